Context: an optimization exercise on an open-source flow, tuned for small area and a short achievable clock period. The choices shown serve that exercise and are no tape-out recipe. RTL that was checked went through simulation tests only; none was proved equivalent to the original. Runs are listed by start time; runs that overlapped did not see each other's results, and the first one shown may already differ from the original design. Not every run is shown, and edits may drop behaviour that the tests do not exercise. No functional check of the RTL was part of runs 2, 4, 6, 7, 11, 13, 18 to 20, 28, 34 to 40, 43, 45 to 50, 55 to 57, 62, 64, 68 and 69. In runs 24 to 59 and 61 to 71 the design's own scripts or RTL, not TritonCTS, make the clock network. The clock port is modelled as an ideal driver, which makes a skipped or thinned clock tree look cheaper than it is; a real chip needs a root buffer or a tree. Power is estimated from default activity; no workload was simulated.

$ cat flow/run.sh
#!/bin/bash
# synth_recipe.tcl (not shown) runs the flow's synth.tcl, then flattens the netlist and writes it again
# the make line also repeats each setting of config.mk as NAME=value (left out here)
make -C /OpenROAD-flow-scripts/flow DESIGN_CONFIG=/design/flow/config.mk WORK_HOME=/design/flow/orfs CLKGATE_MAP_FILE= SYNTH_SCRIPT=/design/flow/synth_recipe.tcl finish
$ cat flow/constraint.sdc
create_clock -name core_clock -period 22.0 [get_ports {clk}]
set_input_delay 4.4000 -clock core_clock [delete_from_list [all_inputs] [get_ports {clk}]]
set_output_delay 4.4000 -clock core_clock [all_outputs]
set_load 0.01 [all_outputs]
$ cat flow/config.mk
export PLATFORM = sky130hd
export DESIGN_NAME = mul16_top
export DESIGN_NICKNAME = mul16_top
export VERILOG_FILES = /design/flow/design.v
export SDC_FILE = /design/flow/constraint.sdc
export NUM_CORES = 4
export LEC_CHECK = 0
export CAP_MARGIN = 20
export CORE_MARGIN = 2
export CORE_UTILIZATION = 40
export SLEW_MARGIN = 20
$ cat flow/design.v
module mul16_top(
    input clk,
    input [15:0] a,
    input [15:0] b,
    output reg [31:0] res
);
    reg [15:0] a_r, b_r;
    wire [31:0] p;
    multiplier u_mul(.a(a_r), .b(b_r), .res(p));
    always @(posedge clk) begin
        a_r <= a;
        b_r <= b;
        res <= p;
    end
endmodule

module multiplier(
    input [15:0] a,
    input [15:0] b,
    output [31:0] res
);
    reg [31:0] tmp;
    reg [31:0] multiplicand;
    integer i;
    always @(*) begin
        tmp = 0;
        multiplicand = {16'b0, a}; 
        for (i = 0; i < 16; i = i + 1) begin
            if (b[i] == 1) begin
                tmp = tmp + multiplicand;
            end
            multiplicand = multiplicand << 1;
        end
    end
    assign res = tmp;
endmodule
==> results of run 1 <==
==> per-layer routing <==
| layer | GRT usage (%) | share of wire, % | vias to the layer above |
|---|---|---|---|
| li1 | - | - | 8493 |
| met1 | 36.74 | 47 | 8159 |
| met2 | 43.50 | 45 | 546 |
| met3 | 2.593 | 5.1 | 94 |
| met4 | 9.096 | 3.1 | 0 |
| met5 | 0 | 0 | - |
==> state kept, by name, summed over array words and instances, names as in the netlist <==
signal,cells
res,32
a_r,16
b_r,16
==> placed cells by master (no fill, tap or decap), types with 14 or more instances in the layout <==
cell and count:
nor3_1 35, ha_1 253, o211ai_1 35, buf_4 129, o31ai_1 15, o21ai_0 151, a21o_1 60, a211oi_1 26
a21oi_1 173, a21oi_2 23, fa_1 14, o21a_1 56, nor2b_1 26, nand3_1 44, mux2_2 50, o21ai_1 15
clkdlybuf4s50_1 64, nor2_1 164, dfxtp_1 62, xor2_1 56, inv_1 113, nand2_1 264, a31oi_1 26, and2_1 23
or3_1 17, nand2b_1 37, xnor2_1 108, mux2i_1 16
==> final cells by class <==
cell class              count  share of cell area (%)
multi-input cells        1983                   77.40
repair buffers            195                   8.550
flip-flops and latches     64                   6.741
well taps                 525                   3.442
inverters                 115                   2.262
clock buffers              10                   1.252
clock inverters             6                  0.3541
==> logic make-up (layout without fill, tap and decap cells) <==
family	after synthesis	in the layout	share of synthesized area, %
AO/OA/AOI/OAI	774	774	31.68
AND/OR/NAND/NOR	687	687	19.49
adder cells (fa/ha/maj)	288	288	22.97
buffers and inverters	184	326	4.347
XOR/XNOR	166	166	8.988
multiplexers	68	68	4.595
flip-flops	64	64	7.921
==> how the worst max path moves through the flow <==
stage	start	endpoint	slack, ns
after floorplan	b_r[0]	res[30]	2.45
after global placement	b_r[0]	res[30]	-0.16
after detailed placement	b_r[0]	res[29]	-0.37
after CTS	b_r[0]	res[29]	0.0005
after global routing	b_r[0]	res[30]	-0.19
final	b_r[0]	res[30]	1.0
==> through the flow <==
stage / util [%] / TNS [ns] / cell area, µm² / instances / worst slack (ns)
after CTS: 45.86 / 0 / 18260 / 2864 / 0.0004725
after global placement: 45.00 / -0.4713 / 17920 / 2847 / -0.1642
after floorplan: - / 0 / 16180 / 2231 / 2.448
after detailed placement: 45.00 / -1.123 / 17920 / 2847 / -0.3672
after global routing: 47.92 / -0.5745 / 19080 / 2898 / -0.1926
final: 47.92 / 0 / 19080 / 2898 / 0.9989
==> worst register-to-register path: cells and delay by family, from the launching register on <==
kind                       cells  cell delay (ns)
muxes                          6             1.54
buffers and inverters          8             0.69
and+or+nand+nor               16             3.05
xor gates and xnor gates      12             1.72
DFF                            1             0.40
adders and majority gates     16             5.08
AOI/OAI and AO/OA             43             8.37
==> timing repair <==
action,in CTS,in global routing
setup endpoints to repair,6,11
buffers inserted,1,34
resized for setup,8,128
pin swaps,1,29
==> flow_summary_export.csv, run 1 <==
group,metric,value,unit
clock_tree,numClockSinks,64,
clock_tree,holdBufCountCts,0,
synth,yosys_warnings,2,
synth,synthTopCellsByArea,"ha_1, dfxtp_1, a21oi_1",
critical_path,reg2reg_depth,101,
route,viasPerCell,5.967,
route,vias,17292,
timing,hold_ws,0.5829,ns
timing,fmax,47.62,MHz
critical_path,path_common_cell,"ha_1",
finish,fillers,4045,
clock_tree,numCtsBuffers,9,
placed_design,gp_congestion,0.9612,
synth,yosysTopAreaCellShare,21.12,%
critical_path,cp_slowest_cell,"or4_1",
status,status,"no timing/DRC/antenna violations",
timing,max_slew.worst_pin.slew,0.8846,ns
route,routed_wl,57.11,mm
die,core-area,0.03982,mm²
placed_design,hpwl,44.20,mm
route,route.detailed.drc,0,
route,wl_per_cell,19.71,µm
timing,final.period_utilization,95.46,%
worst_hold_path,hold_path_class,"register to register",
clock_tree,cts_tree,"built",
clock_tree,htreeDepth,3,
synth,synthFlopType,"dfxtp_1",
timing,hold_viol_final,0,
clock_tree,clock-root-buffer,"clkbuf_16",
critical_path,path_delay_family,"compound AO/OA/AOI/OAI gates",
clock_tree,cts_buffer_depth,2,
timing,maxSlewViolCount,0,
worst_hold_path,whs_endpoint,"res[0]",
critical_path,arrival,21.27,ns
finish,multiInputGateArea,0.01477,mm²
route,drtIter0Drc,1396,
timing,period_needed,21.00,ns
global_routing,grt_max_degree,44,
critical_path,reg2reg_from,"b_r[0]",
finish,ff_latch_area,0.001286,mm²
finish,drive_gt1_share,14.41,%
synth,ys_seq_area_share,7.921,%
critical_path,reg2reg_slack,1.0,ns
critical_path,cp_num_buf_inv,8,
synth,ys_types,87,
worst_hold_path,min-delay-start,"b_r[0]",
critical_path,path_depth,101,
critical_path,r2r-end,"res[30]",
die,placementRows,73,
synth,ys_ff_latch,64,
timing,skew,0.02309,ns
timing,setup-violations-final,0,
finish,area_delta_synth_final,17.97,%
critical_path,crit_fanout,14,
global_routing,grtUsageTotal,26.73,%
global_routing,grt_pass1_wl,88.38,mm
critical_path,endpoint_kind,"register",
clock_tree,path_clk_slew,0.08,ns
die,ios,65,
run,timing.max_cap.violations,0,
critical_path,start_kind,"register",
critical_path,crit_path_max_incr_delay,0.52,ns
route,drtPass1Iterations,5,
die,fp.dieArea,0.04206,mm²
global_routing,grt_remaining_overflow,0,
synth,synth_async_sr_flop_share,0,%
synth,syn_avg_cell_area,7.250,µm²
worst_hold_path,whs_path_depth,1,
synth,netlist.top_cell.by_area,"ha_1",
die,start_util,40.62,%
placed_design,io_buffers,64,
synth,synth_commonest_cells,"ha_1, nand2_1, a21oi_1",
timing,max_slew_margin,40.95,%
global_routing,grt_pass1_vias,16241,
clock_tree,clock_latency,0.39,ns
synth,synth.most_common_cell,"ha_1",
finish,nets,2689,
die,die_y,205.1,µm
synth,syn-cell-area,0.01618,mm²
global_routing,antenna_found_initial,0,
critical_path,required,22.27,ns
finish,antennaDiodeCount,0,
critical_path,crit_type,"register to register",
route,antenna_left,0,
synth,synth_cells,2231,
die,die_x,205.1,µm
synth,synth_edf_count,0,
Power of run 1 is not shown: default switching activity piles up to over one toggle a cycle in this logic, so the estimate is an artifact.
## Run 2: large edit since run 1, in outline
flow/design.v: 36 -> 1175 lines; modules unchanged: 1
  multiplier: edited, 20 -> 1151 lines, shown in part
  mul_fa: new, 4 lines
  mul_ha: new, 4 lines
==> module multiplier, changes in run 2, first 27 of 1164 lines <==
@@ -3,18 +3,1149 @@
     input [15:0] b,
     output [31:0] res
 );
-    reg [31:0] tmp;
-    reg [31:0] multiplicand;
-    integer i;
-    always @(*) begin
-        tmp = 0;
-        multiplicand = {16'b0, a}; 
-        for (i = 0; i < 16; i = i + 1) begin
-            if (b[i] == 1) begin
-                tmp = tmp + multiplicand;
-            end
-            multiplicand = multiplicand << 1;
-        end
-    end
-    assign res = tmp;
+  wire pp1;
+  wire pp2;
+  wire pp3;
+  wire pp4;
+  wire pp5;
+  wire pp6;
+  wire pp7;
+  wire pp8;
+  wire pp9;
==> module mul_fa as of run 2 <==
module mul_fa(input a, input b, input ci, output s, output co);
  assign s = a ^ b ^ ci;
  assign co = (a & b) | (a & ci) | (b & ci);
endmodule
==> module mul_ha as of run 2 <==
module mul_ha(input a, input b, output s, output c);
  assign s = a ^ b;
  assign c = a & b;
endmodule
--- a/flow/config.mk
+++ b/flow/config.mk
@@ -9,3 +9,4 @@
 export CORE_MARGIN = 2
 export CORE_UTILIZATION = 40
 export SLEW_MARGIN = 20
+export SYNTH_HIERARCHICAL = 1
==> run 2 against run 1 <==
Against the previous run:
- area after synthesis down 45%
- non-clock buffer count down 130
- wire length down 60%
- worst hold slack better by 0.17 ns
- final area down 48%
- register-to-register slack better by 15 ns
- sequential share of layout area up 6.1 points
- fmax rose to 3.6 times the previous value
- core utilization down 2.1 points
- first-iteration DRC count down 74%
- critical path type unchanged
- largest cell class unchanged
==> flow_summary_export.csv, run 2 <==
group,metric,value,unit
timing,maxSlewViolCount,0,
route,wl_per_cell,20.48,µm
finish,mostFrequentLayoutCells,"and2_1, fa_1, dfxtp_1, clkdlybuf4s50_1, ha_1",
synth,synth_commonest_cells,"and2_1, fa_1, dfxtp_1",
die,start_util,40.62,%
clock_tree,path_clk_slew,0.06,ns
die,fp.dieArea,0.02330,mm²
clock_tree,holdBufCountCts,0,
global_routing,grt_remaining_overflow,0,
synth,synth_cells,802,
route,wl_met3,1.177,mm
clock_tree,htreeDepth,3,
global_routing,grtUsageTotal,20.36,%
global_routing,grt_max_degree,17,
synth,synth_edf_count,0,
timing,fin_ws,16.15,ns
global_routing,grt_pass1_vias,6509,
critical_path,crit_path_max_incr_delay,0.78,ns
critical_path,arrival,6.11,ns
clock_tree,cts_setup_buffers,0,
synth,netlist.top_cell.by_area,"fa_1",
clock_tree,numClockSinks,64,
clock_tree,cts_buffer_depth,2,
status,status,"no timing/DRC/antenna violations",
clock_tree,clock-root-buffer,"clkbuf_16",
finish,largest_reg_flops,32,
route,route.detailed.drc,0,
die,placementRows,54,
die,die_x,152.6,µm
synth,syn-cell-area,0.008837,mm²
timing,final.period_utilization,26.58,%
die,ios,65,
clock_tree,post_cts_resized,0,
critical_path,reg2reg_depth,15,
synth,synth_async_sr_flop_share,0,%
finish,mostFrequentLayoutCell,"and2_1",
clock_tree,cts_tree,"built",
placed_design,pre_cts_ws,16.16,ns
critical_path,path_depth,15,
finish,fillers,2054,
die,core-area,0.02176,mm²
critical_path,reg2reg_slack,16.15,ns
global_routing,antenna_found_initial,0,
critical_path,endpoint_kind,"register",
synth,syn_avg_cell_area,11.02,µm²
placed_design,hpwl,17.08,mm
worst_hold_path,whs_path_depth,1,
critical_path,cp_num_buf_inv,0,
timing,period_needed,5.848,ns
route,drtPass1Iterations,5,
worst_hold_path,min-delay-start,"b_r[0]",
global_routing,grt_pass1_wl,36.60,mm
route,antenna_left,0,
finish,final_core_util,45.85,%
synth,yosysTopAreaCellShare,44.40,%
route,drtIter0Drc,368,
synth,synthFlopType,"dfxtp_1",
route,wl_met2,10.91,mm
finish,nets,1111,
placed_design,io_buffers,64,
timing,max_slew_margin,48.42,%
finish,reg_top3,"res x32, a_r x16, b_r x16",
synth,ys_ff_latch,64,
route,routed_wl,22.97,mm
timing,finalSetupTns,0,ns
clock_tree,numCtsBuffers,9,
critical_path,crit_end,"res[30]",
critical_path,start_kind,"register",
synth,ys_seq_area_share,14.50,%
finish,area_delta_synth_final,12.88,%
worst_hold_path,whs_endpoint,"res[0]",
## run 2: cell count changes after synthesis, moves of 50 or more
cell | previous run | this run
inv_1 | 113 | 2
and2_1 | 23 | 256
ha_1 | 273 | 45
xor2_1 | 58 | 4
a21o_1 | 60 | 8
o21a_1 | 57 | 1
nor2_1 | 166 | 14
a21oi_1 | 200 | 34
xnor2_1 | 108 | 21
o21ai_0 | 167 | 12
nand2_1 | 265 | 23
fa_1 | 15 | 196
mux2_2 | 50 | 0
## run 2: layout make-up
| type | count | area share [%] |
|---|---|---|
| Tap cell | 280 | 3.512 |
| Clock buffer | 9 | 2.258 |
| Clock inverter | 7 | 0.9658 |
| Inverter | 2 | 0.07525 |
| Timing Repair Buffer | 65 | 6.497 |
| Multi-Input combinational cell | 695 | 73.85 |
| Sequential cell | 64 | 12.84 |
## run 2: per-layer routing
layer / GRT usage, % / up-vias
li1: - / 2682
met1: 27.94 / 3129
met2: 33.31 / 163
met3: 3.697 / 18
met4: 5.644 / 0
met5: 0 / -
## run 2: cells by family (layout without fill, tap and decap cells)
kind of cell | count (synthesis) | after routing | synth area share, %
buffers and inverters | 43 | 83 | 2.138
DFF | 64 | 64 | 14.50
xor gates and xnor gates | 25 | 25 | 2.478
adders and majority gates | 241 | 241 | 50.77
and+or+nand+nor | 331 | 331 | 22.41
AOI/OAI and AO/OA | 98 | 98 | 7.702
## run 2: metrics by stage
step / instance area (µm²) / instances / hold slack [ns]
global placement: 9654 / 1106 / 0.7462
floorplan: 8837 / 802 / 0.5933
CTS: 9976 / 1122 / 0.7593
finish: 9976 / 1122 / 0.7513
global route: 9976 / 1122 / 0.7950
detailed placement: 9654 / 1106 / 0.7516
Power of run 2 is not shown: the default activity estimate is doubtful for this run.
==> run 3: too many edits to list; what changed since run 2 <==
flow/design.v: 1175 -> 1654 lines; modules unchanged: 3
  multiplier: edited, 1151 -> 1630 lines, shown in part
==> module multiplier, changes in run 3, first 73 of 917 lines <==
@@ -679,6 +679,231 @@
   wire c674;
   wire s675;
   wire c676;
+  wire g677;
+  wire p678;
+  wire g679;
+  wire p680;
+  wire g681;
+  wire p682;
+  wire g683;
+  wire p684;
+  wire g685;
+  wire p686;
+  wire g687;
+  wire p688;
+  wire g689;
+  wire p690;
+  wire g691;
+  wire p692;
+  wire g693;
+  wire p694;
+  wire g695;
+  wire p696;
+  wire g697;
+  wire p698;
+  wire g699;
+  wire p700;
+  wire g701;
+  wire p702;
+  wire g703;
+  wire p704;
+  wire g705;
+  wire p706;
+  wire g707;
+  wire p708;
+  wire g709;
+  wire p710;
+  wire g711;
+  wire p712;
+  wire g713;
+  wire p714;
+  wire g715;
+  wire p716;
+  wire g717;
+  wire p718;
+  wire g719;
+  wire p720;
+  wire g721;
+  wire p722;
+  wire g723;
+  wire p724;
+  wire g725;
+  wire p726;
+  wire g727;
+  wire p728;
+  wire g729;
+  wire p730;
+  wire g731;
+  wire p732;
+  wire g733;
+  wire p734;
+  wire g735;
+  wire p736;
+  wire g737;
+  wire p738;
+  wire g739;
+  wire p740;
+  wire g741;
+  wire G742;
+  wire P743;
+  wire G744;
+  wire P745;
==> run 3 against run 2 <==
Against the previous run:
- critical path depth did not move
- worst hold slack worse by 0.0074 ns
- synthesized cell count shrank 8.4%
- global-route usage is 0.37 points lower
- worst setup slack improved by 0.23 ns
- core utilization up 0.20 points
- fmax rose by 4.0%
- critical path type unchanged
==> flow_summary_export.csv, run 3 <==
group,metric,value,unit
status,status,"no timing/DRC/antenna violations",
placed_design,io_buffers,64,
global_routing,use_met2,34.29,%
critical_path,start_kind,"register",
synth,ys_seq_area_share,15.20,%
critical_path,crit_fanout,16,
global_routing,use_met3,3.394,%
finish,nets,1052,
finish,mostFrequentLayoutCell,"and2_1",
die,start_util,40.47,%
synth,syn_avg_cell_area,11.47,µm²
finish,area_delta_synth_final,13.81,%
route,viasPerCell,5.225,
clock_tree,cts_tree,"built",
finish,largest_reg_flops,32,
critical_path,crit_path_max_incr_delay,0.77,ns
synth,synthTopCellsByArea,"fa_1, and2_1, dfxtp_1",
global_routing,grt_remaining_overflow,0,
route,drtPass1Iterations,5,
clock_tree,numCtsBuffers,9,
finish,reg_top3,"res x32, a_r x16, b_r x16",
synth,ys_types,40,
critical_path,crit_type,"register to register",
die,die_x,149.1,µm
global_routing,grt_pass1_wl,33.42,mm
synth,synth_async_sr_flop_share,0,%
timing,fin_ws,16.38,ns
timing,finalSetupTns,0,ns
die,fp.dieArea,0.02224,mm²
critical_path,reg2reg_slack,16.38,ns
clock_tree,clock-root-buffer,"clkbuf_16",
route,wl_met2,10.74,mm
worst_hold_path,hold_path_class,"register to register",
timing,hold_viol_final,0,
synth,yosys_warnings,7,
finish,fillers,1936,
route,routed_wl,20.97,mm
clock_tree,htreeDepth,3,
finish,fin_area,0.009590,mm²
die,core-area,0.02082,mm²
synth,syn-cell-area,0.008427,mm²
timing,maxSlewViolCount,0,
placed_design,pre_cts_ws,16.41,ns
placed_design,dp_cells,1039,
critical_path,cp_num_buf_inv,0,
clock_tree,numClockSinks,64,
route,wl_met3,905,µm
timing,period_needed,5.621,ns
clock_tree,path_clk_slew,0.06,ns
route,routed.top_layer,"met4",
route,wl_per_cell,19.87,µm
critical_path,required,22.24,ns
placed_design,dpl_cell_area,0.009269,mm²
synth,synthFlopType,"dfxtp_1",
global_routing,grtUsageTotal,20.00,%
critical_path,cp_slowest_cell,"dfxtp_1",
route,vias,5512,
global_routing,grtUsageMet1,24.46,%
timing,final.period_utilization,25.55,%
finish,antennaDiodeCount,0,
finish,regMostFlops,"res",
placed_design,gp_congestion,0.8724,
timing,skew,0.009708,ns
timing,setup-violations-final,0,
timing,hold_ws,0.7440,ns
timing,max_slew_margin,51.65,%
synth,yosysTopAreaCellShare,47.28,%
run,timing.max_cap.violations,0,
route,drtIter0Drc,270,
global_routing,grt-busiest-layer,"met2",
clock_tree,cts_setup_buffers,0,
[run 3: changes by cell type in the layout (fill, tap and decap cells not counted), sizes merged, moves of 5 or more]
| cell | delta |
|---|---|
| inv | +12 |
| o211ai | -8 |
| a21oi | -19 |
| xnor2 | -11 |
| xor2 | +5 |
| o21ai | -7 |
| nand2 | -11 |
[run 3: logic make-up after synthesis]
family          share of synthesized area (%)
simple gates                            22.23
fa+ha+maj                               53.96
flops                                   15.20
compound gates                          4.321
buf+inv                                 2.316
xor+xnor                                1.975
[run 3: power groups by stage]
stage / logic, mW / registers, mW / clock network, mW
2_1_floorplan: 0.794 / 0.194 / 0
3_3_place_gp: 1.05 / 0.193 / 0
3_5_place_dp: 1.07 / 0.194 / 0
4_1_cts: 1.08 / 0.192 / 0.164
5_1_grt: 1.20 / 0.194 / 0.167
6_report: 1.06 / 0.191 / 0.159
[run 3: per-module statistics from Yosys (local to each module, per instance)]
module / cell area (µm²) / flops+latches
multiplier: 3054 / 0
mul16_top: 1281 / 64
mul_ha: 12.51 / 0
mul_fa: 20.02 / 0
[run 3: path summary, 6_finish.rpt]
check | start | to | depth (start not counted)
worst max-delay path | a_r[8] | res[31] | 15
worst min-delay path | b_r[0] | res[0] | 1
worst max register to register | a_r[8] | res[31] | 15
worst min register to register | b_r[0] | res[0] | 1
[run 3: final cells by class]
class,count,area (µm²),share of cell area [%]
tap,275,344.1,3.588
multi-input combinational,622,6950,72.47
sequential,64,1281,13.36
timing repair buffer,64,640.6,6.680
clock buffer,9,225.2,2.348
inverter,14,52.55,0.5479
clock inverter,7,96.34,1.005
==> run 4: too many edits to list; what changed since run 3 <==
flow/design.v: 1654 -> 1650 lines; modules unchanged: 2
  multiplier: edited, 1630 -> 1630 lines, shown in part
  removed: mul_ha
==> module multiplier, changes in run 4, first 36 of 688 lines <==
@@ -904,284 +904,284 @@
   wire P899;
   wire G900;
   wire P901;
-  assign pp1 = a[0] & b[0];
-  assign pp2 = a[1] & b[0];
-  assign pp3 = a[2] & b[0];
-  assign pp4 = a[3] & b[0];
-  assign pp5 = a[4] & b[0];
-  assign pp6 = a[5] & b[0];
-  assign pp7 = a[6] & b[0];
-  assign pp8 = a[7] & b[0];
-  assign pp9 = a[8] & b[0];
-  assign pp10 = a[9] & b[0];
-  assign pp11 = a[10] & b[0];
-  assign pp12 = a[11] & b[0];
-  assign pp13 = a[12] & b[0];
-  assign pp14 = a[13] & b[0];
-  assign pp15 = a[14] & b[0];
-  assign pp16 = a[15] & b[0];
-  assign pp17 = a[0] & b[1];
-  assign pp18 = a[1] & b[1];
-  assign pp19 = a[2] & b[1];
-  assign pp20 = a[3] & b[1];
-  assign pp21 = a[4] & b[1];
-  assign pp22 = a[5] & b[1];
-  assign pp23 = a[6] & b[1];
-  assign pp24 = a[7] & b[1];
-  assign pp25 = a[8] & b[1];
-  assign pp26 = a[9] & b[1];
-  assign pp27 = a[10] & b[1];
-  assign pp28 = a[11] & b[1];
-  assign pp29 = a[12] & b[1];
-  assign pp30 = a[13] & b[1];
-  assign pp31 = a[14] & b[1];
-  assign pp32 = a[15] & b[1];
==> run 4 against run 3 <==
Against the previous run:
- largest cell class unchanged
- first-iteration DRC count increased by 31%
- still clean
- non-clock buffer count unchanged
- fmax is 15% lower
- critical endpoint is now res[29]
- global-route usage shrank 0.098 points
- worst hold slack better by 0.086 ns
- critical path depth stayed put
==> flow_summary_export.csv, run 4 <==
group,metric,value,unit
critical_path,startpoint,"a_r[10]",
clock_tree,post_cts_resized,0,
timing,hold_viol_final,0,
finish,area_delta_synth_final,13.11,%
placed_design,dpl_cell_area,0.008761,mm²
critical_path,r2r-end,"res[29]",
synth,synthFlopType,"dfxtp_1",
clock_tree,cts_tree,"built",
clock_tree,clock_latency,0.36,ns
synth,syn-cell-area,0.007988,mm²
timing,finalSetupTns,0,ns
finish,final_core_util,46.27,%
global_routing,grt_pass1_vias,6006,
critical_path,reg2reg_slack,15.40,ns
finish,nets,1058,
synth,netlist.top_cell.by_area,"fa_1",
worst_hold_path,hold_path_class,"register to register",
global_routing,grt_remaining_overflow,0,
worst_hold_path,min-delay-start,"b_r[0]",
synth,yosysTopAreaCellShare,53.63,%
placed_design,gp_congestion,0.8199,
finish,final_cells,1051,
global_routing,grt_max_degree,17,
timing,fin_ws,15.40,ns
finish,reg_top3,"res x32, a_r x16, b_r x16",
critical_path,crit_type,"register to register",
die,die_y,145.3,µm
critical_path,crit_fanout,16,
finish,mostFrequentLayoutCell,"nand2_1",
route,drtIter0Drc,355,
synth,ys_types,44,
finish,mostFrequentLayoutCells,"nand2_1, fa_1, dfxtp_1, clkdlybuf4s50_1, ha_1",
finish,drive_gt1_share,3.053,%
synth,synth_async_sr_flop_share,0,%
clock_tree,holdBufCountCts,0,
timing,period_needed,6.597,ns
route,antenna_left,0,
clock_tree,cts_buffer_depth,2,
global_routing,grt_pass1_wl,32.35,mm
synth,yosys_warnings,7,
timing,max_slew_margin,44.14,%
route,routed_wl,19.60,mm
worst_hold_path,whs_endpoint,"res[0]",
route,viasPerCell,5.167,
status,status,"no timing/DRC/antenna violations",
timing,setup-violations-final,0,
synth,syn_avg_cell_area,10.58,µm²
finish,fin_area,0.009035,mm²
critical_path,start_kind,"register",
synth,ys_seq_area_share,16.04,%
die,fp.dieArea,0.02112,mm²
placed_design,dp_cells,1035,
synth,synth.most_common_cell,"nand2_1",
clock_tree,cts_setup_buffers,0,
route,route.detailed.drc,0,
critical_path,required,22.29,ns
clock_tree,clock-root-buffer,"clkbuf_16",
finish,regMostFlops,"res",
clock_tree,numClockSinks,64,
run,timing.max_cap.violations,0,
synth,ys_ff_latch,64,
critical_path,arrival,6.89,ns
timing,maxSlewViolCount,0,
timing,fmax,151.6,MHz
die,ios,65,
critical_path,reg2reg_depth,15,
die,die_x,145.3,µm
clock_tree,numCtsBuffers,9,
global_routing,antenna_found_initial,0,
placed_design,hpwl,14.83,mm
timing,skew,0.01090,ns
==> run 4: area by class of cell <==
cell class | instances | area (µm²)
multi-input cells | 636 | 6485
clock buffers | 10 | 239.0
clock inverters | 6 | 35.03
fillers | 1845 | 10490
inverters | 6 | 22.52
flip-flops and latches | 64 | 1281
repair buffers | 64 | 640.6
well taps | 265 | 331.6
==> run 4: cells by family after synthesis <==
logic type | synth area share [%]
simple gates | 14.94
compound gates | 4.668
other cells | 0.04695
buf+inv | 3.430
xor+xnor | 2.412
flops | 16.04
fa+ha+maj | 58.33
mux | 0.1253
==> run 4: per-module statistics from Yosys, one instance, submodules excluded <==
module      copies in the design  cells inside
multiplier                     1           481
mul16_top                      1            64
mul_fa                       210             1
==> run 4: critical path, stage by stage (launching register included) <==
cell and delay (ns):
dfxtp_1 0.84, nand2_1 0.17, fa_1 0.59, fa_1 0.43, fa_1 0.49, fa_1 0.42, fa_1 0.52, fa_1 0.42
ha_1 0.40, nand3_1 0.15, nor3b_1 0.61, nand3_1 0.16, a211oi_1 0.56, o21ai_0 0.35, a31oi_1 0.28, xnor2_1 0.13
==> run 4: metal layers <==
metal	vias up	track usage, %	share of wire [%]
li1	2363	-	-
met2	171	33.86	52
met1	2856	26.10	41
met4	0	6.765	2.6
met5	-	0	0
met3	40	3.145	4.6
==> run 4: how the worst max path moves through the flow <==
stage          endpoint  slack [ns]  depth (start not counted)
5_1_grt         res[28]       15.21                         15
3_3_place_gp    res[28]       15.71                         15
2_1_floorplan   res[26]       16.34                         17
6_report        res[29]       15.40                         15
3_5_place_dp    res[28]       15.59                         15
4_1_cts         res[28]       15.57                         15
Power of run 4 is not shown: the default activity estimate is doubtful for this run.
==> run 5: changes to the inputs <==
==> flow/design.v: back to that of run 3 <==
--- a/flow/config.mk
+++ b/flow/config.mk
@@ -5,6 +5,7 @@
 export SDC_FILE = /design/flow/constraint.sdc
 export NUM_CORES = 4
 export LEC_CHECK = 0
+export ABC_CLOCK_PERIOD_IN_PS = 2000
 export CAP_MARGIN = 20
 export CORE_MARGIN = 2
 export CORE_UTILIZATION = 40
==> run 5 against run 4 <==
Against the previous run:
- synthesized cell count shrank 2.6%
- still clean on timing, DRC and antenna
- final area grew 6.1%
- via count grew 1.5%
- critical path depth is the same
- fmax grew 17%
- count of clock-buffer cells in the layout shrank 1
- cell count grew 0.38%
- critical path type unchanged
- critical endpoint is now res[31]
- largest cell class unchanged
- highest routed layer unchanged
- global-route usage grew 0.098 points
- register-to-register slack gained 0.98 ns
==> flow_summary_export.csv, run 5 <==
group,metric,value,unit
synth,netlist.top_cell.by_area,"fa_1",
global_routing,grtUsageMet1,24.46,%
die,placementRows,53,
placed_design,hpwl,15.44,mm
placed_design,gp_congestion,0.8724,
placed_design,pre_cts_ws,16.41,ns
global_routing,antenna_found_initial,1,
route,drtPass1Iterations,5,
global_routing,grt_max_degree,17,
timing,hold_ws,0.7440,ns
route,vias,5512,
synth,synthFlopType,"dfxtp_1",
finish,final_cells,1055,
synth,ys_types,40,
finish,nets,1052,
synth,synth_edf_count,0,
route,antenna_left,0,
die,core-area,0.02082,mm²
synth,ys_ff_latch,64,
clock_tree,holdBufCountCts,0,
critical_path,start_kind,"register",
critical_path,reg2reg_depth,15,
die,die_x,149.1,µm
die,ios,65,
route,drtIter0Drc,270,
route,routed_wl,20.97,mm
global_routing,grt-busiest-layer,"met2",
timing,fin_ws,16.38,ns
clock_tree,numClockSinks,64,
clock_tree,clock-root-buffer,"clkbuf_16",
clock_tree,cts_setup_buffers,0,
finish,largest_reg_flops,32,
route,wl_per_cell,19.87,µm
global_routing,grt_pass1_wl,33.42,mm
critical_path,crit_end,"res[31]",
timing,setup-violations-final,0,
timing,final.period_utilization,25.55,%
finish,final_core_util,46.06,%
die,die_y,149.1,µm
finish,mostFrequentLayoutCells,"and2_1, fa_1, dfxtp_1, clkdlybuf4s50_1, ha_1",
critical_path,crit_path_max_incr_delay,0.77,ns
finish,mostFrequentLayoutCell,"and2_1",
timing,skew,0.009708,ns
global_routing,grt_remaining_overflow,0,
clock_tree,cts_tree,"built",
synth,synth_commonest_cells,"and2_1, fa_1, dfxtp_1",
global_routing,grtUsageTotal,20.00,%
die,fp.dieArea,0.02224,mm²
critical_path,crit_type,"register to register",
status,status,"no timing/DRC/antenna violations",
clock_tree,numCtsBuffers,9,
timing,hold_viol_final,0,
synth,yosys_warnings,7,
synth,synth.most_common_cell,"and2_1",
timing,finalSetupTns,0,ns
synth,yosysTopAreaCellShare,47.28,%
route,viasPerCell,5.225,
finish,area_delta_synth_final,13.81,%
placed_design,io_buffers,64,
synth,synth_top_family_by_area,"adder cells",
critical_path,arrival,5.86,ns
critical_path,reg2reg_from,"a_r[8]",
critical_path,path_delay_family,"adder cells",
die,start_util,40.47,%
critical_path,startpoint,"a_r[8]",
synth,synth_async_sr_flop_share,0,%
finish,reg_top3,"res x32, a_r x16, b_r x16",
clock_tree,post_cts_resized,0,
timing,max_slew.worst_pin.slew,0.7243,ns
clock_tree,htreeDepth,3,
synth,ys_seq_area_share,15.20,%
-- run 5: cell count changes in the layout (fill, tap and decap cells not counted), sizes merged, moves of 3 or more --
cell	previous run	this run
nand2	261	12
xnor2	13	10
inv	6	14
fa	214	199
a21oi	15	18
o21bai	0	3
nand2b	6	3
conb	15	0
nand4	1	5
and2	4	258
ha	30	45
-- run 5: layer usage --
| layer | vias up | share of wire (%) |
|---|---|---|
| li1 | 2393 | - |
| met1 | 2915 | 40 |
| met2 | 162 | 51 |
| met3 | 42 | 4.3 |
| met4 | 0 | 4.7 |
| met5 | - | 0 |
-- run 5: area by class of cell --
cell class	count	area (µm²)	area share, %
multi-input cells	622	6950	72.47
flip-flops and latches	64	1281	13.36
repair buffers	64	640.6	6.680
well taps	275	344.1	3.588
clock buffers	9	225.2	2.348
clock inverters	7	96.34	1.005
inverters	14	52.55	0.5479
-- run 5: Yosys stat by module (local to each module, per instance) --
module	copies in the design	cell area, µm²
mul_fa	195	20.02
mul_ha	15	12.51
mul16_top	1	1281
multiplier	1	3054
-- run 5: how the worst min path moves through the flow --
stage / slack (ns) / from / end / cells past startpoint
2_1_floorplan: 0.59 / a_r[0] / res[0] / 2
3_3_place_gp: 0.72 / b_r[0] / res[0] / 1
3_5_place_dp: 0.75 / b_r[0] / res[0] / 1
4_1_cts: 0.75 / b_r[0] / res[0] / 1
5_1_grt: 0.79 / b_r[0] / res[0] / 1
6_report: 0.74 / b_r[0] / res[0] / 1
-- run 5: power by group --
| group | switching [mW] | internal [mW] |
|---|---|---|
| logic | 0.564 | 0.501 |
| clock network | 0.0593 | 0.0994 |
| registers | 0.0238 | 0.167 |
==> run 6: changes to the inputs <==
--- a/flow/design.v
+++ b/flow/design.v
@@ -874,52 +874,6 @@
   wire P853;
   wire G854;
   wire P855;
-  wire G856;
-  wire P857;
-  wire G858;
-  wire P859;
-  wire G860;
-  wire P861;
-  wire G862;
-  wire P863;
-  wire G864;
-  wire P865;
-  wire G866;
-  wire P867;
-  wire G868;
-  wire P869;
-  wire G870;
-  wire P871;
-  wire G872;
-  wire P873;
-  wire G874;
-  wire P875;
-  wire G876;
-  wire P877;
-  wire G878;
-  wire P879;
-  wire G880;
-  wire P881;
-  wire G882;
-  wire P883;
-  wire G884;
-  wire P885;
-  wire G886;
-  wire P887;
-  wire G888;
-  wire P889;
-  wire G890;
-  wire P891;
-  wire G892;
-  wire P893;
-  wire G894;
-  wire P895;
-  wire G896;
-  wire P897;
-  wire G898;
-  wire P899;
-  wire G900;
-  wire P901;
   assign pp1 = a[0] & b[0];
   assign pp2 = a[1] & b[0];
   assign pp3 = a[2] & b[0];
@@ -1483,166 +1437,120 @@
   assign P771 = p736 & p734;
   assign G772 = g739 | (p740 & g737);
   assign P773 = p740 & p738;
-  assign G774 = g681 | (p682 & G742);
-  assign P775 = p682 & P743;
-  assign G776 = G744 | (P745 & G742);
-  assign P777 = P745 & P743;
-  assign G778 = g689 | (p690 & G746);
-  assign P779 = p690 & P747;
-  assign G780 = G748 | (P749 & G746);
-  assign P781 = P749 & P747;
-  assign G782 = g697 | (p698 & G750);
-  assign P783 = p698 & P751;
-  assign G784 = G752 | (P753 & G750);
-  assign P785 = P753 & P751;
-  assign G786 = g705 | (p706 & G754);
-  assign P787 = p706 & P755;
-  assign G788 = G756 | (P757 & G754);
-  assign P789 = P757 & P755;
-  assign G790 = g713 | (p714 & G758);
-  assign P791 = p714 & P759;
-  assign G792 = G760 | (P761 & G758);
-  assign P793 = P761 & P759;
-  assign G794 = g721 | (p722 & G762);
-  assign P795 = p722 & P763;
-  assign G796 = G764 | (P765 & G762);
-  assign P797 = P765 & P763;
-  assign G798 = g729 | (p730 & G766);
-  assign P799 = p730 & P767;
-  assign G800 = G768 | (P769 & G766);
-  assign P801 = P769 & P767;
-  assign G802 = g737 | (p738 & G770);
-  assign P803 = p738 & P771;
-  assign G804 = G772 | (P773 & G770);
-  assign P805 = P773 & P771;
-  assign G806 = g685 | (p686 & G776);
-  assign P807 = p686 & P777;
-  assign G808 = G746 | (P747 & G776);
-  assign P809 = P747 & P777;
-  assign G810 = G778 | (P779 & G776);
-  assign P811 = P779 & P777;
-  assign G812 = G780 | (P781 & G776);
-  assign P813 = P781 & P777;
-  assign G814 = g701 | (p702 & G784);
-  assign P815 = p702 & P785;
-  assign G816 = G754 | (P755 & G784);
-  assign P817 = P755 & P785;
-  assign G818 = G786 | (P787 & G784);
-  assign P819 = P787 & P785;
-  assign G820 = G788 | (P789 & G784);
-  assign P821 = P789 & P785;
-  assign G822 = g717 | (p718 & G792);
-  assign P823 = p718 & P793;
-  assign G824 = G762 | (P763 & G792);
-  assign P825 = P763 & P793;
-  assign G826 = G794 | (P795 & G792);
-  assign P827 = P795 & P793;
-  assign G828 = G796 | (P797 & G792);
-  assign P829 = P797 & P793;
-  assign G830 = g733 | (p734 & G800);
-  assign P831 = p734 & P801;
-  assign G832 = G770 | (P771 & G800);
-  assign P833 = P771 & P801;
-  assign G834 = G802 | (P803 & G800);
-  assign P835 = P803 & P801;
-  assign G836 = G804 | (P805 & G800);
-  assign P837 = P805 & P801;
-  assign G838 = g693 | (p694 & G812);
-  assign P839 = p694 & P813;
-  assign G840 = G750 | (P751 & G812);
-  assign P841 = P751 & P813;
-  assign G842 = G782 | (P783 & G812);
-  assign P843 = P783 & P813;
-  assign G844 = G784 | (P785 & G812);
-  assign P845 = P785 & P813;
-  assign G846 = G814 | (P815 & G812);
-  assign P847 = P815 & P813;
-  assign G848 = G816 | (P817 & G812);
-  assign P849 = P817 & P813;
-  assign G850 = G818 | (P819 & G812);
-  assign P851 = P819 & P813;
-  assign G852 = G820 | (P821 & G812);
-  assign P853 = P821 & P813;
-  assign G854 = g725 | (p726 & G828);
-  assign P855 = p726 & P829;
-  assign G856 = G766 | (P767 & G828);
-  assign P857 = P767 & P829;
-  assign G858 = G798 | (P799 & G828);
-  assign P859 = P799 & P829;
-  assign G860 = G800 | (P801 & G828);
-  assign P861 = P801 & P829;
-  assign G862 = G830 | (P831 & G828);
-  assign P863 = P831 & P829;
-  assign G864 = G832 | (P833 & G828);
-  assign P865 = P833 & P829;
-  assign G866 = G834 | (P835 & G828);
-  assign P867 = P835 & P829;
-  assign G868 = G836 | (P837 & G828);
-  assign P869 = P837 & P829;
-  assign G870 = g709 | (p710 & G852);
-  assign P871 = p710 & P853;
-  assign G872 = G758 | (P759 & G852);
-  assign P873 = P759 & P853;
-  assign G874 = G790 | (P791 & G852);
-  assign P875 = P791 & P853;
-  assign G876 = G792 | (P793 & G852);
-  assign P877 = P793 & P853;
-  assign G878 = G822 | (P823 & G852);
-  assign P879 = P823 & P853;
-  assign G880 = G824 | (P825 & G852);
-  assign P881 = P825 & P853;
-  assign G882 = G826 | (P827 & G852);
-  assign P883 = P827 & P853;
-  assign G884 = G828 | (P829 & G852);
-  assign P885 = P829 & P853;
-  assign G886 = G854 | (P855 & G852);
-  assign P887 = P855 & P853;
-  assign G888 = G856 | (P857 & G852);
-  assign P889 = P857 & P853;
-  assign G890 = G858 | (P859 & G852);
-  assign P891 = P859 & P853;
-  assign G892 = G860 | (P861 & G852);
-  assign P893 = P861 & P853;
-  assign G894 = G862 | (P863 & G852);
-  assign P895 = P863 & P853;
-  assign G896 = G864 | (P865 & G852);
-  assign P897 = P865 & P853;
-  assign G898 = G866 | (P867 & G852);
-  assign P899 = P867 & P853;
-  assign G900 = G868 | (P869 & G852);
-  assign P901 = P869 & P853;
+  assign G774 = G744 | (P745 & G742);
+  assign P775 = P745 & P743;
+  assign G776 = G748 | (P749 & G746);
+  assign P777 = P749 & P747;
+  assign G778 = G752 | (P753 & G750);
+  assign P779 = P753 & P751;
+  assign G780 = G756 | (P757 & G754);
+  assign P781 = P757 & P755;
+  assign G782 = G760 | (P761 & G758);
+  assign P783 = P761 & P759;
+  assign G784 = G764 | (P765 & G762);
+  assign P785 = P765 & P763;
+  assign G786 = G768 | (P769 & G766);
+  assign P787 = P769 & P767;
+  assign G788 = G772 | (P773 & G770);
+  assign P789 = P773 & P771;
+  assign G790 = G776 | (P777 & G774);
+  assign P791 = P777 & P775;
+  assign G792 = G780 | (P781 & G778);
+  assign P793 = P781 & P779;
+  assign G794 = G784 | (P785 & G782);
+  assign P795 = P785 & P783;
+  assign G796 = G788 | (P789 & G786);
+  assign P797 = P789 & P787;
+  assign G798 = G792 | (P793 & G790);
+  assign P799 = P793 & P791;
+  assign G800 = G796 | (P797 & G794);
+  assign P801 = P797 & P795;
+  assign G802 = G800 | (P801 & G798);
+  assign P803 = P801 & P799;
+  assign G804 = G794 | (P795 & G798);
+  assign P805 = P795 & P799;
+  assign G806 = G778 | (P779 & G790);
+  assign P807 = P779 & P791;
+  assign G808 = G782 | (P783 & G798);
+  assign P809 = P783 & P799;
+  assign G810 = G786 | (P787 & G804);
+  assign P811 = P787 & P805;
+  assign G812 = G746 | (P747 & G774);
+  assign P813 = P747 & P775;
+  assign G814 = G750 | (P751 & G790);
+  assign P815 = P751 & P791;
+  assign G816 = G754 | (P755 & G806);
+  assign P817 = P755 & P807;
+  assign G818 = G758 | (P759 & G798);
+  assign P819 = P759 & P799;
+  assign G820 = G762 | (P763 & G808);
+  assign P821 = P763 & P809;
+  assign G822 = G766 | (P767 & G804);
+  assign P823 = P767 & P805;
+  assign G824 = G770 | (P771 & G810);
+  assign P825 = P771 & P811;
+  assign G826 = g681 | (p682 & G742);
+  assign P827 = p682 & P743;
+  assign G828 = g685 | (p686 & G774);
+  assign P829 = p686 & P775;
+  assign G830 = g689 | (p690 & G812);
+  assign P831 = p690 & P813;
+  assign G832 = g693 | (p694 & G790);
+  assign P833 = p694 & P791;
+  assign G834 = g697 | (p698 & G814);
+  assign P835 = p698 & P815;
+  assign G836 = g701 | (p702 & G806);
+  assign P837 = p702 & P807;
+  assign G838 = g705 | (p706 & G816);
+  assign P839 = p706 & P817;
+  assign G840 = g709 | (p710 & G798);
+  assign P841 = p710 & P799;
+  assign G842 = g713 | (p714 & G818);
+  assign P843 = p714 & P819;
+  assign G844 = g717 | (p718 & G808);
+  assign P845 = p718 & P809;
+  assign G846 = g721 | (p722 & G820);
+  assign P847 = p722 & P821;
+  assign G848 = g725 | (p726 & G804);
+  assign P849 = p726 & P805;
+  assign G850 = g729 | (p730 & G822);
+  assign P851 = p730 & P823;
+  assign G852 = g733 | (p734 & G810);
+  assign P853 = p734 & P811;
+  assign G854 = g737 | (p738 & G824);
+  assign P855 = p738 & P825;
   assign res[0] = (p678 ^ 1'b0);
   assign res[1] = (p680 ^ g741);
   assign res[2] = (p682 ^ G742);
-  assign res[3] = (p684 ^ G774);
-  assign res[4] = (p686 ^ G776);
-  assign res[5] = (p688 ^ G806);
-  assign res[6] = (p690 ^ G808);
-  assign res[7] = (p692 ^ G810);
-  assign res[8] = (p694 ^ G812);
-  assign res[9] = (p696 ^ G838);
-  assign res[10] = (p698 ^ G840);
-  assign res[11] = (p700 ^ G842);
-  assign res[12] = (p702 ^ G844);
-  assign res[13] = (p704 ^ G846);
-  assign res[14] = (p706 ^ G848);
-  assign res[15] = (p708 ^ G850);
-  assign res[16] = (p710 ^ G852);
-  assign res[17] = (p712 ^ G870);
-  assign res[18] = (p714 ^ G872);
-  assign res[19] = (p716 ^ G874);
-  assign res[20] = (p718 ^ G876);
-  assign res[21] = (p720 ^ G878);
-  assign res[22] = (p722 ^ G880);
-  assign res[23] = (p724 ^ G882);
-  assign res[24] = (p726 ^ G884);
-  assign res[25] = (p728 ^ G886);
-  assign res[26] = (p730 ^ G888);
-  assign res[27] = (p732 ^ G890);
-  assign res[28] = (p734 ^ G892);
-  assign res[29] = (p736 ^ G894);
-  assign res[30] = (p738 ^ G896);
-  assign res[31] = (p740 ^ G898);
+  assign res[3] = (p684 ^ G826);
+  assign res[4] = (p686 ^ G774);
+  assign res[5] = (p688 ^ G828);
+  assign res[6] = (p690 ^ G812);
+  assign res[7] = (p692 ^ G830);
+  assign res[8] = (p694 ^ G790);
+  assign res[9] = (p696 ^ G832);
+  assign res[10] = (p698 ^ G814);
+  assign res[11] = (p700 ^ G834);
+  assign res[12] = (p702 ^ G806);
+  assign res[13] = (p704 ^ G836);
+  assign res[14] = (p706 ^ G816);
+  assign res[15] = (p708 ^ G838);
+  assign res[16] = (p710 ^ G798);
+  assign res[17] = (p712 ^ G840);
+  assign res[18] = (p714 ^ G818);
+  assign res[19] = (p716 ^ G842);
+  assign res[20] = (p718 ^ G808);
+  assign res[21] = (p720 ^ G844);
+  assign res[22] = (p722 ^ G820);
+  assign res[23] = (p724 ^ G846);
+  assign res[24] = (p726 ^ G804);
+  assign res[25] = (p728 ^ G848);
+  assign res[26] = (p730 ^ G822);
+  assign res[27] = (p732 ^ G850);
+  assign res[28] = (p734 ^ G810);
+  assign res[29] = (p736 ^ G852);
+  assign res[30] = (p738 ^ G824);
+  assign res[31] = (p740 ^ G854);
 endmodule
 module mul_fa(input a, input b, input ci, output s, output co);
   assign s = a ^ b ^ ci;
==> run 6 against run 5 <==
Against the previous run:
- area after synthesis is 0.34% higher
- critical endpoint is now res[25]
- combinational power hardly changed
- core utilization is 0.24 points lower
- non-clock buffer count stayed put
- sequential power hardly changed
- register-to-register slack worse by 0.18 ns
- wire length is 0.42% higher
- sequential cell count stayed put
- critical path depth stayed put
==> flow_summary_export.csv, run 6 <==
group,metric,value,unit
finish,antennaDiodeCount,0,
critical_path,crit_end,"res[25]",
finish,mostFrequentLayoutCell,"and2_1",
synth,synth_async_sr_flop_share,0,%
timing,final.period_utilization,26.36,%
route,wl_per_cell,20.15,µm
global_routing,grt_pass1_wl,34.22,mm
clock_tree,holdBufCountCts,0,
synth,ys_ff_latch,64,
clock_tree,htreeDepth,3,
die,ios,65,
placed_design,hpwl,16.11,mm
die,fp.dieArea,0.02232,mm²
die,die_y,149.4,µm
placed_design,dpl_cell_area,0.009298,mm²
die,core-area,0.02089,mm²
route,met1Wirelength,8.544,mm
global_routing,grt_max_degree,17,
critical_path,crit_path_max_incr_delay,0.83,ns
synth,synth_fa_ha_area_share,56.23,%
clock_tree,cts_buffer_depth,2,
critical_path,path_common_cell,"fa_1",
status,status,"no timing/DRC/antenna violations",
route,wl_met3,860,µm
synth,ys_seq_area_share,15.15,%
finish,regMostFlops,"res",
synth,synth_cells,725,
synth,synth_commonest_cells,"and2_1, fa_1, dfxtp_1",
finish,area_delta_synth_final,13.18,%
finish,nets,1052,
critical_path,worstPathCellList,"and2_1 -> fa_1 -> fa_1 -> fa_1 -> fa_1 -> fa_1 -> fa_1 -> ha_1 -> a21oi_1 -> o21ai_0 -> a31o_2 -> a41oi_2 -> o21bai_1 -> fa_1 -> xor2_1",
global_routing,grtUsageTotal,20.62,%
finish,ff_latch_area,0.001281,mm²
route,wl_met2,11.17,mm
timing,skew,0.01441,ns
critical_path,reg2reg_depth,15,
finish,mostFrequentLayoutCells,"and2_1, fa_1, dfxtp_1, clkdlybuf4s50_1, ha_1",
global_routing,grt_pass1_vias,6351,
timing,fmax,172.4,MHz
timing,setup-violations-final,0,
finish,drive_gt1_share,3.377,%
synth,synthFlopType,"dfxtp_1",
finish,largest_reg_flops,32,
synth,synth.most_common_cell,"and2_1",
critical_path,endpoint_kind,"register",
critical_path,reg2reg_from,"a_r[8]",
die,placementRows,53,
synth,yosysTopAreaCellShare,49.72,%
route,vias,5350,
global_routing,use_met2,36.47,%
synth,synth_compound_area_share,3.862,%
die,die_x,149.4,µm
critical_path,path_depth,15,
global_routing,grt-busiest-layer,"met2",
timing,fin_ws,16.20,ns
timing,period_needed,5.800,ns
route,routed.top_layer,"met4",
finish,fillers,1932,
synth,synthMuxAreaShare,0,%
critical_path,cp_slowest_cell,"dfxtp_1",
synth,synth_edf_count,0,
die,start_util,40.48,%
critical_path,startpoint,"a_r[8]",
timing,finalSetupTns,0,ns
placed_design,io_buffers,64,
synth,ys_types,33,
global_routing,grt_remaining_overflow,0,
finish,reg_top3,"res x32, a_r x16, b_r x16",
critical_path,start_kind,"register",
synth,yosys.area_share.xor_xnor,1.450,%
critical_path,crit_fanout,16,
run 6: how the worst min path moves through the flow:
stage,slack (ns),start,end,cells past startpoint
4_1_cts,0.81,b_r[0],res[0],1
6_report,0.80,b_r[0],res[0],1
5_1_grt,0.85,b_r[0],res[0],1
3_3_place_gp,0.80,b_r[0],res[0],1
3_5_place_dp,0.80,b_r[0],res[0],1
2_1_floorplan,0.70,a_r[1],res[1],3
run 6: cells by family (layout without fill, tap and decap cells):
kind of cell	count (synthesis)	count (layout)
and+or+nand+nor	276	276
DFF	64	64
AOI/OAI and AO/OA	47	47
adders and majority gates	254	254
xor gates and xnor gates	14	14
buffers and inverters	70	115
run 6: report_power, final:
group	internal, mW	leakage (nW)	switching (mW)
Combinational	0.483	3.53	0.551
Sequential	0.168	0.540	0.0237
Clock	0.0763	0.132	0.0609
run 6: layout make-up:
cell class / count / share of cell area (%)
clock inverter: 7 / 0.4968
tap: 275 / 3.595
sequential: 64 / 13.39
multi-input combinational: 591 / 72.10
clock buffer: 9 / 2.353
inverter: 35 / 1.373
timing repair buffer: 64 / 6.694
run 6: Yosys stat by module (local to each module, per instance):
module | flip-flops and latches | cell area [µm²]
mul16_top | 64 | 1281
mul_fa | 0 | 20.02
multiplier | 0 | 3083
mul_ha | 0 | 12.51
run 6: worst register-to-register path, stage by stage, from the launching register on:
cell and delay [ns]:
dfxtp_1 0.83, and2_1 0.25, fa_1 0.43, fa_1 0.51, fa_1 0.43, fa_1 0.43, fa_1 0.52, fa_1 0.42
ha_1 0.34, a21oi_1 0.18, o21ai_0 0.15, a31o_2 0.25, a41oi_2 0.28, o21bai_1 0.12, fa_1 0.38, xor2_1 0.17
==> run 7: changes to the inputs <==
--- a/flow/config.mk
+++ b/flow/config.mk
@@ -5,7 +5,7 @@
 export SDC_FILE = /design/flow/constraint.sdc
 export NUM_CORES = 4
 export LEC_CHECK = 0
-export ABC_CLOCK_PERIOD_IN_PS = 2000
+export ABC_CLOCK_PERIOD_IN_PS = 1000
 export CAP_MARGIN = 20
 export CORE_MARGIN = 2
 export CORE_UTILIZATION = 40
==> run 7 against run 6 <==
Against the previous run:
- core utilization did not move
- die area did not move
- count of clock-buffer cells in the layout did not move
- sequential power barely moved
- synthesized cell count did not move
- clock skew did not move
- total power did not move
- fmax did not move
- via count did not move
- critical path type unchanged
- largest cell class unchanged
- largest power group unchanged
==> flow_summary_export.csv, run 7 <==
group,metric,value,unit
power_and_ir_drop,seqPwrFrac,14.0,%
power_and_ir_drop,p_int,0.7271,mW
global_routing,grt_pass1_vias,6351,
die,start_util,40.48,%
critical_path,cp_num_buf_inv,0,
global_routing,grt_pass1_wl,34.22,mm
status,status,"no timing/DRC/antenna violations",
worst_hold_path,min-delay-start,"b_r[0]",
timing,skew,0.01441,ns
die,core-area,0.02089,mm²
critical_path,path_common_cell,"fa_1",
timing,maxSlewViolCount,0,
finish,largest_reg_flops,32,
finish,final_core_util,45.82,%
finish,area_delta_synth_final,13.18,%
synth,synth_edf_count,0,
critical_path,startpoint,"a_r[8]",
placed_design,pre_cts_ws,16.19,ns
route,routed_wl,21.06,mm
critical_path,required,22.22,ns
critical_path,crit_type,"register to register",
synth,synth_commonest_cells,"and2_1, fa_1, dfxtp_1",
synth,syn_avg_cell_area,11.66,µm²
die,die_x,149.4,µm
finish,mostFrequentLayoutCell,"and2_1",
timing,hold_ws,0.7969,ns
global_routing,grt_remaining_overflow,0,
placed_design,hpwl,16.11,mm
critical_path,worstPathCellList,"and2_1 -> fa_1 -> fa_1 -> fa_1 -> fa_1 -> fa_1 -> fa_1 -> ha_1 -> a21oi_1 -> o21ai_0 -> a31o_2 -> a41oi_2 -> o21bai_1 -> fa_1 -> xor2_1",
die,die_y,149.4,µm
finish,mostFrequentLayoutCells,"and2_1, fa_1, dfxtp_1, clkdlybuf4s50_1, ha_1",
finish,regMostFlops,"res",
critical_path,start_kind,"register",
finish,reg_top3,"res x32, a_r x16, b_r x16",
finish,antennaDiodeCount,0,
global_routing,antenna_found_initial,0,
synth,ys_types,33,
synth,synthTopCellsByArea,"fa_1, and2_1, dfxtp_1",
power_and_ir_drop,switching_share,46.64,%
synth,yosysTopAreaCellShare,49.72,%
critical_path,path_delay_family,"adder cells",
power_and_ir_drop,combPwrFrac,75.9,%
critical_path,cp_slowest_cell,"dfxtp_1",
timing,finalSetupTns,0,ns
placed_design,dpl_cell_area,0.009298,mm²
critical_path,crit_path_max_incr_delay,0.83,ns
worst_hold_path,hold_path_class,"register to register",
global_routing,grtUsageTotal,20.62,%
timing,fmax,172.4,MHz
die,fp.dieArea,0.02232,mm²
synth,synthFlopType,"dfxtp_1",
timing,fin_ws,16.20,ns
timing,setup-violations-final,0,
critical_path,crit_fanout,16,
route,wl_per_cell,20.15,µm
finish,nets,1052,
synth,syn-cell-area,0.008456,mm²
clock_tree,cts_buffer_depth,2,
critical_path,arrival,6.02,ns
clock_tree,numClockSinks,64,
clock_tree,htreeDepth,3,
clock_tree,numCtsBuffers,9,
power_and_ir_drop,clkPwrFrac,10.1,%
route,viasPerCell,5.120,
critical_path,endpoint_kind,"register",
timing,max_slew.worst_pin.slew,0.7892,ns
finish,fin_area,0.009570,mm²
synth,synth.most_common_cell,"and2_1",
worst_hold_path,whs_path_depth,1,
timing,max_slew_margin,47.31,%
critical_path,reg2reg_slack,16.20,ns
-- run 7: kinds of logic (layout without fill, tap and decap cells) --
group | count (synthesis) | in the layout | share of synthesized area [%]
buffers and inverters | 70 | 115 | 3.241
AO/OA/AOI/OAI | 47 | 47 | 3.862
flip-flops | 64 | 64 | 15.15
XOR/XNOR | 14 | 14 | 1.450
AND/OR/NAND/NOR | 276 | 276 | 20.07
adder cells (fa/ha/maj) | 254 | 254 | 56.23
-- run 7: power by group through the flow --
stage,logic [mW],clock network [mW],registers (mW)
global route,1.19,0.147,0.195
finish,1.03,0.137,0.191
global placement,1.03,0,0.195
floorplan,0.744,0,0.195
detailed placement,1.06,0,0.195
CTS,1.07,0.142,0.192
-- run 7: layout make-up --
| cell class | count | area (µm²) |
|---|---|---|
| well taps | 275 | 344.1 |
| inverters | 35 | 131.4 |
| repair buffers | 64 | 640.6 |
| multi-input cells | 591 | 6900 |
| fillers | 1932 | 11320 |
| clock buffers | 9 | 225.2 |
| flip-flops and latches | 64 | 1281 |
| clock inverters | 7 | 47.55 |
-- run 7: how the worst max path moves through the flow --
stage,to,slack (ns),cells past startpoint
global placement,res[27],16.28,15
finish,res[25],16.20,15
detailed placement,res[23],16.19,15
global route,res[25],15.90,15
CTS,res[25],16.17,15
floorplan,res[27],16.88,15
-- run 7: modules after synthesis (local to each module, per instance) --
module | cell area (µm²) | cells
mul16_top | 1281 | 64
multiplier | 3083 | 451
mul_fa | 20.02 | 1
mul_ha | 12.51 | 1
-- run 7: metal layers --
layer  part of all wire [%]  up-vias  GRT usage, %
met1                     41     2879         26.03
li1                       -     2318             -
met5                      0        -             0
met2                     53      126         36.47
met3                    4.1       27         3.058
met4                    2.3        0         6.524
==> run 8: changes to the inputs <==
==> flow/design.v: back to that of run 3 <==
==> run 8 against run 7 <==
Against the previous run:
- synthesized cell count increased by 1.4%
- critical path depth unchanged
- sequential power about the same
- via count rose by 3.0%
- first-iteration DRC count up 26%
- core utilization up 0.24 points
==> flow_summary_export.csv, run 8 <==
group,metric,value,unit
power_and_ir_drop,clkPwrFrac,11.2,%
power_and_ir_drop,switching_share,45.75,%
timing,max_slew_margin,51.65,%
finish,area_delta_synth_final,13.81,%
global_routing,grt_pass1_wl,33.42,mm
clock_tree,clock_latency,0.35,ns
die,ios,65,
clock_tree,holdBufCountCts,0,
power_and_ir_drop,p_clk,0.159,mW
critical_path,start_kind,"register",
synth,synthMuxAreaShare,0,%
finish,mostFrequentLayoutCells,"and2_1, fa_1, dfxtp_1, clkdlybuf4s50_1, ha_1",
critical_path,crit_fanout,16,
synth,yosysTopAreaCellShare,47.28,%
synth,syn-cell-area,0.008427,mm²
status,status,"no timing/DRC/antenna violations",
timing,final.period_utilization,25.55,%
power_and_ir_drop,powerComb,1.06,mW
global_routing,antenna_found_initial,1,
synth,synthSimpleGateAreaFrac,22.23,%
finish,regMostFlops,"res",
worst_hold_path,min-delay-start,"b_r[0]",
worst_hold_path,whs_endpoint,"res[0]",
route,antenna_left,0,
synth,netlist.top_cell.by_area,"fa_1",
placed_design,gp_congestion,0.8724,
route,vias,5512,
critical_path,crit_type,"register to register",
route,route.detailed.drc,0,
timing,skew,0.009708,ns
clock_tree,numCtsBuffers,9,
critical_path,reg2reg_slack,16.38,ns
route,wl_per_cell,19.87,µm
power_and_ir_drop,combPwrFrac,75.3,%
finish,largest_reg_flops,32,
synth,syn_avg_cell_area,11.47,µm²
route,drtPass1Iterations,5,
critical_path,reg2reg_depth,15,
synth,synth_compound_area_share,4.321,%
placed_design,io_buffers,64,
placed_design,dpl_cell_area,0.009269,mm²
critical_path,required,22.24,ns
clock_tree,path_clk_slew,0.06,ns
finish,antennaDiodeCount,0,
clock_tree,cts_setup_buffers,0,
timing,finalSetupTns,0,ns
finish,drive_gt1_share,3.462,%
global_routing,grt_pass1_vias,6244,
critical_path,r2r-end,"res[31]",
route,viasPerCell,5.225,
timing,max_slew.worst_pin.slew,0.7243,ns
route,routed_wl,20.97,mm
worst_hold_path,hold_path_class,"register to register",
timing,fin_ws,16.38,ns
die,die_y,149.1,µm
clock_tree,cts_tree,"built",
power_and_ir_drop,powerSeq,0.191,mW
placed_design,pre_cts_ws,16.41,ns
timing,maxSlewViolCount,0,
clock_tree,htreeDepth,3,
finish,fin_area,0.009590,mm²
synth,synth_commonest_cells,"and2_1, fa_1, dfxtp_1",
global_routing,grt_remaining_overflow,0,
timing,period_needed,5.621,ns
finish,final_cells,1055,
timing,setup-violations-final,0,
synth,synthTopCellsByArea,"fa_1, and2_1, dfxtp_1",
clock_tree,post_cts_resized,0,
finish,final_core_util,46.06,%
die,placementRows,53,
global_routing,grtUsageTotal,20.00,%
==> run 8: cell types whose count changed after synthesis, sizes merged, moves of 4 or more <==
| cell | previous run | this run |
|---|---|---|
| inv | 35 | 14 |
| fa | 210 | 199 |
| nor2 | 2 | 11 |
| and2 | 254 | 258 |
| nand3 | 0 | 4 |
| o211ai | 4 | 0 |
| xor2 | 5 | 9 |
==> run 8: worst max path at each step <==
stage / endpoint / depth (start not counted)
floorplan: res[31] / 17
global route: res[29] / 15
global placement: res[31] / 15
detailed placement: res[31] / 15
finish: res[31] / 15
CTS: res[31] / 1
==> run 8: routing by layer <==
layer	track usage (%)	up-vias	share of wire (%)
li1	-	2393	-
met1	24.46	2915	40
met2	34.29	162	51
met3	3.394	42	4.3
met4	9.905	0	4.7
met5	0	-	0
==> run 8: worst max-delay path, cell delays in order (launching register included) <==
cell     delay, ns
dfxtp_1       0.77
and2_1        0.24
fa_1          0.45
fa_1          0.53
fa_1          0.47
fa_1          0.40
fa_1          0.50
fa_1          0.41
ha_1          0.37
a21o_1        0.20
a31oi_1       0.26
nor2_1        0.07
o21ai_0       0.29
and2_4        0.24
o21ai_1       0.11
a21o_1        0.19
==> run 8: layout make-up <==
| class | instances | area [µm²] | area share (%) |
|---|---|---|---|
| clock buffers | 9 | 225.2 | 2.348 |
| inverters | 14 | 52.55 | 0.5479 |
| flip-flops and latches | 64 | 1281 | 13.36 |
| clock inverters | 7 | 96.34 | 1.005 |
| multi-input cells | 622 | 6950 | 72.47 |
| repair buffers | 64 | 640.6 | 6.680 |
| well taps | 275 | 344.1 | 3.588 |
==> run 9: changes to the inputs <==
--- a/flow/config.mk
+++ b/flow/config.mk
@@ -5,9 +5,8 @@
 export SDC_FILE = /design/flow/constraint.sdc
 export NUM_CORES = 4
 export LEC_CHECK = 0
-export ABC_CLOCK_PERIOD_IN_PS = 1000
 export CAP_MARGIN = 20
 export CORE_MARGIN = 2
-export CORE_UTILIZATION = 40
+export CORE_UTILIZATION = 70
 export SLEW_MARGIN = 20
 export SYNTH_HIERARCHICAL = 1
==> run 9 against run 8 <==
Against the previous run:
- worst hold slack better by 0.0028 ns
- critical path depth stayed put
- still clean
- worst setup slack worse by 0.11 ns
- count of clock-buffer cells in the layout is 2 higher
- fmax is 1.8% lower
- sequential cell count stayed put
==> flow_summary_export.csv, run 9 <==
group,metric,value,unit
critical_path,path_delay_family,"adder cells",
finish,drive_gt1_share,3.462,%
critical_path,crit_type,"register to register",
clock_tree,htreeDepth,3,
finish,final_core_util,79.24,%
synth,synthFlopType,"dfxtp_1",
critical_path,reg2reg_slack,16.27,ns
global_routing,use_met2,55.97,%
global_routing,grt_max_degree,17,
critical_path,crit_end,"res[29]",
clock_tree,clock_latency,0.35,ns
die,placementRows,40,
route,drtIter0Drc,442,
route,wl_met3,1.390,mm
synth,ys_seq_area_share,15.20,%
die,die_x,113.7,µm
critical_path,crit_path_max_incr_delay,0.76,ns
status,status,"no timing/DRC/antenna violations",
critical_path,worstPathCellList,"and2_1 -> fa_1 -> fa_1 -> fa_1 -> fa_1 -> fa_1 -> fa_1 -> ha_1 -> a21o_1 -> a31oi_1 -> nor2_1 -> o21ai_0 -> nand2_1 -> a311oi_1 -> nor3_1",
die,core-area,0.01186,mm²
finish,mostFrequentLayoutCells,"and2_1, fa_1, dfxtp_1, clkdlybuf4s50_1, ha_1",
synth,synth.most_common_cell,"and2_1",
timing,period_needed,5.726,ns
critical_path,path_depth,15,
route,vias,5643,
synth,yosys_warnings,7,
critical_path,required,22.23,ns
critical_path,cp_num_buf_inv,0,
timing,fmax,174.6,MHz
finish,nets,1052,
global_routing,grt-busiest-layer,"met2",
timing,final.period_utilization,26.03,%
route,met1Wirelength,7.802,mm
synth,synthTopCellsByArea,"fa_1, and2_1, dfxtp_1",
finish,mostFrequentLayoutCell,"and2_1",
placed_design,dp_cells,911,
worst_hold_path,min-delay-start,"b_r[0]",
die,die_y,113.7,µm
finish,antennaDiodeCount,0,
run,timing.max_cap.violations,0,
clock_tree,clock-root-buffer,"clkbuf_16",
clock_tree,numCtsBuffers,9,
global_routing,grtUsageTotal,34.31,%
timing,max_slew_margin,52.98,%
critical_path,endpoint_kind,"register",
worst_hold_path,whs_endpoint,"res[0]",
global_routing,grtUsageMet1,44.52,%
synth,netlist.top_cell.by_area,"fa_1",
synth,synth_edf_count,0,
clock_tree,post_cts_resized,0,
placed_design,io_buffers,64,
synth,syn_avg_cell_area,11.47,µm²
synth,syn-cell-area,0.008427,mm²
finish,regMostFlops,"res",
timing,setup-violations-final,0,
synth,synth_cells,735,
clock_tree,numClockSinks,64,
critical_path,path_common_cell,"fa_1",
finish,largest_reg_flops,32,
global_routing,grt_pass1_vias,6420,
global_routing,grt_remaining_overflow,0,
global_routing,use_met3,7.279,%
synth,synth_async_sr_flop_share,0,%
critical_path,startpoint,"a_r[10]",
placed_design,gp_congestion,0.9127,
synth,ys_ff_latch,64,
clock_tree,holdBufCountCts,0,
synth,synth_commonest_cells,"and2_1, fa_1, dfxtp_1",
die,fp.dieArea,0.01293,mm²
die,start_util,71.04,%
critical_path,reg2reg_depth,15,
run 9: logic make-up (layout without fill, tap and decap cells):
family	count (synthesis)	in the layout	synth area share [%]
and+or+nand+nor	308	308	22.23
adders and majority gates	244	244	53.96
DFF	64	64	15.20
AOI/OAI and AO/OA	51	51	4.321
buffers and inverters	49	94	2.316
xor gates and xnor gates	19	19	1.975
run 9: worst register-to-register path: stages (launching register included):
cell and delay, ns:
dfxtp_1 0.76, and2_1 0.29, fa_1 0.43, fa_1 0.52
fa_1 0.44, fa_1 0.39, fa_1 0.51, fa_1 0.41
ha_1 0.37, a21o_1 0.20, a31oi_1 0.25, nor2_1 0.12
o21ai_0 0.36, nand2_1 0.17, a311oi_1 0.34, nor3_1 0.07
run 9: per-module statistics from Yosys, one instance, submodules excluded:
| module | cells inside | times used |
|---|---|---|
| multiplier | 461 | 1 |
| mul_ha | 1 | 15 |
| mul16_top | 64 | 1 |
| mul_fa | 1 | 195 |
run 9: metrics by stage:
step | worst slack, ns | instance area [µm²] | hold slack, ns
6_report | 16.27 | 9399 | 0.7467
5_1_grt | 15.98 | 9399 | 0.7665
3_5_place_dp | 16.34 | 9109 | 0.7126
2_1_floorplan | 16.94 | 8427 | 0.5919
4_1_cts | 16.30 | 9399 | 0.7309
3_3_place_gp | 16.53 | 9109 | 0.7089
run 9: final cells by class:
type,count,area [µm²]
multi-input combinational,622,6950
fill,786,2462
sequential,64,1281
timing repair buffer,64,640.6
clock buffer,11,252.7
tap,147,183.9
inverter,14,52.55
clock inverter,5,37.54
Power of run 9 is not shown: the default activity estimate is doubtful for this run.
==> run 10: changes to the inputs <==
--- a/flow/config.mk
+++ b/flow/config.mk
@@ -7,6 +7,6 @@
 export LEC_CHECK = 0
 export CAP_MARGIN = 20
 export CORE_MARGIN = 2
-export CORE_UTILIZATION = 70
+export CORE_UTILIZATION = 55
 export SLEW_MARGIN = 20
 export SYNTH_HIERARCHICAL = 1
==> run 10 against run 9 <==
Against the previous run:
- still clean on timing, DRC and antenna
- global-route usage down 6.8 points
- cell count increased by 4.4%
- wire length rose by 1.9%
- clock skew fell by 0.0018 ns
- critical path type is now register to output port
- largest cell class unchanged
- highest routed layer unchanged
==> flow_summary_export.csv, run 10 <==
group,metric,value,unit
route,viasPerCell,5.538,
timing,finalSetupTns,0,ns
synth,synth_commonest_cells,"and2_1, fa_1, dfxtp_1",
finish,antennaDiodeCount,0,
global_routing,grt_pass1_vias,6166,
global_routing,grt_pass1_wl,33.59,mm
route,vias,5361,
route,wl_per_cell,21.05,µm
finish,regMostFlops,"res",
synth,synth_fa_ha_area_share,53.96,%
synth,netlist.top_cell.by_area,"fa_1",
synth,synth_async_sr_flop_share,0,%
timing,maxSlewViolCount,0,
route,wl_met2,10.53,mm
critical_path,cp_slowest_cell,"clkdlybuf4s50_1",
timing,skew,0.008516,ns
placed_design,hpwl,15.83,mm
finish,mostFrequentLayoutCell,"and2_1",
clock_tree,holdBufCountCts,0,
status,status,"no timing/DRC/antenna violations",
route,routed.top_layer,"met4",
global_routing,grt_max_degree,17,
clock_tree,cts_buffer_depth,2,
timing,fin_ws,16.39,ns
global_routing,grtUsageTotal,27.53,%
critical_path,required,17.60,ns
timing,setup-violations-final,0,
timing,period_needed,5.606,ns
synth,ys_ff_latch,64,
finish,mostFrequentLayoutCells,"and2_1, fa_1, dfxtp_1, clkdlybuf4s50_1, ha_1",
critical_path,reg2reg_depth,15,
placed_design,io_buffers,64,
critical_path,path_delay_family,"buffers and inverters",
synth,yosys.area_share.xor_xnor,1.975,%
worst_hold_path,hold_path_class,"register to register",
run,timing.max_cap.violations,0,
finish,final_cells,968,
global_routing,use_met3,6.177,%
route,route.detailed.drc,0,
finish,drive_gt1_share,3.462,%
global_routing,antenna_found_initial,0,
finish,largest_reg_flops,32,
clock_tree,numClockSinks,64,
critical_path,reg2reg_slack,16.40,ns
placed_design,dp_cells,952,
synth,synth_compound_area_share,4.321,%
route,met1Wirelength,8.275,mm
placed_design,gp_congestion,0.8463,
die,ios,65,
die,fp.dieArea,0.01633,mm²
route,antenna_left,0,
route,drtPass1Iterations,4,
synth,yosys_warnings,7,
die,placementRows,45,
route,drtIter0Drc,315,
synth,synthSimpleGateAreaFrac,22.23,%
synth,synth_edf_count,0,
synth,synthMuxAreaShare,0,%
critical_path,reg2reg_from,"a_r[10]",
synth,synth_cells,735,
critical_path,crit_type,"register to output port",
timing,fmax,178.4,MHz
clock_tree,numCtsBuffers,9,
worst_hold_path,whs_endpoint,"res[0]",
critical_path,start_kind,"register",
route,routed_wl,20.38,mm
global_routing,grt-busiest-layer,"met2",
clock_tree,cts_setup_buffers,0,
synth,synth_top_family_by_area,"adder cells",
synth,synth.most_common_cell,"and2_1",
die,die_y,127.8,µm
-- run 10: changes by cell type in the layout (fill, tap and decap cells not counted), sizes merged --
cell and delta:
bufinv +3, inv +1, clkinvlp -2, clkbuf -2
-- run 10: area by class of cell --
| type | instances | area (µm²) |
|---|---|---|
| Multi-Input combinational cell | 622 | 6950 |
| Sequential cell | 64 | 1281 |
| Clock buffer | 9 | 225.2 |
| Timing Repair Buffer | 64 | 640.6 |
| Tap cell | 188 | 235.2 |
| Clock inverter | 7 | 125.1 |
| Inverter | 14 | 52.55 |
| Fill cell | 1228 | 5579 |
-- run 10: metrics by stage --
stage / utilization [%] / hold WS [ns] / area, µm²
2_1_floorplan: - / 0.5919 / 8427
3_3_place_gp: 60.70 / 0.7475 / 9160
3_5_place_dp: 60.70 / 0.7394 / 9160
4_1_cts: 63.03 / 0.7473 / 9510
5_1_grt: 63.03 / 0.7769 / 9510
6_report: 63.03 / 0.7582 / 9510
-- run 10: how the worst max path moves through the flow --
stage | start | to | slack (ns) | cells past startpoint
6_report | res[22] | res[22] | 16.39 | 1
3_5_place_dp | a_r[10] | res[31] | 16.38 | 15
4_1_cts | a_r[10] | res[31] | 16.37 | 15
3_3_place_gp | a_r[10] | res[29] | 16.46 | 15
2_1_floorplan | b_r[7] | res[31] | 16.94 | 17
5_1_grt | a_r[9] | res[29] | 16.12 | 15
-- run 10: modules after synthesis (local to each module, per instance) --
module      flip-flops and latches  copies in the design  cells
mul16_top                       64                     1     64
multiplier                       0                     1    461
mul_ha                           0                    15      1
mul_fa                           0                   195      1
Power of run 10 is not shown: the default activity estimate is doubtful for this run.
==> run 11: too many edits to list; what changed since run 10 <==
flow/design.v: 1654 -> 1558 lines; modules unchanged: 2
  multiplier: edited, 1630 -> 1538 lines, shown in part
  removed: mul_ha
==> module multiplier as of run 11, first 61 of 1538 lines <==
module multiplier(
    input [15:0] a,
    input [15:0] b,
    output [31:0] res
);
  wire pp1;
  wire pp2;
  wire pp3;
  wire pp4;
  wire pp5;
  wire pp6;
  wire pp7;
  wire pp8;
  wire pp9;
  wire pp10;
  wire pp11;
  wire pp12;
  wire pp13;
  wire pp14;
  wire pp15;
  wire pp16;
  wire pp17;
  wire pp18;
  wire pp19;
  wire pp20;
  wire pp21;
  wire pp22;
  wire pp23;
  wire pp24;
  wire pp25;
  wire pp26;
  wire pp27;
  wire pp28;
  wire pp29;
  wire pp30;
  wire pp31;
  wire pp32;
  wire pp33;
  wire pp34;
  wire pp35;
  wire pp36;
  wire pp37;
  wire pp38;
  wire pp39;
  wire pp40;
  wire pp41;
  wire pp42;
  wire pp43;
  wire pp44;
  wire pp45;
  wire pp46;
  wire pp47;
  wire pp48;
  wire pp49;
  wire pp50;
  wire pp51;
  wire pp52;
  wire pp53;
  wire pp54;
  wire pp55;
  wire pp56;
--- a/flow/config.mk
+++ b/flow/config.mk
@@ -7,6 +7,6 @@
 export LEC_CHECK = 0
 export CAP_MARGIN = 20
 export CORE_MARGIN = 2
-export CORE_UTILIZATION = 55
+export CORE_UTILIZATION = 40
 export SLEW_MARGIN = 20
 export SYNTH_HIERARCHICAL = 1
==> run 11 against run 10 <==
Against the previous run:
- still clean on timing, DRC and antenna
- global-route usage shrank 8.1 points
- wire length fell by 4.8%
- via count down 0.80%
- sequential cell count did not move
- core utilization shrank 16 points
- cell count rose by 7.5%
- worst setup slack got worse by 0.44 ns
- register-to-register slack got worse by 0.45 ns
- fmax fell by 7.3%
- critical endpoint is now res[30]
==> flow_summary_export.csv, run 11 <==
group,metric,value,unit
critical_path,crit_type,"register to register",
synth,synth_cells,744,
synth,netlist.top_cell.by_area,"fa_1",
finish,largest_reg_flops,32,
placed_design,gp_congestion,0.8800,
route,vias,5318,
die,placementRows,51,
synth,synth_async_sr_flop_share,0,%
finish,reg_top3,"res x32, a_r x16, b_r x16",
clock_tree,cts_setup_buffers,0,
critical_path,path_common_cell,"fa_1",
route,viasPerCell,5.109,
synth,syn_avg_cell_area,10.76,µm²
clock_tree,clock-root-buffer,"clkbuf_16",
die,start_util,41.02,%
clock_tree,cts_tree,"built",
route,routed_wl,19.41,mm
route,drtPass1Iterations,5,
finish,regMostFlops,"res",
synth,ys_ff_latch,64,
global_routing,grt_remaining_overflow,0,
critical_path,worstPathCellList,"nand2_1 -> fa_1 -> fa_1 -> fa_1 -> fa_1 -> fa_1 -> fa_1 -> ha_1 -> and4_2 -> a221oi_2 -> a21bo_4 -> o31ai_4 -> o31ai_1 -> fa_1 -> inv_1",
critical_path,endpoint_kind,"register",
global_routing,grtUsageTotal,19.42,%
timing,fmax,165.4,MHz
synth,synth_commonest_cells,"nand2_1, fa_1, dfxtp_1",
critical_path,cp_slowest_cell,"dfxtp_1",
critical_path,arrival,6.29,ns
status,status,"no timing/DRC/antenna violations",
route,drtIter0Drc,280,
critical_path,crit_fanout,16,
critical_path,reg2reg_from,"b_r[6]",
global_routing,grt_pass1_vias,5848,
clock_tree,numCtsBuffers,9,
clock_tree,clock_latency,0.35,ns
finish,antennaDiodeCount,0,
finish,area_delta_synth_final,13.51,%
synth,ys_seq_area_share,16.00,%
clock_tree,post_cts_resized,0,
die,die_x,145.5,µm
synth,synthTopCellsByArea,"fa_1, dfxtp_1, nand2_1",
synth,synth_edf_count,0,
finish,mostFrequentLayoutCells,"nand2_1, fa_1, dfxtp_1, clkdlybuf4s50_1, ha_1",
clock_tree,htreeDepth,3,
global_routing,grt_pass1_wl,31.50,mm
timing,finalSetupTns,0,ns
critical_path,startpoint,"b_r[6]",
route,route.detailed.drc,0,
timing,final.period_utilization,27.48,%
global_routing,antenna_found_initial,0,
timing,hold_viol_final,0,
clock_tree,numClockSinks,64,
synth,yosysTopAreaCellShare,56.24,%
timing,setup-violations-final,0,
synth,synth.most_common_cell,"nand2_1",
die,ios,65,
route,antenna_left,0,
clock_tree,path_clk_slew,0.06,ns
clock_tree,holdBufCountCts,0,
synth,yosys_warnings,7,
die,core-area,0.01953,mm²
critical_path,required,22.25,ns
die,fp.dieArea,0.02117,mm²
worst_hold_path,min-delay-start,"b_r[0]",
clock_tree,cts_buffer_depth,2,
placed_design,hpwl,15.21,mm
synth,synthFlopType,"dfxtp_1",
timing,period_needed,6.046,ns
finish,mostFrequentLayoutCell,"nand2_1",
critical_path,crit_path_max_incr_delay,0.78,ns
run,timing.max_cap.violations,0,
run 11: kinds of logic after synthesis:
group | count (synthesis) | synth area share (%)
xor gates and xnor gates | 14 | 1.531
other | 1 | 0.04682
AOI/OAI and AO/OA | 40 | 3.796
DFF | 64 | 16.00
adders and majority gates | 254 | 60.77
and+or+nand+nor | 281 | 13.54
buffers and inverters | 90 | 4.312
run 11: worst paths after layout:
path,to,cells after the start,slack (ns)
setup / recovery,res[30],15,15.95
hold / removal,res[0],1,0.76
setup reg to reg,res[30],15,15.95
hold reg to reg,res[0],1,0.76
run 11: cell type report:
type / instances / area [µm²]
Sequential cell: 64 / 1281
Clock buffer: 9 / 225.2
Tap cell: 265 / 331.6
Inverter: 28 / 105.1
Timing Repair Buffer: 64 / 640.6
Clock inverter: 7 / 72.57
Fill cell: 1892 / 10440
Multi-Input combinational cell: 604 / 6435
run 11: metrics by stage:
step	utilization (%)	cells	setup slack, ns	area [µm²]
2_1_floorplan	-	758	16.40	8061
3_3_place_gp	45.03	1025	16.10	8793
3_5_place_dp	45.03	1025	15.97	8793
4_1_cts	46.56	1041	15.93	9091
5_1_grt	46.56	1041	15.73	9091
6_report	46.56	1041	15.95	9091
run 11: per-module statistics from Yosys, one instance, submodules excluded:
module / cells inside / flip-flops and latches
multiplier: 470 / 0
mul16_top: 64 / 64
mul_fa: 1 / 0
run 11: per-layer routing:
metal  GRT usage [%]  wire [µm]
met2           32.80       9957
met5               0          0
met1           24.37       7457
met4           8.284        849
met3           4.044       1141
Power of run 11 is not shown: the default activity estimate is doubtful for this run.
==> run 12: too many edits to list; what changed since run 11 <==
flow/design.v: 1558 -> 1846 lines; modules unchanged: 2
  multiplier: edited, 1538 -> 1826 lines, shown in part
==> module multiplier, changes in run 12, first 73 of 585 lines <==
@@ -858,6 +858,150 @@
   wire P853;
   wire G854;
   wire P855;
+  wire G856;
+  wire P857;
+  wire G858;
+  wire P859;
+  wire G860;
+  wire P861;
+  wire G862;
+  wire P863;
+  wire G864;
+  wire P865;
+  wire G866;
+  wire P867;
+  wire G868;
+  wire P869;
+  wire G870;
+  wire P871;
+  wire G872;
+  wire P873;
+  wire G874;
+  wire P875;
+  wire G876;
+  wire P877;
+  wire G878;
+  wire P879;
+  wire G880;
+  wire P881;
+  wire G882;
+  wire P883;
+  wire G884;
+  wire P885;
+  wire G886;
+  wire P887;
+  wire G888;
+  wire P889;
+  wire G890;
+  wire P891;
+  wire G892;
+  wire P893;
+  wire G894;
+  wire P895;
+  wire G896;
+  wire P897;
+  wire G898;
+  wire P899;
+  wire G900;
+  wire P901;
+  wire G902;
+  wire P903;
+  wire G904;
+  wire P905;
+  wire G906;
+  wire P907;
+  wire G908;
+  wire P909;
+  wire G910;
+  wire P911;
+  wire G912;
+  wire P913;
+  wire G914;
+  wire P915;
+  wire G916;
+  wire P917;
+  wire G918;
+  wire P919;
+  wire G920;
+  wire P921;
+  wire G922;
+  wire P923;
+  wire G924;
==> run 12 against run 11 <==
Against the previous run:
- highest routed layer unchanged
- register-to-register slack better by 0.38 ns
- cell count up 6.0%
- area after synthesis up 3.4%
- clock skew down 0.0021 ns
- core utilization down 0.52 points
- global-route usage up 0.79 points
- final area up 2.8%
- critical path type unchanged
- worst setup slack better by 0.38 ns
- critical path depth unchanged
==> flow_summary_export.csv, run 12 <==
group,metric,value,unit
status,status,"no timing/DRC/antenna violations",
critical_path,crit_type,"register to register",
synth,netlist.top_cell.by_area,"fa_1",
route,drtIter0Drc,329,
synth,yosys_warnings,7,
die,die_y,147.9,µm
clock_tree,path_clk_slew,0.06,ns
clock_tree,numCtsBuffers,9,
critical_path,reg2reg_slack,16.33,ns
global_routing,grt_pass1_wl,33.96,mm
timing,final.period_utilization,25.76,%
timing,max_slew.worst_pin.slew,0.8423,ns
finish,reg_top3,"res x32, a_r x16, b_r x16",
critical_path,path_delay_family,"adder cells",
synth,ys_ff_latch,64,
placed_design,dpl_cell_area,0.009046,mm²
clock_tree,clock_latency,0.35,ns
placed_design,io_buffers,64,
die,start_util,40.78,%
route,viasPerCell,5.449,
worst_hold_path,whs_path_depth,1,
synth,syn_avg_cell_area,10.27,µm²
route,routed_wl,20.95,mm
global_routing,grt_pass1_vias,6468,
die,fp.dieArea,0.02186,mm²
timing,setup-violations-final,0,
critical_path,startpoint,"a_r[4]",
finish,area_delta_synth_final,12.89,%
die,core-area,0.02030,mm²
synth,synth_commonest_cells,"nand2_1, fa_1, dfxtp_1",
synth,synthFlopType,"dfxtp_1",
synth,synth.most_common_cell,"nand2_1",
critical_path,crit_end,"res[27]",
finish,nets,1102,
synth,ys_seq_area_share,15.48,%
route,drtPass1Iterations,6,
clock_tree,holdBufCountCts,0,
die,ios,65,
route,wl_met3,1.340,mm
clock_tree,cts_buffer_depth,2,
placed_design,gp_congestion,0.8509,
synth,syn-cell-area,0.008278,mm²
route,met1Wirelength,8.150,mm
clock_tree,cts_setup_buffers,0,
run,timing.max_cap.violations,0,
critical_path,reg2reg_depth,15,
route,wl_met2,10.48,mm
timing,finalSetupTns,0,ns
timing,fmax,176.5,MHz
global_routing,use_met2,33.53,%
critical_path,required,22.28,ns
clock_tree,cts_tree,"built",
timing,max_slew_margin,43.77,%
critical_path,arrival,5.95,ns
timing,hold_viol_final,0,
worst_hold_path,hold_path_class,"register to register",
global_routing,use_met3,3.673,%
synth,ys_types,47,
clock_tree,post_cts_resized,0,
critical_path,cp_num_buf_inv,0,
critical_path,path_common_cell,"fa_1",
synth,synth_edf_count,0,
critical_path,worstPathCellList,"nand2_1 -> fa_1 -> fa_1 -> fa_1 -> fa_1 -> fa_1 -> fa_1 -> ha_1 -> a21oi_1 -> o21ai_1 -> a21o_1 -> a211o_1 -> a31o_1 -> a21oi_1 -> xor2_1",
global_routing,grtUsageTotal,20.21,%
die,die_x,147.9,µm
finish,mostFrequentLayoutCells,"nand2_1, fa_1, dfxtp_1, clkdlybuf4s50_1, ha_1",
route,antenna_left,0,
clock_tree,clock-root-buffer,"clkbuf_16",
die,placementRows,52,
route,wl_per_cell,18.99,µm
global_routing,antenna_found_initial,0,
-- run 12: worst min path at each step --
| stage | startpoint | to |
|---|---|---|
| floorplan | b_r[0] | res[0] |
| global placement | b_r[0] | res[0] |
| detailed placement | b_r[0] | res[0] |
| CTS | b_r[0] | res[0] |
| global route | b_r[0] | res[0] |
| finish | b_r[0] | res[0] |
-- run 12: kinds of logic after synthesis --
logic type / count (synthesis) / share of synthesized area [%]
AO/OA/AOI/OAI: 82 / 6.922
XOR/XNOR: 28 / 2.962
adder cells (fa/ha/maj): 241 / 55.47
buffers and inverters: 73 / 3.492
flip-flops: 64 / 15.48
other: 1 / 0.04530
AND/OR/NAND/NOR: 317 / 15.63
-- run 12: stage by stage --
| step | utilization, % | setup slack (ns) | hold slack, ns | cells |
|---|---|---|---|---|
| 2_1_floorplan | - | 16.61 | 0.6290 | 820 |
| 3_3_place_gp | 44.56 | 16.45 | 0.8243 | 1087 |
| 3_5_place_dp | 44.56 | 16.36 | 0.8233 | 1087 |
| 4_1_cts | 46.04 | 16.34 | 0.7940 | 1103 |
| 5_1_grt | 46.04 | 16.06 | 0.8333 | 1103 |
| 6_report | 46.04 | 16.33 | 0.8036 | 1103 |
-- run 12: per-module statistics from Yosys, one instance, submodules excluded --
module	cells	copies in the design	cell area [µm²]	flip-flops and latches
multiplier	532	1	2793	0
mul16_top	64	1	1281	64
mul_fa	1	210	20.02	0
-- run 12: cell type report --
cell class	count	area (µm²)
Tap cell	270	337.8
Inverter	5	18.77
Timing Repair Buffer	65	648.1
Clock inverter	5	56.30
Multi-Input combinational cell	683	6760
Clock buffer	11	242.7
Sequential cell	64	1281
Fill cell	1927	10950
Power of run 12 is not shown: the default activity estimate is doubtful for this run.
==> run 13: too many edits to list; what changed since run 12 <==
flow/design.v: 1846 -> 1171 lines; modules unchanged: 2
  multiplier: edited, 1826 -> 1151 lines, shown in part
==> module multiplier, changes in run 13, first 73 of 693 lines <==
@@ -679,329 +679,6 @@
   wire c674;
   wire s675;
   wire c676;
-  wire g677;
-  wire p678;
-  wire g679;
-  wire p680;
-  wire g681;
-  wire p682;
-  wire g683;
-  wire p684;
-  wire g685;
-  wire p686;
-  wire g687;
-  wire p688;
-  wire g689;
-  wire p690;
-  wire g691;
-  wire p692;
-  wire g693;
-  wire p694;
-  wire g695;
-  wire p696;
-  wire g697;
-  wire p698;
-  wire g699;
-  wire p700;
-  wire g701;
-  wire p702;
-  wire g703;
-  wire p704;
-  wire g705;
-  wire p706;
-  wire g707;
-  wire p708;
-  wire g709;
-  wire p710;
-  wire g711;
-  wire p712;
-  wire g713;
-  wire p714;
-  wire g715;
-  wire p716;
-  wire g717;
-  wire p718;
-  wire g719;
-  wire p720;
-  wire g721;
-  wire p722;
-  wire g723;
-  wire p724;
-  wire g725;
-  wire p726;
-  wire g727;
-  wire p728;
-  wire g729;
-  wire p730;
-  wire g731;
-  wire p732;
-  wire g733;
-  wire p734;
-  wire g735;
-  wire p736;
-  wire g737;
-  wire p738;
-  wire g739;
-  wire p740;
-  wire g741;
-  wire G742;
-  wire P743;
-  wire G744;
-  wire P745;
==> run 13 against run 12 <==
Against the previous run:
- wire length rose by 6.5%
- first-iteration DRC count is 9.4% lower
- non-clock buffer count increased by 1
- fmax decreased by 3.0%
- cell count is 3.8% higher
- worst setup slack worse by 0.17 ns
- global-route usage is 0.75 points higher
- register-to-register slack lost 0.17 ns
- clock skew rose by 0.0027 ns
- largest cell class unchanged
==> flow_summary_export.csv, run 13 <==
group,metric,value,unit
status,status,"no timing/DRC/antenna violations",
run,timing.max_cap.violations,0,
timing,hold_viol_final,0,
placed_design,gp_congestion,0.8806,
global_routing,grtUsageTotal,20.96,%
finish,final_cells,1145,
placed_design,dpl_cell_area,0.009243,mm²
global_routing,antenna_found_initial,0,
synth,ys_seq_area_share,15.12,%
finish,fillers,2025,
timing,fin_ws,16.16,ns
clock_tree,cts_setup_buffers,0,
finish,antennaDiodeCount,0,
die,start_util,40.56,%
route,viasPerCell,5.374,
synth,synth_cells,845,
route,vias,6153,
critical_path,reg2reg_depth,15,
route,antenna_left,0,
clock_tree,htreeDepth,3,
timing,max_slew_margin,39.40,%
finish,largest_reg_flops,32,
clock_tree,path_clk_slew,0.06,ns
global_routing,grt_remaining_overflow,0,
clock_tree,clock_latency,0.35,ns
critical_path,cp_slowest_cell,"dfxtp_1",
finish,reg_top3,"res x32, a_r x16, b_r x16",
timing,setup-violations-final,0,
finish,drive_gt1_share,4.023,%
die,placementRows,53,
synth,syn-cell-area,0.008472,mm²
clock_tree,cts_buffer_depth,2,
critical_path,endpoint_kind,"register",
timing,final.period_utilization,26.55,%
timing,finalSetupTns,0,ns
synth,synth.most_common_cell,"nand2_1",
placed_design,hpwl,16.65,mm
placed_design,io_buffers,64,
route,routed_wl,22.32,mm
timing,max_slew.worst_pin.slew,0.9077,ns
finish,mostFrequentLayoutCells,"nand2_1, fa_1, dfxtp_1, clkdlybuf4s50_1, ha_1",
worst_hold_path,whs_path_depth,4,
route,wl_per_cell,19.49,µm
synth,synthFlopType,"dfxtp_1",
synth,ys_types,56,
die,ios,65,
synth,synth_edf_count,0,
finish,final_core_util,45.62,%
timing,fmax,171.2,MHz
critical_path,crit_type,"register to register",
critical_path,required,22.23,ns
global_routing,grt_pass1_vias,6640,
clock_tree,cts_tree,"built",
synth,synthTopCellsByArea,"fa_1, dfxtp_1, nand2_1",
synth,netlist.top_cell.by_area,"fa_1",
worst_hold_path,hold_path_class,"register to register",
timing,period_needed,5.841,ns
die,core-area,0.02089,mm²
critical_path,path_common_cell,"fa_1",
global_routing,grt_max_degree,17,
critical_path,crit_path_max_incr_delay,0.82,ns
synth,synth_commonest_cells,"nand2_1, fa_1, clkbuf_1",
timing,skew,0.01124,ns
critical_path,start_kind,"register",
clock_tree,clock-root-buffer,"clkbuf_16",
placed_design,dp_cells,1129,
critical_path,arrival,6.07,ns
clock_tree,post_cts_resized,0,
finish,mostFrequentLayoutCell,"nand2_1",
clock_tree,holdBufCountCts,0,
synth,synth_async_sr_flop_share,0,%
-- run 13: final cells by class --
type / count / area (µm²) / share of cell area (%)
multi-input combinational: 716 / 6932 / 72.74
sequential: 64 / 1281 / 13.45
timing repair buffer: 66 / 655.6 / 6.880
tap: 275 / 344.1 / 3.611
clock buffer: 14 / 274.0 / 2.876
inverter: 8 / 30.03 / 0.3151
clock inverter: 2 / 12.51 / 0.1313
-- run 13: metal layers --
layer	up-vias	track usage [%]	part of all wire (%)
li1	2701	-	-
met1	3183	26.31	40
met2	222	35.60	51
met3	47	4.116	5.3
met4	0	8.429	3.5
met5	-	0	0
-- run 13: path summary, 6_finish.rpt --
| check | start | endpoint | slack (ns) |
|---|---|---|---|
| min reg2reg | b_r[15] | res[31] | 0.80 |
| min | b_r[15] | res[31] | 0.80 |
| max | a_r[4] | res[28] | 16.16 |
| max reg2reg | a_r[4] | res[28] | 16.16 |
-- run 13: kinds of logic after synthesis --
| kind of cell | synth area share, % |
|---|---|
| AND/OR/NAND/NOR | 16.70 |
| adder cells (fa/ha/maj) | 54.29 |
| AO/OA/AOI/OAI | 7.783 |
| buffers and inverters | 3.677 |
| flip-flops | 15.12 |
| XOR/XNOR | 2.378 |
| other | 0.04426 |
-- run 13: critical path, delay by kind of cell, from the launching register on --
| kind | cells | cell delay (ns) |
|---|---|---|
| AND/OR/NAND/NOR | 6 | 0.98 |
| flip-flops | 1 | 0.82 |
| AO/OA/AOI/OAI | 2 | 0.58 |
| adder cells (fa/ha/maj) | 7 | 3.32 |
-- run 13: modules after synthesis (local to each module, per instance) --
module,area (µm²),cells inside,copies in the design,flops+latches
mul_fa,20.02,1,210,0
mul16_top,1281,64,1,64
multiplier,2987,571,1,0
Power of run 13 is not shown: the default activity estimate is doubtful for this run.
==> run 14: changes to the inputs <==
==> flow/design.v: back to that of run 3 <==
--- a/flow/config.mk
+++ b/flow/config.mk
@@ -8,5 +8,6 @@
 export CAP_MARGIN = 20
 export CORE_MARGIN = 2
 export CORE_UTILIZATION = 40
+export CTS_BUF_LIST = sky130_fd_sc_hd__clkbuf_8
 export SLEW_MARGIN = 20
 export SYNTH_HIERARCHICAL = 1
==> run 14 against run 13 <==
Against the previous run:
- die area fell by 0.51%
- count of clock-buffer cells in the layout fell by 5
- worst setup slack improved by 0.19 ns
- still clean
- sequential cell count did not move
- fmax rose by 3.3%
- global-route usage fell by 0.92 points
- first-iteration DRC count fell by 14%
- sequential share of layout area rose by 0.057 points
- final area fell by 0.42%
- wire length fell by 6.4%
==> flow_summary_export.csv, run 14 <==
group,metric,value,unit
clock_tree,clock_latency,0.39,ns
route,drtPass1Iterations,4,
critical_path,path_delay_family,"adder cells",
die,die_y,149.1,µm
timing,fmax,176.9,MHz
clock_tree,holdBufCountCts,0,
synth,synthFlopType,"dfxtp_1",
finish,fin_area,0.009489,mm²
status,status,"no timing/DRC/antenna violations",
finish,antennaDiodeCount,0,
finish,final_core_util,45.57,%
timing,period_needed,5.653,ns
placed_design,pre_cts_ws,16.41,ns
route,route.detailed.drc,0,
run,timing.max_cap.violations,0,
clock_tree,htreeDepth,3,
route,drtIter0Drc,257,
route,viasPerCell,5.173,
placed_design,hpwl,15.44,mm
placed_design,dp_cells,1039,
clock_tree,post_cts_resized,0,
placed_design,gp_congestion,0.8724,
critical_path,crit_path_max_incr_delay,0.81,ns
critical_path,worstPathCellList,"and2_1 -> fa_1 -> fa_1 -> fa_1 -> fa_1 -> fa_1 -> fa_1 -> ha_1 -> a21o_1 -> a31oi_1 -> nor2_1 -> o21ai_0 -> and2_4 -> o21ai_1 -> a21o_1",
synth,synth_top_family_by_area,"adder cells",
synth,synth.most_common_cell,"and2_1",
synth,ys_seq_area_share,15.20,%
synth,synth_compound_area_share,4.321,%
critical_path,start_kind,"register",
critical_path,cp_num_buf_inv,0,
finish,area_delta_synth_final,12.61,%
die,core-area,0.02082,mm²
timing,maxSlewViolCount,0,
finish,reg_top3,"res x32, a_r x16, b_r x16",
timing,fin_ws,16.35,ns
clock_tree,cts_tree,"built",
synth,yosys_warnings,7,
global_routing,grt_max_degree,17,
timing,skew,0.01666,ns
synth,synthSimpleGateAreaFrac,22.23,%
die,die_x,149.1,µm
clock_tree,path_clk_slew,0.08,ns
critical_path,endpoint_kind,"register",
synth,synthTopCellsByArea,"fa_1, and2_1, dfxtp_1",
critical_path,crit_fanout,16,
timing,hold_ws,0.7552,ns
placed_design,io_buffers,64,
critical_path,cp_slowest_cell,"dfxtp_1",
die,fp.dieArea,0.02224,mm²
die,placementRows,53,
global_routing,grt_pass1_wl,33.32,mm
synth,yosys.area_share.xor_xnor,1.975,%
synth,synth_async_sr_flop_share,0,%
synth,synth_edf_count,0,
finish,nets,1052,
timing,final.period_utilization,25.70,%
route,vias,5458,
finish,largest_reg_flops,32,
timing,hold_viol_final,0,
global_routing,antenna_found_initial,1,
critical_path,path_common_cell,"fa_1",
finish,regMostFlops,"res",
synth,synthMuxAreaShare,0,%
critical_path,arrival,5.94,ns
clock_tree,clock-root-buffer,"clkbuf_8",
worst_hold_path,hold_path_class,"register to register",
route,wl_per_cell,19.79,µm
die,ios,65,
timing,max_slew_margin,49.40,%
synth,synth_commonest_cells,"and2_1, fa_1, dfxtp_1",
finish,final_cells,1055,
[run 14: cell types whose count changed in the layout (fill, tap and decap cells not counted), moves of 7 or more]
cell / before / now
nand2_1: 280 / 12
and2_1: 6 / 257
conb_1: 15 / 0
ha_1: 30 / 45
a21oi_1: 28 / 15
fa_1: 211 / 199
clkbuf_16: 9 / 0
nor2_1: 19 / 11
xor2_1: 16 / 9
[run 14: worst paths after layout]
check	slack, ns	depth (start not counted)	from	to
worst max register to register	16.35	15	a_r[10]	res[31]
worst min register to register	0.76	1	b_r[0]	res[0]
worst max-delay path	16.35	15	a_r[10]	res[31]
worst min-delay path	0.76	1	b_r[0]	res[0]
[run 14: area by class of cell]
class | instances | area (µm²) | share of cell area (%)
Multi-Input combinational cell | 622 | 6950 | 73.25
Sequential cell | 64 | 1281 | 13.50
Inverter | 14 | 52.55 | 0.5538
Clock buffer | 9 | 123.9 | 1.305
Tap cell | 275 | 344.1 | 3.626
Clock inverter | 7 | 96.34 | 1.015
Timing Repair Buffer | 64 | 640.6 | 6.751
[run 14: layer usage]
layer	part of all wire [%]	track usage [%]	vias to the layer above	routed length [µm]
met5	0	0	-	0
met4	4.4	10.14	0	928
met3	5.2	3.761	37	1077
met2	51	34.10	166	10650
met1	39	24.39	2862	8224
li1	-	-	2393	-
[run 14: power breakdown]
group / leakage (nW) / switching, mW / total [mW] / internal, mW
combinational: 3.50 / 0.563 / 1.06 / 0.500
sequential: 0.540 / 0.0239 / 0.191 / 0.167
clock: 0.113 / 0.0556 / 0.120 / 0.0639
total: 4.15 / 0.642 / 1.37 / 0.731
==> run 15: changes to the inputs <==
==> flow/design.v: back to that of run 12 <==
==> flow/flow/run.sh (new file) <==
#!/bin/bash
# Own layout flow: the standard ORFS flow (standard.sh), with
#  - port buffers of a small, fast buffer cell instead of the default delay buffer,
#  - clock tree built from one buffer type and without dummy loads.
# Every tool's output goes to standard.log here; ORFS keeps per-step logs in orfs/logs.
set -euo pipefail
cd "$(dirname "$0")/.."
export BUFFER_PORTS_ARGS="-buffer_cell sky130_fd_sc_hd__buf_1"
export CTS_ARGS="-sink_clustering_enable -repair_clock_nets -dont_use_dummy_load -buf_list sky130_fd_sc_hd__clkbuf_8"
bash standard.sh > standard.log 2>&1
==> flow/standard.sh (new file) <==
#!/bin/bash
# synth_recipe.tcl (not shown) runs the flow's synth.tcl, then flattens the netlist and writes it again
# the make line also repeats each setting of config.mk as NAME=value (left out here)
make -C /OpenROAD-flow-scripts/flow DESIGN_CONFIG=/design/flow/config.mk WORK_HOME=/design/flow/orfs CLKGATE_MAP_FILE= SYNTH_SCRIPT=/design/flow/synth_recipe.tcl "${@:-finish}"
--- a/flow/config.mk
+++ b/flow/config.mk
@@ -8,6 +8,5 @@
 export CAP_MARGIN = 20
 export CORE_MARGIN = 2
 export CORE_UTILIZATION = 40
-export CTS_BUF_LIST = sky130_fd_sc_hd__clkbuf_8
 export SLEW_MARGIN = 20
 export SYNTH_HIERARCHICAL = 1
removed: flow/run.sh
==> run 15 against run 14 <==
Against the previous run:
- worst hold slack better by 0.061 ns
- non-clock buffer count is 1 higher
- final area down 7.6%
- core utilization fell by 2.4 points
- sequential cell count unchanged
- wire length grew 0.43%
- sequential share of layout area is 1.1 points higher
- cell count increased by 3.9%
- synthesized cell count grew 9.7%
- die area decreased by 1.7%
- largest cell class unchanged
- fmax down 1.5%
- area after synthesis is 1.8% lower
==> flow_summary_export.csv, run 15 <==
group,metric,value,unit
status,status,"no timing/DRC/antenna violations",
timing,max_slew_margin,41.36,%
timing,final.period_utilization,26.10,%
critical_path,crit_fanout,16,
synth,synthSimpleGateAreaFrac,15.63,%
synth,synth.most_common_cell,"nand2_1",
global_routing,grt_pass1_wl,33.17,mm
timing,period_needed,5.742,ns
route,drtIter0Drc,381,
finish,nets,1102,
clock_tree,cts_tree,"built",
critical_path,endpoint_kind,"register",
clock_tree,numClockSinks,64,
global_routing,antenna_found_initial,0,
global_routing,use_met3,2.963,%
synth,synth_edf_count,0,
route,routed_wl,20.97,mm
synth,synth_cells,806,
global_routing,grt-busiest-layer,"met2",
global_routing,use_met2,33.49,%
synth,synth_fa_ha_area_share,55.47,%
critical_path,reg2reg_from,"a_r[9]",
placed_design,io_buffers,64,
synth,ys_types,47,
clock_tree,clock-root-buffer,"clkbuf_8",
placed_design,pre_cts_ws,16.31,ns
clock_tree,path_clk_slew,0.08,ns
critical_path,crit_end,"res[27]",
timing,hold_ws,0.8158,ns
critical_path,crit_type,"register to register",
critical_path,start_kind,"register",
worst_hold_path,whs_path_depth,1,
die,start_util,40.78,%
critical_path,startpoint,"a_r[9]",
worst_hold_path,whs_endpoint,"res[0]",
route,route.detailed.drc,0,
clock_tree,holdBufCountCts,0,
finish,drive_gt1_share,2.785,%
clock_tree,cts_buffer_depth,2,
route,viasPerCell,5.433,
finish,regMostFlops,"res",
synth,synth_top_family_by_area,"adder cells",
synth,syn_avg_cell_area,10.27,µm²
synth,synth_async_sr_flop_share,0,%
die,core-area,0.02030,mm²
finish,largest_reg_flops,32,
route,met1Wirelength,8.514,mm
timing,fmax,174.2,MHz
timing,hold_viol_final,0,
synth,yosys_warnings,7,
synth,ys_seq_area_share,15.48,%
global_routing,grt_remaining_overflow,0,
route,routed.top_layer,"met4",
synth,synthMuxAreaShare,0,%
synth,synthTopCellsByArea,"fa_1, dfxtp_1, nand2_1",
timing,setup-violations-final,0,
clock_tree,htreeDepth,3,
route,wl_met2,10.75,mm
clock_tree,numCtsBuffers,9,
finish,mostFrequentLayoutCell,"nand2_1",
die,fp.dieArea,0.02186,mm²
synth,yosysTopAreaCellShare,50.79,%
route,wl_per_cell,19.14,µm
timing,max_slew.worst_pin.slew,0.8783,ns
finish,reg_top3,"res x32, a_r x16, b_r x16",
global_routing,grt_pass1_vias,6162,
finish,fillers,2018,
die,ios,65,
route,vias,5955,
critical_path,reg2reg_slack,16.26,ns
timing,finalSetupTns,0,ns
[run 15: cell count changes in the layout (fill, tap and decap cells not counted), sizes merged, moves of 10 or more]
cell / previous run / this run
a21oi: 18 / 28
and2: 258 / 1
buf: 0 / 65
clkdlybuf4s50: 64 / 0
conb: 0 / 15
fa: 199 / 210
ha: 45 / 31
nand2: 12 / 275
[run 15: cell type report]
type | count | share of cell area (%)
clock buffers | 9 | 1.412
well taps | 270 | 3.852
multi-input cells | 683 | 77.09
repair buffers | 65 | 2.825
inverters | 5 | 0.2140
flip-flops and latches | 64 | 14.61
[run 15: modules after synthesis, one instance, submodules excluded]
module | flip-flops and latches | area, µm² | cells | copies in the design
multiplier | 0 | 2793 | 532 | 1
mul16_top | 64 | 1281 | 64 | 1
mul_fa | 0 | 20.02 | 1 | 210
[run 15: worst max-delay path, cell delays in order (launching register included)]
cell and delay, ns:
dfxtp_1 0.83, nand2_1 0.17, fa_1 0.60, fa_1 0.44, fa_1 0.49, fa_1 0.39
fa_1 0.51, fa_1 0.42, ha_1 0.42, a21oi_1 0.25, o21ai_1 0.14, a21o_1 0.19
a211o_1 0.26, a31o_1 0.19, a21oi_1 0.21, xor2_1 0.16
[run 15: cell families after synthesis]
kind of cell,count (synthesis)
compound gates,82
xor+xnor,28
fa+ha+maj,241
buf+inv,73
flops,64
other cells,1
simple gates,317
[run 15: per-stage QoR]
stage / cell area, µm² / utilization, % / std cells
2_1_floorplan: 8330 / - / 820
3_3_place_gp: 8646 / 42.59 / 1087
3_5_place_dp: 8646 / 42.59 / 1087
4_1_cts: 8770 / 43.20 / 1096
5_1_grt: 8770 / 43.20 / 1096
6_report: 8770 / 43.20 / 1096
Power of run 15 is not shown: the default activity estimate is doubtful for this run.
==> run 16: changes to the inputs <==
==> flow/flow/run.sh (replaced) <==
#!/bin/bash
# Own layout flow: the standard ORFS flow (standard.sh), with
#  - port buffers of a small, fast buffer cell instead of the default delay buffer,
#  - clock tree built from one buffer type and without dummy loads.
#  - timing repair aiming for setup slack above a margin, so that the design is sized for
#    the period it can reach rather than left at minimum size by the loose clock.
# Every tool's output goes to standard.log here; ORFS keeps per-step logs in orfs/logs.
set -euo pipefail
cd "$(dirname "$0")/.."
export BUFFER_PORTS_ARGS="-buffer_cell sky130_fd_sc_hd__buf_1"
export CTS_ARGS="-sink_clustering_enable -repair_clock_nets -dont_use_dummy_load -buf_list sky130_fd_sc_hd__clkbuf_8"
export SETUP_SLACK_MARGIN=16.4
bash standard.sh > standard.log 2>&1
==> run 16 against run 15 <==
Against the previous run:
- worst hold slack worse by 0.17 ns
- sequential cell count is the same
- sequential share of layout area increased by 0.41 points
- worst setup slack better by 0.34 ns
- via count down 0.44%
- highest routed layer unchanged
==> flow_summary_export.csv, run 16 <==
group,metric,value,unit
status,status,"no timing/DRC/antenna violations",
finish,final_core_util,43.41,%
run,timing.max_cap.violations,0,
clock_tree,numCtsBuffers,9,
global_routing,grt_pass1_vias,6173,
critical_path,startpoint,"a_r[10]",
timing,max_slew_margin,44.00,%
global_routing,grt_remaining_overflow,0,
finish,area_delta_synth_final,6.454,%
placed_design,io_buffers,64,
placed_design,gp_congestion,0.8397,
synth,ys_types,47,
global_routing,grt_pass1_wl,33.19,mm
synth,ys_seq_area_share,15.48,%
route,wl_per_cell,19.18,µm
clock_tree,post_cts_resized,10,
critical_path,crit_fanout,16,
die,placementRows,52,
critical_path,required,22.31,ns
synth,synth.most_common_cell,"nand2_1",
route,vias,5929,
die,die_x,147.9,µm
finish,mostFrequentLayoutCells,"nand2_1, fa_1, buf_1",
placed_design,hpwl,16.11,mm
synth,syn-cell-area,0.008278,mm²
route,drtIter0Drc,343,
global_routing,use_met3,2.963,%
critical_path,reg2reg_from,"a_r[10]",
synth,ys_ff_latch,64,
global_routing,grtUsageMet1,26.69,%
die,start_util,40.78,%
global_routing,grt-busiest-layer,"met2",
finish,antennaDiodeCount,0,
critical_path,crit_end,"res[27]",
clock_tree,holdBufCountCts,0,
finish,reg_top3,"res x32, a_r x16, b_r x16",
timing,hold_viol_final,0,
clock_tree,clock-root-buffer,"clkbuf_8",
route,antenna_left,0,
clock_tree,numClockSinks,64,
die,ios,65,
synth,yosysTopAreaCellShare,50.79,%
route,viasPerCell,5.410,
timing,fmax,185.2,MHz
finish,final_cells,1096,
critical_path,path_delay_family,"adder cells",
timing,period_needed,5.399,ns
clock_tree,cts_setup_buffers,0,
clock_tree,path_clk_slew,0.07,ns
die,die_y,147.9,µm
route,routed_wl,21.03,mm
synth,synth_async_sr_flop_share,0,%
global_routing,grt_max_degree,17,
timing,hold_ws,0.6494,ns
critical_path,endpoint_kind,"register",
critical_path,worstPathCellList,"nand2_1 -> fa_1 -> fa_1 -> fa_1 -> fa_1 -> fa_1 -> fa_1 -> ha_1 -> a21oi_1 -> o21ai_1 -> a21o_1 -> a211o_1 -> a31o_1 -> a21oi_1 -> xor2_1",
global_routing,grtUsageTotal,20.00,%
synth,synthTopCellsByArea,"fa_1, dfxtp_1, nand2_1",
die,core-area,0.02030,mm²
critical_path,crit_path_max_incr_delay,0.60,ns
finish,fillers,2011,
route,route.detailed.drc,0,
finish,largest_reg_flops,32,
synth,synth_edf_count,0,
global_routing,antenna_found_initial,0,
synth,synth_cells,806,
synth,syn_avg_cell_area,10.27,µm²
critical_path,arrival,5.71,ns
finish,regMostFlops,"res",
critical_path,r2r-end,"res[27]",
route,drtPass1Iterations,6,
run 16: cell counts after synthesis:
Identical to the previous run, type by type.
run 16: kinds of logic after synthesis:
kind of cell,after synthesis,share of synthesized area [%]
buffers and inverters,73,3.492
flip-flops,64,15.48
XOR/XNOR,28,2.962
other,1,0.04530
AO/OA/AOI/OAI,82,6.922
AND/OR/NAND/NOR,317,15.63
adder cells (fa/ha/maj),241,55.47
run 16: metal layers:
metal  up-vias  routed length (µm)  part of all wire [%]
met3        44                1019                   4.8
met4         0                 684                   3.3
li1       2561                   -                     -
met5         -                   0                     0
met2       232               10650                    51
met1      3092                8674                    41
run 16: modules after synthesis (local to each module, per instance):
module      cell area, µm²  times used  cells inside
mul_fa               20.02         210             1
mul16_top             1281           1            64
multiplier            2793           1           532
run 16: layout make-up:
cell class / instances / area, µm² / area share [%]
timing repair buffer: 65 / 247.7 / 2.811
inverter: 5 / 18.77 / 0.2130
clock buffer: 9 / 123.9 / 1.406
multi-input combinational: 683 / 6760 / 76.71
sequential: 64 / 1324 / 15.02
tap: 270 / 337.8 / 3.834
run 16: metrics by stage:
stage / area, µm² / worst slack [ns]
6_report: 8812 / 16.60
5_1_grt: 8812 / 16.40
4_1_cts: 8782 / 16.40
3_5_place_dp: 8646 / 16.31
3_3_place_gp: 8646 / 16.39
2_1_floorplan: 8330 / 16.61
run 16: worst min path at each step:
stage / startpoint / endpoint / depth (start not counted)
3_3_place_gp: b_r[0] / res[0] / 1
5_1_grt: b_r[0] / res[0] / 1
3_5_place_dp: b_r[0] / res[0] / 1
2_1_floorplan: b_r[0] / res[0] / 2
4_1_cts: b_r[0] / res[0] / 1
6_report: b_r[0] / res[0] / 1
Power of run 16 is not shown: the default activity estimate is doubtful for this run.
==> run 17: changes to the inputs <==
--- a/flow/flow/run.sh
+++ b/flow/flow/run.sh
@@ -9,5 +9,5 @@
 cd "$(dirname "$0")/.."
 export BUFFER_PORTS_ARGS="-buffer_cell sky130_fd_sc_hd__buf_1"
 export CTS_ARGS="-sink_clustering_enable -repair_clock_nets -dont_use_dummy_load -buf_list sky130_fd_sc_hd__clkbuf_8"
-export SETUP_SLACK_MARGIN=16.4
+export SETUP_SLACK_MARGIN=16.7
 bash standard.sh > standard.log 2>&1
==> run 17 against run 16 <==
Against the previous run:
- still clean on timing, DRC and antenna
- worst hold slack worse by 0.0086 ns
- cell count grew 2.7%
- fmax rose by 3.0%
- global-route usage up 0.11 points
- wire length is 2.0% higher
- register-to-register slack improved by 0.27 ns
- sequential cell count unchanged
- area after synthesis unchanged
- core utilization is 1.5 points higher
- critical endpoint is now res[28]
- highest routed layer unchanged
==> flow_summary_export.csv, run 17 <==
group,metric,value,unit
global_routing,grt_max_degree,17,
timing,hold_ws,0.6408,ns
die,placementRows,52,
synth,yosysTopAreaCellShare,50.79,%
finish,mostFrequentLayoutCells,"nand2_1, fa_1, buf_1",
timing,skew,0.03000,ns
clock_tree,clock_latency,0.38,ns
synth,synthMuxAreaShare,0,%
critical_path,start_kind,"register",
timing,maxSlewViolCount,0,
synth,syn-cell-area,0.008278,mm²
finish,fillers,1974,
finish,largest_reg_flops,32,
synth,synth_edf_count,0,
synth,synth_compound_area_share,6.923,%
timing,hold_viol_final,0,
finish,drive_gt1_share,10.51,%
finish,nets,1132,
die,start_util,40.78,%
finish,multiInputGateArea,0.006778,mm²
synth,ys_seq_area_share,15.48,%
timing,finalSetupTns,0,ns
clock_tree,cts_tree,"built",
synth,netlist.top_cell.by_area,"fa_1",
critical_path,crit_path_max_incr_delay,0.32,ns
route,drtIter0Drc,316,
finish,area_delta_synth_final,10.16,%
critical_path,path_delay_family,"flip-flops",
clock_tree,path_clk_slew,0.07,ns
route,antenna_left,0,
status,status,"no timing/DRC/antenna violations",
route,wl_met3,1.261,mm
synth,synthFlopType,"dfxtp_1",
die,die_x,147.9,µm
clock_tree,cts_buffer_depth,2,
route,wl_met2,10.96,mm
global_routing,grtUsageTotal,20.12,%
die,core-area,0.02030,mm²
route,route.detailed.drc,0,
synth,synth.most_common_cell,"nand2_1",
run,timing.max_cap.violations,0,
route,met1Wirelength,8.523,mm
route,drtPass1Iterations,7,
synth,yosys_warnings,7,
worst_hold_path,hold_path_class,"register to register",
synth,synth_fa_ha_area_share,55.47,%
critical_path,worstPathCellList,"buf_1",
timing,max_slew.worst_pin.slew,0.5418,ns
global_routing,grt_remaining_overflow,0,
synth,synth_cells,806,
synth,ys_ff_latch,64,
synth,syn_avg_cell_area,10.27,µm²
timing,final.period_utilization,23.84,%
critical_path,required,17.60,ns
critical_path,endpoint_kind,"output port",
die,fp.dieArea,0.02186,mm²
placed_design,gp_congestion,0.8372,
finish,antennaDiodeCount,0,
placed_design,dpl_cell_area,0.008653,mm²
timing,period_needed,5.244,ns
route,viasPerCell,5.358,
finish,reg_top3,"res x32, a_r x16, b_r x16",
global_routing,antenna_found_initial,0,
route,wl_per_cell,19.05,µm
synth,synth_commonest_cells,"nand2_1, fa_1, dfxtp_1",
critical_path,cp_num_buf_inv,1,
route,routed.top_layer,"met4",
synth,synth_top_family_by_area,"adder cells",
timing,max_slew_margin,63.81,%
synth,synthTopCellsByArea,"fa_1, dfxtp_1, nand2_1",
finish,regMostFlops,"res",
## run 17: timing repair
| item | 4_1_cts | 5_1_grt |
|---|---|---|
| resized for setup | 36 | 23 |
| setup endpoints to repair | 12 | 15 |
| setup buffers | 0 | 29 |
| pin swaps | 0 | 0 |
## run 17: worst paths after layout
| path | startpoint | to | slack (ns) | cells past startpoint |
|---|---|---|---|---|
| worst min register to register | a_r[0] | res[0] | 0.64 | 1 |
| worst min-delay path | a_r[0] | res[0] | 0.64 | 1 |
| worst max register to register | b_r[11] | res[27] | 16.87 | 15 |
| worst max-delay path | res[28] | res[28] | 16.76 | 1 |
## run 17: stage by stage
stage	std cells	util (%)
4_1_cts	1097	43.52
2_1_floorplan	820	-
3_3_place_gp	1088	42.63
3_5_place_dp	1088	42.63
6_report	1126	44.92
5_1_grt	1126	44.92
## run 17: layout make-up
type                            instances  area share, %
Multi-Input combinational cell        683          74.33
Sequential cell                        64          15.07
Timing Repair Buffer                   95          5.338
Tap cell                              270          3.705
Clock buffer                            9          1.358
Inverter                                5         0.2058
## run 17: routing by layer
metal / vias up / GRT usage [%]
li1: 2622 / -
met1: 3128 / 25.47
met2: 240 / 34.40
met3: 43 / 3.549
met4: 0 / 8.095
met5: - / 0
## run 17: Yosys stat by module (local to each module, per instance)
module / cells / copies in the design / cell area [µm²] / flops+latches
multiplier: 532 / 1 / 2793 / 0
mul16_top: 64 / 1 / 1281 / 64
mul_fa: 1 / 210 / 20.02 / 0
Power of run 17 is not shown: the default activity estimate is doubtful for this run.
==> run 18: changes to the inputs <==
==> flow/design.v: back to that of run 4 <==
==> run 18 against run 17 <==
Against the previous run:
- count of clock-buffer cells in the layout unchanged
- critical path type is now register to register
- global-route usage up 0.57 points
- non-clock buffer count up 23
- still clean on timing, DRC and antenna
- wire length down 3.8%
==> flow_summary_export.csv, run 18 <==
group,metric,value,unit
die,core-area,0.01953,mm²
synth,ys_types,44,
synth,synth_fa_ha_area_share,58.33,%
timing,skew,0.02733,ns
die,die_x,145.3,µm
global_routing,grt_pass1_vias,6371,
finish,reg_top3,"res x32, a_r x16, b_r x16",
clock_tree,clock_latency,0.37,ns
finish,fillers,1856,
die,die_y,145.3,µm
critical_path,worstPathCellList,"nand2_2 -> fa_1 -> fa_1 -> fa_1 -> fa_2 -> fa_1 -> fa_1 -> ha_4 -> a211oi_2 -> nor2_1 -> o41a_1 -> a221o_1 -> or2_4 -> buf_6 -> a21o_1 -> xnor2_1",
synth,synth_edf_count,0,
global_routing,grtUsageTotal,20.69,%
finish,mostFrequentLayoutCells,"nand2_1, fa_1, buf_1",
clock_tree,numCtsBuffers,9,
critical_path,crit_type,"register to register",
critical_path,path_delay_family,"adder cells",
finish,drive_gt1_share,15.01,%
critical_path,crit_path_max_incr_delay,0.57,ns
synth,synth_top_family_by_area,"adder cells",
synth,synthTopCellsByArea,"fa_1, dfxtp_1, nand2_1",
clock_tree,path_clk_slew,0.08,ns
timing,max_slew.worst_pin.slew,0.4928,ns
critical_path,crit_fanout,7,
critical_path,start_kind,"register",
timing,fmax,187.2,MHz
route,viasPerCell,5.237,
synth,yosysTopAreaCellShare,53.63,%
clock_tree,cts_buffer_depth,2,
finish,final_cells,1098,
synth,ys_ff_latch,64,
placed_design,dp_cells,1036,
finish,fin_area,0.009173,mm²
route,drtPass1Iterations,5,
critical_path,cp_num_buf_inv,1,
route,antenna_left,0,
die,fp.dieArea,0.02112,mm²
synth,syn_avg_cell_area,10.58,µm²
timing,finalSetupTns,0,ns
synth,synth.most_common_cell,"nand2_1",
run,timing.max_cap.violations,0,
clock_tree,clock-root-buffer,"clkbuf_8",
clock_tree,cts_tree,"built",
timing,setup-violations-final,0,
status,status,"no timing/DRC/antenna violations",
global_routing,grt_max_degree,17,
clock_tree,numClockSinks,64,
synth,yosys.area_share.xor_xnor,2.412,%
synth,synth_compound_area_share,4.668,%
finish,largest_reg_flops,32,
timing,maxSlewViolCount,0,
timing,period_needed,5.343,ns
timing,max_slew_margin,66.30,%
route,vias,5750,
clock_tree,holdBufCountCts,0,
synth,syn-cell-area,0.007988,mm²
finish,nets,1112,
synth,synth_async_sr_flop_share,0,%
synth,synth_commonest_cells,"nand2_1, fa_1, dfxtp_1",
placed_design,dpl_cell_area,0.008401,mm²
synth,synthMuxAreaShare,0.1253,%
finish,antennaDiodeCount,0,
placed_design,hpwl,14.85,mm
route,route.detailed.drc,0,
worst_hold_path,hold_path_class,"register to register",
route,drtIter0Drc,304,
placed_design,gp_congestion,0.8588,
synth,synth_cells,755,
timing,final.period_utilization,24.29,%
clock_tree,cts_setup_buffers,41,
critical_path,endpoint_kind,"register",
-- run 18: metrics by stage --
stage | hold WS, ns | util, % | worst slack [ns]
after global placement | 0.8051 | 43.02 | 15.66
final | 0.6880 | 46.98 | 16.66
after global routing | 0.7079 | 46.98 | 16.56
after CTS | 0.6902 | 46.00 | 16.69
after floorplan | 0.6215 | - | 16.69
after detailed placement | 0.8143 | 43.02 | 15.77
-- run 18: cell type report --
type                            instances  area, µm²  area share (%)
Sequential cell                        64       1368           14.91
Timing Repair Buffer                  118      691.9           7.543
Clock buffer                            9      123.9           1.350
Multi-Input combinational cell        636       6635           72.34
Inverter                                6      22.52          0.2455
Tap cell                              265      331.6           3.615
-- run 18: path summary, 6_finish.rpt --
check,from,to,slack (ns),depth (start not counted)
max,b_r[8],res[25],16.66,16
min,a_r[0],res[0],0.69,1
max reg2reg,b_r[8],res[25],16.66,16
min reg2reg,a_r[0],res[0],0.69,1
-- run 18: per-layer routing --
metal,track usage (%),up-vias,share of wire [%]
met3,4.277,65,7.0
li1,-,2469,-
met1,25.14,2947,38
met2,35.07,269,50
met5,0,-,0
met4,10.44,0,5.1
-- run 18: Yosys stat by module (local to each module, per instance) --
module,copies in the design,flops+latches,cells inside,cell area (µm²)
mul16_top,1,64,64,1281
mul_fa,210,0,1,20.02
multiplier,1,0,481,2502
-- run 18: kinds of logic (layout without fill, tap and decap cells) --
kind of cell / after synthesis / after routing
AOI/OAI and AO/OA: 54 / 54
xor gates and xnor gates: 22 / 22
adders and majority gates: 244 / 244
buffers and inverters: 69 / 133
DFF: 64 / 64
muxes: 1 / 1
other: 1 / 15
and+or+nand+nor: 300 / 300
Power of run 18 is not shown: the default activity estimate is doubtful for this run.
==> run 19: changes to the inputs <==
==> flow/design.v: back to that of run 13 <==
==> run 19 against run 18 <==
Against the previous run:
- still clean on timing, DRC and antenna
- global-route usage grew 0.086 points
- final area grew 3.5%
- via count grew 11%
- first-iteration DRC count grew 34%
- die area grew 5.9%
- critical endpoint is now res[26]
==> flow_summary_export.csv, run 19 <==
group,metric,value,unit
synth,yosys_warnings,7,
route,viasPerCell,5.374,
critical_path,cp_slowest_cell,"dfxtp_1",
critical_path,cp_num_buf_inv,1,
timing,period_needed,5.235,ns
route,wl_met3,1.292,mm
placed_design,gp_congestion,0.8429,
timing,fmax,191.0,MHz
route,routed.top_layer,"met4",
clock_tree,clock_latency,0.37,ns
clock_tree,numClockSinks,64,
synth,ys_ff_latch,64,
placed_design,dp_cells,1128,
synth,synth_compound_area_share,7.783,%
route,antenna_left,0,
placed_design,pre_cts_ws,16.18,ns
finish,regMostFlops,"res",
critical_path,required,17.60,ns
timing,fin_ws,16.76,ns
global_routing,grt-busiest-layer,"met2",
critical_path,endpoint_kind,"output port",
finish,mostFrequentLayoutCell,"nand2_1",
synth,synthFlopType,"dfxtp_1",
synth,synthSimpleGateAreaFrac,16.70,%
route,routed_wl,22.64,mm
critical_path,arrival,0.84,ns
synth,synth.most_common_cell,"nand2_1",
global_routing,use_met2,34.61,%
timing,hold_viol_final,0,
run,timing.max_cap.violations,0,
synth,synth_fa_ha_area_share,54.29,%
synth,synthTopCellsByArea,"fa_1, dfxtp_1, nand2_1",
status,status,"no timing/DRC/antenna violations",
die,placementRows,53,
clock_tree,cts_tree,"built",
synth,netlist.top_cell.by_area,"fa_1",
clock_tree,htreeDepth,3,
route,route.detailed.drc,0,
route,wl_met2,11.53,mm
critical_path,crit_path_max_incr_delay,0.32,ns
synth,synth_top_family_by_area,"adder cells",
die,die_x,149.5,µm
synth,synth_async_sr_flop_share,0,%
finish,fillers,1998,
placed_design,io_buffers,64,
synth,synth_commonest_cells,"nand2_1, fa_1, clkbuf_1",
die,ios,65,
synth,yosys.area_share.xor_xnor,2.378,%
route,met1Wirelength,9.163,mm
critical_path,start_kind,"register",
critical_path,worstPathCellList,"buf_1",
clock_tree,numCtsBuffers,9,
finish,drive_gt1_share,13.36,%
timing,maxSlewViolCount,0,
finish,largest_reg_flops,32,
die,fp.dieArea,0.02236,mm²
finish,reg_top3,"res x32, a_r x16, b_r x16",
route,drtPass1Iterations,5,
clock_tree,cts_buffer_depth,2,
route,vias,6384,
timing,setup-violations-final,0,
synth,yosysTopAreaCellShare,49.86,%
worst_hold_path,hold_path_class,"register to register",
global_routing,grtUsageMet1,26.87,%
global_routing,grt_pass1_vias,6497,
critical_path,crit_fanout,1,
global_routing,grtUsageTotal,20.78,%
synth,synth_edf_count,0,
timing,skew,0.01994,ns
die,core-area,0.02089,mm²
synth,synthMuxAreaShare,0,%
==> run 19: kinds of logic after synthesis <==
family	after synthesis
xor gates and xnor gates	23
other	1
buffers and inverters	79
AOI/OAI and AO/OA	93
adders and majority gates	241
DFF	64
and+or+nand+nor	344
==> run 19: final timing paths <==
check / startpoint / endpoint / cells past startpoint
worst min register to register: b_r[0] / res[0] / 1
worst max register to register: b_r[0] / res[26] / 15
worst min-delay path: b_r[0] / res[0] / 1
worst max-delay path: res[26] / res[26] / 1
==> run 19: Yosys stat by module, one instance, submodules excluded <==
module / area [µm²] / times used / flops+latches
mul16_top: 1281 / 1 / 64
multiplier: 2987 / 1 / 0
mul_fa: 20.02 / 210 / 0
==> run 19: stage by stage <==
step / util, % / hold slack, ns / cell area [µm²]
after floorplan: - / 0.5126 / 8524
after global placement: 42.29 / 0.7941 / 8835
after detailed placement: 42.29 / 0.7919 / 8835
after CTS: 43.43 / 0.6070 / 9071
after global routing: 45.46 / 0.6129 / 9497
final: 45.46 / 0.5928 / 9497
==> run 19: cell type report <==
| class | count | area (µm²) | share of cell area (%) |
|---|---|---|---|
| clock buffers | 9 | 123.9 | 1.304 |
| inverters | 8 | 30.03 | 0.3162 |
| multi-input cells | 716 | 6993 | 73.64 |
| flip-flops and latches | 64 | 1374 | 14.47 |
| well taps | 275 | 344.1 | 3.623 |
| repair buffers | 116 | 631.9 | 6.653 |
==> run 19: repair_timing <==
item | CTS | global route
setup buffers | 5 | 46
pin swaps | 1 | 2
endpoints found under the hold margin | 0 | 0
resized for setup | 44 | 24
hold buffers | 0 | 0
setup endpoints to repair | 14 | 12
Power of run 19 is not shown: the default activity estimate is doubtful for this run.
==> run 20: changes to the inputs <==
==> flow/design.v: back to that of run 11 <==
==> run 20 against run 19 <==
Against the previous run:
- fmax fell by 0.50%
- area after synthesis fell by 5.5%
- first-iteration DRC count rose by 5.6%
- critical path depth rose by 16
- cell count fell by 8.2%
- via count fell by 13%
- register-to-register slack got worse by 0.13 ns
- sequential cell count did not move
- worst setup slack got worse by 0.026 ns
- count of clock-buffer cells in the layout did not move
- final area fell by 3.0%
- critical path type is now register to register
- highest routed layer unchanged
==> flow_summary_export.csv, run 20 <==
group,metric,value,unit
clock_tree,cts_buffer_depth,2,
timing,final.period_utilization,23.92,%
route,wl_per_cell,18.97,µm
status,status,"no timing/DRC/antenna violations",
timing,hold_viol_final,0,
synth,synth.most_common_cell,"nand2_1",
timing,maxSlewViolCount,0,
synth,synth_edf_count,0,
worst_hold_path,whs_endpoint,"res[0]",
critical_path,reg2reg_depth,17,
finish,final_core_util,47.16,%
placed_design,dp_cells,1025,
placed_design,gp_congestion,0.8364,
synth,synth_cells,744,
synth,yosys_warnings,7,
route,wl_met3,1.233,mm
finish,mostFrequentLayoutCell,"nand2_1",
timing,finalSetupTns,0,ns
clock_tree,numClockSinks,64,
timing,skew,0.02044,ns
route,viasPerCell,5.088,
die,core-area,0.01953,mm²
critical_path,cp_slowest_cell,"fa_1",
finish,antennaDiodeCount,0,
timing,hold_ws,0.6320,ns
route,antenna_left,0,
route,vias,5551,
synth,ys_types,35,
finish,regMostFlops,"res",
die,ios,65,
worst_hold_path,hold_path_class,"register to register",
route,wl_met2,10.83,mm
clock_tree,clock_latency,0.38,ns
synth,synth_commonest_cells,"nand2_1, fa_1, dfxtp_1",
critical_path,r2r-end,"res[30]",
route,routed_wl,20.70,mm
synth,ys_ff_latch,64,
clock_tree,numCtsBuffers,9,
placed_design,pre_cts_ws,16.03,ns
finish,fillers,1879,
global_routing,antenna_found_initial,0,
route,met1Wirelength,8.147,mm
critical_path,path_delay_family,"adder cells",
route,routed.top_layer,"met4",
critical_path,endpoint_kind,"register",
finish,reg_top3,"res x32, a_r x16, b_r x16",
synth,netlist.top_cell.by_area,"fa_1",
placed_design,dpl_cell_area,0.008408,mm²
route,drtPass1Iterations,5,
finish,fin_area,0.009209,mm²
critical_path,reg2reg_slack,16.74,ns
worst_hold_path,whs_path_depth,1,
finish,nets,1115,
finish,mostFrequentLayoutCells,"nand2_1, fa_1, buf_1",
finish,largest_reg_flops,32,
finish,final_cells,1091,
die,start_util,41.02,%
route,drtIter0Drc,431,
synth,syn_avg_cell_area,10.76,µm²
critical_path,required,22.28,ns
critical_path,crit_path_max_incr_delay,0.53,ns
global_routing,grtUsageTotal,20.78,%
clock_tree,clock-root-buffer,"clkbuf_8",
synth,yosysTopAreaCellShare,56.24,%
placed_design,hpwl,15.05,mm
clock_tree,htreeDepth,3,
timing,period_needed,5.262,ns
global_routing,grt_remaining_overflow,0,
finish,drive_gt1_share,16.10,%
timing,fin_ws,16.74,ns
die,fp.dieArea,0.02117,mm²
-- run 20: what timing repair did --
action,in CTS,in global routing
pin swaps,9,4
gates resized for setup,77,14
hold endpoints to repair,0,0
setup buffers,51,6
setup endpoints to repair,16,10
-- run 20: how the worst max path moves through the flow --
stage	slack (ns)	startpoint	end	depth (start not counted)
finish	16.74	b_r[6]	res[30]	17
floorplan	16.70	a_r[14]	res[23]	17
global route	16.54	b_r[6]	res[30]	18
CTS	16.65	b_r[9]	res[30]	18
detailed placement	16.03	a_r[4]	res[30]	16
global placement	16.12	a_r[3]	res[30]	16
-- run 20: layout make-up --
cell class,count,area [µm²],area share [%]
Multi-Input combinational cell,604,6565,71.29
Tap cell,265,331.6,3.601
Timing Repair Buffer,121,686.9,7.459
Sequential cell,64,1396,15.16
Clock buffer,9,123.9,1.345
Inverter,28,105.1,1.141
-- run 20: cells by family (layout without fill, tap and decap cells) --
kind of cell	count (synthesis)	count (layout)	synth area share, %
AND/OR/NAND/NOR	281	281	13.54
XOR/XNOR	14	14	1.531
other	1	15	0.04682
flip-flops	64	64	16.00
adder cells (fa/ha/maj)	254	254	60.77
buffers and inverters	90	158	4.312
AO/OA/AOI/OAI	40	40	3.796
-- run 20: layer usage --
metal	GRT usage, %	up-vias
met1	26.54	2921
met3	4.107	37
met5	0	-
li1	-	2386
met4	6.127	0
met2	36.04	207
-- run 20: per-module statistics from Yosys, one instance, submodules excluded --
module	copies in the design	cell area (µm²)	flip-flops and latches
multiplier	1	2524	0
mul16_top	1	1281	64
mul_fa	210	20.02	0
Power of run 20 is not shown: the default activity estimate is doubtful for this run.
## Run 21: large edit since run 20, in outline
flow/design.v: 1558 -> 1867 lines; modules unchanged: 2
  multiplier: edited, 1538 -> 1841 lines, shown in part
  mul_xnor: new, 3 lines
  mul_or: new, 3 lines
==> module multiplier, changes in run 21, first 31 of 683 lines <==
@@ -858,6 +858,150 @@
   wire P853;
   wire G854;
   wire P855;
+  wire G856;
+  wire P857;
+  wire G858;
+  wire P859;
+  wire G860;
+  wire P861;
+  wire G862;
+  wire P863;
+  wire G864;
+  wire P865;
+  wire G866;
+  wire P867;
+  wire G868;
+  wire P869;
+  wire G870;
+  wire P871;
+  wire G872;
+  wire P873;
+  wire G874;
+  wire P875;
+  wire G876;
+  wire P877;
+  wire G878;
+  wire P879;
+  wire G880;
+  wire P881;
+  wire G882;
==> module mul_xnor as of run 21 <==
module mul_xnor(input a, input b, output y);
  assign y = ~(a ^ b);
endmodule
==> module mul_or as of run 21 <==
module mul_or(input a, input b, output y);
  assign y = a | b;
endmodule
--- a/flow/flow/run.sh
+++ b/flow/flow/run.sh
@@ -9,5 +9,5 @@
 cd "$(dirname "$0")/.."
 export BUFFER_PORTS_ARGS="-buffer_cell sky130_fd_sc_hd__buf_1"
 export CTS_ARGS="-sink_clustering_enable -repair_clock_nets -dont_use_dummy_load -buf_list sky130_fd_sc_hd__clkbuf_8"
-export SETUP_SLACK_MARGIN=16.7
+export SETUP_SLACK_MARGIN=16.85
 bash standard.sh > standard.log 2>&1
==> run 21 against run 20 <==
Against the previous run:
- still clean on timing, DRC and antenna
- via count grew 9.8%
- first-iteration DRC count shrank 12%
- area after synthesis grew 2.4%
- clock skew increased by 0.0017 ns
- global-route usage fell by 0.074 points
- highest routed layer unchanged
==> flow_summary_export.csv, run 21 <==
group,metric,value,unit
global_routing,grtUsageTotal,20.70,%
critical_path,crit_path_max_incr_delay,0.34,ns
global_routing,antenna_found_initial,0,
worst_hold_path,hold_path_class,"register to register",
synth,synth_compound_area_share,6.989,%
synth,synth_edf_count,0,
route,vias,6096,
timing,final.period_utilization,23.72,%
synth,synth_top_family_by_area,"adder cells",
global_routing,grt_pass1_vias,6471,
timing,fmax,191.6,MHz
timing,skew,0.02209,ns
synth,synth.most_common_cell,"nand2_1",
synth,synthSimpleGateAreaFrac,16.92,%
die,fp.dieArea,0.02166,mm²
placed_design,hpwl,15.96,mm
synth,synth_fa_ha_area_share,52.34,%
worst_hold_path,whs_path_depth,1,
critical_path,cp_slowest_cell,"dfxtp_2",
finish,mostFrequentLayoutCell,"nand2_1",
clock_tree,cts_buffer_depth,2,
timing,maxSlewViolCount,0,
clock_tree,holdBufCountCts,0,
critical_path,arrival,0.82,ns
timing,max_slew_margin,63.76,%
route,antenna_left,0,
clock_tree,numCtsBuffers,9,
clock_tree,numClockSinks,64,
synth,yosys.area_share.xor_xnor,4.593,%
critical_path,endpoint_kind,"output port",
synth,synth_cells,820,
critical_path,start_kind,"register",
critical_path,worstPathCellList,"buf_6",
timing,hold_viol_final,0,
synth,yosys_warnings,7,
synth,synth_commonest_cells,"nand2_1, fa_1, dfxtp_1",
die,start_util,40.65,%
synth,synthTopCellsByArea,"fa_1, dfxtp_1, nand2_1",
route,routed_wl,21.80,mm
clock_tree,clock_latency,0.37,ns
synth,syn_avg_cell_area,9.999,µm²
critical_path,path_delay_family,"flip-flops",
status,status,"no timing/DRC/antenna violations",
global_routing,grt_pass1_wl,34.26,mm
global_routing,grt_remaining_overflow,0,
timing,max_slew.worst_pin.slew,0.5426,ns
synth,yosysTopAreaCellShare,47.61,%
route,wl_per_cell,19.26,µm
finish,largest_reg_flops,32,
run,timing.max_cap.violations,0,
finish,nets,1123,
critical_path,required,17.60,ns
critical_path,crit_fanout,1,
synth,synthMuxAreaShare,0,%
clock_tree,cts_tree,"built",
route,drtIter0Drc,378,
die,ios,65,
synth,netlist.top_cell.by_area,"fa_1",
route,drtPass1Iterations,6,
die,die_x,147.2,µm
clock_tree,clock-root-buffer,"clkbuf_8",
synth,synth_async_sr_flop_share,0,%
timing,finalSetupTns,0,ns
route,route.detailed.drc,0,
finish,drive_gt1_share,17.29,%
synth,ys_types,47,
placed_design,gp_congestion,0.8532,
global_routing,grt_max_degree,17,
clock_tree,path_clk_slew,0.07,ns
die,placementRows,52,
synth,ys_seq_area_share,15.63,%
run 21: per-module statistics from Yosys (local to each module, per instance):
module / flip-flops and latches / copies in the design
mul_or: 0 / 15
mul_fa: 0 / 195
mul16_top: 64 / 1
mul_xnor: 0 / 15
multiplier: 0 / 1
run 21: through the flow:
step | util, % | hold WS [ns] | worst slack (ns) | instance area, µm² | instances
final | 45.65 | 0.6233 | 16.78 | 9208 | 1132
after global routing | 45.65 | 0.6366 | 16.74 | 9208 | 1132
after CTS | 44.31 | 0.6210 | 16.76 | 8936 | 1114
after detailed placement | 42.21 | 0.8311 | 16.33 | 8514 | 1087
after global placement | 42.21 | 0.8294 | 16.46 | 8514 | 1087
after floorplan | - | 0.6290 | 16.85 | 8239 | 820
run 21: layout make-up:
type / count / area [µm²]
tap: 270 / 337.8
multi-input combinational: 683 / 6695
sequential: 64 / 1376
inverter: 5 / 18.77
clock buffer: 9 / 123.9
fill: 1975 / 10960
timing repair buffer: 101 / 655.6
run 21: worst paths after layout:
check	from	endpoint	slack (ns)
setup / recovery	res[26]	res[26]	16.78
hold / removal	b_r[0]	res[0]	0.62
setup reg to reg	b_r[7]	res[27]	16.99
hold reg to reg	b_r[0]	res[0]	0.62
run 21: what timing repair did:
item / 4_1_cts / 5_1_grt
resized for setup: 86 / 37
setup endpoints to repair: 44 / 46
hold endpoints to repair: 0 / 0
buffers inserted: 18 / 18
pin swaps: 0 / 2
run 21: metal layers:
layer  vias up  wire, µm  global-route usage (%)
met2       243     11120                   34.21
met4         0       584                   7.740
li1       2670         -                       -
met3        36      1261                   3.913
met5         -         0                       0
met1      3147      8832                   27.27
Power of run 21 is not shown: the default activity estimate is doubtful for this run.
==> run 22: changes to the inputs <==
--- a/flow/flow/run.sh
+++ b/flow/flow/run.sh
@@ -9,5 +9,5 @@
 cd "$(dirname "$0")/.."
 export BUFFER_PORTS_ARGS="-buffer_cell sky130_fd_sc_hd__buf_1"
 export CTS_ARGS="-sink_clustering_enable -repair_clock_nets -dont_use_dummy_load -buf_list sky130_fd_sc_hd__clkbuf_8"
-export SETUP_SLACK_MARGIN=16.85
+export SETUP_SLACK_MARGIN=16.7
 bash standard.sh > standard.log 2>&1
--- a/flow/config.mk
+++ b/flow/config.mk
@@ -7,6 +7,6 @@
 export LEC_CHECK = 0
 export CAP_MARGIN = 20
 export CORE_MARGIN = 2
-export CORE_UTILIZATION = 40
+export CORE_UTILIZATION = 55
 export SLEW_MARGIN = 20
 export SYNTH_HIERARCHICAL = 1
==> run 22 against run 21 <==
Against the previous run:
- still clean on timing, DRC and antenna
- cell count is 9.3% lower
- wire length down 3.5%
- clock skew increased by 0.0072 ns
- sequential share of layout area up 0.69 points
- count of clock-buffer cells in the layout is the same
- critical path depth unchanged
- critical endpoint unchanged
==> flow_summary_export.csv, run 22 <==
group,metric,value,unit
die,ios,65,
critical_path,required,17.60,ns
synth,synth_async_sr_flop_share,0,%
timing,setup-violations-final,0,
run,timing.max_cap.violations,0,
timing,period_needed,5.246,ns
critical_path,startpoint,"res[26]",
synth,syn-cell-area,0.008199,mm²
clock_tree,clock-root-buffer,"clkbuf_8",
timing,hold_viol_final,0,
synth,ys_ff_latch,64,
clock_tree,cts_buffer_depth,2,
timing,fin_ws,16.75,ns
route,vias,6086,
route,routed.top_layer,"met4",
timing,hold_ws,0.6046,ns
synth,yosys_warnings,7,
finish,final_core_util,60.21,%
global_routing,grtUsageMet1,35.00,%
synth,ys_seq_area_share,15.63,%
critical_path,crit_fanout,1,
synth,synth_commonest_cells,"nand2_1, fa_1, dfxtp_1",
clock_tree,clock_latency,0.37,ns
finish,nets,1104,
clock_tree,numCtsBuffers,9,
critical_path,cp_num_buf_inv,1,
synth,synth_edf_count,0,
global_routing,grt-busiest-layer,"met2",
critical_path,path_delay_family,"flip-flops",
critical_path,endpoint_kind,"output port",
critical_path,reg2reg_slack,16.84,ns
global_routing,use_met3,3.993,%
finish,regMostFlops,"res",
global_routing,grtUsageTotal,27.45,%
status,status,"no timing/DRC/antenna violations",
critical_path,reg2reg_from,"a_r[12]",
placed_design,io_buffers,64,
synth,ys_types,47,
finish,mostFrequentLayoutCell,"nand2_1",
finish,area_delta_synth_final,6.730,%
clock_tree,path_clk_slew,0.08,ns
route,drtPass1Iterations,6,
route,route.detailed.drc,0,
synth,synth_cells,820,
placed_design,dpl_cell_area,0.008399,mm²
route,met1Wirelength,8.198,mm
synth,netlist.top_cell.by_area,"fa_1",
die,die_y,126.1,µm
die,placementRows,44,
critical_path,crit_end,"res[26]",
route,wl_met3,1.185,mm
global_routing,grt_pass1_vias,6479,
route,drtIter0Drc,504,
timing,final.period_utilization,23.85,%
die,fp.dieArea,0.01590,mm²
critical_path,crit_path_max_incr_delay,0.32,ns
critical_path,cp_slowest_cell,"dfxtp_1",
worst_hold_path,hold_path_class,"register to register",
die,core-area,0.01453,mm²
route,wl_met2,10.85,mm
timing,maxSlewViolCount,0,
critical_path,crit_type,"register to output port",
route,antenna_left,0,
timing,max_slew.worst_pin.slew,0.4866,ns
timing,finalSetupTns,0,ns
timing,skew,0.02934,ns
finish,mostFrequentLayoutCells,"nand2_1, fa_1, buf_1",
clock_tree,holdBufCountCts,0,
finish,fillers,1283,
route,routed_wl,21.03,mm
route,wl_per_cell,20.48,µm
[run 22: cell counts after synthesis]
No cell type changed its count.
[run 22: repair_timing]
action / in CTS / in global routing
hold endpoints to repair: 0 / 0
resized for setup: 29 / 24
setup endpoints to repair: 12 / 12
setup buffers: 0 / 18
pin swaps: 0 / 0
gates cloned: 0 / 0
[run 22: how the worst min path moves through the flow]
stage | from | endpoint | cells past startpoint
floorplan | b_r[0] | res[0] | 2
global placement | b_r[0] | res[0] | 1
detailed placement | b_r[0] | res[0] | 1
CTS | b_r[0] | res[0] | 1
global route | b_r[0] | res[0] | 1
finish | b_r[0] | res[0] | 1
[run 22: area by class of cell]
| cell class | instances | area [µm²] | share of cell area (%) |
|---|---|---|---|
| Tap cell | 184 | 230.2 | 2.631 |
| Inverter | 5 | 18.77 | 0.2145 |
| Clock buffer | 9 | 123.9 | 1.416 |
| Timing Repair Buffer | 82 | 375.4 | 4.289 |
| Sequential cell | 64 | 1369 | 15.64 |
| Multi-Input combinational cell | 683 | 6634 | 75.81 |
[run 22: cells by family (layout without fill, tap and decap cells)]
family,count (synthesis),after routing,synth area share (%)
and+or+nand+nor,332,332,16.92
DFF,64,64,15.63
xor gates and xnor gates,43,43,4.593
adders and majority gates,226,226,52.34
AOI/OAI and AO/OA,82,82,6.989
buffers and inverters,73,96,3.525
[run 22: per-module statistics from Yosys, one instance, submodules excluded]
| module | cells inside | flip-flops and latches |
|---|---|---|
| mul_or | 1 | 0 |
| mul16_top | 64 | 64 |
| mul_xnor | 1 | 0 |
| mul_fa | 1 | 0 |
| multiplier | 531 | 0 |
Power of run 22 is not shown: the default activity estimate is doubtful for this run.
==> run 23: changes to the inputs <==
--- a/flow/config.mk
+++ b/flow/config.mk
@@ -7,6 +7,6 @@
 export LEC_CHECK = 0
 export CAP_MARGIN = 20
 export CORE_MARGIN = 2
-export CORE_UTILIZATION = 55
+export CORE_UTILIZATION = 40
 export SLEW_MARGIN = 20
 export SYNTH_HIERARCHICAL = 1
==> run 23 against run 22 <==
Against the previous run:
- critical path type unchanged
- critical endpoint is now res[30]
- global-route usage is 6.7 points lower
- largest cell class unchanged
- cell count is 9.7% higher
- register-to-register slack hardly changed
- worst setup slack worse by 0.0040 ns
==> flow_summary_export.csv, run 23 <==
group,metric,value,unit
critical_path,required,17.60,ns
die,die_x,147.2,µm
finish,buf_share,5.634,%
route,routed_wl,21.33,mm
synth,ys_types,47,
placed_design,dp_cells,1086,
synth,synthTopCellsByArea,"fa_1, dfxtp_1, nand2_1",
route,vias,6035,
global_routing,grtUsageTotal,20.75,%
timing,hold_viol_final,0,
global_routing,antenna_found_initial,0,
critical_path,cp_num_buf_inv,1,
timing,maxSlewViolCount,0,
die,num_tap_cells,270,
die,core-area,0.02017,mm²
route,drtIter0Drc,325,
timing,finalSetupTns,0,ns
synth,synth_commonest_cells,"nand2_1, fa_1, dfxtp_1",
finish,ff_latch_area,0.001366,mm²
critical_path,cp_slowest_cell,"dfxtp_1",
finish,n_clock_buffer,9,
critical_path,crit_fanout,1,
timing,final.period_utilization,23.86,%
synth,syn_avg_cell_area,9.999,µm²
clock_tree,numCtsBuffers,9,
global_routing,grt_max_degree,17,
synth,synth_cells,820,
die,placementRows,52,
timing,hold_ws,0.6088,ns
route,drtPass1Iterations,5,
finish,regMostFlops,"res",
synth,netlist.top_cell.by_area,"fa_1",
die,start_util,40.65,%
timing,period_needed,5.250,ns
critical_path,worstPathCellList,"buf_1",
synth,ys_seq_area_share,15.63,%
route,wl_per_cell,18.93,µm
finish,multiInputGateArea,0.006640,mm²
clock_tree,holdBufCountCts,0,
finish,multi_input_area_share,73.83,%
placed_design,dpl_cell_area,0.008507,mm²
global_routing,grt_pass1_wl,34.59,mm
timing,fmax,190.5,MHz
finish,largest_reg_flops,32,
critical_path,endpoint_kind,"output port",
critical_path,arrival,0.85,ns
synth,yosysTopAreaCellShare,47.61,%
finish,drive_gt1_share,10.62,%
synth,synth_edf_count,0,
synth,ys_ff_latch,64,
finish,mostFrequentLayoutCells,"nand2_1, fa_1, buf_1",
critical_path,crit_type,"register to output port",
timing,max_slew.worst_pin.slew,0.5515,ns
timing,fin_ws,16.75,ns
timing,max_slew_margin,63.16,%
finish,multi_input_gates,683,
finish,fin_area,0.008994,mm²
placed_design,pre_cts_ws,16.34,ns
run,timing.max_cap.violations,0,
critical_path,start_kind,"register",
critical_path,path_delay_family,"flip-flops",
timing,setup-violations-final,0,
finish,fillers,1943,
clock_tree,htreeDepth,3,
global_routing,grt_pass1_vias,6635,
finish,seq_share,15.19,%
placed_design,hpwl,15.99,mm
status,status,"no timing/DRC/antenna violations",
route,route.detailed.drc,0,
finish,largestClassByArea,"multi-input gates",
clock_tree,clock-root-buffer,"clkbuf_8",
## run 23: cell types whose count changed in the layout (fill, tap and decap cells not counted)
| cell | delta |
|---|---|
| buf_2 | +1 |
| buf_1 | -1 |
| ha_2 | +1 |
| buf_12 | +2 |
| a21oi_2 | +1 |
| buf_4 | +12 |
| dfxtp_4 | -1 |
| a21oi_1 | -1 |
| ha_1 | -1 |
| dfxtp_2 | +1 |
## run 23: worst register-to-register path: cells and delay by family (launching register included)
kind	cells	cell delay, ns
and+or+nand+nor	1	0.08
AOI/OAI and AO/OA	6	1.16
DFF	1	0.42
adders and majority gates	7	3.13
xor gates and xnor gates	1	0.15
buffers and inverters	1	0.14
## run 23: logic make-up (layout without fill, tap and decap cells)
logic type                 count (synthesis)  count (layout)  synth area share, %
AOI/OAI and AO/OA                         82              82                6.989
and+or+nand+nor                          332             332                16.92
adders and majority gates                226             226                52.34
xor gates and xnor gates                  43              43                4.593
buffers and inverters                     73             110                3.525
DFF                                       64              64                15.63
## run 23: path summary, 6_finish.rpt
kind,startpoint,end,slack [ns],cells past startpoint
max,res[30],res[30],16.75,1
min reg2reg,b_r[0],res[0],0.61,1
min,b_r[0],res[0],0.61,1
max reg2reg,b_r[6],res[27],16.85,16
## run 23: modules after synthesis, one instance, submodules excluded
module / times used / cells
mul16_top: 1 / 64
mul_fa: 195 / 1
mul_or: 15 / 1
mul_xnor: 15 / 1
multiplier: 1 / 531
## run 23: repair_timing
item	in CTS	in global routing
endpoints found under the setup margin	12	13
buffers inserted	0	32
cloned	0	0
resized for setup	28	27
## run 23: layer usage
metal	GRT usage, %	wire, µm
met1	24.81	8320
met2	37.06	11030
met3	3.447	1143
met4	8.798	838
met5	0	0
Power of run 23 is not shown: the default activity estimate is doubtful for this run.
==> run 24: changes to the inputs <==
==> flow/flow/run.sh (replaced) <==
#!/bin/bash
# Own layout flow: the standard ORFS flow (standard.sh), with
#  - port buffers of a small, fast buffer cell instead of the default delay buffer;
#  - the clock tree rebuilt after CTS as one level of four buffers driven by the clock
#    port (flatten_clock.tcl), which shortens the clock's insertion delay for all
#    registers alike;
#  - timing repair aiming for setup slack above a margin, so that the design is sized for
#    the period it can reach rather than left at minimum size by the loose clock.
# make's output goes to standard.log here; ORFS keeps each step's log in orfs/logs.
set -euo pipefail
cd "$(dirname "$0")/.."
export BUFFER_PORTS_ARGS="-buffer_cell sky130_fd_sc_hd__buf_1"
export CTS_ARGS="-sink_clustering_enable -repair_clock_nets -dont_use_dummy_load -buf_list sky130_fd_sc_hd__clkbuf_8"
export POST_CTS_TCL="$PWD/flow/flatten_clock.tcl"
export SETUP_SLACK_MARGIN=16.9
bash standard.sh > standard.log 2>&1
==> flow/flow/flatten_clock.tcl (new file) <==
# Rebuild the clock tree that CTS made as a single level: the clock port drives
# NLEAF clock buffers directly, each driving the registers of one region of the
# core. This removes the root buffer level and so the clock's insertion delay
# (it does not skew registers against each other: all go through one buffer).
set nleaf 4
set bufcell sky130_fd_sc_hd__clkbuf_16
set block [ord::get_db_block]
set clknet [$block findNet clk]
# every register clock pin (sink) of the tree, and every clock-tree buffer
set sinks {}
set bufs {}
set todo [list $clknet]
while {[llength $todo]} {
  set net [lindex $todo 0]
  set todo [lrange $todo 1 end]
  foreach it [$net getITerms] {
    if {![$it isInputSignal] && [$it getIoType] ne "INPUT"} { continue }
    set inst [$it getInst]
    set m [[$inst getMaster] getName]
    if {[string match "sky130_fd_sc_hd__clkbuf*" $m] || [string match "sky130_fd_sc_hd__clkinv*" $m] || [string match "sky130_fd_sc_hd__buf*" $m]} {
      if {[lsearch -exact $bufs $inst] < 0} {
        lappend bufs $inst
        foreach o [$inst getITerms] {
          if {[$o isOutputSignal]} { lappend todo [$o getNet] }
        }
      }
    } else {
      lappend sinks $it
    }
  }
}
puts "flatten_clock: [llength $sinks] sinks, [llength $bufs] buffers"
# split the sinks into nleaf groups: halves by x, then each half by y
proc loc {it} {
  set b [[$it getInst] getBBox]
  return [list [expr {([$b xMin] + [$b xMax]) / 2}] [expr {([$b yMin] + [$b yMax]) / 2}]]
}
proc split_by {items idx} {
  set s [lsort -real -index 1 [lmap it $items {list $it [lindex [loc $it] $idx]}]]
  set n [expr {[llength $s] / 2}]
  return [list [lmap p [lrange $s 0 [expr {$n - 1}]] {lindex $p 0}] [lmap p [lrange $s $n end] {lindex $p 0}]]
}
set groups {}
foreach half [split_by $sinks 0] {
  foreach q [split_by $half 1] { lappend groups $q }
}
# remove the old tree
foreach inst $bufs {
  foreach o [$inst getITerms] {
    if {[$o isOutputSignal]} {
      set n [$o getNet]
      foreach it [$n getITerms] { $it disconnect }
      odb::dbNet_destroy $n
    }
  }
  odb::dbInst_destroy $inst
}
# one buffer per group, at the group's centre
set master [[ord::get_db] findMaster $bufcell]
set k 0
foreach g $groups {
  set sx 0; set sy 0
  foreach it $g { lassign [loc $it] x y; incr sx $x; incr sy $y }
  set cx [expr {$sx / [llength $g]}]; set cy [expr {$sy / [llength $g]}]
  set inst [odb::dbInst_create $block $master "clkbuf_leaf_$k"]
  set net [odb::dbNet_create $block "clknet_leaf_$k"]
  $net setSigType CLOCK
  [$inst findITerm A] connect $clknet
  [$inst findITerm X] connect $net
  foreach it $g { $it connect $net }
  $inst setLocation $cx $cy
  $inst setPlacementStatus PLACED
  puts "flatten_clock: clkbuf_leaf_$k drives [llength $g] sinks"
  incr k
}
detailed_placement
estimate_parasitics -placement
# size the design again for the new clock tree
repair_timing_helper
detailed_placement
check_placement -verbose
--- a/flow/config.mk
+++ b/flow/config.mk
@@ -7,6 +7,6 @@
 export LEC_CHECK = 0
 export CAP_MARGIN = 20
 export CORE_MARGIN = 2
-export CORE_UTILIZATION = 40
+export CORE_UTILIZATION = 55
 export SLEW_MARGIN = 20
 export SYNTH_HIERARCHICAL = 1
==> run 24 against run 23 <==
Against the previous run:
- still clean on timing, DRC and antenna
- area after synthesis is the same
- clock skew grew 0.00059 ns
- sequential share of layout area grew 0.13 points
- core utilization grew 18 points
- die area shrank 27%
- critical path type unchanged
- largest cell class unchanged
==> flow_summary_export.csv, run 24 <==
group,metric,value,unit
timing,period_needed,5.010,ns
synth,synth_edf_count,0,
synth,synthMuxAreaShare,0,%
critical_path,crit_path_max_incr_delay,0.33,ns
finish,nets,1122,
route,routed_wl,22.24,mm
finish,mostFrequentLayoutCells,"nand2_1, fa_1, buf_4",
placed_design,hpwl,16.46,mm
route,drtIter0Drc,445,
synth,synth_cells,820,
placed_design,pre_cts_ws,16.35,ns
route,wl_per_cell,21.29,µm
synth,ys_ff_latch,64,
timing,grt_setup_unrepaired,"yes",
synth,ys_seq_area_share,15.63,%
finish,antennaDiodeCount,0,
synth,yosysTopAreaCellShare,47.61,%
critical_path,worstPathCellList,"buf_2",
global_routing,antenna_found_initial,0,
placed_design,gp_congestion,0.9099,
critical_path,path_delay_family,"flip-flops",
global_routing,grtUsageTotal,28.27,%
critical_path,start_kind,"register",
timing,maxSlewViolCount,0,
critical_path,endpoint_kind,"output port",
clock_tree,numClockSinks,64,
global_routing,grt_pass1_wl,34.80,mm
synth,netlist.top_cell.by_area,"fa_1",
timing,max_slew.worst_pin.slew,0.4993,ns
timing,finalSetupTns,0,ns
synth,synth_commonest_cells,"nand2_1, fa_1, dfxtp_1",
worst_hold_path,whs_path_depth,1,
die,start_util,56.41,%
die,ios,65,
route,route.detailed.drc,0,
status,status,"no timing/DRC/antenna violations",
timing,final.period_utilization,22.77,%
synth,syn_avg_cell_area,9.999,µm²
synth,synth_compound_area_share,6.989,%
die,core-area,0.01453,mm²
finish,drive_gt1_share,16.84,%
die,die_x,126.1,µm
die,die_y,126.1,µm
finish,fillers,1230,
global_routing,grt_max_degree,17,
synth,synth_top_family_by_area,"adder cells",
critical_path,path_depth,1,
finish,regMostFlops,"res",
synth,synthTopCellsByArea,"fa_1, dfxtp_1, nand2_1",
critical_path,reg2reg_depth,13,
synth,synth.most_common_cell,"nand2_1",
worst_hold_path,min-delay-start,"a_r[0]",
critical_path,crit_fanout,1,
synth,synth_async_sr_flop_share,0,%
critical_path,cp_slowest_cell,"dfxtp_1",
route,viasPerCell,5.866,
die,placementRows,44,
synth,yosys.area_share.xor_xnor,4.593,%
synth,yosys_warnings,7,
critical_path,arrival,0.61,ns
timing,max_slew_margin,66.65,%
synth,synthSimpleGateAreaFrac,16.92,%
timing,skew,0.02580,ns
route,vias,6130,
synth,syn-cell-area,0.008199,mm²
finish,mostFrequentLayoutCell,"nand2_1",
synth,ys_types,47,
critical_path,startpoint,"res[13]",
finish,reg_top3,"res x32, a_r x16, b_r x16",
critical_path,reg2reg_from,"b_r[14]",
route,antenna_left,0,
critical_path,required,17.60,ns
finish,area_delta_synth_final,11.16,%
timing,hold_viol_final,0,
global_routing,grt_pass1_vias,6748,
critical_path,crit_type,"register to output port",
worst_hold_path,hold_path_class,"register to register",
clock_tree,path_clk_slew,0.10,ns
run,timing.max_cap.violations,0,
clock_tree,clock_latency,0.16,ns
timing,setup-violations-final,0,
critical_path,cp_num_buf_inv,1,
synth,synth_fa_ha_area_share,52.34,%
timing,fmax,199.6,MHz
die,fp.dieArea,0.01590,mm²
timing,fin_ws,16.99,ns
finish,largest_reg_flops,32,
route,drtPass1Iterations,5,
placed_design,io_buffers,64,
synth,synthFlopType,"dfxtp_1",
global_routing,grt_remaining_overflow,0,
==> run 24: cell counts after synthesis <==
Identical to the previous run, type by type.
==> run 24: logic make-up (layout without fill, tap and decap cells) <==
| kind of cell | after synthesis | after routing |
|---|---|---|
| AND/OR/NAND/NOR | 332 | 332 |
| adder cells (fa/ha/maj) | 226 | 226 |
| AO/OA/AOI/OAI | 82 | 82 |
| buffers and inverters | 73 | 114 |
| flip-flops | 64 | 64 |
| XOR/XNOR | 43 | 43 |
==> run 24: worst paths after layout <==
| kind | end | slack (ns) |
|---|---|---|
| min reg2reg | res[0] | 0.66 |
| min | res[0] | 0.66 |
| max reg2reg | res[29] | 17.03 |
| max | res[13] | 16.99 |
==> run 24: per-layer routing <==
layer / vias up / part of all wire, % / GRT usage [%]
met3: 52 / 5.3 / 3.653
met2: 262 / 52 / 50.13
met1: 3152 / 39 / 35.28
met5: - / 0 / 0
met4: 0 / 3.6 / 11.18
li1: 2664 / - / -
==> run 24: metrics by stage <==
step	area (µm²)	hold slack, ns	std cells	utilization, %
finish	9114	0.6589	1045	62.71
global route	9114	0.6676	1045	62.71
detailed placement	8399	0.8311	1000	57.79
global placement	8399	0.8142	1000	57.79
floorplan	8249	0.6290	820	-
==> run 24: layout make-up <==
cell class	instances	area [µm²]	share of cell area (%)
Sequential cell	64	1396	15.32
Inverter	5	18.77	0.2059
Tap cell	184	230.2	2.526
Multi-Input combinational cell	683	6746	74.03
Timing Repair Buffer	105	621.8	6.823
Buffer	4	100.1	1.098
Power of run 24 is not shown: the default activity estimate is doubtful for this run.
==> run 25: changes to the inputs <==
--- a/flow/flow/run.sh
+++ b/flow/flow/run.sh
@@ -12,5 +12,5 @@
 export BUFFER_PORTS_ARGS="-buffer_cell sky130_fd_sc_hd__buf_1"
 export CTS_ARGS="-sink_clustering_enable -repair_clock_nets -dont_use_dummy_load -buf_list sky130_fd_sc_hd__clkbuf_8"
 export POST_CTS_TCL="$PWD/flow/flatten_clock.tcl"
-export SETUP_SLACK_MARGIN=16.9
+export SETUP_SLACK_MARGIN=17.0
 bash standard.sh > standard.log 2>&1
==> run 25 against run 24 <==
Against the previous run:
- cell count grew 0.19%
- sequential share of layout area shrank 0.15 points
- critical path type unchanged
- clock skew grew 0.0050 ns
- first-iteration DRC count shrank 17%
==> flow_summary_export.csv, run 25 <==
group,metric,value,unit
synth,yosysTopAreaCellShare,47.61,%
synth,synthSimpleGateAreaFrac,16.92,%
synth,ys_types,47,
synth,synth_commonest_cells,"nand2_1, fa_1, dfxtp_1",
synth,synth_edf_count,0,
finish,largest_reg_flops,32,
timing,grt_setup_unrepaired,"yes",
finish,nets,1124,
finish,area_delta_synth_final,12.22,%
placed_design,io_buffers,64,
clock_tree,numClockSinks,64,
finish,reg_top3,"res x32, a_r x16, b_r x16",
critical_path,cp_num_buf_inv,1,
critical_path,path_delay_family,"flip-flops",
run,timing.max_cap.violations,0,
route,route.detailed.drc,0,
finish,mostFrequentLayoutCells,"nand2_1, fa_1, buf_4",
status,status,"no timing/DRC/antenna violations",
synth,synth.most_common_cell,"nand2_1",
critical_path,crit_fanout,1,
synth,yosys.area_share.xor_xnor,4.593,%
synth,synth_top_family_by_area,"adder cells",
global_routing,grtUsageTotal,27.64,%
critical_path,crit_path_max_incr_delay,0.34,ns
route,antenna_left,0,
worst_hold_path,min-delay-start,"a_r[0]",
global_routing,grt_remaining_overflow,0,
die,start_util,56.41,%
finish,antennaDiodeCount,0,
synth,ys_ff_latch,64,
clock_tree,path_clk_slew,0.10,ns
die,core-area,0.01453,mm²
route,vias,6098,
finish,final_core_util,63.31,%
synth,synth_fa_ha_area_share,52.34,%
finish,regMostFlops,"res",
worst_hold_path,hold_path_class,"register to register",
critical_path,required,17.60,ns
synth,yosys_warnings,7,
critical_path,start_kind,"register",
synth,synth_cells,820,
route,viasPerCell,5.824,
timing,setup-violations-final,0,
timing,maxSlewViolCount,0,
finish,mostFrequentLayoutCell,"nand2_1",
synth,syn_avg_cell_area,9.999,µm²
critical_path,reg2reg_from,"a_r[8]",
die,die_x,126.1,µm
synth,ys_seq_area_share,15.63,%
synth,synthMuxAreaShare,0,%
synth,synthFlopType,"dfxtp_1",
critical_path,crit_type,"register to output port",
route,wl_per_cell,20.91,µm
synth,synthTopCellsByArea,"fa_1, dfxtp_1, nand2_1",
synth,synth_compound_area_share,6.989,%
route,drtPass1Iterations,5,
critical_path,cp_slowest_cell,"dfxtp_2",
route,drtIter0Drc,368,
critical_path,r2r-end,"res[27]",
timing,skew,0.03083,ns
critical_path,reg2reg_depth,15,
die,ios,65,
global_routing,antenna_found_initial,0,
timing,final.period_utilization,22.78,%
global_routing,grt_pass1_vias,6454,
timing,max_slew.worst_pin.slew,0.4902,ns
timing,fmax,199.6,MHz
critical_path,endpoint_kind,"output port",
synth,syn-cell-area,0.008199,mm²
clock_tree,clock_latency,0.16,ns
global_routing,grt_pass1_wl,33.80,mm
[run 25: cell counts after synthesis]
Identical to the previous run, type by type.
[run 25: final cells by class]
| type | instances | area, µm² | area share, % |
|---|---|---|---|
| Buffer | 4 | 100.1 | 1.088 |
| Inverter | 5 | 18.77 | 0.2040 |
| Multi-Input combinational cell | 683 | 6809 | 74.00 |
| Sequential cell | 64 | 1396 | 15.18 |
| Tap cell | 184 | 230.2 | 2.502 |
| Timing Repair Buffer | 107 | 646.9 | 7.030 |
[run 25: worst register-to-register path, stage by stage, from the launching register on]
cell,delay (ns)
dfxtp_4,0.43
nand2_1,0.12
fa_1,0.46
fa_1,0.54
fa_2,0.47
fa_2,0.35
fa_1,0.50
fa_1,0.44
ha_4,0.28
a21oi_2,0.17
o21ai_1,0.12
a21o_1,0.18
a211o_1,0.25
a31o_1,0.20
a21oi_2,0.17
xor2_1,0.14
[run 25: per-layer routing]
layer | part of all wire, % | GRT usage [%] | up-vias
li1 | - | - | 2666
met1 | 39 | 35.36 | 3129
met3 | 4.7 | 2.846 | 48
met2 | 53 | 49.34 | 255
met5 | 0 | 0 | -
met4 | 2.9 | 9.308 | 0
[run 25: per-stage QoR]
step           cell area [µm²]  worst slack (ns)  cells
6_report                  9201             16.99   1047
5_1_grt                   9201             16.93   1047
3_5_place_dp              8407             16.40   1000
3_3_place_gp              8407             16.52   1000
2_1_floorplan             8298             17.00    820
[run 25: worst max path at each step]
| stage | endpoint | depth (start not counted) |
|---|---|---|
| 2_1_floorplan | res[27] | 18 |
| 3_5_place_dp | res[27] | 15 |
| 6_report | res[22] | 1 |
| 5_1_grt | res[29] | 15 |
| 3_3_place_gp | res[27] | 15 |
Power of run 25 is not shown: the default activity estimate is doubtful for this run.
==> run 26: changes to the inputs <==
==> flow/flow/run.sh (replaced) <==
#!/bin/bash
# Own layout flow: the standard ORFS flow (standard.sh), with
#  - port buffers of a small, fast buffer cell instead of the default delay buffer;
#  - the clock tree rebuilt after CTS as one level of four buffers driven by the clock
#    port (flatten_clock_core.tcl), which shortens the clock's insertion delay for all
#    registers alike;
#  - after that, and after global routing, timing repair aiming for setup slack above a
#    margin, so that the design is sized for the period it can reach rather than left at
#    minimum size by the loose clock.
# make's output goes to standard.log here; ORFS keeps each step's log in orfs/logs.
set -euo pipefail
cd "$(dirname "$0")/.."
export FLOW_DIR_OWN="$PWD/flow"
export FLOW_SETUP_MARGIN=16.95
export BUFFER_PORTS_ARGS="-buffer_cell sky130_fd_sc_hd__buf_1"
export CTS_ARGS="-sink_clustering_enable -repair_clock_nets -dont_use_dummy_load -buf_list sky130_fd_sc_hd__clkbuf_8"
export POST_CTS_TCL="$PWD/flow/flatten_clock_post.tcl"
export PRE_GLOBAL_ROUTE_TCL="$PWD/flow/grt_margin.tcl"
bash standard.sh > standard.log 2>&1
==> flow/flow/flatten_clock_core.tcl (new file) <==
# Rebuild the clock tree that CTS made as a single level: the clock port drives
# NLEAF clock buffers directly, each driving the registers of one region of the
# core. This removes the root buffer level and so the clock's insertion delay
# (it does not skew registers against each other: all go through one buffer).
set nleaf 4
set bufcell sky130_fd_sc_hd__clkbuf_16
set block [ord::get_db_block]
set clknet [$block findNet clk]
# every register clock pin (sink) of the tree, and every clock-tree buffer
set sinks {}
set bufs {}
set todo [list $clknet]
while {[llength $todo]} {
  set net [lindex $todo 0]
  set todo [lrange $todo 1 end]
  foreach it [$net getITerms] {
    if {![$it isInputSignal] && [$it getIoType] ne "INPUT"} { continue }
    set inst [$it getInst]
    set m [[$inst getMaster] getName]
    if {[string match "sky130_fd_sc_hd__clkbuf*" $m] || [string match "sky130_fd_sc_hd__clkinv*" $m] || [string match "sky130_fd_sc_hd__buf*" $m]} {
      if {[lsearch -exact $bufs $inst] < 0} {
        lappend bufs $inst
        foreach o [$inst getITerms] {
          if {[$o isOutputSignal]} { lappend todo [$o getNet] }
        }
      }
    } else {
      lappend sinks $it
    }
  }
}
puts "flatten_clock: [llength $sinks] sinks, [llength $bufs] buffers"
# split the sinks into nleaf groups: halves by x, then each half by y
proc loc {it} {
  set b [[$it getInst] getBBox]
  return [list [expr {([$b xMin] + [$b xMax]) / 2}] [expr {([$b yMin] + [$b yMax]) / 2}]]
}
proc split_by {items idx} {
  set s [lsort -real -index 1 [lmap it $items {list $it [lindex [loc $it] $idx]}]]
  set n [expr {[llength $s] / 2}]
  return [list [lmap p [lrange $s 0 [expr {$n - 1}]] {lindex $p 0}] [lmap p [lrange $s $n end] {lindex $p 0}]]
}
set groups {}
foreach half [split_by $sinks 0] {
  foreach q [split_by $half 1] { lappend groups $q }
}
# remove the old tree
foreach inst $bufs {
  foreach o [$inst getITerms] {
    if {[$o isOutputSignal]} {
      set n [$o getNet]
      foreach it [$n getITerms] { $it disconnect }
      odb::dbNet_destroy $n
    }
  }
  odb::dbInst_destroy $inst
}
# one buffer per group, at the group's centre
set master [[ord::get_db] findMaster $bufcell]
set k 0
foreach g $groups {
  set sx 0; set sy 0
  foreach it $g { lassign [loc $it] x y; incr sx $x; incr sy $y }
  set cx [expr {$sx / [llength $g]}]; set cy [expr {$sy / [llength $g]}]
  set inst [odb::dbInst_create $block $master "clkbuf_leaf_$k"]
  set net [odb::dbNet_create $block "clknet_leaf_$k"]
  $net setSigType CLOCK
  [$inst findITerm A] connect $clknet
  [$inst findITerm X] connect $net
  foreach it $g { $it connect $net }
  $inst setLocation $cx $cy
  $inst setPlacementStatus PLACED
  puts "flatten_clock: clkbuf_leaf_$k drives [llength $g] sinks"
  incr k
}
==> flow/flow/flatten_clock_post.tcl (new file) <==
source $::env(FLOW_DIR_OWN)/flatten_clock_core.tcl
detailed_placement
estimate_parasitics -placement
# size the design for the period it can reach: repair setup against a margin
set ::env(SETUP_SLACK_MARGIN) $::env(FLOW_SETUP_MARGIN)
repair_timing_helper
detailed_placement
check_placement -verbose
==> flow/flow/grt_margin.tcl (new file) <==
# the global-route stage's timing repair uses the same setup margin as after CTS
set ::env(SETUP_SLACK_MARGIN) $::env(FLOW_SETUP_MARGIN)
removed: flow/flow/flatten_clock.tcl
==> run 26 against run 25 <==
Against the previous run:
- fmax decreased by 0.37%
- wire length increased by 2.5%
- critical path depth unchanged
- global-route usage up 1.6 points
- critical endpoint is now res[19]
- highest routed layer unchanged
==> flow_summary_export.csv, run 26 <==
group,metric,value,unit
finish,reg_top3,"res x32, a_r x16, b_r x16",
synth,synthTopCellsByArea,"fa_1, dfxtp_1, nand2_1",
timing,finalSetupTns,0,ns
critical_path,crit_fanout,1,
critical_path,endpoint_kind,"output port",
critical_path,cp_slowest_cell,"dfxtp_1",
route,drtPass1Iterations,5,
route,route.detailed.drc,0,
critical_path,arrival,0.63,ns
synth,ys_ff_latch,64,
critical_path,crit_type,"register to output port",
synth,yosysTopAreaCellShare,47.61,%
synth,yosys_warnings,7,
global_routing,antenna_found_initial,0,
finish,mostFrequentLayoutCells,"nand2_1, fa_1, buf_1",
timing,period_needed,5.029,ns
finish,regMostFlops,"res",
timing,fmax,198.8,MHz
global_routing,grt_pass1_vias,6843,
timing,setup-violations-final,0,
clock_tree,clock_latency,0.16,ns
synth,ys_types,47,
finish,nets,1132,
worst_hold_path,hold_path_class,"register to register",
finish,mostFrequentLayoutCell,"nand2_1",
route,vias,6269,
die,placementRows,44,
synth,synth_cells,820,
critical_path,reg2reg_depth,16,
die,die_x,126.1,µm
critical_path,crit_path_max_incr_delay,0.32,ns
timing,max_slew_margin,63.13,%
route,antenna_left,0,
die,fp.dieArea,0.01590,mm²
synth,syn_avg_cell_area,9.999,µm²
timing,final.period_utilization,22.86,%
die,start_util,56.41,%
synth,syn-cell-area,0.008199,mm²
placed_design,io_buffers,64,
synth,synth_async_sr_flop_share,0,%
timing,grt_setup_unrepaired,"yes",
route,drtIter0Drc,371,
global_routing,grt_max_degree,17,
finish,drive_gt1_share,15.04,%
die,ios,65,
critical_path,worstPathCellList,"buf_1",
placed_design,hpwl,16.11,mm
synth,netlist.top_cell.by_area,"fa_1",
critical_path,required,17.60,ns
timing,hold_viol_final,0,
clock_tree,path_clk_slew,0.09,ns
timing,max_slew.worst_pin.slew,0.5506,ns
route,viasPerCell,5.942,
critical_path,path_depth,1,
run,timing.max_cap.violations,0,
global_routing,grt_remaining_overflow,0,
finish,area_delta_synth_final,12.03,%
timing,skew,0.02317,ns
synth,synth_edf_count,0,
worst_hold_path,whs_path_depth,1,
synth,synthFlopType,"dfxtp_1",
finish,antennaDiodeCount,0,
status,status,"no timing/DRC/antenna violations",
timing,hold_ws,0.6545,ns
critical_path,path_delay_family,"flip-flops",
placed_design,pre_cts_ws,16.36,ns
synth,ys_seq_area_share,15.63,%
placed_design,gp_congestion,0.9516,
timing,fin_ws,16.97,ns
global_routing,grt_pass1_wl,35.58,mm
route,routed_wl,22.44,mm
die,core-area,0.01453,mm²
die,die_y,126.1,µm
finish,largest_reg_flops,32,
critical_path,start_kind,"register",
global_routing,grtUsageTotal,29.22,%
critical_path,cp_num_buf_inv,1,
synth,synth_commonest_cells,"nand2_1, fa_1, dfxtp_1",
synth,synth.most_common_cell,"nand2_1",
clock_tree,numClockSinks,64,
timing,maxSlewViolCount,0,
route,wl_per_cell,21.27,µm
-- run 26: Yosys stat by module (local to each module, per instance) --
module | cells | flops+latches
mul_or | 1 | 0
multiplier | 531 | 0
mul_fa | 1 | 0
mul_xnor | 1 | 0
mul16_top | 64 | 64
-- run 26: kinds of logic after synthesis --
| group | after synthesis | synth area share [%] |
|---|---|---|
| adder cells (fa/ha/maj) | 226 | 52.34 |
| AND/OR/NAND/NOR | 332 | 16.92 |
| buffers and inverters | 73 | 3.525 |
| flip-flops | 64 | 15.63 |
| AO/OA/AOI/OAI | 82 | 6.989 |
| XOR/XNOR | 43 | 4.593 |
-- run 26: cell type report --
cell class	count	area, µm²
tap	184	230.2
multi-input combinational	683	6787
timing repair buffer	115	659.4
inverter	5	18.77
sequential	64	1390
fill	1192	5349
buffer	4	100.1
-- run 26: stage by stage --
| step | area (µm²) | util (%) | instances |
|---|---|---|---|
| after detailed placement | 8407 | 57.84 | 1001 |
| after global placement | 8407 | 57.84 | 1001 |
| after floorplan | 8199 | - | 820 |
| after global routing | 9185 | 63.20 | 1055 |
| final | 9185 | 63.20 | 1055 |
-- run 26: metal layers --
metal / global-route usage [%] / wire length [µm] / vias up
li1: - / - / 2693
met1: 36.54 / 8679 / 3259
met4: 12.61 / 876 / 0
met5: 0 / 0 / -
met2: 50.95 / 11680 / 268
met3: 4.121 / 1203 / 49
-- run 26: worst paths after layout --
check / start / to / slack (ns)
max: res[19] / res[19] / 16.97
min: a_r[0] / res[0] / 0.65
max reg2reg: b_r[7] / res[27] / 17.03
min reg2reg: a_r[0] / res[0] / 0.65
Power of run 26 is not shown: the default activity estimate is doubtful for this run.
==> run 27: changes to the inputs <==
--- a/flow/flow/run.sh
+++ b/flow/flow/run.sh
@@ -11,7 +11,7 @@
 set -euo pipefail
 cd "$(dirname "$0")/.."
 export FLOW_DIR_OWN="$PWD/flow"
-export FLOW_SETUP_MARGIN=16.95
+export FLOW_SETUP_MARGIN=16.85
 export BUFFER_PORTS_ARGS="-buffer_cell sky130_fd_sc_hd__buf_1"
 export CTS_ARGS="-sink_clustering_enable -repair_clock_nets -dont_use_dummy_load -buf_list sky130_fd_sc_hd__clkbuf_8"
 export POST_CTS_TCL="$PWD/flow/flatten_clock_post.tcl"
==> run 27 against run 26 <==
Against the previous run:
- register-to-register slack worse by 0.099 ns
- fmax down 0.79%
- final area down 3.0%
- critical path type is now register to register
- sequential cell count unchanged
- worst setup slack worse by 0.040 ns
- synthesized cell count unchanged
- still clean on timing, DRC and antenna
- global-route usage down 0.47 points
- first-iteration DRC count up 18%
- sequential share of layout area up 0.36 points
- wire length down 2.0%
- worst hold slack worse by 0.025 ns
- clock skew down 0.00082 ns
==> flow_summary_export.csv, run 27 <==
group,metric,value,unit
timing,setup-violations-final,0,
critical_path,crit_type,"register to register",
placed_design,dp_cells,1001,
finish,final_core_util,61.29,%
timing,final.period_utilization,23.04,%
synth,synthFlopType,"dfxtp_1",
synth,synth.most_common_cell,"nand2_1",
route,vias,6238,
global_routing,grtUsageTotal,28.75,%
route,drtPass1Iterations,5,
finish,antennaDiodeCount,0,
die,die_y,126.1,µm
critical_path,endpoint_kind,"register",
synth,synth_edf_count,0,
global_routing,grt_pass1_vias,6692,
route,routed_wl,21.99,mm
finish,regMostFlops,"res",
finish,fillers,1218,
synth,ys_types,47,
synth,syn_avg_cell_area,9.999,µm²
placed_design,gp_congestion,0.9516,
synth,synth_commonest_cells,"nand2_1, fa_1, dfxtp_1",
finish,mostFrequentLayoutCell,"nand2_1",
synth,synthMuxAreaShare,0,%
route,drtIter0Drc,439,
worst_hold_path,hold_path_class,"register to register",
die,die_x,126.1,µm
timing,finalSetupTns,0,ns
critical_path,arrival,5.14,ns
synth,ys_seq_area_share,15.63,%
global_routing,grt_max_degree,17,
synth,synth_top_family_by_area,"adder cells",
synth,yosys_warnings,7,
die,start_util,56.41,%
global_routing,antenna_found_initial,0,
route,antenna_left,0,
die,core-area,0.01453,mm²
die,placementRows,44,
critical_path,start_kind,"register",
status,status,"no timing/DRC/antenna violations",
timing,hold_viol_final,0,
timing,hold_ws,0.6291,ns
timing,grt_setup_unrepaired,"yes",
synth,syn-cell-area,0.008199,mm²
finish,largest_reg_flops,32,
timing,max_slew.worst_pin.slew,0.5987,ns
finish,multiInputGateArea,0.006666,mm²
clock_tree,clock_latency,0.16,ns
timing,fmax,197.3,MHz
route,viasPerCell,5.998,
clock_tree,path_clk_slew,0.09,ns
placed_design,dpl_cell_area,0.008407,mm²
finish,mostFrequentLayoutCells,"nand2_1, fa_1, buf_1",
synth,synthTopCellsByArea,"fa_1, dfxtp_1, nand2_1",
synth,synth_compound_area_share,6.989,%
synth,synth_async_sr_flop_share,0,%
finish,area_delta_synth_final,8.637,%
finish,ff_latch_area,0.001380,mm²
timing,maxSlewViolCount,0,
critical_path,required,22.07,ns
finish,reg_top3,"res x32, a_r x16, b_r x16",
placed_design,io_buffers,64,
timing,skew,0.02235,ns
timing,period_needed,5.069,ns
finish,fin_area,0.008907,mm²
synth,synth_fa_ha_area_share,52.34,%
synth,synth_cells,820,
placed_design,pre_cts_ws,16.36,ns
die,fp.dieArea,0.01590,mm²
global_routing,grt_remaining_overflow,0,
die,ios,65,
[run 27: logic make-up after synthesis]
| group | after synthesis |
|---|---|
| AOI/OAI and AO/OA | 82 |
| xor gates and xnor gates | 43 |
| adders and majority gates | 226 |
| buffers and inverters | 73 |
| DFF | 64 |
| and+or+nand+nor | 332 |
[run 27: Yosys stat by module, one instance, submodules excluded]
module | times used | cell area [µm²] | cells inside
mul_xnor | 15 | 8.758 | 1
mul16_top | 1 | 1281 | 64
mul_or | 15 | 6.256 | 1
multiplier | 1 | 2789 | 531
mul_fa | 195 | 20.02 | 1
[run 27: area by class of cell]
class                      count  share of cell area [%]
tap                          184                   2.585
inverter                       5                  0.2107
multi-input combinational    683                   74.84
timing repair buffer         100                   5.745
sequential                    64                   15.49
buffer                         4                   1.124
[run 27: critical path, cell delays in order, from the launching register on]
cell,delay [ns]
dfxtp_4,0.47
nand2_1,0.11
fa_1,0.47
fa_1,0.54
fa_1,0.43
fa_1,0.42
fa_1,0.46
fa_1,0.50
ha_2,0.32
a21oi_1,0.18
o21ai_1,0.12
a21o_1,0.19
a211o_1,0.26
a31o_1,0.21
a21oi_2,0.17
xor2_1,0.15
[run 27: per-layer routing]
layer  global-route usage, %  wire length [µm]
met1                   36.09              8361
met2                   50.76             11580
met3                   3.568              1326
met4                   11.57               720
met5                       0                 0
[run 27: final timing paths]
| path | cells after the start | start | to |
|---|---|---|---|
| setup / recovery | 15 | a_r[7] | res[27] |
| hold reg to reg | 1 | b_r[0] | res[0] |
| setup reg to reg | 15 | a_r[7] | res[27] |
| hold / removal | 1 | b_r[0] | res[0] |
Power of run 27 is not shown: the default activity estimate is doubtful for this run.
==> run 28: changes to the inputs <==
--- a/flow/design.v
+++ b/flow/design.v
@@ -1501,66 +1501,66 @@
   mul_fa u_s675 (.a(pp240), .b(pp255), .ci(c620), .s(s675), .co(c676));
   assign g677 = pp1 & 1'b1;
   assign p678 = pp1 ^ 1'b1;
-  assign g679 = pp17 & pp2;
-  assign p680 = pp17 ^ pp2;
-  assign g681 = pp33 & s621;
-  assign p682 = pp33 ^ s621;
-  assign g683 = c622 & s623;
-  assign p684 = c622 ^ s623;
-  assign g685 = c624 & s625;
-  assign p686 = c624 ^ s625;
-  assign g687 = c626 & s627;
-  assign p688 = c626 ^ s627;
-  assign g689 = c628 & s629;
-  assign p690 = c628 ^ s629;
-  assign g691 = c630 & s631;
-  assign p692 = c630 ^ s631;
-  assign g693 = c632 & s633;
-  assign p694 = c632 ^ s633;
-  assign g695 = c634 & s635;
-  assign p696 = c634 ^ s635;
-  assign g697 = c636 & s637;
-  assign p698 = c636 ^ s637;
-  assign g699 = c638 & s639;
-  assign p700 = c638 ^ s639;
-  assign g701 = c640 & s641;
-  assign p702 = c640 ^ s641;
-  assign g703 = c642 & s643;
-  assign p704 = c642 ^ s643;
-  assign g705 = c644 & s645;
-  assign p706 = c644 ^ s645;
-  assign g707 = c646 & s647;
-  assign p708 = c646 ^ s647;
-  assign g709 = c648 & s649;
-  assign p710 = c648 ^ s649;
-  assign g711 = c650 & s651;
-  assign p712 = c650 ^ s651;
-  assign g713 = c652 & s653;
-  assign p714 = c652 ^ s653;
-  assign g715 = c654 & s655;
-  assign p716 = c654 ^ s655;
-  assign g717 = c656 & s657;
-  assign p718 = c656 ^ s657;
-  assign g719 = s659 & c658;
-  assign p720 = s659 ^ c658;
-  assign g721 = s661 & c660;
-  assign p722 = s661 ^ c660;
-  assign g723 = c662 & s663;
-  assign p724 = c662 ^ s663;
-  assign g725 = c664 & s665;
-  assign p726 = c664 ^ s665;
-  assign g727 = s667 & c666;
-  assign p728 = s667 ^ c666;
-  assign g729 = s669 & c668;
-  assign p730 = s669 ^ c668;
-  assign g731 = s671 & c670;
-  assign p732 = s671 ^ c670;
-  assign g733 = s673 & c672;
-  assign p734 = s673 ^ c672;
-  assign g735 = s675 & c674;
-  assign p736 = s675 ^ c674;
-  assign g737 = pp256 & c676;
-  assign p738 = pp256 ^ c676;
+  mul_and u_g679 (.a(pp17), .b(pp2), .y(g679));
+  mul_xor u_p680 (.a(pp17), .b(pp2), .y(p680));
+  mul_and u_g681 (.a(pp33), .b(s621), .y(g681));
+  mul_xor u_p682 (.a(pp33), .b(s621), .y(p682));
+  mul_and u_g683 (.a(c622), .b(s623), .y(g683));
+  mul_xor u_p684 (.a(c622), .b(s623), .y(p684));
+  mul_and u_g685 (.a(c624), .b(s625), .y(g685));
+  mul_xor u_p686 (.a(c624), .b(s625), .y(p686));
+  mul_and u_g687 (.a(c626), .b(s627), .y(g687));
+  mul_xor u_p688 (.a(c626), .b(s627), .y(p688));
+  mul_and u_g689 (.a(c628), .b(s629), .y(g689));
+  mul_xor u_p690 (.a(c628), .b(s629), .y(p690));
+  mul_and u_g691 (.a(c630), .b(s631), .y(g691));
+  mul_xor u_p692 (.a(c630), .b(s631), .y(p692));
+  mul_and u_g693 (.a(c632), .b(s633), .y(g693));
+  mul_xor u_p694 (.a(c632), .b(s633), .y(p694));
+  mul_and u_g695 (.a(c634), .b(s635), .y(g695));
+  mul_xor u_p696 (.a(c634), .b(s635), .y(p696));
+  mul_and u_g697 (.a(c636), .b(s637), .y(g697));
+  mul_xor u_p698 (.a(c636), .b(s637), .y(p698));
+  mul_and u_g699 (.a(c638), .b(s639), .y(g699));
+  mul_xor u_p700 (.a(c638), .b(s639), .y(p700));
+  mul_and u_g701 (.a(c640), .b(s641), .y(g701));
+  mul_xor u_p702 (.a(c640), .b(s641), .y(p702));
+  mul_and u_g703 (.a(c642), .b(s643), .y(g703));
+  mul_xor u_p704 (.a(c642), .b(s643), .y(p704));
+  mul_and u_g705 (.a(c644), .b(s645), .y(g705));
+  mul_xor u_p706 (.a(c644), .b(s645), .y(p706));
+  mul_and u_g707 (.a(c646), .b(s647), .y(g707));
+  mul_xor u_p708 (.a(c646), .b(s647), .y(p708));
+  mul_and u_g709 (.a(c648), .b(s649), .y(g709));
+  mul_xor u_p710 (.a(c648), .b(s649), .y(p710));
+  mul_and u_g711 (.a(c650), .b(s651), .y(g711));
+  mul_xor u_p712 (.a(c650), .b(s651), .y(p712));
+  mul_and u_g713 (.a(c652), .b(s653), .y(g713));
+  mul_xor u_p714 (.a(c652), .b(s653), .y(p714));
+  mul_and u_g715 (.a(c654), .b(s655), .y(g715));
+  mul_xor u_p716 (.a(c654), .b(s655), .y(p716));
+  mul_and u_g717 (.a(c656), .b(s657), .y(g717));
+  mul_xor u_p718 (.a(c656), .b(s657), .y(p718));
+  mul_and u_g719 (.a(s659), .b(c658), .y(g719));
+  mul_xor u_p720 (.a(s659), .b(c658), .y(p720));
+  mul_and u_g721 (.a(s661), .b(c660), .y(g721));
+  mul_xor u_p722 (.a(s661), .b(c660), .y(p722));
+  mul_and u_g723 (.a(c662), .b(s663), .y(g723));
+  mul_xor u_p724 (.a(c662), .b(s663), .y(p724));
+  mul_and u_g725 (.a(c664), .b(s665), .y(g725));
+  mul_xor u_p726 (.a(c664), .b(s665), .y(p726));
+  mul_and u_g727 (.a(s667), .b(c666), .y(g727));
+  mul_xor u_p728 (.a(s667), .b(c666), .y(p728));
+  mul_and u_g729 (.a(s669), .b(c668), .y(g729));
+  mul_xor u_p730 (.a(s669), .b(c668), .y(p730));
+  mul_and u_g731 (.a(s671), .b(c670), .y(g731));
+  mul_xor u_p732 (.a(s671), .b(c670), .y(p732));
+  mul_and u_g733 (.a(s673), .b(c672), .y(g733));
+  mul_xor u_p734 (.a(s673), .b(c672), .y(p734));
+  mul_and u_g735 (.a(s675), .b(c674), .y(g735));
+  mul_xor u_p736 (.a(s675), .b(c674), .y(p736));
+  mul_and u_g737 (.a(pp256), .b(c676), .y(g737));
+  mul_xor u_p738 (.a(pp256), .b(c676), .y(p738));
   assign g739 = 1'b1 & 1'b1;
   assign p740 = 1'b1 ^ 1'b1;
   assign g741 = g677 | (p678 & 1'b1);
@@ -1859,6 +1859,12 @@
   assign s = a ^ b ^ ci;
   assign co = (a & b) | (a & ci) | (b & ci);
 endmodule
+module mul_and(input a, input b, output y);
+  assign y = a & b;
+endmodule
+module mul_xor(input a, input b, output y);
+  assign y = a ^ b;
+endmodule
 module mul_xnor(input a, input b, output y);
   assign y = ~(a ^ b);
 endmodule
--- a/flow/flow/run.sh
+++ b/flow/flow/run.sh
@@ -11,7 +11,7 @@
 set -euo pipefail
 cd "$(dirname "$0")/.."
 export FLOW_DIR_OWN="$PWD/flow"
-export FLOW_SETUP_MARGIN=16.85
+export FLOW_SETUP_MARGIN=0
 export BUFFER_PORTS_ARGS="-buffer_cell sky130_fd_sc_hd__buf_1"
 export CTS_ARGS="-sink_clustering_enable -repair_clock_nets -dont_use_dummy_load -buf_list sky130_fd_sc_hd__clkbuf_8"
 export POST_CTS_TCL="$PWD/flow/flatten_clock_post.tcl"
==> run 28 against run 27 <==
Against the previous run:
- register-to-register slack lost 0.74 ns
- synthesized cell count grew 7.4%
- core utilization shrank 3.5 points
- final area shrank 2.5%
- fmax shrank 13%
- cell count grew 2.8%
- sequential cell count is the same
- die area grew 2.1%
- critical path depth shrank 1
- first-iteration DRC count grew 5.7%
- worst setup slack lost 0.74 ns
==> flow_summary_export.csv, run 28 <==
group,metric,value,unit
global_routing,antenna_found_initial,0,
placed_design,dpl_cell_area,0.008586,mm²
die,ios,65,
synth,synth.most_common_cell,"nand2_1",
critical_path,r2r-end,"res[24]",
synth,synthTopCellsByArea,"fa_1, dfxtp_1, nand2_1",
die,start_util,55.70,%
critical_path,reg2reg_slack,16.19,ns
timing,finalSetupTns,0,ns
global_routing,grtUsageTotal,30.18,%
synth,synth_edf_count,0,
finish,final_core_util,57.78,%
route,antenna_left,0,
critical_path,path_common_cell,"fa_1",
critical_path,crit_type,"register to register",
synth,synth_commonest_cells,"nand2_1, fa_1, clkbuf_1",
global_routing,grt_pass1_wl,36.97,mm
finish,area_delta_synth_final,3.736,%
worst_hold_path,whs_path_depth,1,
finish,largest_reg_flops,32,
placed_design,dp_cells,1065,
route,drtPass1Iterations,7,
placed_design,hpwl,17.39,mm
timing,hold_viol_final,0,
critical_path,cp_slowest_cell,"dfxtp_1",
placed_design,gp_congestion,0.9969,
run,timing.max_cap.violations,0,
critical_path,start_kind,"register",
timing,setup-violations-final,0,
finish,drive_gt1_share,1.703,%
synth,netlist.top_cell.by_area,"fa_1",
timing,grt_setup_unrepaired,"no",
finish,regMostFlops,"res",
finish,final_cells,1069,
synth,ys_types,53,
critical_path,crit_fanout,16,
die,placementRows,45,
global_routing,grt_pass1_vias,7019,
route,route.detailed.drc,0,
clock_tree,clock_latency,0.15,ns
finish,reg_top3,"res x32, a_r x16, b_r x16",
timing,period_needed,5.808,ns
status,status,"no timing/DRC/antenna violations",
synth,ys_ff_latch,64,
synth,syn-cell-area,0.008373,mm²
synth,synth_async_sr_flop_share,0,%
route,drtIter0Drc,464,
clock_tree,numClockSinks,64,
synth,yosysTopAreaCellShare,46.62,%
critical_path,path_delay_family,"adder cells",
route,routed_wl,22.70,mm
finish,mostFrequentLayoutCells,"nand2_1, fa_1, dfxtp_1, buf_1, xor2_1",
clock_tree,path_clk_slew,0.09,ns
finish,antennaDiodeCount,0,
global_routing,grt_max_degree,17,
synth,syn_avg_cell_area,9.504,µm²
finish,fin_area,0.008686,mm²
critical_path,required,21.99,ns
synth,yosys_warnings,7,
critical_path,reg2reg_depth,14,
critical_path,arrival,5.80,ns
timing,final.period_utilization,26.40,%
worst_hold_path,hold_path_class,"register to register",
critical_path,cp_num_buf_inv,0,
critical_path,endpoint_kind,"register",
placed_design,io_buffers,64,
route,wl_per_cell,21.23,µm
critical_path,worstPathCellList,"nand2_1 -> fa_1 -> fa_1 -> fa_1 -> fa_1 -> fa_1 -> fa_1 -> xor2_1 -> nand2_1 -> o21ai_1 -> a211oi_1 -> a31oi_2 -> a31oi_1 -> xor2_1",
route,viasPerCell,6.018,
die,fp.dieArea,0.01623,mm²
die,core-area,0.01503,mm²
## run 28: cell type report
type	count	area [µm²]
multi-input cells	743	6807
fillers	1344	6347
flip-flops and latches	64	1281
repair buffers	64	240.2
well taps	188	235.2
plain buffers	4	100.1
inverters	6	22.52
## run 28: per-stage QoR
stage / setup WS, ns / hold WS [ns]
floorplan: 16.86 / 0.6290
global placement: 16.41 / 0.7715
detailed placement: 16.32 / 0.8012
global route: 15.76 / 0.8645
finish: 16.19 / 0.8275
## run 28: worst max path at each step
stage | endpoint | from | depth (start not counted)
floorplan | res[24] | a_r[10] | 16
finish | res[24] | b_r[6] | 14
global route | res[24] | b_r[6] | 14
detailed placement | res[24] | b_r[6] | 14
global placement | res[24] | b_r[6] | 14
## run 28: per-module statistics from Yosys, one instance, submodules excluded
module	flip-flops and latches	cells	times used
multiplier	0	532	1
mul16_top	64	64	1
mul_fa	0	1	195
mul_xnor	0	1	15
mul_xor	0	1	30
mul_and	0	1	30
mul_or	0	1	15
## run 28: cells by family (layout without fill, tap and decap cells)
kind of cell	after synthesis	in the layout	synth area share, %
compound gates	90	90	7.621
flops	64	64	15.30
buf+inv	74	74	3.407
fa+ha+maj	195	195	46.62
xor+xnor	65	65	6.799
simple gates	392	392	20.13
mux	1	1	0.1196
## run 28: routing by layer
metal	global-route usage [%]	part of all wire, %	up-vias
li1	-	-	2756
met1	38.24	39	3306
met2	49.76	49	298
met3	5.193	6.7	73
met4	16.48	5.4	0
met5	0	0	-
Power of run 28 is not shown: the default activity estimate is doubtful for this run.
==> run 29: changes to the inputs <==
==> flow/design.v: back to that of run 21 <==
==> run 29 against run 28 <==
Against the previous run:
- global-route usage fell by 1.5 points
- sequential share of layout area rose by 0.31 points
- core utilization up 0.75 points
- first-iteration DRC count shrank 30%
- worst setup slack better by 0.043 ns
- final area is 2.1% lower
- worst hold slack better by 0.019 ns
- largest cell class unchanged
- highest routed layer unchanged
==> flow_summary_export.csv, run 29 <==
group,metric,value,unit
worst_hold_path,whs_path_depth,1,
die,num_tap_cells,184,
synth,ys_ff_latch,64,
timing,setup-violations-final,0,
finish,nFlopsAndLatches,64,
global_routing,grt_pass1_wl,34.77,mm
synth,synthTopCellsByArea,"fa_1, dfxtp_1, nand2_1",
route,drtPass1Iterations,5,
finish,reg_top3,"res x32, a_r x16, b_r x16",
clock_tree,clock_latency,0.15,ns
clock_tree,path_clk_slew,0.09,ns
finish,multiInputGateArea,0.006629,mm²
synth,syn_avg_cell_area,9.999,µm²
route,drtIter0Drc,326,
die,placementRows,44,
synth,synthFlopType,"dfxtp_1",
synth,ys_types,47,
worst_hold_path,min-delay-start,"b_r[0]",
status,status,"no timing/DRC/antenna violations",
finish,antennaDiodeCount,0,
synth,synth_cells,820,
finish,nets,1082,
timing,finalSetupTns,0,ns
global_routing,grtUsageMet1,35.96,%
route,viasPerCell,6.025,
synth,synth_edf_count,0,
route,route.detailed.drc,0,
route,met1Wirelength,8.261,mm
timing,hold_viol_final,0,
synth,synth_commonest_cells,"nand2_1, fa_1, dfxtp_1",
die,die_x,126.1,µm
clock_tree,numClockSinks,64,
timing,final.period_utilization,26.21,%
global_routing,use_met3,3.908,%
global_routing,antenna_found_initial,0,
die,fp.dieArea,0.01590,mm²
synth,synth_async_sr_flop_share,0,%
critical_path,reg2reg_slack,16.23,ns
synth,syn-cell-area,0.008199,mm²
die,ios,65,
critical_path,r2r-end,"res[27]",
global_routing,grt_pass1_vias,6679,
finish,fillers,1256,
timing,grt_setup_unrepaired,"no",
route,antenna_left,0,
critical_path,required,22.07,ns
finish,ff_latch_area,0.001281,mm²
route,vias,6055,
finish,drive_gt1_share,2.192,%
critical_path,arrival,5.83,ns
synth,netlist.top_cell.by_area,"fa_1",
route,routed_wl,21.47,mm
finish,mostFrequentLayoutCell,"nand2_1",
route,routed.top_layer,"met4",
timing,fmax,173.5,MHz
finish,regMostFlops,"res",
critical_path,start_kind,"register",
finish,largestClassByArea,"multi-input gates",
finish,nNonClkInverters,5,
finish,area_delta_synth_final,3.754,%
placed_design,gp_congestion,0.9516,
timing,skew,0.02319,ns
route,wl_met2,11.16,mm
finish,seq_share,15.06,%
finish,largest_reg_flops,32,
global_routing,use_met2,50.00,%
die,die_y,126.1,µm
route,wl_met3,1.204,mm
synth,yosys_warnings,7,
die,core-area,0.01453,mm²
synth,synth.most_common_cell,"nand2_1",
-- run 29: how the worst max path moves through the flow --
stage          startpoint  endpoint  slack, ns  cells after the start
5_1_grt            b_r[6]   res[27]      16.09                     15
6_report           b_r[6]   res[27]      16.23                     15
3_3_place_gp       b_r[6]   res[27]      16.44                     15
3_5_place_dp       b_r[6]   res[27]      16.36                     15
2_1_floorplan      b_r[6]   res[27]      16.67                     18
-- run 29: worst max-delay path: stages, from the launching register on --
cell     delay [ns]
dfxtp_1        0.85
nand2_1        0.18
fa_1           0.59
fa_1           0.43
fa_1           0.49
fa_1           0.40
fa_1           0.51
fa_1           0.41
ha_1           0.41
a21oi_1        0.25
o21ai_1        0.14
a21o_1         0.20
a211o_1        0.26
a31o_1         0.19
a21oi_1        0.22
xor2_1         0.16
-- run 29: Yosys stat by module (local to each module, per instance) --
module      flip-flops and latches  cells  copies in the design
mul_xnor                         0      1                    15
mul_or                           0      1                    15
mul_fa                           0      1                   195
mul16_top                       64     64                     1
multiplier                       0    531                     1
-- run 29: metrics by stage --
step	setup slack, ns	util, %	hold slack [ns]	cells	instance area [µm²]
after floorplan	16.67	-	0.6290	820	8199
after detailed placement	16.36	57.84	0.8414	1001	8407
final	16.23	58.53	0.8462	1005	8507
after global placement	16.44	57.84	0.8311	1001	8407
after global routing	16.09	58.53	0.8821	1005	8507
-- run 29: cell families after synthesis --
kind of cell | after synthesis | synth area share (%)
and+or+nand+nor | 332 | 16.92
adders and majority gates | 226 | 52.34
AOI/OAI and AO/OA | 82 | 6.989
buffers and inverters | 73 | 3.525
DFF | 64 | 15.63
xor gates and xnor gates | 43 | 4.593
Power of run 29 is not shown: the default activity estimate is doubtful for this run.
==> run 30: changes to the inputs <==
--- a/flow/flow/run.sh
+++ b/flow/flow/run.sh
@@ -12,6 +12,7 @@
 cd "$(dirname "$0")/.."
 export FLOW_DIR_OWN="$PWD/flow"
 export FLOW_SETUP_MARGIN=0
+export FLOW_IN_REG_CELL=sky130_fd_sc_hd__dfxtp_4
 export BUFFER_PORTS_ARGS="-buffer_cell sky130_fd_sc_hd__buf_1"
 export CTS_ARGS="-sink_clustering_enable -repair_clock_nets -dont_use_dummy_load -buf_list sky130_fd_sc_hd__clkbuf_8"
 export POST_CTS_TCL="$PWD/flow/flatten_clock_post.tcl"
--- a/flow/flow/flatten_clock_post.tcl
+++ b/flow/flow/flatten_clock_post.tcl
@@ -1,4 +1,9 @@
 source $::env(FLOW_DIR_OWN)/flatten_clock_core.tcl
+if {[info exists ::env(FLOW_IN_REG_CELL)] && $::env(FLOW_IN_REG_CELL) ne ""} {
+  foreach inst [get_cells {a_r* b_r*}] {
+    replace_cell $inst $::env(FLOW_IN_REG_CELL)
+  }
+}
 detailed_placement
 estimate_parasitics -placement
 # size the design for the period it can reach: repair setup against a margin
==> run 30 against run 29 <==
Against the previous run:
- critical path type unchanged
- final area grew 1.4%
- critical path depth is the same
- critical endpoint unchanged
- register-to-register slack gained 0.46 ns
- worst hold slack lost 0.21 ns
- worst setup slack gained 0.46 ns
==> flow_summary_export.csv, run 30 <==
group,metric,value,unit
status,status,"no timing/DRC/antenna violations",
clock_tree,numClockSinks,64,
synth,syn_avg_cell_area,9.999,µm²
finish,mostFrequentLayoutCells,"nand2_1, fa_1, buf_1",
critical_path,startpoint,"b_r[6]",
finish,final_core_util,59.36,%
synth,synthFlopType,"dfxtp_1",
global_routing,use_met3,3.738,%
synth,synth_top_family_by_area,"adder cells",
die,ios,65,
timing,maxSlewViolCount,0,
timing,finalSetupTns,0,ns
synth,ys_ff_latch,64,
die,core-area,0.01453,mm²
finish,drive_gt1_share,6.090,%
global_routing,grtUsageMet1,36.09,%
synth,synth_compound_area_share,6.989,%
placed_design,dpl_cell_area,0.008407,mm²
synth,synthTopCellsByArea,"fa_1, dfxtp_1, nand2_1",
route,drtIter0Drc,439,
critical_path,crit_fanout,16,
timing,period_needed,5.310,ns
route,drtPass1Iterations,5,
route,antenna_left,0,
synth,synth_edf_count,0,
finish,regMostFlops,"res",
die,fp.dieArea,0.01590,mm²
synth,synth_cells,820,
die,die_y,126.1,µm
synth,ys_types,47,
route,viasPerCell,5.978,
timing,max_slew_margin,59.94,%
synth,syn-cell-area,0.008199,mm²
synth,synth_async_sr_flop_share,0,%
route,routed.top_layer,"met4",
critical_path,arrival,5.38,ns
global_routing,grt-busiest-layer,"met2",
clock_tree,path_clk_slew,0.09,ns
timing,hold_viol_final,0,
timing,fmax,188.3,MHz
synth,ys_seq_area_share,15.63,%
run,timing.max_cap.violations,0,
timing,grt_setup_unrepaired,"no",
route,vias,6008,
synth,synth_fa_ha_area_share,52.34,%
timing,max_slew.worst_pin.slew,0.5997,ns
synth,synthMuxAreaShare,0,%
finish,fin_area,0.008627,mm²
clock_tree,clock_latency,0.15,ns
critical_path,reg2reg_slack,16.69,ns
route,met1Wirelength,8.279,mm
finish,mostFrequentLayoutCell,"nand2_1",
synth,synth.most_common_cell,"nand2_1",
global_routing,grt_pass1_vias,6672,
critical_path,start_kind,"register",
timing,final.period_utilization,24.14,%
global_routing,grt_pass1_wl,34.71,mm
timing,setup-violations-final,0,
synth,netlist.top_cell.by_area,"fa_1",
worst_hold_path,hold_path_class,"register to register",
route,wl_met2,11.20,mm
synth,yosys_warnings,7,
synth,synth_commonest_cells,"nand2_1, fa_1, dfxtp_1",
route,route.detailed.drc,0,
synth,yosys.area_share.xor_xnor,4.593,%
route,wl_met3,1.130,mm
placed_design,hpwl,16.11,mm
critical_path,crit_type,"register to register",
critical_path,reg2reg_from,"b_r[6]",
die,placementRows,44,
synth,synthSimpleGateAreaFrac,16.92,%
## run 30: cell count changes in the layout (fill, tap and decap cells not counted)
cell / previous run / this run
dfxtp_1: 64 / 32
dfxtp_4: 0 / 32
## run 30: kinds of logic (layout without fill, tap and decap cells)
| family | Yosys count | in the layout |
|---|---|---|
| xor gates and xnor gates | 43 | 43 |
| buffers and inverters | 73 | 74 |
| adders and majority gates | 226 | 226 |
| and+or+nand+nor | 332 | 332 |
| AOI/OAI and AO/OA | 82 | 82 |
| DFF | 64 | 64 |
## run 30: per-stage QoR
| step | std cells | hold WS, ns |
|---|---|---|
| global route | 1005 | 0.6462 |
| floorplan | 820 | 0.6290 |
| finish | 1005 | 0.6328 |
| global placement | 1001 | 0.8311 |
| detailed placement | 1001 | 0.8414 |
## run 30: critical path, cell delays in order (launching register included)
cell     delay [ns]
dfxtp_4        0.49
nand2_1        0.12
fa_1           0.56
fa_1           0.43
fa_1           0.49
fa_1           0.40
fa_1           0.51
fa_1           0.41
ha_1           0.41
a21oi_1        0.25
o21ai_1        0.13
a21o_1         0.19
a211o_1        0.26
a31o_1         0.19
a21oi_1        0.22
xor2_1         0.16
## run 30: worst paths after layout
check	end	depth (start not counted)
hold reg to reg	res[0]	1
setup reg to reg	res[27]	15
hold / removal	res[0]	1
setup / recovery	res[27]	15
## run 30: area by class of cell
class,count,area [µm²]
Buffer,4,100.1
Tap cell,184,230.2
Sequential cell,64,1401
Multi-Input combinational cell,683,6629
Timing Repair Buffer,65,247.7
Fill cell,1236,5907
Inverter,5,18.77
Power of run 30 is not shown: the default activity estimate is doubtful for this run.
==> run 31: changes to the inputs <==
--- a/flow/flow/run.sh
+++ b/flow/flow/run.sh
@@ -12,7 +12,7 @@
 cd "$(dirname "$0")/.."
 export FLOW_DIR_OWN="$PWD/flow"
 export FLOW_SETUP_MARGIN=0
-export FLOW_IN_REG_CELL=sky130_fd_sc_hd__dfxtp_4
+export FLOW_IN_REG_CELL=sky130_fd_sc_hd__dfxtp_2
 export BUFFER_PORTS_ARGS="-buffer_cell sky130_fd_sc_hd__buf_1"
 export CTS_ARGS="-sink_clustering_enable -repair_clock_nets -dont_use_dummy_load -buf_list sky130_fd_sc_hd__clkbuf_8"
 export POST_CTS_TCL="$PWD/flow/flatten_clock_post.tcl"
==> run 31 against run 30 <==
Against the previous run:
- still clean
- worst setup slack got worse by 0.14 ns
- via count decreased by 0.23%
- worst hold slack improved by 0.046 ns
- clock skew increased by 0.0015 ns
- sequential share of layout area decreased by 0.78 points
- wire length decreased by 0.25%
- first-iteration DRC count decreased by 22%
- sequential cell count unchanged
- cell count unchanged
- register-to-register slack got worse by 0.14 ns
- core utilization decreased by 0.55 points
- area after synthesis unchanged
==> flow_summary_export.csv, run 31 <==
group,metric,value,unit
placed_design,io_buffers,64,
placed_design,dpl_cell_area,0.008407,mm²
placed_design,hpwl,16.11,mm
status,status,"no timing/DRC/antenna violations",
synth,synth_cells,820,
die,fp.dieArea,0.01590,mm²
placed_design,gp_congestion,0.9516,
global_routing,grtUsageTotal,28.64,%
timing,maxSlewViolCount,0,
die,ios,65,
clock_tree,numClockSinks,64,
global_routing,grt_remaining_overflow,0,
synth,ys_seq_area_share,15.63,%
global_routing,grt_pass1_vias,6680,
finish,ff_latch_area,0.001321,mm²
placed_design,pre_cts_ws,16.36,ns
timing,final.period_utilization,24.76,%
finish,regMostFlops,"res",
critical_path,reg2reg_depth,15,
timing,fin_ws,16.55,ns
finish,mostFrequentLayoutCells,"nand2_1, fa_1, buf_1",
timing,max_slew.worst_pin.slew,0.5943,ns
global_routing,grt_pass1_wl,34.81,mm
synth,ys_ff_latch,64,
die,die_x,126.1,µm
synth,synth_commonest_cells,"nand2_1, fa_1, dfxtp_1",
synth,netlist.top_cell.by_area,"fa_1",
route,antenna_left,0,
synth,synth_edf_count,0,
route,wl_per_cell,21.28,µm
critical_path,crit_type,"register to register",
timing,grt_setup_unrepaired,"no",
clock_tree,clock_latency,0.16,ns
critical_path,reg2reg_slack,16.55,ns
timing,period_needed,5.448,ns
timing,fmax,183.6,MHz
timing,skew,0.02339,ns
critical_path,required,22.07,ns
timing,finalSetupTns,0,ns
global_routing,antenna_found_initial,0,
worst_hold_path,hold_path_class,"register to register",
finish,fin_area,0.008547,mm²
route,drtPass1Iterations,5,
synth,synthTopCellsByArea,"fa_1, dfxtp_1, nand2_1",
synth,synth_async_sr_flop_share,0,%
worst_hold_path,whs_endpoint,"res[0]",
route,vias,5994,
critical_path,crit_fanout,16,
timing,hold_ws,0.6784,ns
finish,final_core_util,58.81,%
critical_path,reg2reg_from,"b_r[6]",
die,placementRows,44,
critical_path,r2r-end,"res[27]",
placed_design,dp_cells,1001,
synth,yosysTopAreaCellShare,47.61,%
finish,largest_reg_flops,32,
critical_path,startpoint,"b_r[6]",
critical_path,endpoint_kind,"register",
clock_tree,path_clk_slew,0.09,ns
synth,syn_avg_cell_area,9.999,µm²
finish,final_cells,1005,
finish,nets,1082,
critical_path,crit_end,"res[27]",
route,routed_wl,21.39,mm
route,drtIter0Drc,342,
finish,drive_gt1_share,6.090,%
critical_path,start_kind,"register",
synth,yosys_warnings,7,
timing,max_slew_margin,60.31,%
synth,ys_types,47,
finish,antennaDiodeCount,0,
## run 31: cell type report
| class | instances | area share [%] |
|---|---|---|
| inverters | 5 | 0.2196 |
| repair buffers | 65 | 2.899 |
| plain buffers | 4 | 1.171 |
| well taps | 184 | 2.694 |
| flip-flops and latches | 64 | 15.46 |
| multi-input cells | 683 | 77.56 |
## run 31: critical path: stages (launching register included)
cell and delay [ns]:
dfxtp_2 0.59, nand2_1 0.15, fa_1 0.58, fa_1 0.43
fa_1 0.48, fa_1 0.40, fa_1 0.51, fa_1 0.41
ha_1 0.41, a21oi_1 0.25, o21ai_1 0.13, a21o_1 0.19
a211o_1 0.26, a31o_1 0.19, a21oi_1 0.22, xor2_1 0.16
## run 31: cells by family after synthesis
group,after synthesis,synth area share (%)
AND/OR/NAND/NOR,332,16.92
adder cells (fa/ha/maj),226,52.34
AO/OA/AOI/OAI,82,6.989
buffers and inverters,73,3.525
flip-flops,64,15.63
XOR/XNOR,43,4.593
## run 31: metal layers
metal / track usage [%] / vias to the layer above / wire length [µm]
li1: - / 2579 / -
met2: 50.13 / 222 / 11170
met4: 12.15 / 0 / 784
met1: 36.05 / 3151 / 8178
met3: 3.611 / 42 / 1250
met5: 0 / - / 0
## run 31: Yosys stat by module, one instance, submodules excluded
module | cells inside | cell area, µm² | flip-flops and latches
mul_xnor | 1 | 8.758 | 0
mul16_top | 64 | 1281 | 64
multiplier | 531 | 2789 | 0
mul_fa | 1 | 20.02 | 0
mul_or | 1 | 6.256 | 0
Power of run 31 is not shown: the default activity estimate is doubtful for this run.
==> run 32: changes to the inputs <==
--- a/flow/flow/run.sh
+++ b/flow/flow/run.sh
@@ -11,8 +11,8 @@
 set -euo pipefail
 cd "$(dirname "$0")/.."
 export FLOW_DIR_OWN="$PWD/flow"
-export FLOW_SETUP_MARGIN=0
-export FLOW_IN_REG_CELL=sky130_fd_sc_hd__dfxtp_2
+export FLOW_SETUP_MARGIN=16.95
+export FLOW_IN_REG_CELL=sky130_fd_sc_hd__dfxtp_4
 export BUFFER_PORTS_ARGS="-buffer_cell sky130_fd_sc_hd__buf_1"
 export CTS_ARGS="-sink_clustering_enable -repair_clock_nets -dont_use_dummy_load -buf_list sky130_fd_sc_hd__clkbuf_8"
 export POST_CTS_TCL="$PWD/flow/flatten_clock_post.tcl"
==> run 32 against run 31 <==
Against the previous run:
- synthesized cell count did not move
- cell count rose by 5.1%
- first-iteration DRC count rose by 14%
- global-route usage rose by 0.55 points
- sequential cell count did not move
- critical path depth fell by 14
==> flow_summary_export.csv, run 32 <==
group,metric,value,unit
critical_path,endpoint_kind,"output port",
timing,fmax,199.0,MHz
global_routing,grt_pass1_vias,6842,
synth,ys_types,47,
critical_path,start_kind,"register",
run,timing.max_cap.violations,0,
route,viasPerCell,5.929,
timing,hold_ws,0.6527,ns
synth,synth.most_common_cell,"nand2_1",
timing,setup-violations-final,0,
timing,max_slew_margin,62.41,%
global_routing,grt_remaining_overflow,0,
finish,drive_gt1_share,15.60,%
critical_path,required,17.60,ns
finish,area_delta_synth_final,12.19,%
global_routing,grtUsageMet1,36.60,%
synth,synth_cells,820,
finish,ff_latch_area,0.001401,mm²
route,vias,6261,
critical_path,cp_slowest_cell,"dfxtp_1",
timing,maxSlewViolCount,0,
timing,final.period_utilization,22.84,%
die,core-area,0.01453,mm²
finish,largest_reg_flops,32,
route,routed_wl,22.54,mm
timing,skew,0.02200,ns
finish,reg_top3,"res x32, a_r x16, b_r x16",
synth,yosys_warnings,7,
global_routing,use_met2,50.60,%
synth,synthFlopType,"dfxtp_1",
placed_design,dpl_cell_area,0.008407,mm²
synth,syn_avg_cell_area,9.999,µm²
clock_tree,numClockSinks,64,
timing,max_slew.worst_pin.slew,0.5613,ns
placed_design,gp_congestion,0.9516,
synth,ys_seq_area_share,15.63,%
global_routing,use_met3,4.121,%
route,drtPass1Iterations,5,
placed_design,io_buffers,64,
finish,mostFrequentLayoutCells,"nand2_1, fa_1, buf_1",
critical_path,worstPathCellList,"buf_1",
finish,final_core_util,63.29,%
die,fp.dieArea,0.01590,mm²
global_routing,grt-busiest-layer,"met2",
critical_path,crit_fanout,1,
timing,period_needed,5.026,ns
synth,synth_async_sr_flop_share,0,%
placed_design,hpwl,16.11,mm
die,die_x,126.1,µm
finish,antennaDiodeCount,0,
critical_path,arrival,0.63,ns
synth,netlist.top_cell.by_area,"fa_1",
route,wl_per_cell,21.34,µm
finish,mostFrequentLayoutCell,"nand2_1",
global_routing,grt_pass1_wl,35.52,mm
critical_path,cp_num_buf_inv,1,
synth,yosysTopAreaCellShare,47.61,%
synth,ys_ff_latch,64,
finish,fillers,1183,
synth,synth_commonest_cells,"nand2_1, fa_1, dfxtp_1",
clock_tree,clock_latency,0.15,ns
finish,fin_area,0.009199,mm²
finish,nets,1133,
critical_path,crit_path_max_incr_delay,0.32,ns
die,start_util,56.41,%
status,status,"no timing/DRC/antenna violations",
route,antenna_left,0,
synth,synth_edf_count,0,
global_routing,grt_max_degree,17,
synth,syn-cell-area,0.008199,mm²
global_routing,grtUsageTotal,29.19,%
timing,finalSetupTns,0,ns
clock_tree,path_clk_slew,0.09,ns
global_routing,antenna_found_initial,0,
die,ios,65,
critical_path,crit_type,"register to output port",
finish,regMostFlops,"res",
timing,hold_viol_final,0,
worst_hold_path,hold_path_class,"register to register",
critical_path,path_delay_family,"flip-flops",
timing,grt_setup_unrepaired,"yes",
die,die_y,126.1,µm
finish,multiInputGateArea,0.006792,mm²
route,drtIter0Drc,390,
die,placementRows,44,
synth,synthTopCellsByArea,"fa_1, dfxtp_1, nand2_1",
route,route.detailed.drc,0,
-- run 32: cells by family (layout without fill, tap and decap cells) --
logic type	count (synthesis)	count (layout)	share of synthesized area, %
compound gates	82	82	6.989
xor+xnor	43	43	4.593
fa+ha+maj	226	226	52.34
buf+inv	73	125	3.525
flops	64	64	15.63
simple gates	332	332	16.92
-- run 32: per-module statistics from Yosys, one instance, submodules excluded --
module | times used | cells inside
mul_fa | 195 | 1
mul16_top | 1 | 64
mul_or | 15 | 1
mul_xnor | 15 | 1
multiplier | 1 | 531
-- run 32: cell type report --
class / count / area share [%]
flip-flops and latches: 64 / 15.23
plain buffers: 4 / 1.088
inverters: 5 / 0.2040
repair buffers: 116 / 7.141
well taps: 184 / 2.503
multi-input cells: 683 / 73.83
-- run 32: worst paths after layout --
check	from	to	slack (ns)	cells after the start
max	res[19]	res[19]	16.97	1
min	a_r[0]	res[0]	0.65	1
max reg2reg	b_r[6]	res[30]	17.02	14
min reg2reg	a_r[0]	res[0]	0.65	1
-- run 32: metal layers --
layer  part of all wire [%]  routed length (µm)  up-vias
met5                      0                   0        -
met4                    4.0                 902        0
met3                    5.2                1177       52
met2                     52               11710      266
met1                     39                8746     3258
li1                       -                   -     2685
-- run 32: stage by stage --
step	instances	worst slack, ns
2_1_floorplan	820	16.67
5_1_grt	1056	16.89
3_3_place_gp	1001	16.44
3_5_place_dp	1001	16.36
6_report	1056	16.97
Power of run 32 is not shown: the default activity estimate is doubtful for this run.
==> run 33: changes to the inputs <==
--- a/flow/flow/run.sh
+++ b/flow/flow/run.sh
@@ -11,7 +11,7 @@
 set -euo pipefail
 cd "$(dirname "$0")/.."
 export FLOW_DIR_OWN="$PWD/flow"
-export FLOW_SETUP_MARGIN=16.95
+export FLOW_SETUP_MARGIN=16.85
 export FLOW_IN_REG_CELL=sky130_fd_sc_hd__dfxtp_4
 export BUFFER_PORTS_ARGS="-buffer_cell sky130_fd_sc_hd__buf_1"
 export CTS_ARGS="-sink_clustering_enable -repair_clock_nets -dont_use_dummy_load -buf_list sky130_fd_sc_hd__clkbuf_8"
==> run 33 against run 32 <==
Against the previous run:
- die area unchanged
- final area decreased by 3.1%
- fmax shrank 0.27%
- wire length decreased by 3.0%
- area after synthesis unchanged
==> flow_summary_export.csv, run 33 <==
group,metric,value,unit
finish,drive_gt1_share,10.92,%
critical_path,cp_slowest_cell,"fa_1",
critical_path,path_delay_family,"adder cells",
status,status,"no timing/DRC/antenna violations",
route,drtPass1Iterations,5,
finish,regMostFlops,"res",
worst_hold_path,whs_path_depth,1,
timing,final.period_utilization,22.91,%
global_routing,grt_pass1_wl,34.94,mm
critical_path,reg2reg_depth,15,
placed_design,gp_congestion,0.9516,
synth,synthFlopType,"dfxtp_1",
timing,max_slew.worst_pin.slew,0.5971,ns
synth,synthTopCellsByArea,"fa_1, dfxtp_1, nand2_1",
worst_hold_path,hold_path_class,"register to register",
critical_path,cp_num_buf_inv,0,
timing,finalSetupTns,0,ns
synth,synth_edf_count,0,
finish,largest_reg_flops,32,
die,fp.dieArea,0.01590,mm²
die,start_util,56.41,%
critical_path,path_depth,15,
die,ios,65,
route,wl_per_cell,21.10,µm
synth,ys_types,47,
finish,area_delta_synth_final,8.714,%
global_routing,grt_pass1_vias,6732,
finish,fillers,1216,
route,viasPerCell,5.971,
timing,period_needed,5.039,ns
synth,ys_ff_latch,64,
clock_tree,numClockSinks,64,
global_routing,grt_remaining_overflow,0,
finish,nets,1113,
synth,yosysTopAreaCellShare,47.61,%
synth,synth_commonest_cells,"nand2_1, fa_1, dfxtp_1",
timing,fmax,198.4,MHz
timing,hold_viol_final,0,
placed_design,hpwl,16.11,mm
run,timing.max_cap.violations,0,
synth,yosys_warnings,7,
route,drtIter0Drc,408,
synth,synth.most_common_cell,"nand2_1",
timing,max_slew_margin,60.12,%
route,route.detailed.drc,0,
critical_path,endpoint_kind,"register",
synth,syn_avg_cell_area,9.999,µm²
synth,netlist.top_cell.by_area,"fa_1",
clock_tree,clock_latency,0.16,ns
finish,antennaDiodeCount,0,
die,placementRows,44,
synth,synth_async_sr_flop_share,0,%
die,core-area,0.01453,mm²
global_routing,antenna_found_initial,0,
die,die_x,126.1,µm
timing,grt_setup_unrepaired,"yes",
route,routed_wl,21.86,mm
critical_path,arrival,5.11,ns
timing,skew,0.02291,ns
global_routing,grtUsageTotal,28.72,%
synth,ys_seq_area_share,15.63,%
placed_design,io_buffers,64,
critical_path,required,22.07,ns
critical_path,crit_path_max_incr_delay,0.54,ns
critical_path,start_kind,"register",
critical_path,path_common_cell,"fa_1",
route,vias,6186,
route,antenna_left,0,
synth,synth_cells,820,
clock_tree,path_clk_slew,0.09,ns
critical_path,crit_fanout,16,
synth,syn-cell-area,0.008199,mm²
finish,reg_top3,"res x32, a_r x16, b_r x16",
die,die_y,126.1,µm
timing,setup-violations-final,0,
critical_path,worstPathCellList,"nand2_1 -> fa_1 -> fa_1 -> fa_1 -> fa_1 -> fa_1 -> fa_1 -> ha_2 -> a21oi_1 -> o21ai_1 -> a21o_1 -> a211o_1 -> a31o_1 -> a21oi_2 -> xor2_1",
finish,mostFrequentLayoutCell,"nand2_1",
global_routing,grt_max_degree,17,
critical_path,crit_type,"register to register",
timing,maxSlewViolCount,0,
finish,mostFrequentLayoutCells,"nand2_1, fa_1, buf_1",
critical_path,reg2reg_slack,16.96,ns
## run 33: cell counts after synthesis
No cell type changed its count.
## run 33: final timing paths
kind,start,endpoint
min reg2reg,b_r[0],res[0]
min,b_r[0],res[0]
max reg2reg,b_r[10],res[27]
max,b_r[10],res[27]
## run 33: Yosys stat by module (local to each module, per instance)
module,cell area [µm²],flip-flops and latches,copies in the design,cells
multiplier,2789,0,1,531
mul_xnor,8.758,0,15,1
mul16_top,1281,64,1,64
mul_fa,20.02,0,195,1
mul_or,6.256,0,15,1
## run 33: layer usage
layer  wire [µm]  part of all wire [%]  global-route usage, %
met1        8332                    38                  36.01
met3        1266                   5.8                  3.823
met5           0                     0                      0
met4         966                   4.4                  12.67
met2       11300                    52                  50.03
## run 33: stage by stage
stage	cells	setup WS, ns	utilization [%]	cell area (µm²)	hold WS, ns
finish	1036	16.96	61.33	8914	0.6329
floorplan	820	16.67	-	8199	0.6290
global placement	1001	16.44	57.84	8407	0.8311
detailed placement	1001	16.36	57.84	8407	0.8414
global route	1036	16.82	61.33	8914	0.6462
## run 33: cells by family (layout without fill, tap and decap cells)
| family | count (synthesis) | count (layout) | synth area share, % |
|---|---|---|---|
| simple gates | 332 | 332 | 16.92 |
| fa+ha+maj | 226 | 226 | 52.34 |
| compound gates | 82 | 82 | 6.989 |
| buf+inv | 73 | 105 | 3.525 |
| flops | 64 | 64 | 15.63 |
| xor+xnor | 43 | 43 | 4.593 |
## run 33: cell type report
type                    instances  area (µm²)  area share, %
plain buffers                   4       100.1          1.123
multi-input cells             683        6666          74.79
repair buffers                 96       496.7          5.573
inverters                       5       18.77         0.2106
flip-flops and latches         64        1401          15.72
well taps                     184       230.2          2.583
Power of run 33 is not shown: the default activity estimate is doubtful for this run.
## Run 34: large edit since run 33, in outline
flow/design.v: 1867 -> 1579 lines; modules unchanged: 4
  multiplier: edited, 1841 -> 1553 lines, shown in part
==> module multiplier, changes in run 34, first 42 of 585 lines <==
@@ -858,150 +858,6 @@
   wire P853;
   wire G854;
   wire P855;
-  wire G856;
-  wire P857;
-  wire G858;
-  wire P859;
-  wire G860;
-  wire P861;
-  wire G862;
-  wire P863;
-  wire G864;
-  wire P865;
-  wire G866;
-  wire P867;
-  wire G868;
-  wire P869;
-  wire G870;
-  wire P871;
-  wire G872;
-  wire P873;
-  wire G874;
-  wire P875;
-  wire G876;
-  wire P877;
-  wire G878;
-  wire P879;
-  wire G880;
-  wire P881;
-  wire G882;
-  wire P883;
-  wire G884;
-  wire P885;
-  wire G886;
-  wire P887;
-  wire G888;
-  wire P889;
-  wire G890;
-  wire P891;
-  wire G892;
-  wire P893;
--- a/flow/flow/run.sh
+++ b/flow/flow/run.sh
@@ -11,7 +11,7 @@
 set -euo pipefail
 cd "$(dirname "$0")/.."
 export FLOW_DIR_OWN="$PWD/flow"
-export FLOW_SETUP_MARGIN=16.85
+export FLOW_SETUP_MARGIN=0
 export FLOW_IN_REG_CELL=sky130_fd_sc_hd__dfxtp_4
 export BUFFER_PORTS_ARGS="-buffer_cell sky130_fd_sc_hd__buf_1"
 export CTS_ARGS="-sink_clustering_enable -repair_clock_nets -dont_use_dummy_load -buf_list sky130_fd_sc_hd__clkbuf_8"
==> run 34 against run 33 <==
Against the previous run:
- via count is 13% lower
- clock skew fell by 0.0061 ns
- critical path depth rose by 1
- sequential cell count unchanged
- final area shrank 6.0%
- critical path type unchanged
- core utilization is 1.4 points lower
- sequential share of layout area grew 0.99 points
- worst setup slack lost 0.56 ns
- global-route usage fell by 0.83 points
- synthesized cell count down 7.6%
- area after synthesis fell by 3.3%
==> flow_summary_export.csv, run 34 <==
group,metric,value,unit
synth,syn_avg_cell_area,10.46,µm²
critical_path,reg2reg_from,"a_r[9]",
route,wl_per_cell,20.26,µm
route,route.detailed.drc,0,
synth,synthTopCellsByArea,"fa_1, dfxtp_1, nand2_1",
route,wl_met3,1.143,mm
finish,area_delta_synth_final,5.712,%
critical_path,r2r-end,"res[30]",
die,start_util,56.69,%
route,routed_wl,19.15,mm
synth,ys_types,35,
timing,max_slew_margin,62.53,%
critical_path,crit_path_max_incr_delay,0.56,ns
finish,nets,1039,
critical_path,worstPathCellList,"nand2_1 -> fa_1 -> fa_1 -> fa_1 -> fa_1 -> fa_1 -> fa_1 -> ha_1 -> a21oi_1 -> o211ai_1 -> a21oi_1 -> nor2_1 -> o31ai_4 -> o31ai_1 -> fa_1 -> inv_1",
status,status,"no timing/DRC/antenna violations",
synth,synth_commonest_cells,"nand2_1, fa_1, dfxtp_1",
clock_tree,numClockSinks,64,
route,wl_met2,10.01,mm
route,drtPass1Iterations,4,
die,core-area,0.01399,mm²
die,placementRows,43,
synth,ys_ff_latch,64,
finish,mostFrequentLayoutCells,"nand2_1, fa_1, buf_1",
placed_design,hpwl,14.84,mm
finish,regMostFlops,"res",
route,met1Wirelength,7.571,mm
global_routing,grt_pass1_vias,6097,
placed_design,io_buffers,64,
timing,final.period_utilization,25.44,%
synth,synthFlopType,"dfxtp_1",
critical_path,reg2reg_depth,16,
finish,reg_top3,"res x32, a_r x16, b_r x16",
timing,hold_viol_final,0,
synth,netlist.top_cell.by_area,"fa_1",
global_routing,grt_pass1_wl,31.81,mm
synth,ys_seq_area_share,16.16,%
timing,max_slew.worst_pin.slew,0.5583,ns
finish,mostFrequentLayoutCell,"nand2_1",
finish,multiInputGateArea,0.006304,mm²
placed_design,gp_congestion,0.8709,
timing,finalSetupTns,0,ns
critical_path,path_common_cell,"fa_1",
synth,yosys_warnings,7,
die,ios,65,
critical_path,crit_type,"register to register",
synth,yosysTopAreaCellShare,53.01,%
route,drtIter0Drc,330,
critical_path,start_kind,"register",
critical_path,path_depth,16,
synth,syn-cell-area,0.007930,mm²
critical_path,endpoint_kind,"register",
worst_hold_path,whs_endpoint,"res[0]",
critical_path,reg2reg_slack,16.40,ns
global_routing,grt_max_degree,17,
critical_path,arrival,5.68,ns
die,fp.dieArea,0.01539,mm²
critical_path,cp_num_buf_inv,1,
critical_path,crit_end,"res[30]",
clock_tree,clock_latency,0.15,ns
global_routing,antenna_found_initial,0,
synth,synth_edf_count,0,
finish,fillers,1220,
timing,skew,0.01678,ns
worst_hold_path,hold_path_class,"register to register",
timing,fmax,178.7,MHz
worst_hold_path,min-delay-start,"a_r[0]",
timing,period_needed,5.596,ns
clock_tree,path_clk_slew,0.09,ns
worst_hold_path,whs_path_depth,1,
critical_path,path_delay_family,"adder cells",
## run 34: cell types whose count changed after synthesis, sizes merged, moves of 5 or more
cell | previous run | this run
a21oi | 28 | 14
nand4 | 6 | 1
buf | 11 | 2
and3 | 6 | 0
xor2 | 18 | 8
o2111ai | 5 | 0
inv | 5 | 28
nand2 | 275 | 264
o21ai | 16 | 7
a21o | 9 | 4
fa | 195 | 210
## run 34: cell type report
cell class	instances	share of cell area (%)
repair buffers	65	2.955
well taps	180	2.687
plain buffers	4	1.194
inverters	28	1.254
multi-input cells	604	75.19
flip-flops and latches	64	16.72
## run 34: per-stage QoR
| stage | area, µm² | utilization [%] | setup WS [ns] | cells | hold slack [ns] |
|---|---|---|---|---|---|
| detailed placement | 8163 | 58.35 | 16.01 | 941 | 0.7919 |
| global placement | 8163 | 58.35 | 16.08 | 941 | 0.7929 |
| global route | 8383 | 59.93 | 16.19 | 945 | 0.6343 |
| finish | 8383 | 59.93 | 16.40 | 945 | 0.6012 |
| floorplan | 7930 | - | 16.60 | 758 | 0.6224 |
## run 34: kinds of logic (layout without fill, tap and decap cells)
family | after synthesis | in the layout | synth area share, %
AND/OR/NAND/NOR | 296 | 296 | 14.86
adder cells (fa/ha/maj) | 239 | 239 | 57.59
buffers and inverters | 90 | 97 | 4.355
XOR/XNOR | 29 | 29 | 3.203
AO/OA/AOI/OAI | 40 | 40 | 3.834
flip-flops | 64 | 64 | 16.16
## run 34: per-layer routing
layer	track usage (%)	vias up
li1	-	2306
met1	36.04	2847
met2	47.47	172
met3	6.273	31
met4	8.006	0
met5	0	-
Power of run 34 is not shown: the default activity estimate is doubtful for this run.
==> run 35: changes to the inputs <==
--- a/flow/design.v
+++ b/flow/design.v
@@ -874,6 +874,52 @@
   wire P853;
   wire G854;
   wire P855;
+  wire G856;
+  wire P857;
+  wire G858;
+  wire P859;
+  wire G860;
+  wire P861;
+  wire G862;
+  wire P863;
+  wire G864;
+  wire P865;
+  wire G866;
+  wire P867;
+  wire G868;
+  wire P869;
+  wire G870;
+  wire P871;
+  wire G872;
+  wire P873;
+  wire G874;
+  wire P875;
+  wire G876;
+  wire P877;
+  wire G878;
+  wire P879;
+  wire G880;
+  wire P881;
+  wire G882;
+  wire P883;
+  wire G884;
+  wire P885;
+  wire G886;
+  wire P887;
+  wire G888;
+  wire P889;
+  wire G890;
+  wire P891;
+  wire G892;
+  wire P893;
+  wire G894;
+  wire P895;
+  wire G896;
+  wire P897;
+  wire G898;
+  wire P899;
+  wire G900;
+  wire P901;
   assign pp1 = ~(a[0] & b[0]);
   assign pp2 = ~(a[1] & b[0]);
   assign pp3 = ~(a[2] & b[0]);
@@ -1452,120 +1498,166 @@
   assign P771 = p736 & p734;
   assign G772 = g739 | (p740 & g737);
   assign P773 = p740 & p738;
-  assign G774 = G744 | (P745 & G742);
-  assign P775 = P745 & P743;
-  assign G776 = G748 | (P749 & G746);
-  assign P777 = P749 & P747;
-  assign G778 = G752 | (P753 & G750);
-  assign P779 = P753 & P751;
-  assign G780 = G756 | (P757 & G754);
-  assign P781 = P757 & P755;
-  assign G782 = G760 | (P761 & G758);
-  assign P783 = P761 & P759;
-  assign G784 = G764 | (P765 & G762);
-  assign P785 = P765 & P763;
-  assign G786 = G768 | (P769 & G766);
-  assign P787 = P769 & P767;
-  assign G788 = G772 | (P773 & G770);
-  assign P789 = P773 & P771;
-  assign G790 = G776 | (P777 & G774);
-  assign P791 = P777 & P775;
-  assign G792 = G780 | (P781 & G778);
-  assign P793 = P781 & P779;
-  assign G794 = G784 | (P785 & G782);
-  assign P795 = P785 & P783;
-  assign G796 = G788 | (P789 & G786);
-  assign P797 = P789 & P787;
-  assign G798 = G792 | (P793 & G790);
-  assign P799 = P793 & P791;
-  assign G800 = G796 | (P797 & G794);
-  assign P801 = P797 & P795;
-  assign G802 = G800 | (P801 & G798);
-  assign P803 = P801 & P799;
-  assign G804 = G794 | (P795 & G798);
-  assign P805 = P795 & P799;
-  assign G806 = G778 | (P779 & G790);
-  assign P807 = P779 & P791;
-  assign G808 = G782 | (P783 & G798);
-  assign P809 = P783 & P799;
-  assign G810 = G786 | (P787 & G804);
-  assign P811 = P787 & P805;
-  assign G812 = G746 | (P747 & G774);
-  assign P813 = P747 & P775;
-  assign G814 = G750 | (P751 & G790);
-  assign P815 = P751 & P791;
-  assign G816 = G754 | (P755 & G806);
-  assign P817 = P755 & P807;
-  assign G818 = G758 | (P759 & G798);
-  assign P819 = P759 & P799;
-  assign G820 = G762 | (P763 & G808);
-  assign P821 = P763 & P809;
-  assign G822 = G766 | (P767 & G804);
-  assign P823 = P767 & P805;
-  assign G824 = G770 | (P771 & G810);
-  assign P825 = P771 & P811;
-  assign G826 = g681 | (p682 & G742);
-  assign P827 = p682 & P743;
-  assign G828 = g685 | (p686 & G774);
-  assign P829 = p686 & P775;
-  assign G830 = g689 | (p690 & G812);
-  assign P831 = p690 & P813;
-  assign G832 = g693 | (p694 & G790);
-  assign P833 = p694 & P791;
-  assign G834 = g697 | (p698 & G814);
-  assign P835 = p698 & P815;
-  assign G836 = g701 | (p702 & G806);
-  assign P837 = p702 & P807;
-  assign G838 = g705 | (p706 & G816);
-  assign P839 = p706 & P817;
-  assign G840 = g709 | (p710 & G798);
-  assign P841 = p710 & P799;
-  assign G842 = g713 | (p714 & G818);
-  assign P843 = p714 & P819;
-  assign G844 = g717 | (p718 & G808);
-  assign P845 = p718 & P809;
-  assign G846 = g721 | (p722 & G820);
-  assign P847 = p722 & P821;
-  assign G848 = g725 | (p726 & G804);
-  assign P849 = p726 & P805;
-  assign G850 = g729 | (p730 & G822);
-  assign P851 = p730 & P823;
-  assign G852 = g733 | (p734 & G810);
-  assign P853 = p734 & P811;
-  assign G854 = g737 | (p738 & G824);
-  assign P855 = p738 & P825;
+  assign G774 = g681 | (p682 & G742);
+  assign P775 = p682 & P743;
+  assign G776 = G744 | (P745 & G742);
+  assign P777 = P745 & P743;
+  assign G778 = g689 | (p690 & G746);
+  assign P779 = p690 & P747;
+  assign G780 = G748 | (P749 & G746);
+  assign P781 = P749 & P747;
+  assign G782 = g697 | (p698 & G750);
+  assign P783 = p698 & P751;
+  assign G784 = G752 | (P753 & G750);
+  assign P785 = P753 & P751;
+  assign G786 = g705 | (p706 & G754);
+  assign P787 = p706 & P755;
+  assign G788 = G756 | (P757 & G754);
+  assign P789 = P757 & P755;
+  assign G790 = g713 | (p714 & G758);
+  assign P791 = p714 & P759;
+  assign G792 = G760 | (P761 & G758);
+  assign P793 = P761 & P759;
+  assign G794 = g721 | (p722 & G762);
+  assign P795 = p722 & P763;
+  assign G796 = G764 | (P765 & G762);
+  assign P797 = P765 & P763;
+  assign G798 = g729 | (p730 & G766);
+  assign P799 = p730 & P767;
+  assign G800 = G768 | (P769 & G766);
+  assign P801 = P769 & P767;
+  assign G802 = g737 | (p738 & G770);
+  assign P803 = p738 & P771;
+  assign G804 = G772 | (P773 & G770);
+  assign P805 = P773 & P771;
+  assign G806 = g685 | (p686 & G776);
+  assign P807 = p686 & P777;
+  assign G808 = G746 | (P747 & G776);
+  assign P809 = P747 & P777;
+  assign G810 = G778 | (P779 & G776);
+  assign P811 = P779 & P777;
+  assign G812 = G780 | (P781 & G776);
+  assign P813 = P781 & P777;
+  assign G814 = g701 | (p702 & G784);
+  assign P815 = p702 & P785;
+  assign G816 = G754 | (P755 & G784);
+  assign P817 = P755 & P785;
+  assign G818 = G786 | (P787 & G784);
+  assign P819 = P787 & P785;
+  assign G820 = G788 | (P789 & G784);
+  assign P821 = P789 & P785;
+  assign G822 = g717 | (p718 & G792);
+  assign P823 = p718 & P793;
+  assign G824 = G762 | (P763 & G792);
+  assign P825 = P763 & P793;
+  assign G826 = G794 | (P795 & G792);
+  assign P827 = P795 & P793;
+  assign G828 = G796 | (P797 & G792);
+  assign P829 = P797 & P793;
+  assign G830 = g733 | (p734 & G800);
+  assign P831 = p734 & P801;
+  assign G832 = G770 | (P771 & G800);
+  assign P833 = P771 & P801;
+  assign G834 = G802 | (P803 & G800);
+  assign P835 = P803 & P801;
+  assign G836 = G804 | (P805 & G800);
+  assign P837 = P805 & P801;
+  assign G838 = g693 | (p694 & G812);
+  assign P839 = p694 & P813;
+  assign G840 = G750 | (P751 & G812);
+  assign P841 = P751 & P813;
+  assign G842 = G782 | (P783 & G812);
+  assign P843 = P783 & P813;
+  assign G844 = G784 | (P785 & G812);
+  assign P845 = P785 & P813;
+  assign G846 = G814 | (P815 & G812);
+  assign P847 = P815 & P813;
+  assign G848 = G816 | (P817 & G812);
+  assign P849 = P817 & P813;
+  assign G850 = G818 | (P819 & G812);
+  assign P851 = P819 & P813;
+  assign G852 = G820 | (P821 & G812);
+  assign P853 = P821 & P813;
+  assign G854 = g725 | (p726 & G828);
+  assign P855 = p726 & P829;
+  assign G856 = G766 | (P767 & G828);
+  assign P857 = P767 & P829;
+  assign G858 = G798 | (P799 & G828);
+  assign P859 = P799 & P829;
+  assign G860 = G800 | (P801 & G828);
+  assign P861 = P801 & P829;
+  assign G862 = G830 | (P831 & G828);
+  assign P863 = P831 & P829;
+  assign G864 = G832 | (P833 & G828);
+  assign P865 = P833 & P829;
+  assign G866 = G834 | (P835 & G828);
+  assign P867 = P835 & P829;
+  assign G868 = G836 | (P837 & G828);
+  assign P869 = P837 & P829;
+  assign G870 = g709 | (p710 & G852);
+  assign P871 = p710 & P853;
+  assign G872 = G758 | (P759 & G852);
+  assign P873 = P759 & P853;
+  assign G874 = G790 | (P791 & G852);
+  assign P875 = P791 & P853;
+  assign G876 = G792 | (P793 & G852);
+  assign P877 = P793 & P853;
+  assign G878 = G822 | (P823 & G852);
+  assign P879 = P823 & P853;
+  assign G880 = G824 | (P825 & G852);
+  assign P881 = P825 & P853;
+  assign G882 = G826 | (P827 & G852);
+  assign P883 = P827 & P853;
+  assign G884 = G828 | (P829 & G852);
+  assign P885 = P829 & P853;
+  assign G886 = G854 | (P855 & G852);
+  assign P887 = P855 & P853;
+  assign G888 = G856 | (P857 & G852);
+  assign P889 = P857 & P853;
+  assign G890 = G858 | (P859 & G852);
+  assign P891 = P859 & P853;
+  assign G892 = G860 | (P861 & G852);
+  assign P893 = P861 & P853;
+  assign G894 = G862 | (P863 & G852);
+  assign P895 = P863 & P853;
+  assign G896 = G864 | (P865 & G852);
+  assign P897 = P865 & P853;
+  assign G898 = G866 | (P867 & G852);
+  assign P899 = P867 & P853;
+  assign G900 = G868 | (P869 & G852);
+  assign P901 = P869 & P853;
   assign res[0] = ~(p678 ^ 1'b1);
   assign res[1] = ~(p680 ^ g741);
   assign res[2] = ~(p682 ^ G742);
-  assign res[3] = ~(p684 ^ G826);
-  assign res[4] = ~(p686 ^ G774);
-  assign res[5] = ~(p688 ^ G828);
-  assign res[6] = ~(p690 ^ G812);
-  assign res[7] = ~(p692 ^ G830);
-  assign res[8] = ~(p694 ^ G790);
-  assign res[9] = ~(p696 ^ G832);
-  assign res[10] = ~(p698 ^ G814);
-  assign res[11] = ~(p700 ^ G834);
-  assign res[12] = ~(p702 ^ G806);
-  assign res[13] = ~(p704 ^ G836);
-  assign res[14] = ~(p706 ^ G816);
-  assign res[15] = ~(p708 ^ G838);
-  assign res[16] = ~(p710 ^ G798);
-  assign res[17] = ~(p712 ^ G840);
-  assign res[18] = ~(p714 ^ G818);
-  assign res[19] = ~(p716 ^ G842);
-  assign res[20] = ~(p718 ^ G808);
-  assign res[21] = ~(p720 ^ G844);
-  assign res[22] = ~(p722 ^ G820);
-  assign res[23] = ~(p724 ^ G846);
-  assign res[24] = ~(p726 ^ G804);
-  assign res[25] = ~(p728 ^ G848);
-  assign res[26] = ~(p730 ^ G822);
-  assign res[27] = ~(p732 ^ G850);
-  assign res[28] = ~(p734 ^ G810);
-  assign res[29] = ~(p736 ^ G852);
-  assign res[30] = ~(p738 ^ G824);
-  assign res[31] = ~(p740 ^ G854);
+  assign res[3] = ~(p684 ^ G774);
+  assign res[4] = ~(p686 ^ G776);
+  assign res[5] = ~(p688 ^ G806);
+  assign res[6] = ~(p690 ^ G808);
+  assign res[7] = ~(p692 ^ G810);
+  assign res[8] = ~(p694 ^ G812);
+  assign res[9] = ~(p696 ^ G838);
+  assign res[10] = ~(p698 ^ G840);
+  assign res[11] = ~(p700 ^ G842);
+  assign res[12] = ~(p702 ^ G844);
+  assign res[13] = ~(p704 ^ G846);
+  assign res[14] = ~(p706 ^ G848);
+  assign res[15] = ~(p708 ^ G850);
+  assign res[16] = ~(p710 ^ G852);
+  assign res[17] = ~(p712 ^ G870);
+  assign res[18] = ~(p714 ^ G872);
+  assign res[19] = ~(p716 ^ G874);
+  assign res[20] = ~(p718 ^ G876);
+  assign res[21] = ~(p720 ^ G878);
+  assign res[22] = ~(p722 ^ G880);
+  assign res[23] = ~(p724 ^ G882);
+  assign res[24] = ~(p726 ^ G884);
+  assign res[25] = ~(p728 ^ G886);
+  assign res[26] = ~(p730 ^ G888);
+  assign res[27] = ~(p732 ^ G890);
+  assign res[28] = ~(p734 ^ G892);
+  assign res[29] = ~(p736 ^ G894);
+  assign res[30] = ~(p738 ^ G896);
+  assign res[31] = ~(p740 ^ G898);
 endmodule
 module mul_fa(input a, input b, input ci, output s, output co);
   assign s = a ^ b ^ ci;
==> run 35 against run 34 <==
Against the previous run:
- wire length grew 3.9%
- sequential cell count is the same
- fmax down 6.5%
- worst hold slack better by 0.029 ns
- register-to-register slack lost 0.39 ns
- cell count up 1.2%
- first-iteration DRC count increased by 14%
- core utilization fell by 0.18 points
- critical endpoint is now res[28]
- largest cell class unchanged
- highest routed layer unchanged
==> flow_summary_export.csv, run 35 <==
group,metric,value,unit
critical_path,cp_num_buf_inv,0,
route,routed_wl,19.90,mm
synth,synth_edf_count,0,
route,vias,5484,
global_routing,antenna_found_initial,0,
placed_design,hpwl,15.31,mm
route,drtPass1Iterations,6,
timing,finalSetupTns,0,ns
critical_path,crit_path_max_incr_delay,0.56,ns
synth,yosysTopAreaCellShare,50.37,%
finish,regMostFlops,"res",
finish,fillers,1197,
finish,final_core_util,59.75,%
synth,synthFlopType,"dfxtp_1",
critical_path,crit_type,"register to register",
finish,nets,1040,
synth,ys_seq_area_share,16.20,%
route,antenna_left,0,
synth,syn-cell-area,0.007909,mm²
run,timing.max_cap.violations,0,
synth,netlist.top_cell.by_area,"fa_1",
synth,yosys_warnings,7,
finish,largest_reg_flops,32,
global_routing,grt_max_degree,17,
critical_path,crit_fanout,16,
worst_hold_path,hold_path_class,"register to register",
critical_path,required,22.05,ns
synth,synth_async_sr_flop_share,0,%
die,start_util,56.54,%
global_routing,grtUsageTotal,28.98,%
critical_path,start_kind,"register",
synth,synth.most_common_cell,"nand2_1",
clock_tree,numClockSinks,64,
synth,synthTopCellsByArea,"fa_1, dfxtp_1, nand2_1",
route,drtIter0Drc,375,
finish,antennaDiodeCount,0,
critical_path,arrival,6.04,ns
timing,fmax,167.0,MHz
die,die_y,123.9,µm
status,status,"no timing/DRC/antenna violations",
die,fp.dieArea,0.01535,mm²
placed_design,gp_congestion,0.8828,
global_routing,grt_remaining_overflow,0,
die,placementRows,43,
synth,synthMuxAreaShare,0.1266,%
route,route.detailed.drc,0,
timing,setup-violations-final,0,
synth,synth_commonest_cells,"nand2_1, fa_1, dfxtp_1",
critical_path,path_delay_family,"adder cells",
critical_path,worstPathCellList,"nand2_1 -> fa_1 -> fa_1 -> fa_1 -> fa_1 -> fa_1 -> fa_1 -> ha_1 -> nand3_1 -> nor3b_1 -> nand3_1 -> a211oi_1 -> or2_1 -> and3b_1 -> a311oi_1",
synth,synth_cells,769,
critical_path,path_common_cell,"fa_1",
die,core-area,0.01399,mm²
synth,ys_types,43,
route,wl_per_cell,20.81,µm
synth,ys_ff_latch,64,
timing,maxSlewViolCount,0,
synth,synthSimpleGateAreaFrac,16.28,%
synth,synth_top_family_by_area,"adder cells",
synth,synth_fa_ha_area_share,55.12,%
timing,final.period_utilization,27.21,%
global_routing,grt_pass1_vias,6244,
finish,mostFrequentLayoutCells,"nand2_1, fa_1, buf_1",
global_routing,grt_pass1_wl,32.55,mm
clock_tree,clock_latency,0.15,ns
finish,drive_gt1_share,5.928,%
finish,area_delta_synth_final,5.680,%
timing,skew,0.01189,ns
die,die_x,123.9,µm
finish,reg_top3,"res x32, a_r x16, b_r x16",
finish,mostFrequentLayoutCell,"nand2_1",
-- run 35: through the flow --
step | hold WS, ns | worst slack, ns | instance area (µm²) | instances
floorplan | 0.6215 | 16.40 | 7909 | 769
global placement | 0.8289 | 15.86 | 8138 | 952
detailed placement | 0.8333 | 15.69 | 8138 | 952
global route | 0.6470 | 15.78 | 8358 | 956
finish | 0.6306 | 16.01 | 8358 | 956
-- run 35: kinds of logic (layout without fill, tap and decap cells) --
kind of cell / count (synthesis) / after routing
xor+xnor: 37 / 37
buf+inv: 69 / 76
simple gates: 315 / 315
fa+ha+maj: 229 / 229
flops: 64 / 64
mux: 1 / 1
compound gates: 54 / 54
-- run 35: final timing paths --
path | cells after the start | slack, ns | start | to
max | 15 | 16.01 | a_r[9] | res[28]
min | 1 | 0.63 | b_r[0] | res[0]
min reg2reg | 1 | 0.63 | b_r[0] | res[0]
max reg2reg | 15 | 16.01 | a_r[9] | res[28]
-- run 35: metal layers --
metal / track usage [%] / wire (µm) / up-vias
met2: 52.30 / 10730 / 213
li1: - / - / 2391
met5: 0 / 0 / -
met4: 11.66 / 758 / 0
met1: 34.26 / 7297 / 2829
met3: 5.174 / 1110 / 51
-- run 35: area by class of cell --
class	instances	area, µm²	area share [%]
Timing Repair Buffer	66	255.2	3.054
Multi-Input combinational cell	636	6354	76.02
Sequential cell	64	1401	16.77
Tap cell	180	225.2	2.695
Buffer	4	100.1	1.198
Inverter	6	22.52	0.2695
-- run 35: Yosys stat by module (local to each module, per instance) --
module | flip-flops and latches | cells
multiplier | 0 | 480
mul16_top | 64 | 64
mul_fa | 0 | 1
mul_xnor | 0 | 1
mul_or | 0 | 1
Power of run 35 is not shown: the default activity estimate is doubtful for this run.
==> run 36: changes to the inputs <==
--- a/flow/design.v
+++ b/flow/design.v
@@ -695,231 +695,6 @@
   wire c674;
   wire s675;
   wire c676;
-  wire g677;
-  wire p678;
-  wire g679;
-  wire p680;
-  wire g681;
-  wire p682;
-  wire g683;
-  wire p684;
-  wire g685;
-  wire p686;
-  wire g687;
-  wire p688;
-  wire g689;
-  wire p690;
-  wire g691;
-  wire p692;
-  wire g693;
-  wire p694;
-  wire g695;
-  wire p696;
-  wire g697;
-  wire p698;
-  wire g699;
-  wire p700;
-  wire g701;
-  wire p702;
-  wire g703;
-  wire p704;
-  wire g705;
-  wire p706;
-  wire g707;
-  wire p708;
-  wire g709;
-  wire p710;
-  wire g711;
-  wire p712;
-  wire g713;
-  wire p714;
-  wire g715;
-  wire p716;
-  wire g717;
-  wire p718;
-  wire g719;
-  wire p720;
-  wire g721;
-  wire p722;
-  wire g723;
-  wire p724;
-  wire g725;
-  wire p726;
-  wire g727;
-  wire p728;
-  wire g729;
-  wire p730;
-  wire g731;
-  wire p732;
-  wire g733;
-  wire p734;
-  wire g735;
-  wire p736;
-  wire g737;
-  wire p738;
-  wire g739;
-  wire p740;
-  wire g741;
-  wire G742;
-  wire P743;
-  wire G744;
-  wire P745;
-  wire G746;
-  wire P747;
-  wire G748;
-  wire P749;
-  wire G750;
-  wire P751;
-  wire G752;
-  wire P753;
-  wire G754;
-  wire P755;
-  wire G756;
-  wire P757;
-  wire G758;
-  wire P759;
-  wire G760;
-  wire P761;
-  wire G762;
-  wire P763;
-  wire G764;
-  wire P765;
-  wire G766;
-  wire P767;
-  wire G768;
-  wire P769;
-  wire G770;
-  wire P771;
-  wire G772;
-  wire P773;
-  wire G774;
-  wire P775;
-  wire G776;
-  wire P777;
-  wire G778;
-  wire P779;
-  wire G780;
-  wire P781;
-  wire G782;
-  wire P783;
-  wire G784;
-  wire P785;
-  wire G786;
-  wire P787;
-  wire G788;
-  wire P789;
-  wire G790;
-  wire P791;
-  wire G792;
-  wire P793;
-  wire G794;
-  wire P795;
-  wire G796;
-  wire P797;
-  wire G798;
-  wire P799;
-  wire G800;
-  wire P801;
-  wire G802;
-  wire P803;
-  wire G804;
-  wire P805;
-  wire G806;
-  wire P807;
-  wire G808;
-  wire P809;
-  wire G810;
-  wire P811;
-  wire G812;
-  wire P813;
-  wire G814;
-  wire P815;
-  wire G816;
-  wire P817;
-  wire G818;
-  wire P819;
-  wire G820;
-  wire P821;
-  wire G822;
-  wire P823;
-  wire G824;
-  wire P825;
-  wire G826;
-  wire P827;
-  wire G828;
-  wire P829;
-  wire G830;
-  wire P831;
-  wire G832;
-  wire P833;
-  wire G834;
-  wire P835;
-  wire G836;
-  wire P837;
-  wire G838;
-  wire P839;
-  wire G840;
-  wire P841;
-  wire G842;
-  wire P843;
-  wire G844;
-  wire P845;
-  wire G846;
-  wire P847;
-  wire G848;
-  wire P849;
-  wire G850;
-  wire P851;
-  wire G852;
-  wire P853;
-  wire G854;
-  wire P855;
-  wire G856;
-  wire P857;
-  wire G858;
-  wire P859;
-  wire G860;
-  wire P861;
-  wire G862;
-  wire P863;
-  wire G864;
-  wire P865;
-  wire G866;
-  wire P867;
-  wire G868;
-  wire P869;
-  wire G870;
-  wire P871;
-  wire G872;
-  wire P873;
-  wire G874;
-  wire P875;
-  wire G876;
-  wire P877;
-  wire G878;
-  wire P879;
-  wire G880;
-  wire P881;
-  wire G882;
-  wire P883;
-  wire G884;
-  wire P885;
-  wire G886;
-  wire P887;
-  wire G888;
-  wire P889;
-  wire G890;
-  wire P891;
-  wire G892;
-  wire P893;
-  wire G894;
-  wire P895;
-  wire G896;
-  wire P897;
-  wire G898;
-  wire P899;
-  wire G900;
-  wire P901;
   assign pp1 = ~(a[0] & b[0]);
   assign pp2 = ~(a[1] & b[0]);
   assign pp3 = ~(a[2] & b[0]);
@@ -1401,263 +1176,9 @@
   mul_fa u_s671 (.a(c566), .b(s617), .ci(c616), .s(s671), .co(c672));
   mul_fa u_s673 (.a(c568), .b(s619), .ci(c618), .s(s673), .co(c674));
   mul_fa u_s675 (.a(pp240), .b(pp255), .ci(c620), .s(s675), .co(c676));
-  assign g677 = pp1 & 1'b1;
-  assign p678 = pp1 ^ 1'b1;
-  assign g679 = pp17 & pp2;
-  assign p680 = pp17 ^ pp2;
-  assign g681 = pp33 & s621;
-  assign p682 = pp33 ^ s621;
-  assign g683 = c622 & s623;
-  assign p684 = c622 ^ s623;
-  assign g685 = c624 & s625;
-  assign p686 = c624 ^ s625;
-  assign g687 = c626 & s627;
-  assign p688 = c626 ^ s627;
-  assign g689 = c628 & s629;
-  assign p690 = c628 ^ s629;
-  assign g691 = c630 & s631;
-  assign p692 = c630 ^ s631;
-  assign g693 = c632 & s633;
-  assign p694 = c632 ^ s633;
-  assign g695 = c634 & s635;
-  assign p696 = c634 ^ s635;
-  assign g697 = c636 & s637;
-  assign p698 = c636 ^ s637;
-  assign g699 = c638 & s639;
-  assign p700 = c638 ^ s639;
-  assign g701 = c640 & s641;
-  assign p702 = c640 ^ s641;
-  assign g703 = c642 & s643;
-  assign p704 = c642 ^ s643;
-  assign g705 = c644 & s645;
-  assign p706 = c644 ^ s645;
-  assign g707 = c646 & s647;
-  assign p708 = c646 ^ s647;
-  assign g709 = c648 & s649;
-  assign p710 = c648 ^ s649;
-  assign g711 = c650 & s651;
-  assign p712 = c650 ^ s651;
-  assign g713 = c652 & s653;
-  assign p714 = c652 ^ s653;
-  assign g715 = c654 & s655;
-  assign p716 = c654 ^ s655;
-  assign g717 = c656 & s657;
-  assign p718 = c656 ^ s657;
-  assign g719 = s659 & c658;
-  assign p720 = s659 ^ c658;
-  assign g721 = s661 & c660;
-  assign p722 = s661 ^ c660;
-  assign g723 = c662 & s663;
-  assign p724 = c662 ^ s663;
-  assign g725 = c664 & s665;
-  assign p726 = c664 ^ s665;
-  assign g727 = s667 & c666;
-  assign p728 = s667 ^ c666;
-  assign g729 = s669 & c668;
-  assign p730 = s669 ^ c668;
-  assign g731 = s671 & c670;
-  assign p732 = s671 ^ c670;
-  assign g733 = s673 & c672;
-  assign p734 = s673 ^ c672;
-  assign g735 = s675 & c674;
-  assign p736 = s675 ^ c674;
-  assign g737 = pp256 & c676;
-  assign p738 = pp256 ^ c676;
-  assign g739 = 1'b1 & 1'b1;
-  assign p740 = 1'b1 ^ 1'b1;
-  assign g741 = g677 | (p678 & 1'b1);
-  assign G742 = g679 | (p680 & g741);
-  assign P743 = p680 & p678;
-  assign G744 = g683 | (p684 & g681);
-  assign P745 = p684 & p682;
-  assign G746 = g687 | (p688 & g685);
-  assign P747 = p688 & p686;
-  assign G748 = g691 | (p692 & g689);
-  assign P749 = p692 & p690;
-  assign G750 = g695 | (p696 & g693);
-  assign P751 = p696 & p694;
-  assign G752 = g699 | (p700 & g697);
-  assign P753 = p700 & p698;
-  assign G754 = g703 | (p704 & g701);
-  assign P755 = p704 & p702;
-  assign G756 = g707 | (p708 & g705);
-  assign P757 = p708 & p706;
-  assign G758 = g711 | (p712 & g709);
-  assign P759 = p712 & p710;
-  assign G760 = g715 | (p716 & g713);
-  assign P761 = p716 & p714;
-  assign G762 = g719 | (p720 & g717);
-  assign P763 = p720 & p718;
-  assign G764 = g723 | (p724 & g721);
-  assign P765 = p724 & p722;
-  assign G766 = g727 | (p728 & g725);
-  assign P767 = p728 & p726;
-  assign G768 = g731 | (p732 & g729);
-  assign P769 = p732 & p730;
-  assign G770 = g735 | (p736 & g733);
-  assign P771 = p736 & p734;
-  assign G772 = g739 | (p740 & g737);
-  assign P773 = p740 & p738;
-  assign G774 = g681 | (p682 & G742);
-  assign P775 = p682 & P743;
-  assign G776 = G744 | (P745 & G742);
-  assign P777 = P745 & P743;
-  assign G778 = g689 | (p690 & G746);
-  assign P779 = p690 & P747;
-  assign G780 = G748 | (P749 & G746);
-  assign P781 = P749 & P747;
-  assign G782 = g697 | (p698 & G750);
-  assign P783 = p698 & P751;
-  assign G784 = G752 | (P753 & G750);
-  assign P785 = P753 & P751;
-  assign G786 = g705 | (p706 & G754);
-  assign P787 = p706 & P755;
-  assign G788 = G756 | (P757 & G754);
-  assign P789 = P757 & P755;
-  assign G790 = g713 | (p714 & G758);
-  assign P791 = p714 & P759;
-  assign G792 = G760 | (P761 & G758);
-  assign P793 = P761 & P759;
-  assign G794 = g721 | (p722 & G762);
-  assign P795 = p722 & P763;
-  assign G796 = G764 | (P765 & G762);
-  assign P797 = P765 & P763;
-  assign G798 = g729 | (p730 & G766);
-  assign P799 = p730 & P767;
-  assign G800 = G768 | (P769 & G766);
-  assign P801 = P769 & P767;
-  assign G802 = g737 | (p738 & G770);
-  assign P803 = p738 & P771;
-  assign G804 = G772 | (P773 & G770);
-  assign P805 = P773 & P771;
-  assign G806 = g685 | (p686 & G776);
-  assign P807 = p686 & P777;
-  assign G808 = G746 | (P747 & G776);
-  assign P809 = P747 & P777;
-  assign G810 = G778 | (P779 & G776);
-  assign P811 = P779 & P777;
-  assign G812 = G780 | (P781 & G776);
-  assign P813 = P781 & P777;
-  assign G814 = g701 | (p702 & G784);
-  assign P815 = p702 & P785;
-  assign G816 = G754 | (P755 & G784);
-  assign P817 = P755 & P785;
-  assign G818 = G786 | (P787 & G784);
-  assign P819 = P787 & P785;
-  assign G820 = G788 | (P789 & G784);
-  assign P821 = P789 & P785;
-  assign G822 = g717 | (p718 & G792);
-  assign P823 = p718 & P793;
-  assign G824 = G762 | (P763 & G792);
-  assign P825 = P763 & P793;
-  assign G826 = G794 | (P795 & G792);
-  assign P827 = P795 & P793;
-  assign G828 = G796 | (P797 & G792);
-  assign P829 = P797 & P793;
-  assign G830 = g733 | (p734 & G800);
-  assign P831 = p734 & P801;
-  assign G832 = G770 | (P771 & G800);
-  assign P833 = P771 & P801;
-  assign G834 = G802 | (P803 & G800);
-  assign P835 = P803 & P801;
-  assign G836 = G804 | (P805 & G800);
-  assign P837 = P805 & P801;
-  assign G838 = g693 | (p694 & G812);
-  assign P839 = p694 & P813;
-  assign G840 = G750 | (P751 & G812);
-  assign P841 = P751 & P813;
-  assign G842 = G782 | (P783 & G812);
-  assign P843 = P783 & P813;
-  assign G844 = G784 | (P785 & G812);
-  assign P845 = P785 & P813;
-  assign G846 = G814 | (P815 & G812);
-  assign P847 = P815 & P813;
-  assign G848 = G816 | (P817 & G812);
-  assign P849 = P817 & P813;
-  assign G850 = G818 | (P819 & G812);
-  assign P851 = P819 & P813;
-  assign G852 = G820 | (P821 & G812);
-  assign P853 = P821 & P813;
-  assign G854 = g725 | (p726 & G828);
-  assign P855 = p726 & P829;
-  assign G856 = G766 | (P767 & G828);
-  assign P857 = P767 & P829;
-  assign G858 = G798 | (P799 & G828);
-  assign P859 = P799 & P829;
-  assign G860 = G800 | (P801 & G828);
-  assign P861 = P801 & P829;
-  assign G862 = G830 | (P831 & G828);
-  assign P863 = P831 & P829;
-  assign G864 = G832 | (P833 & G828);
-  assign P865 = P833 & P829;
-  assign G866 = G834 | (P835 & G828);
-  assign P867 = P835 & P829;
-  assign G868 = G836 | (P837 & G828);
-  assign P869 = P837 & P829;
-  assign G870 = g709 | (p710 & G852);
-  assign P871 = p710 & P853;
-  assign G872 = G758 | (P759 & G852);
-  assign P873 = P759 & P853;
-  assign G874 = G790 | (P791 & G852);
-  assign P875 = P791 & P853;
-  assign G876 = G792 | (P793 & G852);
-  assign P877 = P793 & P853;
-  assign G878 = G822 | (P823 & G852);
-  assign P879 = P823 & P853;
-  assign G880 = G824 | (P825 & G852);
-  assign P881 = P825 & P853;
-  assign G882 = G826 | (P827 & G852);
-  assign P883 = P827 & P853;
-  assign G884 = G828 | (P829 & G852);
-  assign P885 = P829 & P853;
-  assign G886 = G854 | (P855 & G852);
-  assign P887 = P855 & P853;
-  assign G888 = G856 | (P857 & G852);
-  assign P889 = P857 & P853;
-  assign G890 = G858 | (P859 & G852);
-  assign P891 = P859 & P853;
-  assign G892 = G860 | (P861 & G852);
-  assign P893 = P861 & P853;
-  assign G894 = G862 | (P863 & G852);
-  assign P895 = P863 & P853;
-  assign G896 = G864 | (P865 & G852);
-  assign P897 = P865 & P853;
-  assign G898 = G866 | (P867 & G852);
-  assign P899 = P867 & P853;
-  assign G900 = G868 | (P869 & G852);
-  assign P901 = P869 & P853;
-  assign res[0] = ~(p678 ^ 1'b1);
-  assign res[1] = ~(p680 ^ g741);
-  assign res[2] = ~(p682 ^ G742);
-  assign res[3] = ~(p684 ^ G774);
-  assign res[4] = ~(p686 ^ G776);
-  assign res[5] = ~(p688 ^ G806);
-  assign res[6] = ~(p690 ^ G808);
-  assign res[7] = ~(p692 ^ G810);
-  assign res[8] = ~(p694 ^ G812);
-  assign res[9] = ~(p696 ^ G838);
-  assign res[10] = ~(p698 ^ G840);
-  assign res[11] = ~(p700 ^ G842);
-  assign res[12] = ~(p702 ^ G844);
-  assign res[13] = ~(p704 ^ G846);
-  assign res[14] = ~(p706 ^ G848);
-  assign res[15] = ~(p708 ^ G850);
-  assign res[16] = ~(p710 ^ G852);
-  assign res[17] = ~(p712 ^ G870);
-  assign res[18] = ~(p714 ^ G872);
-  assign res[19] = ~(p716 ^ G874);
-  assign res[20] = ~(p718 ^ G876);
-  assign res[21] = ~(p720 ^ G878);
-  assign res[22] = ~(p722 ^ G880);
-  assign res[23] = ~(p724 ^ G882);
-  assign res[24] = ~(p726 ^ G884);
-  assign res[25] = ~(p728 ^ G886);
-  assign res[26] = ~(p730 ^ G888);
-  assign res[27] = ~(p732 ^ G890);
-  assign res[28] = ~(p734 ^ G892);
-  assign res[29] = ~(p736 ^ G894);
-  assign res[30] = ~(p738 ^ G896);
-  assign res[31] = ~(p740 ^ G898);
+  wire [31:0] fx = {1'b1, pp256, s675, s673, s671, s669, s667, c664, c662, s661, s659, c656, c654, c652, c650, c648, c646, c644, c642, c640, c638, c636, c634, c632, c630, c628, c626, c624, c622, pp33, pp17, pp1};
+  wire [31:0] fy = {1'b1, c676, c674, c672, c670, c668, c666, s665, s663, c660, c658, s657, s655, s653, s651, s649, s647, s645, s643, s641, s639, s637, s635, s633, s631, s629, s627, s625, s623, s621, pp2, 1'b1};
+  assign res = ~(fx + fy + 32'd1);
 endmodule
 module mul_fa(input a, input b, input ci, output s, output co);
   assign s = a ^ b ^ ci;
==> run 36 against run 35 <==
Against the previous run:
- still clean on timing, DRC and antenna
- cell count increased by 9.3%
- wire length increased by 10%
- die area increased by 5.9%
- sequential share of layout area decreased by 0.87 points
- area after synthesis increased by 6.1%
- register-to-register slack improved by 0.56 ns
- fmax increased by 10%
- final area increased by 5.5%
- worst setup slack improved by 0.56 ns
- critical path type unchanged
- largest cell class unchanged
==> flow_summary_export.csv, run 36 <==
group,metric,value,unit
status,status,"no timing/DRC/antenna violations",
critical_path,start_kind,"register",
critical_path,endpoint_kind,"register",
die,start_util,55.83,%
timing,period_needed,5.425,ns
finish,area_delta_synth_final,5.024,%
timing,setup-violations-final,0,
critical_path,reg2reg_slack,16.57,ns
placed_design,hpwl,16.56,mm
finish,regMostFlops,"res",
die,die_y,127.5,µm
timing,skew,0.02125,ns
critical_path,r2r-end,"res[26]",
die,ios,65,
finish,final_core_util,58.64,%
worst_hold_path,whs_path_depth,1,
clock_tree,numClockSinks,64,
timing,hold_viol_final,0,
route,vias,6193,
clock_tree,path_clk_slew,0.09,ns
synth,yosysTopAreaCellShare,46.75,%
critical_path,reg2reg_from,"b_r[6]",
synth,ys_types,55,
route,routed.top_layer,"met4",
synth,synth_async_sr_flop_share,0,%
finish,mostFrequentLayoutCell,"nand2_1",
critical_path,required,22.01,ns
critical_path,path_common_cell,"fa_1",
synth,synth_cells,859,
timing,max_slew_margin,69.04,%
global_routing,grtUsageMet1,35.61,%
route,routed_wl,21.93,mm
critical_path,arrival,5.44,ns
timing,max_slew.worst_pin.slew,0.4596,ns
synth,syn_avg_cell_area,9.771,µm²
route,drtIter0Drc,421,
global_routing,antenna_found_initial,0,
placed_design,io_buffers,64,
synth,synth.most_common_cell,"nand2_1",
global_routing,use_met2,50.11,%
timing,finalSetupTns,0,ns
finish,nets,1118,
route,route.detailed.drc,0,
synth,netlist.top_cell.by_area,"fa_1",
global_routing,grtUsageTotal,28.29,%
timing,grt_setup_unrepaired,"no",
synth,syn-cell-area,0.008393,mm²
critical_path,crit_type,"register to register",
route,wl_per_cell,20.99,µm
global_routing,use_met3,4.271,%
run,timing.max_cap.violations,0,
global_routing,grt_max_degree,17,
worst_hold_path,whs_endpoint,"res[0]",
die,placementRows,45,
timing,fmax,184.3,MHz
critical_path,crit_fanout,16,
critical_path,reg2reg_depth,15,
route,viasPerCell,5.926,
clock_tree,clock_latency,0.16,ns
global_routing,grt_remaining_overflow,0,
synth,yosys_warnings,7,
finish,mostFrequentLayoutCells,"nand2_1, fa_1, buf_1",
route,drtPass1Iterations,5,
finish,drive_gt1_share,6.534,%
route,antenna_left,0,
synth,synth_commonest_cells,"nand2_1, fa_1, clkbuf_1",
synth,synth_edf_count,0,
placed_design,gp_congestion,0.8936,
die,core-area,0.01503,mm²
synth,ys_seq_area_share,15.27,%
worst_hold_path,hold_path_class,"register to register",
run 36: through the flow:
step | cells | setup WS, ns | hold WS [ns] | area (µm²)
final | 1045 | 16.57 | 0.6263 | 8815
after global routing | 1045 | 16.41 | 0.6360 | 8815
after detailed placement | 1041 | 16.24 | 0.7973 | 8594
after global placement | 1041 | 16.39 | 0.7974 | 8594
after floorplan | 859 | 16.75 | 0.5126 | 8393
run 36: critical path, delay by kind of cell, from the launching register on:
family / cells / cell delay, ns
simple gates: 4 / 0.89
compound gates: 4 / 0.72
fa+ha+maj: 7 / 3.19
flops: 1 / 0.50
run 36: final cells by class:
cell class,instances,area (µm²)
buffer,4,100.1
inverter,8,30.03
sequential,64,1401
multi-input combinational,716,6800
timing repair buffer,65,247.7
fill,1367,6218
tap,188,235.2
run 36: Yosys stat by module (local to each module, per instance):
module,copies in the design,area (µm²)
mul_fa,195,20.02
mul_xnor,15,8.758
multiplier,1,2983
mul16_top,1,1281
mul_or,15,6.256
run 36: worst max-delay path by stage:
stage | startpoint | end | slack, ns | cells past startpoint
6_report | b_r[6] | res[26] | 16.57 | 15
2_1_floorplan | a_r[10] | res[25] | 16.75 | 16
5_1_grt | a_r[15] | res[28] | 16.41 | 16
3_5_place_dp | b_r[6] | res[28] | 16.24 | 15
3_3_place_gp | b_r[6] | res[28] | 16.39 | 15
run 36: cell families after synthesis:
group / synth area share [%]
DFF: 15.27
AOI/OAI and AO/OA: 7.856
xor gates and xnor gates: 3.965
buffers and inverters: 3.712
adders and majority gates: 51.22
and+or+nand+nor: 17.98
Power of run 36 is not shown: the default activity estimate is doubtful for this run.
==> run 37: too many edits to list; what changed since run 36 <==
flow/design.v: 1192 -> 1694 lines; modules unchanged: 4
  multiplier: edited, 1166 -> 1647 lines, shown in part
  mul_a21oi: new, 3 lines, not shown
  mul_inv: new, 3 lines
  mul_nand2: new, 3 lines
  mul_nor2: new, 3 lines
  mul_o21ai: new, 3 lines, not shown
  mul_xnor2: new, 3 lines, not shown
  mul_xor2: new, 3 lines
==> module multiplier, changes in run 37, first 32 of 499 lines <==
@@ -679,6 +679,232 @@
   wire c674;
   wire s675;
   wire c676;
+  wire n677;
+  wire n678;
+  wire n679;
+  wire n680;
+  wire n681;
+  wire n682;
+  wire n683;
+  wire n684;
+  wire n685;
+  wire n686;
+  wire n687;
+  wire n688;
+  wire n689;
+  wire n690;
+  wire n691;
+  wire n692;
+  wire n693;
+  wire n694;
+  wire n695;
+  wire n696;
+  wire n697;
+  wire n698;
+  wire n699;
+  wire n700;
+  wire n701;
+  wire n702;
+  wire n703;
+  wire n704;
==> module mul_inv as of run 37 <==
module mul_inv(input a, output y);
  assign y = ~a;
endmodule
==> module mul_nand2 as of run 37 <==
module mul_nand2(input a, input b, output y);
  assign y = ~(a & b);
endmodule
==> module mul_nor2 as of run 37 <==
module mul_nor2(input a, input b, output y);
  assign y = ~(a | b);
endmodule
==> module mul_xor2 as of run 37 <==
module mul_xor2(input a, input b, output y);
  assign y = a ^ b;
endmodule
==> run 37 against run 36 <==
Against the previous run:
- global-route usage shrank 0.19 points
- synthesized cell count grew 0.93%
- still clean
- critical path depth shrank 14
- worst hold slack gained 0.0040 ns
- highest routed layer unchanged
==> flow_summary_export.csv, run 37 <==
group,metric,value,unit
global_routing,antenna_found_initial,0,
finish,reg_top3,"res x32, a_r x16, b_r x16",
critical_path,cp_slowest_cell,"dfxtp_1",
critical_path,path_depth,1,
finish,fillers,1435,
finish,drive_gt1_share,8.462,%
placed_design,io_buffers,64,
critical_path,start_kind,"register",
timing,grt_setup_unrepaired,"no",
status,status,"no timing/DRC/antenna violations",
timing,fmax,197.1,MHz
global_routing,grt_max_degree,17,
die,placementRows,45,
clock_tree,path_clk_slew,0.09,ns
synth,synthFlopType,"dfxtp_1",
critical_path,crit_fanout,1,
route,drtPass1Iterations,5,
placed_design,gp_congestion,0.9080,
finish,nets,1069,
global_routing,grtUsageTotal,28.10,%
finish,area_delta_synth_final,-2.860,%
synth,ys_ff_latch,64,
timing,max_slew_margin,62.26,%
synth,synth_async_sr_flop_share,0,%
critical_path,r2r-end,"res[29]",
synth,yosysTopAreaCellShare,44.84,%
critical_path,endpoint_kind,"output port",
timing,skew,0.02391,ns
synth,synthTopCellsByArea,"fa_1, dfxtp_1, nand2_1",
critical_path,reg2reg_from,"b_r[6]",
route,wl_per_cell,20.79,µm
global_routing,grt_remaining_overflow,0,
die,ios,65,
timing,final.period_utilization,23.06,%
synth,synth_cells,867,
timing,finalSetupTns,0,ns
route,antenna_left,0,
synth,synth_edf_count,0,
die,fp.dieArea,0.01685,mm²
synth,ys_types,15,
synth,ys_seq_area_share,14.72,%
critical_path,crit_type,"register to output port",
critical_path,path_delay_family,"flip-flops",
global_routing,grt_pass1_vias,6530,
die,die_x,129.8,µm
timing,hold_viol_final,0,
synth,syn_avg_cell_area,10.04,µm²
critical_path,startpoint,"res[19]",
placed_design,pre_cts_ws,16.55,ns
critical_path,worstPathCellList,"buf_1",
timing,max_slew.worst_pin.slew,0.5624,ns
synth,netlist.top_cell.by_area,"fa_1",
route,viasPerCell,5.579,
route,vias,5858,
critical_path,cp_num_buf_inv,1,
finish,regMostFlops,"res",
die,die_y,129.8,µm
route,route.detailed.drc,0,
route,drtIter0Drc,332,
finish,mostFrequentLayoutCell,"nand2_1",
critical_path,reg2reg_depth,16,
global_routing,grt_pass1_wl,34.92,mm
worst_hold_path,hold_path_class,"register to register",
finish,mostFrequentLayoutCells,"nand2_1, fa_1, buf_1",
synth,synth.most_common_cell,"nand2_1",
die,core-area,0.01531,mm²
timing,fin_ws,16.93,ns
die,start_util,56.85,%
placed_design,hpwl,16.26,mm
clock_tree,numClockSinks,64,
critical_path,arrival,0.67,ns
route,routed_wl,21.83,mm
timing,setup-violations-final,0,
synth,yosys_warnings,7,
run,timing.max_cap.violations,0,
clock_tree,clock_latency,0.15,ns
critical_path,reg2reg_slack,16.93,ns
synth,syn-cell-area,0.008706,mm²
synth,synth_commonest_cells,"nand2_1, fa_1, dfxtp_1",
finish,antennaDiodeCount,0,
timing,period_needed,5.073,ns
critical_path,crit_end,"res[19]",
timing,maxSlewViolCount,0,
finish,largest_reg_flops,32,
critical_path,required,17.60,ns
worst_hold_path,min-delay-start,"a_r[0]",
critical_path,crit_path_max_incr_delay,0.36,ns
## run 37: changes by cell type in the layout (fill, tap and decap cells not counted), moves of 10 or more
cell / previous run / this run
xor2_1: 16 / 26
xnor2_1: 22 / 49
ha_1: 30 / 0
a21oi_2: 4 / 25
o21ai_1: 1 / 50
nand2_1: 280 / 297
nand2_2: 0 / 10
a21oi_1: 28 / 0
o21ai_0: 11 / 0
a21o_1: 12 / 0
## run 37: routing by layer
layer  up-vias  share of wire, %  global-route usage, %
met5         -                 0                      0
met3        28               8.7                  5.330
li1       2531                 -                      -
met4         0               2.2                  9.108
met2       288                47                  46.66
met1      3011                42                  37.65
## run 37: cells by family after synthesis
logic type                 share of synthesized area, %
AOI/OAI and AO/OA                                 5.389
adders and majority gates                         44.84
and+or+nand+nor                                   15.68
DFF                                               14.72
buffers and inverters                             11.83
xor gates and xnor gates                          7.545
## run 37: worst min-delay path by stage
stage	end	slack (ns)	cells after the start
after floorplan	res[0]	0.64	4
after global placement	res[0]	0.86	2
after detailed placement	res[0]	0.87	2
after global routing	res[0]	0.66	2
final	res[0]	0.63	2
## run 37: area by class of cell
class,count,area [µm²],area share (%)
multi-input cells,692,6395,75.62
flip-flops and latches,64,1401,16.57
well taps,211,264.0,3.122
repair buffers,64,240.2,2.841
plain buffers,4,100.1,1.184
inverters,15,56.30,0.6658
## run 37: per-stage QoR
step           cells  area (µm²)  utilization (%)  hold WS [ns]
3_5_place_dp    1046        8237            53.78        0.8715
6_report        1050        8457            55.22        0.6304
5_1_grt         1050        8457            55.22        0.6650
2_1_floorplan    867        8706                -        0.6417
3_3_place_gp    1046        8237            53.78        0.8646
Power of run 37 is not shown: the default activity estimate is doubtful for this run.
## Run 38: large edit since run 37, in outline
flow/design.v: 1694 -> 1882 lines; modules unchanged: 11
  multiplier: edited, 1647 -> 1835 lines, shown in part
==> module multiplier, changes in run 38, first 73 of 588 lines <==
@@ -905,6 +905,100 @@
   wire n900;
   wire n901;
   wire n902;
+  wire n903;
+  wire n904;
+  wire n905;
+  wire n906;
+  wire n907;
+  wire n908;
+  wire n909;
+  wire n910;
+  wire n911;
+  wire n912;
+  wire n913;
+  wire n914;
+  wire n915;
+  wire n916;
+  wire n917;
+  wire n918;
+  wire n919;
+  wire n920;
+  wire n921;
+  wire n922;
+  wire n923;
+  wire n924;
+  wire n925;
+  wire n926;
+  wire n927;
+  wire n928;
+  wire n929;
+  wire n930;
+  wire n931;
+  wire n932;
+  wire n933;
+  wire n934;
+  wire n935;
+  wire n936;
+  wire n937;
+  wire n938;
+  wire n939;
+  wire n940;
+  wire n941;
+  wire n942;
+  wire n943;
+  wire n944;
+  wire n945;
+  wire n946;
+  wire n947;
+  wire n948;
+  wire n949;
+  wire n950;
+  wire n951;
+  wire n952;
+  wire n953;
+  wire n954;
+  wire n955;
+  wire n956;
+  wire n957;
+  wire n958;
+  wire n959;
+  wire n960;
+  wire n961;
+  wire n962;
+  wire n963;
+  wire n964;
+  wire n965;
+  wire n966;
+  wire n967;
+  wire n968;
+  wire n969;
+  wire n970;
+  wire n971;
==> run 38 against run 37 <==
Against the previous run:
- still clean
- die area increased by 5.6%
- register-to-register slack got worse by 0.06 ns
- global-route usage decreased by 0.85 points
- largest cell class unchanged
- wire length increased by 4.9%
- highest routed layer unchanged
==> flow_summary_export.csv, run 38 <==
group,metric,value,unit
placed_design,dpl_cell_area,0.008756,mm²
global_routing,grtUsageTotal,27.25,%
finish,multi_input_gates,790,
finish,nFlopsAndLatches,64,
die,num_tap_cells,220,
critical_path,path_common_cell,"fa_1",
route,antenna_left,0,
finish,seq_share,15.61,%
synth,yosysTopAreaCellShare,42.41,%
placed_design,pre_cts_ws,16.42,ns
route,vias,6458,
die,placementRows,47,
die,fp.dieArea,0.01779,mm²
critical_path,worstPathCellList,"nand2_1 -> fa_1 -> fa_1 -> fa_1 -> fa_1 -> fa_1 -> fa_1 -> xnor2_1 -> o21ai_1 -> a21oi_2 -> o21ai_1 -> a21oi_2 -> o21ai_1 -> xor2_1",
placed_design,gp_congestion,0.9016,
finish,regMostFlops,"res",
timing,fin_ws,16.86,ns
clock_tree,clock_latency,0.14,ns
synth,synthTopCellsByArea,"fa_1, dfxtp_1, nand2_1",
placed_design,io_buffers,64,
worst_hold_path,hold_path_class,"register to register",
critical_path,reg2reg_from,"a_r[6]",
critical_path,endpoint_kind,"register",
synth,synthFlopType,"dfxtp_1",
timing,skew,0.01120,ns
route,route.detailed.drc,0,
timing,finalSetupTns,0,ns
finish,final_cells,1153,
finish,mostFrequentLayoutCell,"nand2_1",
synth,netlist.top_cell.by_area,"fa_1",
die,core-area,0.01647,mm²
route,viasPerCell,5.601,
timing,grt_setup_unrepaired,"no",
synth,yosys_warnings,7,
finish,fin_area,0.008976,mm²
status,status,"no timing/DRC/antenna violations",
route,routed_wl,22.91,mm
synth,syn-cell-area,0.009205,mm²
finish,largest_reg_flops,32,
die,die_x,133.4,µm
placed_design,hpwl,17.73,mm
timing,hold_ws,0.6237,ns
synth,synth_edf_count,0,
synth,synth.most_common_cell,"nand2_1",
finish,antennaDiodeCount,0,
finish,multi_input_area_share,77.07,%
global_routing,grt_pass1_wl,37.05,mm
critical_path,crit_path_max_incr_delay,0.53,ns
global_routing,grt_pass1_vias,6913,
global_routing,grt_max_degree,17,
critical_path,crit_fanout,16,
critical_path,crit_type,"register to register",
timing,setup-violations-final,0,
critical_path,startpoint,"a_r[6]",
worst_hold_path,min-delay-start,"a_r[0]",
route,wl_per_cell,19.87,µm
synth,ys_types,14,
finish,multiInputGateArea,0.006918,mm²
clock_tree,numClockSinks,64,
timing,hold_viol_final,0,
timing,maxSlewViolCount,0,
timing,fmax,194.7,MHz
global_routing,grt_remaining_overflow,0,
critical_path,path_delay_family,"adder cells",
critical_path,required,22.00,ns
synth,synth_async_sr_flop_share,0,%
critical_path,cp_slowest_cell,"fa_1",
finish,nNonClkInverters,11,
critical_path,start_kind,"register",
synth,synth_commonest_cells,"nand2_1, fa_1, o21ai_1",
critical_path,cp_num_buf_inv,0,
run 38: cell types whose count changed after synthesis, moves of 3 or more:
cell,before,now
inv_1,15,11
o21ai_1,50,72
nor2_1,25,52
xnor2_1,49,53
xor2_1,26,22
a21oi_2,25,52
nand2_2,10,7
nand2_1,297,322
run 38: worst paths after layout:
check                               end  slack (ns)  cells past startpoint
worst min-delay path             res[0]        0.62                      2
worst min register to register   res[0]        0.62                      2
worst max-delay path            res[26]       16.86                     14
worst max register to register  res[26]       16.86                     14
run 38: cells by family (layout without fill, tap and decap cells):
group / count (synthesis) / count (layout) / share of synthesized area [%]
and+or+nand+nor: 396 / 396 / 16.75
adders and majority gates: 195 / 195 / 42.41
AOI/OAI and AO/OA: 124 / 124 / 8.862
buffers and inverters: 107 / 79 / 10.93
xor gates and xnor gates: 75 / 75 / 7.136
DFF: 64 / 64 / 13.92
run 38: modules after synthesis, one instance, submodules excluded:
module / copies in the design / area [µm²]
mul_xnor2: 38 / 8.758
mul_a21oi: 52 / 8.758
mul_o21ai: 72 / 5.005
mul16_top: 1 / 1281
mul_xnor: 15 / 8.758
mul_nor2: 52 / 3.754
multiplier: 1 / 1943
mul_inv: 11 / 3.754
mul_xor2: 22 / 8.758
mul_or: 15 / 6.256
mul_nand2: 73 / 3.754
mul_fa: 195 / 20.02
run 38: metal layers:
metal	vias to the layer above	wire length (µm)	track usage, %
met5	-	0	0
met4	0	469	7.683
met3	32	1802	5.556
met2	295	10950	45.13
met1	3263	9693	36.75
li1	2868	-	-
run 38: tightest hold or removal path: cells and delay by family (launching register included):
family	cells	cell delay [ns]
buffers and inverters	1	0.04
and+or+nand+nor	1	0.12
DFF	1	0.42
Power of run 38 is not shown: default switching activity piles up to over one toggle a cycle in this logic, so the estimate is an artifact.
## Run 39: large edit since run 38, in outline
flow/design.v: 1882 -> 1736 lines; modules unchanged: 11
  multiplier: edited, 1835 -> 1689 lines, shown in part
==> module multiplier, changes in run 39, first 73 of 588 lines <==
@@ -926,79 +926,6 @@
   wire n921;
   wire n922;
   wire n923;
-  wire n924;
-  wire n925;
-  wire n926;
-  wire n927;
-  wire n928;
-  wire n929;
-  wire n930;
-  wire n931;
-  wire n932;
-  wire n933;
-  wire n934;
-  wire n935;
-  wire n936;
-  wire n937;
-  wire n938;
-  wire n939;
-  wire n940;
-  wire n941;
-  wire n942;
-  wire n943;
-  wire n944;
-  wire n945;
-  wire n946;
-  wire n947;
-  wire n948;
-  wire n949;
-  wire n950;
-  wire n951;
-  wire n952;
-  wire n953;
-  wire n954;
-  wire n955;
-  wire n956;
-  wire n957;
-  wire n958;
-  wire n959;
-  wire n960;
-  wire n961;
-  wire n962;
-  wire n963;
-  wire n964;
-  wire n965;
-  wire n966;
-  wire n967;
-  wire n968;
-  wire n969;
-  wire n970;
-  wire n971;
-  wire n972;
-  wire n973;
-  wire n974;
-  wire n975;
-  wire n976;
-  wire n977;
-  wire n978;
-  wire n979;
-  wire n980;
-  wire n981;
-  wire n982;
-  wire n983;
-  wire n984;
-  wire n985;
-  wire n986;
-  wire n987;
-  wire n988;
-  wire n989;
-  wire n990;
-  wire n991;
-  wire n992;
==> run 39 against run 38 <==
Against the previous run:
- still clean on timing, DRC and antenna
- die area shrank 4.1%
- worst hold slack improved by 0.0061 ns
- final area decreased by 4.3%
- register-to-register slack worse by 0.13 ns
- fmax fell by 2.5%
- global-route usage is 2.2 points lower
- worst setup slack worse by 0.13 ns
- cell count down 6.5%
==> flow_summary_export.csv, run 39 <==
group,metric,value,unit
synth,synth.most_common_cell,"nand2_1",
critical_path,reg2reg_from,"b_r[6]",
synth,synth_commonest_cells,"nand2_1, fa_1, dfxtp_1",
finish,multi_input_area_share,74.84,%
clock_tree,path_clk_slew,0.07,ns
finish,area_delta_synth_final,-2.540,%
status,status,"no timing/DRC/antenna violations",
critical_path,endpoint_kind,"register",
synth,synth_compound_area_share,5.705,%
finish,antennaDiodeCount,0,
critical_path,reg2reg_slack,16.73,ns
die,start_util,55.91,%
die,core-area,0.01577,mm²
clock_tree,clock_latency,0.15,ns
die,num_tap_cells,216,
finish,multiInputGateArea,0.006431,mm²
critical_path,crit_end,"res[28]",
critical_path,start_kind,"register",
worst_hold_path,whs_path_depth,2,
route,drtPass1Iterations,5,
global_routing,grt_pass1_wl,32.32,mm
critical_path,crit_fanout,16,
critical_path,cp_num_buf_inv,1,
die,die_y,130.6,µm
finish,nFlopsAndLatches,64,
global_routing,grt_remaining_overflow,0,
finish,largestClassByArea,"multi-input gates",
finish,seq_share,16.31,%
synth,ys_seq_area_share,14.53,%
finish,nets,1092,
die,fp.dieArea,0.01706,mm²
route,vias,5850,
finish,drive_gt1_share,9.629,%
synth,synth_edf_count,0,
synth,synth_async_sr_flop_share,0,%
critical_path,r2r-end,"res[28]",
critical_path,path_delay_family,"adder cells",
die,die_x,130.6,µm
critical_path,crit_path_max_incr_delay,0.62,ns
timing,max_slew_margin,50.43,%
synth,synth_cells,888,
run,timing.max_cap.violations,0,
critical_path,crit_type,"register to register",
worst_hold_path,hold_path_class,"register to register",
placed_design,io_buffers,64,
critical_path,worstPathCellList,"nand2_1 -> fa_1 -> fa_1 -> fa_1 -> fa_1 -> fa_1 -> fa_1 -> xnor2_1 -> o21ai_1 -> a21oi_2 -> o21ai_1 -> inv_1 -> o21ai_1 -> a21oi_2 -> xnor2_1",
synth,synthTopCellsByArea,"fa_1, dfxtp_1, nand2_1",
timing,period_needed,5.266,ns
critical_path,required,22.02,ns
finish,fillers,1465,
synth,yosys.area_share.xor_xnor,7.450,%
synth,yosysTopAreaCellShare,44.27,%
synth,yosys_warnings,7,
synth,ys_ff_latch,64,
critical_path,reg2reg_depth,15,
timing,setup-violations-final,0,
critical_path,cp_slowest_cell,"o21ai_1",
critical_path,path_depth,15,
critical_path,path_common_cell,"fa_1",
worst_hold_path,whs_endpoint,"res[0]",
global_routing,grt_pass1_vias,6381,
critical_path,arrival,5.29,ns
synth,ys_types,14,
route,antenna_left,0,
clock_tree,numClockSinks,64,
timing,final.period_utilization,23.93,%
timing,fmax,189.9,MHz
route,drtIter0Drc,390,
finish,nNonClkInverters,36,
route,route.detailed.drc,0,
critical_path,startpoint,"b_r[6]",
-- run 39: through the flow --
stage	util, %	setup slack [ns]	cells	instance area (µm²)
6_report	54.49	16.73	1078	8593
3_3_place_gp	53.09	16.47	1074	8373
3_5_place_dp	53.09	16.42	1074	8373
2_1_floorplan	-	16.96	888	8817
5_1_grt	54.49	16.39	1078	8593
-- run 39: cell families (layout without fill, tap and decap cells) --
group | count (synthesis) | count (layout)
fa+ha+maj | 195 | 195
flops | 64 | 64
xor+xnor | 75 | 75
simple gates | 347 | 347
buf+inv | 132 | 106
compound gates | 75 | 75
-- run 39: modules after synthesis, one instance, submodules excluded --
| module | flops+latches | copies in the design | cells inside |
|---|---|---|---|
| mul_xnor2 | 0 | 45 | 1 |
| mul_xnor | 0 | 15 | 1 |
| mul_a21oi | 0 | 34 | 1 |
| mul_o21ai | 0 | 41 | 1 |
| mul_nor2 | 0 | 34 | 1 |
| mul_fa | 0 | 195 | 1 |
| mul_nand2 | 0 | 42 | 1 |
| mul_inv | 0 | 36 | 1 |
| mul16_top | 64 | 1 | 64 |
| multiplier | 0 | 1 | 352 |
| mul_or | 0 | 15 | 1 |
| mul_xor2 | 0 | 15 | 1 |
-- run 39: metal layers --
| metal | wire length, µm | global-route usage [%] | up-vias |
|---|---|---|---|
| li1 | - | - | 2574 |
| met1 | 7703 | 32.00 | 3000 |
| met2 | 10280 | 44.36 | 234 |
| met3 | 1206 | 4.682 | 42 |
| met4 | 427 | 6.446 | 0 |
| met5 | 0 | 0 | - |
Power of run 39 is not shown: the default activity estimate is doubtful for this run.
==> run 40: changes to the inputs <==
==> flow/design.v: back to that of run 37 <==
--- a/flow/flow/run.sh
+++ b/flow/flow/run.sh
@@ -11,7 +11,7 @@
 set -euo pipefail
 cd "$(dirname "$0")/.."
 export FLOW_DIR_OWN="$PWD/flow"
-export FLOW_SETUP_MARGIN=0
+export FLOW_SETUP_MARGIN=16.95
 export FLOW_IN_REG_CELL=sky130_fd_sc_hd__dfxtp_4
 export BUFFER_PORTS_ARGS="-buffer_cell sky130_fd_sc_hd__buf_1"
 export CTS_ARGS="-sink_clustering_enable -repair_clock_nets -dont_use_dummy_load -buf_list sky130_fd_sc_hd__clkbuf_8"
==> run 40 against run 39 <==
Against the previous run:
- die area fell by 1.2%
- first-iteration DRC count fell by 11%
- sequential share of layout area fell by 0.39 points
- register-to-register slack improved by 0.39 ns
- sequential cell count did not move
- still clean on timing, DRC and antenna
- clock skew barely moved
==> flow_summary_export.csv, run 40 <==
group,metric,value,unit
timing,hold_ws,0.6267,ns
global_routing,grt_pass1_vias,6530,
synth,synth_edf_count,0,
global_routing,antenna_found_initial,0,
route,viasPerCell,5.550,
finish,largestClassByArea,"multi-input gates",
placed_design,pre_cts_ws,16.55,ns
finish,nNonClkInverters,15,
route,route.detailed.drc,0,
global_routing,grt_pass1_wl,34.92,mm
die,die_y,129.8,µm
synth,ys_types,15,
synth,synthTopCellsByArea,"fa_1, dfxtp_1, nand2_1",
worst_hold_path,min-delay-start,"a_r[0]",
timing,final.period_utilization,22.82,%
die,num_tap_cells,211,
finish,final_core_util,57.60,%
synth,yosys_warnings,7,
critical_path,worstPathCellList,"buf_1",
synth,syn-cell-area,0.008706,mm²
critical_path,endpoint_kind,"output port",
timing,finalSetupTns,0,ns
timing,max_slew_margin,60.25,%
die,fp.dieArea,0.01685,mm²
clock_tree,clock_latency,0.15,ns
worst_hold_path,hold_path_class,"register to register",
placed_design,dpl_cell_area,0.008237,mm²
synth,synth_async_sr_flop_share,0,%
clock_tree,path_clk_slew,0.09,ns
route,antenna_left,0,
finish,regMostFlops,"res",
critical_path,arrival,0.62,ns
critical_path,crit_path_max_incr_delay,0.32,ns
finish,ff_latch_area,0.001404,mm²
critical_path,cp_num_buf_inv,1,
critical_path,cp_slowest_cell,"dfxtp_1",
route,drtPass1Iterations,5,
timing,fin_ws,16.98,ns
synth,syn_avg_cell_area,10.04,µm²
critical_path,startpoint,"res[20]",
synth,ys_ff_latch,64,
finish,area_delta_synth_final,1.322,%
die,die_x,129.8,µm
synth,synth.most_common_cell,"nand2_1",
route,routed_wl,22.16,mm
placed_design,io_buffers,64,
finish,mostFrequentLayoutCell,"nand2_1",
die,ios,65,
global_routing,grtUsageTotal,28.10,%
critical_path,crit_fanout,1,
synth,synth_commonest_cells,"nand2_1, fa_1, dfxtp_1",
synth,synth_cells,867,
global_routing,grt_remaining_overflow,0,
placed_design,dp_cells,1046,
finish,drive_gt1_share,14.53,%
synth,synthFlopType,"dfxtp_1",
timing,max_slew.worst_pin.slew,0.5922,ns
finish,seq_share,15.91,%
critical_path,path_delay_family,"flip-flops",
timing,setup-violations-final,0,
route,drtIter0Drc,348,
synth,yosysTopAreaCellShare,44.84,%
global_routing,grt_max_degree,17,
finish,fin_area,0.008821,mm²
die,core-area,0.01531,mm²
finish,reg_top3,"res x32, a_r x16, b_r x16",
status,status,"no timing/DRC/antenna violations",
timing,skew,0.02406,ns
finish,largest_reg_flops,32,
finish,mostFrequentLayoutCells,"nand2_1, fa_1, buf_1",
run,timing.max_cap.violations,0,
[run 40: cell count changes after synthesis, sizes merged]
cell   previous run  this run
a21oi            34        25
xnor2            60        49
o21ai            41        50
nand2           298       307
inv              36        15
nor2             34        25
xor2             15        26
[run 40: metal layers]
layer	wire length (µm)	part of all wire, %	GRT usage [%]
met1	9182	41	37.65
met2	10470	47	46.66
met3	1923	8.7	5.330
met4	590	2.7	9.108
met5	0	0	0
[run 40: tightest hold or removal path: cells and delay by family, from the launching register on]
family,cells,cell delay [ns]
AND/OR/NAND/NOR,1,0.12
flip-flops,1,0.42
buffers and inverters,1,0.04
[run 40: cell families (layout without fill, tap and decap cells)]
kind of cell | count (synthesis) | count (layout) | share of synthesized area (%)
xor+xnor | 75 | 75 | 7.545
compound gates | 75 | 75 | 5.389
flops | 64 | 64 | 14.72
simple gates | 347 | 347 | 15.68
fa+ha+maj | 195 | 195 | 44.84
buf+inv | 111 | 118 | 11.83
[run 40: final timing paths]
check,depth (start not counted),slack (ns),end
max reg2reg,16,17.12,res[29]
max,1,16.98,res[20]
min,2,0.63,res[0]
min reg2reg,2,0.63,res[0]
[run 40: Yosys stat by module, one instance, submodules excluded, a selection]
| module | cells | flip-flops and latches |
|---|---|---|
| multiplier | 352 | 0 |
| mul_xnor | 1 | 0 |
| mul_nand2 | 1 | 0 |
| mul_xor2 | 1 | 0 |
| mul_fa | 1 | 0 |
| mul_o21ai | 1 | 0 |
| mul_nor2 | 1 | 0 |
| mul_inv | 1 | 0 |
| mul16_top | 64 | 64 |
Power of run 40 is not shown: the default activity estimate is doubtful for this run.
==> run 41: too many edits to list; what changed since run 40 <==
flow/design.v: 1694 -> 1596 lines; modules unchanged: 11
  multiplier: edited, 1647 -> 1549 lines, shown in part
==> module multiplier, changes in run 41, first 42 of 342 lines <==
@@ -856,55 +856,6 @@
   wire n851;
   wire n852;
   wire n853;
-  wire n854;
-  wire n855;
-  wire n856;
-  wire n857;
-  wire n858;
-  wire n859;
-  wire n860;
-  wire n861;
-  wire n862;
-  wire n863;
-  wire n864;
-  wire n865;
-  wire n866;
-  wire n867;
-  wire n868;
-  wire n869;
-  wire n870;
-  wire n871;
-  wire n872;
-  wire n873;
-  wire n874;
-  wire n875;
-  wire n876;
-  wire n877;
-  wire n878;
-  wire n879;
-  wire n880;
-  wire n881;
-  wire n882;
-  wire n883;
-  wire n884;
-  wire n885;
-  wire n886;
-  wire n887;
-  wire n888;
-  wire n889;
-  wire n890;
-  wire n891;
--- a/flow/flow/run.sh
+++ b/flow/flow/run.sh
@@ -11,7 +11,7 @@
 set -euo pipefail
 cd "$(dirname "$0")/.."
 export FLOW_DIR_OWN="$PWD/flow"
-export FLOW_SETUP_MARGIN=16.95
+export FLOW_SETUP_MARGIN=16.9
 export FLOW_IN_REG_CELL=sky130_fd_sc_hd__dfxtp_4
 export BUFFER_PORTS_ARGS="-buffer_cell sky130_fd_sc_hd__buf_1"
 export CTS_ARGS="-sink_clustering_enable -repair_clock_nets -dont_use_dummy_load -buf_list sky130_fd_sc_hd__clkbuf_8"
==> run 41 against run 40 <==
Against the previous run:
- critical endpoint is now res[27]
- core utilization is 0.12 points higher
- via count is 4.8% lower
- global-route usage is 3.2 points lower
- cell count is 4.3% lower
- critical path depth stayed put
- fmax is 0.33% lower
- synthesized cell count is 5.7% lower
- still clean on timing, DRC and antenna
- worst hold slack better by 0.0023 ns
- first-iteration DRC count is 5.5% lower
- worst setup slack worse by 0.017 ns
==> flow_summary_export.csv, run 41 <==
group,metric,value,unit
critical_path,worstPathCellList,"buf_1",
global_routing,antenna_found_initial,0,
finish,nets,1080,
synth,netlist.top_cell.by_area,"fa_1",
finish,fin_area,0.008742,mm²
route,drtIter0Drc,329,
global_routing,grt_pass1_wl,31.04,mm
critical_path,crit_type,"register to output port",
finish,mostFrequentLayoutCell,"nand2_1",
synth,syn-cell-area,0.008466,mm²
synth,synth_top_family_by_area,"adder cells",
critical_path,crit_fanout,1,
route,met1Wirelength,7.879,mm
timing,hold_ws,0.6290,ns
route,wl_met2,9.410,mm
critical_path,reg2reg_depth,18,
route,viasPerCell,5.525,
finish,reg_top3,"res x32, a_r x16, b_r x16",
route,route.detailed.drc,0,
synth,synthFlopType,"dfxtp_1",
synth,synthTopCellsByArea,"fa_1, dfxtp_1, nand2_1",
timing,period_needed,5.036,ns
synth,yosys.area_share.xor_xnor,7.759,%
route,wl_met3,1.538,mm
critical_path,required,17.60,ns
status,status,"no timing/DRC/antenna violations",
placed_design,dpl_cell_area,0.007964,mm²
route,wl_per_cell,18.82,µm
timing,grt_setup_unrepaired,"yes",
global_routing,grt_max_degree,17,
critical_path,endpoint_kind,"output port",
critical_path,cp_num_buf_inv,1,
finish,drive_gt1_share,15.88,%
critical_path,cp_slowest_cell,"dfxtp_1",
die,fp.dieArea,0.01640,mm²
synth,synth_compound_area_share,3.784,%
worst_hold_path,whs_path_depth,2,
global_routing,grt_pass1_vias,6011,
worst_hold_path,min-delay-start,"a_r[0]",
global_routing,grt_remaining_overflow,0,
worst_hold_path,whs_endpoint,"res[0]",
route,vias,5735,
global_routing,grtUsageTotal,24.87,%
finish,regMostFlops,"res",
synth,ys_seq_area_share,15.13,%
critical_path,reg2reg_from,"b_r[6]",
synth,yosys_warnings,7,
route,routed.top_layer,"met4",
placed_design,gp_congestion,0.8387,
synth,synth_cells,818,
timing,setup-violations-final,0,
route,drtPass1Iterations,5,
critical_path,startpoint,"res[27]",
placed_design,hpwl,14.11,mm
timing,final.period_utilization,22.89,%
placed_design,dp_cells,974,
finish,antennaDiodeCount,0,
synth,synthSimpleGateAreaFrac,15.13,%
critical_path,path_depth,1,
finish,fillers,1327,
finish,mostFrequentLayoutCells,"nand2_1, fa_1, buf_1",
synth,yosysTopAreaCellShare,46.11,%
run,timing.max_cap.violations,0,
die,ios,65,
synth,ys_ff_latch,64,
die,start_util,55.89,%
die,core-area,0.01515,mm²
synth,ys_types,15,
clock_tree,clock_latency,0.15,ns
synth,synthMuxAreaShare,0,%
finish,final_cells,1038,
==> run 41: cell count changes after synthesis <==
| cell | change |
|---|---|
| inv_1 | -3 |
| o21ai_1 | -14 |
| buf_8 | +1 |
| xor2_1 | -3 |
| a21oi_2 | -9 |
| buf_6 | -1 |
| nor2_1 | -9 |
| xnor2_1 | +3 |
| nand2_1 | -15 |
| nand2_2 | +1 |
==> run 41: cell type report <==
type,instances,area (µm²),share of cell area [%]
tap,188,235.2,2.691
buffer,4,100.1,1.145
multi-input combinational,646,6240,71.38
inverter,12,45.04,0.5152
timing repair buffer,124,720.7,8.244
sequential,64,1401,16.03
==> run 41: modules after synthesis (local to each module, per instance) <==
module | flops+latches | cell area [µm²] | copies in the design | cells inside
mul16_top | 64 | 1281 | 1 | 64
mul_a21oi | 0 | 8.758 | 16 | 1
mul_fa | 0 | 20.02 | 195 | 1
mul_inv | 0 | 3.754 | 12 | 1
mul_nand2 | 0 | 3.754 | 37 | 1
mul_nor2 | 0 | 3.754 | 16 | 1
mul_o21ai | 0 | 5.005 | 36 | 1
mul_or | 0 | 6.256 | 15 | 1
mul_xnor | 0 | 8.758 | 15 | 1
mul_xnor2 | 0 | 8.758 | 37 | 1
mul_xor2 | 0 | 8.758 | 23 | 1
multiplier | 0 | 1966 | 1 | 352
==> run 41: per-layer routing <==
metal,vias to the layer above,GRT usage [%]
li1,2481,-
met1,2935,33.34
met2,269,40.01
met3,50,4.674
met4,0,10.73
met5,-,0
==> run 41: per-stage QoR <==
step | setup WS [ns] | utilization [%]
2_1_floorplan | 17.19 | -
3_3_place_gp | 16.52 | 52.58
5_1_grt | 16.84 | 57.72
6_report | 16.96 | 57.72
3_5_place_dp | 16.39 | 52.58
Power of run 41 is not shown: the default activity estimate is doubtful for this run.
==> run 42: changes to the inputs <==
--- a/flow/flow/run.sh
+++ b/flow/flow/run.sh
@@ -11,7 +11,7 @@
 set -euo pipefail
 cd "$(dirname "$0")/.."
 export FLOW_DIR_OWN="$PWD/flow"
-export FLOW_SETUP_MARGIN=16.9
+export FLOW_SETUP_MARGIN=16.8
 export FLOW_IN_REG_CELL=sky130_fd_sc_hd__dfxtp_4
 export BUFFER_PORTS_ARGS="-buffer_cell sky130_fd_sc_hd__buf_1"
 export CTS_ARGS="-sink_clustering_enable -repair_clock_nets -dont_use_dummy_load -buf_list sky130_fd_sc_hd__clkbuf_8"
==> run 42 against run 41 <==
Against the previous run:
- first-iteration DRC count down 1.5%
- cell count down 2.3%
- sequential share of layout area up 0.39 points
- die area unchanged
- synthesized cell count unchanged
- sequential cell count unchanged
- core utilization down 1.4 points
- via count down 2.9%
- critical path depth unchanged
- worst setup slack about the same
- fmax about the same
- critical path type unchanged
- critical endpoint unchanged
- largest cell class unchanged
==> flow_summary_export.csv, run 42 <==
group,metric,value,unit
status,status,"no timing/DRC/antenna violations",
timing,finalSetupTns,0,ns
route,drtIter0Drc,324,
timing,maxSlewViolCount,0,
global_routing,antenna_found_initial,0,
critical_path,reg2reg_slack,16.99,ns
die,placementRows,45,
timing,grt_setup_unrepaired,"no",
timing,final.period_utilization,22.89,%
timing,skew,0.02008,ns
placed_design,io_buffers,64,
critical_path,start_kind,"register",
synth,yosys.area_share.xor_xnor,7.759,%
synth,synth_commonest_cells,"nand2_1, fa_1, dfxtp_1",
synth,syn-cell-area,0.008466,mm²
synth,netlist.top_cell.by_area,"fa_1",
critical_path,arrival,0.64,ns
timing,fmax,198.5,MHz
timing,max_slew_margin,55.61,%
critical_path,worstPathCellList,"buf_1",
die,ios,65,
worst_hold_path,min-delay-start,"a_r[0]",
clock_tree,numClockSinks,64,
die,core-area,0.01515,mm²
route,vias,5568,
synth,synthFlopType,"dfxtp_1",
finish,reg_top3,"res x32, a_r x16, b_r x16",
synth,synthSimpleGateAreaFrac,15.13,%
route,route.detailed.drc,0,
route,wl_per_cell,18.92,µm
finish,mostFrequentLayoutCells,"nand2_1, fa_1, buf_1",
critical_path,cp_num_buf_inv,1,
die,fp.dieArea,0.01640,mm²
timing,setup-violations-final,0,
finish,antennaDiodeCount,0,
critical_path,path_delay_family,"flip-flops",
run,timing.max_cap.violations,0,
critical_path,crit_fanout,1,
synth,synth_edf_count,0,
critical_path,path_depth,1,
synth,synth_async_sr_flop_share,0,%
synth,synth_fa_ha_area_share,46.11,%
die,die_x,128.1,µm
route,viasPerCell,5.491,
worst_hold_path,hold_path_class,"register to register",
synth,ys_types,15,
synth,synth_cells,818,
synth,synth_compound_area_share,3.784,%
critical_path,crit_path_max_incr_delay,0.32,ns
critical_path,required,17.60,ns
synth,ys_ff_latch,64,
synth,yosys_warnings,7,
timing,hold_viol_final,0,
synth,synthMuxAreaShare,0,%
critical_path,endpoint_kind,"output port",
clock_tree,clock_latency,0.15,ns
critical_path,reg2reg_from,"b_r[6]",
finish,final_cells,1014,
synth,synthTopCellsByArea,"fa_1, dfxtp_1, nand2_1",
global_routing,grt_max_degree,17,
finish,area_delta_synth_final,0.7833,%
route,routed_wl,19.19,mm
finish,drive_gt1_share,13.32,%
global_routing,grt_pass1_vias,6006,
die,die_y,128.1,µm
critical_path,cp_slowest_cell,"dfxtp_1",
global_routing,grtUsageTotal,24.86,%
timing,period_needed,5.037,ns
worst_hold_path,whs_path_depth,2,
placed_design,dp_cells,974,
critical_path,r2r-end,"res[29]",
[run 42: kinds of logic after synthesis]
kind of cell,after synthesis
xor gates and xnor gates,75
and+or+nand+nor,324
buffers and inverters,108
AOI/OAI and AO/OA,52
DFF,64
adders and majority gates,195
[run 42: cell type report]
| cell class | instances | area (µm²) |
|---|---|---|
| inverter | 12 | 45.04 |
| buffer | 4 | 100.1 |
| tap | 188 | 235.2 |
| multi-input combinational | 646 | 6242 |
| fill | 1344 | 6614 |
| timing repair buffer | 100 | 508.0 |
| sequential | 64 | 1401 |
[run 42: worst max-delay path by stage]
stage	startpoint	end	slack, ns
floorplan	b_r[6]	res[27]	17.19
global placement	a_r[6]	res[27]	16.52
detailed placement	a_r[6]	res[27]	16.39
global route	b_r[6]	res[27]	16.79
finish	res[27]	res[27]	16.96
[run 42: stage by stage]
step	util, %	hold slack (ns)	instance area (µm²)	setup WS [ns]
floorplan	-	0.7461	8466	17.19
global route	56.33	0.6673	8532	16.79
detailed placement	52.58	0.8290	7964	16.39
global placement	52.58	0.8403	7964	16.52
finish	56.33	0.6287	8532	16.96
[run 42: routing by layer]
layer / share of wire (%) / track usage, % / wire length [µm] / vias to the layer above
met5: 0 / 0 / 0 / -
li1: - / - / - / 2435
met4: 3.6 / 10.67 / 690 / 0
met3: 6.9 / 4.674 / 1320 / 41
met1: 41 / 33.34 / 7867 / 2870
met2: 49 / 40.01 / 9306 / 222
Power of run 42 is not shown: the default activity estimate is doubtful for this run.
==> run 43: changes to the inputs <==
==> flow/design.v: back to that of run 37 <==
--- a/flow/flow/run.sh
+++ b/flow/flow/run.sh
@@ -11,7 +11,7 @@
 set -euo pipefail
 cd "$(dirname "$0")/.."
 export FLOW_DIR_OWN="$PWD/flow"
-export FLOW_SETUP_MARGIN=16.8
+export FLOW_SETUP_MARGIN=16.9
 export FLOW_IN_REG_CELL=sky130_fd_sc_hd__dfxtp_4
 export BUFFER_PORTS_ARGS="-buffer_cell sky130_fd_sc_hd__buf_1"
 export CTS_ARGS="-sink_clustering_enable -repair_clock_nets -dont_use_dummy_load -buf_list sky130_fd_sc_hd__clkbuf_8"
==> run 43 against run 42 <==
Against the previous run:
- highest routed layer unchanged
- worst setup slack lost 0.0069 ns
- largest cell class unchanged
- cell count up 6.6%
- global-route usage is 3.2 points higher
- register-to-register slack better by 0.12 ns
- die area up 2.7%
- clock skew increased by 0.0031 ns
- sequential cell count unchanged
- area after synthesis rose by 2.8%
- critical path type unchanged
- via count rose by 8.3%
==> flow_summary_export.csv, run 43 <==
group,metric,value,unit
timing,fin_ws,16.96,ns
timing,setup-violations-final,0,
finish,antennaDiodeCount,0,
route,drtPass1Iterations,5,
synth,netlist.top_cell.by_area,"fa_1",
finish,mostFrequentLayoutCells,"nand2_1, fa_1, buf_1",
timing,finalSetupTns,0,ns
global_routing,grt_pass1_wl,34.92,mm
critical_path,crit_path_max_incr_delay,0.34,ns
synth,ys_ff_latch,64,
critical_path,path_depth,1,
placed_design,hpwl,16.26,mm
synth,yosys_warnings,7,
finish,reg_top3,"res x32, a_r x16, b_r x16",
critical_path,cp_num_buf_inv,1,
placed_design,pre_cts_ws,16.55,ns
die,die_y,129.8,µm
finish,final_core_util,57.23,%
die,placementRows,45,
placed_design,io_buffers,64,
timing,final.period_utilization,22.93,%
route,vias,6028,
die,start_util,56.85,%
synth,synth.most_common_cell,"nand2_1",
critical_path,crit_fanout,1,
finish,mostFrequentLayoutCell,"nand2_1",
timing,fmax,198.3,MHz
global_routing,grt_max_degree,17,
route,routed_wl,22.09,mm
timing,skew,0.02320,ns
synth,synthFlopType,"dfxtp_1",
synth,ys_types,15,
finish,area_delta_synth_final,0.6755,%
timing,maxSlewViolCount,0,
die,die_x,129.8,µm
critical_path,cp_slowest_cell,"dfxtp_1",
route,antenna_left,0,
synth,ys_seq_area_share,14.72,%
global_routing,grtUsageTotal,28.10,%
synth,synth_async_sr_flop_share,0,%
route,drtIter0Drc,336,
timing,grt_setup_unrepaired,"no",
clock_tree,path_clk_slew,0.09,ns
run,timing.max_cap.violations,0,
critical_path,required,17.60,ns
die,fp.dieArea,0.01685,mm²
route,wl_per_cell,20.43,µm
critical_path,arrival,0.64,ns
critical_path,reg2reg_slack,17.11,ns
placed_design,gp_congestion,0.9080,
timing,max_slew.worst_pin.slew,0.5844,ns
die,core-area,0.01531,mm²
critical_path,endpoint_kind,"output port",
route,route.detailed.drc,0,
timing,period_needed,5.044,ns
critical_path,path_delay_family,"flip-flops",
synth,syn-cell-area,0.008706,mm²
worst_hold_path,hold_path_class,"register to register",
placed_design,dpl_cell_area,0.008237,mm²
finish,largest_reg_flops,32,
finish,regMostFlops,"res",
clock_tree,numClockSinks,64,
global_routing,grt_remaining_overflow,0,
finish,drive_gt1_share,12.99,%
synth,synth_commonest_cells,"nand2_1, fa_1, dfxtp_1",
finish,fin_area,0.008765,mm²
status,status,"no timing/DRC/antenna violations",
synth,synthTopCellsByArea,"fa_1, dfxtp_1, nand2_1",
timing,max_slew_margin,60.78,%
global_routing,grt_pass1_vias,6530,
synth,synth_edf_count,0,
[run 43: path summary, 6_finish.rpt]
path,from,end
setup / recovery,res[21],res[21]
hold / removal,a_r[0],res[0]
setup reg to reg,b_r[6],res[29]
hold reg to reg,a_r[0],res[0]
[run 43: cells by family (layout without fill, tap and decap cells)]
family          count (synthesis)  count (layout)  synth area share, %
compound gates                 75              75                5.389
xor+xnor                       75              75                7.545
fa+ha+maj                     195             195                44.84
buf+inv                       111             114                11.83
flops                          64              64                14.72
simple gates                  347             347                15.68
[run 43: layout make-up]
cell class | instances | area [µm²]
multi-input combinational | 692 | 6430
inverter | 15 | 56.30
buffer | 4 | 100.1
tap | 211 | 264.0
timing repair buffer | 95 | 511.7
fill | 1412 | 6550
sequential | 64 | 1403
[run 43: layer usage]
layer	up-vias	global-route usage (%)	part of all wire, %
li1	2591	-	-
met4	0	9.108	2.2
met3	33	5.330	8.5
met1	3117	37.65	42
met5	-	0	0
met2	287	46.66	48
[run 43: through the flow]
step	hold slack (ns)	std cells
after global placement	0.8646	1046
final	0.6277	1081
after detailed placement	0.8715	1046
after floorplan	0.6417	867
after global routing	0.6650	1081
[run 43: Yosys stat by module (local to each module, per instance)]
module      flip-flops and latches  cells  cell area (µm²)  copies in the design
mul16_top                       64     64             1281                     1
mul_xnor2                        0      1            8.758                    34
mul_o21ai                        0      1            5.005                    50
mul_xnor                         0      1            8.758                    15
multiplier                       0    352             1959                     1
mul_xor2                         0      1            8.758                    26
mul_a21oi                        0      1            8.758                    25
mul_fa                           0      1            20.02                   195
mul_inv                          0      1            3.754                    15
mul_nand2                        0      1            3.754                    51
mul_nor2                         0      1            3.754                    25
mul_or                           0      1            6.256                    15
Power of run 43 is not shown: the default activity estimate is doubtful for this run.
==> run 44: changes to the inputs <==
==> flow/design.v: back to that of run 41 <==
--- a/flow/flow/run.sh
+++ b/flow/flow/run.sh
@@ -11,7 +11,7 @@
 set -euo pipefail
 cd "$(dirname "$0")/.."
 export FLOW_DIR_OWN="$PWD/flow"
-export FLOW_SETUP_MARGIN=16.9
+export FLOW_SETUP_MARGIN=0
 export FLOW_IN_REG_CELL=sky130_fd_sc_hd__dfxtp_4
 export BUFFER_PORTS_ARGS="-buffer_cell sky130_fd_sc_hd__buf_1"
 export CTS_ARGS="-sink_clustering_enable -repair_clock_nets -dont_use_dummy_load -buf_list sky130_fd_sc_hd__clkbuf_8"
==> run 44 against run 43 <==
Against the previous run:
- synthesized cell count fell by 5.7%
- worst hold slack got worse by 0.0019 ns
- wire length fell by 16%
- critical path type is now register to register
- core utilization fell by 3.2 points
- cell count fell by 9.5%
- critical endpoint is now res[27]
- still clean on timing, DRC and antenna
- clock skew fell by 0.0045 ns
==> flow_summary_export.csv, run 44 <==
group,metric,value,unit
status,status,"no timing/DRC/antenna violations",
clock_tree,path_clk_slew,0.08,ns
placed_design,gp_congestion,0.8387,
critical_path,reg2reg_slack,16.73,ns
timing,grt_setup_unrepaired,"no",
finish,final_core_util,54.04,%
synth,yosys_warnings,7,
die,placementRows,45,
global_routing,grt_remaining_overflow,0,
finish,mostFrequentLayoutCell,"nand2_1",
critical_path,required,22.03,ns
critical_path,reg2reg_from,"a_r[6]",
finish,fillers,1344,
critical_path,start_kind,"register",
global_routing,antenna_found_initial,0,
critical_path,path_delay_family,"adder cells",
synth,yosysTopAreaCellShare,46.11,%
synth,synthFlopType,"dfxtp_1",
critical_path,cp_slowest_cell,"fa_1",
placed_design,hpwl,14.11,mm
run,timing.max_cap.violations,0,
finish,reg_top3,"res x32, a_r x16, b_r x16",
finish,area_delta_synth_final,-3.325,%
route,route.detailed.drc,0,
synth,synth_commonest_cells,"nand2_1, fa_1, dfxtp_1",
finish,antennaDiodeCount,0,
worst_hold_path,min-delay-start,"a_r[0]",
critical_path,reg2reg_depth,18,
finish,ff_latch_area,0.001401,mm²
finish,drive_gt1_share,7.975,%
route,wl_per_cell,19.01,µm
critical_path,crit_type,"register to register",
timing,period_needed,5.268,ns
timing,setup-violations-final,0,
route,viasPerCell,5.504,
global_routing,grt_pass1_wl,31.02,mm
synth,synth_edf_count,0,
critical_path,worstPathCellList,"nand2_1 -> or2_1 -> fa_1 -> fa_1 -> fa_1 -> fa_1 -> fa_1 -> xnor2_1 -> nor2_1 -> a21oi_2 -> o21ai_1 -> a21oi_2 -> inv_1 -> a21oi_2 -> inv_1 -> a21oi_2 -> o21ai_1 -> xor2_1",
synth,synthTopCellsByArea,"fa_1, dfxtp_1, nand2_1",
route,routed_wl,18.59,mm
global_routing,grt_pass1_vias,6006,
timing,skew,0.01868,ns
route,drtIter0Drc,314,
finish,nets,1020,
synth,netlist.top_cell.by_area,"fa_1",
synth,ys_seq_area_share,15.13,%
synth,syn-cell-area,0.008466,mm²
critical_path,path_common_cell,"fa_1",
critical_path,startpoint,"a_r[6]",
timing,fmax,189.8,MHz
timing,final.period_utilization,23.95,%
critical_path,cp_num_buf_inv,2,
critical_path,r2r-end,"res[27]",
die,die_x,128.1,µm
finish,regMostFlops,"res",
finish,mostFrequentLayoutCells,"nand2_1, fa_1, buf_1",
timing,maxSlewViolCount,0,
critical_path,path_depth,18,
finish,final_cells,978,
die,die_y,128.1,µm
route,drtPass1Iterations,4,
critical_path,crit_path_max_incr_delay,0.56,ns
die,core-area,0.01515,mm²
synth,synth_cells,818,
synth,synth.most_common_cell,"nand2_1",
synth,syn_avg_cell_area,10.35,µm²
die,ios,65,
critical_path,arrival,5.30,ns
synth,ys_ff_latch,64,
critical_path,crit_end,"res[27]",
placed_design,dp_cells,974,
==> run 44: changes by cell type after synthesis, sizes merged <==
| cell | delta |
|---|---|
| a21oi | -9 |
| inv | -3 |
| nand2 | -14 |
| nor2 | -9 |
| o21ai | -14 |
| xnor2 | +3 |
| xor2 | -3 |
==> run 44: metrics by stage <==
stage,cell area [µm²],hold slack [ns],setup WS (ns)
global route,8184,0.6673,16.45
global placement,7964,0.8403,16.52
finish,8184,0.6258,16.73
floorplan,8466,0.7461,17.19
detailed placement,7964,0.8290,16.39
==> run 44: layout make-up <==
type | instances | share of cell area (%)
plain buffers | 4 | 1.223
flip-flops and latches | 64 | 17.12
well taps | 188 | 2.874
repair buffers | 64 | 2.935
multi-input cells | 646 | 75.29
inverters | 12 | 0.5504
==> run 44: cell families after synthesis <==
logic type               Yosys count  synth area share (%)
AO/OA/AOI/OAI                     52                 3.784
XOR/XNOR                          75                 7.759
adder cells (fa/ha/maj)          195                 46.11
buffers and inverters            108                 12.08
flip-flops                        64                 15.13
AND/OR/NAND/NOR                  324                 15.13
==> run 44: per-layer routing <==
layer | routed length [µm] | share of wire, % | vias up | global-route usage [%]
li1 | - | - | 2363 | -
met1 | 7647 | 41 | 2777 | 33.33
met4 | 692 | 3.7 | 0 | 10.67
met2 | 8934 | 48 | 206 | 40.01
met3 | 1315 | 7.1 | 37 | 4.674
met5 | 0 | 0 | - | 0
==> run 44: how the worst min path moves through the flow <==
stage	slack, ns	end	cells after the start
finish	0.63	res[0]	2
floorplan	0.75	res[31]	6
detailed placement	0.83	res[0]	2
global placement	0.84	res[0]	2
global route	0.67	res[0]	2
Power of run 44 is not shown: the default activity estimate is doubtful for this run.
==> run 45: changes to the inputs <==
--- a/flow/design.v
+++ b/flow/design.v
@@ -1129,35 +1129,35 @@
   assign pp255 = ~(a[14] & b[15]);
   assign pp256 = ~(a[15] & b[15]);
   mul_xnor u_s257 (.a(pp104), .b(pp119), .y(s257));
-  mul_or u_c258 (.a(pp104), .b(pp119), .y(c258));
+  mul_nand4 u_c258 (.a(a[7]), .b(b[6]), .c(a[6]), .d(b[7]), .y(c258));
   mul_fa u_s259 (.a(pp105), .b(pp120), .ci(pp135), .s(s259), .co(c260));
   mul_xnor u_s261 (.a(pp15), .b(pp150), .y(s261));
-  mul_or u_c262 (.a(pp15), .b(pp150), .y(c262));
+  mul_nand4 u_c262 (.a(a[14]), .b(b[0]), .c(a[5]), .d(b[9]), .y(c262));
   mul_fa u_s263 (.a(pp106), .b(pp121), .ci(pp136), .s(s263), .co(c264));
   mul_fa u_s265 (.a(pp151), .b(pp16), .ci(pp166), .s(s265), .co(c266));
   mul_xnor u_s267 (.a(pp181), .b(pp196), .y(s267));
-  mul_or u_c268 (.a(pp181), .b(pp196), .y(c268));
+  mul_nand4 u_c268 (.a(a[4]), .b(b[11]), .c(a[3]), .d(b[12]), .y(c268));
   mul_fa u_s269 (.a(pp107), .b(pp122), .ci(pp137), .s(s269), .co(c270));
   mul_fa u_s271 (.a(pp152), .b(pp167), .ci(pp182), .s(s271), .co(c272));
   mul_xnor u_s273 (.a(pp197), .b(pp212), .y(s273));
-  mul_or u_c274 (.a(pp197), .b(pp212), .y(c274));
+  mul_nand4 u_c274 (.a(a[4]), .b(b[12]), .c(a[3]), .d(b[13]), .y(c274));
   mul_fa u_s275 (.a(pp108), .b(pp123), .ci(pp138), .s(s275), .co(c276));
   mul_fa u_s277 (.a(pp153), .b(pp168), .ci(pp183), .s(s277), .co(c278));
   mul_fa u_s279 (.a(pp109), .b(pp124), .ci(pp139), .s(s279), .co(c280));
   mul_xnor u_s281 (.a(pp10), .b(pp100), .y(s281));
-  mul_or u_c282 (.a(pp10), .b(pp100), .y(c282));
+  mul_nand4 u_c282 (.a(a[9]), .b(b[0]), .c(a[3]), .d(b[6]), .y(c282));
   mul_fa u_s283 (.a(pp101), .b(pp11), .ci(pp116), .s(s283), .co(c284));
   mul_xnor u_s285 (.a(pp131), .b(pp146), .y(s285));
-  mul_or u_c286 (.a(pp131), .b(pp146), .y(c286));
+  mul_nand4 u_c286 (.a(a[2]), .b(b[8]), .c(a[1]), .d(b[9]), .y(c286));
   mul_fa u_s287 (.a(pp102), .b(pp117), .ci(pp12), .s(s287), .co(c288));
   mul_fa u_s289 (.a(pp132), .b(pp147), .ci(pp162), .s(s289), .co(c290));
   mul_xnor u_s291 (.a(pp177), .b(pp27), .y(s291));
-  mul_or u_c292 (.a(pp177), .b(pp27), .y(c292));
+  mul_nand4 u_c292 (.a(a[0]), .b(b[11]), .c(a[10]), .d(b[1]), .y(c292));
   mul_fa u_s293 (.a(pp103), .b(pp118), .ci(pp13), .s(s293), .co(c294));
   mul_fa u_s295 (.a(pp133), .b(pp148), .ci(pp163), .s(s295), .co(c296));
   mul_fa u_s297 (.a(pp178), .b(pp193), .ci(pp28), .s(s297), .co(c298));
   mul_xnor u_s299 (.a(pp43), .b(pp58), .y(s299));
-  mul_or u_c300 (.a(pp43), .b(pp58), .y(c300));
+  mul_nand4 u_c300 (.a(a[10]), .b(b[2]), .c(a[9]), .d(b[3]), .y(c300));
   mul_fa u_s301 (.a(pp134), .b(pp14), .ci(pp149), .s(s301), .co(c302));
   mul_fa u_s303 (.a(pp164), .b(pp179), .ci(pp194), .s(s303), .co(c304));
   mul_fa u_s305 (.a(pp209), .b(pp29), .ci(pp44), .s(s305), .co(c306));
@@ -1193,14 +1193,14 @@
   mul_fa u_s365 (.a(pp157), .b(pp172), .ci(pp187), .s(s365), .co(c366));
   mul_fa u_s367 (.a(pp128), .b(pp143), .ci(pp158), .s(s367), .co(c368));
   mul_xnor u_s369 (.a(pp22), .b(pp37), .y(s369));
-  mul_or u_c370 (.a(pp22), .b(pp37), .y(c370));
+  mul_nand4 u_c370 (.a(a[5]), .b(b[1]), .c(a[4]), .d(b[2]), .y(c370));
   mul_fa u_s371 (.a(pp113), .b(pp23), .ci(pp38), .s(s371), .co(c372));
   mul_xnor u_s373 (.a(pp53), .b(pp68), .y(s373));
-  mul_or u_c374 (.a(pp53), .b(pp68), .y(c374));
+  mul_nand4 u_c374 (.a(a[4]), .b(b[3]), .c(a[3]), .d(b[4]), .y(c374));
   mul_fa u_s375 (.a(pp114), .b(pp129), .ci(pp24), .s(s375), .co(c376));
   mul_fa u_s377 (.a(pp39), .b(pp54), .ci(pp69), .s(s377), .co(c378));
   mul_xnor u_s379 (.a(pp84), .b(pp9), .y(s379));
-  mul_or u_c380 (.a(pp84), .b(pp9), .y(c380));
+  mul_nand4 u_c380 (.a(a[3]), .b(b[5]), .c(a[8]), .d(b[0]), .y(c380));
   mul_fa u_s381 (.a(pp115), .b(pp130), .ci(pp145), .s(s381), .co(c382));
   mul_fa u_s383 (.a(pp25), .b(pp40), .ci(pp55), .s(s383), .co(c384));
   mul_fa u_s385 (.a(pp70), .b(pp85), .ci(s281), .s(s385), .co(c386));
@@ -1250,10 +1250,10 @@
   mul_fa u_s473 (.a(pp205), .b(pp220), .ci(pp235), .s(s473), .co(c474));
   mul_fa u_s475 (.a(pp176), .b(pp191), .ci(pp206), .s(s475), .co(c476));
   mul_xnor u_s477 (.a(pp20), .b(pp35), .y(s477));
-  mul_or u_c478 (.a(pp20), .b(pp35), .y(c478));
+  mul_nand4 u_c478 (.a(a[3]), .b(b[1]), .c(a[2]), .d(b[2]), .y(c478));
   mul_fa u_s479 (.a(pp21), .b(pp36), .ci(pp51), .s(s479), .co(c480));
   mul_xnor u_s481 (.a(pp6), .b(pp66), .y(s481));
-  mul_or u_c482 (.a(pp6), .b(pp66), .y(c482));
+  mul_nand4 u_c482 (.a(a[5]), .b(b[0]), .c(a[1]), .d(b[4]), .y(c482));
   mul_fa u_s483 (.a(pp52), .b(pp67), .ci(pp7), .s(s483), .co(c484));
   mul_fa u_s485 (.a(pp82), .b(pp97), .ci(s369), .s(s485), .co(c486));
   mul_fa u_s487 (.a(pp8), .b(pp83), .ci(pp98), .s(s487), .co(c488));
@@ -1298,7 +1298,7 @@
   mul_fa u_s565 (.a(pp237), .b(pp252), .ci(c476), .s(s565), .co(c566));
   mul_fa u_s567 (.a(pp208), .b(pp223), .ci(pp238), .s(s567), .co(c568));
   mul_xnor u_s569 (.a(pp19), .b(pp34), .y(s569));
-  mul_or u_c570 (.a(pp19), .b(pp34), .y(c570));
+  mul_nand4 u_c570 (.a(a[2]), .b(b[1]), .c(a[1]), .d(b[2]), .y(c570));
   mul_fa u_s571 (.a(pp5), .b(pp50), .ci(pp65), .s(s571), .co(c572));
   mul_fa u_s573 (.a(pp81), .b(c478), .ci(s481), .s(s573), .co(c574));
   mul_fa u_s575 (.a(c482), .b(c480), .ci(s483), .s(s575), .co(c576));
@@ -1325,7 +1325,7 @@
   mul_fa u_s617 (.a(pp253), .b(c564), .ci(s567), .s(s617), .co(c618));
   mul_fa u_s619 (.a(pp224), .b(pp239), .ci(pp254), .s(s619), .co(c620));
   mul_xnor u_s621 (.a(pp18), .b(pp3), .y(s621));
-  mul_or u_c622 (.a(pp18), .b(pp3), .y(c622));
+  mul_nand4 u_c622 (.a(a[1]), .b(b[1]), .c(a[2]), .d(b[0]), .y(c622));
   mul_fa u_s623 (.a(pp4), .b(pp49), .ci(s569), .s(s623), .co(c624));
   mul_fa u_s625 (.a(c570), .b(s477), .ci(s571), .s(s625), .co(c626));
   mul_fa u_s627 (.a(c572), .b(s479), .ci(s573), .s(s627), .co(c628));
@@ -1594,3 +1594,6 @@
 module mul_or(input a, input b, output y);
   assign y = a | b;
 endmodule
+module mul_nand4(input a, input b, input c, input d, output y);
+  assign y = ~(a & b & c & d);
+endmodule
==> run 45 against run 44 <==
Against the previous run:
- still clean
- worst setup slack improved by 0.059 ns
- sequential cell count unchanged
- via count increased by 2.7%
- synthesized cell count unchanged
- sequential share of layout area decreased by 0.063 points
- worst hold slack improved by 0.039 ns
- cell count increased by 0.41%
- global-route usage increased by 0.54 points
- clock skew decreased by 0.0034 ns
- fmax increased by 1.1%
- final area increased by 0.37%
- wire length increased by 4.9%
- highest routed layer unchanged
==> flow_summary_export.csv, run 45 <==
group,metric,value,unit
finish,reg_top3,"res x32, a_r x16, b_r x16",
critical_path,crit_end,"res[27]",
synth,yosysTopAreaCellShare,46.11,%
timing,setup-violations-final,0,
synth,synth.most_common_cell,"nand2_1",
critical_path,required,22.01,ns
timing,fin_ws,16.79,ns
placed_design,gp_congestion,0.8785,
global_routing,grt_pass1_vias,6040,
placed_design,pre_cts_ws,16.42,ns
timing,fmax,192.0,MHz
finish,fillers,1344,
die,start_util,55.89,%
critical_path,r2r-end,"res[27]",
synth,synth_top_family_by_area,"adder cells",
worst_hold_path,whs_path_depth,2,
power_and_ir_drop,seqPwrFrac,15.0,%
route,drtIter0Drc,393,
critical_path,path_common_cell,"fa_1",
die,num_tap_cells,188,
power_and_ir_drop,p_sw,0.6588,mW
critical_path,reg2reg_depth,16,
critical_path,crit_fanout,18,
timing,max_slew.worst_pin.slew,0.7349,ns
timing,period_needed,5.209,ns
power_and_ir_drop,maxPowerGroup,"combinational cells",
synth,synth_compound_area_share,3.784,%
global_routing,grtUsageTotal,25.39,%
synth,synth_fa_ha_area_share,46.11,%
timing,grt_setup_unrepaired,"no",
critical_path,worstPathCellList,"nand2_1 -> fa_1 -> fa_1 -> fa_1 -> fa_1 -> fa_1 -> fa_1 -> xnor2_1 -> nor2_1 -> a21oi_2 -> o21ai_1 -> a21oi_2 -> inv_1 -> a21oi_2 -> o21ai_1 -> xor2_1",
critical_path,path_depth,16,
placed_design,dpl_cell_area,0.007994,mm²
synth,synth_edf_count,0,
global_routing,antenna_found_initial,0,
clock_tree,clock_latency,0.15,ns
critical_path,arrival,5.22,ns
finish,seq_share,17.06,%
critical_path,crit_type,"register to register",
route,route.detailed.drc,0,
worst_hold_path,min-delay-start,"b_r[0]",
synth,yosys.area_share.xor_xnor,7.759,%
synth,synth_commonest_cells,"nand2_1, fa_1, dfxtp_1",
finish,nFlopsAndLatches,64,
power_and_ir_drop,powerSeq,0.196,mW
timing,maxSlewViolCount,0,
synth,ys_ff_latch,64,
timing,skew,0.01529,ns
synth,synthTopCellsByArea,"fa_1, dfxtp_1, nand2_1",
synth,synth_async_sr_flop_share,0,%
die,fp.dieArea,0.01640,mm²
finish,largest_reg_flops,32,
finish,multiInputGateArea,0.006162,mm²
status,status,"no timing/DRC/antenna violations",
synth,synthSimpleGateAreaFrac,15.13,%
critical_path,cp_slowest_cell,"fa_1",
route,antenna_left,0,
finish,mostFrequentLayoutCells,"nand2_1, fa_1, buf_1",
finish,regMostFlops,"res",
timing,hold_viol_final,0,
synth,syn-cell-area,0.008466,mm²
critical_path,cp_num_buf_inv,1,
synth,syn_avg_cell_area,10.35,µm²
clock_tree,path_clk_slew,0.08,ns
die,die_y,128.1,µm
die,ios,65,
critical_path,endpoint_kind,"register",
worst_hold_path,hold_path_class,"register to register",
synth,netlist.top_cell.by_area,"fa_1",
finish,antennaDiodeCount,0,
finish,nNonClkInverters,12,
## run 45: metal layers
layer  global-route usage (%)  wire length (µm)  vias to the layer above
li1                         -                 -                     2393
met1                    36.26              8313                     2847
met2                    41.18              9316                      261
met3                    4.758              1563                       25
met4                    5.365               300                        0
met5                        0                 0                        -
## run 45: modules after synthesis, one instance, submodules excluded, a selection
module | cells | flops+latches | copies in the design
multiplier | 352 | 0 | 1
mul16_top | 64 | 64 | 1
mul_fa | 1 | 0 | 195
mul_a21oi | 1 | 0 | 16
mul_xor2 | 1 | 0 | 23
mul_xnor2 | 1 | 0 | 37
mul_xnor | 1 | 0 | 15
mul_o21ai | 1 | 0 | 36
mul_nand2 | 1 | 0 | 37
mul_inv | 1 | 0 | 12
## run 45: through the flow
step / hold WS (ns) / utilization, % / std cells
global placement: 0.8578 / 52.78 / 978
finish: 0.6644 / 54.23 / 982
global route: 0.7226 / 54.23 / 982
detailed placement: 0.8953 / 52.78 / 978
floorplan: 0.7461 / - / 818
## run 45: logic make-up after synthesis
family | after synthesis
DFF | 64
buffers and inverters | 108
adders and majority gates | 195
AOI/OAI and AO/OA | 52
and+or+nand+nor | 324
xor gates and xnor gates | 75
## run 45: worst register-to-register path: stages (launching register included)
cell and delay (ns):
dfxtp_4 0.54, nand2_1 0.14, fa_1 0.47, fa_1 0.58, fa_1 0.46, fa_1 0.40
fa_1 0.51, fa_1 0.45, xnor2_1 0.32, nor2_1 0.13, a21oi_2 0.18, o21ai_1 0.10
a21oi_2 0.23, inv_1 0.12, a21oi_2 0.17, o21ai_1 0.10, xor2_1 0.17
--- run 46: outline of the changes from run 45 ---
flow/design.v: 1599 -> 1885 lines; modules unchanged: 12
  multiplier: edited, 1549 -> 1835 lines, shown in part
==> module multiplier, changes in run 46, first 73 of 588 lines <==
@@ -856,6 +856,149 @@
   wire n851;
   wire n852;
   wire n853;
+  wire n854;
+  wire n855;
+  wire n856;
+  wire n857;
+  wire n858;
+  wire n859;
+  wire n860;
+  wire n861;
+  wire n862;
+  wire n863;
+  wire n864;
+  wire n865;
+  wire n866;
+  wire n867;
+  wire n868;
+  wire n869;
+  wire n870;
+  wire n871;
+  wire n872;
+  wire n873;
+  wire n874;
+  wire n875;
+  wire n876;
+  wire n877;
+  wire n878;
+  wire n879;
+  wire n880;
+  wire n881;
+  wire n882;
+  wire n883;
+  wire n884;
+  wire n885;
+  wire n886;
+  wire n887;
+  wire n888;
+  wire n889;
+  wire n890;
+  wire n891;
+  wire n892;
+  wire n893;
+  wire n894;
+  wire n895;
+  wire n896;
+  wire n897;
+  wire n898;
+  wire n899;
+  wire n900;
+  wire n901;
+  wire n902;
+  wire n903;
+  wire n904;
+  wire n905;
+  wire n906;
+  wire n907;
+  wire n908;
+  wire n909;
+  wire n910;
+  wire n911;
+  wire n912;
+  wire n913;
+  wire n914;
+  wire n915;
+  wire n916;
+  wire n917;
+  wire n918;
+  wire n919;
+  wire n920;
+  wire n921;
+  wire n922;
==> run 46 against run 45 <==
Against the previous run:
- die area rose by 8.5%
- still clean on timing, DRC and antenna
- area after synthesis rose by 8.7%
- first-iteration DRC count rose by 26%
- clock skew fell by 0.0055 ns
- worst hold slack got worse by 0.029 ns
- critical endpoint is now res[24]
- sequential cell count did not move
- final area rose by 9.3%
- register-to-register slack improved by 0.26 ns
- global-route usage rose by 2.5 points
- fmax rose by 3.5%
- wire length rose by 19%
- via count rose by 17%
==> flow_summary_export.csv, run 46 <==
group,metric,value,unit
clock_tree,clock_latency,0.14,ns
route,drtPass1Iterations,5,
route,antenna_left,0,
global_routing,grt-busiest-layer,"met2",
route,routed_wl,23.21,mm
finish,antennaDiodeCount,0,
die,die_x,133.4,µm
run,timing.max_cap.violations,0,
timing,setup-violations-final,0,
global_routing,use_met3,6.317,%
global_routing,grt_pass1_vias,6983,
placed_design,hpwl,17.59,mm
finish,fillers,1528,
critical_path,path_delay_family,"flip-flops",
synth,synthTopCellsByArea,"fa_1, dfxtp_1, nand2_1",
global_routing,grt_max_degree,23,
synth,ys_ff_latch,64,
synth,syn-cell-area,0.009205,mm²
route,vias,6470,
die,die_y,133.4,µm
timing,skew,0.009783,ns
timing,hold_viol_final,0,
critical_path,worstPathCellList,"buf_1",
global_routing,grt_pass1_wl,37.76,mm
placed_design,gp_congestion,0.9473,
route,wl_per_cell,20.13,µm
timing,max_slew_margin,58.71,%
synth,synthFlopType,"dfxtp_1",
synth,synth_compound_area_share,8.862,%
finish,area_delta_synth_final,-2.487,%
synth,yosys_warnings,7,
critical_path,crit_fanout,1,
finish,multiInputGateArea,0.006918,mm²
clock_tree,numClockSinks,64,
critical_path,arrival,0.63,ns
finish,mostFrequentLayoutCells,"nand2_1, fa_1, o21ai_1",
finish,reg_top3,"res x32, a_r x16, b_r x16",
finish,nets,1163,
die,start_util,55.90,%
critical_path,endpoint_kind,"output port",
global_routing,grt_remaining_overflow,0,
synth,synthSimpleGateAreaFrac,16.75,%
timing,fmax,198.7,MHz
critical_path,crit_type,"register to output port",
timing,max_slew.worst_pin.slew,0.6149,ns
placed_design,pre_cts_ws,16.60,ns
finish,final_core_util,54.51,%
finish,drive_gt1_share,10.18,%
finish,regMostFlops,"res",
global_routing,grtUsageMet1,35.99,%
route,drtIter0Drc,496,
finish,ff_latch_area,0.001401,mm²
finish,mostFrequentLayoutCell,"nand2_1",
synth,synth_async_sr_flop_share,0,%
timing,hold_ws,0.6349,ns
global_routing,use_met2,46.48,%
synth,netlist.top_cell.by_area,"fa_1",
critical_path,cp_num_buf_inv,1,
die,placementRows,47,
synth,ys_seq_area_share,13.92,%
synth,synth.most_common_cell,"nand2_1",
die,core-area,0.01647,mm²
worst_hold_path,hold_path_class,"register to register",
global_routing,antenna_found_initial,0,
route,viasPerCell,5.611,
status,status,"no timing/DRC/antenna violations",
timing,final.period_utilization,22.87,%
synth,ys_types,14,
synth,syn_avg_cell_area,9.579,µm²
synth,synthMuxAreaShare,0,%
die,fp.dieArea,0.01779,mm²
## run 46: cell count changes after synthesis, sizes merged
cell,previous run,this run
o21ai,36,72
inv,12,11
a21oi,16,52
nand2,293,329
xor2,23,22
nor2,16,52
xnor2,52,53
## run 46: layout make-up
| class | count | area share, % |
|---|---|---|
| repair buffers | 64 | 2.676 |
| inverters | 11 | 0.4600 |
| plain buffers | 4 | 1.115 |
| flip-flops and latches | 64 | 15.61 |
| multi-input cells | 790 | 77.07 |
| well taps | 220 | 3.067 |
## run 46: modules after synthesis, one instance, submodules excluded, a selection
module | cells inside | area, µm²
mul_a21oi | 1 | 8.758
mul_nand2 | 1 | 3.754
mul_inv | 1 | 3.754
mul_nand4 | 1 | 6.256
multiplier | 352 | 1943
mul_fa | 1 | 20.02
mul_xor2 | 1 | 8.758
mul_nor2 | 1 | 3.754
mul_xnor | 1 | 8.758
## run 46: cell families (layout without fill, tap and decap cells)
logic type | after synthesis | in the layout
AND/OR/NAND/NOR | 396 | 396
AO/OA/AOI/OAI | 124 | 124
XOR/XNOR | 75 | 75
buffers and inverters | 107 | 79
adder cells (fa/ha/maj) | 195 | 195
flip-flops | 64 | 64
## run 46: worst paths after layout
check / cells after the start / end / from / slack (ns)
hold reg to reg: 2 / res[0] / a_r[0] / 0.63
setup / recovery: 1 / res[24] / res[24] / 16.97
setup reg to reg: 14 / res[26] / b_r[6] / 17.05
hold / removal: 2 / res[0] / a_r[0] / 0.63
## run 46: routing by layer
layer	part of all wire (%)	wire, µm	vias to the layer above
met5	0	0	-
met4	3.2	735	0
met1	41	9628	3241
met2	47	10990	277
li1	-	-	2906
met3	8.0	1861	46
Power of run 46 is left out: the tool's default activity adds up to more than one toggle a clock period on the data nets, which glitch-free logic cannot reach.
==> run 47: too many edits to list; what changed since run 46 <==
flow/design.v: 1885 -> 1697 lines; modules unchanged: 12
  multiplier: edited, 1835 -> 1647 lines, shown in part
==> module multiplier, changes in run 47, first 73 of 588 lines <==
@@ -905,100 +905,6 @@
   wire n900;
   wire n901;
   wire n902;
-  wire n903;
-  wire n904;
-  wire n905;
-  wire n906;
-  wire n907;
-  wire n908;
-  wire n909;
-  wire n910;
-  wire n911;
-  wire n912;
-  wire n913;
-  wire n914;
-  wire n915;
-  wire n916;
-  wire n917;
-  wire n918;
-  wire n919;
-  wire n920;
-  wire n921;
-  wire n922;
-  wire n923;
-  wire n924;
-  wire n925;
-  wire n926;
-  wire n927;
-  wire n928;
-  wire n929;
-  wire n930;
-  wire n931;
-  wire n932;
-  wire n933;
-  wire n934;
-  wire n935;
-  wire n936;
-  wire n937;
-  wire n938;
-  wire n939;
-  wire n940;
-  wire n941;
-  wire n942;
-  wire n943;
-  wire n944;
-  wire n945;
-  wire n946;
-  wire n947;
-  wire n948;
-  wire n949;
-  wire n950;
-  wire n951;
-  wire n952;
-  wire n953;
-  wire n954;
-  wire n955;
-  wire n956;
-  wire n957;
-  wire n958;
-  wire n959;
-  wire n960;
-  wire n961;
-  wire n962;
-  wire n963;
-  wire n964;
-  wire n965;
-  wire n966;
-  wire n967;
-  wire n968;
-  wire n969;
-  wire n970;
-  wire n971;
==> run 47 against run 46 <==
Against the previous run:
- sequential share of layout area is 0.94 points higher
- sequential cell count stayed put
- worst hold slack better by 0.0023 ns
- final area is 5.7% lower
- area after synthesis is 5.4% lower
- synthesized cell count is 9.8% lower
- fmax is 2.9% lower
==> flow_summary_export.csv, run 47 <==
group,metric,value,unit
critical_path,reg2reg_from,"a_r[10]",
timing,grt_setup_unrepaired,"no",
synth,syn-cell-area,0.008706,mm²
global_routing,grtUsageMet1,37.04,%
clock_tree,path_clk_slew,0.06,ns
route,wl_per_cell,20.29,µm
die,die_x,129.8,µm
finish,largest_reg_flops,32,
synth,ys_ff_latch,64,
placed_design,hpwl,15.90,mm
finish,final_cells,1051,
critical_path,crit_path_max_incr_delay,0.59,ns
synth,syn_avg_cell_area,10.04,µm²
route,viasPerCell,5.567,
synth,yosys_warnings,7,
die,ios,65,
die,die_y,129.8,µm
finish,antennaDiodeCount,0,
synth,synth_edf_count,0,
global_routing,grt_pass1_wl,34.19,mm
clock_tree,clock_latency,0.15,ns
finish,drive_gt1_share,8.571,%
finish,final_core_util,55.27,%
global_routing,grtUsageTotal,27.27,%
finish,reg_top3,"res x32, a_r x16, b_r x16",
timing,max_slew.worst_pin.slew,0.4197,ns
timing,finalSetupTns,0,ns
synth,yosysTopAreaCellShare,44.84,%
timing,final.period_utilization,23.55,%
critical_path,path_delay_family,"adder cells",
worst_hold_path,hold_path_class,"register to register",
synth,synth_commonest_cells,"nand2_1, fa_1, dfxtp_1",
critical_path,crit_fanout,18,
synth,synth.most_common_cell,"nand2_1",
timing,fmax,193.0,MHz
finish,mostFrequentLayoutCell,"nand2_1",
global_routing,grt_pass1_vias,6416,
finish,area_delta_synth_final,-2.774,%
synth,netlist.top_cell.by_area,"fa_1",
route,drtPass1Iterations,5,
synth,synth_compound_area_share,5.389,%
timing,hold_viol_final,0,
finish,nets,1070,
timing,maxSlewViolCount,0,
synth,synth_async_sr_flop_share,0,%
die,core-area,0.01531,mm²
finish,mostFrequentLayoutCells,"nand2_1, fa_1, buf_1",
placed_design,dp_cells,1047,
global_routing,antenna_found_initial,0,
status,status,"no timing/DRC/antenna violations",
critical_path,start_kind,"register",
finish,ff_latch_area,0.001401,mm²
timing,period_needed,5.182,ns
critical_path,cp_slowest_cell,"fa_1",
route,routed_wl,21.33,mm
route,antenna_left,0,
critical_path,arrival,5.23,ns
die,fp.dieArea,0.01685,mm²
critical_path,endpoint_kind,"register",
finish,fillers,1405,
critical_path,required,22.05,ns
placed_design,io_buffers,64,
finish,fin_area,0.008464,mm²
critical_path,cp_num_buf_inv,1,
synth,synthFlopType,"dfxtp_1",
finish,multiInputGateArea,0.006395,mm²
global_routing,grt_max_degree,23,
critical_path,path_common_cell,"fa_1",
run,timing.max_cap.violations,0,
critical_path,startpoint,"a_r[10]",
global_routing,use_met3,6.888,%
run 47: cell count changes after synthesis, sizes merged:
cell   before  now
o21ai      72   50
a21oi      52   25
xnor2      53   49
inv        11   15
xor2       22   26
nor2       52   25
nand2     329  307
run 47: kinds of logic (layout without fill, tap and decap cells):
kind of cell	after synthesis	count (layout)
DFF	64	64
buffers and inverters	111	84
AOI/OAI and AO/OA	75	75
adders and majority gates	195	195
xor gates and xnor gates	75	75
and+or+nand+nor	347	347
run 47: routing by layer:
layer | vias up | part of all wire, %
li1 | 2551 | -
met3 | 44 | 8.7
met4 | 0 | 2.8
met1 | 2937 | 43
met5 | - | 0
met2 | 319 | 45
run 47: per-stage QoR:
stage	hold slack, ns	worst slack (ns)
6_report	0.6373	16.82
5_1_grt	0.6764	16.50
3_3_place_gp	0.8647	16.49
2_1_floorplan	0.6652	17.18
3_5_place_dp	0.8795	16.42
run 47: path summary, 6_finish.rpt:
path / depth (start not counted) / slack (ns) / end
worst max-delay path: 16 / 16.82 / res[21]
worst min-delay path: 2 / 0.64 / res[0]
worst max register to register: 16 / 16.82 / res[21]
worst min register to register: 2 / 0.64 / res[0]
run 47: cell type report:
class	count	area share (%)
plain buffers	4	1.183
inverters	15	0.6652
multi-input cells	692	75.55
flip-flops and latches	64	16.56
well taps	211	3.119
repair buffers	65	2.927
run 47: tightest hold or removal path: cells and delay by family (launching register included):
| family | cells | cell delay (ns) |
|---|---|---|
| flip-flops | 1 | 0.42 |
| AND/OR/NAND/NOR | 1 | 0.12 |
| buffers and inverters | 1 | 0.04 |
Power of run 47 is not shown: the default activity estimate is doubtful for this run.
==> run 48: too many edits to list; what changed since run 47 <==
flow/design.v: 1697 -> 1765 lines; modules unchanged: 12
  multiplier: edited, 1647 -> 1715 lines, shown in part
==> module multiplier, changes in run 48, first 48 of 452 lines <==
@@ -905,6 +905,40 @@
   wire n900;
   wire n901;
   wire n902;
+  wire n903;
+  wire n904;
+  wire n905;
+  wire n906;
+  wire n907;
+  wire n908;
+  wire n909;
+  wire n910;
+  wire n911;
+  wire n912;
+  wire n913;
+  wire n914;
+  wire n915;
+  wire n916;
+  wire n917;
+  wire n918;
+  wire n919;
+  wire n920;
+  wire n921;
+  wire n922;
+  wire n923;
+  wire n924;
+  wire n925;
+  wire n926;
+  wire n927;
+  wire n928;
+  wire n929;
+  wire n930;
+  wire n931;
+  wire n932;
+  wire n933;
+  wire n934;
+  wire n935;
+  wire n936;
   assign pp1 = ~(a[0] & b[0]);
   assign pp2 = ~(a[1] & b[0]);
   assign pp3 = ~(a[2] & b[0]);
@@ -1458,190 +1492,224 @@
   mul_o21ai u_n746 (.a(n690), .b(n687), .c(n689), .y(n746));
   mul_nor2 u_n747 (.a(n694), .b(n692), .y(n747));
   mul_o21ai u_n748 (.a(n694), .b(n691), .c(n693), .y(n748));
-  mul_nor2 u_n749 (.a(n698), .b(n696), .y(n749));
-  mul_o21ai u_n750 (.a(n698), .b(n695), .c(n697), .y(n750));
-  mul_nor2 u_n751 (.a(n702), .b(n700), .y(n751));
==> run 48 against run 47 <==
Against the previous run:
- cell count rose by 3.6%
- critical path depth fell by 15
- critical path type is now register to output port
- register-to-register slack improved by 0.23 ns
- still clean on timing, DRC and antenna
- sequential cell count did not move
- wire length rose by 3.2%
- die area rose by 2.4%
- synthesized cell count rose by 3.9%
- first-iteration DRC count rose by 14%
- via count rose by 4.4%
==> flow_summary_export.csv, run 48 <==
group,metric,value,unit
run,timing.max_cap.violations,0,
placed_design,dpl_cell_area,0.008452,mm²
die,die_y,131.4,µm
synth,synth_async_sr_flop_share,0,%
critical_path,r2r-end,"res[26]",
clock_tree,numClockSinks,64,
critical_path,reg2reg_slack,17.05,ns
timing,fin_ws,16.98,ns
finish,final_cells,1089,
global_routing,grt-busiest-layer,"met2",
die,core-area,0.01589,mm²
timing,maxSlewViolCount,0,
route,drtPass1Iterations,5,
clock_tree,path_clk_slew,0.08,ns
die,start_util,56.15,%
route,routed.top_layer,"met4",
synth,synth.most_common_cell,"nand2_1",
timing,max_slew_margin,62.56,%
critical_path,cp_num_buf_inv,1,
global_routing,grtUsageTotal,26.90,%
finish,reg_top3,"res x32, a_r x16, b_r x16",
finish,mostFrequentLayoutCells,"nand2_1, fa_1, buf_1",
route,route.detailed.drc,0,
status,status,"no timing/DRC/antenna violations",
die,ios,65,
finish,regMostFlops,"res",
route,drtIter0Drc,493,
global_routing,grt_pass1_vias,6571,
critical_path,worstPathCellList,"buf_1",
critical_path,crit_path_max_incr_delay,0.32,ns
finish,antennaDiodeCount,0,
synth,synth_commonest_cells,"nand2_1, fa_1, dfxtp_1",
finish,largest_reg_flops,32,
critical_path,arrival,0.62,ns
critical_path,reg2reg_from,"a_r[9]",
placed_design,gp_congestion,0.9638,
global_routing,use_met3,3.858,%
critical_path,crit_type,"register to output port",
route,wl_met2,10.50,mm
route,wl_per_cell,20.21,µm
critical_path,start_kind,"register",
route,wl_met3,1.267,mm
global_routing,grt_pass1_wl,36.10,mm
die,placementRows,46,
critical_path,endpoint_kind,"output port",
synth,netlist.top_cell.by_area,"fa_1",
route,viasPerCell,5.610,
timing,finalSetupTns,0,ns
placed_design,hpwl,16.87,mm
timing,final.period_utilization,22.82,%
timing,max_slew.worst_pin.slew,0.5576,ns
synth,yosys_warnings,7,
route,routed_wl,22.00,mm
timing,period_needed,5.020,ns
placed_design,dp_cells,1085,
die,fp.dieArea,0.01725,mm²
synth,yosysTopAreaCellShare,43.76,%
synth,synth_cells,901,
worst_hold_path,whs_path_depth,2,
timing,setup-violations-final,0,
timing,hold_ws,0.6449,ns
synth,synthTopCellsByArea,"fa_1, dfxtp_1, nand2_1",
global_routing,grtUsageMet1,38.17,%
global_routing,use_met2,44.15,%
finish,nets,1103,
synth,ys_types,14,
synth,syn-cell-area,0.008920,mm²
timing,skew,0.01566,ns
timing,hold_viol_final,0,
synth,synth_edf_count,0,
critical_path,required,17.60,ns
-- run 48: cell types whose count changed after synthesis, sizes merged --
cell	before	now
nor2	25	38
xor2	26	21
inv	15	13
o21ai	50	55
nand2	307	312
xnor2	49	54
a21oi	25	38
-- run 48: final cells by class --
cell class              instances  area [µm²]  area share [%]
plain buffers                   4       100.1           1.154
inverters                      13       48.80          0.5627
flip-flops and latches         64        1401           16.16
repair buffers                 64       240.2           2.770
multi-input cells             728        6611           76.24
well taps                     216       270.3           3.116
-- run 48: per-module statistics from Yosys (local to each module, per instance) --
module | cell area [µm²] | cells | copies in the design | flops+latches
mul16_top | 1281 | 64 | 1 | 64
mul_a21oi | 8.758 | 1 | 38 | 0
mul_fa | 20.02 | 1 | 195 | 0
mul_inv | 3.754 | 1 | 13 | 0
mul_nand2 | 3.754 | 1 | 56 | 0
mul_nand4 | 6.256 | 1 | 15 | 0
mul_nor2 | 3.754 | 1 | 38 | 0
mul_o21ai | 5.005 | 1 | 55 | 0
mul_xnor | 8.758 | 1 | 15 | 0
mul_xnor2 | 8.758 | 1 | 39 | 0
mul_xor2 | 8.758 | 1 | 21 | 0
multiplier | 1974 | 352 | 1 | 0
-- run 48: kinds of logic after synthesis --
| logic type | Yosys count | synth area share [%] |
|---|---|---|
| XOR/XNOR | 75 | 7.364 |
| buffers and inverters | 109 | 11.52 |
| AO/OA/AOI/OAI | 93 | 6.817 |
| AND/OR/NAND/NOR | 365 | 16.17 |
| flip-flops | 64 | 14.36 |
| adder cells (fa/ha/maj) | 195 | 43.76 |
Power of run 48 is not shown: the default activity estimate is doubtful for this run.
## Run 49: large edit since run 48, in outline
flow/design.v: 1765 -> 1723 lines; modules unchanged: 12
  multiplier: edited, 1715 -> 1673 lines, shown in part
==> module multiplier, changes in run 49, first 38 of 452 lines <==
@@ -918,27 +918,6 @@
   wire n913;
   wire n914;
   wire n915;
-  wire n916;
-  wire n917;
-  wire n918;
-  wire n919;
-  wire n920;
-  wire n921;
-  wire n922;
-  wire n923;
-  wire n924;
-  wire n925;
-  wire n926;
-  wire n927;
-  wire n928;
-  wire n929;
-  wire n930;
-  wire n931;
-  wire n932;
-  wire n933;
-  wire n934;
-  wire n935;
-  wire n936;
   assign pp1 = ~(a[0] & b[0]);
   assign pp2 = ~(a[1] & b[0]);
   assign pp3 = ~(a[2] & b[0]);
@@ -1492,224 +1471,203 @@
   mul_o21ai u_n746 (.a(n690), .b(n687), .c(n689), .y(n746));
   mul_nor2 u_n747 (.a(n694), .b(n692), .y(n747));
   mul_o21ai u_n748 (.a(n694), .b(n691), .c(n693), .y(n748));
-  mul_a21oi u_n749 (.a(n741), .b(n740), .c(n742), .y(n749));
-  mul_nand2 u_n750 (.a(n745), .b(n743), .y(n750));
-  mul_a21oi u_n751 (.a(n745), .b(n744), .c(n746), .y(n751));
-  mul_o21ai u_n752 (.a(n750), .b(n749), .c(n751), .y(n752));
-  mul_inv u_n753 (.a(n749), .y(n753));
-  mul_a21oi u_n754 (.a(n743), .b(n753), .c(n744), .y(n754));
==> run 49 against run 48 <==
Against the previous run:
- worst setup slack got worse by 0.42 ns
- sequential cell count unchanged
- clock skew shrank 0.0012 ns
- area after synthesis down 1.4%
- cell count fell by 1.9%
- register-to-register slack got worse by 0.49 ns
- still clean on timing, DRC and antenna
- synthesized cell count down 2.3%
==> flow_summary_export.csv, run 49 <==
group,metric,value,unit
synth,synthTopCellsByArea,"fa_1, dfxtp_1, nand2_1",
die,start_util,55.78,%
finish,area_delta_synth_final,-2.816,%
synth,synth_top_family_by_area,"adder cells",
route,drtPass1Iterations,7,
synth,synthSimpleGateAreaFrac,15.83,%
clock_tree,path_clk_slew,0.07,ns
synth,synth_compound_area_share,6.130,%
critical_path,path_common_cell,"fa_1",
critical_path,required,22.02,ns
timing,hold_ws,0.6428,ns
worst_hold_path,whs_endpoint,"res[0]",
finish,final_core_util,54.21,%
timing,fmax,183.9,MHz
timing,max_slew.worst_pin.slew,0.5792,ns
die,placementRows,46,
placed_design,gp_congestion,0.8763,
die,die_y,130.5,µm
status,status,"no timing/DRC/antenna violations",
finish,nets,1082,
timing,final.period_utilization,24.72,%
placed_design,hpwl,15.77,mm
critical_path,reg2reg_depth,18,
critical_path,crit_fanout,20,
critical_path,worstPathCellList,"nand2_1 -> fa_1 -> fa_1 -> fa_1 -> fa_1 -> fa_1 -> xnor2_1 -> nor2_1 -> nand2_1 -> o21ai_1 -> inv_1 -> o21ai_1 -> inv_1 -> o21ai_1 -> a21oi_2 -> o21ai_1 -> a21oi_2 -> xnor2_1",
route,drtIter0Drc,522,
finish,mostFrequentLayoutCells,"nand2_1, fa_1, buf_1",
die,core-area,0.01577,mm²
timing,setup-violations-final,0,
die,ios,65,
synth,syn_avg_cell_area,9.997,µm²
run,timing.max_cap.violations,0,
synth,synth_cells,880,
clock_tree,clock_latency,0.15,ns
synth,synth_commonest_cells,"nand2_1, fa_1, dfxtp_1",
synth,synthFlopType,"dfxtp_1",
finish,reg_top3,"res x32, a_r x16, b_r x16",
timing,hold_viol_final,0,
synth,yosys.area_share.xor_xnor,7.467,%
synth,yosysTopAreaCellShare,44.37,%
finish,regMostFlops,"res",
die,die_x,130.5,µm
route,vias,5969,
timing,maxSlewViolCount,0,
finish,antennaDiodeCount,0,
synth,ys_ff_latch,64,
global_routing,grt_max_degree,23,
worst_hold_path,hold_path_class,"register to register",
synth,synth_edf_count,0,
timing,fin_ws,16.56,ns
route,route.detailed.drc,0,
synth,synth_async_sr_flop_share,0,%
synth,synth.most_common_cell,"nand2_1",
critical_path,r2r-end,"res[28]",
route,antenna_left,0,
critical_path,cp_num_buf_inv,2,
route,viasPerCell,5.589,
synth,synth_fa_ha_area_share,44.37,%
global_routing,grtUsageTotal,26.17,%
clock_tree,numClockSinks,64,
critical_path,arrival,5.46,ns
global_routing,grt_pass1_vias,6438,
synth,yosys_warnings,7,
placed_design,io_buffers,64,
worst_hold_path,whs_path_depth,2,
synth,synthMuxAreaShare,0,%
critical_path,endpoint_kind,"register",
synth,netlist.top_cell.by_area,"fa_1",
synth,ys_seq_area_share,14.56,%
critical_path,start_kind,"register",
route,wl_per_cell,19.47,µm
## run 49: changes by cell type after synthesis, sizes merged
cell	previous run	this run
a21oi	38	33
inv	13	12
nand2	312	307
nor2	38	33
o21ai	55	50
xnor2	54	55
xor2	21	20
## run 49: metal layers
metal | routed length [µm] | part of all wire, % | vias to the layer above | global-route usage [%]
met5 | 0 | 0 | - | 0
met1 | 9053 | 44 | 3047 | 37.27
met2 | 9811 | 47 | 267 | 41.67
met4 | 506 | 2.4 | 0 | 7.947
met3 | 1419 | 6.8 | 45 | 4.560
li1 | - | - | 2610 | -
## run 49: worst max-delay path by stage
| stage | slack [ns] | end | cells after the start | start |
|---|---|---|---|---|
| 2_1_floorplan | 16.95 | res[28] | 21 | a_r[4] |
| 3_3_place_gp | 16.33 | res[26] | 18 | a_r[4] |
| 3_5_place_dp | 16.15 | res[28] | 18 | a_r[4] |
| 5_1_grt | 16.16 | res[28] | 18 | a_r[4] |
| 6_report | 16.56 | res[28] | 18 | a_r[4] |
## run 49: per-module statistics from Yosys, one instance, submodules excluded, excerpt
module	cells inside	flops+latches	cell area, µm²
multiplier	352	0	1962
mul16_top	64	64	1281
mul_fa	1	0	20.02
mul_a21oi	1	0	8.758
mul_xnor2	1	0	8.758
mul_xor2	1	0	8.758
## run 49: layout make-up
cell class	count	area [µm²]
inverter	12	45.04
multi-input combinational	708	6492
fill	1488	7221
sequential	64	1401
buffer	4	100.1
tap	216	270.3
timing repair buffer	64	240.2
## run 49: stage by stage
stage          std cells  cell area, µm²
6_report            1068            8549
5_1_grt             1068            8549
3_5_place_dp        1064            8329
3_3_place_gp        1064            8329
2_1_floorplan        880            8797
Power of run 49 is not shown: the default activity estimate is doubtful for this run.
--- run 50: outline of the changes from run 49 ---
flow/design.v: 1723 -> 1659 lines; modules unchanged: 12
  multiplier: edited, 1673 -> 1609 lines, shown in part
==> module multiplier, changes in run 50, first 47 of 406 lines <==
@@ -886,38 +886,6 @@
   wire n881;
   wire n882;
   wire n883;
-  wire n884;
-  wire n885;
-  wire n886;
-  wire n887;
-  wire n888;
-  wire n889;
-  wire n890;
-  wire n891;
-  wire n892;
-  wire n893;
-  wire n894;
-  wire n895;
-  wire n896;
-  wire n897;
-  wire n898;
-  wire n899;
-  wire n900;
-  wire n901;
-  wire n902;
-  wire n903;
-  wire n904;
-  wire n905;
-  wire n906;
-  wire n907;
-  wire n908;
-  wire n909;
-  wire n910;
-  wire n911;
-  wire n912;
-  wire n913;
-  wire n914;
-  wire n915;
   assign pp1 = ~(a[0] & b[0]);
   assign pp2 = ~(a[1] & b[0]);
   assign pp3 = ~(a[2] & b[0]);
@@ -1473,201 +1441,169 @@
   mul_o21ai u_n748 (.a(n694), .b(n691), .c(n693), .y(n748));
   mul_nor2 u_n749 (.a(n698), .b(n696), .y(n749));
   mul_o21ai u_n750 (.a(n698), .b(n695), .c(n697), .y(n750));
-  mul_a21oi u_n751 (.a(n741), .b(n740), .c(n742), .y(n751));
-  mul_nand2 u_n752 (.a(n745), .b(n743), .y(n752));
-  mul_a21oi u_n753 (.a(n745), .b(n744), .c(n746), .y(n753));
-  mul_nand2 u_n754 (.a(n749), .b(n747), .y(n754));
==> run 50 against run 49 <==
Against the previous run:
- wire length is 3.2% lower
- critical path type unchanged
- die area is 1.9% lower
- core utilization rose by 1.0 points
- cell count decreased by 2.8%
- worst hold slack got worse by 0.036 ns
==> flow_summary_export.csv, run 50 <==
group,metric,value,unit
status,status,"no timing/DRC/antenna violations",
critical_path,cp_slowest_cell,"fa_1",
synth,syn-cell-area,0.008627,mm²
global_routing,grt_remaining_overflow,0,
clock_tree,clock_latency,0.14,ns
critical_path,path_common_cell,"fa_1",
synth,synth_cells,848,
worst_hold_path,whs_path_depth,2,
synth,synth_edf_count,0,
finish,fin_area,0.008426,mm²
route,wl_met2,10.45,mm
critical_path,reg2reg_from,"a_r[9]",
placed_design,io_buffers,64,
die,core-area,0.01526,mm²
finish,regMostFlops,"res",
critical_path,startpoint,"a_r[9]",
finish,drive_gt1_share,9.311,%
synth,yosysTopAreaCellShare,45.25,%
route,viasPerCell,5.587,
clock_tree,numClockSinks,64,
timing,maxSlewViolCount,0,
finish,area_delta_synth_final,-2.335,%
timing,period_needed,5.507,ns
synth,synth_commonest_cells,"nand2_1, fa_1, dfxtp_1",
placed_design,gp_congestion,0.8613,
global_routing,grt_max_degree,23,
critical_path,start_kind,"register",
global_routing,grt_pass1_wl,33.53,mm
critical_path,cp_num_buf_inv,4,
route,wl_met3,1.356,mm
global_routing,grt-busiest-layer,"met2",
die,start_util,56.54,%
global_routing,use_met2,46.69,%
finish,reg_top3,"res x32, a_r x16, b_r x16",
route,route.detailed.drc,0,
route,vias,5799,
run,timing.max_cap.violations,0,
global_routing,use_met3,4.913,%
placed_design,pre_cts_ws,16.10,ns
worst_hold_path,min-delay-start,"a_r[0]",
critical_path,r2r-end,"res[30]",
finish,nets,1057,
route,antenna_left,0,
die,placementRows,45,
critical_path,worstPathCellList,"buf_4 -> nand2_1 -> fa_1 -> fa_1 -> fa_1 -> fa_1 -> fa_1 -> xnor2_1 -> nor2_1 -> nand2_1 -> o21ai_1 -> a21oi_2 -> inv_1 -> a21oi_2 -> o21ai_1 -> inv_1 -> o21ai_1 -> a21oi_2 -> inv_1 -> a21oi_2 -> xnor2_1",
die,fp.dieArea,0.01670,mm²
timing,fmax,181.6,MHz
global_routing,antenna_found_initial,0,
route,drtIter0Drc,491,
route,wl_per_cell,19.38,µm
finish,mostFrequentLayoutCells,"nand2_1, fa_1, buf_1",
timing,max_slew.worst_pin.slew,0.5948,ns
critical_path,crit_end,"res[30]",
placed_design,hpwl,14.81,mm
synth,netlist.top_cell.by_area,"fa_1",
die,die_y,129.2,µm
route,routed_wl,20.12,mm
critical_path,path_depth,21,
synth,ys_seq_area_share,14.85,%
global_routing,grt_pass1_vias,6431,
synth,synthFlopType,"dfxtp_1",
critical_path,crit_type,"register to register",
critical_path,path_delay_family,"adder cells",
critical_path,crit_fanout,18,
timing,hold_ws,0.6063,ns
critical_path,reg2reg_slack,16.49,ns
timing,finalSetupTns,0,ns
finish,antennaDiodeCount,0,
worst_hold_path,whs_endpoint,"res[0]",
synth,ys_types,14,
worst_hold_path,hold_path_class,"register to register",
## run 50: cell types whose count changed after synthesis, sizes merged
cell,change
nor2,-8
xnor2,-2
nand2,-8
xor2,+2
a21oi,-8
o21ai,-8
## run 50: cell type report
class,count,area (µm²)
fillers,1344,6833
multi-input cells,676,6322
flip-flops and latches,64,1401
repair buffers,71,292.8
well taps,211,264.0
plain buffers,4,100.1
inverters,12,45.04
## run 50: kinds of logic after synthesis
| logic type | synth area share (%) |
|---|---|
| buffers and inverters | 11.86 |
| AO/OA/AOI/OAI | 4.975 |
| flip-flops | 14.85 |
| AND/OR/NAND/NOR | 15.45 |
| adder cells (fa/ha/maj) | 45.25 |
| XOR/XNOR | 7.614 |
## run 50: per-module statistics from Yosys (local to each module, per instance), excerpt
| module | flops+latches | cells | copies in the design |
|---|---|---|---|
| mul_xnor | 0 | 1 | 15 |
| mul_nand2 | 0 | 1 | 43 |
| mul_xnor2 | 0 | 1 | 38 |
| mul_nand4 | 0 | 1 | 15 |
| mul_o21ai | 0 | 1 | 42 |
| mul_fa | 0 | 1 | 195 |
| mul16_top | 64 | 64 | 1 |
| mul_a21oi | 0 | 1 | 25 |
| mul_xor2 | 0 | 1 | 22 |
| mul_nor2 | 0 | 1 | 25 |
## run 50: per-stage QoR
step,instances,utilization (%)
after floorplan,848,-
after global placement,1034,53.78
after detailed placement,1034,53.78
after global routing,1038,55.22
final,1038,55.22
## run 50: worst min-delay path, delay by kind of cell (launching register included)
kind,cells,cell delay (ns)
buffers and inverters,1,0.04
DFF,1,0.43
and+or+nand+nor,1,0.10
Power of run 50 is not shown: the default activity estimate is doubtful for this run.
--- run 51: outline of the changes from run 50 ---
flow/design.v: 1659 -> 1689 lines; modules unchanged: 12
  multiplier: edited, 1609 -> 1639 lines, shown in part
==> module multiplier, changes in run 51, first 30 of 364 lines <==
@@ -886,6 +886,21 @@
   wire n881;
   wire n882;
   wire n883;
+  wire n884;
+  wire n885;
+  wire n886;
+  wire n887;
+  wire n888;
+  wire n889;
+  wire n890;
+  wire n891;
+  wire n892;
+  wire n893;
+  wire n894;
+  wire n895;
+  wire n896;
+  wire n897;
+  wire n898;
   assign pp1 = ~(a[0] & b[0]);
   assign pp2 = ~(a[1] & b[0]);
   assign pp3 = ~(a[2] & b[0]);
@@ -1445,165 +1460,180 @@
   mul_o21ai u_n752 (.a(n702), .b(n699), .c(n701), .y(n752));
   mul_nor2 u_n753 (.a(n706), .b(n704), .y(n753));
   mul_o21ai u_n754 (.a(n706), .b(n703), .c(n705), .y(n754));
-  mul_nor2 u_n755 (.a(n710), .b(n708), .y(n755));
-  mul_o21ai u_n756 (.a(n710), .b(n707), .c(n709), .y(n756));
-  mul_a21oi u_n757 (.a(n741), .b(n740), .c(n742), .y(n757));
-  mul_nand2 u_n758 (.a(n745), .b(n743), .y(n758));
--- a/flow/config.mk
+++ b/flow/config.mk
@@ -7,6 +7,6 @@
 export LEC_CHECK = 0
 export CAP_MARGIN = 20
 export CORE_MARGIN = 2
-export CORE_UTILIZATION = 55
+export CORE_UTILIZATION = 72
 export SLEW_MARGIN = 20
 export SYNTH_HIERARCHICAL = 1
==> run 51 against run 50 <==
Against the previous run:
- die area is 22% lower
- area after synthesis grew 0.77%
- synthesized cell count grew 1.8%
- core utilization is 15 points higher
- sequential cell count unchanged
- register-to-register slack better by 0.43 ns
- global-route usage grew 6.8 points
- critical endpoint is now res[29]
==> flow_summary_export.csv, run 51 <==
group,metric,value,unit
status,status,"no timing/DRC/antenna violations",
finish,nNonClkInverters,11,
clock_tree,numClockSinks,64,
finish,largestClassByArea,"multi-input gates",
synth,yosys_warnings,7,
global_routing,use_met3,7.386,%
global_routing,grtUsageMet1,40.39,%
critical_path,crit_fanout,17,
finish,nets,1069,
global_routing,grt_max_degree,23,
die,fp.dieArea,0.01297,mm²
die,start_util,72.98,%
synth,yosysTopAreaCellShare,44.91,%
timing,finalSetupTns,0,ns
finish,fin_area,0.008403,mm²
route,route.detailed.drc,0,
synth,syn_avg_cell_area,10.07,µm²
global_routing,use_met2,58.00,%
timing,fin_ws,16.92,ns
die,die_y,113.9,µm
finish,mostFrequentLayoutCells,"nand2_1, fa_1, buf_1",
route,met1Wirelength,6.829,mm
timing,grt_setup_unrepaired,"no",
critical_path,path_common_cell,"fa_1",
synth,netlist.top_cell.by_area,"fa_1",
route,routed_wl,19.86,mm
timing,period_needed,5.079,ns
finish,regMostFlops,"res",
critical_path,endpoint_kind,"register",
clock_tree,path_clk_slew,0.07,ns
route,vias,6042,
critical_path,start_kind,"register",
placed_design,dpl_cell_area,0.008183,mm²
finish,multi_input_gates,692,
die,ios,65,
synth,syn-cell-area,0.008693,mm²
critical_path,cp_slowest_cell,"fa_1",
finish,seq_share,16.68,%
placed_design,pre_cts_ws,16.52,ns
run,timing.max_cap.violations,0,
route,wl_met2,10.41,mm
route,antenna_left,0,
finish,mostFrequentLayoutCell,"nand2_1",
die,num_tap_cells,147,
timing,skew,0.008320,ns
finish,reg_top3,"res x32, a_r x16, b_r x16",
synth,synthFlopType,"dfxtp_1",
synth,synth_cells,863,
timing,max_slew.worst_pin.slew,0.6299,ns
global_routing,antenna_found_initial,0,
finish,area_delta_synth_final,-3.339,%
timing,hold_ws,0.6117,ns
finish,antennaDiodeCount,0,
finish,ff_latch_area,0.001401,mm²
timing,hold_viol_final,0,
finish,final_cells,986,
synth,ys_seq_area_share,14.74,%
die,die_x,113.9,µm
finish,largest_reg_flops,32,
finish,multiInputGateArea,0.006406,mm²
synth,synth_edf_count,0,
timing,fmax,196.9,MHz
timing,setup-violations-final,0,
synth,synthTopCellsByArea,"fa_1, dfxtp_1, nand2_1",
synth,ys_ff_latch,64,
finish,nFlopsAndLatches,64,
synth,synth_commonest_cells,"nand2_1, fa_1, dfxtp_1",
global_routing,grt_pass1_wl,33.18,mm
route,drtIter0Drc,498,
route,drtPass1Iterations,5,
placed_design,dp_cells,982,
-- run 51: cell types whose count changed after synthesis, moves of 3 or more --
cell	previous run	this run
a21oi_2	25	30
nand2_1	290	295
nor2_1	25	30
o21ai_1	42	45
-- run 51: path summary, 6_finish.rpt --
path              startpoint  endpoint  slack (ns)  cells after the start
setup / recovery     b_r[13]   res[29]       16.92                     17
hold / removal        a_r[0]    res[0]        0.61                      2
setup reg to reg     b_r[13]   res[29]       16.92                     17
hold reg to reg       a_r[0]    res[0]        0.61                      2
-- run 51: critical path, delay by kind of cell, from the launching register on --
| kind | cells | cell delay (ns) |
|---|---|---|
| AOI/OAI and AO/OA | 4 | 0.90 |
| xor gates and xnor gates | 2 | 0.34 |
| adders and majority gates | 5 | 2.47 |
| buffers and inverters | 2 | 0.33 |
| DFF | 1 | 0.33 |
| and+or+nand+nor | 4 | 0.58 |
-- run 51: kinds of logic (layout without fill, tap and decap cells) --
family | after synthesis | count (layout) | synth area share, %
AND/OR/NAND/NOR | 347 | 347 | 15.62
AO/OA/AOI/OAI | 75 | 75 | 5.613
buffers and inverters | 107 | 83 | 11.57
flip-flops | 64 | 64 | 14.74
XOR/XNOR | 75 | 75 | 7.556
adder cells (fa/ha/maj) | 195 | 195 | 44.90
-- run 51: per-module statistics from Yosys (local to each module, per instance) --
module	flops+latches	cells inside
mul_o21ai	0	1
mul_nand4	0	1
multiplier	0	352
mul_nor2	0	1
mul_inv	0	1
mul16_top	64	64
mul_xor2	0	1
mul_xnor	0	1
mul_xnor2	0	1
mul_nand2	0	1
mul_a21oi	0	1
mul_fa	0	1
Power of run 51 is not shown: the default activity estimate is doubtful for this run.
==> run 52: changes to the inputs <==
--- a/flow/config.mk
+++ b/flow/config.mk
@@ -7,6 +7,6 @@
 export LEC_CHECK = 0
 export CAP_MARGIN = 20
 export CORE_MARGIN = 2
-export CORE_UTILIZATION = 72
+export CORE_UTILIZATION = 65
 export SLEW_MARGIN = 20
 export SYNTH_HIERARCHICAL = 1
==> run 52 against run 51 <==
Against the previous run:
- critical path depth fell by 16
- clock skew rose by 0.0038 ns
- final area rose by 0.79%
- largest cell class unchanged
- via count fell by 3.3%
- sequential cell count did not move
- sequential share of layout area fell by 0.13 points
- critical path type is now register to output port
- worst hold slack improved by 0.025 ns
==> flow_summary_export.csv, run 52 <==
group,metric,value,unit
placed_design,gp_congestion,0.8579,
placed_design,io_buffers,64,
global_routing,grtUsageTotal,30.71,%
finish,final_cells,1019,
synth,synthMuxAreaShare,0,%
finish,fillers,1137,
timing,max_slew.worst_pin.slew,0.6273,ns
synth,ys_seq_area_share,14.74,%
timing,maxSlewViolCount,0,
critical_path,reg2reg_depth,18,
synth,yosys.area_share.xor_xnor,7.556,%
timing,max_slew_margin,57.90,%
clock_tree,clock_latency,0.15,ns
placed_design,hpwl,14.87,mm
finish,area_delta_synth_final,-2.576,%
timing,hold_ws,0.6367,ns
synth,syn_avg_cell_area,10.07,µm²
route,vias,5845,
synth,yosys_warnings,7,
synth,synth_fa_ha_area_share,44.91,%
route,drtPass1Iterations,5,
die,ios,65,
timing,finalSetupTns,0,ns
timing,skew,0.01213,ns
critical_path,crit_type,"register to output port",
critical_path,startpoint,"res[30]",
global_routing,grt_pass1_wl,33.69,mm
timing,grt_setup_unrepaired,"no",
die,core-area,0.01314,mm²
critical_path,reg2reg_slack,16.99,ns
synth,synthTopCellsByArea,"fa_1, dfxtp_1, nand2_1",
critical_path,crit_end,"res[30]",
global_routing,grt_max_degree,23,
finish,drive_gt1_share,9.609,%
critical_path,r2r-end,"res[29]",
clock_tree,path_clk_slew,0.07,ns
timing,setup-violations-final,0,
route,drtIter0Drc,386,
route,viasPerCell,5.736,
critical_path,path_delay_family,"flip-flops",
critical_path,crit_path_max_incr_delay,0.35,ns
finish,largest_reg_flops,32,
timing,final.period_utilization,22.96,%
timing,fmax,198.0,MHz
synth,ys_types,14,
global_routing,grt_pass1_vias,6578,
route,met1Wirelength,7.551,mm
route,routed.top_layer,"met4",
critical_path,path_depth,1,
critical_path,cp_num_buf_inv,1,
route,route.detailed.drc,0,
synth,synthFlopType,"dfxtp_1",
synth,ys_ff_latch,64,
status,status,"no timing/DRC/antenna violations",
critical_path,crit_fanout,1,
synth,synth_commonest_cells,"nand2_1, fa_1, dfxtp_1",
worst_hold_path,hold_path_class,"register to register",
clock_tree,numClockSinks,64,
finish,mostFrequentLayoutCells,"nand2_1, fa_1, buf_1",
run,timing.max_cap.violations,0,
finish,regMostFlops,"res",
finish,multiInputGateArea,0.006406,mm²
die,start_util,66.17,%
synth,synth_top_family_by_area,"adder cells",
finish,antennaDiodeCount,0,
timing,period_needed,5.050,ns
placed_design,pre_cts_ws,16.65,ns
critical_path,cp_slowest_cell,"dfxtp_1",
synth,synth_cells,863,
synth,yosysTopAreaCellShare,44.91,%
finish,final_core_util,64.47,%
## run 52: cell counts after synthesis
Identical to the previous run, type by type.
## run 52: routing by layer
layer	global-route usage [%]	up-vias
met1	37.51	3036
met4	8.971	0
met3	4.040	27
met2	56.86	218
li1	-	2564
met5	0	-
## run 52: worst min path at each step
stage / from / endpoint / slack, ns / cells past startpoint
3_5_place_dp: a_r[0] / res[0] / 0.83 / 2
3_3_place_gp: a_r[0] / res[0] / 0.82 / 2
2_1_floorplan: a_r[0] / res[0] / 0.67 / 4
5_1_grt: a_r[0] / res[0] / 0.67 / 2
6_report: a_r[0] / res[0] / 0.64 / 2
## run 52: worst reg2reg max path, cell delays in order (launching register included)
cell     delay (ns)
dfxtp_4        0.34
buf_4          0.25
nand2_1        0.11
xnor2_1        0.20
fa_1           0.48
fa_1           0.47
fa_1           0.39
fa_1           0.52
fa_1           0.46
xnor2_1        0.19
nor2_1         0.17
nand2_1        0.09
o21ai_1        0.15
a21oi_2        0.09
o21ai_1        0.42
inv_1          0.08
o21ai_1        0.25
a21oi_2        0.09
xnor2_1        0.13
## run 52: final cells by class
| class | count | area share (%) |
|---|---|---|
| inverter | 11 | 0.4875 |
| buffer | 4 | 1.182 |
| tap | 176 | 2.600 |
| timing repair buffer | 72 | 3.546 |
| sequential | 64 | 16.55 |
| multi-input combinational | 692 | 75.64 |
## run 52: Yosys stat by module, one instance, submodules excluded, a selection
module | cells inside | copies in the design
multiplier | 352 | 1
mul16_top | 64 | 1
mul_fa | 1 | 195
mul_a21oi | 1 | 30
mul_xor2 | 1 | 20
mul_xnor | 1 | 15
mul_nand4 | 1 | 15
mul_o21ai | 1 | 45
mul_inv | 1 | 11
Power of run 52 is not shown: the default activity estimate is doubtful for this run.
==> run 53: changes to the inputs <==
--- a/flow/flow/run.sh
+++ b/flow/flow/run.sh
@@ -12,7 +12,7 @@
 cd "$(dirname "$0")/.."
 export FLOW_DIR_OWN="$PWD/flow"
 export FLOW_SETUP_MARGIN=0
-export FLOW_IN_REG_CELL=sky130_fd_sc_hd__dfxtp_4
+export FLOW_IN_REG_CELL=sky130_fd_sc_hd__dfxtp_2
 export BUFFER_PORTS_ARGS="-buffer_cell sky130_fd_sc_hd__buf_1"
 export CTS_ARGS="-sink_clustering_enable -repair_clock_nets -dont_use_dummy_load -buf_list sky130_fd_sc_hd__clkbuf_8"
 export POST_CTS_TCL="$PWD/flow/flatten_clock_post.tcl"
--- a/flow/config.mk
+++ b/flow/config.mk
@@ -7,6 +7,6 @@
 export LEC_CHECK = 0
 export CAP_MARGIN = 20
 export CORE_MARGIN = 2
-export CORE_UTILIZATION = 65
+export CORE_UTILIZATION = 55
 export SLEW_MARGIN = 20
 export SYNTH_HIERARCHICAL = 1
==> run 53 against run 52 <==
Against the previous run:
- sequential share of layout area is 0.82 points lower
- worst setup slack worse by 0.14 ns
- area after synthesis stayed put
- critical path type is now register to register
- critical endpoint is now res[29]
==> flow_summary_export.csv, run 53 <==
group,metric,value,unit
synth,synthFlopType,"dfxtp_1",
worst_hold_path,whs_path_depth,2,
global_routing,grt_max_degree,23,
finish,reg_top3,"res x32, a_r x16, b_r x16",
critical_path,path_common_cell,"fa_1",
worst_hold_path,whs_endpoint,"res[0]",
critical_path,reg2reg_slack,16.81,ns
worst_hold_path,min-delay-start,"a_r[0]",
clock_tree,clock_latency,0.15,ns
finish,regMostFlops,"res",
placed_design,dpl_cell_area,0.008263,mm²
critical_path,path_delay_family,"adder cells",
synth,syn-cell-area,0.008693,mm²
critical_path,arrival,5.20,ns
critical_path,cp_slowest_cell,"dfxtp_2",
route,vias,5883,
synth,yosys_warnings,7,
placed_design,io_buffers,64,
timing,max_slew.worst_pin.slew,0.6233,ns
global_routing,grt_pass1_vias,6636,
route,antenna_left,0,
synth,synth_edf_count,0,
finish,area_delta_synth_final,-3.339,%
synth,synth_cells,863,
global_routing,grtUsageMet1,33.66,%
global_routing,grtUsageTotal,26.94,%
critical_path,worstPathCellList,"nand2_1 -> fa_1 -> fa_1 -> fa_1 -> fa_1 -> fa_1 -> xnor2_1 -> nor2_1 -> nand2_1 -> nor2_1 -> a21oi_2 -> o21ai_1 -> inv_1 -> o21ai_1 -> a21oi_2 -> xnor2_1",
synth,ys_ff_latch,64,
timing,final.period_utilization,23.59,%
route,routed_wl,20.31,mm
finish,drive_gt1_share,9.178,%
finish,largest_reg_flops,32,
critical_path,start_kind,"register",
timing,finalSetupTns,0,ns
die,start_util,56.76,%
route,routed.top_layer,"met4",
route,wl_met2,10.66,mm
synth,synthTopCellsByArea,"fa_1, dfxtp_1, nand2_1",
critical_path,reg2reg_depth,16,
timing,grt_setup_unrepaired,"no",
synth,synth_commonest_cells,"nand2_1, fa_1, dfxtp_1",
finish,mostFrequentLayoutCells,"nand2_1, fa_1, buf_1",
die,ios,65,
status,status,"no timing/DRC/antenna violations",
global_routing,use_met2,47.86,%
placed_design,hpwl,15.33,mm
synth,ys_types,14,
finish,mostFrequentLayoutCell,"nand2_1",
timing,setup-violations-final,0,
die,fp.dieArea,0.01683,mm²
route,wl_met3,1.369,mm
critical_path,endpoint_kind,"register",
timing,max_slew_margin,58.15,%
synth,syn_avg_cell_area,10.07,µm²
route,viasPerCell,5.603,
critical_path,crit_type,"register to register",
global_routing,grt_remaining_overflow,0,
finish,fin_area,0.008403,mm²
timing,period_needed,5.189,ns
clock_tree,path_clk_slew,0.07,ns
critical_path,cp_num_buf_inv,1,
die,die_x,129.7,µm
placed_design,dp_cells,1046,
finish,antennaDiodeCount,0,
critical_path,crit_path_max_incr_delay,0.66,ns
critical_path,reg2reg_from,"b_r[6]",
route,wl_per_cell,19.35,µm
die,die_y,129.7,µm
finish,final_core_util,54.87,%
synth,netlist.top_cell.by_area,"fa_1",
placed_design,gp_congestion,0.9045,
-- run 53: how the worst max path moves through the flow --
stage / start / endpoint / slack (ns) / cells after the start
2_1_floorplan: a_r[3] / res[29] / 17.27 / 19
3_3_place_gp: b_r[6] / res[29] / 16.65 / 16
3_5_place_dp: b_r[6] / res[29] / 16.52 / 16
5_1_grt: b_r[6] / res[29] / 16.53 / 16
6_report: b_r[6] / res[29] / 16.81 / 16
-- run 53: through the flow --
| step | hold slack (ns) | setup WS, ns |
|---|---|---|
| finish | 0.6669 | 16.81 |
| global route | 0.7073 | 16.53 |
| detailed placement | 0.8201 | 16.52 |
| global placement | 0.8321 | 16.65 |
| floorplan | 0.6651 | 17.27 |
-- run 53: worst reg2reg max path: stages (launching register included) --
cell,delay (ns)
dfxtp_2,0.66
nand2_1,0.18
fa_1,0.58
fa_1,0.45
fa_1,0.54
fa_1,0.45
fa_1,0.51
xnor2_1,0.19
nor2_1,0.17
nand2_1,0.09
nor2_1,0.13
a21oi_2,0.12
o21ai_1,0.43
inv_1,0.09
o21ai_1,0.25
a21oi_2,0.09
xnor2_1,0.13
-- run 53: cells by family after synthesis --
| family | synth area share [%] |
|---|---|
| AND/OR/NAND/NOR | 15.62 |
| XOR/XNOR | 7.556 |
| flip-flops | 14.74 |
| AO/OA/AOI/OAI | 5.613 |
| adder cells (fa/ha/maj) | 44.90 |
| buffers and inverters | 11.57 |
-- run 53: cell type report --
type | count | area, µm²
plain buffers | 4 | 100.1
flip-flops and latches | 64 | 1321
inverters | 11 | 41.29
multi-input cells | 692 | 6406
fillers | 1417 | 6912
repair buffers | 68 | 270.3
well taps | 211 | 264.0
Power of run 53 is not shown: the default activity estimate is doubtful for this run.
==> run 54: changes to the inputs <==
--- a/flow/flow/run.sh
+++ b/flow/flow/run.sh
@@ -12,7 +12,7 @@
 cd "$(dirname "$0")/.."
 export FLOW_DIR_OWN="$PWD/flow"
 export FLOW_SETUP_MARGIN=0
-export FLOW_IN_REG_CELL=sky130_fd_sc_hd__dfxtp_2
+export FLOW_IN_REG_CELL=sky130_fd_sc_hd__dfxtp_4
 export BUFFER_PORTS_ARGS="-buffer_cell sky130_fd_sc_hd__buf_1"
 export CTS_ARGS="-sink_clustering_enable -repair_clock_nets -dont_use_dummy_load -buf_list sky130_fd_sc_hd__clkbuf_8"
 export POST_CTS_TCL="$PWD/flow/flatten_clock_post.tcl"
==> run 54 against run 53 <==
Against the previous run:
- still clean
- cell count unchanged
- clock skew is 0.00078 ns lower
- synthesized cell count is the same
- critical path type is now register to output port
- critical endpoint is now res[29]
==> flow_summary_export.csv, run 54 <==
group,metric,value,unit
die,die_x,129.7,µm
route,wl_per_cell,19.44,µm
die,fp.dieArea,0.01683,mm²
critical_path,crit_path_max_incr_delay,0.32,ns
timing,grt_setup_unrepaired,"no",
finish,area_delta_synth_final,-2.418,%
synth,synth_cells,863,
clock_tree,clock_latency,0.15,ns
global_routing,antenna_found_initial,0,
critical_path,required,17.60,ns
finish,fillers,1403,
finish,largest_reg_flops,32,
synth,synth_async_sr_flop_share,0,%
finish,antennaDiodeCount,0,
timing,skew,0.01395,ns
critical_path,reg2reg_from,"b_r[6]",
die,ios,65,
timing,final.period_utilization,22.85,%
timing,max_slew_margin,58.59,%
timing,hold_viol_final,0,
die,core-area,0.01531,mm²
global_routing,grt_remaining_overflow,0,
critical_path,cp_slowest_cell,"dfxtp_1",
run,timing.max_cap.violations,0,
placed_design,hpwl,15.33,mm
synth,synthTopCellsByArea,"fa_1, dfxtp_1, nand2_1",
global_routing,grt_pass1_vias,6635,
finish,nets,1069,
timing,setup-violations-final,0,
synth,syn_avg_cell_area,10.07,µm²
route,route.detailed.drc,0,
route,routed_wl,20.41,mm
critical_path,worstPathCellList,"buf_1",
synth,synthFlopType,"dfxtp_1",
finish,reg_top3,"res x32, a_r x16, b_r x16",
route,viasPerCell,5.593,
global_routing,grtUsageTotal,26.94,%
synth,synth_edf_count,0,
die,die_y,129.7,µm
synth,ys_types,14,
route,vias,5873,
synth,netlist.top_cell.by_area,"fa_1",
die,start_util,56.76,%
synth,ys_seq_area_share,14.74,%
critical_path,arrival,0.63,ns
critical_path,path_delay_family,"flip-flops",
worst_hold_path,hold_path_class,"register to register",
global_routing,grt_pass1_wl,34.44,mm
finish,mostFrequentLayoutCells,"nand2_1, fa_1, buf_1",
critical_path,endpoint_kind,"output port",
synth,synth_commonest_cells,"nand2_1, fa_1, dfxtp_1",
synth,ys_ff_latch,64,
critical_path,reg2reg_slack,17.00,ns
synth,synth.most_common_cell,"nand2_1",
finish,drive_gt1_share,9.178,%
critical_path,start_kind,"register",
critical_path,crit_type,"register to output port",
timing,period_needed,5.026,ns
clock_tree,path_clk_slew,0.07,ns
critical_path,startpoint,"res[29]",
timing,max_slew.worst_pin.slew,0.6167,ns
finish,regMostFlops,"res",
timing,maxSlewViolCount,0,
status,status,"no timing/DRC/antenna violations",
die,placementRows,45,
worst_hold_path,min-delay-start,"a_r[0]",
synth,syn-cell-area,0.008693,mm²
synth,yosysTopAreaCellShare,44.91,%
synth,yosys_warnings,7,
placed_design,gp_congestion,0.9045,
critical_path,crit_fanout,1,
route,drtIter0Drc,376,
global_routing,grt_max_degree,23,
finish,mostFrequentLayoutCell,"nand2_1",
route,antenna_left,0,
clock_tree,numClockSinks,64,
route,drtPass1Iterations,5,
critical_path,cp_num_buf_inv,1,
timing,fmax,199.0,MHz
timing,finalSetupTns,0,ns
placed_design,io_buffers,64,
==> run 54: cell counts after synthesis <==
Identical to the previous run, type by type.
==> run 54: cells by family (layout without fill, tap and decap cells) <==
| kind of cell | count (synthesis) | count (layout) | synth area share (%) |
|---|---|---|---|
| buffers and inverters | 107 | 83 | 11.57 |
| AO/OA/AOI/OAI | 75 | 75 | 5.613 |
| XOR/XNOR | 75 | 75 | 7.556 |
| AND/OR/NAND/NOR | 347 | 347 | 15.62 |
| flip-flops | 64 | 64 | 14.74 |
| adder cells (fa/ha/maj) | 195 | 195 | 44.90 |
==> run 54: layout make-up <==
class                   instances  area (µm²)  share of cell area, %
plain buffers                   4       100.1                  1.180
multi-input cells             692        6406                  75.52
inverters                      11       41.29                 0.4867
repair buffers                 68       270.3                  3.186
well taps                     211       264.0                  3.112
flip-flops and latches         64        1401                  16.52
==> run 54: per-stage QoR <==
stage | hold slack [ns] | utilization [%] | setup slack (ns) | std cells | cell area (µm²)
2_1_floorplan | 0.6651 | - | 17.27 | 863 | 8693
3_3_place_gp | 0.8321 | 53.95 | 16.65 | 1046 | 8263
3_5_place_dp | 0.8201 | 53.95 | 16.52 | 1046 | 8263
5_1_grt | 0.6502 | 55.39 | 16.71 | 1050 | 8483
6_report | 0.6271 | 55.39 | 16.97 | 1050 | 8483
==> run 54: per-layer routing <==
layer  track usage (%)  part of all wire [%]
met2             48.41                    53
met1             33.56                    39
met3             3.977                   5.3
met4             8.855                   2.5
met5                 0                     0
==> run 54: worst paths after layout <==
check | to | cells past startpoint
max reg2reg | res[29] | 16
min reg2reg | res[0] | 2
min | res[0] | 2
max | res[29] | 1
Power of run 54 is not shown: the default activity estimate is doubtful for this run.
==> run 55: too many edits to list; what changed since run 54 <==
flow/design.v: 1689 -> 1677 lines; modules unchanged: 12
  multiplier: edited, 1639 -> 1627 lines, shown in part
==> module multiplier, changes in run 55, first 24 of 343 lines <==
@@ -895,12 +895,6 @@
   wire n890;
   wire n891;
   wire n892;
-  wire n893;
-  wire n894;
-  wire n895;
-  wire n896;
-  wire n897;
-  wire n898;
   assign pp1 = ~(a[0] & b[0]);
   assign pp2 = ~(a[1] & b[0]);
   assign pp3 = ~(a[2] & b[0]);
@@ -1251,15 +1245,15 @@
   mul_fa u_s417 (.a(c310), .b(c312), .ci(c314), .s(s417), .co(c418));
   mul_fa u_s419 (.a(s265), .b(s317), .ci(s319), .s(s419), .co(c420));
   mul_fa u_s421 (.a(s321), .b(c316), .ci(s323), .s(s421), .co(c422));
-  mul_fa u_s423 (.a(c318), .b(c320), .ci(s271), .s(s423), .co(c424));
-  mul_fa u_s425 (.a(s325), .b(s327), .ci(c322), .s(s425), .co(c426));
+  mul_fa u_s423 (.a(c318), .b(c320), .ci(c322), .s(s423), .co(c424));
+  mul_fa u_s425 (.a(s271), .b(s325), .ci(s327), .s(s425), .co(c426));
   mul_fa u_s427 (.a(s329), .b(c324), .ci(s331), .s(s427), .co(c428));
   mul_fa u_s429 (.a(c326), .b(c328), .ci(s277), .s(s429), .co(c430));
   mul_fa u_s431 (.a(s333), .b(s335), .ci(s337), .s(s431), .co(c432));
==> run 55 against run 54 <==
Against the previous run:
- wire length fell by 0.31%
- still clean
- sequential share of layout area barely moved
- largest cell class unchanged
- register-to-register slack got worse by 0.56 ns
==> flow_summary_export.csv, run 55 <==
group,metric,value,unit
timing,hold_viol_final,0,
finish,nFlopsAndLatches,64,
placed_design,pre_cts_ws,16.09,ns
finish,multi_input_gates,686,
finish,fillers,1439,
die,die_y,129.7,µm
critical_path,crit_fanout,21,
finish,drive_gt1_share,10.51,%
synth,yosysTopAreaCellShare,44.92,%
clock_tree,numClockSinks,64,
synth,ys_seq_area_share,14.74,%
finish,regMostFlops,"res",
finish,mostFrequentLayoutCells,"nand2_1, fa_1, buf_1",
timing,max_slew.worst_pin.slew,0.6655,ns
die,fp.dieArea,0.01682,mm²
placed_design,hpwl,15.42,mm
synth,ys_ff_latch,64,
timing,maxSlewViolCount,0,
timing,period_needed,5.558,ns
synth,synthTopCellsByArea,"fa_1, dfxtp_1, nand2_1",
critical_path,crit_type,"register to register",
route,vias,5794,
critical_path,endpoint_kind,"register",
route,routed_wl,20.34,mm
synth,netlist.top_cell.by_area,"fa_1",
finish,mostFrequentLayoutCell,"nand2_1",
die,core-area,0.01531,mm²
synth,synthFlopType,"dfxtp_1",
route,route.detailed.drc,0,
synth,synth_async_sr_flop_share,0,%
global_routing,grt_pass1_vias,6492,
synth,syn-cell-area,0.008691,mm²
global_routing,grt_pass1_wl,34.19,mm
route,wl_per_cell,19.41,µm
route,viasPerCell,5.529,
synth,synth_edf_count,0,
finish,antennaDiodeCount,0,
critical_path,required,22.02,ns
timing,fmax,179.9,MHz
clock_tree,path_clk_slew,0.07,ns
synth,ys_types,15,
finish,fin_area,0.008502,mm²
global_routing,grt_max_degree,23,
route,drtPass1Iterations,6,
finish,final_core_util,55.51,%
synth,synth_commonest_cells,"nand2_1, fa_1, dfxtp_1",
finish,nets,1067,
die,ios,65,
die,die_x,129.7,µm
finish,reg_top3,"res x32, a_r x16, b_r x16",
finish,largest_reg_flops,32,
timing,fin_ws,16.44,ns
finish,seq_share,16.48,%
timing,finalSetupTns,0,ns
die,placementRows,45,
finish,area_delta_synth_final,-2.174,%
placed_design,io_buffers,64,
global_routing,grt_remaining_overflow,0,
global_routing,grtUsageTotal,26.86,%
status,status,"no timing/DRC/antenna violations",
timing,skew,0.01572,ns
finish,nNonClkInverters,11,
finish,ff_latch_area,0.001401,mm²
critical_path,start_kind,"register",
timing,max_slew_margin,55.34,%
timing,final.period_utilization,25.26,%
die,num_tap_cells,211,
die,start_util,56.75,%
route,antenna_left,0,
global_routing,antenna_found_initial,0,
synth,synth_cells,857,
worst_hold_path,hold_path_class,"register to register",
timing,grt_setup_unrepaired,"no",
finish,largestClassByArea,"multi-input gates",
placed_design,gp_congestion,0.8792,
run,timing.max_cap.violations,0,
synth,synth.most_common_cell,"nand2_1",
critical_path,arrival,5.58,ns
placed_design,dpl_cell_area,0.008282,mm²
route,drtIter0Drc,421,
clock_tree,clock_latency,0.15,ns
finish,multiInputGateArea,0.006395,mm²
synth,yosys_warnings,7,
timing,setup-violations-final,0,
finish,multi_input_area_share,75.22,%
synth,syn_avg_cell_area,10.14,µm²
## run 55: changes by cell type in the layout (fill, tap and decap cells not counted)
cell,delta
nand2_1,-10
nand2_2,+9
buf_4,+4
a21oi_2,-2
nor2_1,-2
o21ai_1,-1
## run 55: critical path, stage by stage, from the launching register on
cell	delay, ns
dfxtp_4	0.34
buf_4	0.30
nand2_1	0.11
xnor2_1	0.18
fa_1	0.48
fa_1	0.46
fa_1	0.39
fa_1	0.51
fa_1	0.44
xnor2_1	0.19
nor2_1	0.19
nand2_1	0.10
nor2_1	0.15
a21oi_2	0.09
o21ai_1	0.42
inv_1	0.13
o21ai_1	0.42
inv_1	0.09
o21ai_1	0.24
a21oi_2	0.09
xnor2_1	0.13
## run 55: final timing paths
kind	from	to	slack (ns)	cells after the start
worst max-delay path	b_r[0]	res[30]	16.44	20
worst min-delay path	a_r[0]	res[0]	0.59	2
worst max register to register	b_r[0]	res[30]	16.44	20
worst min register to register	a_r[0]	res[0]	0.59	2
## run 55: layer usage
layer | track usage [%] | vias to the layer above | share of wire, %
met1 | 33.85 | 2955 | 38
met5 | 0 | - | 0
li1 | - | 2536 | -
met3 | 4.879 | 52 | 6.3
met4 | 9.488 | 0 | 3.7
met2 | 46.84 | 251 | 52
## run 55: logic make-up after synthesis
logic type | synth area share [%]
xor+xnor | 7.558
simple gates | 15.75
compound gates | 5.356
buf+inv | 11.68
fa+ha+maj | 44.92
flops | 14.74
## run 55: per-stage QoR
step                cells  hold WS [ns]
finish               1048        0.5898
global route         1048        0.6245
detailed placement   1044        0.7289
global placement     1044        0.7206
floorplan             857        0.7610
Power of run 55 is not shown: the default activity estimate is doubtful for this run.
--- run 56: outline of the changes from run 55 ---
flow/design.v: 1677 -> 1711 lines; modules unchanged: 12
  multiplier: edited, 1627 -> 1661 lines, shown in part
==> module multiplier, changes in run 56, first 35 of 390 lines <==
@@ -895,6 +895,23 @@
   wire n890;
   wire n891;
   wire n892;
+  wire n893;
+  wire n894;
+  wire n895;
+  wire n896;
+  wire n897;
+  wire n898;
+  wire n899;
+  wire n900;
+  wire n901;
+  wire n902;
+  wire n903;
+  wire n904;
+  wire n905;
+  wire n906;
+  wire n907;
+  wire n908;
+  wire n909;
   assign pp1 = ~(a[0] & b[0]);
   assign pp2 = ~(a[1] & b[0]);
   assign pp3 = ~(a[2] & b[0]);
@@ -1452,176 +1469,193 @@
   mul_o21ai u_n750 (.a(n698), .b(n695), .c(n697), .y(n750));
   mul_nor2 u_n751 (.a(n702), .b(n700), .y(n751));
   mul_o21ai u_n752 (.a(n702), .b(n699), .c(n701), .y(n752));
-  mul_nor2 u_n753 (.a(n706), .b(n704), .y(n753));
-  mul_o21ai u_n754 (.a(n706), .b(n703), .c(n705), .y(n754));
-  mul_a21oi u_n755 (.a(n741), .b(n740), .c(n742), .y(n755));
-  mul_nand2 u_n756 (.a(n745), .b(n743), .y(n756));
-  mul_a21oi u_n757 (.a(n745), .b(n744), .c(n746), .y(n757));
-  mul_nand2 u_n758 (.a(n749), .b(n747), .y(n758));
-  mul_a21oi u_n759 (.a(n749), .b(n748), .c(n750), .y(n759));
==> run 56 against run 55 <==
Against the previous run:
- critical path type unchanged
- synthesized cell count grew 2.0%
- cell count grew 1.4%
- largest cell class unchanged
- still clean on timing, DRC and antenna
- sequential cell count is the same
- worst hold slack gained 0.066 ns
- worst setup slack gained 0.47 ns
- highest routed layer unchanged
- sequential share of layout area shrank 0.13 points
- die area grew 1.8%
- global-route usage shrank 0.99 points
- clock skew grew 0.0057 ns
==> flow_summary_export.csv, run 56 <==
group,metric,value,unit
global_routing,grt_pass1_wl,33.20,mm
route,drtIter0Drc,385,
route,drtPass1Iterations,5,
die,placementRows,46,
placed_design,hpwl,15.28,mm
critical_path,crit_path_max_incr_delay,0.57,ns
placed_design,gp_congestion,0.9019,
die,die_x,130.9,µm
global_routing,grtUsageTotal,25.87,%
timing,hold_ws,0.6561,ns
critical_path,crit_fanout,20,
critical_path,endpoint_kind,"register",
route,wl_per_cell,18.96,µm
global_routing,use_met2,40.20,%
die,core-area,0.01583,mm²
finish,fin_area,0.008569,mm²
timing,finalSetupTns,0,ns
route,route.detailed.drc,0,
timing,max_slew_margin,58.12,%
timing,grt_setup_unrepaired,"no",
clock_tree,clock_latency,0.15,ns
clock_tree,numClockSinks,64,
synth,synth_commonest_cells,"nand2_1, fa_1, dfxtp_1",
synth,synthTopCellsByArea,"fa_1, dfxtp_1, nand2_1",
synth,ys_ff_latch,64,
critical_path,arrival,5.10,ns
route,viasPerCell,5.519,
timing,max_slew.worst_pin.slew,0.6238,ns
route,wl_met3,1.471,mm
critical_path,cp_slowest_cell,"fa_1",
critical_path,crit_type,"register to register",
global_routing,grt_max_degree,23,
synth,ys_types,15,
global_routing,antenna_found_initial,0,
timing,fin_ws,16.92,ns
synth,netlist.top_cell.by_area,"fa_1",
critical_path,reg2reg_slack,16.92,ns
finish,reg_top3,"res x32, a_r x16, b_r x16",
synth,synth.most_common_cell,"nand2_1",
synth,yosysTopAreaCellShare,44.11,%
timing,maxSlewViolCount,0,
critical_path,reg2reg_from,"a_r[4]",
placed_design,dpl_cell_area,0.008349,mm²
worst_hold_path,whs_endpoint,"res[0]",
synth,yosys_warnings,7,
critical_path,start_kind,"register",
critical_path,path_common_cell,"fa_1",
timing,final.period_utilization,23.10,%
critical_path,path_depth,16,
critical_path,required,22.01,ns
die,start_util,55.92,%
synth,syn-cell-area,0.008851,mm²
die,ios,65,
critical_path,crit_end,"res[29]",
critical_path,r2r-end,"res[29]",
timing,hold_viol_final,0,
critical_path,reg2reg_depth,16,
placed_design,dp_cells,1059,
status,status,"no timing/DRC/antenna violations",
die,die_y,130.9,µm
critical_path,startpoint,"a_r[4]",
worst_hold_path,min-delay-start,"a_r[0]",
finish,regMostFlops,"res",
finish,final_cells,1063,
run,timing.max_cap.violations,0,
timing,setup-violations-final,0,
finish,final_core_util,54.14,%
finish,nets,1077,
timing,fmax,196.7,MHz
synth,syn_avg_cell_area,10.13,µm²
die,fp.dieArea,0.01712,mm²
## run 56: cell count changes after synthesis
cell,previous run,this run
o21ai_1,44,48
nand2_2,16,26
buf_6,62,55
buf_8,1,4
a21oi_2,28,32
nand2_1,285,279
buf_12,1,5
inv_1,11,12
nor2_1,28,32
## run 56: cell type report
type	count	area, µm²
Sequential cell	64	1401
Buffer	4	100.1
Multi-Input combinational cell	702	6505
Tap cell	216	270.3
Timing Repair Buffer	65	247.7
Inverter	12	45.04
Fill cell	1470	7258
## run 56: worst register-to-register path, stage by stage, from the launching register on
cell and delay, ns:
dfxtp_4 0.52, nand2_1 0.14, fa_1 0.57, fa_1 0.44, fa_1 0.39, fa_1 0.51
fa_1 0.44, xnor2_1 0.18, nor2_1 0.17, nand2_1 0.08, o21ai_1 0.25, a21oi_2 0.16
o21ai_1 0.46, a21oi_2 0.12, o21ai_1 0.28, a21oi_2 0.09, xnor2_1 0.13
## run 56: kinds of logic after synthesis
family / synth area share (%)
flip-flops: 14.48
buffers and inverters: 12.03
AO/OA/AOI/OAI: 5.881
XOR/XNOR: 7.422
adder cells (fa/ha/maj): 44.11
AND/OR/NAND/NOR: 16.09
## run 56: Yosys stat by module, one instance, submodules excluded
module,cells inside,times used,flops+latches
mul_nand2,1,49,0
mul_nand4,1,15,0
mul_o21ai,1,48,0
mul_inv,1,12,0
mul_fa,1,195,0
mul_a21oi,1,32,0
mul16_top,64,1,64
mul_nor2,1,32,0
mul_xnor,1,15,0
mul_xor2,1,20,0
mul_xnor2,1,40,0
multiplier,352,1,0
Power of run 56 is not shown: the default activity estimate is doubtful for this run.
==> run 57: too many edits to list; what changed since run 56 <==
flow/design.v: 1711 -> 1671 lines; modules unchanged: 12
  multiplier: edited, 1661 -> 1621 lines, shown in part
==> module multiplier, changes in run 57, first 38 of 390 lines <==
@@ -892,26 +892,6 @@
   wire n887;
   wire n888;
   wire n889;
-  wire n890;
-  wire n891;
-  wire n892;
-  wire n893;
-  wire n894;
-  wire n895;
-  wire n896;
-  wire n897;
-  wire n898;
-  wire n899;
-  wire n900;
-  wire n901;
-  wire n902;
-  wire n903;
-  wire n904;
-  wire n905;
-  wire n906;
-  wire n907;
-  wire n908;
-  wire n909;
   assign pp1 = ~(a[0] & b[0]);
   assign pp2 = ~(a[1] & b[0]);
   assign pp3 = ~(a[2] & b[0]);
@@ -1469,193 +1449,173 @@
   mul_o21ai u_n750 (.a(n698), .b(n695), .c(n697), .y(n750));
   mul_nor2 u_n751 (.a(n702), .b(n700), .y(n751));
   mul_o21ai u_n752 (.a(n702), .b(n699), .c(n701), .y(n752));
-  mul_a21oi u_n753 (.a(n741), .b(n740), .c(n742), .y(n753));
-  mul_nand2 u_n754 (.a(n745), .b(n743), .y(n754));
-  mul_a21oi u_n755 (.a(n745), .b(n744), .c(n746), .y(n755));
-  mul_nand2 u_n756 (.a(n749), .b(n747), .y(n756));
-  mul_a21oi u_n757 (.a(n749), .b(n748), .c(n750), .y(n757));
-  mul_o21ai u_n758 (.a(n754), .b(n753), .c(n755), .y(n758));
-  mul_inv u_n759 (.a(n758), .y(n759));
==> run 57 against run 56 <==
Against the previous run:
- core utilization rose by 0.93 points
- first-iteration DRC count grew 0.78%
- register-to-register slack got worse by 0.06 ns
- fmax fell by 1.2%
==> flow_summary_export.csv, run 57 <==
group,metric,value,unit
status,status,"no timing/DRC/antenna violations",
die,placementRows,45,
finish,final_core_util,55.07,%
clock_tree,numClockSinks,64,
die,ios,65,
critical_path,path_delay_family,"adder cells",
route,route.detailed.drc,0,
global_routing,grtUsageTotal,27.23,%
timing,fmax,194.4,MHz
finish,reg_top3,"res x32, a_r x16, b_r x16",
finish,nets,1059,
critical_path,crit_fanout,19,
synth,synthFlopType,"dfxtp_1",
route,vias,5856,
die,start_util,56.55,%
placed_design,hpwl,15.29,mm
synth,syn_avg_cell_area,10.14,µm²
placed_design,gp_congestion,0.8924,
synth,synthTopCellsByArea,"fa_1, dfxtp_1, nand2_1",
timing,period_needed,5.145,ns
global_routing,antenna_found_initial,0,
die,die_y,129.5,µm
finish,drive_gt1_share,9.288,%
timing,finalSetupTns,0,ns
timing,final.period_utilization,23.39,%
finish,final_cells,1040,
synth,ys_seq_area_share,14.79,%
route,viasPerCell,5.631,
clock_tree,clock_latency,0.15,ns
route,antenna_left,0,
global_routing,grt_max_degree,23,
synth,ys_types,15,
placed_design,dpl_cell_area,0.008214,mm²
finish,fin_area,0.008434,mm²
worst_hold_path,hold_path_class,"register to register",
critical_path,cp_num_buf_inv,2,
critical_path,start_kind,"register",
finish,mostFrequentLayoutCells,"nand2_1, fa_1, buf_1",
run,timing.max_cap.violations,0,
synth,synth.most_common_cell,"nand2_1",
finish,regMostFlops,"res",
placed_design,io_buffers,64,
die,core-area,0.01531,mm²
route,drtPass1Iterations,5,
placed_design,pre_cts_ws,16.43,ns
timing,grt_setup_unrepaired,"no",
finish,area_delta_synth_final,-2.615,%
synth,yosys_warnings,7,
synth,yosysTopAreaCellShare,45.07,%
critical_path,crit_type,"register to register",
critical_path,reg2reg_slack,16.86,ns
timing,max_slew.worst_pin.slew,0.6247,ns
synth,ys_ff_latch,64,
timing,fin_ws,16.86,ns
critical_path,crit_path_max_incr_delay,0.54,ns
synth,syn-cell-area,0.008661,mm²
timing,max_slew_margin,58.08,%
die,fp.dieArea,0.01677,mm²
global_routing,grt_pass1_vias,6421,
timing,skew,0.01628,ns
critical_path,arrival,5.17,ns
synth,synth_edf_count,0,
timing,hold_ws,0.6008,ns
critical_path,cp_slowest_cell,"dfxtp_4",
timing,hold_viol_final,0,
synth,netlist.top_cell.by_area,"fa_1",
finish,antennaDiodeCount,0,
die,die_x,129.5,µm
synth,synth_cells,854,
critical_path,worstPathCellList,"nand2_1 -> xnor2_1 -> fa_1 -> fa_1 -> fa_1 -> fa_1 -> fa_1 -> xnor2_1 -> nor2_1 -> a21oi_2 -> o21ai_1 -> a21oi_2 -> inv_1 -> a21oi_2 -> o21ai_1 -> a21oi_2 -> inv_1 -> a21oi_2 -> xnor2_1",
finish,largest_reg_flops,32,
timing,maxSlewViolCount,0,
timing,setup-violations-final,0,
route,routed_wl,20.52,mm
synth,synth_commonest_cells,"nand2_1, fa_1, dfxtp_1",
critical_path,endpoint_kind,"register",
synth,synth_async_sr_flop_share,0,%
global_routing,grt_remaining_overflow,0,
global_routing,grt_pass1_wl,34.10,mm
finish,mostFrequentLayoutCell,"nand2_1",
route,wl_per_cell,19.73,µm
placed_design,dp_cells,1036,
route,drtIter0Drc,388,
clock_tree,path_clk_slew,0.08,ns
critical_path,required,22.03,ns
run 57: cell count changes after synthesis:
cell,previous run,this run
xor2_1,20,22
nand2_2,26,11
buf_12,5,1
nor2_1,32,27
buf_6,55,62
xnor2_1,55,53
o21ai_1,48,43
buf_8,4,1
nand2_1,279,289
a21oi_2,32,27
run 57: logic make-up (layout without fill, tap and decap cells):
kind of cell	after synthesis	count (layout)	share of synthesized area (%)
buffers and inverters	108	83	11.76
xor gates and xnor gates	75	75	7.585
and+or+nand+nor	342	342	15.57
adders and majority gates	195	195	45.07
AOI/OAI and AO/OA	70	70	5.215
DFF	64	64	14.79
run 57: layout make-up:
type	instances	area, µm²
Multi-Input combinational cell	682	6361
Inverter	12	45.04
Sequential cell	64	1401
Timing Repair Buffer	67	262.8
Buffer	4	100.1
Fill cell	1417	6880
Tap cell	211	264.0
run 57: metal layers:
layer  vias up  routed length [µm]  GRT usage (%)
li1       2525                   -              -
met1      3055                7942          34.31
met2       221               10760          48.17
met3        55                1179          4.583
met4         0                 641          8.792
met5         -                   0              0
run 57: per-module statistics from Yosys (local to each module, per instance), excerpt:
module	times used	flops+latches
mul16_top	1	64
mul_xnor2	38	0
mul_xnor	15	0
mul_a21oi	27	0
mul_o21ai	43	0
mul_nor2	27	0
mul_nand2	44	0
run 57: worst paths after layout:
check | endpoint | from | depth (start not counted)
setup / recovery | res[29] | a_r[5] | 19
hold / removal | res[0] | a_r[0] | 2
setup reg to reg | res[29] | a_r[5] | 19
hold reg to reg | res[0] | a_r[0] | 2
Power of run 57 is not shown: the default activity estimate is doubtful for this run.
--- run 58: outline of the changes from run 57 ---
flow/design.v: 1671 -> 1689 lines; modules unchanged: 12
  multiplier: edited, 1621 -> 1639 lines, not shown
--- a/flow/flow/run.sh
+++ b/flow/flow/run.sh
@@ -11,7 +11,7 @@
 set -euo pipefail
 cd "$(dirname "$0")/.."
 export FLOW_DIR_OWN="$PWD/flow"
-export FLOW_SETUP_MARGIN=0
+export FLOW_SETUP_MARGIN=16.95
 export FLOW_IN_REG_CELL=sky130_fd_sc_hd__dfxtp_4
 export BUFFER_PORTS_ARGS="-buffer_cell sky130_fd_sc_hd__buf_1"
 export CTS_ARGS="-sink_clustering_enable -repair_clock_nets -dont_use_dummy_load -buf_list sky130_fd_sc_hd__clkbuf_8"
--- a/flow/flow/flatten_clock_post.tcl
+++ b/flow/flow/flatten_clock_post.tcl
@@ -2,6 +2,14 @@
 if {[info exists ::env(FLOW_IN_REG_CELL)] && $::env(FLOW_IN_REG_CELL) ne ""} {
   foreach inst [get_cells {a_r* b_r*}] {
     replace_cell $inst $::env(FLOW_IN_REG_CELL)
+  }
+}
+# optionally a stronger cell for the buffers that drive the output ports
+if {[info exists ::env(FLOW_OUT_BUF_CELL)] && $::env(FLOW_OUT_BUF_CELL) ne ""} {
+  foreach port [get_ports -filter "direction == output"] {
+    foreach pin [get_pins -of_objects [get_nets -of_objects $port] -filter "direction == output"] {
+      replace_cell [get_cells -of_objects $pin] $::env(FLOW_OUT_BUF_CELL)
+    }
   }
 }
 detailed_placement
==> run 58 against run 57 <==
Against the previous run:
- still clean on timing, DRC and antenna
- final area rose by 4.0%
- wire length about the same
- core utilization increased by 2.2 points
- fmax rose by 2.7%
- clock skew fell by 0.0069 ns
- sequential cell count stayed put
- critical path depth decreased by 18
- area after synthesis up 0.38%
- die area is 0.36% higher
- global-route usage shrank 0.41 points
==> flow_summary_export.csv, run 58 <==
group,metric,value,unit
status,status,"no timing/DRC/antenna violations",
critical_path,path_delay_family,"flip-flops",
synth,synth_cells,863,
synth,synthTopCellsByArea,"fa_1, dfxtp_1, nand2_1",
finish,largest_reg_flops,32,
timing,maxSlewViolCount,0,
finish,fin_area,0.008775,mm²
critical_path,endpoint_kind,"output port",
timing,period_needed,5.011,ns
clock_tree,path_clk_slew,0.07,ns
synth,ys_ff_latch,64,
critical_path,start_kind,"register",
finish,area_delta_synth_final,0.9356,%
timing,skew,0.009337,ns
clock_tree,clock_latency,0.14,ns
synth,synth_async_sr_flop_share,0,%
placed_design,dpl_cell_area,0.008263,mm²
route,routed_wl,20.52,mm
finish,reg_top3,"res x32, a_r x16, b_r x16",
synth,yosys_warnings,7,
global_routing,grt_pass1_vias,6666,
placed_design,io_buffers,64,
finish,multiInputGateArea,0.006432,mm²
placed_design,hpwl,15.39,mm
synth,syn-cell-area,0.008693,mm²
global_routing,use_met3,4.141,%
critical_path,crit_type,"register to output port",
global_routing,use_met2,47.27,%
critical_path,r2r-end,"res[30]",
worst_hold_path,hold_path_class,"register to register",
synth,synth_commonest_cells,"nand2_1, fa_1, dfxtp_1",
critical_path,crit_fanout,1,
synth,ys_seq_area_share,14.74,%
critical_path,worstPathCellList,"buf_1",
finish,ff_latch_area,0.001401,mm²
route,routed.top_layer,"met4",
clock_tree,numClockSinks,64,
route,vias,6007,
synth,syn_avg_cell_area,10.07,µm²
critical_path,cp_num_buf_inv,1,
die,die_x,129.7,µm
finish,antennaDiodeCount,0,
finish,mostFrequentLayoutCells,"nand2_1, fa_1, buf_1",
timing,fmax,199.6,MHz
finish,mostFrequentLayoutCell,"nand2_1",
die,ios,65,
die,placementRows,45,
timing,max_slew_margin,61.21,%
route,antenna_left,0,
critical_path,arrival,0.61,ns
placed_design,gp_congestion,0.8665,
synth,yosysTopAreaCellShare,44.91,%
timing,finalSetupTns,0,ns
run,timing.max_cap.violations,0,
timing,setup-violations-final,0,
critical_path,reg2reg_slack,17.19,ns
global_routing,grt_remaining_overflow,0,
critical_path,reg2reg_from,"a_r[6]",
timing,final.period_utilization,22.78,%
finish,final_core_util,57.30,%
synth,netlist.top_cell.by_area,"fa_1",
timing,grt_setup_unrepaired,"yes",
global_routing,grt-busiest-layer,"met2",
finish,fillers,1372,
die,fp.dieArea,0.01683,mm²
global_routing,grtUsageMet1,33.33,%
finish,nets,1100,
timing,hold_ws,0.6436,ns
route,drtIter0Drc,512,
worst_hold_path,whs_endpoint,"res[0]",
route,wl_met3,1.242,mm
-- run 58: changes by cell type after synthesis, sizes merged --
cell,change
o21ai,+2
nand2,+2
a21oi,+3
xor2,-2
xnor2,+2
inv,-1
nor2,+3
-- run 58: worst max-delay path by stage --
stage / cells past startpoint / endpoint / from / slack [ns]
floorplan: 19 / res[29] / a_r[3] / 17.27
global placement: 16 / res[30] / b_r[6] / 16.62
detailed placement: 17 / res[30] / a_r[5] / 16.57
global route: 16 / res[30] / a_r[6] / 16.93
finish: 1 / res[28] / res[28] / 16.99
-- run 58: kinds of logic after synthesis --
logic type               synth area share (%)
AO/OA/AOI/OAI                           5.613
XOR/XNOR                                7.556
adder cells (fa/ha/maj)                 44.90
buffers and inverters                   11.57
flip-flops                              14.74
AND/OR/NAND/NOR                         15.62
-- run 58: through the flow --
stage | setup WS [ns] | std cells
after floorplan | 17.27 | 863
after global placement | 16.62 | 1046
after detailed placement | 16.57 | 1046
after global routing | 16.93 | 1081
final | 16.99 | 1081
-- run 58: layout make-up --
| type | count | area share, % |
|---|---|---|
| multi-input combinational | 692 | 73.31 |
| sequential | 64 | 15.97 |
| timing repair buffer | 99 | 6.103 |
| tap | 211 | 3.009 |
| buffer | 4 | 1.141 |
| inverter | 11 | 0.4706 |
-- run 58: per-module statistics from Yosys (local to each module, per instance), excerpt --
module      cells  cell area (µm²)  copies in the design
mul_o21ai       1            5.005                    45
mul_xnor2       1            8.758                    40
mul_xnor        1            8.758                    15
mul_nor2        1            3.754                    30
multiplier    352             1943                     1
mul_inv         1            3.754                    11
Power of run 58 is not shown: the default activity estimate is doubtful for this run.
==> run 59: changes to the inputs <==
--- a/flow/flow/run.sh
+++ b/flow/flow/run.sh
@@ -11,7 +11,7 @@
 set -euo pipefail
 cd "$(dirname "$0")/.."
 export FLOW_DIR_OWN="$PWD/flow"
-export FLOW_SETUP_MARGIN=16.95
+export FLOW_SETUP_MARGIN=0
 export FLOW_IN_REG_CELL=sky130_fd_sc_hd__dfxtp_4
 export BUFFER_PORTS_ARGS="-buffer_cell sky130_fd_sc_hd__buf_1"
 export CTS_ARGS="-sink_clustering_enable -repair_clock_nets -dont_use_dummy_load -buf_list sky130_fd_sc_hd__clkbuf_8"
--- a/flow/config.mk
+++ b/flow/config.mk
@@ -7,6 +7,6 @@
 export LEC_CHECK = 0
 export CAP_MARGIN = 20
 export CORE_MARGIN = 2
-export CORE_UTILIZATION = 55
+export CORE_UTILIZATION = 60
 export SLEW_MARGIN = 20
 export SYNTH_HIERARCHICAL = 1
==> run 59 against run 58 <==
Against the previous run:
- first-iteration DRC count decreased by 29%
- cell count down 5.8%
- area after synthesis unchanged
- synthesized cell count did not move
- global-route usage increased by 0.98 points
- fmax decreased by 0.86%
- core utilization increased by 2.8 points
- critical path type unchanged
- register-to-register slack got worse by 0.17 ns
- wire length shrank 2.2%
- still clean
==> flow_summary_export.csv, run 59 <==
group,metric,value,unit
synth,synthFlopType,"dfxtp_1",
die,start_util,61.91,%
timing,hold_viol_final,0,
global_routing,grt_pass1_vias,6572,
placed_design,gp_congestion,0.9215,
status,status,"no timing/DRC/antenna violations",
synth,synth.most_common_cell,"nand2_1",
global_routing,antenna_found_initial,0,
die,core-area,0.01404,mm²
timing,max_slew.worst_pin.slew,0.6565,ns
synth,ys_ff_latch,64,
global_routing,grt_pass1_wl,33.71,mm
critical_path,endpoint_kind,"output port",
run,timing.max_cap.violations,0,
critical_path,crit_path_max_incr_delay,0.33,ns
critical_path,reg2reg_depth,16,
route,vias,5766,
critical_path,crit_end,"res[29]",
timing,finalSetupTns,0,ns
route,wl_per_cell,19.71,µm
global_routing,grt_max_degree,23,
synth,synth_async_sr_flop_share,0,%
critical_path,path_depth,1,
timing,grt_setup_unrepaired,"no",
critical_path,cp_num_buf_inv,1,
synth,synth_edf_count,0,
finish,regMostFlops,"res",
finish,drive_gt1_share,9.069,%
finish,largest_reg_flops,32,
die,fp.dieArea,0.01547,mm²
critical_path,worstPathCellList,"buf_1",
synth,netlist.top_cell.by_area,"fa_1",
critical_path,startpoint,"res[29]",
timing,final.period_utilization,22.97,%
route,route.detailed.drc,0,
critical_path,reg2reg_slack,17.02,ns
placed_design,io_buffers,64,
critical_path,required,17.60,ns
die,die_y,124.4,µm
global_routing,grt_remaining_overflow,0,
route,viasPerCell,5.664,
finish,mostFrequentLayoutCell,"nand2_1",
clock_tree,path_clk_slew,0.07,ns
die,placementRows,43,
synth,syn_avg_cell_area,10.07,µm²
critical_path,start_kind,"register",
timing,setup-violations-final,0,
finish,final_core_util,60.08,%
critical_path,crit_fanout,1,
synth,synth_commonest_cells,"nand2_1, fa_1, dfxtp_1",
clock_tree,numClockSinks,64,
finish,antennaDiodeCount,0,
timing,max_slew_margin,55.94,%
worst_hold_path,whs_path_depth,2,
synth,yosysTopAreaCellShare,44.91,%
critical_path,cp_slowest_cell,"dfxtp_1",
route,antenna_left,0,
critical_path,arrival,0.65,ns
finish,mostFrequentLayoutCells,"nand2_1, fa_1, buf_1",
route,routed_wl,20.06,mm
die,ios,65,
placed_design,hpwl,15.37,mm
placed_design,pre_cts_ws,16.62,ns
worst_hold_path,hold_path_class,"register to register",
synth,yosys_warnings,7,
critical_path,reg2reg_from,"a_r[5]",
synth,synth_cells,863,
synth,synthTopCellsByArea,"fa_1, dfxtp_1, nand2_1",
timing,period_needed,5.054,ns
route,drtIter0Drc,361,
global_routing,grtUsageTotal,27.80,%
## run 59: metrics by stage
| step | area, µm² | hold slack, ns | std cells |
|---|---|---|---|
| global placement | 8217 | 0.7974 | 1014 |
| detailed placement | 8217 | 0.8084 | 1014 |
| floorplan | 8693 | 0.6651 | 863 |
| global route | 8437 | 0.6557 | 1018 |
| finish | 8437 | 0.6127 | 1018 |
## run 59: final cells by class
cell class / count / area [µm²]
multi-input combinational: 692 / 6406
fill: 1202 / 5605
sequential: 64 / 1401
timing repair buffer: 67 / 262.8
tap: 180 / 225.2
buffer: 4 / 100.1
inverter: 11 / 41.29
## run 59: cell families after synthesis
family | synth area share (%)
XOR/XNOR | 7.556
AND/OR/NAND/NOR | 15.62
AO/OA/AOI/OAI | 5.613
buffers and inverters | 11.57
adder cells (fa/ha/maj) | 44.90
flip-flops | 14.74
## run 59: per-layer routing
metal / up-vias / routed length, µm / track usage [%]
met4: 0 / 629 / 10.24
met2: 223 / 10780 / 50.24
met1: 2935 / 7535 / 33.19
li1: 2558 / - / -
met3: 50 / 1121 / 4.983
met5: - / 0 / 0
## run 59: Yosys stat by module, one instance, submodules excluded
| module | flops+latches | times used |
|---|---|---|
| multiplier | 0 | 1 |
| mul16_top | 64 | 1 |
| mul_fa | 0 | 195 |
| mul_a21oi | 0 | 30 |
| mul_xnor | 0 | 15 |
| mul_xnor2 | 0 | 40 |
| mul_xor2 | 0 | 20 |
| mul_nand4 | 0 | 15 |
| mul_o21ai | 0 | 45 |
| mul_inv | 0 | 11 |
| mul_nand2 | 0 | 46 |
| mul_nor2 | 0 | 30 |
Power of run 59 is not shown: the default activity estimate is doubtful for this run.
==> run 60: changes to the inputs <==
--- a/flow/flow/run.sh
+++ b/flow/flow/run.sh
@@ -13,6 +13,7 @@
 export FLOW_DIR_OWN="$PWD/flow"
 export FLOW_SETUP_MARGIN=0
 export FLOW_IN_REG_CELL=sky130_fd_sc_hd__dfxtp_4
+export FLOW_OUT_BUF_CELL=sky130_fd_sc_hd__buf_2
 export BUFFER_PORTS_ARGS="-buffer_cell sky130_fd_sc_hd__buf_1"
 export CTS_ARGS="-sink_clustering_enable -repair_clock_nets -dont_use_dummy_load -buf_list sky130_fd_sc_hd__clkbuf_8"
 export POST_CTS_TCL="$PWD/flow/flatten_clock_post.tcl"
--- a/flow/config.mk
+++ b/flow/config.mk
@@ -7,6 +7,6 @@
 export LEC_CHECK = 0
 export CAP_MARGIN = 20
 export CORE_MARGIN = 2
-export CORE_UTILIZATION = 60
+export CORE_UTILIZATION = 55
 export SLEW_MARGIN = 20
 export SYNTH_HIERARCHICAL = 1
==> run 60 against run 59 <==
Against the previous run:
- the run now fails in 4_1_cts
- synthesized cell count stayed put
- area after synthesis stayed put
==> flow_summary_export.csv, run 60 <==
group,metric,value,unit
synth,synthTopCellsByArea,"fa_1, dfxtp_1, nand2_1",
synth,syn_avg_cell_area,10.07,µm²
die,die_x,129.7,µm
placed_design,pre_cts_ws,16.57,ns
synth,synth.most_common_cell,"nand2_1",
synth,netlist.top_cell.by_area,"fa_1",
placed_design,dp_cells,1046,
die,die_y,129.7,µm
synth,ys_seq_area_share,14.74,%
status,status,"stopped before the end",
synth,yosysTopAreaCellShare,44.91,%
synth,synth_commonest_cells,"nand2_1, fa_1, dfxtp_1",
clock_tree,numClockSinks,64,
synth,ys_types,14,
status,flow.stopped_at,"4_1_cts",
status,error_line,"[ERROR STA-0100] unsupported object type Port.",
synth,ys_ff_latch,64,
die,placementRows,45,
synth,syn-cell-area,0.008693,mm²
placed_design,io_buffers,64,
synth,synth_async_sr_flop_share,0,%
synth,yosys_warnings,7,
synth,synthFlopType,"dfxtp_1",
die,ios,65,
synth,synth_cells,863,
placed_design,hpwl,15.39,mm
placed_design,gp_congestion,0.8665,
synth,synth_edf_count,0,
die,start_util,56.76,%
## run 60: cell counts after synthesis
Identical to the previous run, type by type.
## run 60: worst max path at each step
stage               endpoint  slack, ns  cells after the start
detailed placement   res[30]      16.57                     17
floorplan            res[29]      17.27                     19
global placement     res[30]      16.62                     16
## run 60: metrics by stage
stage	instance area (µm²)	util, %	hold slack, ns
floorplan	8693	-	0.6651
global placement	8263	53.95	0.8294
detailed placement	8263	53.95	0.8305
## run 60: Yosys stat by module (local to each module, per instance)
module / times used / cell area [µm²] / cells
mul16_top: 1 / 1281 / 64
mul_nand2: 46 / 3.754 / 1
multiplier: 1 / 1943 / 352
mul_a21oi: 30 / 8.758 / 1
mul_nor2: 30 / 3.754 / 1
mul_o21ai: 45 / 5.005 / 1
mul_nand4: 15 / 6.256 / 1
mul_xnor2: 40 / 8.758 / 1
mul_xor2: 20 / 8.758 / 1
mul_xnor: 15 / 8.758 / 1
mul_inv: 11 / 3.754 / 1
mul_fa: 195 / 20.02 / 1
## run 60: cells by family after synthesis
kind of cell / Yosys count / synth area share [%]
AOI/OAI and AO/OA: 75 / 5.613
and+or+nand+nor: 347 / 15.62
DFF: 64 / 14.74
buffers and inverters: 107 / 11.57
adders and majority gates: 195 / 44.90
xor gates and xnor gates: 75 / 7.556
==> run 61: changes to the inputs <==
--- a/flow/flow/flatten_clock_post.tcl
+++ b/flow/flow/flatten_clock_post.tcl
@@ -6,9 +6,12 @@
 }
 # optionally a stronger cell for the buffers that drive the output ports
 if {[info exists ::env(FLOW_OUT_BUF_CELL)] && $::env(FLOW_OUT_BUF_CELL) ne ""} {
-  foreach port [get_ports -filter "direction == output"] {
-    foreach pin [get_pins -of_objects [get_nets -of_objects $port] -filter "direction == output"] {
-      replace_cell [get_cells -of_objects $pin] $::env(FLOW_OUT_BUF_CELL)
+  foreach bt [[ord::get_db_block] getBTerms] {
+    if {[$bt getIoType] ne "OUTPUT"} { continue }
+    foreach it [[$bt getNet] getITerms] {
+      if {[$it isOutputSignal]} {
+        replace_cell [get_cells [[$it getInst] getName]] $::env(FLOW_OUT_BUF_CELL)
+      }
     }
   }
 }
==> run 61 against run 60 <==
Against the previous run:
- now clean on timing, DRC and antenna
- synthesized cell count unchanged
- area after synthesis stayed put
==> flow_summary_export.csv, run 61 <==
group,metric,value,unit
worst_hold_path,whs_path_depth,2,
critical_path,reg2reg_depth,16,
route,vias,5810,
synth,ys_types,14,
clock_tree,path_clk_slew,0.07,ns
critical_path,crit_type,"register to output port",
global_routing,grtUsageTotal,26.84,%
critical_path,arrival,0.60,ns
finish,nets,1069,
synth,synthSimpleGateAreaFrac,15.62,%
critical_path,endpoint_kind,"output port",
synth,netlist.top_cell.by_area,"fa_1",
synth,synth_fa_ha_area_share,44.91,%
synth,synth_edf_count,0,
status,status,"no timing/DRC/antenna violations",
critical_path,worstPathCellList,"buf_2",
synth,synth_commonest_cells,"nand2_1, fa_1, dfxtp_1",
clock_tree,numClockSinks,64,
synth,ys_seq_area_share,14.74,%
timing,skew,0.008904,ns
timing,max_slew.worst_pin.slew,0.5881,ns
timing,setup-violations-final,0,
timing,period_needed,5.000,ns
die,die_y,129.7,µm
placed_design,dpl_cell_area,0.008263,mm²
synth,syn_avg_cell_area,10.07,µm²
placed_design,io_buffers,64,
critical_path,r2r-end,"res[23]",
placed_design,hpwl,15.39,mm
global_routing,grt_remaining_overflow,0,
critical_path,crit_path_max_incr_delay,0.33,ns
critical_path,crit_fanout,1,
global_routing,grt_max_degree,23,
finish,regMostFlops,"res",
finish,reg_top3,"res x32, a_r x16, b_r x16",
critical_path,start_kind,"register",
placed_design,gp_congestion,0.8665,
die,placementRows,45,
synth,synthFlopType,"dfxtp_1",
synth,synth.most_common_cell,"nand2_1",
synth,ys_ff_latch,64,
timing,maxSlewViolCount,0,
route,wl_per_cell,19.14,µm
worst_hold_path,hold_path_class,"register to register",
die,die_x,129.7,µm
finish,mostFrequentLayoutCell,"nand2_1",
worst_hold_path,min-delay-start,"a_r[0]",
synth,synth_compound_area_share,5.613,%
synth,yosys.area_share.xor_xnor,7.556,%
timing,finalSetupTns,0,ns
worst_hold_path,whs_endpoint,"res[0]",
timing,fmax,200.0,MHz
critical_path,reg2reg_from,"b_r[9]",
synth,synthTopCellsByArea,"fa_1, dfxtp_1, nand2_1",
timing,final.period_utilization,22.73,%
critical_path,cp_slowest_cell,"dfxtp_1",
finish,drive_gt1_share,12.99,%
clock_tree,clock_latency,0.14,ns
route,antenna_left,0,
die,ios,65,
synth,syn-cell-area,0.008693,mm²
synth,yosys_warnings,7,
finish,largest_reg_flops,32,
die,core-area,0.01531,mm²
die,fp.dieArea,0.01683,mm²
global_routing,antenna_found_initial,0,
route,viasPerCell,5.533,
global_routing,grt_pass1_vias,6666,
finish,fin_area,0.008523,mm²
timing,max_slew_margin,60.51,%
critical_path,cp_num_buf_inv,1,
critical_path,required,17.60,ns
run,timing.max_cap.violations,0,
timing,hold_viol_final,0,
synth,synth_cells,863,
synth,synthMuxAreaShare,0,%
timing,grt_setup_unrepaired,"no",
route,route.detailed.drc,0,
route,routed_wl,20.10,mm
global_routing,grt_pass1_wl,34.30,mm
finish,area_delta_synth_final,-1.957,%
finish,mostFrequentLayoutCells,"nand2_1, fa_1, xnor2_1",
synth,synth_top_family_by_area,"adder cells",
route,drtPass1Iterations,5,
critical_path,path_delay_family,"flip-flops",
synth,yosysTopAreaCellShare,44.91,%
synth,synth_async_sr_flop_share,0,%
die,start_util,56.76,%
critical_path,reg2reg_slack,17.02,ns
finish,antennaDiodeCount,0,
route,drtIter0Drc,423,
-- run 61: routing by layer --
layer  vias to the layer above  part of all wire (%)  global-route usage [%]
met1                      2996                    39                   33.36
li1                       2558                     -                       -
met2                       215                    53                   47.27
met4                         0                   2.9                   10.69
met5                         -                     0                       0
met3                        41                   5.3                   4.141
-- run 61: kinds of logic after synthesis --
group / count (synthesis)
AO/OA/AOI/OAI: 75
XOR/XNOR: 75
adder cells (fa/ha/maj): 195
buffers and inverters: 107
flip-flops: 64
AND/OR/NAND/NOR: 347
-- run 61: worst max path at each step --
stage / from / endpoint / slack (ns) / cells after the start
after detailed placement: a_r[5] / res[30] / 16.57 / 17
final: res[29] / res[29] / 17.00 / 1
after global routing: b_r[11] / res[30] / 16.72 / 17
after floorplan: a_r[3] / res[29] / 17.27 / 19
after global placement: b_r[6] / res[30] / 16.62 / 16
-- run 61: layout make-up --
type | instances | area [µm²]
plain buffers | 4 | 100.1
fillers | 1393 | 6792
inverters | 11 | 41.29
multi-input cells | 692 | 6406
flip-flops and latches | 64 | 1401
well taps | 211 | 264.0
repair buffers | 68 | 310.3
-- run 61: stage by stage --
stage / utilization, % / hold WS, ns / cells / setup WS [ns]
after global routing: 55.65 / 0.6862 / 1050 / 16.72
after global placement: 53.95 / 0.8294 / 1046 / 16.62
final: 55.65 / 0.6431 / 1050 / 17.00
after floorplan: - / 0.6651 / 863 / 17.27
after detailed placement: 53.95 / 0.8305 / 1046 / 16.57
Power of run 61 is not shown: the default activity estimate is doubtful for this run.
## Run 62: large edit since run 61, in outline
flow/design.v: 1689 -> 1683 lines; modules unchanged: 11
  multiplier: edited, 1639 -> 1636 lines, not shown
  removed: mul_nand4
--- a/flow/flow/run.sh
+++ b/flow/flow/run.sh
@@ -13,7 +13,6 @@
 export FLOW_DIR_OWN="$PWD/flow"
 export FLOW_SETUP_MARGIN=0
 export FLOW_IN_REG_CELL=sky130_fd_sc_hd__dfxtp_4
-export FLOW_OUT_BUF_CELL=sky130_fd_sc_hd__buf_2
 export BUFFER_PORTS_ARGS="-buffer_cell sky130_fd_sc_hd__buf_1"
 export CTS_ARGS="-sink_clustering_enable -repair_clock_nets -dont_use_dummy_load -buf_list sky130_fd_sc_hd__clkbuf_8"
 export POST_CTS_TCL="$PWD/flow/flatten_clock_post.tcl"
--- a/flow/flow/flatten_clock_core.tcl
+++ b/flow/flow/flatten_clock_core.tcl
@@ -4,6 +4,7 @@
 # (it does not skew registers against each other: all go through one buffer).
 set nleaf 4
 set bufcell sky130_fd_sc_hd__clkbuf_16
+if {[info exists ::env(FLOW_CLK_LEAF_CELL)] && $::env(FLOW_CLK_LEAF_CELL) ne ""} { set bufcell $::env(FLOW_CLK_LEAF_CELL) }
 set block [ord::get_db_block]
 set clknet [$block findNet clk]
 # every register clock pin (sink) of the tree, and every clock-tree buffer
==> run 62 against run 61 <==
Against the previous run:
- area after synthesis grew 1.4%
- global-route usage down 1.1 points
- wire length fell by 3.2%
- clock skew about the same
- cell count up 0.19%
- register-to-register slack lost 0.14 ns
==> flow_summary_export.csv, run 62 <==
group,metric,value,unit
critical_path,start_kind,"register",
finish,mostFrequentLayoutCell,"nand2_1",
global_routing,grt_max_degree,17,
critical_path,arrival,5.14,ns
timing,maxSlewViolCount,0,
critical_path,path_common_cell,"fa_1",
timing,fmax,195.3,MHz
synth,ys_ff_latch,64,
synth,ys_types,15,
timing,hold_viol_final,0,
synth,synth_fa_ha_area_share,44.52,%
critical_path,crit_path_max_incr_delay,0.57,ns
critical_path,endpoint_kind,"register",
status,status,"no timing/DRC/antenna violations",
synth,synth_compound_area_share,5.537,%
route,drtIter0Drc,362,
finish,mostFrequentLayoutCells,"nand2_1, fa_1, buf_1",
synth,synth_top_family_by_area,"adder cells",
critical_path,path_delay_family,"adder cells",
route,viasPerCell,5.425,
route,route.detailed.drc,0,
synth,synth_cells,861,
placed_design,gp_congestion,0.8970,
route,antenna_left,0,
critical_path,reg2reg_depth,17,
critical_path,crit_end,"res[29]",
finish,drive_gt1_share,12.08,%
synth,synthTopCellsByArea,"fa_1, dfxtp_1, nand2_1",
global_routing,antenna_found_initial,0,
synth,synth_edf_count,0,
route,vias,5707,
clock_tree,numClockSinks,64,
global_routing,use_met3,4.397,%
die,core-area,0.01577,mm²
die,die_x,130.6,µm
route,drtPass1Iterations,5,
run,timing.max_cap.violations,0,
synth,yosysTopAreaCellShare,44.52,%
global_routing,grt_pass1_wl,33.20,mm
global_routing,grtUsageTotal,25.73,%
worst_hold_path,min-delay-start,"a_r[0]",
timing,final.period_utilization,23.27,%
synth,ys_seq_area_share,14.54,%
finish,reg_top3,"res x32, a_r x16, b_r x16",
critical_path,crit_type,"register to register",
clock_tree,clock_latency,0.14,ns
synth,yosys.area_share.xor_xnor,7.254,%
route,wl_per_cell,18.49,µm
critical_path,crit_fanout,16,
critical_path,cp_slowest_cell,"fa_1",
die,start_util,55.89,%
route,wl_met3,1.058,mm
synth,synth_async_sr_flop_share,0,%
timing,period_needed,5.120,ns
synth,yosys_warnings,7,
worst_hold_path,whs_endpoint,"res[0]",
clock_tree,path_clk_slew,0.07,ns
die,ios,65,
die,placementRows,46,
timing,setup-violations-final,0,
critical_path,reg2reg_from,"b_r[6]",
synth,synth.most_common_cell,"nand2_1",
global_routing,grtUsageMet1,31.47,%
critical_path,worstPathCellList,"nand2_2 -> fa_1 -> fa_1 -> or2_1 -> fa_1 -> fa_1 -> fa_1 -> xnor2_1 -> nor2_1 -> nand2_1 -> o21ai_1 -> a21oi_2 -> o21ai_1 -> inv_1 -> o21ai_1 -> a21oi_2 -> xnor2_1",
route,wl_met2,10.35,mm
placed_design,io_buffers,64,
synth,synthSimpleGateAreaFrac,16.00,%
die,die_y,130.6,µm
critical_path,r2r-end,"res[29]",
synth,netlist.top_cell.by_area,"fa_1",
finish,regMostFlops,"res",
-- run 62: cell types whose count changed in the layout (fill, tap and decap cells not counted), sizes merged --
cell   before  now
buf        68   67
nand4      15    0
or2         0   14
inv        11   12
nand2     302  301
xnor2      55   53
fa        195  196
-- run 62: metrics by stage --
stage               worst slack [ns]  hold slack (ns)  util [%]  instance area (µm²)  instances
floorplan                      17.18           0.7537         -                 8813        861
global placement               16.70           0.8532     52.76                 8320       1048
detailed placement             16.54           0.8652     52.76                 8320       1048
global route                   16.66           0.6403     54.16                 8541       1052
finish                         16.88           0.6107     54.16                 8541       1052
-- run 62: modules after synthesis (local to each module, per instance) --
| module | cells inside | cell area, µm² | flops+latches |
|---|---|---|---|
| mul16_top | 64 | 1281 | 64 |
| mul_a21oi | 1 | 8.758 | 0 |
| mul_fa | 1 | 20.02 | 0 |
| mul_inv | 1 | 3.754 | 0 |
| mul_nand2 | 1 | 3.754 | 0 |
| mul_nor2 | 1 | 3.754 | 0 |
| mul_o21ai | 1 | 5.005 | 0 |
| mul_or | 1 | 6.256 | 0 |
| mul_xnor | 1 | 8.758 | 0 |
| mul_xnor2 | 1 | 8.758 | 0 |
| mul_xor2 | 1 | 8.758 | 0 |
| multiplier | 352 | 2067 | 0 |
-- run 62: cell type report --
| cell class | count | area [µm²] |
|---|---|---|
| fill | 1438 | 7229 |
| multi-input combinational | 689 | 6461 |
| sequential | 64 | 1401 |
| tap | 216 | 270.3 |
| timing repair buffer | 67 | 262.8 |
| buffer | 4 | 100.1 |
| inverter | 12 | 45.04 |
Power of run 62 is not shown: the default activity estimate is doubtful for this run.
==> run 63: changes to the inputs <==
==> flow/design.v: back to that of run 58 <==
--- a/flow/flow/run.sh
+++ b/flow/flow/run.sh
@@ -13,6 +13,7 @@
 export FLOW_DIR_OWN="$PWD/flow"
 export FLOW_SETUP_MARGIN=0
 export FLOW_IN_REG_CELL=sky130_fd_sc_hd__dfxtp_4
+export FLOW_CLK_LEAF_CELL=sky130_fd_sc_hd__clkbuf_8
 export BUFFER_PORTS_ARGS="-buffer_cell sky130_fd_sc_hd__buf_1"
 export CTS_ARGS="-sink_clustering_enable -repair_clock_nets -dont_use_dummy_load -buf_list sky130_fd_sc_hd__clkbuf_8"
 export POST_CTS_TCL="$PWD/flow/flatten_clock_post.tcl"
==> run 63 against run 62 <==
Against the previous run:
- clock skew increased by 0.0054 ns
- critical path depth fell by 16
- critical endpoint is now res[29]
- via count up 2.7%
- global-route usage rose by 1.1 points
- sequential cell count unchanged
- cell count is 0.19% lower
- highest routed layer unchanged
- wire length grew 3.1%
- first-iteration DRC count is 7.7% higher
- sequential share of layout area rose by 0.20 points
- worst hold slack gained 0.042 ns
- still clean on timing, DRC and antenna
- core utilization increased by 0.94 points
==> flow_summary_export.csv, run 63 <==
group,metric,value,unit
synth,synth_async_sr_flop_share,0,%
timing,final.period_utilization,22.94,%
global_routing,grtUsageTotal,26.80,%
die,placementRows,45,
route,routed_wl,20.05,mm
critical_path,worstPathCellList,"buf_1",
worst_hold_path,hold_path_class,"register to register",
finish,nets,1069,
finish,reg_top3,"res x32, a_r x16, b_r x16",
timing,fmax,198.1,MHz
finish,ff_latch_area,0.001401,mm²
finish,area_delta_synth_final,-2.936,%
critical_path,crit_fanout,1,
route,routed.top_layer,"met4",
placed_design,hpwl,15.39,mm
die,ios,65,
placed_design,io_buffers,64,
synth,yosys_warnings,7,
run,timing.max_cap.violations,0,
critical_path,start_kind,"register",
die,fp.dieArea,0.01683,mm²
timing,skew,0.01475,ns
timing,max_slew.worst_pin.slew,0.6101,ns
status,status,"no timing/DRC/antenna violations",
route,wl_met3,1.354,mm
synth,synthFlopType,"dfxtp_1",
clock_tree,clock_latency,0.16,ns
global_routing,grt_pass1_wl,34.31,mm
finish,largest_reg_flops,32,
route,antenna_left,0,
synth,ys_seq_area_share,14.74,%
global_routing,grt-busiest-layer,"met2",
finish,mostFrequentLayoutCells,"nand2_1, fa_1, buf_1",
timing,hold_viol_final,0,
timing,grt_setup_unrepaired,"no",
synth,ys_ff_latch,64,
placed_design,pre_cts_ws,16.57,ns
critical_path,crit_path_max_incr_delay,0.34,ns
global_routing,use_met2,47.24,%
finish,antennaDiodeCount,0,
critical_path,endpoint_kind,"output port",
timing,fin_ws,16.95,ns
timing,max_slew_margin,59.03,%
global_routing,antenna_found_initial,0,
timing,period_needed,5.047,ns
synth,synth_commonest_cells,"nand2_1, fa_1, dfxtp_1",
finish,mostFrequentLayoutCell,"nand2_1",
synth,synth_edf_count,0,
route,drtIter0Drc,390,
critical_path,path_delay_family,"flip-flops",
critical_path,cp_slowest_cell,"dfxtp_1",
route,wl_per_cell,19.10,µm
route,wl_met2,10.49,mm
synth,yosysTopAreaCellShare,44.91,%
synth,syn-cell-area,0.008693,mm²
route,vias,5860,
global_routing,grt_max_degree,23,
finish,regMostFlops,"res",
die,core-area,0.01531,mm²
critical_path,cp_num_buf_inv,1,
route,route.detailed.drc,0,
route,viasPerCell,5.581,
route,drtPass1Iterations,5,
global_routing,grtUsageMet1,33.57,%
synth,synthTopCellsByArea,"fa_1, dfxtp_1, nand2_1",
synth,syn_avg_cell_area,10.07,µm²
global_routing,grt_remaining_overflow,0,
timing,finalSetupTns,0,ns
synth,netlist.top_cell.by_area,"fa_1",
timing,maxSlewViolCount,0,
die,start_util,56.76,%
[run 63: logic make-up after synthesis]
kind of cell	synth area share (%)
and+or+nand+nor	15.62
adders and majority gates	44.90
AOI/OAI and AO/OA	5.613
buffers and inverters	11.57
DFF	14.74
xor gates and xnor gates	7.556
[run 63: final cells by class]
type,count,share of cell area (%)
inverters,11,0.4893
well taps,211,3.129
plain buffers,4,0.6524
flip-flops and latches,64,16.61
multi-input cells,692,75.92
repair buffers,68,3.203
[run 63: per-module statistics from Yosys, one instance, submodules excluded]
module | flops+latches | cell area (µm²)
mul_xnor2 | 0 | 8.758
multiplier | 0 | 1943
mul_xor2 | 0 | 8.758
mul_nand2 | 0 | 3.754
mul_nand4 | 0 | 6.256
mul_xnor | 0 | 8.758
mul_nor2 | 0 | 3.754
mul_o21ai | 0 | 5.005
mul_a21oi | 0 | 8.758
mul_inv | 0 | 3.754
mul_fa | 0 | 20.02
mul16_top | 64 | 1281
[run 63: path summary, 6_finish.rpt]
path | startpoint | to | slack (ns) | cells after the start
worst min-delay path | a_r[0] | res[0] | 0.65 | 2
worst min register to register | a_r[0] | res[0] | 0.65 | 2
worst max-delay path | res[29] | res[29] | 16.95 | 1
worst max register to register | b_r[9] | res[29] | 17.00 | 17
[run 63: through the flow]
stage                     hold WS, ns  utilization (%)  instance area [µm²]
after detailed placement       0.8305            53.95                 8263
final                          0.6530            55.10                 8438
after global placement         0.8294            53.95                 8263
after global routing           0.6917            55.10                 8438
after floorplan                0.6651                -                 8693
Power of run 63 is not shown: the default activity estimate is doubtful for this run.
## Run 64: large edit since run 63, in outline
flow/design.v: 1689 -> 1599 lines; modules unchanged: 12
  multiplier: edited, 1639 -> 1549 lines, shown in part
==> module multiplier, changes in run 64, first 56 of 364 lines <==
@@ -856,51 +856,6 @@
   wire n851;
   wire n852;
   wire n853;
-  wire n854;
-  wire n855;
-  wire n856;
-  wire n857;
-  wire n858;
-  wire n859;
-  wire n860;
-  wire n861;
-  wire n862;
-  wire n863;
-  wire n864;
-  wire n865;
-  wire n866;
-  wire n867;
-  wire n868;
-  wire n869;
-  wire n870;
-  wire n871;
-  wire n872;
-  wire n873;
-  wire n874;
-  wire n875;
-  wire n876;
-  wire n877;
-  wire n878;
-  wire n879;
-  wire n880;
-  wire n881;
-  wire n882;
-  wire n883;
-  wire n884;
-  wire n885;
-  wire n886;
-  wire n887;
-  wire n888;
-  wire n889;
-  wire n890;
-  wire n891;
-  wire n892;
-  wire n893;
-  wire n894;
-  wire n895;
-  wire n896;
-  wire n897;
-  wire n898;
   assign pp1 = ~(a[0] & b[0]);
   assign pp2 = ~(a[1] & b[0]);
   assign pp3 = ~(a[2] & b[0]);
@@ -1460,180 +1415,135 @@
   mul_o21ai u_n752 (.a(n702), .b(n699), .c(n701), .y(n752));
   mul_nor2 u_n753 (.a(n706), .b(n704), .y(n753));
   mul_o21ai u_n754 (.a(n706), .b(n703), .c(n705), .y(n754));
==> run 64 against run 63 <==
Against the previous run:
- synthesized cell count shrank 5.2%
- final area is 3.2% lower
- area after synthesis shrank 2.6%
- fmax fell by 3.8%
- worst hold slack lost 0.024 ns
- sequential share of layout area rose by 0.55 points
- critical path type is now register to register
- cell count is 6.5% lower
- clock skew up 0.015 ns
- critical endpoint is now res[27]
- die area fell by 2.5%
==> flow_summary_export.csv, run 64 <==
group,metric,value,unit
clock_tree,clock_latency,0.18,ns
timing,hold_viol_final,0,
die,core-area,0.01515,mm²
finish,largestClassByArea,"multi-input gates",
synth,synth_cells,818,
finish,multi_input_area_share,75.43,%
die,start_util,55.89,%
route,route.detailed.drc,0,
synth,ys_ff_latch,64,
finish,multi_input_gates,646,
critical_path,cp_slowest_cell,"fa_1",
finish,nNonClkInverters,12,
critical_path,path_common_cell,"fa_1",
placed_design,io_buffers,64,
finish,nets,1024,
synth,syn_avg_cell_area,10.35,µm²
worst_hold_path,hold_path_class,"register to register",
critical_path,crit_type,"register to register",
die,ios,65,
synth,synth_compound_area_share,3.784,%
finish,multiInputGateArea,0.006162,mm²
timing,finalSetupTns,0,ns
placed_design,dpl_cell_area,0.007994,mm²
run,timing.max_cap.violations,0,
synth,synthMuxAreaShare,0,%
synth,ys_types,15,
finish,reg_top3,"res x32, a_r x16, b_r x16",
global_routing,grt_pass1_wl,31.72,mm
die,die_y,128.1,µm
critical_path,worstPathCellList,"nand2_1 -> fa_1 -> fa_1 -> fa_1 -> fa_1 -> fa_1 -> fa_1 -> xnor2_1 -> o21ai_1 -> a21oi_2 -> o21ai_1 -> a21oi_2 -> inv_1 -> a21oi_2 -> o21ai_1 -> xor2_1",
timing,skew,0.02950,ns
route,routed_wl,19.72,mm
synth,yosysTopAreaCellShare,46.11,%
synth,synthTopCellsByArea,"fa_1, dfxtp_1, nand2_1",
placed_design,gp_congestion,0.9274,
finish,seq_share,17.15,%
synth,synth_top_family_by_area,"adder cells",
timing,setup-violations-final,0,
power_and_ir_drop,powerComb,1.05,mW
power_and_ir_drop,combPwrFrac,81.1,%
route,vias,5591,
global_routing,antenna_found_initial,0,
global_routing,grt_max_degree,23,
timing,grt_setup_unrepaired,"no",
die,num_tap_cells,188,
synth,synthFlopType,"dfxtp_1",
synth,ys_seq_area_share,15.13,%
clock_tree,numClockSinks,64,
clock_tree,path_clk_slew,0.09,ns
synth,synth.most_common_cell,"nand2_1",
timing,period_needed,5.249,ns
placed_design,hpwl,14.55,mm
finish,area_delta_synth_final,-3.503,%
power_and_ir_drop,p_sw,0.6637,mW
synth,synth_commonest_cells,"nand2_1, fa_1, dfxtp_1",
finish,ff_latch_area,0.001401,mm²
route,antenna_left,0,
finish,antennaDiodeCount,0,
finish,drive_gt1_share,8.438,%
critical_path,start_kind,"register",
finish,fillers,1356,
finish,fin_area,0.008169,mm²
power_and_ir_drop,p_int,0.6296,mW
status,status,"no timing/DRC/antenna violations",
synth,syn-cell-area,0.008466,mm²
power_and_ir_drop,p_clk,0.0499,mW
power_and_ir_drop,maxPowerGroup,"combinational cells",
timing,max_slew.worst_pin.slew,0.7591,ns
synth,synth_async_sr_flop_share,0,%
route,wl_per_cell,20.08,µm
critical_path,endpoint_kind,"register",
run 64: worst max-delay path, delay by kind of cell (launching register included):
family                   cells  cell delay, ns
AO/OA/AOI/OAI                6            0.99
XOR/XNOR                     2            0.49
adder cells (fa/ha/maj)      6            2.84
buffers and inverters        1            0.14
flip-flops                   1            0.54
AND/OR/NAND/NOR              1            0.13
run 64: layer usage:
layer	global-route usage, %	vias up	wire length, µm
met4	6.012	0	299
met1	36.57	2905	8359
met5	0	-	0
li1	-	2392	-
met3	4.549	23	1724
met2	40.89	271	9333
run 64: final timing paths:
check / startpoint / end / slack [ns] / depth (start not counted)
hold reg to reg: a_r[0] / res[0] / 0.63 / 2
hold / removal: a_r[0] / res[0] / 0.63 / 2
setup reg to reg: b_r[9] / res[27] / 16.75 / 16
setup / recovery: b_r[9] / res[27] / 16.75 / 16
run 64: per-stage QoR:
step | hold slack [ns] | cells | setup WS, ns | utilization, % | total power, mW
floorplan | 0.7461 | 818 | 17.15 | - | 1.366
global route | 0.6752 | 982 | 16.52 | 53.94 | 1.433
detailed placement | 0.8492 | 978 | 16.32 | 52.78 | 1.254
global placement | 0.8785 | 978 | 16.38 | 52.78 | 1.226
finish | 0.6295 | 982 | 16.75 | 53.94 | 1.293
run 64: cells by family (layout without fill, tap and decap cells):
| logic type | after synthesis | in the layout |
|---|---|---|
| AOI/OAI and AO/OA | 52 | 52 |
| xor gates and xnor gates | 75 | 75 |
| adders and majority gates | 195 | 195 |
| buffers and inverters | 108 | 84 |
| DFF | 64 | 64 |
| and+or+nand+nor | 324 | 324 |
==> run 65: changes to the inputs <==
==> flow/design.v: back to that of run 58 <==
--- a/flow/config.mk
+++ b/flow/config.mk
@@ -7,6 +7,6 @@
 export LEC_CHECK = 0
 export CAP_MARGIN = 20
 export CORE_MARGIN = 2
-export CORE_UTILIZATION = 55
+export CORE_UTILIZATION = 60
 export SLEW_MARGIN = 20
 export SYNTH_HIERARCHICAL = 1
==> run 65 against run 64 <==
Against the previous run:
- first-iteration DRC count up 16%
- clock skew fell by 0.015 ns
- cell count up 3.7%
- worst setup slack better by 0.17 ns
- core utilization is 5.8 points higher
- sequential cell count is the same
- area after synthesis up 2.7%
- sequential share of layout area is 0.46 points lower
- via count increased by 3.3%
- die area decreased by 5.7%
- critical path depth is 15 lower
- critical path type is now register to output port
==> flow_summary_export.csv, run 65 <==
group,metric,value,unit
status,status,"no timing/DRC/antenna violations",
critical_path,crit_type,"register to output port",
synth,synth_fa_ha_area_share,44.91,%
clock_tree,numClockSinks,64,
synth,synth_top_family_by_area,"adder cells",
synth,synthSimpleGateAreaFrac,15.62,%
critical_path,reg2reg_depth,16,
die,start_util,61.91,%
synth,synthMuxAreaShare,0,%
synth,synth_edf_count,0,
route,route.detailed.drc,0,
critical_path,required,17.60,ns
finish,antennaDiodeCount,0,
global_routing,grt_max_degree,23,
worst_hold_path,whs_path_depth,2,
finish,reg_top3,"res x32, a_r x16, b_r x16",
synth,yosys.area_share.xor_xnor,7.556,%
finish,regMostFlops,"res",
finish,nets,1068,
global_routing,grt_pass1_wl,33.74,mm
synth,ys_ff_latch,64,
route,antenna_left,0,
worst_hold_path,hold_path_class,"register to register",
synth,synthFlopType,"dfxtp_1",
global_routing,antenna_found_initial,0,
critical_path,startpoint,"res[29]",
critical_path,crit_fanout,1,
clock_tree,clock_latency,0.17,ns
finish,mostFrequentLayoutCells,"nand2_1, fa_1, buf_1",
synth,yosysTopAreaCellShare,44.91,%
placed_design,hpwl,15.37,mm
critical_path,cp_num_buf_inv,1,
route,routed_wl,20.01,mm
critical_path,reg2reg_from,"a_r[5]",
route,wl_per_cell,19.65,µm
die,core-area,0.01404,mm²
timing,period_needed,5.083,ns
synth,yosys_warnings,7,
die,ios,65,
route,vias,5777,
finish,drive_gt1_share,9.069,%
critical_path,crit_path_max_incr_delay,0.34,ns
route,viasPerCell,5.675,
finish,area_delta_synth_final,-3.469,%
die,die_x,124.4,µm
synth,synth_cells,863,
timing,final.period_utilization,23.10,%
timing,hold_ws,0.6123,ns
die,die_y,124.4,µm
timing,grt_setup_unrepaired,"no",
timing,max_slew.worst_pin.slew,0.6568,ns
critical_path,cp_slowest_cell,"dfxtp_1",
finish,largest_reg_flops,32,
route,drtPass1Iterations,5,
clock_tree,path_clk_slew,0.10,ns
synth,syn_avg_cell_area,10.07,µm²
global_routing,grtUsageTotal,27.81,%
timing,skew,0.01490,ns
synth,synthTopCellsByArea,"fa_1, dfxtp_1, nand2_1",
timing,fmax,196.7,MHz
critical_path,arrival,0.68,ns
critical_path,endpoint_kind,"output port",
placed_design,gp_congestion,0.9215,
global_routing,grt_remaining_overflow,0,
global_routing,grt_pass1_vias,6553,
timing,finalSetupTns,0,ns
finish,mostFrequentLayoutCell,"nand2_1",
timing,setup-violations-final,0,
synth,netlist.top_cell.by_area,"fa_1",
critical_path,start_kind,"register",
timing,max_slew_margin,55.92,%
[run 65: cell count changes after synthesis, sizes merged]
cell   delta
nor2     +14
a21oi    +14
inv       -1
nand2     +9
xor2      -3
xnor2     +3
o21ai     +9
[run 65: layout make-up]
type,instances,area (µm²)
Multi-Input combinational cell,692,6406
Fill cell,1215,5650
Sequential cell,64,1401
Timing Repair Buffer,67,262.8
Tap cell,180,225.2
Buffer,4,55.05
Inverter,11,41.29
[run 65: modules after synthesis, one instance, submodules excluded, a selection]
module	times used	cells inside	flip-flops and latches	cell area, µm²
mul16_top	1	64	64	1281
mul_a21oi	30	1	0	8.758
mul_inv	11	1	0	3.754
mul_nand2	46	1	0	3.754
mul_nor2	30	1	0	3.754
mul_xnor	15	1	0	8.758
mul_xnor2	40	1	0	8.758
mul_xor2	20	1	0	8.758
[run 65: routing by layer]
metal / track usage, % / part of all wire (%) / wire (µm) / vias to the layer above
met4: 9.451 / 3.0 / 605 / 0
met3: 5.069 / 5.6 / 1126 / 46
met1: 33.41 / 38 / 7530 / 2937
met5: 0 / 0 / 0 / -
met2: 50.34 / 54 / 10750 / 237
li1: - / - / - / 2557
[run 65: final timing paths]
path,end,slack [ns]
setup / recovery,res[29],16.92
hold / removal,res[0],0.61
setup reg to reg,res[29],17.00
hold reg to reg,res[0],0.61
[run 65: stage by stage]
step	setup WS, ns	cells
after floorplan	17.27	863
after global placement	16.71	1014
after detailed placement	16.62	1014
after global routing	16.68	1018
final	16.92	1018
[run 65: logic make-up after synthesis]
| kind of cell | after synthesis |
|---|---|
| compound gates | 75 |
| xor+xnor | 75 |
| flops | 64 |
| simple gates | 347 |
| buf+inv | 107 |
| fa+ha+maj | 195 |
Power of run 65 is not shown: the default activity estimate is doubtful for this run.
==> run 66: changes to the inputs <==
--- a/flow/flow/run.sh
+++ b/flow/flow/run.sh
@@ -11,7 +11,8 @@
 set -euo pipefail
 cd "$(dirname "$0")/.."
 export FLOW_DIR_OWN="$PWD/flow"
-export FLOW_SETUP_MARGIN=0
+export FLOW_SETUP_MARGIN=16.98
+export SETUP_MOVE_SEQUENCE=sizeup,swap
 export FLOW_IN_REG_CELL=sky130_fd_sc_hd__dfxtp_4
 export FLOW_CLK_LEAF_CELL=sky130_fd_sc_hd__clkbuf_8
 export BUFFER_PORTS_ARGS="-buffer_cell sky130_fd_sc_hd__buf_1"
==> run 66 against run 65 <==
Against the previous run:
- still clean
- wire length grew 0.83%
- via count up 0.14%
- die area is the same
- final area increased by 2.5%
- register-to-register slack gained 0.15 ns
- sequential share of layout area fell by 0.21 points
- largest cell class unchanged
==> flow_summary_export.csv, run 66 <==
group,metric,value,unit
die,start_util,61.91,%
die,fp.dieArea,0.01547,mm²
route,route.detailed.drc,0,
finish,antennaDiodeCount,0,
timing,fmax,199.7,MHz
route,viasPerCell,5.683,
finish,area_delta_synth_final,-1.079,%
clock_tree,clock_latency,0.17,ns
critical_path,crit_path_max_incr_delay,0.34,ns
run,timing.max_cap.violations,0,
synth,synthSimpleGateAreaFrac,15.62,%
timing,period_needed,5.009,ns
route,vias,5785,
finish,final_cells,1018,
finish,fillers,1182,
placed_design,dpl_cell_area,0.008217,mm²
critical_path,crit_fanout,1,
timing,max_slew.worst_pin.slew,0.6446,ns
route,drtPass1Iterations,5,
timing,hold_ws,0.6073,ns
worst_hold_path,hold_path_class,"register to register",
timing,final.period_utilization,22.77,%
synth,synthFlopType,"dfxtp_1",
critical_path,start_kind,"register",
timing,fin_ws,16.99,ns
placed_design,hpwl,15.37,mm
global_routing,grt_remaining_overflow,0,
synth,yosysTopAreaCellShare,44.91,%
clock_tree,path_clk_slew,0.10,ns
route,wl_met3,1.125,mm
global_routing,grt_pass1_vias,6559,
synth,synth_async_sr_flop_share,0,%
synth,synth_cells,863,
critical_path,worstPathCellList,"buf_6",
die,die_x,124.4,µm
finish,nets,1068,
synth,netlist.top_cell.by_area,"fa_1",
die,die_y,124.4,µm
synth,syn_avg_cell_area,10.07,µm²
route,antenna_left,0,
synth,ys_types,14,
status,status,"no timing/DRC/antenna violations",
critical_path,cp_slowest_cell,"dfxtp_2",
timing,finalSetupTns,0,ns
finish,fin_area,0.008600,mm²
global_routing,grtUsageTotal,27.86,%
route,routed_wl,20.17,mm
route,routed.top_layer,"met4",
critical_path,required,17.60,ns
synth,synth_commonest_cells,"nand2_1, fa_1, dfxtp_1",
synth,synth_edf_count,0,
synth,ys_seq_area_share,14.74,%
placed_design,dp_cells,1014,
die,ios,65,
placed_design,pre_cts_ws,16.62,ns
synth,syn-cell-area,0.008693,mm²
placed_design,gp_congestion,0.9215,
synth,synthMuxAreaShare,0,%
critical_path,arrival,0.61,ns
synth,yosys_warnings,7,
die,core-area,0.01404,mm²
synth,synth_top_family_by_area,"adder cells",
synth,synth_fa_ha_area_share,44.91,%
finish,largest_reg_flops,32,
critical_path,cp_num_buf_inv,1,
timing,max_slew_margin,56.74,%
finish,mostFrequentLayoutCell,"nand2_1",
global_routing,grt_max_degree,23,
timing,hold_viol_final,0,
finish,drive_gt1_share,15.63,%
synth,synth_compound_area_share,5.613,%
run 66: changes by cell type in the layout (fill, tap and decap cells not counted), moves of 6 or more:
cell,change
buf_6,+15
dfxtp_2,+13
buf_1,-32
dfxtp_1,-13
xnor2_1,-6
buf_2,+18
xnor2_2,+6
run 66: layout make-up:
class                      instances  area, µm²  share of cell area [%]
buffer                             4      55.05                  0.6402
inverter                          11      41.29                  0.4801
multi-input combinational        692       6469                   75.22
sequential                        64       1418                   16.48
tap                              180      225.2                   2.619
timing repair buffer              67      391.6                   4.554
run 66: worst paths after layout:
kind	startpoint	to	slack, ns	depth (start not counted)
max reg2reg	b_r[6]	res[28]	17.15	13
max	res[29]	res[29]	16.99	1
min reg2reg	a_r[0]	res[0]	0.61	2
min	a_r[0]	res[0]	0.61	2
run 66: Yosys stat by module (local to each module, per instance), excerpt:
module / cells inside / flops+latches / times used
mul_fa: 1 / 0 / 195
mul_nand4: 1 / 0 / 15
mul_nand2: 1 / 0 / 46
mul_nor2: 1 / 0 / 30
mul_o21ai: 1 / 0 / 45
mul_xor2: 1 / 0 / 20
mul_xnor: 1 / 0 / 15
mul_xnor2: 1 / 0 / 40
multiplier: 352 / 0 / 1
run 66: worst register-to-register path: stages (launching register included):
cell and delay (ns):
dfxtp_4 0.53, nand2_1 0.13, fa_1 0.61, fa_1 0.44, fa_1 0.48, fa_1 0.41
fa_1 0.53, fa_1 0.47, xnor2_2 0.20, nor2_1 0.26, nand2_1 0.13, o21ai_1 0.30
a21oi_2 0.11, xnor2_1 0.14
run 66: metal layers:
metal	up-vias	global-route usage (%)
li1	2561	-
met1	2954	33.44
met2	224	50.47
met3	46	5.069
met4	0	9.451
met5	-	0
Power of run 66 is not shown: the default activity estimate is doubtful for this run.
==> run 67: changes to the inputs <==
--- a/flow/flow/run.sh
+++ b/flow/flow/run.sh
@@ -11,7 +11,7 @@
 set -euo pipefail
 cd "$(dirname "$0")/.."
 export FLOW_DIR_OWN="$PWD/flow"
-export FLOW_SETUP_MARGIN=16.98
+export FLOW_SETUP_MARGIN=16.93
 export SETUP_MOVE_SEQUENCE=sizeup,swap
 export FLOW_IN_REG_CELL=sky130_fd_sc_hd__dfxtp_4
 export FLOW_CLK_LEAF_CELL=sky130_fd_sc_hd__clkbuf_8
==> run 67 against run 66 <==
Against the previous run:
- first-iteration DRC count grew 21%
- register-to-register slack lost 0.07 ns
- core utilization shrank 1.1 points
- largest cell class unchanged
- clock skew grew 0.00062 ns
- global-route usage is essentially flat
- area after synthesis is the same
- fmax shrank 0.53%
- sequential share of layout area grew 0.11 points
- sequential cell count is the same
- final area shrank 1.8%
- cell count is the same
- wire length shrank 0.48%
- highest routed layer unchanged
==> flow_summary_export.csv, run 67 <==
group,metric,value,unit
status,status,"no timing/DRC/antenna violations",
synth,ys_seq_area_share,14.74,%
critical_path,r2r-end,"res[30]",
route,vias,5795,
synth,synthFlopType,"dfxtp_1",
timing,fin_ws,16.96,ns
finish,area_delta_synth_final,-2.879,%
route,drtPass1Iterations,5,
worst_hold_path,whs_endpoint,"res[0]",
finish,drive_gt1_share,10.50,%
global_routing,antenna_found_initial,0,
global_routing,grt_pass1_wl,33.74,mm
route,route.detailed.drc,0,
worst_hold_path,hold_path_class,"register to register",
placed_design,dpl_cell_area,0.008217,mm²
critical_path,path_depth,1,
critical_path,arrival,0.64,ns
synth,syn_avg_cell_area,10.07,µm²
clock_tree,path_clk_slew,0.11,ns
critical_path,path_delay_family,"flip-flops",
synth,synth_cells,863,
placed_design,dp_cells,1014,
placed_design,pre_cts_ws,16.62,ns
critical_path,startpoint,"res[11]",
timing,finalSetupTns,0,ns
placed_design,gp_congestion,0.9215,
timing,max_slew_margin,56.20,%
synth,netlist.top_cell.by_area,"fa_1",
global_routing,grt_remaining_overflow,0,
worst_hold_path,min-delay-start,"a_r[0]",
route,antenna_left,0,
die,core-area,0.01404,mm²
critical_path,crit_fanout,1,
timing,skew,0.01438,ns
synth,synth_commonest_cells,"nand2_1, fa_1, dfxtp_1",
finish,antennaDiodeCount,0,
finish,mostFrequentLayoutCells,"nand2_1, fa_1, buf_1",
global_routing,grt_max_degree,23,
critical_path,cp_slowest_cell,"dfxtp_1",
finish,fin_area,0.008443,mm²
synth,ys_types,14,
timing,hold_viol_final,0,
die,die_y,124.4,µm
critical_path,endpoint_kind,"output port",
timing,setup-violations-final,0,
finish,final_cells,1018,
timing,hold_ws,0.6139,ns
critical_path,cp_num_buf_inv,1,
critical_path,start_kind,"register",
critical_path,worstPathCellList,"buf_1",
timing,maxSlewViolCount,0,
timing,max_slew.worst_pin.slew,0.6526,ns
timing,fmax,198.6,MHz
synth,synth_async_sr_flop_share,0,%
critical_path,reg2reg_depth,16,
route,viasPerCell,5.693,
finish,mostFrequentLayoutCell,"nand2_1",
die,fp.dieArea,0.01547,mm²
finish,largest_reg_flops,32,
critical_path,required,17.60,ns
finish,final_core_util,60.13,%
die,die_x,124.4,µm
finish,regMostFlops,"res",
critical_path,reg2reg_slack,17.08,ns
global_routing,grt_pass1_vias,6553,
timing,period_needed,5.035,ns
synth,yosys_warnings,7,
placed_design,hpwl,15.37,mm
route,routed_wl,20.08,mm
finish,nets,1068,
timing,grt_setup_unrepaired,"yes",
[run 67: cell counts after synthesis]
No cell type changed its count.
[run 67: logic make-up after synthesis]
family | count (synthesis) | synth area share [%]
xor gates and xnor gates | 75 | 7.556
adders and majority gates | 195 | 44.90
and+or+nand+nor | 347 | 15.62
buffers and inverters | 107 | 11.57
DFF | 64 | 14.74
AOI/OAI and AO/OA | 75 | 5.613
[run 67: area by class of cell]
class / count / area (µm²)
Multi-Input combinational cell: 692 / 6440
Fill cell: 1203 / 5599
Sequential cell: 64 / 1401
Timing Repair Buffer: 67 / 280.3
Tap cell: 180 / 225.2
Buffer: 4 / 55.05
Inverter: 11 / 41.29
[run 67: modules after synthesis, one instance, submodules excluded]
| module | cell area, µm² | flip-flops and latches | times used | cells inside |
|---|---|---|---|---|
| mul_a21oi | 8.758 | 0 | 30 | 1 |
| mul_nand2 | 3.754 | 0 | 46 | 1 |
| mul_xnor | 8.758 | 0 | 15 | 1 |
| mul_xor2 | 8.758 | 0 | 20 | 1 |
| mul_o21ai | 5.005 | 0 | 45 | 1 |
| mul_xnor2 | 8.758 | 0 | 40 | 1 |
| mul16_top | 1281 | 64 | 1 | 64 |
| mul_inv | 3.754 | 0 | 11 | 1 |
| mul_nand4 | 6.256 | 0 | 15 | 1 |
| mul_nor2 | 3.754 | 0 | 30 | 1 |
| multiplier | 1943 | 0 | 1 | 352 |
| mul_fa | 20.02 | 0 | 195 | 1 |
[run 67: layer usage]
metal | part of all wire, % | GRT usage [%]
met4 | 2.9 | 9.451
met2 | 54 | 50.34
met5 | 0 | 0
met1 | 37 | 33.41
met3 | 6.2 | 5.069
Power of run 67 is not shown: the default activity estimate is doubtful for this run.
==> run 68: changes to the inputs <==
==> flow/design.v: back to that of run 64 <==
==> run 68 against run 67 <==
Against the previous run:
- critical path depth unchanged
- worst hold slack better by 0.038 ns
- highest routed layer unchanged
- via count is 4.1% lower
- critical endpoint is now res[19]
- register-to-register slack worse by 0.10 ns
- clock skew up 0.012 ns
- final area hardly changed
==> flow_summary_export.csv, run 68 <==
group,metric,value,unit
status,status,"no timing/DRC/antenna violations",
timing,grt_setup_unrepaired,"yes",
global_routing,grt_pass1_vias,5893,
synth,netlist.top_cell.by_area,"fa_1",
route,wl_per_cell,20.04,µm
route,viasPerCell,5.698,
die,start_util,61.23,%
die,ios,65,
synth,synth_top_family_by_area,"adder cells",
timing,max_slew.worst_pin.slew,0.6909,ns
synth,syn-cell-area,0.008466,mm²
critical_path,required,17.60,ns
worst_hold_path,hold_path_class,"register to register",
finish,mostFrequentLayoutCells,"nand2_1, fa_1, buf_1",
critical_path,cp_num_buf_inv,1,
global_routing,grtUsageTotal,27.63,%
timing,hold_ws,0.6524,ns
synth,syn_avg_cell_area,10.35,µm²
route,antenna_left,0,
timing,final.period_utilization,22.89,%
finish,mostFrequentLayoutCell,"nand2_1",
synth,synth.most_common_cell,"nand2_1",
die,fp.dieArea,0.01507,mm²
synth,yosys.area_share.xor_xnor,7.759,%
worst_hold_path,whs_endpoint,"res[0]",
critical_path,worstPathCellList,"clkbuf_2",
synth,ys_ff_latch,64,
synth,synth_async_sr_flop_share,0,%
placed_design,hpwl,14.47,mm
timing,period_needed,5.035,ns
finish,nets,1025,
synth,ys_types,15,
synth,synthSimpleGateAreaFrac,15.13,%
critical_path,startpoint,"res[19]",
synth,synth_cells,818,
global_routing,grt_max_degree,23,
synth,ys_seq_area_share,15.13,%
die,die_x,122.8,µm
critical_path,reg2reg_slack,16.98,ns
timing,max_slew_margin,53.63,%
route,routed_wl,19.54,mm
placed_design,io_buffers,64,
timing,setup-violations-final,0,
critical_path,reg2reg_from,"b_r[6]",
route,vias,5556,
finish,fillers,1176,
global_routing,grt_remaining_overflow,0,
critical_path,crit_path_max_incr_delay,0.34,ns
timing,hold_viol_final,0,
global_routing,grt_pass1_wl,31.04,mm
placed_design,gp_congestion,0.9112,
synth,synthMuxAreaShare,0,%
die,placementRows,43,
finish,antennaDiodeCount,0,
finish,largest_reg_flops,32,
synth,synthTopCellsByArea,"fa_1, dfxtp_1, nand2_1",
critical_path,crit_fanout,1,
route,route.detailed.drc,0,
worst_hold_path,whs_path_depth,2,
route,drtPass1Iterations,5,
clock_tree,numClockSinks,64,
route,drtIter0Drc,562,
timing,maxSlewViolCount,0,
worst_hold_path,min-delay-start,"b_r[0]",
run,timing.max_cap.violations,0,
synth,synthFlopType,"dfxtp_1",
critical_path,cp_slowest_cell,"dfxtp_2",
critical_path,reg2reg_depth,16,
clock_tree,clock_latency,0.17,ns
finish,area_delta_synth_final,-0.1774,%
synth,synth_fa_ha_area_share,46.11,%
[run 68: per-stage QoR]
step / instance area [µm²] / instances / worst slack, ns / util (%)
floorplan: 8466 / 818 / 17.15 / -
global placement: 7991 / 971 / 16.41 / 57.80
detailed placement: 7991 / 971 / 16.37 / 57.80
global route: 8451 / 975 / 16.81 / 61.12
finish: 8451 / 975 / 16.97 / 61.12
[run 68: final cells by class]
class / count / area, µm² / area share (%)
buffer: 4 / 55.05 / 0.6515
inverter: 12 / 45.04 / 0.5330
multi-input combinational: 646 / 6409 / 75.84
sequential: 64 / 1404 / 16.61
tap: 180 / 225.2 / 2.665
timing repair buffer: 69 / 312.8 / 3.702
[run 68: kinds of logic after synthesis]
logic type	after synthesis
compound gates	52
flops	64
xor+xnor	75
simple gates	324
fa+ha+maj	195
buf+inv	108
[run 68: worst max path at each step]
stage,to,slack (ns),cells after the start
after floorplan,res[27],17.15,19
after global placement,res[27],16.41,16
after detailed placement,res[27],16.37,17
after global routing,res[27],16.81,17
final,res[19],16.97,1
[run 68: per-layer routing]
layer  GRT usage, %  wire length [µm]
met1          40.41              8184
met2          42.82              9333
met3          5.390              1703
met4          6.897               317
met5              0                 0
[run 68: Yosys stat by module, one instance, submodules excluded, a selection]
module     times used  flip-flops and latches
mul_nand2          37                       0
mul_nand4          15                       0
mul_xnor2          37                       0
mul_xnor           15                       0
mul_o21ai          36                       0
mul_a21oi          16                       0
mul_fa            195                       0
mul_nor2           16                       0
Power of run 68 is not shown: the default activity estimate is doubtful for this run.
==> run 69: changes to the inputs <==
--- a/flow/flow/run.sh
+++ b/flow/flow/run.sh
@@ -13,7 +13,7 @@
 export FLOW_DIR_OWN="$PWD/flow"
 export FLOW_SETUP_MARGIN=16.93
 export SETUP_MOVE_SEQUENCE=sizeup,swap
-export FLOW_IN_REG_CELL=sky130_fd_sc_hd__dfxtp_4
+export FLOW_IN_REG_CELL=
 export FLOW_CLK_LEAF_CELL=sky130_fd_sc_hd__clkbuf_8
 export BUFFER_PORTS_ARGS="-buffer_cell sky130_fd_sc_hd__buf_1"
 export CTS_ARGS="-sink_clustering_enable -repair_clock_nets -dont_use_dummy_load -buf_list sky130_fd_sc_hd__clkbuf_8"
==> run 69 against run 68 <==
Against the previous run:
- die area unchanged
- cell count is the same
- area after synthesis unchanged
- sequential cell count unchanged
- register-to-register slack hardly changed
- sequential share of layout area is 0.20 points lower
- final area fell by 0.30%
- synthesized cell count unchanged
- critical path type unchanged
- largest cell class unchanged
==> flow_summary_export.csv, run 69 <==
group,metric,value,unit
status,status,"no timing/DRC/antenna violations",
global_routing,grt_pass1_vias,5859,
finish,multi_input_area_share,76.06,%
global_routing,grt_remaining_overflow,0,
route,drtPass1Iterations,7,
finish,nFlopsAndLatches,64,
critical_path,worstPathCellList,"clkbuf_2",
synth,synth_compound_area_share,3.784,%
finish,regMostFlops,"res",
timing,skew,0.02791,ns
finish,mostFrequentLayoutCell,"nand2_1",
route,viasPerCell,5.731,
finish,drive_gt1_share,16.10,%
synth,synthSimpleGateAreaFrac,15.13,%
die,die_x,122.8,µm
timing,finalSetupTns,0,ns
finish,antennaDiodeCount,0,
synth,synthTopCellsByArea,"fa_1, dfxtp_1, nand2_1",
finish,fin_area,0.008426,mm²
critical_path,cp_slowest_cell,"dfxtp_2",
synth,yosys_warnings,7,
synth,synth_async_sr_flop_share,0,%
finish,multi_input_gates,646,
timing,fmax,198.5,MHz
timing,maxSlewViolCount,0,
die,placementRows,43,
worst_hold_path,whs_endpoint,"res[0]",
finish,ff_latch_area,0.001383,mm²
synth,synthFlopType,"dfxtp_1",
critical_path,r2r-end,"res[27]",
critical_path,reg2reg_slack,16.97,ns
finish,seq_share,16.41,%
synth,netlist.top_cell.by_area,"fa_1",
synth,synth_cells,818,
timing,max_slew.worst_pin.slew,0.6772,ns
synth,ys_types,15,
finish,fillers,1177,
finish,multiInputGateArea,0.006409,mm²
synth,ys_seq_area_share,15.13,%
finish,largest_reg_flops,32,
die,die_y,122.8,µm
synth,yosysTopAreaCellShare,46.11,%
finish,mostFrequentLayoutCells,"nand2_1, fa_1, buf_1",
global_routing,antenna_found_initial,0,
synth,syn_avg_cell_area,10.35,µm²
placed_design,hpwl,14.47,mm
synth,synth_top_family_by_area,"adder cells",
route,routed_wl,19.56,mm
synth,synth_edf_count,0,
finish,nNonClkInverters,12,
global_routing,grt_pass1_wl,30.95,mm
route,antenna_left,0,
critical_path,crit_path_max_incr_delay,0.34,ns
timing,grt_setup_unrepaired,"yes",
finish,area_delta_synth_final,-0.4730,%
critical_path,path_depth,1,
global_routing,grtUsageTotal,27.52,%
worst_hold_path,hold_path_class,"register to register",
critical_path,reg2reg_from,"b_r[6]",
die,fp.dieArea,0.01507,mm²
timing,setup-violations-final,0,
synth,syn-cell-area,0.008466,mm²
die,core-area,0.01383,mm²
placed_design,gp_congestion,0.9112,
critical_path,startpoint,"res[19]",
finish,reg_top3,"res x32, a_r x16, b_r x16",
clock_tree,clock_latency,0.18,ns
synth,synthMuxAreaShare,0,%
timing,final.period_utilization,22.89,%
finish,largestClassByArea,"multi-input gates",
run,timing.max_cap.violations,0,
## run 69: cell types whose count changed in the layout (fill, tap and decap cells not counted)
cell,previous run,this run
dfxtp_1,30,35
dfxtp_2,2,3
dfxtp_4,32,26
buf_4,2,3
buf_6,2,1
## run 69: metrics by stage
stage,setup WS (ns),instances,hold slack (ns),utilization [%]
after floorplan,17.15,818,0.7461,-
after global placement,16.41,971,0.8624,57.80
after detailed placement,16.37,971,0.8624,57.80
after global routing,16.81,975,0.6900,60.94
final,16.96,975,0.6516,60.94
## run 69: per-module statistics from Yosys (local to each module, per instance)
| module | cells | times used |
|---|---|---|
| mul16_top | 64 | 1 |
| mul_a21oi | 1 | 16 |
| mul_fa | 1 | 195 |
| mul_inv | 1 | 12 |
| mul_nand2 | 1 | 37 |
| mul_nand4 | 1 | 15 |
| mul_nor2 | 1 | 16 |
| mul_o21ai | 1 | 36 |
| mul_xnor | 1 | 15 |
| mul_xnor2 | 1 | 37 |
| mul_xor2 | 1 | 23 |
| multiplier | 352 | 1 |
## run 69: worst max path at each step
stage              end  slack [ns]
6_report       res[19]       16.96
5_1_grt        res[27]       16.81
3_5_place_dp   res[27]       16.37
3_3_place_gp   res[27]       16.41
2_1_floorplan  res[27]       17.15
## run 69: routing by layer
layer	up-vias	part of all wire (%)	track usage [%]
met5	-	0	0
li1	2393	-	-
met2	287	47	42.47
met1	2876	42	40.49
met3	32	8.6	5.344
met4	0	1.7	6.753
Power of run 69 is not shown: the default activity estimate is doubtful for this run.
==> run 70: changes to the inputs <==
==> flow/design.v: back to that of run 58 <==
==> run 70 against run 69 <==
Against the previous run:
- first-iteration DRC count fell by 24%
- still clean on timing, DRC and antenna
- critical path depth did not move
- highest routed layer unchanged
- wire length rose by 2.5%
- critical endpoint is now res[11]
==> flow_summary_export.csv, run 70 <==
group,metric,value,unit
status,status,"no timing/DRC/antenna violations",
finish,final_core_util,60.00,%
route,drtIter0Drc,375,
die,placementRows,43,
finish,multiInputGateArea,0.006447,mm²
critical_path,arrival,0.63,ns
die,start_util,61.91,%
finish,nets,1068,
finish,regMostFlops,"res",
finish,fillers,1205,
placed_design,dpl_cell_area,0.008217,mm²
placed_design,io_buffers,64,
finish,fin_area,0.008426,mm²
clock_tree,numClockSinks,64,
synth,synth_commonest_cells,"nand2_1, fa_1, dfxtp_1",
synth,synth_cells,863,
critical_path,crit_fanout,1,
finish,ff_latch_area,0.001384,mm²
timing,fmax,198.6,MHz
critical_path,cp_num_buf_inv,1,
finish,drive_gt1_share,10.14,%
timing,hold_ws,0.6131,ns
synth,netlist.top_cell.by_area,"fa_1",
critical_path,cp_slowest_cell,"dfxtp_1",
die,die_x,124.4,µm
synth,ys_types,14,
run,timing.max_cap.violations,0,
critical_path,worstPathCellList,"buf_1",
die,die_y,124.4,µm
critical_path,crit_type,"register to output port",
route,routed_wl,20.05,mm
clock_tree,path_clk_slew,0.11,ns
critical_path,start_kind,"register",
synth,synthFlopType,"dfxtp_1",
timing,setup-violations-final,0,
synth,ys_ff_latch,64,
finish,largest_reg_flops,32,
die,core-area,0.01404,mm²
synth,synth_async_sr_flop_share,0,%
timing,grt_setup_unrepaired,"yes",
worst_hold_path,hold_path_class,"register to register",
timing,fin_ws,16.97,ns
critical_path,path_delay_family,"flip-flops",
route,drtPass1Iterations,5,
placed_design,pre_cts_ws,16.62,ns
finish,mostFrequentLayoutCells,"nand2_1, fa_1, buf_1",
finish,final_cells,1018,
finish,area_delta_synth_final,-3.080,%
timing,period_needed,5.035,ns
synth,syn-cell-area,0.008693,mm²
timing,skew,0.01379,ns
global_routing,grtUsageTotal,27.82,%
synth,synth_edf_count,0,
global_routing,grt_pass1_wl,33.79,mm
global_routing,grt_max_degree,23,
global_routing,grt_remaining_overflow,0,
synth,synthTopCellsByArea,"fa_1, dfxtp_1, nand2_1",
timing,maxSlewViolCount,0,
global_routing,grt_pass1_vias,6565,
global_routing,antenna_found_initial,0,
placed_design,dp_cells,1014,
synth,yosysTopAreaCellShare,44.91,%
route,antenna_left,0,
die,fp.dieArea,0.01547,mm²
finish,antennaDiodeCount,0,
route,vias,5755,
die,ios,65,
placed_design,hpwl,15.37,mm
route,route.detailed.drc,0,
synth,yosys_warnings,7,
critical_path,required,17.60,ns
timing,max_slew_margin,49.44,%
clock_tree,clock_latency,0.17,ns
synth,ys_seq_area_share,14.74,%
placed_design,gp_congestion,0.9215,
timing,finalSetupTns,0,ns
finish,mostFrequentLayoutCell,"nand2_1",
timing,hold_viol_final,0,
route,wl_per_cell,19.69,µm
synth,syn_avg_cell_area,10.07,µm²
route,viasPerCell,5.653,
timing,max_slew.worst_pin.slew,0.7574,ns
critical_path,endpoint_kind,"output port",
finish,reg_top3,"res x32, a_r x16, b_r x16",
timing,final.period_utilization,22.89,%
critical_path,crit_path_max_incr_delay,0.33,ns
synth,synth.most_common_cell,"nand2_1",
-- run 70: layout make-up --
| class | count | area share (%) |
|---|---|---|
| multi-input cells | 692 | 76.52 |
| flip-flops and latches | 64 | 16.42 |
| repair buffers | 67 | 3.237 |
| well taps | 180 | 2.673 |
| plain buffers | 4 | 0.6534 |
| inverters | 11 | 0.4901 |
-- run 70: routing by layer --
metal	routed length [µm]	global-route usage, %	vias to the layer above
met2	10760	50.37	233
met1	7470	33.37	2916
met3	1206	5.026	47
met4	610	9.584	0
li1	-	-	2559
met5	0	0	-
-- run 70: path summary, 6_finish.rpt --
| path | startpoint | endpoint | slack [ns] | depth (start not counted) |
|---|---|---|---|---|
| hold / removal | a_r[0] | res[0] | 0.61 | 2 |
| setup reg to reg | a_r[5] | res[30] | 17.07 | 16 |
| hold reg to reg | a_r[0] | res[0] | 0.61 | 2 |
| setup / recovery | res[11] | res[11] | 16.97 | 1 |
-- run 70: cell families after synthesis --
group	Yosys count	share of synthesized area, %
AND/OR/NAND/NOR	347	15.62
adder cells (fa/ha/maj)	195	44.90
buffers and inverters	107	11.57
AO/OA/AOI/OAI	75	5.613
XOR/XNOR	75	7.556
flip-flops	64	14.74
-- run 70: per-module statistics from Yosys, one instance, submodules excluded, excerpt --
module      times used  cells  area, µm²  flops+latches
multiplier           1    352       1943              0
mul_a21oi           30      1      8.758              0
mul_nand2           46      1      3.754              0
mul_xnor2           40      1      8.758              0
mul_nand4           15      1      6.256              0
mul16_top            1     64       1281             64
mul_o21ai           45      1      5.005              0
Power of run 70 is not shown: the default activity estimate is doubtful for this run.
==> run 71: changes to the inputs <==
==> flow/flow/run.sh (replaced) <==
#!/bin/bash
# Own layout flow: the standard ORFS flow (standard.sh), with
#  - port buffers of a small, fast buffer cell (buf_1) instead of the default delay buffer;
#  - the clock tree rebuilt after CTS as one level of four clkbuf_8 buffers driven by the
#    clock port (flatten_clock_core.tcl), which shortens the clock's insertion delay for
#    all registers alike (every register is one buffer away from the clock port);
#  - after that, and after global routing, timing repair by gate sizing only (no new
#    buffers) against a setup margin, so that the critical cells are sized for the
#    period the design can reach rather than left at minimum size by the loose clock.
# make's output goes to standard.log here; ORFS keeps each step's log in orfs/logs.
set -euo pipefail
cd "$(dirname "$0")/.."
export FLOW_DIR_OWN="$PWD/flow"
export FLOW_SETUP_MARGIN=16.93
export SETUP_MOVE_SEQUENCE=sizeup,swap
export FLOW_IN_REG_CELL=
export FLOW_CLK_LEAF_CELL=sky130_fd_sc_hd__clkbuf_8
export BUFFER_PORTS_ARGS="-buffer_cell sky130_fd_sc_hd__buf_1"
export CTS_ARGS="-sink_clustering_enable -repair_clock_nets -dont_use_dummy_load -buf_list sky130_fd_sc_hd__clkbuf_8"
export POST_CTS_TCL="$PWD/flow/flatten_clock_post.tcl"
export PRE_GLOBAL_ROUTE_TCL="$PWD/flow/grt_margin.tcl"
bash standard.sh > standard.log 2>&1
==> run 71 against run 70 <==
Against the previous run:
- still clean on timing, DRC and antenna
- synthesized cell count unchanged
- sequential cell count unchanged
- fmax unchanged
- clock skew unchanged
- worst setup slack unchanged
- sequential share of layout area unchanged
- die area unchanged
- worst hold slack unchanged
- critical path depth unchanged
- final area unchanged
- first-iteration DRC count unchanged
- wire length unchanged
==> flow_summary_export.csv, run 71 <==
group,metric,value,unit
synth,synthFlopType,"dfxtp_1",
critical_path,path_delay_family,"flip-flops",
synth,ys_seq_area_share,14.74,%
finish,ff_latch_area,0.001384,mm²
timing,skew,0.01379,ns
finish,area_delta_synth_final,-3.080,%
timing,fin_ws,16.97,ns
critical_path,cp_slowest_cell,"dfxtp_1",
placed_design,dpl_cell_area,0.008217,mm²
route,wl_per_cell,19.69,µm
synth,synth_async_sr_flop_share,0,%
synth,synth_top_family_by_area,"adder cells",
placed_design,io_buffers,64,
finish,mostFrequentLayoutCell,"nand2_1",
synth,synth_compound_area_share,5.613,%
route,vias,5755,
route,drtIter0Drc,375,
synth,ys_types,14,
route,antenna_left,0,
critical_path,endpoint_kind,"output port",
synth,synthMuxAreaShare,0,%
route,viasPerCell,5.653,
die,start_util,61.91,%
die,die_y,124.4,µm
critical_path,crit_path_max_incr_delay,0.33,ns
finish,drive_gt1_share,10.14,%
clock_tree,numClockSinks,64,
timing,finalSetupTns,0,ns
synth,synth.most_common_cell,"nand2_1",
critical_path,required,17.60,ns
finish,multiInputGateArea,0.006447,mm²
global_routing,grt_remaining_overflow,0,
critical_path,crit_fanout,1,
timing,setup-violations-final,0,
critical_path,worstPathCellList,"buf_1",
die,ios,65,
critical_path,cp_num_buf_inv,1,
timing,grt_setup_unrepaired,"yes",
die,placementRows,43,
critical_path,crit_type,"register to output port",
placed_design,dp_cells,1014,
finish,fin_area,0.008426,mm²
synth,synth_cells,863,
route,routed_wl,20.05,mm
finish,fillers,1205,
worst_hold_path,hold_path_class,"register to register",
placed_design,hpwl,15.37,mm
finish,regMostFlops,"res",
timing,fmax,198.6,MHz
finish,final_core_util,60.00,%
status,status,"no timing/DRC/antenna violations",
finish,antennaDiodeCount,0,
finish,reg_top3,"res x32, a_r x16, b_r x16",
global_routing,grt_pass1_vias,6565,
synth,synthSimpleGateAreaFrac,15.62,%
clock_tree,clock_latency,0.17,ns
clock_tree,path_clk_slew,0.11,ns
timing,maxSlewViolCount,0,
finish,nets,1068,
synth,syn-cell-area,0.008693,mm²
critical_path,start_kind,"register",
synth,yosysTopAreaCellShare,44.91,%
global_routing,antenna_found_initial,0,
die,core-area,0.01404,mm²
timing,hold_viol_final,0,
synth,yosys_warnings,7,
timing,max_slew_margin,49.44,%
synth,synth_edf_count,0,
route,drtPass1Iterations,5,
synth,synthTopCellsByArea,"fa_1, dfxtp_1, nand2_1",
global_routing,grt_pass1_wl,33.79,mm
-- run 71: cell counts in the layout (fill, tap and decap cells not counted) --
No cell type changed its count.
-- run 71: layout make-up --
cell class	instances	area share, %
Timing Repair Buffer	67	3.237
Multi-Input combinational cell	692	76.52
Buffer	4	0.6534
Inverter	11	0.4901
Tap cell	180	2.673
Sequential cell	64	16.42
-- run 71: Yosys stat by module (local to each module, per instance) --
module	cell area [µm²]	cells	times used
mul_nand4	6.256	1	15
mul_a21oi	8.758	1	30
mul_nor2	3.754	1	30
mul_xnor2	8.758	1	40
mul_inv	3.754	1	11
mul_xor2	8.758	1	20
mul_o21ai	5.005	1	45
mul_fa	20.02	1	195
multiplier	1943	352	1
mul16_top	1281	64	1
mul_nand2	3.754	1	46
mul_xnor	8.758	1	15
-- run 71: routing by layer --
layer | vias up | part of all wire, % | global-route usage, %
li1 | 2559 | - | -
met1 | 2916 | 37 | 33.37
met2 | 233 | 54 | 50.37
met3 | 47 | 6.0 | 5.026
met4 | 0 | 3.0 | 9.584
met5 | - | 0 | 0
-- run 71: cell families (layout without fill, tap and decap cells) --
| group | count (synthesis) | count (layout) |
|---|---|---|
| flip-flops | 64 | 64 |
| AND/OR/NAND/NOR | 347 | 347 |
| AO/OA/AOI/OAI | 75 | 75 |
| adder cells (fa/ha/maj) | 195 | 195 |
| XOR/XNOR | 75 | 75 |
| buffers and inverters | 107 | 82 |
-- run 71: path summary, 6_finish.rpt --
path                start  endpoint  slack [ns]  cells past startpoint
setup / recovery  res[11]   res[11]       16.97                      1
setup reg to reg   a_r[5]   res[30]       17.07                     16
hold / removal     a_r[0]    res[0]        0.61                      2
hold reg to reg    a_r[0]    res[0]        0.61                      2
Power of run 71 is not shown: the default activity estimate is doubtful for this run.

## re-timing with driven ports
In the flow no input, the clock included, has a driving cell. The finished layouts below were timed again as built, in two steps. Step 1 assumes that a clkbuf_16 drives the clock port and a buf_2 every other input. Step 2 moves the port delays by t, midway between the first and last clock arrival at a register: inputs arrive t later, outputs are due t later. That takes back most of the time a late clock gives input paths. Slacks: ideal ports / drivers / drivers and shift; pairs: ideal ports / drivers.
| run | shift t [ns] | setup WS [ns] | worst setup path after step 2 |
|---|---|---|---|
| run 1 | 0.433 | 0.999 / 0.999 / 0.999 | register to register |
| run 2 | 0.398 | 16.152 / 16.152 / 16.152 | register to register |
| run 3 | 0.387 | 16.379 / 16.344 / 16.379 | register to register |
| run 4 | 0.398 | 15.403 / 15.403 / 15.403 | register to register |
| run 5 | 0.387 | 16.379 / 16.344 / 16.379 | register to register |
| run 6 | 0.386 | 16.200 / 16.200 / 16.200 | register to register |
| run 7 | 0.386 | 16.200 / 16.200 / 16.200 | register to register |
| run 8 | 0.387 | 16.379 / 16.344 / 16.379 | register to register |
| run 9 | 0.386 | 16.274 / 16.274 / 16.274 | register to register |
| run 10 | 0.390 | 16.394 / 16.350 / 16.403 | register to register |
| run 11 | 0.386 | 15.954 / 15.954 / 15.954 | register to register |
| run 12 | 0.387 | 16.333 / 16.319 / 16.333 | register to register |
| run 13 | 0.387 | 16.159 / 16.159 / 16.159 | register to register |
| run 14 | 0.425 | 16.347 / 16.306 / 16.347 | register to register |
| run 15 | 0.409 | 16.258 / 16.258 / 16.258 | register to register |
| run 16 | 0.407 | 16.601 / 16.601 / 16.601 | register to register |
| run 17 | 0.404 | 16.756 / 16.716 / 16.866 | register to register |
| run 18 | 0.394 | 16.657 / 16.657 / 16.657 | register to register |
| run 19 | 0.399 | 16.765 / 16.725 / 16.872 | register to register |
| run 20 | 0.404 | 16.738 / 16.717 / 16.738 | register to register |
| run 21 | 0.402 | 16.782 / 16.740 / 16.993 | register to register |
| run 22 | 0.396 | 16.754 / 16.716 / 16.837 | register to register |
| run 23 | 0.407 | 16.750 / 16.709 / 16.853 | register to register |
| run 24 | 0.233 | 16.990 / 16.905 / 17.031 | register to register |
| run 25 | 0.235 | 16.989 / 16.903 / 17.125 | register to register |
| run 26 | 0.241 | 16.971 / 16.876 / 17.033 | register to register |
| run 27 | 0.241 | 16.931 / 16.871 / 16.931 | register to register |
| run 28 | 0.243 | 16.191 / 16.191 / 16.191 | register to register |
| run 29 | 0.241 | 16.235 / 16.235 / 16.235 | register to register |
| run 30 | 0.241 | 16.690 / 16.690 / 16.690 | register to register |
| run 31 | 0.241 | 16.552 / 16.552 / 16.552 | register to register |
| run 32 | 0.240 | 16.974 / 16.878 / 17.018 | register to register |
| run 33 | 0.240 | 16.961 / 16.872 / 16.961 | register to register |
| run 34 | 0.235 | 16.404 / 16.404 / 16.404 | register to register |
| run 35 | 0.239 | 16.013 / 16.013 / 16.013 | register to register |
| run 36 | 0.242 | 16.575 / 16.575 / 16.575 | register to register |
| run 37 | 0.247 | 16.927 / 16.822 / 16.932 | register to register |
| run 38 | 0.229 | 16.865 / 16.809 / 16.865 | register to register |
| run 39 | 0.233 | 16.734 / 16.734 / 16.734 | register to register |
| run 40 | 0.246 | 16.980 / 16.876 / 17.122 | register to output |
| run 41 | 0.231 | 16.964 / 16.874 / 17.030 | register to register |
| run 42 | 0.230 | 16.963 / 16.875 / 16.994 | register to register |
| run 43 | 0.245 | 16.956 / 16.852 / 17.098 | register to output |
| run 44 | 0.229 | 16.732 / 16.732 / 16.732 | register to register |
| run 45 | 0.231 | 16.790 / 16.790 / 16.790 | register to register |
| run 46 | 0.237 | 16.968 / 16.869 / 17.054 | register to register |
| run 47 | 0.235 | 16.818 / 16.818 / 16.818 | register to register |
| run 48 | 0.236 | 16.980 / 16.884 / 17.046 | register to register |
| run 49 | 0.238 | 16.562 / 16.562 / 16.562 | register to register |
| run 50 | 0.235 | 16.493 / 16.493 / 16.493 | register to register |
| run 51 | 0.229 | 16.921 / 16.863 / 16.921 | register to register |
| run 52 | 0.232 | 16.950 / 16.857 / 16.992 | register to register |
| run 53 | 0.232 | 16.811 / 16.811 / 16.811 | register to register |
| run 54 | 0.231 | 16.974 / 16.882 / 16.999 | register to register |
| run 55 | 0.233 | 16.442 / 16.443 / 16.443 | register to register |
| run 56 | 0.241 | 16.917 / 16.878 / 16.917 | register to register |
| run 57 | 0.237 | 16.855 / 16.841 / 16.855 | register to register |
| run 58 | 0.232 | 16.989 / 16.893 / 17.126 | register to output |
| run 59 | 0.230 | 16.946 / 16.857 / 17.021 | register to register |
| run 61 | 0.231 | 17.000 / 16.905 / 17.018 | register to register |
| run 62 | 0.235 | 16.880 / 16.880 / 16.880 | register to register |
| run 63 | 0.231 | 16.953 / 16.878 / 16.999 | register to register |
| run 64 | 0.234 | 16.751 / 16.751 / 16.751 | register to register |
| run 65 | 0.234 | 16.917 / 16.843 / 17.003 | register to register |
| run 66 | 0.232 | 16.991 / 16.917 / 17.149 | register to output |
| run 67 | 0.232 | 16.964 / 16.891 / 17.082 | register to register |
| run 68 | 0.232 | 16.965 / 16.893 / 16.984 | register to register |
| run 69 | 0.233 | 16.963 / 16.891 / 16.970 | register to register |
| run 70 | 0.233 | 16.965 / 16.891 / 17.073 | register to register |
| run 71 | 0.233 | 16.965 / 16.891 / 17.073 | register to register |
After both steps setup and hold are still met in every run listed.
